Context: an optimization exercise on an open-source flow, tuned for small area, a short achievable clock period and few clock cycles. The choices shown serve that exercise and are no tape-out recipe. Where RTL was checked, it was by simulation tests only, not by an equivalence proof against the original. The runs stand in the order in which they began. Some may have run side by side, so a run need not build on the results above it, and the first need not be the original design. Not every run is shown, and edits may drop behaviour that the tests do not exercise. No functional check of the RTL was part of runs 2 to 5, 11 to 13, 18, 23 and 26. Power and IR drop assume default switching activity.

===== design.v =====
module Register(clk, reset, wrtEn, dataIn, dataOut);
	parameter BIT_WIDTH = 32;
	parameter INST_BIT_WIDTH				 = 32;
	parameter RESET_VALUE = 0;
	input clk, reset, wrtEn;
	input[BIT_WIDTH - 1: 0] dataIn;
	output[BIT_WIDTH - 1: 0] dataOut;
	reg[BIT_WIDTH - 1: 0] dataOut;
	always @(posedge clk) begin
		if (reset == 1'b1)
			dataOut <= RESET_VALUE;
		else if (wrtEn == 1'b1)
			dataOut <= dataIn;
	end
endmodule
module Mux2(s, d0, d1, out);
	parameter BIT_WIDTH = 32;
	input s;
	input [BIT_WIDTH - 1 : 0] d0, d1;
	output [BIT_WIDTH - 1 : 0] out;
	assign out = (s == 0) ? d0 : d1;
endmodule
module Mux4(s, d0, d1, d2, d3, out);
	parameter BIT_WIDTH = 32;
	input [1 : 0] s;
	input [BIT_WIDTH - 1 : 0] d0, d1, d2, d3;
	output [BIT_WIDTH - 1 : 0] out;
	assign out = (s == 0) ? d0 : (s == 1) ? d1 : (s == 2) ? d2 : d3;
endmodule
module PCIncrementer(a, c);
	parameter BIT_WIDTH = 32;
	input[BIT_WIDTH - 1 : 0] a;
	output[BIT_WIDTH - 1 : 0] c;
	assign c = a + {{(BIT_WIDTH - 3){1'b0}}, 3'b100};
endmodule
module SignExtension (dIn, dOut);
  parameter IN_BIT_WIDTH = 16;
  parameter OUT_BIT_WIDTH = 32;
  input [(IN_BIT_WIDTH-1):0]  dIn;
  output[(OUT_BIT_WIDTH-1):0] dOut;
  assign dOut = {{(OUT_BIT_WIDTH - IN_BIT_WIDTH){dIn[IN_BIT_WIDTH-1]}}, dIn};
endmodule
module ALU(aluop, a, b, c, cmdflag);
	parameter BIT_WIDTH = 32;
	input[4 : 0] aluop;
	input[BIT_WIDTH - 1 : 0] a;
	input[BIT_WIDTH - 1 : 0] b;
	output reg[BIT_WIDTH - 1 : 0] c;
	output reg cmdflag;
	wire[BIT_WIDTH - 1 : 0] out_one = {{(BIT_WIDTH - 1){1'b0}}, 1'b1};
	wire[BIT_WIDTH - 1 : 0] out_zero = {BIT_WIDTH{1'b0}};
	wire lt, gt, eq;
	SignedComparator #(BIT_WIDTH) sc1(a, b, lt, gt, eq);
	wire ltz, gtz, eqz;
	SignedComparator #(BIT_WIDTH) sc2(a, out_zero, ltz, gtz, eqz);
	always @(aluop or a or b) begin
		case (aluop)
			5'b0: begin
				c <= {BIT_WIDTH{1'b0}};
				cmdflag <= 1'b0;
			end
			5'b1: begin
				c <= a + b;
				cmdflag <= 1'b0;
			end
			5'b10: begin
				c <= a - b;
				cmdflag <= 1'b0;
			end
			5'b11: begin
				c <= a & b;
				cmdflag <= 1'b0;
			end
			5'b100: begin
				c <= a | b;
				cmdflag <= 1'b0;
			end
			5'b101: begin
				c <= a ^ b;
				cmdflag <= 1'b0;
			end
			5'b110: begin
				c <= ~(a & b);
				cmdflag <= 1'b0;
			end
			5'b111: begin
				c <= ~(a | b);
				cmdflag <= 1'b0;
			end
			5'b1000: begin
				c <= a ^~ b;
				cmdflag <= 1'b0;
			end
			5'b1001: begin
				c <= ((b & ((1 << ((BIT_WIDTH >> 1) + 1))) - 1) << (BIT_WIDTH >> 1));
				cmdflag <= 1'b0;
			end
			5'b1010: begin
				c <= out_zero;
				cmdflag <= 1'b0;
			end
			5'b1011: begin
				if (eq) begin
					c <= out_one;
					cmdflag <= 1'b1;
				end else begin
					c <= out_zero;
					cmdflag <= 1'b0;
				end
			end
			5'b1100: begin
				if (lt) begin
					c <= out_one;
					cmdflag <= 1'b1;
				end else begin
					c <= out_zero;
					cmdflag <= 1'b0;
				end
			end
			5'b1101: begin
				if (lt || eq) begin
					c <= out_one;
					cmdflag <= 1'b1;
				end else begin
					c <= out_zero;
					cmdflag <= 1'b0;
				end
			end
			5'b1110: begin
				c <= out_one;
				cmdflag <= 1'b1;
			end
			5'b1111: begin
				if (a != b) begin
					c <= out_one;
					cmdflag <= 1'b1;
				end else begin
					c <= out_zero;
					cmdflag <= 1'b0;
				end
			end
			5'b10000: begin
				if (gt || eq) begin
					c <= out_one;
					cmdflag <= 1'b1;
				end else begin
					c <= out_zero;
					cmdflag <= 1'b0;
				end
			end
			5'b10001: begin
				if (gt) begin
					c <= out_one;
					cmdflag <= 1'b1;
				end else begin
					c <= out_zero;
					cmdflag <= 1'b0;
				end
			end
			5'b10010: begin
				if (eqz) begin
					c <= out_one;
					cmdflag <= 1'b1;
				end else begin
					c <= out_zero;
					cmdflag <= 1'b0;
				end
			end
			5'b10011: begin
				if (ltz) begin
					c <= out_one;
					cmdflag <= 1'b1;
				end else begin
					c <= out_zero;
					cmdflag <= 1'b0;
				end
			end
			5'b10100: begin
				if (ltz || eqz) begin
					c <= out_one;
					cmdflag <= 1'b1;
				end else begin
					c <= out_zero;
					cmdflag <= 1'b0;
				end
			end
			5'b10101: begin
				if (!eqz) begin
					c <= out_one;
					cmdflag <= 1'b1;
				end else begin
					c <= out_zero;
					cmdflag <= 1'b0;
				end
			end
			5'b10110: begin
				if (gtz || eqz) begin
					c <= out_one;
					cmdflag <= 1'b1;
				end else begin
					c <= out_zero;
					cmdflag <= 1'b0;
				end
			end
			5'b10111: begin
				if (gtz) begin
					c <= out_one;
					cmdflag <= 1'b1;
				end else begin
					c <= out_zero;
					cmdflag <= 1'b0;
				end
			end
			default: begin
				c <= {BIT_WIDTH{1'bx}};
				cmdflag <= 1'b0;
			end
		endcase
	end
endmodule
module SignedComparator(a, b, lt, gt, eq);
	parameter BIT_WIDTH = 32;
	input[BIT_WIDTH - 1 : 0] a;
	input[BIT_WIDTH  - 1: 0] b;
	output lt;
	output gt;
	output eq;
	wire[BIT_WIDTH - 1 : 0] delta = a - b;
	wire diff = delta[BIT_WIDTH - 1];
	assign eq = (a == b) ? 1'b1 : 1'b0;
	assign lt = (!eq && diff == 1'b1) ? 1'b1 : 1'b0;
	assign gt = (!eq && diff == 1'b0) ? 1'b1 : 1'b0;
endmodule
module Controller(in, src_index1, src_index2, dst_index, imm, alu_op, alu_mux, dstdata_mux, reg_wrt_en, mem_wrt_en, nextpc_mux, cmd_flag, fn_exe_in, fn_exe_out, jump_sel);
	parameter INST_BIT_WIDTH = 32;
	input [INST_BIT_WIDTH - 1 : 0] in;
	input cmd_flag;
	output[3:0] src_index1, src_index2, dst_index;
	output alu_mux, dstdata_mux;
	output[1:0] nextpc_mux;
	output reg_wrt_en, mem_wrt_en;
	output [4:0] alu_op;
	output[15:0] imm;
	input[3:0] fn_exe_in;
	output[3:0] fn_exe_out;
	output jump_sel;
	wire [3:0] op;
	wire [3:0] fn;
	wire [8:0] x;
	wire [8:0] out;
	assign fn = in[31:28];
	assign src_index1 = (fn == 4'b0010) ? in[23:20] : in[19:16];
	assign src_index2 = (fn == 4'b0010) ? in[19:16] : (fn == 4'b0011) ? in [23:20] : in[15:12];
	assign dst_index = in[23:20];
	assign imm = in[15:0];
	assign x = {in[INST_BIT_WIDTH - 1 : 24]};
	assign alu_op = out[8:4];
	assign alu_mux = out[3];
	assign dstdata_mux = out[2];
	assign reg_wrt_en = out[1];
	assign mem_wrt_en = out[0];
	assign fn_exe_out = fn;
	assign jump_sel = (fn_exe_in == 4'b0110) ? 1 : 0;
	assign nextpc_mux =	(fn_exe_in == 4'b0110) ? 2 :
						(cmd_flag == 1 & fn_exe_in == 4'b0010) ? 1 : 0;
	assign out =	(x == 8'b11000111) ? 9'b000010010 :
					(x == 8'b11000110) ? 9'b000100010 :
					(x == 8'b11000000) ? 9'b000110010 :
					(x == 8'b11000001) ? 9'b001000010 :
					(x == 8'b11000010) ? 9'b001010010 :
					(x == 8'b11001000) ? 9'b001100010 :
					(x == 8'b11001001) ? 9'b001110010 :
					(x == 8'b11001010) ? 9'b010000010 :
					(x == 8'b01000111) ? 9'b000011010 :
					(x == 8'b01000110) ? 9'b000101010 :
					(x == 8'b01000000) ? 9'b000111010 :
					(x == 8'b01000001) ? 9'b001001010 :
					(x == 8'b01000010) ? 9'b001011010 :
					(x == 8'b01001000) ? 9'b001101010 :
					(x == 8'b01001001) ? 9'b001111010 :
					(x == 8'b01001010) ? 9'b010001010 :
					(x == 8'b01001111) ? 9'b010011010 :
					(x == 8'b01110000) ? 9'b000011110 :
					(x == 8'b00110000) ? 9'b000011001 :
					(x == 8'b11010011) ? 9'b010100010 :
					(x == 8'b11010110) ? 9'b010110010 :
					(x == 8'b11011001) ? 9'b011000010 :
					(x == 8'b11011100) ? 9'b011010010 :
					(x == 8'b11010000) ? 9'b011100010 :
					(x == 8'b11010101) ? 9'b011110010 :
					(x == 8'b11011010) ? 9'b100000010 :
					(x == 8'b11011111) ? 9'b100010010 :
					(x == 8'b01010011) ? 9'b010101010 :
					(x == 8'b01010110) ? 9'b010111010 :
					(x == 8'b01011001) ? 9'b011001010 :
					(x == 8'b01011100) ? 9'b011011010 :
					(x == 8'b01010000) ? 9'b011101010 :
					(x == 8'b01010101) ? 9'b011111010 :
					(x == 8'b01011010) ? 9'b100001010 :
					(x == 8'b01011111) ? 9'b100011010 :
					(x == 8'b00100011) ? 9'b010100000 :
					(x == 8'b00100110) ? 9'b010110000 :
					(x == 8'b00101001) ? 9'b011000000 :
					(x == 8'b00101100) ? 9'b011010000 :
					(x == 8'b00100010) ? 9'b100100000 :
					(x == 8'b00101101) ? 9'b100110000 :
					(x == 8'b00101000) ? 9'b101000000 :
					(x == 8'b00100000) ? 9'b011100000 :
					(x == 8'b00100101) ? 9'b011110000 :
					(x == 8'b00101010) ? 9'b100000000 :
					(x == 8'b00101011) ? 9'b100010000 :
					(x == 8'b00100001) ? 9'b101010000 :
					(x == 8'b00101110) ? 9'b101100000 :
					(x == 8'b00101111) ? 9'b101110000 :
					(x == 8'b01100000) ? 9'b000011010 :
					(x == 8'b11000111) ? 9'b000010010 :
					(x == 8'b11000110) ? 9'b000100010 :
					(x == 8'b11000000) ? 9'b000110010 :
					(x == 8'b11000001) ? 9'b001000010 :
					(x == 8'b11000010) ? 9'b001010010 :
					(x == 8'b11001000) ? 9'b001100010 :
					(x == 8'b11001001) ? 9'b001110010 :
					(x == 8'b11001010) ? 9'b010000010 :
					(x == 8'b01000111) ? 9'b000011010 :
					(x == 8'b01000110) ? 9'b000101010 :
					(x == 8'b01000000) ? 9'b000111010 :
					(x == 8'b01000001) ? 9'b001001010 :
					(x == 8'b01000010) ? 9'b001011010 :
					(x == 8'b01001000) ? 9'b001101010 :
					(x == 8'b01001001) ? 9'b001111010 :
					(x == 8'b01001010) ? 9'b010001010 :
					(x == 8'b01001111) ? 9'b010011010 :
					(x == 8'b01110000) ? 9'b000011110 :
					(x == 8'b00110000) ? 9'b000011001 :
					(x == 8'b11010011) ? 9'b010100010 :
					(x == 8'b11010110) ? 9'b010110010 :
					(x == 8'b11011001) ? 9'b011000010 :
					(x == 8'b11011100) ? 9'b011010010 :
					(x == 8'b11010000) ? 9'b011100010 :
					(x == 8'b11010101) ? 9'b011110010 :
					(x == 8'b11011010) ? 9'b100000010 :
					(x == 8'b11011111) ? 9'b100010010 :
					(x == 8'b01010011) ? 9'b010101010 :
					(x == 8'b01010110) ? 9'b010111010 :
					(x == 8'b01011001) ? 9'b011001010 :
					(x == 8'b01011100) ? 9'b011011010 :
					(x == 8'b01010000) ? 9'b011101010 :
					(x == 8'b01010101) ? 9'b011111010 :
					(x == 8'b01011010) ? 9'b100001010 :
					(x == 8'b01011111) ? 9'b100011010 :
					(x == 8'b00100011) ? 9'b010100000 :
					(x == 8'b00100110) ? 9'b010110000 :
					(x == 8'b00101001) ? 9'b011000000 :
					(x == 8'b00101100) ? 9'b011010000 :
					(x == 8'b00100010) ? 9'b100100000 :
					(x == 8'b00101101) ? 9'b100110000 :
					(x == 8'b00101000) ? 9'b101000000 :
					(x == 8'b00100000) ? 9'b011100000 :
					(x == 8'b00100101) ? 9'b011110000 :
					(x == 8'b00101010) ? 9'b100000000 :
					(x == 8'b00101011) ? 9'b100010000 :
					(x == 8'b00100001) ? 9'b101010000 :
					(x == 8'b00101110) ? 9'b101100000 :
					(x == 8'b00101111) ? 9'b101110000 :
					(x == 8'b01100000) ? 9'b000011010 :
					{13{x}};
endmodule
module HazardControl(src1, src2, cmd_flag, dst_exe, wrt_en_exe, dst_data_mux_exe, dst_mem, wrt_en_mem, src1_sel, src2_sel,
    if_dec_reset, dec_exe_reset, if_dec_en, dec_exe_en, pc_wrt_en, dst_wb, wrt_en_wb, fn_exe_in);
    parameter BIT_WIDTH = 32;
    parameter REG_INDEX_BIT_WIDTH = 4;
    input [REG_INDEX_BIT_WIDTH - 1 : 0] src1, src2, dst_exe, dst_mem, dst_wb;
    input wrt_en_exe, wrt_en_mem, wrt_en_wb, cmd_flag;
    input dst_data_mux_exe;
    input [3:0] fn_exe_in;
    output reg[1 : 0] src1_sel, src2_sel;
    output reg if_dec_reset, if_dec_en, dec_exe_en, pc_wrt_en, dec_exe_reset;
    always @ (*) begin
        if (src1 == dst_exe & dst_data_mux_exe == 0 & wrt_en_exe == 1) begin
            src1_sel <= 1;
        end else if (src1 == dst_mem & wrt_en_mem == 1) begin
            src1_sel <= 2;
        end else if (src1 == dst_wb & wrt_en_wb == 1) begin
            src1_sel <= 3;
        end else begin
            src1_sel <= 0;
        end
        if (src2 == dst_exe & dst_data_mux_exe == 0 & wrt_en_exe == 1) begin
            src2_sel <= 1;
        end else if (src2 == dst_mem & wrt_en_mem == 1) begin
            src2_sel <= 2;
        end else if (src2 == dst_wb & wrt_en_wb == 1) begin
            src2_sel <= 3;
        end else begin
            src2_sel <= 0;
        end
        if ((src1 == dst_exe | src2 == dst_exe) & dst_data_mux_exe == 1 & wrt_en_exe == 1) begin
            if_dec_en <= 0;
            dec_exe_en <= 0;
            pc_wrt_en <= 0;
            if_dec_reset <= 0;
            dec_exe_reset <= 1;
        end else if ((cmd_flag == 1 & fn_exe_in == 4'b0010 ) | fn_exe_in == 4'b0110) begin
            dec_exe_en <= 1;
            if_dec_en <= 0;
            if_dec_reset <= 1;
            pc_wrt_en <= 1;
            dec_exe_reset <= 1;
        end else begin
            dec_exe_en <= 1;
            if_dec_en <= 1;
            if_dec_reset <= 0;
            pc_wrt_en <= 1;
            dec_exe_reset <= 0;
        end
    end
endmodule
module RegFile(clk, rst, src1, src2, dst, dst_data, src1_data, src2_data, wrt_en);
	parameter BIT_WIDTH = 32;
	input clk, rst;
	input [3:0] src1, src2, dst;
	input [BIT_WIDTH - 1 : 0] dst_data;
	input	wrt_en;
	output [BIT_WIDTH - 1 : 0] src1_data, src2_data;
	reg [BIT_WIDTH - 1 : 0]	file [0:15];
	assign src1_data = file[src1];
	assign src2_data = file[src2];
	integer i;
	always @ (posedge clk) begin
		if (rst) begin
			for (i = 0; i < 16; i = i + 1) begin
				file[i] <= 0;
			end
		end else if (wrt_en == 1'b1) begin
			file[dst] <= dst_data;
		end
	end
endmodule
module IF_DEC_Buffer(clk, reset, en, pc_in, pc_out, inst_in, inst_out);
	parameter BIT_WIDTH = 32;
	parameter INST_BIT_WIDTH				 = 32;
	input clk, reset, en;
	input[BIT_WIDTH-1 : 0] pc_in;
	input[INST_BIT_WIDTH-1 : 0] inst_in;
	output[BIT_WIDTH-1 : 0] pc_out;
	output[INST_BIT_WIDTH-1 : 0] inst_out;
	Register #(.BIT_WIDTH(BIT_WIDTH)) pc_reg(clk, reset, en, pc_in, pc_out);
	Register #(.BIT_WIDTH(INST_BIT_WIDTH)) inst_reg(clk, reset, en, inst_in, inst_out);
endmodule
module DEC_EXE_Buffer(clk, reset, en, pc_in, pc_out, src1_in, src1_out, src2_in,
	src2_out, imm_in, imm_out, alu_op_in, alu_op_out, alu_mux_in, alu_mux_out, dst_mux_in, 
	dst_mux_out, dst_ind_in, dst_ind_out, mem_wrt_en_in, mem_wrt_en_out, reg_file_wrt_en_in,
	reg_file_wrt_en_out, fn_exe_in, fn_exe_out);
	parameter BIT_WIDTH = 32;
	parameter REG_INDEX_BIT_WIDTH 		 = 4;
	input clk, reset, en, mem_wrt_en_in, reg_file_wrt_en_in;
	input[BIT_WIDTH-1 : 0] pc_in, imm_in;
	input[BIT_WIDTH-1 : 0] src1_in, src2_in;
	input[REG_INDEX_BIT_WIDTH-1: 0] dst_ind_in;
	input alu_mux_in;
	input[4:0] alu_op_in;
	input[3:0] fn_exe_in;
	input dst_mux_in;
	output mem_wrt_en_out, reg_file_wrt_en_out;
	output[BIT_WIDTH-1 : 0] pc_out, imm_out;
	output[BIT_WIDTH-1 : 0] src1_out, src2_out;
	output[REG_INDEX_BIT_WIDTH-1: 0] dst_ind_out;
	output alu_mux_out;
	output[4:0] alu_op_out;
	output[3:0] fn_exe_out;
	output dst_mux_out;
	Register #(.BIT_WIDTH(1)) mem_en_reg(clk, reset, en, mem_wrt_en_in, mem_wrt_en_out);
	Register #(.BIT_WIDTH(1)) reg_file_en_reg(clk, reset, en,
		reg_file_wrt_en_in, reg_file_wrt_en_out);
	Register #(.BIT_WIDTH(1)) alu_mux_reg(clk, reset, en, alu_mux_in, alu_mux_out);
	Register #(.BIT_WIDTH(BIT_WIDTH)) pc_reg(clk, reset, en, pc_in, pc_out);
	Register #(.BIT_WIDTH(5)) alu_op_reg(clk, reset, en, alu_op_in, alu_op_out);
	Register #(.BIT_WIDTH(BIT_WIDTH)) src1_reg(clk,
		reset, en, src1_in, src1_out);
	Register #(.BIT_WIDTH(BIT_WIDTH)) src2_reg(clk,
		reset, en, src2_in, src2_out);
	Register #(.BIT_WIDTH(BIT_WIDTH)) imm_reg(clk,
		reset, en, imm_in, imm_out);
	Register #(.BIT_WIDTH(REG_INDEX_BIT_WIDTH)) dst_reg(clk,
		reset, en, dst_ind_in, dst_ind_out);
	Register #(.BIT_WIDTH(1)) dst_mux_reg(clk, reset, en, dst_mux_in, dst_mux_out);
	Register #(.BIT_WIDTH(4)) fn_exe_reg(clk, reset, en, fn_exe_in, fn_exe_out);
endmodule
module EXE_MEM_Buffer(clk, reset, en, src1_in, src1_out, alu_res_in, alu_res_out, dst_ind_in,
	dst_ind_out, dst_mux_in, dst_mux_out, mem_wrt_en_in, mem_wrt_en_out, reg_file_wrt_en_in, reg_file_wrt_en_out, src2_in, src2_out);
	parameter BIT_WIDTH = 32;
	parameter REG_INDEX_BIT_WIDTH 		 = 4;
	input clk, reset, en, mem_wrt_en_in, reg_file_wrt_en_in;
	input[REG_INDEX_BIT_WIDTH-1 : 0] dst_ind_in;
	input[BIT_WIDTH-1 : 0] alu_res_in, src1_in, src2_in;
	input dst_mux_in;
	output mem_wrt_en_out, reg_file_wrt_en_out;
	output[REG_INDEX_BIT_WIDTH-1 : 0] dst_ind_out;
	output[BIT_WIDTH-1 : 0] alu_res_out, src1_out, src2_out;
	output dst_mux_out;
	Register #(.BIT_WIDTH(1)) mem_en_reg(clk, reset, en, mem_wrt_en_in, mem_wrt_en_out);
	Register #(.BIT_WIDTH(1)) reg_file_en_reg(clk, reset, en,
		reg_file_wrt_en_in, reg_file_wrt_en_out);
	Register #(.BIT_WIDTH(BIT_WIDTH)) alu_res_reg(clk, reset, en, alu_res_in,
		alu_res_out);
	Register #(.BIT_WIDTH(BIT_WIDTH)) src1_reg(clk,
		reset, en, src1_in, src1_out);
	Register #(.BIT_WIDTH(BIT_WIDTH)) src2_reg(clk,
		reset, en, src2_in, src2_out);
	Register #(.BIT_WIDTH(REG_INDEX_BIT_WIDTH)) dst_reg(clk,
		reset, en, dst_ind_in, dst_ind_out);
	Register #(.BIT_WIDTH(1)) dst_mux_reg(clk, reset, en, dst_mux_in, dst_mux_out);
endmodule
module MEM_WB_Buffer(clk, reset, en, reg_file_wrt_en_in, reg_file_wrt_en_out, dst_ind_in,
	dst_ind_out, end_res_in, end_res_out);
    parameter BIT_WIDTH = 32;
    parameter REG_INDEX_BIT_WIDTH        = 4;
    input clk, reset, en, reg_file_wrt_en_in;
    input[REG_INDEX_BIT_WIDTH-1 : 0] dst_ind_in;
    input[BIT_WIDTH-1 : 0] end_res_in;
    output reg_file_wrt_en_out;
    output[REG_INDEX_BIT_WIDTH-1 : 0] dst_ind_out;
    output[BIT_WIDTH-1 : 0] end_res_out;
    Register #(.BIT_WIDTH(1)) reg_file_en_reg(clk, reset, en,
        reg_file_wrt_en_in, reg_file_wrt_en_out);
    Register #(.BIT_WIDTH(REG_INDEX_BIT_WIDTH)) dst_reg(clk,
        reset, en, dst_ind_in, dst_ind_out);
    Register #(.BIT_WIDTH(BIT_WIDTH)) end_res(clk,
        reset, en, end_res_in, end_res_out);
endmodule
module PipelinedCPU(clk, reset, imem_addr, imem_data, dmem_addr, dmem_wdata, dmem_we, dmem_rdata);
	input  clk;
	input  reset;
	output [31:0] imem_addr;
	input  [31:0] imem_data;
	output [31:0] dmem_addr;
	output [31:0] dmem_wdata;
	output dmem_we;
	input  [31:0] dmem_rdata;
	parameter DBITS                        = 32;
	parameter INST_SIZE                    = 32'd4;
	parameter INST_BIT_WIDTH               = 32;
	parameter START_PC                     = 32'h40;
	parameter REG_INDEX_BIT_WIDTH          = 4;
	parameter ADDR_KEY                     = 32'hF0000010;
	parameter ADDR_SW                      = 32'hF0000014;
	parameter ADDR_HEX                     = 32'hF0000000;
	parameter ADDR_LEDR                    = 32'hF0000004;
	parameter IMEM_INIT_FILE               = "Sorter2.mif";
	parameter IMEM_ADDR_BIT_WIDTH          = 11;
	parameter IMEM_DATA_BIT_WIDTH          = INST_BIT_WIDTH;
	parameter IMEM_PC_BITS_HI              = IMEM_ADDR_BIT_WIDTH + 2;
	parameter IMEM_PC_BITS_LO              = 2;
	parameter DMEMADDRBITS                 = 13;
	parameter DMEMWORDBITS                 = 2;
	parameter DMEMTOTALBITS                = 32;
	parameter DMEMWORDS                    = 2048;
	parameter OP1_ALUR                     = 4'b0000;
	parameter OP1_ALUI                     = 4'b1000;
	parameter OP1_CMPR                     = 4'b0010;
	parameter OP1_CMPI                     = 4'b1010;
	parameter OP1_BCOND                    = 4'b0110;
	parameter OP1_SW                       = 4'b0101;
	parameter OP1_LW                       = 4'b1001;
	parameter OP1_JAL                      = 4'b1011;
	wire ifDecEn, decExeEn, exeMemEn, memWbEn;
	wire[DBITS - 1: 0] pcOutPlusOne;
	wire[DBITS - 1: 0] pcBranchIn;
	wire[DBITS - 1: 0] pcBufOut1;
	wire pcWrtEn;
	wire[DBITS - 1: 0] pcIn;
	wire[DBITS - 1: 0] pcOut;
	wire[IMEM_DATA_BIT_WIDTH - 1: 0] instOut;
	wire[IMEM_DATA_BIT_WIDTH - 1: 0] instBufOut;
	wire[15:0] imm;
	wire[DBITS-1: 0] imm_ext;
	wire alu_mux, dstdata_mux;
	wire[1:0] next_pc_mux;
	wire reg_wrt_en, mem_wrt_en;
	wire[REG_INDEX_BIT_WIDTH - 1: 0] src_index1, src_index2, dst_index;
	wire[4:0] alu_op;
	wire[DBITS - 1 : 0] src1_data, src2_data;
	wire[DBITS - 1 : 0] src1_forward, src2_forward;
	wire[DBITS - 1 : 0] pcBufOut2, src1_buf_out, src2_buf_out, imm_buf_out;
	wire reg_wrt_en_1;
	wire mem_wrt_en_1;
	wire[REG_INDEX_BIT_WIDTH - 1: 0] dst_index_1;
	wire[4:0] alu_op_buf_out;
	wire alu_mux_buf_out, dstdata_mux_1;
	wire[DBITS - 1 : 0] alu_b;
	wire[DBITS - 1 : 0] alu_out;
	wire[DBITS - 1 : 0] alu_res_in;
	wire cmd_flag;
	wire[DBITS - 1 : 0] alu_res_out, src1_buf_out_1, src2_buf_out_1;
	wire reg_wrt_en_2;
	wire mem_wrt_en_2;
	wire[REG_INDEX_BIT_WIDTH - 1: 0] dst_index_2;
	wire dstdata_mux_2;
	wire[DBITS - 1 : 0] mem_out;
	wire[DBITS - 1 : 0] end_res_in;
	wire[DBITS - 1 : 0] end_res_out; 
	wire reg_wrt_en_3;
	wire[REG_INDEX_BIT_WIDTH - 1: 0] dst_index_3;
	wire ifDecReset, decExeReset;
	wire isStalled = 1'b0;
	wire [1:0] src1_sel, src2_sel;
	wire[9:0] led_wire;
	wire[15:0] hex_wire;
	wire[3:0] fn_exe_out, fn_exe_in;
	wire jump_sel;
	assign exeMemEn = 1;
	assign memWbEn = 1;
	HazardControl #(.BIT_WIDTH(DBITS), .REG_INDEX_BIT_WIDTH(REG_INDEX_BIT_WIDTH)) hazardControl(src_index1, src_index2, cmd_flag,
		dst_index_1, reg_wrt_en_1, dstdata_mux_1, dst_index_2, reg_wrt_en_2, src1_sel, src2_sel,
		ifDecReset, decExeReset, ifDecEn, decExeEn, pcWrtEn, dst_index_3, reg_wrt_en_3, fn_exe_in);
	PCIncrementer #(.BIT_WIDTH(DBITS)) pcPlusOneAdder (pcOut, pcOutPlusOne);
	Mux4 #(.BIT_WIDTH(DBITS)) pcInMux (next_pc_mux, pcOutPlusOne, imm_buf_out * 4 + pcBufOut2, imm_buf_out * 4 + src1_buf_out, 0, pcIn);
	Register #(.BIT_WIDTH(DBITS), .RESET_VALUE(START_PC)) pc (clk, reset, pcWrtEn, pcIn, pcOut);
	assign imem_addr = pcOut;
	assign instOut = imem_data;
	IF_DEC_Buffer if_dec_buf(clk, ifDecReset | reset, ifDecEn, pcOutPlusOne, pcBufOut1, instOut, instBufOut);
	Controller #(.INST_BIT_WIDTH(DBITS)) control(instBufOut, src_index1, src_index2, dst_index, imm,
	  alu_op, alu_mux, dstdata_mux, reg_wrt_en, mem_wrt_en, next_pc_mux, cmd_flag, fn_exe_in, fn_exe_out, jump_sel);
	Mux4 #(.BIT_WIDTH(DBITS)) src1_mux(src1_sel, src1_data, alu_res_in, end_res_in, end_res_out, src1_forward);
	Mux4 #(.BIT_WIDTH(DBITS)) src2_mux(src2_sel, src2_data, alu_res_in, end_res_in, end_res_out, src2_forward);
	RegFile #(.BIT_WIDTH(DBITS)) regfile(clk, reset, src_index1, src_index2, dst_index_3, end_res_out, src1_data, src2_data, reg_wrt_en_3);
	DEC_EXE_Buffer dec_exe_buf(clk, decExeReset | reset, decExeEn, pcBufOut1, pcBufOut2, src1_forward, src1_buf_out, src2_forward, 
	  src2_buf_out, imm_ext, imm_buf_out, alu_op, alu_op_buf_out, alu_mux, alu_mux_buf_out, dstdata_mux, dstdata_mux_1,
	  dst_index, dst_index_1, mem_wrt_en, mem_wrt_en_1, reg_wrt_en, reg_wrt_en_1, fn_exe_out, fn_exe_in);
	Mux2 #(.BIT_WIDTH(DBITS)) aluSrc2Mux (alu_mux_buf_out, src2_buf_out, imm_buf_out, alu_b);
	SignExtension #(16, DBITS) sign_ext(imm, imm_ext);
	ALU #(.BIT_WIDTH(DBITS)) alu(alu_op_buf_out, src1_buf_out, alu_b, alu_out, cmd_flag);
	Mux2 #(.BIT_WIDTH(DBITS)) aluOut2Mux (jump_sel, alu_out, pcBufOut2, alu_res_in);
	EXE_MEM_Buffer exe_mem_buf(clk, reset, exeMemEn, src1_buf_out, src1_buf_out_1, alu_res_in, alu_res_out, dst_index_1, 
	  dst_index_2, dstdata_mux_1, dstdata_mux_2, mem_wrt_en_1, mem_wrt_en_2, reg_wrt_en_1, reg_wrt_en_2, src2_buf_out, src2_buf_out_1);
	assign dmem_addr = alu_res_out;
	assign dmem_wdata = src2_buf_out_1;
	assign dmem_we = mem_wrt_en_2;
	assign mem_out = dmem_rdata;
	Mux2 #(.BIT_WIDTH(DBITS)) registerDestMux (dstdata_mux_2, alu_res_out, mem_out, end_res_in);
	MEM_WB_Buffer mem_wb_buf(clk, reset, memWbEn, reg_wrt_en_2, reg_wrt_en_3, dst_index_2,
	  dst_index_3, end_res_in, end_res_out);
endmodule

===== run.sh =====
#!/bin/bash
# synth_recipe.tcl (not shown) runs the flow's synth.tcl, then flattens the netlist and writes it again
# the make line also repeats each setting of config.mk as NAME=value (left out here)
make -C /OpenROAD-flow-scripts/flow DESIGN_CONFIG=/design/flow/config.mk WORK_HOME=/design/flow/orfs CLKGATE_MAP_FILE= SYNTH_SCRIPT=/design/flow/synth_recipe.tcl finish

===== config.mk =====
export PLATFORM = sky130hd
export DESIGN_NAME = PipelinedCPU
export DESIGN_NICKNAME = PipelinedCPU
export VERILOG_FILES = /design/flow/design.v
export SDC_FILE = /design/flow/constraint.sdc
export NUM_CORES = 4
export LEC_CHECK = 0
export CAP_MARGIN = 20
export CORE_MARGIN = 2
export CORE_UTILIZATION = 40
export SLEW_MARGIN = 20

===== constraint.sdc =====
create_clock -name core_clock -period 8.0 [get_ports {clk}]
set_input_delay 1.6000 -clock core_clock [delete_from_list [all_inputs] [get_ports {clk}]]
set_output_delay 1.6000 -clock core_clock [all_outputs]
set_load 0.01 [all_outputs]

==> results.txt, run 1 <==
Root Driver -> clkbuf_16
clock transition at the registers of the reported paths -> 0.06 ns
Routed WL -> 194 mm
Final Hold Vio Count -> 0
Synth warnings -> 8
crit path kind -> reg -> reg
P&R area growth vs syn -> 13.0%
peak supply drop -> 170 uV
Hold Crit Start -> if_dec_buf.pc_reg.dataOut[7]$_SDFFE_PP0P_
most frequent cells in the layout -> and2_1, edfxtp_1, a21oi_1, nand2_1, dfxtp_1
post-synth cell types -> 92
final setup fails -> 0
Setup TNS -> 0 ns
H-tree Lvls -> 3
chip width -> 358 um
largest net degree at the start of global routing -> 100
cts bufs inserted -> 93
Mapped Cells -> 4,817
R2R Path End -> pc.dataOut[7]$_SDFFE_PP0N_
final count of pins violating max slew -> 0
dpl cell area -> 53,500 um2
via/cell ratio -> 6.21
# Max-Cap Violations -> 0
Final ANT Viol Nets -> 0
Final GP Congestion -> 1.11
# fillers -> 11,400
drt pass-1 iters -> 6
number of global-route vias before repair -> 38,800
drt wl/cell -> 29.8 um
post-CTS setup buffer count -> 0
CTS tree -> done
Reg area -> 22,000 um2
Worst EP required -> 8.61 ns
Placed Cells -> 6,334
Overall Power -> 12.4 mW
share of flip-flops with an asynchronous set or reset -> 0
Hold WC Path Type -> reg -> reg
status -> complete, no violations
FMAX -> 0.166 GHz
drc violations -> 0
Ports -> 163
clk sinks -> 845
Slew HR -> 0.163
post-route cell area -> 56,700 um2
hold path depth -> 2
R2R Setup Slk -> 1.98 ns
cell area after synthesis -> 50,100 um2
RR Startpoint -> dec_exe_buf.alu_mux_reg.dataOut$_SDFFE_PP0N_
initial antenna violation count -> 9
most common cell after layout, fill and taps aside -> and2_1
core area -> 124,000 um2
Total GRT Usage -> 0.297
final period utilization -> 0.753
PwrDens -> 219 nW/um2
Die Ht -> 358 um
Final min period -> 6.02 ns
most common flop cell mapped by yosys -> edfxtp_1
Die ar. -> 128,000 um2
critical path startpoint category -> flip-flop
Congestion Overflow GR -> 0
worst skew pair latency -> 0.73 ns
first-iteration detailed-routing DRC count -> 4,940
crit path max fanout -> 32
first-pass GRT wire length -> 277 mm
hold buffers post-CTS -> 0
#FFs+latches synth -> 845
share of cells above drive strength 1 -> 0.127
Avg Cell Area, Syn -> 10.4 um2
vias post-DR -> 40,400
r2r worst-path depth -> 14
post-detail-place hpwl -> 129 mm
Hold Path Sink -> if_dec_buf.pc_reg.dataOut[7]$_SDFFE_PP0P_
post-CTS sizing -> 0
Final Skew -> 0.0562 ns
crit path DAT -> 6.63 ns
Seq/Total Area, Yosys -> 0.440
Port Buf Inserts -> 162
final non-filler cell total -> 6,504
footprint of the multi-input gates -> 26,300 um2
RSZ-0062 raised after global routing -> no
Initial Util -> 0.404
fin util -> 0.457
Tightest Pin Transition -> 1.22 ns
final net count -> 5,017
# rows -> 129
P_leak -> 21.2 nW
maximum clock insertion buffer count -> 3
Worst setup EP type -> flip-flop
EDFF count, synth -> 512
area by class of cell:
type                    count  area share
repair buffers            274      0.0454
well taps                1637      0.0361
flip-flops and latches    845       0.389
clock inverters            36     0.00826
multi-input cells        3431       0.464
clock buffers             132      0.0471
inverters                 148     0.00980
diodes                      1   0.0000442
per-stage QoR:
step	setup slack, ns	hold WS (ns)
final	1.98	0.446
after global routing	1.67	0.462
after CTS	2.09	0.450
after detailed placement	2.13	0.439
after global placement	2.28	0.434
after floorplan	2.89	0.408
registers in the layout, summed over array words and instances (netlist names), 4 cells and up:
register,flops
if_dec_buf.inst_reg.dataOut,32
exe_mem_buf.src2_reg.dataOut,32
mem_wb_buf.end_res.dataOut,32
dec_exe_buf.src1_reg.dataOut,32
mem_wb_buf.dst_reg.dataOut,4
exe_mem_buf.dst_reg.dataOut,4
dec_exe_buf.fn_exe_reg.dataOut,4
if_dec_buf.pc_reg.dataOut,32
exe_mem_buf.alu_res_reg.dataOut,32
pc.dataOut,32
regfile.file,512
dec_exe_buf.imm_reg.dataOut,16
dec_exe_buf.dst_reg.dataOut,4
dec_exe_buf.alu_op_reg.dataOut,5
dec_exe_buf.pc_reg.dataOut,32
dec_exe_buf.src2_reg.dataOut,32
synthesized netlist by cell type (all sizes together) (11+ instances only):
master,count,area (um2)
a221oi,27,236
nand3,168,841
o22ai,21,131
mux2,25,282
xor2,41,359
o21a,29,218
a311oi,16,140
edfxtp,512,15400
o221ai,12,105
a21boi,11,82.6
ha,154,1930
a22oi,12,90.1
a2111oi,16,159
clkbuf,309,1170
nor2b,70,438
nor4,33,219
nor3,59,312
o21ai,165,830
nand2b,42,263
a211o,12,105
nor2,308,1160
nand2,345,1290
o211ai,31,233
dfxtp,333,6670
mux2i,110,1100
buf,84,420
xnor2,86,753
and3,29,186
a21o,29,218
a211oi,124,931
o32ai,14,123
o21bai,18,135
inv,147,552
o2111ai,13,114
or2,11,68.8
a21oi,346,1730
nand4,19,119
and2,584,3650
mux4,256,5770
or3,19,124
a31oi,53,332
report_power, final:
part	internal [mW]	switching (mW)	leakage (nW)
Sequential	4.84	0.328	8.02
Clock	2.54	1.92	1.53
Combinational	1.05	1.76	11.6
Total	8.42	4.01	21.2
per-layer routing:
| layer | routed length, um | GRT usage | share of wire |
|---|---|---|---|
| met5 | 115 | 0 | 0.00059 |
| met4 | 12800 | 0.171 | 0.066 |
| met3 | 19100 | 0.0641 | 0.099 |
| met2 | 87700 | 0.467 | 0.45 |
| met1 | 74000 | 0.380 | 0.38 |
cells by family after synthesis:
logic type      share of synthesized area
compound gates                      0.135
flops                               0.440
mux                                 0.143
simple gates                        0.178
fa+ha+maj                          0.0400
xor+xnor                           0.0222
buf+inv                            0.0427
worst max-delay path: stages (launching register included):
cell      delay [ns]
dfxtp_1         0.34
buf_4           0.36
mux2i_1         0.40
ha_1            0.47
nor3_1          0.54
nand3_1         0.19
a311o_1         0.43
a211o_1         0.31
a21oi_1         0.48
nor3_1          0.16
or3_1           0.68
nor2_4          0.74
buf_4           0.44
a221oi_1        0.14
o21ai_0         0.17
worst max-delay path by stage:
stage / from / endpoint / slack, ns / cells after the start
global route: dec_exe_buf.alu_mux_reg.dataOut$_SDFFE_PP0N_ / if_dec_buf.inst_reg.dataOut[16]$_SDFFE_PP0P_ / 1.67 / 14
floorplan: reset / regfile.file[12][0]$_SDFFCE_PN0P_ / 2.89 / 6
CTS: dec_exe_buf.alu_mux_reg.dataOut$_SDFFE_PP0N_ / pc.dataOut[7]$_SDFFE_PP0N_ / 2.09 / 14
finish: dec_exe_buf.alu_mux_reg.dataOut$_SDFFE_PP0N_ / pc.dataOut[7]$_SDFFE_PP0N_ / 1.98 / 14
detailed placement: dec_exe_buf.alu_mux_reg.dataOut$_SDFFE_PP0N_ / pc.dataOut[7]$_SDFFE_PP0N_ / 2.13 / 14
global placement: dec_exe_buf.alu_mux_reg.dataOut$_SDFFE_PP0N_ / pc.dataOut[7]$_SDFFE_PP0N_ / 2.28 / 14
Testbench counts, summed over its fixed seeds: cycles 43,327.
==> run 2: changes to the inputs <==
==> design.v (replaced) <==
module RegFile(clk, rst, src1, src2, src1_data, src2_data, wrt_en, dst, dst_data);
	input clk, rst;
	input [3:0] src1, src2, dst;
	input wrt_en;
	input [31:0] dst_data;
	output [31:0] src1_data, src2_data;
	wire [31:0] wdata = rst ? 32'b0 : dst_data;
	wire [31:0] q [0:15];
	genvar i;
	generate
		for (i = 0; i < 16; i = i + 1) begin : r
			reg [31:0] val;
			always @(posedge clk)
				if (rst | (wrt_en & (dst == i)))
					val <= wdata;
			assign q[i] = val;
		end
	endgenerate
	assign src1_data = q[src1];
	assign src2_data = q[src2];
endmodule
module PipelinedCPU(clk, reset, imem_addr, imem_data, dmem_addr, dmem_wdata, dmem_we, dmem_rdata);
	input  clk;
	input  reset;
	output [31:0] imem_addr;
	input  [31:0] imem_data;
	output [31:0] dmem_addr;
	output [31:0] dmem_wdata;
	output dmem_we;
	input  [31:0] dmem_rdata;
	parameter START_PC = 32'h40;
	wire [3:0]  f_cls = imem_data[31:28];
	wire [3:0]  f_op  = imem_data[27:24];
	wire [3:0]  f_a   = imem_data[23:20];
	wire [3:0]  f_b   = imem_data[19:16];
	wire [3:0]  f_c   = imem_data[15:12];
	wire [15:0] f_imm = imem_data[15:0];
	wire f_alur = (f_cls == 4'hC);
	wire f_alui = (f_cls == 4'h4);
	wire f_cmpr = (f_cls == 4'hD);
	wire f_cmpi = (f_cls == 4'h5);
	wire f_br   = (f_cls == 4'h2);
	wire f_jal  = (f_cls == 4'h6);
	wire f_lw   = (f_cls == 4'h7);
	wire f_sw   = (f_cls == 4'h3);
	wire f_mvhi = f_alui & (f_op == 4'hF);
	wire f_brz  = f_br & (f_op == 4'h2 | f_op == 4'hD | f_op == 4'h8 |
	                      f_op == 4'h1 | f_op == 4'hE | f_op == 4'hF);
	wire [3:0] idx1 = f_br ? f_a : f_b;
	wire [3:0] idx2 = f_br ? f_b : (f_sw ? f_a : f_c);
	wire [31:0] rf1, rf2;
	wire        x_we;
	wire [3:0]  x_dst;
	wire [31:0] x_res;
	RegFile regfile(clk, reset, idx1, idx2, rf1, rf2, x_we, x_dst, x_res);
	wire fwd1 = x_we & (x_dst == idx1);
	wire fwd2 = x_we & (x_dst == idx2);
	wire [31:0] f_simm = {{16{f_imm[15]}}, f_imm};
	wire [31:0] f_opa = fwd1 ? x_res : rf1;
	wire [31:0] f_opb = f_mvhi ? {f_imm, 16'b0} :
	                    (f_alui | f_cmpi) ? f_simm :
	                    f_brz ? 32'b0 :
	                    fwd2 ? x_res : rf2;
	reg [2:0] f_tt;
	always @(*) begin
		case (f_op)
			4'h0: f_tt = 3'b111;  
			4'h1: f_tt = 3'b011;  
			4'h2: f_tt = 3'b100;  
			4'h3: f_tt = 3'b000;  
			4'h5: f_tt = 3'b011;  
			4'h6: f_tt = 3'b100;  
			4'h8: f_tt = 3'b110;  
			4'h9: f_tt = 3'b010;  
			4'hA: f_tt = 3'b101;  
			4'hB: f_tt = 3'b001;  
			4'hC: f_tt = 3'b110;  
			4'hD: f_tt = 3'b010;  
			4'hE: f_tt = 3'b101;  
			default: f_tt = 3'b001;  
		endcase
	end
	wire f_isalu = f_alur | (f_alui & ~f_mvhi);
	wire f_radd  = f_isalu & (f_op == 4'h7);
	wire f_rsub  = f_isalu & (f_op == 4'h6);
	wire f_rlog  = f_isalu & ~(f_op == 4'h7) & ~(f_op == 4'h6);
	wire f_rcmp  = f_cmpr | f_cmpi;
	wire [17:0] f_immr = (f_lw | f_sw) ? {{2{f_imm[15]}}, f_imm} : {f_imm, 2'b00};
	reg  [31:0] opA, opB;
	reg  [31:0] pc4;       
	reg  [17:0] immr;
	reg  [3:0]  dst;
	reg         we, st, ld, br, jal;
	reg         radd, rsub, rlog, rcmp, rmvhi, rlink;
	reg  [2:0]  lop;       
	reg  [2:0]  tt;
	wire [31:0] next_pc;
	always @(posedge clk) begin
		opA  <= f_opa;
		opB  <= f_opb;
		immr <= f_immr;
		dst  <= f_a;
		lop  <= {f_op[3], f_op[1], f_op[0]};
		tt   <= f_tt;
		radd <= f_radd;
		rsub <= f_rsub;
		rlog <= f_rlog;
		rcmp <= f_rcmp;
		rmvhi <= f_mvhi;
		rlink <= f_jal;
		if (reset) begin
			pc4 <= START_PC;
			we  <= 1'b0;
			st  <= 1'b0;
			ld  <= 1'b0;
			br  <= 1'b0;
			jal <= 1'b0;
		end else begin
			pc4 <= next_pc + 32'd4;
			we  <= f_alur | f_alui | f_cmpr | f_cmpi | f_jal | f_lw;
			st  <= f_sw;
			ld  <= f_lw;
			br  <= f_br;
			jal <= f_jal;
		end
	end
	wire [31:0] simmr = {{14{immr[17]}}, immr};
	wire [31:0] addr  = opA + simmr;         
	wire [31:0] btgt  = pc4 + simmr;         
	wire [31:0] sum   = opA + opB;
	wire [31:0] diff  = opA - opB;
	wire        eq    = (opA == opB);
	wire        cond  = eq ? tt[2] : (diff[31] ? tt[1] : tt[0]);
	wire [31:0] lres0 = lop[1] ? (opA ^ opB) : lop[0] ? (opA | opB) : (opA & opB);
	wire [31:0] lres  = lres0 ^ {32{lop[2]}};
	assign x_res = ld    ? dmem_rdata :
	               rlink ? pc4 :
	               rmvhi ? opB :
	               radd  ? sum :
	               rsub  ? diff :
	               rlog  ? lres :
	               {31'b0, cond};
	assign x_we  = we;
	assign x_dst = dst;
	assign next_pc = (br & cond) ? btgt : jal ? addr : pc4;
	assign imem_addr  = next_pc;
	assign dmem_addr  = addr;
	assign dmem_wdata = opB;
	assign dmem_we    = st;
endmodule
==> results.txt, run 2 <==
cts bufs inserted -> 69 (was 93)
core area -> 92,900 um2 (was 124,000 um2)
maximum clock insertion buffer count -> 3 (unchanged)
clk sinks -> 646 (was 845)
critical path startpoint category -> flip-flop (unchanged)
crit path kind -> reg -> out (was reg -> reg)
final count of pins violating max slew -> 0 (unchanged)
drt pass-1 iters -> 8 (was 6)
hold buffers post-CTS -> 0 (unchanged)
RR Startpoint -> opA[19]$_DFF_P_ (was dec_exe_buf.alu_mux_reg.dataOut$_SDFFE_PP0N_)
clock transition at the registers of the reported paths -> 0.07 ns (was 0.06 ns)
Tightest Pin Transition -> 1.17 ns (was 1.22 ns)
Worst path slowest cell -> dfxtp_1 (was nor2_4)
CTS tree -> done (unchanged)
max reg flops -> 512 (unchanged)
Die ar. -> 95,800 um2 (was 128,000 um2)
via/cell ratio -> 6.82 (was 6.21)
EDFF count, synth -> 512 (unchanged)
cell area after synthesis -> 37,300 um2 (was 50,100 um2)
Routed WL -> 167 mm (was 194 mm)
Port Buf Inserts -> 162 (unchanged)
share of cells above drive strength 1 -> 0.0888 (was 0.127)
FMAX -> 0.135 GHz (was 0.166 GHz)
Root Driver -> clkbuf_16 (unchanged)
final period utilization -> 0.923 (was 0.753)
crit path DAT -> 5.79 ns (was 6.63 ns)
first-pass GRT wire length -> 232 mm (was 277 mm)
Crit path largest cell delay -> 0.62 ns (was 0.74 ns)
Die Ht -> 309 um (was 358 um)
worst skew pair latency -> 0.66 ns (was 0.73 ns)
Hold Crit Start -> regfile.r[0].val[19]$_DFFE_PP_ (was if_dec_buf.pc_reg.dataOut[7]$_SDFFE_PP0P_)
peak supply drop -> 134 uV (was 170 uV)
P_leak -> 15.5 nW (was 21.2 nW)
Final min period -> 7.39 ns (was 6.02 ns)
Synth top area share -> 0.412 (was 0.307)
Synth top cells by count -> edfxtp_1, a22oi_1, a21oi_1 (was and2_1, edfxtp_1, a21oi_1)
#FFs+latches synth -> 646 (was 845)
P&R area growth vs syn -> 15.6% (was 13.0%)
H-tree Lvls -> 3 (unchanged)
most frequent cell after synthesis -> edfxtp_1 (was and2_1)
pre-CTS setup slack -> 1.36 ns (was 2.13 ns)
hold path depth -> 2 (unchanged)
r2r worst-path depth -> 21 (was 14)
final net count -> 3,963 (was 5,017)
Final ANT Viol Nets -> 0 (unchanged)
largest net degree at the start of global routing -> 64 (was 100)
share of flip-flops with an asynchronous set or reset -> 0 (unchanged)
PwrDens -> 252 nW/um2 (was 219 nW/um2)
Worst EP required -> 6.40 ns (was 8.61 ns)
Worst setup EP type -> primary output (was flip-flop)
crit path max fanout -> 18 (was 32)
Mapped Cells -> 3,632 (was 4,817)
Setup TNS -> 0 ns (unchanged)
vias post-DR -> 34,300 (was 40,400)
Hold WC Path Type -> reg -> reg (unchanged)
WP buf/inv -> 4 (was 2)
top post-synthesis cells by area -> edfxtp_1, dfxtp_1, a22oi_1 (was edfxtp_1, dfxtp_1, mux4_2)
leading area contributor after synthesis -> edfxtp_1 (unchanged)
post-synth cell types -> 86 (was 92)
most frequent cells in the layout -> edfxtp_1, a22oi_1, a21oi_1, nor2_1, nand2_1 (was and2_1, edfxtp_1, a21oi_1, nand2_1, dfxtp_1)
CP top delay family -> simple AND/OR/NAND/NOR gates (unchanged)
final setup fails -> 0 (unchanged)
Hold Path Sink -> opA[19]$_DFF_P_ (was if_dec_buf.pc_reg.dataOut[7]$_SDFFE_PP0P_)
R2R Path End -> pc4[30]$_SDFF_PP0_ (was pc.dataOut[7]$_SDFFE_PP0N_)
final setup margin -> 0.613 ns (was 1.98 ns)
CP Cell Sequence -> inv_1 -> ha_1 -> nor4_1 -> o311a_1 -> o41a_1 -> nor4_2 -> or2_1 -> a2111oi_4 -> buf_4 -> or2_1 -> buf_4 -> nor2_1 -> a21oi_1 -> clkdlybuf4s50_1 (was buf_4 -> mux2i_1 -> ha_1 -> nor3_1 -> nand3_1 -> a311o_1 -> a211o_1 -> a21oi_1 -> nor3_1 -> or3_1 -> nor2_4 -> buf_4 -> a221oi_1 -> o21ai_0)
drt wl/cell -> 33.1 um (was 29.8 um)
status -> complete, no violations (unchanged)
Avg Cell Area, Syn -> 10.3 um2 (was 10.4 um2)
Initial Util -> 0.402 (was 0.404)
post-detail-place hpwl -> 112 mm (was 129 mm)
Placed Cells -> 4,911 (was 6,334)
post-CTS setup buffer count -> 0 (unchanged)
register with the most flip-flops -> regfile.r.val (was regfile.file)
chip width -> 309 um (was 358 um)
Final Hold Vio Count -> 0 (unchanged)
Final GP Congestion -> 1.06 (was 1.11)
first-iteration detailed-routing DRC count -> 5,307 (was 4,940)
Slew HR -> 0.212 (was 0.163)
RSZ-0062 raised after global routing -> no (unchanged)
Final Skew -> 0.0605 ns (was 0.0562 ns)
Total GRT Usage -> 0.338 (was 0.297)
most common cell after layout, fill and taps aside -> edfxtp_1 (was and2_1)
post-CTS sizing -> 0 (unchanged)
Overall Power -> 10.9 mW (was 12.4 mW)
number of global-route vias before repair -> 32,100 (was 38,800)
# rows -> 112 (was 129)
Synth warnings -> 2 (was 8)
# Max-Cap Violations -> 0 (unchanged)
drc violations -> 0 (unchanged)
most common flop cell mapped by yosys -> edfxtp_1 (unchanged)
final non-filler cell total -> 5,038 (was 6,504)
R2R Setup Slk -> 1.31 ns (was 1.98 ns)
initial antenna violation count -> 8 (was 9)
Seq/Total Area, Yosys -> 0.484 (was 0.440)
Congestion Overflow GR -> 0 (unchanged)
Ports -> 163 (unchanged)
## run 2: cell families (layout without fill, tap and decap cells)
logic type,count (synthesis),after routing,share of synthesized area
AOI/OAI and AO/OA,1319,1319,0.245
other,0,1,0
muxes,87,87,0.0243
adders and majority gates,168,168,0.0571
DFF,646,646,0.484
buffers and inverters,393,544,0.0401
xor gates and xnor gates,153,153,0.0359
and+or+nand+nor,866,866,0.114
## run 2: layer usage
layer | wire [um] | GRT usage
met5 | 94 | 0
met4 | 12800 | 0.223
met3 | 23200 | 0.115
met2 | 72000 | 0.511
met1 | 58700 | 0.409
## run 2: layout make-up
cell class	instances	area (um2)
clock buffers	87	1900
multi-input cells	2593	18200
fillers	8627	49800
flip-flops and latches	646	18100
diodes	1	2.50
inverters	146	548
clock inverters	38	375
repair buffers	273	2460
well taps	1254	1570
## run 2: how the worst max path moves through the flow
stage	startpoint	to	slack [ns]	depth (start not counted)
2_1_floorplan	opB[9]$_SDFF_PP0_	pc4[30]$_SDFF_PP0_	2.27	23
3_3_place_gp	opB[29]$_DFF_P_	pc4[30]$_SDFF_PP0_	1.33	22
3_5_place_dp	opB[29]$_DFF_P_	pc4[30]$_SDFF_PP0_	1.36	22
4_1_cts	opA[4]$_DFF_P_	imem_addr[18]	0.68	14
5_1_grt	opA[4]$_DFF_P_	imem_addr[18]	0.40	14
6_report	opA[4]$_DFF_P_	imem_addr[18]	0.61	14
## run 2: power by group
part	internal, mW	switching, mW
Clock	1.86	1.42
Combinational	1.15	2.01
Sequential	4.04	0.373
Total	7.05	3.81
## run 2: worst min-delay path, delay by kind of cell, from the launching register on
kind	cells	cell delay [ns]
AOI/OAI and AO/OA	2	0.27
DFF	1	0.36
## run 2: stage by stage
step | area, um2 | util | hold slack, ns
floorplan | 37300 | - | 0.532
global placement | 40800 | 0.439 | 0.609
detailed placement | 40800 | 0.439 | 0.623
CTS | 43100 | 0.464 | 0.647
global route | 43100 | 0.464 | 0.700
finish | 43100 | 0.464 | 0.666
==> run 3: changes to the inputs <==
--- a/config.mk
+++ b/config.mk
@@ -8,4 +8,5 @@
 export CAP_MARGIN = 20
 export CORE_MARGIN = 2
 export CORE_UTILIZATION = 40
+export SETUP_SLACK_MARGIN = 3.5
 export SLEW_MARGIN = 20
==> results.txt, run 3 <==
Total GRT Usage -> 0.375 (was 0.338)
pre-CTS setup slack -> 1.48 ns (was 1.36 ns)
crit path DAT -> 4.14 ns (was 5.79 ns)
maximum clock insertion buffer count -> 3 (unchanged)
Die Ht -> 309 um (unchanged)
most frequent cells in the layout -> edfxtp_1, a22oi_1, buf_4, a21oi_1, nor2_1 (was edfxtp_1, a22oi_1, a21oi_1, nor2_1, nand2_1)
vias post-DR -> 36,400 (was 34,300)
Synth top cells by count -> edfxtp_1, a22oi_1, a21oi_1 (unchanged)
CP Cell Sequence -> inv_4 -> ha_4 -> or4_4 -> or3_4 -> a21oi_4 -> nor4_4 -> or2_4 -> a2111oi_4 -> buf_6 -> or2_4 -> buf_6 -> nand2_4 -> o21ai_2 -> o22ai_2 -> nor2_1 -> buf_2 (was inv_1 -> ha_1 -> nor4_1 -> o311a_1 -> o41a_1 -> nor4_2 -> or2_1 -> a2111oi_4 -> buf_4 -> or2_1 -> buf_4 -> nor2_1 -> a21oi_1 -> clkdlybuf4s50_1)
chip width -> 309 um (unchanged)
Final Hold Vio Count -> 0 (unchanged)
R2R Setup Slk -> 2.79 ns (was 1.31 ns)
Seq/Total Area, Yosys -> 0.484 (unchanged)
largest net degree at the start of global routing -> 58 (was 64)
Final min period -> 5.74 ns (was 7.39 ns)
final non-filler cell total -> 5,334 (was 5,038)
# fillers -> 8,117 (was 8,627)
status -> complete, no violations (unchanged)
first-pass GRT wire length -> 254 mm (was 232 mm)
Congestion Overflow GR -> 0 (unchanged)
top post-synthesis cells by area -> edfxtp_1, dfxtp_1, a22oi_1 (unchanged)
Worst path slowest cell -> or4_4 (was dfxtp_1)
RSZ-0062 raised after global routing -> yes (was no)
register with the most flip-flops -> regfile.r.val (unchanged)
Port Buf Inserts -> 162 (unchanged)
Setup TNS -> 0 ns (unchanged)
share of cells above drive strength 1 -> 0.255 (was 0.0888)
drc violations -> 0 (unchanged)
post-synth cell types -> 86 (unchanged)
Min Hold Slack -> 0.698 ns (was 0.666 ns)
fin util -> 0.522 (was 0.464)
PwrDens -> 247 nW/um2 (was 252 nW/um2)
max reg flops -> 512 (unchanged)
final setup fails -> 0 (unchanged)
most common flop cell mapped by yosys -> edfxtp_1 (unchanged)
Final Skew -> 0.0433 ns (was 0.0605 ns)
clock transition at the registers of the reported paths -> 0.07 ns (about the same)
core area -> 92,900 um2 (unchanged)
Worst setup EP type -> primary output (unchanged)
Slew HR -> 0.214 (was 0.212)
cell area after synthesis -> 37,300 um2 (unchanged)
post-route cell area -> 48,500 um2 (was 43,100 um2)
clk sinks -> 646 (unchanged)
Avg Cell Area, Syn -> 10.3 um2 (unchanged)
Synth top area share -> 0.412 (unchanged)
Root Driver -> clkbuf_16 (unchanged)
Worst EP required -> 6.40 ns (about the same)
EDFF count, synth -> 512 (unchanged)
final setup margin -> 2.26 ns (was 0.613 ns)
number of global-route vias before repair -> 33,800 (was 32,100)
final net count -> 4,249 (was 3,963)
#FFs+latches synth -> 646 (unchanged)
Ports -> 163 (unchanged)
Tightest Pin Transition -> 1.18 ns (was 1.17 ns)
crit path kind -> reg -> out (unchanged)
dpl cell area -> 41,200 um2 (was 40,800 um2)
Mapped Cells -> 3,632 (unchanged)
peak supply drop -> 156 uV (was 134 uV)
# rows -> 112 (unchanged)
worst skew pair latency -> 0.66 ns (about the same)
CTS tree -> done (unchanged)
Final ANT Viol Nets -> 0 (unchanged)
share of flip-flops with an asynchronous set or reset -> 0 (unchanged)
Placed Cells -> 4,922 (was 4,911)
P&R area growth vs syn -> 30.0% (was 15.6%)
H-tree Lvls -> 3 (unchanged)
Synth warnings -> 2 (unchanged)
final period utilization -> 0.718 (was 0.923)
final count of pins violating max slew -> 0 (unchanged)
cts bufs inserted -> 72 (was 69)
most frequent cell after synthesis -> edfxtp_1 (unchanged)
Final GP Congestion -> 1.02 (was 1.06)
drt wl/cell -> 35.0 um (was 33.1 um)
most common cell after layout, fill and taps aside -> edfxtp_1 (unchanged)
Routed WL -> 187 mm (was 167 mm)
Initial Util -> 0.402 (unchanged)
initial antenna violation count -> 12 (was 8)
FMAX -> 0.174 GHz (was 0.135 GHz)
critical path startpoint category -> flip-flop (unchanged)
Crit path largest cell delay -> 0.55 ns (was 0.62 ns)
Hold WC Path Type -> reg -> reg (unchanged)
first-iteration detailed-routing DRC count -> 6,429 (was 5,307)
# Max-Cap Violations -> 0 (unchanged)
drt pass-1 iters -> 10 (was 8)
crit path max fanout -> 7 (was 18)
post-detail-place hpwl -> 118 mm (was 112 mm)
via/cell ratio -> 6.83 (was 6.82)
Die ar. -> 95,800 um2 (unchanged)
Overall Power -> 12.0 mW (was 10.9 mW)
hold buffers post-CTS -> 0 (unchanged)
P_leak -> 17.8 nW (was 15.5 nW)
leading area contributor after synthesis -> edfxtp_1 (unchanged)
==> run 3: cell count changes in the layout (fill, tap and decap cells not counted), sizes merged, moves of 2 or more <==
cell           previous run  this run
bufinv                    5         8
or2                      12        14
clkbuf                   87        95
nor2                    249       255
clkinvlp                  6         2
diode                     1        10
dlygate4sd2               0         6
buf                     112       438
dlymetal6s2s              0         3
clkdlybuf4s50           161        94
==> run 3: power by group <==
| part | leakage [nW] | internal (mW) | total (mW) | switching [mW] |
|---|---|---|---|---|
| Combinational | 10.2 | 1.63 | 4.12 | 2.49 |
| Sequential | 6.41 | 4.05 | 4.36 | 0.314 |
| Clock | 1.21 | 2.02 | 3.52 | 1.50 |
| Total | 17.8 | 7.70 | 12.0 | 4.30 |
==> run 3: layer usage <==
metal  routed length, um  track usage  vias to the layer above
met2               79700        0.556                     3070
li1                    -            -                    14900
met1               66700        0.460                    17600
met3               25500        0.128                      800
met4               14600        0.255                        6
met5                 115            0                        -
==> run 3: cell type report <==
class,count,area [um2],share of cell area
Antenna cell,10,25.0,0.000516
Clock buffer,90,1950,0.0403
Clock inverter,39,505,0.0104
Inverter,146,559,0.0115
Multi-Input combinational cell,2603,20700,0.427
Sequential cell,646,18200,0.375
Tap cell,1254,1570,0.0324
Timing Repair Buffer,546,4990,0.103
==> run 3: final timing paths <==
path | to | startpoint | cells after the start
worst min register to register | opA[15]$_DFF_P_ | regfile.r[0].val[15]$_DFFE_PP_ | 2
worst max-delay path | imem_addr[31] | opA[7]$_DFF_P_ | 16
worst max register to register | pc4[30]$_SDFF_PP0_ | opA[7]$_DFF_P_ | 23
worst min-delay path | opA[15]$_DFF_P_ | regfile.r[0].val[15]$_DFFE_PP_ | 2
==> run 3: critical path: cells and delay by family, from the launching register on <==
| kind | cells | cell delay (ns) |
|---|---|---|
| AOI/OAI and AO/OA | 4 | 0.68 |
| adders and majority gates | 1 | 0.23 |
| buffers and inverters | 4 | 0.54 |
| DFF | 1 | 0.37 |
| and+or+nand+nor | 7 | 1.66 |
==> run 3: what timing repair did <==
item	in CTS	in global routing
gates resized for setup	527	280
buffers inserted	153	109
setup endpoints to repair	469	450
pin swaps	94	108
cloned	10	1
==> run 3: kinds of logic after synthesis <==
logic type,count (synthesis),synth area share
AOI/OAI and AO/OA,1319,0.245
and+or+nand+nor,866,0.114
DFF,646,0.484
buffers and inverters,393,0.0401
adders and majority gates,168,0.0571
xor gates and xnor gates,153,0.0359
muxes,87,0.0243
==> run 4: changes to the inputs <==
--- a/config.mk
+++ b/config.mk
@@ -5,6 +5,7 @@
 export SDC_FILE = /design/flow/constraint.sdc
 export NUM_CORES = 4
 export LEC_CHECK = 0
+export ABC_AREA = 1
 export CAP_MARGIN = 20
 export CORE_MARGIN = 2
 export CORE_UTILIZATION = 40
==> results.txt, run 4 <==
Hold WC Path Type -> reg -> reg (unchanged)
Synth top area share -> 0.384 (was 0.412)
Tightest Pin Transition -> 1.37 ns (was 1.18 ns)
Die ar. -> 103,000 um2 (was 95,800 um2)
# rows -> 116 (was 112)
Avg Cell Area, Syn -> 8.07 um2 (was 10.3 um2)
peak supply drop -> 219 uV (was 156 uV)
Final Skew -> 0.0456 ns (was 0.0433 ns)
hold buffers post-CTS -> 0 (unchanged)
CTS tree -> done (unchanged)
core area -> 99,700 um2 (was 92,900 um2)
P&R area growth vs syn -> 30.8% (was 30.0%)
Congestion Overflow GR -> 0 (unchanged)
largest net degree at the start of global routing -> 52 (was 58)
Initial Util -> 0.401 (was 0.402)
drc violations -> 0 (unchanged)
max reg flops -> 512 (unchanged)
final count of pins violating max slew -> 0 (unchanged)
drt wl/cell -> 29.9 um (was 35.0 um)
# Max-Cap Violations -> 0 (unchanged)
crit path kind -> reg -> out (unchanged)
leading area contributor after synthesis -> edfxtp_1 (unchanged)
crit path max fanout -> 6 (was 7)
RSZ-0062 raised after global routing -> yes (unchanged)
Final Hold Vio Count -> 0 (unchanged)
most common cell after layout, fill and taps aside -> nand2_1 (was edfxtp_1)
most common flop cell mapped by yosys -> edfxtp_1 (unchanged)
P_leak -> 21.2 nW (was 17.8 nW)
Final min period -> 5.02 ns (was 5.74 ns)
top post-synthesis cells by area -> edfxtp_1, nand2_1, dfxtp_1 (was edfxtp_1, dfxtp_1, a22oi_1)
Synth warnings -> 2 (unchanged)
chip width -> 320 um (was 309 um)
Ports -> 163 (unchanged)
FMAX -> 0.199 GHz (was 0.174 GHz)
final period utilization -> 0.628 (was 0.718)
Worst setup EP type -> primary output (unchanged)
status -> complete, no violations (unchanged)
Mapped Cells -> 4,957 (was 3,632)
post-detail-place hpwl -> 134 mm (was 118 mm)
drt pass-1 iters -> 8 (was 10)
Routed WL -> 203 mm (was 187 mm)
Slew HR -> 0.0802 (was 0.214)
Die Ht -> 320 um (was 309 um)
share of flip-flops with an asynchronous set or reset -> 0 (unchanged)
via/cell ratio -> 6.19 (was 6.83)
maximum clock insertion buffer count -> 3 (unchanged)
EDFF count, synth -> 512 (unchanged)
#FFs+latches synth -> 646 (unchanged)
share of cells above drive strength 1 -> 0.237 (was 0.255)
Final GP Congestion -> 1.04 (was 1.02)
Seq/Total Area, Yosys -> 0.451 (was 0.484)
Setup TNS -> 0 ns (unchanged)
most frequent cells in the layout -> nand2_1, inv_1, edfxtp_1, buf_4, o21ai_0 (was edfxtp_1, a22oi_1, buf_4, a21oi_1, nor2_1)
post-route cell area -> 52,400 um2 (was 48,500 um2)
crit path DAT -> 3.42 ns (was 4.14 ns)
PwrDens -> 240 nW/um2 (was 247 nW/um2)
initial antenna violation count -> 8 (was 12)
register with the most flip-flops -> regfile.r.val (unchanged)
Synth top cells by count -> nand2_1, inv_1, edfxtp_1 (was edfxtp_1, a22oi_1, a21oi_1)
dpl cell area -> 43,400 um2 (was 41,200 um2)
Port Buf Inserts -> 162 (unchanged)
vias post-DR -> 42,100 (was 36,400)
clk sinks -> 646 (unchanged)
clock transition at the registers of the reported paths -> 0.06 ns (was 0.07 ns)
first-iteration detailed-routing DRC count -> 6,819 (was 6,429)
number of global-route vias before repair -> 38,600 (was 33,800)
final setup fails -> 0 (unchanged)
cts bufs inserted -> 75 (was 72)
most frequent cell after synthesis -> nand2_1 (was edfxtp_1)
Worst EP required -> 6.40 ns (about the same)
post-synth cell types -> 66 (was 86)
critical path startpoint category -> flip-flop (unchanged)
cell area after synthesis -> 40,000 um2 (was 37,300 um2)
Root Driver -> clkbuf_16 (unchanged)
Final ANT Viol Nets -> 0 (unchanged)
H-tree Lvls -> 3 (unchanged)
Total GRT Usage -> 0.380 (was 0.375)
first-pass GRT wire length -> 279 mm (was 254 mm)
worst skew pair latency -> 0.67 ns (was 0.66 ns)
final net count -> 5,680 (was 4,249)
-- run 4: worst paths after layout --
path	slack [ns]	cells past startpoint	from	endpoint
worst max-delay path	2.98	20	opA[21]$_DFF_P_	imem_addr[12]
worst min-delay path	0.51	2	regfile.r[0].val[13]$_DFFE_PP_	opA[13]$_DFF_P_
worst min register to register	0.51	2	regfile.r[0].val[13]$_DFFE_PP_	opA[13]$_DFF_P_
worst max register to register	3.42	31	opB[18]$_DFF_P_	regfile.r[2].val[23]$_DFFE_PP_
-- run 4: timing repair --
item | CTS | global route
resized for setup | 785 | 388
setup buffers | 223 | 111
setup endpoints to repair | 378 | 398
pin swaps | 106 | 137
gates cloned | 7 | 4
-- run 4: kinds of logic after synthesis --
logic type	Yosys count	share of synthesized area
muxes	1	0.000250
DFF	646	0.451
adders and majority gates	168	0.0533
and+or+nand+nor	1955	0.210
AOI/OAI and AO/OA	1227	0.182
xor gates and xnor gates	69	0.0151
buffers and inverters	891	0.0881
-- run 4: metrics by stage --
| step | utilization | std cells | power [mW] | hold WS (ns) | setup slack [ns] |
|---|---|---|---|---|---|
| 6_report | 0.525 | 6808 | 12.6 | 0.511 | 2.98 |
| 3_5_place_dp | 0.435 | 6322 | 7.47 | 0.515 | 1.76 |
| 5_1_grt | 0.525 | 6806 | 12.9 | 0.573 | 2.90 |
| 4_1_cts | 0.502 | 6691 | 12.0 | 0.501 | 2.89 |
| 2_1_floorplan | - | 4957 | 6.06 | 0.493 | 3.82 |
| 3_3_place_gp | 0.435 | 6322 | 7.47 | 0.509 | 1.73 |
-- run 4: power by group --
part / internal, mW / total [mW] / leakage [nW] / switching (mW)
combinational: 1.78 / 4.68 / 13.6 / 2.90
sequential: 3.95 / 4.20 / 6.43 / 0.255
clock: 2.17 / 3.71 / 1.26 / 1.54
total: 7.90 / 12.6 / 21.2 / 4.69
-- run 4: worst max-delay path, cell delays in order, from the launching register on --
cell     delay, ns
dfxtp_4       0.42
inv_1         0.09
ha_4          0.34
nor2_4        0.07
inv_1         0.11
nor2_4        0.05
nand2_1       0.08
nand2_2       0.07
a21oi_4       0.24
nand2_4       0.10
nand2_4       0.08
nand3_4       0.09
nand3_4       0.10
buf_12        0.17
nand3_4       0.11
buf_12        0.16
buf_6         0.11
buf_6         0.11
nand2_4       0.06
nand2_4       0.06
buf_6         0.13
-- run 4: routing by layer --
layer,track usage,share of wire,up-vias
met2,0.579,0.43,3336
met1,0.465,0.36,19800
met4,0.249,0.082,6
met5,0,0.00033,-
met3,0.116,0.13,872
li1,-,-,18100
-- run 4: final cells by class --
type | count | area (um2)
antenna | 2 | 5.00
clock buffer | 97 | 2050
clock inverter | 42 | 602
fill | 9166 | 47300
inverter | 695 | 2740
multi-input combinational | 3427 | 21500
sequential | 646 | 18300
tap | 1298 | 1620
timing repair buffer | 601 | 5580
==> run 5: changes to the inputs <==
--- a/config.mk
+++ b/config.mk
@@ -9,5 +9,6 @@
 export CAP_MARGIN = 20
 export CORE_MARGIN = 2
 export CORE_UTILIZATION = 40
-export SETUP_SLACK_MARGIN = 3.5
+export SETUP_SLACK_MARGIN = 4.0
 export SLEW_MARGIN = 20
+export TNS_END_PERCENT = 20
==> results.txt, run 5 <==
most frequent cell after synthesis -> nand2_1 (unchanged)
R2R Setup Slk -> 3.24 ns (was 3.42 ns)
first-pass GRT wire length -> 280 mm (was 279 mm)
PwrDens -> 237 nW/um2 (was 240 nW/um2)
EDFF count, synth -> 512 (unchanged)
Initial Util -> 0.401 (unchanged)
maximum clock insertion buffer count -> 3 (unchanged)
P&R area growth vs syn -> 30.3% (was 30.8%)
Die ar. -> 103,000 um2 (unchanged)
most common flop cell mapped by yosys -> edfxtp_1 (unchanged)
combinational power share -> 0.383 (was 0.372)
most frequent cells in the layout -> nand2_1, inv_1, edfxtp_1, buf_4, o21ai_0 (unchanged)
Hold WC Path Type -> reg -> reg (unchanged)
Crit path largest cell delay -> 0.41 ns (was 0.42 ns)
drc violations -> 0 (unchanged)
most common cell after layout, fill and taps aside -> nand2_1 (unchanged)
# rows -> 116 (unchanged)
Worst setup EP type -> primary output (unchanged)
crit path kind -> reg -> out (unchanged)
RSZ-0062 raised after global routing -> yes (unchanged)
mux share of post-synthesis cell area -> 0.000250 (unchanged)
Total GRT Usage -> 0.379 (was 0.380)
Mapped Cells -> 4,957 (unchanged)
drt wl/cell -> 29.6 um (was 29.9 um)
Avg Cell Area, Syn -> 8.07 um2 (unchanged)
CP dominant cell by count -> nand2_1 (was nand2_4)
largest net degree at the start of global routing -> 61 (was 52)
Final Hold Vio Count -> 0 (unchanged)
power share of the sequential group -> 0.342 (was 0.334)
final net count -> 5,688 (was 5,680)
Slew HR -> 0.251 (was 0.0802)
Synth top area share -> 0.384 (unchanged)
FMAX -> 0.198 GHz (was 0.199 GHz)
crit path DAT -> 3.44 ns (was 3.42 ns)
Tightest Pin Transition -> 1.12 ns (was 1.37 ns)
Ports -> 163 (unchanged)
drt pass-1 iters -> 7 (was 8)
Die Ht -> 320 um (unchanged)
P_sw -> 4.61 mW (was 4.69 mW)
top post-synthesis cells by area -> edfxtp_1, nand2_1, dfxtp_1 (unchanged)
Synth top cells by count -> nand2_1, inv_1, edfxtp_1 (unchanged)
RR Startpoint -> opB[26]$_DFF_P_ (was opB[18]$_DFF_P_)
crit path max fanout -> 8 (was 6)
Hold Path Sink -> opA[17]$_DFF_P_ (was opA[13]$_DFF_P_)
H-tree Lvls -> 3 (unchanged)
Final min period -> 5.04 ns (was 5.02 ns)
Synth warnings -> 2 (unchanged)
P_leak -> 21.2 nW (about the same)
max reg flops -> 512 (unchanged)
#FFs+latches synth -> 646 (unchanged)
initial antenna violation count -> 12 (was 8)
post-detail-place hpwl -> 133 mm (was 134 mm)
via/cell ratio -> 6.22 (was 6.19)
post-synth cell types -> 66 (unchanged)
critical path startpoint category -> flip-flop (unchanged)
Seq/Total Area, Yosys -> 0.451 (unchanged)
Switching Fraction -> 0.373 (about the same)
Power Internal -> 7.75 mW (was 7.90 mW)
clock transition at the registers of the reported paths -> 0.06 ns (about the same)
number of global-route vias before repair -> 39,400 (was 38,600)
clk sinks -> 646 (unchanged)
Congestion Overflow GR -> 0 (unchanged)
cell area after synthesis -> 40,000 um2 (unchanged)
hold path depth -> 2 (unchanged)
vias post-DR -> 42,400 (was 42,100)
CP Cell Sequence -> buf_4 -> buf_6 -> ha_4 -> nand2_1 -> nor2_2 -> nand2_1 -> o21a_1 -> nand2_1 -> inv_1 -> o21ai_4 -> xor2_2 -> buf_4 -> o21bai_1 -> nand2_1 -> buf_2 (was inv_1 -> ha_4 -> nor2_4 -> inv_1 -> nor2_4 -> nand2_1 -> nand2_2 -> a21oi_4 -> nand2_4 -> nand2_4 -> nand3_4 -> nand3_4 -> buf_12 -> nand3_4 -> buf_12 -> buf_6 -> buf_6 -> nand2_4 -> nand2_4 -> buf_6)
leading area contributor after synthesis -> edfxtp_1 (unchanged)
combinational family with the most area after synthesis -> simple AND/OR/NAND/NOR gates (unchanged)
Hold Crit Start -> regfile.r[0].val[17]$_DFFE_PP_ (was regfile.r[0].val[13]$_DFFE_PP_)
final period utilization -> 0.630 (was 0.628)
status -> complete, no violations (unchanged)
complex-gate fraction of the synthesized area -> 0.182 (unchanged)
worst skew pair latency -> 0.67 ns (about the same)
Clk pwr share -> 0.275 (was 0.294)
Min Hold Slack -> 0.543 ns (was 0.511 ns)
Port Buf Inserts -> 162 (unchanged)
final setup fails -> 0 (unchanged)
R2R Path End -> pc4[12]$_SDFF_PP0_ (was regfile.r[2].val[23]$_DFFE_PP_)
post-synthesis adder-cell area fraction -> 0.0533 (unchanged)
# Max-Cap Violations -> 0 (unchanged)
final count of pins violating max slew -> 0 (unchanged)
Setup TNS -> 0 ns (unchanged)
share of flip-flops with an asynchronous set or reset -> 0 (unchanged)
r2r worst-path depth -> 36 (was 31)
Final ANT Viol Nets -> 0 (unchanged)
Routed WL -> 202 mm (was 203 mm)
core area -> 99,700 um2 (unchanged)
first-iteration detailed-routing DRC count -> 7,330 (was 6,819)
Final Skew -> 0.0481 ns (was 0.0456 ns)
CTS tree -> done (unchanged)
peak supply drop -> 148 uV (was 219 uV)
share of cells above drive strength 1 -> 0.233 (was 0.237)
Root Driver -> clkbuf_16 (unchanged)
register with the most flip-flops -> regfile.r.val (unchanged)
# fillers -> 9,260 (was 9,166)
Simple-Gate Fraction of Synth Area -> 0.210 (unchanged)
chip width -> 320 um (unchanged)
Final GP Congestion -> 1.03 (was 1.04)
Synth Area in XOR/XNOR -> 0.0151 (unchanged)
cts bufs inserted -> 71 (was 75)
Worst EP required -> 6.40 ns (about the same)
Worst path slowest cell -> dfxtp_4 (unchanged)
[run 5: cell families after synthesis]
family / Yosys count
adders and majority gates: 168
xor gates and xnor gates: 69
DFF: 646
and+or+nand+nor: 1955
buffers and inverters: 891
AOI/OAI and AO/OA: 1227
muxes: 1
[run 5: how the worst max path moves through the flow]
stage | start | to | slack [ns] | cells after the start
CTS | opA[9]$_DFF_P_ | imem_addr[31] | 2.99 | 19
floorplan | opB[4]$_SDFF_PP0_ | imem_addr[31] | 4.00 | 21
finish | immr[17]$_DFF_P_ | imem_addr[31] | 2.96 | 15
global placement | imem_data[28] | opB[28]$_DFF_P_ | 1.65 | 20
detailed placement | imem_data[29] | opA[30]$_DFF_P_ | 1.60 | 15
global route | opA[18]$_DFF_P_ | imem_addr[21] | 2.92 | 19
[run 5: layout make-up]
cell class / count / area, um2 / share of cell area
antenna: 5 / 12.5 / 0.000240
clock buffer: 92 / 1940 / 0.0372
clock inverter: 35 / 422 / 0.00809
inverter: 695 / 2740 / 0.0526
multi-input combinational: 3429 / 21300 / 0.408
sequential: 646 / 18300 / 0.351
tap: 1298 / 1620 / 0.0311
timing repair buffer: 611 / 5830 / 0.112
[run 5: metal layers]
metal | share of wire | track usage | wire length [um] | up-vias
li1 | - | - | - | 18100
met1 | 0.36 | 0.468 | 72500 | 19900
met2 | 0.42 | 0.572 | 85500 | 3438
met3 | 0.13 | 0.107 | 26100 | 924
met4 | 0.088 | 0.266 | 17700 | 10
met5 | 0.00036 | 0 | 73 | -
[run 5: metrics by stage]
step | setup slack (ns) | instances | util | power (mW) | instance area (um2)
finish | 2.96 | 6811 | 0.523 | 12.4 | 52100
detailed placement | 1.60 | 6324 | 0.439 | 7.60 | 43800
global route | 2.92 | 6806 | 0.523 | 12.7 | 52100
CTS | 2.99 | 6734 | 0.509 | 11.9 | 50700
floorplan | 4.00 | 4957 | - | 6.20 | 40500
global placement | 1.65 | 6322 | 0.439 | 7.60 | 43700
[run 5: repair_timing]
action | 4_1_cts | 5_1_grt
hold buffers | 0 | 0
pin swaps | 126 | 105
buffers inserted | 271 | 71
gates resized for setup | 787 | 230
endpoints found under the setup margin | 556 | 552
hold endpoints to repair | 0 | 0
gates cloned | 12 | 1
[run 5: power by group through the flow]
stage                     Sequential (mW)  Combinational [mW]  Clock [mW]
after floorplan                      4.15                2.05           0
after global placement               4.29                3.31           0
after detailed placement             4.30                3.31           0
after CTS                            4.21                4.24        3.40
after global routing                 4.23                4.96        3.54
final                                4.23                4.74        3.39
[run 5: worst max-delay path, delay by kind of cell (launching register included)]
family,cells,cell delay [ns]
xor+xnor,1,0.10
simple gates,5,0.62
fa+ha+maj,1,0.31
flops,1,0.41
buf+inv,5,0.69
compound gates,3,0.65
==> run 6: changes to the inputs <==
==> design.v (replaced) <==
module RegFile(clk, rst, src1, src2, byp1, byp2, byp_data, src1_data, src2_data, wrt_en, dst, dst_data);
	input clk, rst;
	input [3:0] src1, src2, dst;
	input byp1, byp2;
	input [31:0] byp_data;
	input wrt_en;
	input [31:0] dst_data;
	output reg [31:0] src1_data, src2_data;
	wire [31:0] wdata = rst ? 32'b0 : dst_data;
	wire [31:0] q [0:15];
	genvar i;
	generate
		for (i = 0; i < 16; i = i + 1) begin : r
			reg [31:0] val;
			always @(posedge clk)
				if (rst | (wrt_en & (dst == i)))
					val <= wdata;
			assign q[i] = val;
		end
	endgenerate
	integer k;
	always @(*) begin
		src1_data = byp_data & {32{byp1}};
		src2_data = byp_data & {32{byp2}};
		for (k = 0; k < 16; k = k + 1) begin
			src1_data = src1_data | (q[k] & {32{~byp1 & (src1 == k)}});
			src2_data = src2_data | (q[k] & {32{~byp2 & (src2 == k)}});
		end
	end
endmodule
module PipelinedCPU(clk, reset, imem_addr, imem_data, dmem_addr, dmem_wdata, dmem_we, dmem_rdata);
	input  clk;
	input  reset;
	output [31:0] imem_addr;
	input  [31:0] imem_data;
	output [31:0] dmem_addr;
	output [31:0] dmem_wdata;
	output dmem_we;
	input  [31:0] dmem_rdata;
	parameter START_PC = 32'h40;
	wire [3:0]  f_cls = imem_data[31:28];
	wire [3:0]  f_op  = imem_data[27:24];
	wire [3:0]  f_a   = imem_data[23:20];
	wire [3:0]  f_b   = imem_data[19:16];
	wire [3:0]  f_c   = imem_data[15:12];
	wire [15:0] f_imm = imem_data[15:0];
	wire f_alur = (f_cls == 4'hC);
	wire f_alui = (f_cls == 4'h4);
	wire f_cmpr = (f_cls == 4'hD);
	wire f_cmpi = (f_cls == 4'h5);
	wire f_br   = (f_cls == 4'h2);
	wire f_jal  = (f_cls == 4'h6);
	wire f_lw   = (f_cls == 4'h7);
	wire f_sw   = (f_cls == 4'h3);
	wire f_mvhi = f_alui & (f_op == 4'hF);
	wire f_brz  = f_br & (f_op == 4'h2 | f_op == 4'hD | f_op == 4'h8 |
	                      f_op == 4'h1 | f_op == 4'hE | f_op == 4'hF);
	wire [3:0] idx1 = f_br ? f_a : f_b;
	wire [3:0] idx2 = f_br ? f_b : (f_sw ? f_a : f_c);
	wire       use2 = f_alur | f_cmpr | f_sw | (f_br & ~f_brz);
	wire [31:0] rf1, rf2;
	wire        x_we;
	wire [3:0]  x_dst;
	wire [31:0] x_res;
	wire byp1 = x_we & (x_dst == idx1);
	wire byp2 = x_we & (x_dst == idx2) & use2;
	RegFile regfile(clk, reset, idx1, idx2, byp1, byp2, x_res, rf1, rf2, x_we, x_dst, x_res);
	wire [31:0] f_simm = {{16{f_imm[15]}}, f_imm};
	wire [31:0] f_bval = f_mvhi ? {f_imm, 16'b0} :
	                     (f_alui | f_cmpi) ? f_simm :
	                     use2 ? rf2 : 32'b0;
	reg [2:0] f_tt;
	always @(*) begin
		case (f_op)
			4'h0: f_tt = 3'b111;  
			4'h1: f_tt = 3'b011;  
			4'h2: f_tt = 3'b100;  
			4'h3: f_tt = 3'b000;  
			4'h5: f_tt = 3'b011;  
			4'h6: f_tt = 3'b100;  
			4'h8: f_tt = 3'b110;  
			4'h9: f_tt = 3'b010;  
			4'hA: f_tt = 3'b101;  
			4'hB: f_tt = 3'b001;  
			4'hC: f_tt = 3'b110;  
			4'hD: f_tt = 3'b010;  
			4'hE: f_tt = 3'b101;  
			default: f_tt = 3'b001;  
		endcase
	end
	wire f_isalu = f_alur | (f_alui & ~f_mvhi);
	wire f_radd  = f_isalu & (f_op == 4'h7);
	wire f_rsub  = f_isalu & (f_op == 4'h6);
	wire f_rlog  = f_isalu & ~(f_op == 4'h7) & ~(f_op == 4'h6);
	wire f_cmp   = f_cmpr | f_cmpi;
	wire f_sub   = f_rsub | f_cmp | f_br;
	wire [18:0] f_imm4 = {f_imm[15], f_imm, 2'b00};
	wire [18:0] f_immr = (f_lw | f_sw) ? {{3{f_imm[15]}}, f_imm} :
	                     f_br ? f_imm4 + 19'd4 : f_imm4;
	reg  [31:0] opA, opB;
	reg  [31:2] pc;        
	reg  [18:0] immr;
	reg  [3:0]  dst;
	reg         we, st, ld, br, jal;
	reg         sub, rarith, rlog, rmvhi, rlink;
	reg  [2:0]  lop;       
	reg  [2:0]  tt;
	wire [31:2] next_pc;
	always @(posedge clk) begin
		opA  <= rf1;
		opB  <= f_bval ^ {32{f_sub}};
		immr <= f_immr;
		dst  <= f_a;
		lop  <= {f_op[3], f_op[1], f_op[0]};
		tt   <= f_tt;
		sub  <= f_sub;
		rarith <= f_radd | f_rsub;
		rlog <= f_rlog;
		rmvhi <= f_mvhi;
		rlink <= f_jal;
		if (reset) begin
			pc  <= (START_PC >> 2) - 30'd1;
			we  <= 1'b0;
			st  <= 1'b0;
			ld  <= 1'b0;
			br  <= 1'b0;
			jal <= 1'b0;
		end else begin
			pc  <= next_pc;
			we  <= f_alur | f_alui | f_cmpr | f_cmpi | f_jal | f_lw;
			st  <= f_sw;
			ld  <= f_lw;
			br  <= f_br;
			jal <= f_jal;
		end
	end
	wire [31:0] simmr = {{13{immr[18]}}, immr};
	wire [31:0] as    = opA + opB + {31'b0, sub};   
	wire [31:0] addr  = opA + simmr;                
	wire [31:2] pc4   = pc + 30'd1;
	wire [31:2] btgt  = pc + simmr[31:2];           
	wire        eq    = &(opA ^ opB);               
	wire        cond  = eq ? tt[2] : (as[31] ? tt[1] : tt[0]);
	wire [31:0] lres0 = lop[1] ? (opA ^ opB) : lop[0] ? (opA | opB) : (opA & opB);
	wire [31:0] lres  = lres0 ^ {32{lop[2]}};
	assign x_res = ld     ? dmem_rdata :
	               rlink  ? {pc4, 2'b00} :
	               rmvhi  ? opB :
	               rarith ? as :
	               rlog   ? lres :
	               {31'b0, cond};
	assign x_we  = we;
	assign x_dst = dst;
	assign next_pc = (br & cond) ? btgt : jal ? addr[31:2] : pc4;
	assign imem_addr  = {next_pc, 2'b00};
	assign dmem_addr  = addr;
	assign dmem_wdata = opB;
	assign dmem_we    = st;
endmodule
--- a/config.mk
+++ b/config.mk
@@ -5,10 +5,8 @@
 export SDC_FILE = /design/flow/constraint.sdc
 export NUM_CORES = 4
 export LEC_CHECK = 0
-export ABC_AREA = 1
 export CAP_MARGIN = 20
 export CORE_MARGIN = 2
 export CORE_UTILIZATION = 40
-export SETUP_SLACK_MARGIN = 4.0
+export SETUP_SLACK_MARGIN = 3.5
 export SLEW_MARGIN = 20
-export TNS_END_PERCENT = 20
==> results.txt, run 6 <==
status -> complete, no violations (unchanged)
chip width -> 300 um (was 320 um)
Worst EP required -> 6.40 ns (about the same)
PwrDens -> 229 nW/um2 (was 237 nW/um2)
cell area after synthesis -> 35,100 um2 (was 40,000 um2)
worst skew pair latency -> 0.65 ns (was 0.67 ns)
Tightest Pin Transition -> 1.09 ns (was 1.12 ns)
footprint of the multi-input gates -> 17,400 um2 (was 21,300 um2)
Worst setup EP type -> primary output (unchanged)
Final GP Congestion -> 0.979 (was 1.03)
Reg area -> 18,100 um2 (was 18,300 um2)
most frequent cell after synthesis -> edfxtp_1 (was nand2_1)
Die ar. -> 90,200 um2 (was 103,000 um2)
crit path max fanout -> 9 (was 8)
Hold WC Path Type -> reg -> reg (unchanged)
crit path kind -> reg -> out (unchanged)
max reg flops -> 512 (unchanged)
P&R area growth vs syn -> 25.2% (was 30.3%)
post-detail-place hpwl -> 102 mm (was 133 mm)
peak supply drop -> 155 uV (was 148 uV)
drt wl/cell -> 34.2 um (was 29.6 um)
# fillers -> 7,641 (was 9,260)
most common cell after layout, fill and taps aside -> edfxtp_1 (was nand2_1)
clock transition at the registers of the reported paths -> 0.06 ns (about the same)
initial antenna violation count -> 8 (was 12)
clk sinks -> 645 (was 646)
drc violations -> 0 (unchanged)
Largest regs -> regfile.r.val: 512 flops, opA: 32 flops, opB: 32 flops
via/cell ratio -> 6.80 (was 6.22)
largest net degree at the start of global routing -> 52 (was 61)
final setup margin -> 1.86 ns (was 2.96 ns)
final period utilization -> 0.768 (was 0.630)
Placed Cells -> 4,474 (was 6,324)
final count of pins violating max slew -> 0 (unchanged)
Final ANT Viol Nets -> 0 (unchanged)
Final Skew -> 0.0270 ns (was 0.0481 ns)
Synth warnings -> 2 (unchanged)
Overall Power -> 10.1 mW (was 12.4 mW)
Final Hold Vio Count -> 0 (unchanged)
EDFF count, synth -> 512 (unchanged)
CTS tree -> done (unchanged)
Routed WL -> 163 mm (was 202 mm)
post-synth cell types -> 88 (was 66)
Setup TNS -> 0 ns (unchanged)
pre-CTS setup slack -> 1.27 ns (was 1.60 ns)
share of flip-flops with an asynchronous set or reset -> 0 (unchanged)
core area -> 86,900 um2 (was 99,700 um2)
drt pass-1 iters -> 10 (was 7)
Slew HR -> 0.275 (was 0.251)
vias post-DR -> 32,400 (was 42,400)
dpl cell area -> 38,800 um2 (was 43,800 um2)
Avg Cell Area, Syn -> 10.8 um2 (was 8.07 um2)
most frequent cells in the layout -> edfxtp_1, a22oi_1, buf_4, a21oi_1, nor2_1 (was nand2_1, inv_1, edfxtp_1, buf_4, o21ai_0)
top post-synthesis cells by area -> edfxtp_1, a22oi_1, dfxtp_1 (was edfxtp_1, nand2_1, dfxtp_1)
cts bufs inserted -> 73 (was 71)
Synth top cells by count -> edfxtp_1, a22oi_1, nor2_1 (was nand2_1, inv_1, edfxtp_1)
final setup fails -> 0 (unchanged)
Die Ht -> 300 um (was 320 um)
critical path startpoint category -> flip-flop (unchanged)
post-route cell area -> 44,000 um2 (was 52,100 um2)
leading area contributor after synthesis -> edfxtp_1 (unchanged)
fin util -> 0.506 (was 0.523)
FMAX -> 0.163 GHz (was 0.198 GHz)
number of global-route vias before repair -> 30,900 (was 39,400)
# Max-Cap Violations -> 0 (unchanged)
Port Buf Inserts -> 160 (was 162)
final non-filler cell total -> 4,767 (was 6,811)
share of cells above drive strength 1 -> 0.210 (was 0.233)
Congestion Overflow GR -> 0 (unchanged)
H-tree Lvls -> 3 (unchanged)
# rows -> 108 (was 116)
Synth top area share -> 0.438 (was 0.384)
Final min period -> 6.14 ns (was 5.04 ns)
Total GRT Usage -> 0.349 (was 0.379)
P_leak -> 16.1 nW (was 21.2 nW)
Root Driver -> clkbuf_16 (unchanged)
final net count -> 3,748 (was 5,688)
maximum clock insertion buffer count -> 3 (unchanged)
first-pass GRT wire length -> 226 mm (was 280 mm)
Seq/Total Area, Yosys -> 0.514 (was 0.451)
register with the most flip-flops -> regfile.r.val (unchanged)
Mapped Cells -> 3,264 (was 4,957)
#FFs+latches synth -> 645 (was 646)
most common flop cell mapped by yosys -> edfxtp_1 (unchanged)
RSZ-0062 raised after global routing -> yes (unchanged)
crit path DAT -> 4.54 ns (was 3.44 ns)
first-iteration detailed-routing DRC count -> 5,823 (was 7,330)
Initial Util -> 0.404 (was 0.401)
Min Hold Slack -> 0.637 ns (was 0.543 ns)
Ports -> 163 (unchanged)
[run 6: what timing repair did]
| item | 4_1_cts | 5_1_grt |
|---|---|---|
| endpoints found under the setup margin | 242 | 264 |
| pin swaps | 71 | 76 |
| gates cloned | 7 | 3 |
| resized for setup | 492 | 152 |
| endpoints found under the hold margin | 0 | 0 |
| hold buffers | 0 | 0 |
| buffers inserted | 90 | 58 |
[run 6: path summary, 6_finish.rpt]
| path | startpoint | endpoint | slack [ns] | cells after the start |
|---|---|---|---|---|
| max | opB[6]$_DFF_P_ | imem_addr[14] | 1.86 | 16 |
| min | regfile.r[3].val[11]$_DFFE_PP_ | opA[11]$_DFF_P_ | 0.64 | 3 |
| min reg2reg | regfile.r[3].val[11]$_DFFE_PP_ | opA[11]$_DFF_P_ | 0.64 | 3 |
| max reg2reg | opB[0]$_DFF_P_ | opA[28]$_DFF_P_ | 3.58 | 15 |
[run 6: where the power goes]
group / switching, mW / internal [mW]
clock: 1.47 / 1.95
sequential: 0.272 / 3.91
combinational: 1.47 / 0.995
[run 6: cell type report]
type                       instances  area share
timing repair buffer             420      0.0939
inverter                         113     0.00979
clock inverter                    40      0.0106
antenna                            2    0.000114
multi-input combinational       2299       0.397
tap                             1155      0.0329
sequential                       645       0.412
clock buffer                      93      0.0437
[run 6: layer usage]
layer  GRT usage  vias to the layer above  wire length, um
met3       0.105                      798            21800
met1       0.424                    15500            57100
met4       0.231                        8            13200
met5           0                        -               50
met2       0.538                     2838            70900
li1            -                    13300                -
[run 6: worst max-delay path, cell delays in order, from the launching register on]
cell and delay, ns:
dfxtp_4 0.40, inv_4 0.05, ha_4 0.21, a21o_1 0.18
a221oi_2 0.31, o211ai_1 0.16, o211ai_2 0.27, a21oi_2 0.11
a221o_2 0.41, a31oi_4 0.35, a21oi_4 0.15, buf_6 0.15
or4b_4 0.51, buf_12 0.18, nor2_4 0.12, a21oi_4 0.03
dlygate4sd2_1 0.28
[run 6: kinds of logic after synthesis]
family          count (synthesis)  synth area share
xor+xnor                      184            0.0459
buf+inv                       327            0.0377
flops                         645             0.514
compound gates               1143             0.228
fa+ha+maj                     130            0.0472
simple gates                  785             0.112
other cells                     1          0.000107
mux                            49            0.0151
Testbench counts for the RTL of run 6, summed over its fixed seeds: cycles 34,244.
==> run 7: changes to the inputs <==
--- a/config.mk
+++ b/config.mk
@@ -5,6 +5,7 @@
 export SDC_FILE = /design/flow/constraint.sdc
 export NUM_CORES = 4
 export LEC_CHECK = 0
+export ABC_AREA = 1
 export CAP_MARGIN = 20
 export CORE_MARGIN = 2
 export CORE_UTILIZATION = 40
==> results.txt, run 7 <==
status -> complete, no violations (unchanged)
share of cells above drive strength 1 -> 0.180 (was 0.210)
first-pass GRT wire length -> 262 mm (was 226 mm)
crit path DAT -> 3.53 ns (was 4.54 ns)
CTS tree -> done (unchanged)
final count of pins violating max slew -> 0 (unchanged)
Initial Util -> 0.403 (was 0.404)
Tightest Pin Transition -> 1.14 ns (was 1.09 ns)
critical path startpoint category -> flip-flop (unchanged)
vias post-DR -> 39,500 (was 32,400)
Synth warnings -> 2 (unchanged)
Routed WL -> 191 mm (was 163 mm)
post-detail-place hpwl -> 123 mm (was 102 mm)
met2 routed wirelength -> 80.8 mm (was 70.9 mm)
post-synth cell types -> 56 (was 88)
most frequent cells in the layout -> nand2_1, edfxtp_1, inv_1, nor2_1, nand3_1 (was edfxtp_1, a22oi_1, buf_4, a21oi_1, nor2_1)
#FFs+latches synth -> 645 (unchanged)
Setup TNS -> 0 ns (unchanged)
fin util -> 0.509 (was 0.506)
most common flop cell mapped by yosys -> edfxtp_1 (unchanged)
drt wl/cell -> 29.5 um (was 34.2 um)
via/cell ratio -> 6.09 (was 6.80)
worst skew pair latency -> 0.68 ns (was 0.65 ns)
final net count -> 5,342 (was 3,748)
Final ANT Viol Nets -> 0 (unchanged)
P&R area growth vs syn -> 26.5% (was 25.2%)
Final min period -> 5.13 ns (was 6.14 ns)
Synth top cells by count -> nand2_1, inv_1, edfxtp_1 (was edfxtp_1, a22oi_1, nor2_1)
# rows -> 113 (was 108)
FMAX -> 0.195 GHz (was 0.163 GHz)
top post-synthesis cells by area -> edfxtp_1, nand2_1, dfxtp_1 (was edfxtp_1, a22oi_1, dfxtp_1)
most frequent cell after synthesis -> nand2_1 (was edfxtp_1)
drt pass-1 iters -> 7 (was 10)
cell area after synthesis -> 38,200 um2 (was 35,100 um2)
Largest regs -> regfile.r.val: 512 flops, opA: 32 flops, opB: 32 flops (unchanged)
uppermost routed layer -> met5 (unchanged)
Final GP Congestion -> 1.04 (was 0.979)
hold buffers post-CTS -> 0 (unchanged)
largest net degree at the start of global routing -> 50 (was 52)
final period utilization -> 0.641 (was 0.768)
share of flip-flops with an asynchronous set or reset -> 0 (unchanged)
initial antenna violation count -> 7 (was 8)
Port Buf Inserts -> 160 (unchanged)
Die Ht -> 313 um (was 300 um)
register with the most flip-flops -> regfile.r.val (unchanged)
clock transition at the registers of the reported paths -> 0.06 ns (about the same)
most common cell after layout, fill and taps aside -> nand2_1 (was edfxtp_1)
RSZ-0062 raised after global routing -> yes (unchanged)
Seq/Total Area, Yosys -> 0.472 (was 0.514)
drc violations -> 0 (unchanged)
peak supply drop -> 147 uV (was 155 uV)
Final Skew -> 0.0398 ns (was 0.0270 ns)
Root Driver -> clkbuf_16 (unchanged)
Worst setup EP type -> primary output (unchanged)
Die ar. -> 98,000 um2 (was 90,200 um2)
Ports -> 163 (unchanged)
Congestion Overflow GR -> 0 (unchanged)
WL met3 -> 26.7 mm (was 21.8 mm)
H-tree Lvls -> 3 (unchanged)
Worst EP required -> 6.40 ns (about the same)
Final Hold Vio Count -> 0 (unchanged)
# Max-Cap Violations -> 0 (unchanged)
wl on met1 -> 68.7 mm (was 57.1 mm)
core area -> 94,900 um2 (was 86,900 um2)
EDFF count, synth -> 512 (unchanged)
cts bufs inserted -> 73 (unchanged)
Mapped Cells -> 4,796 (was 3,264)
leading area contributor after synthesis -> edfxtp_1 (unchanged)
crit path max fanout -> 9 (unchanged)
Synth top area share -> 0.402 (was 0.438)
Hold WC Path Type -> reg -> reg (unchanged)
chip width -> 313 um (was 300 um)
crit path kind -> reg -> out (unchanged)
first-iteration detailed-routing DRC count -> 6,330 (was 5,823)
Overall Power -> 10.6 mW (was 10.1 mW)
P_leak -> 20.4 nW (was 16.1 nW)
number of global-route vias before repair -> 36,000 (was 30,900)
final setup fails -> 0 (unchanged)
PwrDens -> 220 nW/um2 (was 229 nW/um2)
clk sinks -> 645 (unchanged)
Total GRT Usage -> 0.375 (was 0.349)
Slew HR -> 0.238 (was 0.275)
Avg Cell Area, Syn -> 7.96 um2 (was 10.8 um2)
# fillers -> 8,901 (was 7,641)
maximum clock insertion buffer count -> 3 (unchanged)
max reg flops -> 512 (unchanged)
run 7: cell count changes after synthesis, moves of 89 or more:
cell,change
a22oi_1,-375
inv_1,+403
nand2_1,+1178
nand3_1,+328
nor2_1,+185
o21ai_0,+183
xnor2_1,-89
run 7: stage by stage:
| stage | instance area [um2] | hold WS, ns | worst slack [ns] | cells |
|---|---|---|---|---|
| floorplan | 38200 | 0.464 | 3.66 | 4797 |
| global placement | 41600 | 0.505 | 1.78 | 6151 |
| detailed placement | 41600 | 0.510 | 1.73 | 6151 |
| CTS | 47200 | 0.526 | 2.89 | 6410 |
| global route | 48300 | 0.544 | 2.80 | 6473 |
| finish | 48300 | 0.537 | 2.87 | 6477 |
run 7: path summary, 6_finish.rpt:
kind / slack, ns / depth (start not counted) / end / start
worst min register to register: 0.54 / 2 / opA[18]$_DFF_P_ / regfile.r[13].val[18]$_DFFE_PP_
worst max register to register: 2.88 / 34 / pc[26]$_SDFF_PP0_ / opA[4]$_DFF_P_
worst min-delay path: 0.54 / 2 / opA[18]$_DFF_P_ / regfile.r[13].val[18]$_DFFE_PP_
worst max-delay path: 2.87 / 17 / imem_addr[29] / opA[4]$_DFF_P_
run 7: report_power, final:
| part | internal [mW] | switching [mW] | leakage (nW) |
|---|---|---|---|
| Combinational | 1.15 | 1.90 | 12.8 |
| Clock | 1.94 | 1.50 | 1.15 |
| Sequential | 3.91 | 0.242 | 6.42 |
| Total | 7.00 | 3.64 | 20.4 |
run 7: timing repair:
action | CTS | global route
endpoints found under the setup margin | 123 | 165
cloned | 13 | 0
resized for setup | 689 | 201
buffers inserted | 110 | 62
hold endpoints to repair | 0 | 0
pin swaps | 99 | 91
run 7: final cells by class:
cell class / count / area, um2 / share of cell area
inverter: 540 / 2070 / 0.0429
timing repair buffer: 447 / 4330 / 0.0897
antenna: 5 / 12.5 / 0.000259
tap: 1265 / 1580 / 0.0328
multi-input combinational: 3439 / 19700 / 0.407
clock inverter: 33 / 399 / 0.00826
sequential: 645 / 18200 / 0.377
clock buffer: 103 / 2010 / 0.0416
run 7: critical path, cell delays in order, from the launching register on:
cell	delay, ns
dfxtp_4	0.45
inv_4	0.05
ha_4	0.30
nand2_4	0.06
nor2_4	0.11
nand4_1	0.20
nor3_4	0.22
nand4_1	0.16
buf_4	0.18
nand3_4	0.07
nand3_4	0.15
buf_6	0.17
buf_12	0.13
buf_16	0.15
a21oi_2	0.12
o21ai_1	0.10
nand2_1	0.10
buf_2	0.13
run 7: kinds of logic (layout without fill, tap and decap cells):
family	count (synthesis)	after routing	synth area share
other	1	7	0.0000982
flip-flops	645	645	0.472
XOR/XNOR	92	92	0.0211
AO/OA/AOI/OAI	874	874	0.134
AND/OR/NAND/NOR	2340	2341	0.256
buffers and inverters	714	1123	0.0732
adder cells (fa/ha/maj)	130	130	0.0434
run 7: layer usage:
metal | up-vias | global-route usage
met1 | 18500 | 0.476
met3 | 748 | 0.110
met2 | 3249 | 0.560
met4 | 4 | 0.238
li1 | 17000 | -
met5 | - | 0
==> run 8: changes to the inputs <==
==> flow/run.sh (new file) <==
#!/bin/bash
# Own flow: the standard layout (standard.sh, unchanged synthesis), with the port buffers
# made from plain buffers (sky130_fd_sc_hd__buf_4) instead of the delay cells buffer_ports
# picks by default. Each step's output goes to its own log file here.
set -euo pipefail
export BUFFER_PORTS_ARGS="-buffer_cell sky130_fd_sc_hd__buf_4"
bash standard.sh synth > synth.log 2>&1
bash standard.sh > layout.log 2>&1
==> standard.sh (new file) <==
#!/bin/bash
# synth_recipe.tcl (not shown) runs the flow's synth.tcl, then flattens the netlist and writes it again
# the make line also repeats each setting of config.mk as NAME=value (left out here)
make -C /OpenROAD-flow-scripts/flow DESIGN_CONFIG=/design/flow/config.mk WORK_HOME=/design/flow/orfs CLKGATE_MAP_FILE= SYNTH_SCRIPT=/design/flow/synth_recipe.tcl "${@:-finish}"
removed: run.sh
==> results.txt, run 8 <==
H-tree Lvls -> 3 (unchanged)
core area -> 94,900 um2 (unchanged)
Min Hold Slack -> 0.554 ns (was 0.537 ns)
Avg Cell Area, Syn -> 7.96 um2 (unchanged)
Reg area -> 18,300 um2 (was 18,200 um2)
most frequent cell after synthesis -> nand2_1 (unchanged)
Die ar. -> 98,000 um2 (unchanged)
clock transition at the registers of the reported paths -> 0.06 ns (about the same)
crit path DAT -> 3.59 ns (was 3.53 ns)
RSZ-0062 raised after global routing -> yes (unchanged)
most frequent cells in the layout -> nand2_1, edfxtp_1, inv_1, nor2_1, nand3_1 (unchanged)
crit path kind -> reg -> out (unchanged)
Port Buf Inserts -> 160 (unchanged)
final count of pins violating max slew -> 0 (unchanged)
first-pass GRT wire length -> 263 mm (was 262 mm)
Final Hold Vio Count -> 0 (unchanged)
chip width -> 313 um (unchanged)
post-detail-place hpwl -> 124 mm (was 123 mm)
clk sinks -> 645 (unchanged)
CTS tree -> done (unchanged)
final setup fails -> 0 (unchanged)
Worst path slowest cell -> dfxtp_4 (unchanged)
critical path startpoint category -> flip-flop (unchanged)
Mapped Cells -> 4,796 (unchanged)
max reg flops -> 512 (unchanged)
#FFs+latches synth -> 645 (unchanged)
footprint of the multi-input gates -> 19,900 um2 (was 19,700 um2)
maximum clock insertion buffer count -> 3 (unchanged)
Ports -> 163 (unchanged)
via/cell ratio -> 6.11 (was 6.09)
Hold WC Path Type -> reg -> reg (unchanged)
drc violations -> 0 (unchanged)
share of flip-flops with an asynchronous set or reset -> 0 (unchanged)
worst skew pair latency -> 0.66 ns (was 0.68 ns)
hold buffers post-CTS -> 0 (unchanged)
P_leak -> 20.4 nW (about the same)
Critical Path Start -> opB[29]$_DFF_P_ (was opA[4]$_DFF_P_)
Routed WL -> 191 mm (about the same)
Total GRT Usage -> 0.375 (about the same)
R2R Setup Slk -> 2.87 ns (was 2.88 ns)
Switching Fraction -> 0.346 (was 0.343)
first-iteration detailed-routing DRC count -> 6,758 (was 6,330)
# fillers -> 8,884 (was 8,901)
peak supply drop -> 132 uV (was 147 uV)
Root Driver -> clkbuf_16 (unchanged)
Crit path largest cell delay -> 0.40 ns (was 0.45 ns)
most common cell after layout, fill and taps aside -> nand2_1 (unchanged)
number of global-route vias before repair -> 36,100 (was 36,000)
P_sw -> 3.64 mW (about the same)
r2r worst-path depth -> 31 (was 34)
leading area contributor after synthesis -> edfxtp_1 (unchanged)
register with the most flip-flops -> regfile.r.val (unchanged)
cts bufs inserted -> 74 (was 73)
EDFF count, synth -> 512 (unchanged)
Initial Util -> 0.403 (unchanged)
drt pass-1 iters -> 9 (was 7)
status -> complete, no violations (unchanged)
P&R area growth vs syn -> 26.3% (was 26.5%)
Final ANT Viol Nets -> 0 (unchanged)
most common flop cell mapped by yosys -> edfxtp_1 (unchanged)
Seq/Total Area, Yosys -> 0.472 (unchanged)
Synth top cells by count -> nand2_1, inv_1, edfxtp_1 (unchanged)
Overall Power -> 10.5 mW (was 10.6 mW)
post-synth cell types -> 56 (unchanged)
Synth warnings -> 2 (unchanged)
PwrDens -> 218 nW/um2 (was 220 nW/um2)
Worst setup EP type -> primary output (unchanged)
final period utilization -> 0.648 (was 0.641)
drt wl/cell -> 29.6 um (was 29.5 um)
final net count -> 5,337 (was 5,342)
vias post-DR -> 39,500 (about the same)
Final min period -> 5.19 ns (was 5.13 ns)
Setup TNS -> 0 ns (unchanged)
top post-synthesis cells by area -> edfxtp_1, nand2_1, dfxtp_1 (unchanged)
CP Cell Sequence -> inv_1 -> ha_4 -> nand2_1 -> inv_1 -> a21oi_1 -> nand2_1 -> a21oi_4 -> nand2_2 -> nand2_2 -> nand3_2 -> nand3_2 -> nand3_4 -> buf_4 -> buf_6 -> buf_12 -> buf_16 -> o211ai_1 -> inv_1 -> a21oi_2 -> buf_4 (was inv_4 -> ha_4 -> nand2_4 -> nor2_4 -> nand4_1 -> nor3_4 -> nand4_1 -> buf_4 -> nand3_4 -> nand3_4 -> buf_6 -> buf_12 -> buf_16 -> a21oi_2 -> o21ai_1 -> nand2_1 -> buf_2)
Slew HR -> 0.243 (was 0.238)
Setup crit end -> imem_addr[12] (was imem_addr[29])
CP dominant cell by count -> inv_1
Clk pwr share -> 0.323 (about the same)
R2R Path End -> pc[15]$_SDFF_PP0_ (was pc[26]$_SDFF_PP0_)
Final GP Congestion -> 1.05 (was 1.04)
Final Skew -> 0.0579 ns (was 0.0398 ns)
Congestion Overflow GR -> 0 (unchanged)
# Max-Cap Violations -> 0 (unchanged)
combinational power share -> 0.284 (was 0.286)
RR Startpoint -> opB[31]$_DFF_P_ (was opA[4]$_DFF_P_)
largest net degree at the start of global routing -> 69 (was 50)
Synth top area share -> 0.402 (unchanged)
power share of the sequential group -> 0.393 (was 0.390)
Power Internal -> 6.89 mW (was 7.00 mW)
crit path max fanout -> 5 (was 9)
share of cells above drive strength 1 -> 0.206 (was 0.180)
Largest regs -> regfile.r.val: 512 flops, opA: 32 flops, opB: 32 flops (unchanged)
Tightest Pin Transition -> 1.14 ns (about the same)
Worst EP required -> 6.40 ns (about the same)
Die Ht -> 313 um (unchanged)
# rows -> 113 (unchanged)
FMAX -> 0.193 GHz (was 0.195 GHz)
cell area after synthesis -> 38,200 um2 (unchanged)
initial antenna violation count -> 12 (was 7)
==> run 8: cell count changes in the layout (fill, tap and decap cells not counted), moves of 8 or more <==
| cell | change |
|---|---|
| buf_2 | -28 |
| ha_4 | +9 |
| nand2_1 | -24 |
| nand2_4 | +14 |
| nand2_2 | +10 |
| clkbuf_1 | -11 |
| nor2_4 | +8 |
| clkdlybuf4s50_1 | -89 |
| clkbuf_2 | -8 |
| buf_6 | +18 |
| buf_4 | +118 |
==> run 8: how the worst min path moves through the flow <==
stage                                         start              end  slack (ns)  cells after the start
floorplan            regfile.r[13].val[9]$_DFFE_PP_   opA[9]$_DFF_P_        0.46                      2
global placement     regfile.r[0].val[25]$_DFFE_PP_  opA[25]$_DFF_P_        0.53                      2
detailed placement   regfile.r[4].val[25]$_DFFE_PP_  opA[25]$_DFF_P_        0.52                      2
CTS                  regfile.r[0].val[25]$_DFFE_PP_  opA[25]$_DFF_P_        0.54                      2
global route        regfile.r[13].val[25]$_DFFE_PP_  opA[25]$_DFF_P_        0.58                      2
finish              regfile.r[15].val[31]$_DFFE_PP_  opA[31]$_DFF_P_        0.55                      2
==> run 8: metrics by stage <==
stage / cells / cell area, um2 / utilization / worst slack (ns)
after CTS: 6416 / 46700 / 0.493 / 2.95
after detailed placement: 6142 / 41200 / 0.434 / 2.09
after floorplan: 4797 / 38200 / - / 3.66
after global routing: 6462 / 48200 / 0.508 / 2.75
final: 6469 / 48200 / 0.508 / 2.81
after global placement: 6142 / 41200 / 0.434 / 2.13
==> run 8: critical path, delay by kind of cell, from the launching register on <==
kind | cells | cell delay [ns]
compound gates | 4 | 0.62
fa+ha+maj | 1 | 0.27
buf+inv | 8 | 0.88
flops | 1 | 0.40
simple gates | 7 | 0.72
==> run 8: layout make-up <==
| class | instances | share of cell area |
|---|---|---|
| repair buffers | 437 | 0.0829 |
| multi-input cells | 3441 | 0.412 |
| clock inverters | 43 | 0.00900 |
| repair inverters | 2 | 0.000571 |
| clock buffers | 89 | 0.0402 |
| flip-flops and latches | 645 | 0.378 |
| diodes | 7 | 0.000363 |
| inverters | 540 | 0.0435 |
| well taps | 1265 | 0.0328 |
==> run 8: per-layer routing <==
metal | wire length (um) | up-vias | global-route usage
li1 | - | 17000 | -
met1 | 68600 | 18400 | 0.474
met2 | 80900 | 3250 | 0.563
met3 | 26400 | 803 | 0.113
met4 | 15500 | 8 | 0.231
met5 | 58 | - | 0
==> run 8: kinds of logic (layout without fill, tap and decap cells) <==
kind of cell	after synthesis	count (layout)	share of synthesized area
flip-flops	645	645	0.472
AO/OA/AOI/OAI	874	874	0.134
AND/OR/NAND/NOR	2340	2343	0.256
other	1	9	0.0000982
adder cells (fa/ha/maj)	130	130	0.0434
XOR/XNOR	92	92	0.0211
buffers and inverters	714	1111	0.0732
==> run 8: timing repair <==
item | CTS | global route
hold endpoints to repair | 0 | 0
cloned | 11 | 3
resized for setup | 464 | 255
setup buffers | 131 | 43
endpoints found under the setup margin | 117 | 114
pin swaps | 76 | 85
==> run 8: power groups by stage <==
| stage | Clock [mW] | Sequential [mW] | Combinational (mW) |
|---|---|---|---|
| global route | 3.55 | 4.15 | 3.13 |
| global placement | 0 | 4.18 | 2.22 |
| detailed placement | 0 | 4.18 | 2.22 |
| CTS | 3.42 | 4.13 | 2.67 |
| finish | 3.40 | 4.14 | 2.99 |
| floorplan | 0 | 4.08 | 1.26 |
==> run 9: changes to the inputs <==
--- a/design.v
+++ b/design.v
@@ -55,20 +55,20 @@
 	wire f_mvhi = f_alui & (f_op == 4'hF);
 	wire f_brz  = f_br & (f_op == 4'h2 | f_op == 4'hD | f_op == 4'h8 |
 	                      f_op == 4'h1 | f_op == 4'hE | f_op == 4'hF);
-	wire [3:0] idx1 = f_br ? f_a : f_b;
-	wire [3:0] idx2 = f_br ? f_b : (f_sw ? f_a : f_c);
-	wire       use2 = f_alur | f_cmpr | f_sw | (f_br & ~f_brz);
+	wire       f_bs  = (f_cls[3:1] == 3'b001);         
+	wire [3:0] idx1 = f_b;
+	wire [3:0] idx2 = f_bs ? f_a : f_c;
 	wire [31:0] rf1, rf2;
 	wire        x_we;
 	wire [3:0]  x_dst;
 	wire [31:0] x_res;
 	wire byp1 = x_we & (x_dst == idx1);
-	wire byp2 = x_we & (x_dst == idx2) & use2;
+	wire byp2 = x_we & (x_dst == idx2);
 	RegFile regfile(clk, reset, idx1, idx2, byp1, byp2, x_res, rf1, rf2, x_we, x_dst, x_res);
 	wire [31:0] f_simm = {{16{f_imm[15]}}, f_imm};
 	wire [31:0] f_bval = f_mvhi ? {f_imm, 16'b0} :
 	                     (f_alui | f_cmpi) ? f_simm :
-	                     use2 ? rf2 : 32'b0;
+	                     rf2;
 	reg [2:0] f_tt;
 	always @(*) begin
 		case (f_op)
@@ -94,21 +94,30 @@
 	wire f_rlog  = f_isalu & ~(f_op == 4'h7) & ~(f_op == 4'h6);
 	wire f_cmp   = f_cmpr | f_cmpi;
 	wire f_sub   = f_rsub | f_cmp | f_br;
-	wire [18:0] f_imm4 = {f_imm[15], f_imm, 2'b00};
-	wire [18:0] f_immr = (f_lw | f_sw) ? {{3{f_imm[15]}}, f_imm} :
-	                     f_br ? f_imm4 + 19'd4 : f_imm4;
+	wire f_invb  = f_rsub | f_cmp;
+	wire f_inva  = f_br;
+	wire [17:0] f_immr = f_jal ? {f_imm, 2'b00} : {{2{f_imm[15]}}, f_imm};
+	wire f_bwd  = f_imm[15];
+	wire f_nul  = (f_imm == 16'h0000);
+	wire f_pred = f_br & (f_bwd ? (f_op != 4'h3) : (f_op == 4'h0 | f_op == 4'h5 | f_op == 4'h1));
+	wire [31:2] fa     = imem_addr[31:2];
+	wire [31:2] f_npc  = fa + 30'd1;
+	wire [31:2] f_btgt = fa + {{14{f_imm[15]}}, f_imm} + 30'd1;
 	reg  [31:0] opA, opB;
-	reg  [31:2] pc;        
-	reg  [18:0] immr;
+	reg  [31:2] npc;       
+	reg  [31:2] btgt;      
+	reg  [17:0] immr;
 	reg  [3:0]  dst;
-	reg         we, st, ld, br, jal;
+	reg         we, st, ld, br, jal, pred, nul;
 	reg         sub, rarith, rlog, rmvhi, rlink;
 	reg  [2:0]  lop;       
 	reg  [2:0]  tt;
-	wire [31:2] next_pc;
+	wire        cond;
+	wire        mispredict = br & ~nul & (cond ^ pred);
 	always @(posedge clk) begin
-		opA  <= rf1;
-		opB  <= f_bval ^ {32{f_sub}};
+		opA  <= (rf1 ^ {32{f_inva}}) | {32{f_brz}};
+		opB  <= f_bval ^ {32{f_invb}};
+		btgt <= f_btgt;
 		immr <= f_immr;
 		dst  <= f_a;
 		lop  <= {f_op[3], f_op[1], f_op[0]};
@@ -118,15 +127,17 @@
 		rlog <= f_rlog;
 		rmvhi <= f_mvhi;
 		rlink <= f_jal;
-		if (reset) begin
-			pc  <= (START_PC >> 2) - 30'd1;
+		pred <= f_pred;
+		nul  <= f_nul;
+		if (reset | mispredict) begin
+			npc <= reset ? START_PC[31:2] : (cond ? btgt : npc);
 			we  <= 1'b0;
 			st  <= 1'b0;
 			ld  <= 1'b0;
 			br  <= 1'b0;
 			jal <= 1'b0;
 		end else begin
-			pc  <= next_pc;
+			npc <= f_npc;
 			we  <= f_alur | f_alui | f_cmpr | f_cmpi | f_jal | f_lw;
 			st  <= f_sw;
 			ld  <= f_lw;
@@ -134,25 +145,22 @@
 			jal <= f_jal;
 		end
 	end
-	wire [31:0] simmr = {{13{immr[18]}}, immr};
+	wire [31:0] simmr = {{14{immr[17]}}, immr};
 	wire [31:0] as    = opA + opB + {31'b0, sub};   
 	wire [31:0] addr  = opA + simmr;                
-	wire [31:2] pc4   = pc + 30'd1;
-	wire [31:2] btgt  = pc + simmr[31:2];           
 	wire        eq    = &(opA ^ opB);               
-	wire        cond  = eq ? tt[2] : (as[31] ? tt[1] : tt[0]);
+	assign      cond  = eq ? tt[2] : (as[31] ? tt[1] : tt[0]);
 	wire [31:0] lres0 = lop[1] ? (opA ^ opB) : lop[0] ? (opA | opB) : (opA & opB);
 	wire [31:0] lres  = lres0 ^ {32{lop[2]}};
 	assign x_res = ld     ? dmem_rdata :
-	               rlink  ? {pc4, 2'b00} :
+	               rlink  ? {npc, 2'b00} :
 	               rmvhi  ? opB :
 	               rarith ? as :
 	               rlog   ? lres :
 	               {31'b0, cond};
 	assign x_we  = we;
 	assign x_dst = dst;
-	assign next_pc = (br & cond) ? btgt : jal ? addr[31:2] : pc4;
-	assign imem_addr  = {next_pc, 2'b00};
+	assign imem_addr  = {jal ? addr[31:2] : (br & pred) ? btgt : npc, 2'b00};
 	assign dmem_addr  = addr;
 	assign dmem_wdata = opB;
 	assign dmem_we    = st;
==> run.sh (new file) <==
#!/bin/bash
# synth_recipe.tcl (not shown) runs the flow's synth.tcl, then flattens the netlist and writes it again
# the make line also repeats each setting of config.mk as NAME=value (left out here)
make -C /OpenROAD-flow-scripts/flow DESIGN_CONFIG=/design/flow/config.mk WORK_HOME=/design/flow/orfs CLKGATE_MAP_FILE= SYNTH_SCRIPT=/design/flow/synth_recipe.tcl finish
--- a/config.mk
+++ b/config.mk
@@ -5,9 +5,8 @@
 export SDC_FILE = /design/flow/constraint.sdc
 export NUM_CORES = 4
 export LEC_CHECK = 0
-export ABC_AREA = 1
 export CAP_MARGIN = 20
 export CORE_MARGIN = 2
 export CORE_UTILIZATION = 40
-export SETUP_SLACK_MARGIN = 3.5
+export SETUP_SLACK_MARGIN = 3.8
 export SLEW_MARGIN = 20
removed: flow/run.sh
removed: standard.sh
==> results.txt, run 9 <==
vias post-DR -> 35,700 (was 39,500)
share of flip-flops with an asynchronous set or reset -> 0 (unchanged)
fin util -> 0.529 (was 0.508)
Synth top area share -> 0.436 (was 0.402)
Final Hold Vio Count -> 0 (unchanged)
Mapped Cells -> 3,462 (was 4,796)
Total GRT Usage -> 0.353 (was 0.375)
RSZ-0062 raised after global routing -> yes (unchanged)
Hold WC Path Type -> reg -> reg (unchanged)
Avg Cell Area, Syn -> 10.8 um2 (was 7.96 um2)
PwrDens -> 233 nW/um2 (was 218 nW/um2)
final net count -> 4,045 (was 5,337)
final period utilization -> 0.662 (was 0.648)
# Max-Cap Violations -> 0 (unchanged)
post-detail-place hpwl -> 109 mm (was 124 mm)
share of cells above drive strength 1 -> 0.271 (was 0.206)
R2R Setup Slk -> 3.16 ns (was 2.87 ns)
drt wl/cell -> 34.6 um (was 29.6 um)
Worst EP required -> 6.40 ns (about the same)
Seq/Total Area, Yosys -> 0.508 (was 0.472)
final setup fails -> 0 (unchanged)
crit path DAT -> 3.70 ns (was 3.59 ns)
max reg flops -> 512 (unchanged)
FMAX -> 0.189 GHz (was 0.193 GHz)
Congestion Overflow GR -> 0 (unchanged)
Final GP Congestion -> 0.975 (was 1.05)
Crit path largest cell delay -> 0.44 ns (was 0.40 ns)
complex-gate fraction of the synthesized area -> 0.231 (was 0.134)
crit path kind -> reg -> out (unchanged)
via/cell ratio -> 6.93 (was 6.11)
WP buf/inv -> 2 (was 8)
hold buffers post-CTS -> 0 (unchanged)
Worst setup EP type -> primary output (unchanged)
Synth Area in XOR/XNOR -> 0.0381 (was 0.0211)
Die ar. -> 95,700 um2 (was 98,000 um2)
Die Ht -> 309 um (was 313 um)
Critical Path Start -> opA[12]$_DFF_P_ (was opB[29]$_DFF_P_)
most frequent cell after synthesis -> edfxtp_1 (was nand2_1)
number of global-route vias before repair -> 33,200 (was 36,100)
drc violations -> 0 (unchanged)
chip width -> 309 um (was 313 um)
Final Skew -> 0.0308 ns (was 0.0579 ns)
WP depth -> 12 (was 20)
P&R area growth vs syn -> 30.7% (was 26.3%)
Synth warnings -> 2 (unchanged)
R2R Path End -> btgt[31]$_DFF_P_ (was pc[15]$_SDFF_PP0_)
drt pass-1 iters -> 17 (was 9)
clk sinks -> 676 (was 645)
first-pass GRT wire length -> 241 mm (was 263 mm)
EDFF count, synth -> 542 (was 512)
core area -> 92,100 um2 (was 94,900 um2)
register with the most flip-flops -> regfile.r.val (unchanged)
maximum clock insertion buffer count -> 3 (unchanged)
status -> complete, no violations (unchanged)
most common cell after layout, fill and taps aside -> edfxtp_1 (was nand2_1)
Setup crit end -> imem_addr[31] (was imem_addr[12])
post-synth cell types -> 101 (was 56)
Worst path slowest cell -> a2111oi_4 (was dfxtp_4)
top post-synthesis cells by area -> edfxtp_1, dfxtp_1, a22oi_1 (was edfxtp_1, nand2_1, dfxtp_1)
met2 GRT Util -> 0.524 (was 0.563)
critical path startpoint category -> flip-flop (unchanged)
final count of pins violating max slew -> 0 (unchanged)
Setup TNS -> 0 ns (unchanged)
met1 Usage GRT -> 0.424 (was 0.474)
mux share of post-synthesis cell area -> 0.0261 (was 0)
cts bufs inserted -> 74 (unchanged)
Root Driver -> clkbuf_16 (unchanged)
Largest regs -> regfile.r.val: 512 flops, opA: 32 flops, opB: 32 flops (unchanged)
Tightest Pin Transition -> 1.37 ns (was 1.14 ns)
Slew HR -> 0.0835 (was 0.243)
clock transition at the registers of the reported paths -> 0.06 ns (about the same)
met3 track demand over resource -> 0.119 (was 0.113)
post-route cell area -> 48,700 um2 (was 48,200 um2)
P_leak -> 18.0 nW (was 20.4 nW)
CTS tree -> done (unchanged)
Min Hold Slack -> 0.601 ns (was 0.554 ns)
initial antenna violation count -> 7 (was 12)
Final ANT Viol Nets -> 0 (unchanged)
Initial Util -> 0.405 (was 0.403)
Final min period -> 5.30 ns (was 5.19 ns)
dpl cell area -> 41,200 um2 (about the same)
# rows -> 111 (was 113)
Simple-Gate Fraction of Synth Area -> 0.113 (was 0.256)
CP top delay family -> compound AO/OA/AOI/OAI gates (was buffers and inverters)
r2r worst-path depth -> 26 (was 31)
Port Buf Inserts -> 160 (unchanged)
cell area after synthesis -> 37,300 um2 (was 38,200 um2)
first-iteration detailed-routing DRC count -> 7,149 (was 6,758)
largest net degree at the start of global routing -> 65 (was 69)
Ports -> 163 (unchanged)
worst skew pair latency -> 0.66 ns (about the same)
final non-filler cell total -> 5,159 (was 6,469)
Placed Cells -> 4,729 (was 6,142)
combinational family with the most area after synthesis -> compound AO/OA/AOI/OAI gates (was simple AND/OR/NAND/NOR gates)
H-tree Lvls -> 3 (unchanged)
#FFs+latches synth -> 676 (was 645)
most frequent cells in the layout -> edfxtp_1, a22oi_1, buf_4, nor2_1, nand2_1 (was nand2_1, edfxtp_1, inv_1, nor2_1, nand3_1)
post-synthesis adder-cell area fraction -> 0.0441 (was 0.0434)
most common flop cell mapped by yosys -> edfxtp_1 (unchanged)
CP Cell Sequence -> ha_4 -> a211oi_4 -> o21bai_4 -> a2111oi_4 -> a21oi_4 -> a221o_1 -> a31o_4 -> and2_4 -> or4_4 -> nand3_4 -> inv_2 -> buf_6 (was inv_1 -> ha_4 -> nand2_1 -> inv_1 -> a21oi_1 -> nand2_1 -> a21oi_4 -> nand2_2 -> nand2_2 -> nand3_2 -> nand3_2 -> nand3_4 -> buf_4 -> buf_6 -> buf_12 -> buf_16 -> o211ai_1 -> inv_1 -> a21oi_2 -> buf_4)
Synth top cells by count -> edfxtp_1, a22oi_1, nor2_1 (was nand2_1, inv_1, edfxtp_1)
Routed WL -> 178 mm (was 191 mm)
busiest grt layer -> met2 (unchanged)
crit path max fanout -> 3 (was 5)
RR Startpoint -> opA[0]$_DFF_P_ (was opB[31]$_DFF_P_)
leading area contributor after synthesis -> edfxtp_1 (unchanged)
peak supply drop -> 177 uV (was 132 uV)
## run 9: changes by cell type in the layout (fill, tap and decap cells not counted), sizes merged, moves of 173 or more
cell / change
nand3: -301
o21ai: -173
inv: -417
nand2: -1150
nor2: -202
a22oi: +290
## run 9: layout make-up
cell class | instances | area, um2
Tap cell | 1243 | 1560
Inverter | 121 | 470
Clock buffer | 98 | 2010
Clock inverter | 38 | 438
Multi-Input combinational cell | 2421 | 19800
Sequential cell | 676 | 19100
Antenna cell | 6 | 15.0
Timing Repair Buffer | 556 | 5370
Fill cell | 7776 | 43400
## run 9: worst min-delay path, delay by kind of cell, from the launching register on
| family | cells | cell delay, ns |
|---|---|---|
| DFF | 1 | 0.34 |
| and+or+nand+nor | 1 | 0.08 |
| muxes | 1 | 0.07 |
## run 9: power breakdown
| group | switching [mW] | total [mW] | internal [mW] |
|---|---|---|---|
| combinational | 1.90 | 3.28 | 1.38 |
| clock | 1.49 | 3.53 | 2.04 |
| sequential | 0.399 | 4.56 | 4.16 |
| total | 3.79 | 11.4 | 7.58 |
## run 9: per-stage QoR
step           setup WS (ns)  power [mW]
3_5_place_dp            1.58        7.09
6_report                2.70        11.4
5_1_grt                 2.67        11.7
2_1_floorplan           3.61        5.96
4_1_cts                 2.70        10.9
3_3_place_gp            1.75        7.08
## run 9: how the worst min path moves through the flow
stage | slack, ns | start | cells after the start | end
after floorplan | 0.52 | btgt[31]$_DFF_P_ | 1 | npc[31]$_DFFE_PP_
after global placement | 0.58 | btgt[31]$_DFF_P_ | 1 | npc[31]$_DFFE_PP_
after detailed placement | 0.57 | btgt[31]$_DFF_P_ | 1 | npc[31]$_DFFE_PP_
after CTS | 0.58 | btgt[31]$_DFF_P_ | 1 | npc[31]$_DFFE_PP_
after global routing | 0.64 | btgt[31]$_DFF_P_ | 1 | npc[31]$_DFFE_PP_
final | 0.60 | btgt[5]$_DFF_P_ | 2 | npc[5]$_DFFE_PP_
## run 9: logic make-up after synthesis
logic type	count (synthesis)
AO/OA/AOI/OAI	1186
AND/OR/NAND/NOR	844
flip-flops	676
buffers and inverters	370
XOR/XNOR	162
adder cells (fa/ha/maj)	129
multiplexers	94
other	1
## run 9: repair_timing
action | CTS | global route
gates resized for setup | 519 | 352
setup buffers | 157 | 113
cloned | 7 | 11
pin swaps | 104 | 198
setup endpoints to repair | 515 | 580
## run 9: layer usage
metal / vias up / routed length, um
met2: 3263 / 74300
met4: 10 / 17300
met3: 993 / 25600
met5: - / 224
met1: 17000 / 60800
li1: 14500 / -
Testbench counts for the RTL of run 9, summed over its fixed seeds: cycles 35,396.
==> run 10: changes to the inputs <==
--- a/config.mk
+++ b/config.mk
@@ -5,6 +5,7 @@
 export SDC_FILE = /design/flow/constraint.sdc
 export NUM_CORES = 4
 export LEC_CHECK = 0
+export ABC_AREA = 1
 export CAP_MARGIN = 20
 export CORE_MARGIN = 2
 export CORE_UTILIZATION = 40
==> results.txt, run 10 <==
status -> complete, no violations (unchanged)
crit path kind -> reg -> out (unchanged)
post-synth cell types -> 61 (was 101)
worst skew pair latency -> 0.68 ns (was 0.66 ns)
first-iteration detailed-routing DRC count -> 6,274 (was 7,149)
Worst path slowest cell -> dfxtp_4 (was a2111oi_4)
largest net degree at the start of global routing -> 54 (was 65)
P&R area growth vs syn -> 26.0% (was 30.7%)
WP depth -> 13 (was 12)
register with the most flip-flops -> regfile.r.val (unchanged)
Largest regs -> regfile.r.val: 512 flops, opA: 32 flops, opB: 32 flops (unchanged)
number of global-route vias before repair -> 36,300 (was 33,200)
#FFs+latches synth -> 676 (unchanged)
CP Cell Sequence -> ha_4 -> a21o_1 -> nand2_1 -> nand2_2 -> a21oi_4 -> inv_1 -> nand2_2 -> nand3_1 -> nand2_1 -> nand3_1 -> nand2_2 -> inv_2 -> clkdlybuf4s15_2 (was ha_4 -> a211oi_4 -> o21bai_4 -> a2111oi_4 -> a21oi_4 -> a221o_1 -> a31o_4 -> and2_4 -> or4_4 -> nand3_4 -> inv_2 -> buf_6)
Mapped Cells -> 4,981 (was 3,462)
Synth top area share -> 0.409 (was 0.436)
CP top delay family -> simple AND/OR/NAND/NOR gates (was compound AO/OA/AOI/OAI gates)
cts bufs inserted -> 79 (was 74)
dpl cell area -> 42,900 um2 (was 41,200 um2)
most frequent cells in the layout -> nand2_1, inv_1, edfxtp_1, nor2_1, o21ai_0 (was edfxtp_1, a22oi_1, buf_4, nor2_1, nand2_1)
chip width -> 319 um (was 309 um)
final count of pins violating max slew -> 0 (unchanged)
first-pass GRT wire length -> 265 mm (was 241 mm)
core area -> 98,400 um2 (was 92,100 um2)
CP dominant cell by count -> nand2_2
initial antenna violation count -> 4 (was 7)
hold path depth -> 2 (unchanged)
Routed WL -> 194 mm (was 178 mm)
Seq/Total Area, Yosys -> 0.477 (was 0.508)
Root Driver -> clkbuf_16 (unchanged)
Synth warnings -> 2 (unchanged)
CTS tree -> done (unchanged)
drc violations -> 0 (unchanged)
FMAX -> 0.222 GHz (was 0.189 GHz)
Congestion Overflow GR -> 0 (unchanged)
clk sinks -> 676 (unchanged)
vias post-DR -> 40,000 (was 35,700)
WP buf/inv -> 3 (was 2)
Reg area -> 19,000 um2 (was 19,100 um2)
drt wl/cell -> 28.9 um (was 34.6 um)
Synth top cells by count -> nand2_1, inv_1, edfxtp_1 (was edfxtp_1, a22oi_1, nor2_1)
Final GP Congestion -> 1.02 (was 0.975)
P_leak -> 21.2 nW (was 18.0 nW)
most common flop cell mapped by yosys -> edfxtp_1 (unchanged)
share of cells above drive strength 1 -> 0.187 (was 0.271)
# Max-Cap Violations -> 0 (unchanged)
Setup TNS -> 0 ns (unchanged)
clock transition at the registers of the reported paths -> 0.06 ns (about the same)
Crit path largest cell delay -> 0.39 ns (was 0.44 ns)
Initial Util -> 0.404 (was 0.405)
most frequent cell after synthesis -> nand2_1 (was edfxtp_1)
RSZ-0062 raised after global routing -> yes (unchanged)
drt pass-1 iters -> 8 (was 17)
Final min period -> 4.50 ns (was 5.30 ns)
post-detail-place hpwl -> 127 mm (was 109 mm)
final net count -> 5,547 (was 4,045)
footprint of the multi-input gates -> 19,900 um2 (was 19,800 um2)
Tightest Pin Transition -> 1.17 ns (was 1.37 ns)
PwrDens -> 229 nW/um2 (was 233 nW/um2)
Ports -> 163 (unchanged)
max reg flops -> 512 (unchanged)
Avg Cell Area, Syn -> 7.99 um2 (was 10.8 um2)
final non-filler cell total -> 6,697 (was 5,159)
crit path DAT -> 2.90 ns (was 3.70 ns)
crit path max fanout -> 4 (was 3)
final setup fails -> 0 (unchanged)
Slew HR -> 0.221 (was 0.0835)
maximum clock insertion buffer count -> 3 (unchanged)
# rows -> 115 (was 111)
most common cell after layout, fill and taps aside -> nand2_1 (was edfxtp_1)
H-tree Lvls -> 3 (unchanged)
Worst EP required -> 6.40 ns (about the same)
Placed Cells -> 6,332 (was 4,729)
Hold WC Path Type -> reg -> reg (unchanged)
EDFF count, synth -> 542 (unchanged)
peak supply drop -> 133 uV (was 177 uV)
Final ANT Viol Nets -> 0 (unchanged)
share of flip-flops with an asynchronous set or reset -> 0 (unchanged)
critical path startpoint category -> flip-flop (unchanged)
top post-synthesis cells by area -> edfxtp_1, nand2_1, dfxtp_1 (was edfxtp_1, dfxtp_1, a22oi_1)
post-route cell area -> 50,100 um2 (was 48,700 um2)
Total GRT Usage -> 0.365 (was 0.353)
Final Skew -> 0.0277 ns (was 0.0308 ns)
Final Hold Vio Count -> 0 (unchanged)
# fillers -> 9,305 (was 7,776)
Port Buf Inserts -> 160 (unchanged)
Die Ht -> 319 um (was 309 um)
final period utilization -> 0.562 (was 0.662)
Worst setup EP type -> primary output (unchanged)
Die ar. -> 102,000 um2 (was 95,700 um2)
r2r worst-path depth -> 25 (was 26)
via/cell ratio -> 5.97 (was 6.93)
leading area contributor after synthesis -> edfxtp_1 (unchanged)
cell area after synthesis -> 39,800 um2 (was 37,300 um2)
## run 10: routing by layer
| metal | up-vias | global-route usage | wire length, um |
|---|---|---|---|
| li1 | 17500 | - | - |
| met1 | 18700 | 0.458 | 71200 |
| met2 | 3049 | 0.545 | 82100 |
| met3 | 700 | 0.116 | 26000 |
| met4 | 4 | 0.226 | 14300 |
| met5 | - | 0 | 183 |
## run 10: worst reg2reg max path: cells and delay by family (launching register included)
family          cells  cell delay, ns
buf+inv             5            0.53
xor+xnor            3            0.51
flops               1            0.39
compound gates      7            1.24
simple gates        8            0.76
fa+ha+maj           2            0.59
## run 10: area by class of cell
class | instances | share of cell area
Clock inverter | 31 | 0.00579
Timing Repair Buffer | 460 | 0.0867
Timing Repair inverter | 2 | 0.000300
Multi-Input combinational cell | 3440 | 0.397
Antenna cell | 1 | 0.0000499
Clock buffer | 107 | 0.0432
Sequential cell | 676 | 0.380
Inverter | 693 | 0.0546
Tap cell | 1287 | 0.0321
## run 10: kinds of logic after synthesis
kind of cell             Yosys count  synth area share
flip-flops                       676             0.477
AO/OA/AOI/OAI                    981             0.142
other                              1         0.0000943
adder cells (fa/ha/maj)          129            0.0413
AND/OR/NAND/NOR                 2247             0.235
multiplexers                       3          0.000786
buffers and inverters            868            0.0875
XOR/XNOR                          76            0.0169
## run 10: where the power goes
group / switching (mW) / internal (mW) / leakage, nW
sequential: 0.343 / 4.17 / 6.78
combinational: 2.14 / 1.28 / 13.2
clock: 1.53 / 2.00 / 1.20
## run 10: repair_timing
item	CTS	global route
resized for setup	725	263
buffers inserted	133	88
gates cloned	2	3
endpoints found under the setup margin	326	474
pin swaps	121	85
hold buffers	0	0
## run 10: worst paths after layout
| check | from | end | slack (ns) |
|---|---|---|---|
| worst max-delay path | opA[6]$_DFF_P_ | imem_addr[21] | 3.50 |
| worst min-delay path | btgt[20]$_DFF_P_ | npc[20]$_DFFE_PP_ | 0.56 |
| worst max register to register | opA[6]$_DFF_P_ | btgt[31]$_DFF_P_ | 3.87 |
| worst min register to register | btgt[20]$_DFF_P_ | npc[20]$_DFFE_PP_ | 0.56 |
## run 10: per-stage QoR
| stage | utilization | worst slack, ns | total power [mW] | hold slack [ns] |
|---|---|---|---|---|
| 2_1_floorplan | - | 3.99 | 5.90 | 0.496 |
| 3_3_place_gp | 0.436 | 2.27 | 7.14 | 0.550 |
| 3_5_place_dp | 0.436 | 2.25 | 7.15 | 0.557 |
| 4_1_cts | 0.492 | 3.49 | 11.1 | 0.563 |
| 5_1_grt | 0.509 | 3.41 | 11.8 | 0.590 |
| 6_report | 0.509 | 3.50 | 11.5 | 0.562 |
==> run 11: changes to the inputs <==
--- a/design.v
+++ b/design.v
@@ -113,7 +113,8 @@
 	reg  [2:0]  lop;       
 	reg  [2:0]  tt;
 	wire        cond;
-	wire        mispredict = br & ~nul & (cond ^ pred);
+	wire [31:0] addr;
+	wire        mispredict = (br & ~nul & (cond ^ pred)) | jal;
 	always @(posedge clk) begin
 		opA  <= (rf1 ^ {32{f_inva}}) | {32{f_brz}};
 		opB  <= f_bval ^ {32{f_invb}};
@@ -130,7 +131,7 @@
 		pred <= f_pred;
 		nul  <= f_nul;
 		if (reset | mispredict) begin
-			npc <= reset ? START_PC[31:2] : (cond ? btgt : npc);
+			npc <= reset ? START_PC[31:2] : jal ? addr[31:2] : (cond ? btgt : npc);
 			we  <= 1'b0;
 			st  <= 1'b0;
 			ld  <= 1'b0;
@@ -147,7 +148,7 @@
 	end
 	wire [31:0] simmr = {{14{immr[17]}}, immr};
 	wire [31:0] as    = opA + opB + {31'b0, sub};   
-	wire [31:0] addr  = opA + simmr;                
+	assign      addr  = opA + simmr;                
 	wire        eq    = &(opA ^ opB);               
 	assign      cond  = eq ? tt[2] : (as[31] ? tt[1] : tt[0]);
 	wire [31:0] lres0 = lop[1] ? (opA ^ opB) : lop[0] ? (opA | opB) : (opA & opB);
@@ -160,7 +161,7 @@
 	               {31'b0, cond};
 	assign x_we  = we;
 	assign x_dst = dst;
-	assign imem_addr  = {jal ? addr[31:2] : (br & pred) ? btgt : npc, 2'b00};
+	assign imem_addr  = {(br & pred) ? btgt : npc, 2'b00};
 	assign dmem_addr  = addr;
 	assign dmem_wdata = opB;
 	assign dmem_we    = st;
==> results.txt, run 11 <==
Final GP Congestion -> 1.05 (was 1.02)
worst skew pair latency -> 0.67 ns (was 0.68 ns)
Port Buf Inserts -> 160 (unchanged)
complex-gate fraction of the synthesized area -> 0.148 (was 0.142)
Synth warnings -> 2 (unchanged)
Simple-Gate Fraction of Synth Area -> 0.220 (was 0.235)
Power Internal -> 7.81 mW (was 7.45 mW)
Seq/Total Area, Yosys -> 0.484 (was 0.477)
Largest regs -> regfile.r.val: 512 flops, opA: 32 flops, opB: 32 flops (unchanged)
post-synth cell types -> 70 (was 61)
combinational power share -> 0.317 (was 0.299)
Avg Cell Area, Syn -> 8.27 um2 (was 7.99 um2)
Mapped Cells -> 4,742 (was 4,981)
register with the most flip-flops -> regfile.r.val (unchanged)
P_sw -> 4.35 mW (was 4.02 mW)
Slew HR -> 0.274 (was 0.221)
RR Startpoint -> opB[0]$_DFF_P_ (was opA[6]$_DFF_P_)
clock transition at the registers of the reported paths -> 0.06 ns (about the same)
P&R area growth vs syn -> 22.4% (was 26.0%)
top post-synthesis cells by area -> edfxtp_1, nand2_1, dfxtp_1 (unchanged)
Die ar. -> 101,000 um2 (was 102,000 um2)
R2R Setup Slk -> 3.97 ns (was 3.87 ns)
mux share of post-synthesis cell area -> 0.000287 (was 0.000786)
Die Ht -> 317 um (was 319 um)
first-pass GRT wire length -> 254 mm (was 265 mm)
Synth top cells by count -> nand2_1, inv_1, edfxtp_1 (unchanged)
post-detail-place hpwl -> 123 mm (was 127 mm)
Setup TNS -> 0 ns (unchanged)
Ports -> 163 (unchanged)
Final min period -> 4.62 ns (was 4.50 ns)
H-tree Lvls -> 3 (unchanged)
final setup fails -> 0 (unchanged)
post-synthesis adder-cell area fraction -> 0.0419 (was 0.0413)
final net count -> 5,190 (was 5,547)
cts bufs inserted -> 75 (was 79)
R2R Path End -> regfile.r[6].val[16]$_DFFE_PP_ (was btgt[31]$_DFF_P_)
Congestion Overflow GR -> 0 (unchanged)
Total GRT Usage -> 0.356 (was 0.365)
P_leak -> 19.7 nW (was 21.2 nW)
CTS tree -> done (unchanged)
Min Hold Slack -> 0.688 ns (was 0.562 ns)
combinational family with the most area after synthesis -> simple AND/OR/NAND/NOR gates (unchanged)
most common cell after layout, fill and taps aside -> nand2_1 (unchanged)
Hold WC Path Type -> reg -> reg (unchanged)
chip width -> 317 um (was 319 um)
maximum clock insertion buffer count -> 3 (unchanged)
final period utilization -> 0.578 (was 0.562)
Routed WL -> 185 mm (was 194 mm)
Clk pwr share -> 0.302 (was 0.308)
Tightest Pin Transition -> 1.08 ns (was 1.17 ns)
clk sinks -> 676 (unchanged)
vias post-DR -> 38,300 (was 40,000)
Synth Area in XOR/XNOR -> 0.0228 (was 0.0169)
crit path DAT -> 3.02 ns (was 2.90 ns)
Initial Util -> 0.405 (was 0.404)
initial antenna violation count -> 6 (was 4)
EDFF count, synth -> 542 (unchanged)
RSZ-0062 raised after global routing -> yes (unchanged)
drt pass-1 iters -> 10 (was 8)
Final ANT Viol Nets -> 0 (unchanged)
final count of pins violating max slew -> 0 (unchanged)
drc violations -> 0 (unchanged)
via/cell ratio -> 6.04 (was 5.97)
Root Driver -> clkbuf_16 (unchanged)
leading area contributor after synthesis -> edfxtp_1 (unchanged)
Worst EP required -> 6.40 ns (about the same)
# rows -> 114 (was 115)
share of flip-flops with an asynchronous set or reset -> 0 (unchanged)
power share of the sequential group -> 0.381 (was 0.393)
Critical Path Start -> opA[0]$_DFF_P_ (was opA[6]$_DFF_P_)
r2r worst-path depth -> 16 (was 25)
most common flop cell mapped by yosys -> edfxtp_1 (unchanged)
number of global-route vias before repair -> 35,000 (was 36,300)
most frequent cells in the layout -> nand2_1, inv_1, edfxtp_1, nor2_1, o21ai_0 (unchanged)
Switching Fraction -> 0.358 (was 0.351)
largest net degree at the start of global routing -> 55 (was 54)
Synth top area share -> 0.415 (was 0.409)
# Max-Cap Violations -> 0 (unchanged)
cell area after synthesis -> 39,200 um2 (was 39,800 um2)
Final Hold Vio Count -> 0 (unchanged)
status -> complete, no violations (unchanged)
PwrDens -> 253 nW/um2 (was 229 nW/um2)
share of cells above drive strength 1 -> 0.150 (was 0.187)
critical path startpoint category -> flip-flop (unchanged)
peak supply drop -> 177 uV (was 133 uV)
FMAX -> 0.216 GHz (was 0.222 GHz)
Worst setup EP type -> primary output (unchanged)
crit path kind -> reg -> out (unchanged)
max reg flops -> 512 (unchanged)
#FFs+latches synth -> 676 (unchanged)
core area -> 96,900 um2 (was 98,400 um2)
crit path max fanout -> 4 (unchanged)
Overall Power -> 12.2 mW (was 11.5 mW)
Final Skew -> 0.0236 ns (was 0.0277 ns)
first-iteration detailed-routing DRC count -> 6,409 (was 6,274)
Setup crit end -> dmem_addr[26] (was imem_addr[21])
most frequent cell after synthesis -> nand2_1 (unchanged)
drt wl/cell -> 29.2 um (was 28.9 um)
# fillers -> 9,155 (was 9,305)
[run 11: cell types whose count changed after synthesis, sizes merged, moves of 11 or more]
cell	change
nand2	-72
inv	-66
nor2	-66
nand3	-51
xor2	+15
xnor2	+11
[run 11: routing by layer]
metal,wire length [um],vias to the layer above,global-route usage
met3,25500,770,0.107
met4,14300,14,0.224
met2,78600,3135,0.532
met1,66200,17900,0.451
li1,-,16500,-
met5,166,-,0
[run 11: what timing repair did]
action / 4_1_cts / 5_1_grt
pin swaps: 59 / 69
cloned: 1 / 2
gates resized for setup: 423 / 198
setup endpoints to repair: 226 / 429
hold buffers: 0 / 0
setup buffers: 66 / 39
[run 11: stage by stage]
step / utilization / worst slack (ns) / cell area [um2] / cells
after detailed placement: 0.437 / 2.10 / 42300 / 6085
after global routing: 0.495 / 3.30 / 48000 / 6331
final: 0.496 / 3.38 / 48000 / 6332
after global placement: 0.437 / 2.18 / 42300 / 6083
after floorplan: - / 3.99 / 39200 / 4743
after CTS: 0.484 / 3.41 / 46800 / 6289
[run 11: how the worst min path moves through the flow]
stage / slack (ns) / end / startpoint / cells past startpoint
6_report: 0.69 / opA[24]$_DFF_P_ / regfile.r[13].val[24]$_DFFE_PP_ / 4
4_1_cts: 0.67 / opA[24]$_DFF_P_ / regfile.r[12].val[24]$_DFFE_PP_ / 4
2_1_floorplan: 0.59 / npc[27]$_DFFE_PP_ / btgt[27]$_DFF_P_ / 2
3_3_place_gp: 0.65 / opA[24]$_DFF_P_ / regfile.r[13].val[24]$_DFFE_PP_ / 4
5_1_grt: 0.73 / npc[6]$_DFFE_PP_ / btgt[6]$_DFF_P_ / 2
3_5_place_dp: 0.65 / opA[24]$_DFF_P_ / regfile.r[13].val[24]$_DFFE_PP_ / 4
[run 11: logic make-up after synthesis]
logic type / count (synthesis)
flip-flops: 676
AND/OR/NAND/NOR: 2046
XOR/XNOR: 102
buffers and inverters: 803
other: 1
multiplexers: 1
adder cells (fa/ha/maj): 129
AO/OA/AOI/OAI: 984
[run 11: final cells by class]
| class | count | area [um2] | area share |
|---|---|---|---|
| sequential | 676 | 19000 | 0.397 |
| multi-input combinational | 3266 | 19000 | 0.396 |
| antenna | 1 | 2.50 | 0.0000521 |
| inverter | 629 | 2470 | 0.0515 |
| timing repair buffer | 347 | 3280 | 0.0684 |
| clock buffer | 93 | 2070 | 0.0431 |
| tap | 1276 | 1600 | 0.0333 |
| clock inverter | 44 | 513 | 0.0107 |
[run 11: power groups by stage]
stage          Clock [mW]  Combinational (mW)  Sequential, mW
5_1_grt              3.81                4.13            4.64
4_1_cts              3.68                3.55            4.61
3_3_place_gp            0                3.21            4.66
6_report             3.67                3.86            4.63
3_5_place_dp            0                3.23            4.66
2_1_floorplan           0                1.95            4.50
[run 11: critical path, cell delays in order (launching register included)]
cell,delay (ns)
dfxtp_4,0.40
ha_4,0.15
inv_2,0.04
fa_2,0.41
o21ai_4,0.20
nand3_2,0.11
nand3_4,0.15
a21oi_4,0.08
o21bai_4,0.16
a21oi_4,0.09
o21ai_2,0.14
xor2_1,0.16
buf_4,0.17
buf_6,0.10
==> run 12: changes to the inputs <==
==> flow/run.sh (new file) <==
#!/bin/bash
# Own flow: the standard layout (standard.sh, unchanged synthesis), with the port buffers
# made from plain buffers (sky130_fd_sc_hd__buf_4) instead of the delay cells buffer_ports
# picks by default. Each step's output goes to its own log file here.
set -euo pipefail
export BUFFER_PORTS_ARGS="-buffer_cell sky130_fd_sc_hd__buf_4"
bash standard.sh synth > synth.log 2>&1
bash standard.sh > layout.log 2>&1
==> standard.sh (new file) <==
#!/bin/bash
# synth_recipe.tcl (not shown) runs the flow's synth.tcl, then flattens the netlist and writes it again
# the make line also repeats each setting of config.mk as NAME=value (left out here)
make -C /OpenROAD-flow-scripts/flow DESIGN_CONFIG=/design/flow/config.mk WORK_HOME=/design/flow/orfs CLKGATE_MAP_FILE= SYNTH_SCRIPT=/design/flow/synth_recipe.tcl "${@:-finish}"
removed: run.sh
==> results.txt, run 12 <==
status -> complete, no violations (unchanged)
Ports -> 163 (unchanged)
Mapped Cells -> 4,742 (unchanged)
dpl cell area -> 41,900 um2 (was 42,300 um2)
final count of pins violating max slew -> 0 (unchanged)
Routed WL -> 185 mm (about the same)
Worst EP required -> 6.40 ns (about the same)
crit path max fanout -> 6 (was 4)
max reg flops -> 512 (unchanged)
Final ANT Viol Nets -> 0 (unchanged)
core area -> 96,900 um2 (unchanged)
CTS tree -> done (unchanged)
chip width -> 317 um (unchanged)
Power Internal -> 7.59 mW (was 7.81 mW)
CP top delay family -> compound AO/OA/AOI/OAI gates (unchanged)
Final Hold Vio Count -> 0 (unchanged)
Worst path slowest cell -> ha_1 (was fa_2)
most common flop cell mapped by yosys -> edfxtp_1 (unchanged)
Port Buf Inserts -> 160 (unchanged)
Setup TNS -> 0 ns (unchanged)
Final GP Congestion -> 1.02 (was 1.05)
RSZ-0062 raised after global routing -> yes (unchanged)
share of cells above drive strength 1 -> 0.158 (was 0.150)
post-route cell area -> 46,700 um2 (was 48,000 um2)
# fillers -> 9,203 (was 9,155)
largest net degree at the start of global routing -> 60 (was 55)
Initial Util -> 0.405 (unchanged)
PwrDens -> 255 nW/um2 (was 253 nW/um2)
# rows -> 114 (unchanged)
Synth top area share -> 0.415 (unchanged)
drc violations -> 0 (unchanged)
clock transition at the registers of the reported paths -> 0.06 ns (about the same)
first-pass GRT wire length -> 253 mm (was 254 mm)
vias post-DR -> 38,300 (about the same)
most frequent cells in the layout -> nand2_1, inv_1, edfxtp_1, nor2_1, o21ai_0 (unchanged)
Total GRT Usage -> 0.357 (was 0.356)
post-synth cell types -> 70 (unchanged)
worst skew pair latency -> 0.68 ns (was 0.67 ns)
Largest regs -> regfile.r.val: 512 flops, opA: 32 flops, opB: 32 flops (unchanged)
combinational power share -> 0.309 (was 0.317)
crit path kind -> reg -> out (unchanged)
P_leak -> 19.5 nW (was 19.7 nW)
peak supply drop -> 158 uV (was 177 uV)
first-iteration detailed-routing DRC count -> 6,641 (was 6,409)
Final min period -> 4.64 ns (was 4.62 ns)
Synth top cells by count -> nand2_1, inv_1, edfxtp_1 (unchanged)
# Max-Cap Violations -> 0 (unchanged)
P&R area growth vs syn -> 19.1% (was 22.4%)
Die Ht -> 317 um (unchanged)
Seq/Total Area, Yosys -> 0.484 (unchanged)
Placed Cells -> 6,078 (was 6,085)
most frequent cell after synthesis -> nand2_1 (unchanged)
top post-synthesis cells by area -> edfxtp_1, nand2_1, dfxtp_1 (unchanged)
Congestion Overflow GR -> 0 (unchanged)
EDFF count, synth -> 542 (unchanged)
cell area after synthesis -> 39,200 um2 (unchanged)
via/cell ratio -> 6.07 (was 6.04)
fin util -> 0.482 (was 0.496)
Slew HR -> 0.234 (was 0.274)
CP Cell Sequence -> ha_1 -> a21oi_1 -> o21ai_1 -> a21oi_1 -> nor2_1 -> a211oi_1 -> nand2_1 -> xor2_4 -> buf_4 (was ha_4 -> inv_2 -> fa_2 -> o21ai_4 -> nand3_2 -> nand3_4 -> a21oi_4 -> o21bai_4 -> a21oi_4 -> o21ai_2 -> xor2_1 -> buf_4 -> buf_6)
CP dominant cell by count -> a21oi_1 (was a21oi_4)
hold buffers post-CTS -> 0 (unchanged)
leading area contributor after synthesis -> edfxtp_1 (unchanged)
initial antenna violation count -> 4 (was 6)
register with the most flip-flops -> regfile.r.val (unchanged)
cts bufs inserted -> 76 (was 75)
Hold WC Path Type -> reg -> reg (unchanged)
maximum clock insertion buffer count -> 3 (unchanged)
number of global-route vias before repair -> 34,600 (was 35,000)
crit path DAT -> 3.04 ns (was 3.02 ns)
final setup fails -> 0 (unchanged)
most common cell after layout, fill and taps aside -> nand2_1 (unchanged)
post-detail-place hpwl -> 120 mm (was 123 mm)
clk sinks -> 676 (unchanged)
drt pass-1 iters -> 6 (was 10)
critical path startpoint category -> flip-flop (unchanged)
Tightest Pin Transition -> 1.14 ns (was 1.08 ns)
Clk pwr share -> 0.301 (was 0.302)
#FFs+latches synth -> 676 (unchanged)
FMAX -> 0.215 GHz (was 0.216 GHz)
final period utilization -> 0.580 (was 0.578)
Final Skew -> 0.0317 ns (was 0.0236 ns)
H-tree Lvls -> 3 (unchanged)
WP buf/inv -> 1 (was 3)
power share of the sequential group -> 0.390 (was 0.381)
final net count -> 5,162 (was 5,190)
final non-filler cell total -> 6,309 (was 6,332)
share of flip-flops with an asynchronous set or reset -> 0 (unchanged)
Root Driver -> clkbuf_16 (unchanged)
Die ar. -> 101,000 um2 (unchanged)
Crit path largest cell delay -> 0.44 ns (was 0.41 ns)
Avg Cell Area, Syn -> 8.27 um2 (unchanged)
P_sw -> 4.31 mW (was 4.35 mW)
drt wl/cell -> 29.3 um (was 29.2 um)
Worst setup EP type -> primary output (unchanged)
Synth warnings -> 2 (unchanged)
Switching Fraction -> 0.362 (was 0.358)
==> run 12: cell counts after synthesis <==
No cell type changed its count.
==> run 12: final timing paths <==
check | cells past startpoint | start | slack [ns] | endpoint
worst max-delay path | 9 | opA[13]$_DFF_P_ | 3.36 | dmem_addr[28]
worst min-delay path | 4 | regfile.r[6].val[2]$_DFFE_PP_ | 0.68 | opA[2]$_DFF_P_
worst max register to register | 9 | lop[1]$_DFF_P_ | 3.83 | regfile.r[6].val[4]$_DFFE_PP_
worst min register to register | 4 | regfile.r[6].val[2]$_DFFE_PP_ | 0.68 | opA[2]$_DFF_P_
==> run 12: logic make-up after synthesis <==
logic type,share of synthesized area
XOR/XNOR,0.0228
buffers and inverters,0.0832
AND/OR/NAND/NOR,0.220
AO/OA/AOI/OAI,0.148
multiplexers,0.000287
flip-flops,0.484
other,0.0000957
adder cells (fa/ha/maj),0.0419
==> run 12: metal layers <==
layer	global-route usage	up-vias	wire length (um)
met5	0	-	26
met4	0.222	4	14200
met3	0.103	760	26100
met2	0.529	3124	77600
met1	0.458	18000	67000
li1	-	16500	-
==> run 12: timing repair <==
| action | 4_1_cts | 5_1_grt |
|---|---|---|
| pin swaps | 43 | 52 |
| gates resized for setup | 223 | 151 |
| setup endpoints to repair | 154 | 307 |
| hold endpoints to repair | 0 | 0 |
| setup buffers | 47 | 37 |
==> run 12: layout make-up <==
class                   count  area, um2  share of cell area
diodes                      5       12.5            0.000268
clock buffers              99       2080              0.0446
clock inverters            40        424             0.00908
inverters                 629       2410              0.0516
multi-input cells        3264      18500               0.397
flip-flops and latches    676      19100               0.408
well taps                1276       1600              0.0342
repair buffers            320       2570              0.0551
==> run 12: metrics by stage <==
| stage | setup WS, ns | total power [mW] | hold WS [ns] |
|---|---|---|---|
| 2_1_floorplan | 3.99 | 6.45 | 0.588 |
| 3_5_place_dp | 2.61 | 7.79 | 0.660 |
| 3_3_place_gp | 2.62 | 7.78 | 0.660 |
| 4_1_cts | 3.42 | 11.6 | 0.665 |
| 6_report | 3.36 | 11.9 | 0.680 |
| 5_1_grt | 3.27 | 12.3 | 0.712 |
==> run 12: power groups by stage <==
stage	Clock (mW)	Sequential [mW]	Combinational (mW)
final	3.58	4.64	3.68
after global routing	3.72	4.65	3.96
after CTS	3.59	4.61	3.37
after detailed placement	0	4.67	3.12
after global placement	0	4.67	3.10
after floorplan	0	4.50	1.95
==> run 12: tightest hold or removal path, delay by kind of cell, from the launching register on <==
family,cells,cell delay (ns)
buffers and inverters,1,0.05
and+or+nand+nor,1,0.10
DFF,1,0.34
AOI/OAI and AO/OA,2,0.16
==> run 13: changes to the inputs <==
==> run.sh (new file) <==
#!/bin/bash
# synth_recipe.tcl (not shown) runs the flow's synth.tcl, then flattens the netlist and writes it again
# the make line also repeats each setting of config.mk as NAME=value (left out here)
make -C /OpenROAD-flow-scripts/flow DESIGN_CONFIG=/design/flow/config.mk WORK_HOME=/design/flow/orfs CLKGATE_MAP_FILE= SYNTH_SCRIPT=/design/flow/synth_recipe.tcl finish
--- a/config.mk
+++ b/config.mk
@@ -9,5 +9,6 @@
 export CAP_MARGIN = 20
 export CORE_MARGIN = 2
 export CORE_UTILIZATION = 40
+export CTS_BUF_LIST = sky130_fd_sc_hd__clkbuf_8
 export SETUP_SLACK_MARGIN = 3.8
 export SLEW_MARGIN = 20
removed: flow/run.sh
removed: standard.sh
==> results.txt, run 13 <==
H-tree Lvls -> 3 (unchanged)
final period utilization -> 0.589 (was 0.580)
# fillers -> 9,177 (was 9,203)
leading area contributor after synthesis -> edfxtp_1 (unchanged)
crit path DAT -> 3.11 ns (was 3.04 ns)
final net count -> 5,236 (was 5,162)
register with the most flip-flops -> regfile.r.val (unchanged)
Final GP Congestion -> 1.05 (was 1.02)
drt pass-1 iters -> 7 (was 6)
Root Driver -> clkbuf_8 (was clkbuf_16)
crit path max fanout -> 4 (was 6)
via/cell ratio -> 6.00 (was 6.07)
most frequent cells in the layout -> nand2_1, inv_1, edfxtp_1, nor2_1, o21ai_0 (unchanged)
cell area after synthesis -> 39,200 um2 (unchanged)
Worst setup EP type -> primary output (unchanged)
critical path startpoint category -> flip-flop (unchanged)
post-synth cell types -> 70 (unchanged)
Power Internal -> 7.46 mW (was 7.59 mW)
Synth warnings -> 2 (unchanged)
first-pass GRT wire length -> 254 mm (was 253 mm)
Final Hold Vio Count -> 0 (unchanged)
R2R Setup Slk -> 3.80 ns (was 3.83 ns)
Slew HR -> 0.287 (was 0.234)
post-detail-place hpwl -> 123 mm (was 120 mm)
#FFs+latches synth -> 676 (unchanged)
Switching Fraction -> 0.370 (was 0.362)
Setup TNS -> 0 ns (unchanged)
max reg flops -> 512 (unchanged)
Placed Cells -> 6,085 (was 6,078)
P_sw -> 4.37 mW (was 4.31 mW)
Largest regs -> regfile.r.val: 512 flops, opA: 32 flops, opB: 32 flops (unchanged)
status -> complete, no violations (unchanged)
clk sinks -> 676 (unchanged)
P_leak -> 19.9 nW (was 19.5 nW)
top post-synthesis cells by area -> edfxtp_1, nand2_1, dfxtp_1 (unchanged)
footprint of the multi-input gates -> 19,100 um2 (was 18,500 um2)
maximum clock insertion buffer count -> 3 (unchanged)
Synth top area share -> 0.415 (unchanged)
number of global-route vias before repair -> 35,300 (was 34,600)
final count of pins violating max slew -> 0 (unchanged)
core area -> 96,900 um2 (unchanged)
Ports -> 163 (unchanged)
Final Skew -> 0.0723 ns (was 0.0317 ns)
Avg Cell Area, Syn -> 8.27 um2 (unchanged)
Routed WL -> 186 mm (was 185 mm)
Clk pwr share -> 0.278 (was 0.301)
Total GRT Usage -> 0.356 (was 0.357)
Port Buf Inserts -> 160 (unchanged)
combinational power share -> 0.331 (was 0.309)
EDFF count, synth -> 542 (unchanged)
Hold WC Path Type -> reg -> reg (unchanged)
PwrDens -> 246 nW/um2 (was 255 nW/um2)
Final min period -> 4.71 ns (was 4.64 ns)
Mapped Cells -> 4,742 (unchanged)
chip width -> 317 um (unchanged)
FMAX -> 0.212 GHz (was 0.215 GHz)
cts bufs inserted -> 114 (was 76)
initial antenna violation count -> 3 (was 4)
clock transition at the registers of the reported paths -> 0.06 ns (about the same)
Initial Util -> 0.405 (unchanged)
Overall Power -> 11.8 mW (was 11.9 mW)
worst skew pair latency -> 0.81 ns (was 0.68 ns)
Congestion Overflow GR -> 0 (unchanged)
Final ANT Viol Nets -> 0 (unchanged)
vias post-DR -> 38,500 (was 38,300)
Die Ht -> 317 um (unchanged)
crit path kind -> reg -> out (unchanged)
Seq/Total Area, Yosys -> 0.484 (unchanged)
drc violations -> 0 (unchanged)
Reg area -> 19,000 um2 (was 19,100 um2)
share of flip-flops with an asynchronous set or reset -> 0 (unchanged)
CTS tree -> done (unchanged)
power share of the sequential group -> 0.391 (was 0.390)
final setup fails -> 0 (unchanged)
# Max-Cap Violations -> 0 (unchanged)
most common flop cell mapped by yosys -> edfxtp_1 (unchanged)
Worst EP required -> 6.40 ns (about the same)
RSZ-0062 raised after global routing -> yes (unchanged)
Die ar. -> 101,000 um2 (unchanged)
share of cells above drive strength 1 -> 0.156 (was 0.158)
final non-filler cell total -> 6,421 (was 6,309)
P&R area growth vs syn -> 22.5% (was 19.1%)
drt wl/cell -> 29.0 um (was 29.3 um)
largest net degree at the start of global routing -> 55 (was 60)
most frequent cell after synthesis -> nand2_1 (unchanged)
most common cell after layout, fill and taps aside -> nand2_1 (unchanged)
Tightest Pin Transition -> 1.07 ns (was 1.14 ns)
first-iteration detailed-routing DRC count -> 6,454 (was 6,641)
# rows -> 114 (unchanged)
peak supply drop -> 137 uV (was 158 uV)
Synth top cells by count -> nand2_1, inv_1, edfxtp_1 (unchanged)
==> run 13: cell count changes in the layout (fill, tap and decap cells not counted), sizes merged <==
cell | previous run | this run
clkbuf | 99 | 135
clkinvlp | 7 | 11
nand2 | 1290 | 1292
clkdlybuf4s50 | 0 | 115
dlymetal6s2s | 0 | 8
dlygate4sd2 | 0 | 10
bufinv | 4 | 7
buf | 320 | 217
clkinv | 31 | 39
bufbuf | 0 | 1
diode | 5 | 7
inv | 627 | 653
==> run 13: repair_timing <==
action / 4_1_cts / 5_1_grt
buffers inserted: 66 / 43
gates resized for setup: 432 / 219
gates cloned: 1 / 5
pin swaps: 65 / 59
hold buffers: 0 / 0
setup endpoints to repair: 211 / 432
==> run 13: logic make-up (layout without fill, tap and decap cells) <==
family	after synthesis	after routing	synth area share
multiplexers	1	1	0.000287
XOR/XNOR	102	102	0.0228
AO/OA/AOI/OAI	984	984	0.148
buffers and inverters	803	1196	0.0832
AND/OR/NAND/NOR	2046	2048	0.220
flip-flops	676	676	0.484
other	1	9	0.0000957
adder cells (fa/ha/maj)	129	129	0.0419
==> run 13: metal layers <==
metal,vias up,wire length [um],global-route usage
li1,16600,-,-
met1,18100,68100,0.455
met2,3101,79400,0.534
met3,716,24500,0.0983
met4,2,14000,0.224
met5,-,11,0.00142
==> run 13: final cells by class <==
cell class | count | share of cell area
multi-input cells | 3266 | 0.397
flip-flops and latches | 676 | 0.397
repair buffers | 354 | 0.0713
inverters | 629 | 0.0516
clock buffers | 132 | 0.0378
well taps | 1276 | 0.0333
clock inverters | 81 | 0.0118
diodes | 7 | 0.000365
==> run 13: worst max-delay path, cell delays in order (launching register included) <==
cell and delay, ns:
dfxtp_4 0.39, ha_4 0.15, inv_2 0.03, fa_2 0.37, o21ai_4 0.21, nand3_2 0.13
nand3_4 0.16, a21oi_4 0.09, o21bai_4 0.15, a21oi_2 0.08, o21ai_1 0.15, xor2_1 0.16
buf_4 0.16, buf_6 0.10
==> run 13: worst paths after layout <==
kind                                        start               to  cells after the start
hold reg to reg   regfile.r[13].val[24]$_DFFE_PP_  opA[24]$_DFF_P_                      4
setup / recovery                   opA[0]$_DFF_P_    dmem_addr[26]                     13
hold / removal    regfile.r[13].val[24]$_DFFE_PP_  opA[24]$_DFF_P_                      4
setup reg to reg                   lop[0]$_DFF_P_   opB[3]$_DFF_P_                     16
==> run 13: stage by stage <==
step	setup WS (ns)	area (um2)	utilization	hold slack (ns)
floorplan	3.99	39200	-	0.588
global placement	2.18	42300	0.437	0.651
detailed placement	2.10	42300	0.437	0.655
CTS	3.29	46600	0.482	0.664
global route	3.23	48000	0.495	0.734
finish	3.29	48000	0.496	0.695
==> run 13: power groups by stage <==
stage	Sequential [mW]	Clock, mW	Combinational, mW
after floorplan	4.50	0	1.95
after detailed placement	4.66	0	3.23
after CTS	4.61	3.30	3.58
after global routing	4.64	3.45	4.18
final	4.63	3.29	3.91
after global placement	4.66	0	3.21
==> run 14: changes to the inputs <==
--- a/design.v
+++ b/design.v
@@ -113,8 +113,7 @@
 	reg  [2:0]  lop;       
 	reg  [2:0]  tt;
 	wire        cond;
-	wire [31:0] addr;
-	wire        mispredict = (br & ~nul & (cond ^ pred)) | jal;
+	wire        mispredict = br & ~nul & (cond ^ pred);
 	always @(posedge clk) begin
 		opA  <= (rf1 ^ {32{f_inva}}) | {32{f_brz}};
 		opB  <= f_bval ^ {32{f_invb}};
@@ -131,7 +130,7 @@
 		pred <= f_pred;
 		nul  <= f_nul;
 		if (reset | mispredict) begin
-			npc <= reset ? START_PC[31:2] : jal ? addr[31:2] : (cond ? btgt : npc);
+			npc <= reset ? START_PC[31:2] : (cond ? btgt : npc);
 			we  <= 1'b0;
 			st  <= 1'b0;
 			ld  <= 1'b0;
@@ -148,7 +147,7 @@
 	end
 	wire [31:0] simmr = {{14{immr[17]}}, immr};
 	wire [31:0] as    = opA + opB + {31'b0, sub};   
-	assign      addr  = opA + simmr;                
+	wire [31:0] addr  = opA + simmr;                
 	wire        eq    = &(opA ^ opB);               
 	assign      cond  = eq ? tt[2] : (as[31] ? tt[1] : tt[0]);
 	wire [31:0] lres0 = lop[1] ? (opA ^ opB) : lop[0] ? (opA | opB) : (opA & opB);
@@ -161,7 +160,7 @@
 	               {31'b0, cond};
 	assign x_we  = we;
 	assign x_dst = dst;
-	assign imem_addr  = {(br & pred) ? btgt : npc, 2'b00};
+	assign imem_addr  = {jal ? addr[31:2] : (br & pred) ? btgt : npc, 2'b00};
 	assign dmem_addr  = addr;
 	assign dmem_wdata = opB;
 	assign dmem_we    = st;
==> flow/run.sh (new file) <==
#!/bin/bash
# Own flow: the standard layout (standard.sh, unchanged synthesis), with the port buffers
# made from plain buffers (sky130_fd_sc_hd__buf_4) instead of the delay cells buffer_ports
# picks by default. Each step's output goes to its own log file here.
set -euo pipefail
export BUFFER_PORTS_ARGS="-buffer_cell sky130_fd_sc_hd__buf_4"
bash standard.sh synth > synth.log 2>&1
bash standard.sh > layout.log 2>&1
==> standard.sh (new file) <==
#!/bin/bash
# synth_recipe.tcl (not shown) runs the flow's synth.tcl, then flattens the netlist and writes it again
# the make line also repeats each setting of config.mk as NAME=value (left out here)
make -C /OpenROAD-flow-scripts/flow DESIGN_CONFIG=/design/flow/config.mk WORK_HOME=/design/flow/orfs CLKGATE_MAP_FILE= SYNTH_SCRIPT=/design/flow/synth_recipe.tcl "${@:-finish}"
--- a/config.mk
+++ b/config.mk
@@ -9,6 +9,5 @@
 export CAP_MARGIN = 20
 export CORE_MARGIN = 2
 export CORE_UTILIZATION = 40
-export CTS_BUF_LIST = sky130_fd_sc_hd__clkbuf_8
 export SETUP_SLACK_MARGIN = 3.8
 export SLEW_MARGIN = 20
removed: run.sh
==> results.txt, run 14 <==
P_leak -> 20.9 nW (was 19.9 nW)
EDFF count, synth -> 542 (unchanged)
share of cells above drive strength 1 -> 0.194 (was 0.156)
# rows -> 115 (was 114)
Critical Path Start -> opA[13]$_DFF_P_ (was opA[0]$_DFF_P_)
crit path max fanout -> 4 (unchanged)
leading area contributor after synthesis -> edfxtp_1 (unchanged)
Synth warnings -> 2 (unchanged)
cts bufs inserted -> 76 (was 114)
final period utilization -> 0.560 (was 0.589)
Largest regs -> regfile.r.val: 512 flops, opA: 32 flops, opB: 32 flops (unchanged)
final net count -> 5,504 (was 5,236)
Port Buf Inserts -> 160 (unchanged)
final non-filler cell total -> 6,658 (was 6,421)
Ports -> 163 (unchanged)
Root Driver -> clkbuf_16 (was clkbuf_8)
R2R Setup Slk -> 3.80 ns (about the same)
drt pass-1 iters -> 7 (unchanged)
hold path depth -> 2 (was 4)
post-synth cell types -> 61 (was 70)
Hold Crit Start -> btgt[8]$_DFF_P_ (was regfile.r[13].val[24]$_DFFE_PP_)
Setup TNS -> 0 ns (unchanged)
first-iteration detailed-routing DRC count -> 6,027 (was 6,454)
RSZ-0062 raised after global routing -> yes (unchanged)
PwrDens -> 232 nW/um2 (was 246 nW/um2)
top post-synthesis cells by area -> edfxtp_1, nand2_1, dfxtp_1 (unchanged)
H-tree Lvls -> 3 (unchanged)
post-detail-place hpwl -> 128 mm (was 123 mm)
# fillers -> 9,359 (was 9,177)
peak supply drop -> 155 uV (was 137 uV)
Routed WL -> 193 mm (was 186 mm)
Worst EP required -> 6.40 ns (about the same)
chip width -> 319 um (was 317 um)
most frequent cells in the layout -> nand2_1, inv_1, edfxtp_1, nor2_1, buf_4 (was nand2_1, inv_1, edfxtp_1, nor2_1, o21ai_0)
register with the most flip-flops -> regfile.r.val (unchanged)
P&R area growth vs syn -> 23.3% (was 22.5%)
Total GRT Usage -> 0.365 (was 0.356)
Slew HR -> 0.203 (was 0.287)
hold buffers post-CTS -> 0 (unchanged)
cell area after synthesis -> 39,800 um2 (was 39,200 um2)
Worst setup EP type -> primary output (unchanged)
initial antenna violation count -> 2 (was 3)
Final GP Congestion -> 1.01 (was 1.05)
final setup fails -> 0 (unchanged)
FMAX -> 0.223 GHz (was 0.212 GHz)
Synth top area share -> 0.409 (was 0.415)
r2r worst-path depth -> 25 (was 16)
max reg flops -> 512 (unchanged)
# Max-Cap Violations -> 0 (unchanged)
core area -> 98,400 um2 (was 96,900 um2)
CTS tree -> done (unchanged)
drt wl/cell -> 29.0 um (about the same)
Final Skew -> 0.0371 ns (was 0.0723 ns)
worst skew pair latency -> 0.67 ns (was 0.81 ns)
most common cell after layout, fill and taps aside -> nand2_1 (unchanged)
via/cell ratio -> 5.94 (was 6.00)
Hold WC Path Type -> reg -> reg (unchanged)
Die ar. -> 102,000 um2 (was 101,000 um2)
most frequent cell after synthesis -> nand2_1 (unchanged)
Initial Util -> 0.404 (was 0.405)
status -> complete, no violations (unchanged)
number of global-route vias before repair -> 36,100 (was 35,300)
crit path DAT -> 2.88 ns (was 3.11 ns)
Die Ht -> 319 um (was 317 um)
first-pass GRT wire length -> 265 mm (was 254 mm)
Congestion Overflow GR -> 0 (unchanged)
Final min period -> 4.48 ns (was 4.71 ns)
drc violations -> 0 (unchanged)
vias post-DR -> 39,600 (was 38,500)
RR Startpoint -> opA[7]$_DFF_P_ (was lop[0]$_DFF_P_)
Avg Cell Area, Syn -> 7.99 um2 (was 8.27 um2)
Placed Cells -> 6,329 (was 6,085)
maximum clock insertion buffer count -> 3 (unchanged)
#FFs+latches synth -> 676 (unchanged)
Hold Path Sink -> npc[8]$_DFFE_PP_ (was opA[24]$_DFF_P_)
Tightest Pin Transition -> 1.20 ns (was 1.07 ns)
Seq/Total Area, Yosys -> 0.477 (was 0.484)
Final ANT Viol Nets -> 0 (unchanged)
R2R Path End -> btgt[31]$_DFF_P_ (was opB[3]$_DFF_P_)
most common flop cell mapped by yosys -> edfxtp_1 (unchanged)
Synth top cells by count -> nand2_1, inv_1, edfxtp_1 (unchanged)
critical path startpoint category -> flip-flop (unchanged)
share of flip-flops with an asynchronous set or reset -> 0 (unchanged)
Mapped Cells -> 4,981 (was 4,742)
clock transition at the registers of the reported paths -> 0.06 ns (about the same)
final count of pins violating max slew -> 0 (unchanged)
largest net degree at the start of global routing -> 54 (was 55)
clk sinks -> 676 (unchanged)
Final Hold Vio Count -> 0 (unchanged)
crit path kind -> reg -> out (unchanged)
-- run 14: cell types whose count changed in the layout (fill, tap and decap cells not counted), moves of 30 or more --
cell	previous run	this run
clkbuf_16	3	78
nand2_2	28	66
inv_2	18	48
nand2_4	16	46
nor2_1	320	385
buf_4	139	335
clkbuf_8	132	3
clkdlybuf4s50_1	115	0
-- run 14: cell type report --
class	count	area, um2	share of cell area
sequential	676	19000	0.388
multi-input combinational	3440	19700	0.402
clock buffer	103	2080	0.0423
inverter	693	2670	0.0544
tap	1287	1610	0.0328
antenna	1	2.50	0.0000510
clock inverter	36	374	0.00763
timing repair buffer	421	3520	0.0718
timing repair inverter	1	7.51	0.000153
-- run 14: logic make-up after synthesis --
logic type	Yosys count	share of synthesized area
and+or+nand+nor	2247	0.235
AOI/OAI and AO/OA	981	0.142
buffers and inverters	868	0.0875
DFF	676	0.477
adders and majority gates	129	0.0413
xor gates and xnor gates	76	0.0169
muxes	3	0.000786
other	1	0.0000943
-- run 14: worst max path at each step --
stage | to | slack, ns | depth (start not counted)
floorplan | btgt[28]$_DFF_P_ | 3.99 | 16
global placement | opB[18]$_DFF_P_ | 2.31 | 19
detailed placement | opB[18]$_DFF_P_ | 2.28 | 21
CTS | imem_addr[24] | 3.46 | 16
global route | imem_addr[31] | 3.42 | 14
finish | imem_addr[31] | 3.52 | 13
-- run 14: metal layers --
metal | wire [um] | part of all wire | vias up | global-route usage
met1 | 72000 | 0.37 | 18600 | 0.470
met3 | 25700 | 0.13 | 619 | 0.109
li1 | - | - | 17400 | -
met4 | 13000 | 0.067 | 2 | 0.198
met5 | 31 | 0.00016 | - | 0
met2 | 82300 | 0.43 | 2947 | 0.550
-- run 14: what timing repair did --
item,in CTS,in global routing
buffers inserted,117,68
cloned,2,1
pin swaps,102,114
setup endpoints to repair,302,475
gates resized for setup,468,221
-- run 14: power by group --
| group | switching, mW | total (mW) | internal (mW) | leakage, nW |
|---|---|---|---|---|
| logic | 2.12 | 3.36 | 1.24 | 12.9 |
| clock network | 1.50 | 3.50 | 2.00 | 1.18 |
| registers | 0.353 | 4.52 | 4.17 | 6.78 |
-- run 14: critical path: stages (launching register included) --
cell and delay [ns]:
dfxtp_4 0.41, ha_4 0.32, nand2_4 0.07, o21ai_0 0.35
nand2_1 0.13, nand2_1 0.12, a21oi_2 0.08, nand2_2 0.09
inv_2 0.04, o211ai_1 0.24, nand3_2 0.11, nand2_2 0.11
inv_2 0.05, buf_6 0.11
-- run 14: stage by stage --
stage	total power [mW]	instance area, um2	util	hold slack (ns)	worst slack, ns
finish	11.4	49100	0.498	0.572	3.52
detailed placement	7.10	42500	0.432	0.541	2.28
CTS	11.1	47700	0.484	0.557	3.46
global route	11.8	49000	0.498	0.589	3.42
global placement	7.09	42500	0.432	0.532	2.31
floorplan	5.90	39800	-	0.496	3.99
Testbench counts for the RTL of run 14, summed over its fixed seeds: cycles 35,396.
==> run 15: changes to the inputs <==
==> flow/run.sh (replaced) <==
#!/bin/bash
# Own flow: the standard layout (standard.sh, unchanged synthesis) with two changes:
#  - the port buffers are plain buffers (sky130_fd_sc_hd__buf_4) instead of the delay cells
#    buffer_ports picks by default;
#  - clock tree synthesis uses larger sink clusters and no dummy loads, for a shallower tree.
# Each step's output goes to its own log file here.
set -euo pipefail
export BUFFER_PORTS_ARGS="-buffer_cell sky130_fd_sc_hd__buf_4"
export CTS_ARGS="-sink_clustering_enable -repair_clock_nets -sink_clustering_size 30 -sink_clustering_max_diameter 100 -dont_use_dummy_load"
bash standard.sh synth > synth.log 2>&1
bash standard.sh > layout.log 2>&1
==> results.txt, run 15 <==
drt wl/cell -> 29.3 um (was 29.0 um)
H-tree Lvls -> 1 (was 3)
Final ANT Viol Nets -> 0 (unchanged)
most frequent cell after synthesis -> nand2_1 (unchanged)
Slew HR -> 0.207 (was 0.203)
Routed WL -> 192 mm (was 193 mm)
Die Ht -> 319 um (unchanged)
post-synth cell types -> 61 (unchanged)
FMAX -> 0.221 GHz (was 0.223 GHz)
register with the most flip-flops -> regfile.r.val (unchanged)
Worst EP required -> 6.40 ns (about the same)
Hold Path Sink -> npc[8]$_DFFE_PP_ (unchanged)
Root Driver -> clkbuf_16 (unchanged)
Crit path largest cell delay -> 0.42 ns (was 0.41 ns)
crit path kind -> reg -> out (unchanged)
first-iteration detailed-routing DRC count -> 6,205 (was 6,027)
initial antenna violation count -> 4 (was 2)
clk sinks -> 676 (unchanged)
Mapped Cells -> 4,981 (unchanged)
Final Hold Vio Count -> 0 (unchanged)
cell area after synthesis -> 39,800 um2 (unchanged)
crit path max fanout -> 4 (unchanged)
CP Cell Sequence -> ha_4 -> nand2_2 -> nor2_4 -> buf_4 -> nand2_1 -> nand2_1 -> a21oi_4 -> nand2_4 -> inv_1 -> o211ai_1 -> nand3_2 -> nand2_2 -> inv_2 -> buf_4 (was ha_4 -> nand2_4 -> o21ai_0 -> nand2_1 -> nand2_1 -> a21oi_2 -> nand2_2 -> inv_2 -> o211ai_1 -> nand3_2 -> nand2_2 -> inv_2 -> buf_6)
crit path DAT -> 2.93 ns (was 2.88 ns)
first-pass GRT wire length -> 262 mm (was 265 mm)
final count of pins violating max slew -> 0 (unchanged)
hold path depth -> 2 (unchanged)
share of cells above drive strength 1 -> 0.181 (was 0.194)
PwrDens -> 204 nW/um2 (was 232 nW/um2)
chip width -> 319 um (unchanged)
final setup fails -> 0 (unchanged)
most common flop cell mapped by yosys -> edfxtp_1 (unchanged)
maximum clock insertion buffer count -> 3 (unchanged)
Ports -> 163 (unchanged)
drt pass-1 iters -> 7 (unchanged)
R2R Setup Slk -> 3.74 ns (was 3.80 ns)
Final Skew -> 0.127 ns (was 0.0371 ns)
R2R Path End -> btgt[31]$_DFF_P_ (unchanged)
status -> complete, no violations (unchanged)
vias post-DR -> 39,100 (was 39,600)
post-route cell area -> 47,200 um2 (was 49,100 um2)
Largest regs -> regfile.r.val: 512 flops, opA: 32 flops, opB: 32 flops (unchanged)
Initial Util -> 0.404 (unchanged)
#FFs+latches synth -> 676 (unchanged)
Hold Crit Start -> btgt[8]$_DFF_P_ (unchanged)
Setup TNS -> 0 ns (unchanged)
Total GRT Usage -> 0.360 (was 0.365)
Final GP Congestion -> 1.01 (unchanged)
dpl cell area -> 42,500 um2 (unchanged)
share of flip-flops with an asynchronous set or reset -> 0 (unchanged)
largest net degree at the start of global routing -> 54 (unchanged)
leading area contributor after synthesis -> edfxtp_1 (unchanged)
final period utilization -> 0.567 (was 0.560)
Die ar. -> 102,000 um2 (unchanged)
top post-synthesis cells by area -> edfxtp_1, nand2_1, dfxtp_1 (unchanged)
critical path startpoint category -> flip-flop (unchanged)
Worst path slowest cell -> dfxtp_4 (unchanged)
hold buffers post-CTS -> 0 (unchanged)
core area -> 98,400 um2 (unchanged)
Synth top cells by count -> nand2_1, inv_1, edfxtp_1 (unchanged)
clock transition at the registers of the reported paths -> 0.11 ns (was 0.06 ns)
Tightest Pin Transition -> 1.19 ns (was 1.20 ns)
Min Hold Slack -> 0.574 ns (was 0.572 ns)
# rows -> 115 (unchanged)
CTS tree -> done (unchanged)
P_leak -> 20.0 nW (was 20.9 nW)
final net count -> 5,439 (was 5,504)
RSZ-0062 raised after global routing -> yes (unchanged)
Port Buf Inserts -> 160 (unchanged)
Hold WC Path Type -> reg -> reg (unchanged)
# Max-Cap Violations -> 0 (unchanged)
via/cell ratio -> 5.99 (was 5.94)
post-detail-place hpwl -> 128 mm (unchanged)
cts bufs inserted -> 30 (was 76)
Seq/Total Area, Yosys -> 0.477 (unchanged)
Worst setup EP type -> primary output (unchanged)
P&R area growth vs syn -> 18.7% (was 23.3%)
most frequent cells in the layout -> nand2_1, inv_1, edfxtp_1, nor2_1, buf_4 (unchanged)
Synth warnings -> 2 (unchanged)
Synth top area share -> 0.409 (unchanged)
Final min period -> 4.53 ns (was 4.48 ns)
Congestion Overflow GR -> 0 (unchanged)
EDFF count, synth -> 542 (unchanged)
worst skew pair latency -> 0.70 ns (was 0.67 ns)
max reg flops -> 512 (unchanged)
Avg Cell Area, Syn -> 7.99 um2 (unchanged)
number of global-route vias before repair -> 35,400 (was 36,100)
RR Startpoint -> opA[2]$_DFF_P_ (was opA[7]$_DFF_P_)
r2r worst-path depth -> 26 (was 25)
drc violations -> 0 (unchanged)
peak supply drop -> 144 uV (was 155 uV)
most common cell after layout, fill and taps aside -> nand2_1 (unchanged)
==> run 15: power breakdown <==
| group | switching (mW) | internal (mW) | total (mW) |
|---|---|---|---|
| clock | 1.10 | 0.668 | 1.77 |
| sequential | 0.351 | 4.16 | 4.51 |
| combinational | 2.12 | 1.24 | 3.36 |
==> run 15: worst max-delay path by stage <==
stage,from,to,slack [ns],depth (start not counted)
2_1_floorplan,imem_data[0],btgt[28]$_DFF_P_,3.99,16
3_3_place_gp,imem_data[30],opB[18]$_DFF_P_,2.31,19
3_5_place_dp,imem_data[30],opB[18]$_DFF_P_,2.28,21
4_1_cts,opA[16]$_DFF_P_,imem_addr[31],3.39,13
5_1_grt,opA[13]$_DFF_P_,imem_addr[31],3.38,13
6_report,opA[16]$_DFF_P_,imem_addr[31],3.47,14
==> run 15: layout make-up <==
type	instances	area (um2)
inverter	693	2660
fill	9551	51200
clock buffer	30	751
sequential	676	19000
timing repair buffer	402	3380
timing repair inverter	1	7.51
antenna	5	12.5
tap	1287	1610
multi-input combinational	3440	19800
==> run 15: critical path: cells and delay by family, from the launching register on <==
kind | cells | cell delay (ns)
AND/OR/NAND/NOR | 7 | 0.78
flip-flops | 1 | 0.42
buffers and inverters | 4 | 0.38
AO/OA/AOI/OAI | 2 | 0.34
adder cells (fa/ha/maj) | 1 | 0.32
==> run 15: what timing repair did <==
action,4_1_cts,5_1_grt
gates resized for setup,423,244
endpoints found under the setup margin,299,473
pin swaps,74,87
cloned,2,1
setup buffers,96,70
==> run 15: cell families (layout without fill, tap and decap cells) <==
kind of cell             after synthesis  count (layout)  synth area share
AO/OA/AOI/OAI                        981             981             0.142
XOR/XNOR                              76              76            0.0169
adder cells (fa/ha/maj)              129             129            0.0413
buffers and inverters                868            1126            0.0875
flip-flops                           676             676             0.477
multiplexers                           3               3          0.000786
other                                  1               7         0.0000943
AND/OR/NAND/NOR                     2247            2249             0.235
==> run 15: metal layers <==
layer  GRT usage  vias up  wire length (um)
met5           0        -                 0
met4       0.191        0             13400
met3       0.106      628             26100
met2       0.543     2942             81200
met1       0.466    18400             71000
li1            -    17200                 -
==> run 15: through the flow <==
step / utilization / cells / setup WS, ns / power, mW
6_report: 0.480 / 6534 / 3.47 / 9.64
5_1_grt: 0.480 / 6530 / 3.38 / 9.98
4_1_cts: 0.465 / 6457 / 3.39 / 9.27
3_5_place_dp: 0.432 / 6329 / 2.28 / 7.10
3_3_place_gp: 0.432 / 6329 / 2.31 / 7.09
2_1_floorplan: - / 4982 / 3.99 / 5.90
==> run 16: changes to the inputs <==
--- a/flow/run.sh
+++ b/flow/run.sh
@@ -6,6 +6,6 @@
 # Each step's output goes to its own log file here.
 set -euo pipefail
 export BUFFER_PORTS_ARGS="-buffer_cell sky130_fd_sc_hd__buf_4"
-export CTS_ARGS="-sink_clustering_enable -repair_clock_nets -sink_clustering_size 30 -sink_clustering_max_diameter 100 -dont_use_dummy_load"
+export CTS_ARGS="-sink_clustering_enable -repair_clock_nets -sink_clustering_size 20 -sink_clustering_max_diameter 80 -dont_use_dummy_load"
 bash standard.sh synth > synth.log 2>&1
 bash standard.sh > layout.log 2>&1
==> results.txt, run 16 <==
dpl cell area -> 42,500 um2 (unchanged)
most frequent cells in the layout -> nand2_1, inv_1, edfxtp_1, nor2_1, buf_4 (unchanged)
Synth top area share -> 0.409 (unchanged)
first-pass GRT wire length -> 261 mm (was 262 mm)
Root Driver -> clkbuf_16 (unchanged)
EDFF count, synth -> 542 (unchanged)
register with the most flip-flops -> regfile.r.val (unchanged)
most common cell after layout, fill and taps aside -> nand2_1 (unchanged)
Synth warnings -> 2 (unchanged)
worst skew pair latency -> 0.66 ns (was 0.70 ns)
Worst setup EP type -> primary output (unchanged)
clock transition at the registers of the reported paths -> 0.09 ns (was 0.11 ns)
#FFs+latches synth -> 676 (unchanged)
initial antenna violation count -> 5 (was 4)
FMAX -> 0.225 GHz (was 0.221 GHz)
Port Buf Inserts -> 160 (unchanged)
share of cells above drive strength 1 -> 0.176 (was 0.181)
CP top delay family -> simple AND/OR/NAND/NOR gates (unchanged)
drc violations -> 0 (unchanged)
WL met3 -> 26.8 mm (was 26.1 mm)
complex-gate fraction of the synthesized area -> 0.142 (unchanged)
Mapped Cells -> 4,981 (unchanged)
Critical Path Start -> opA[2]$_DFF_P_ (was opA[16]$_DFF_P_)
Tightest Pin Transition -> 1.18 ns (was 1.19 ns)
Worst path slowest cell -> dfxtp_4 (unchanged)
clk sinks -> 676 (unchanged)
via/cell ratio -> 5.99 (about the same)
post-detail-place hpwl -> 128 mm (unchanged)
# fillers -> 9,576 (was 9,551)
post-synthesis adder-cell area fraction -> 0.0413 (unchanged)
cts bufs inserted -> 44 (was 30)
# rows -> 115 (unchanged)
number of global-route vias before repair -> 35,300 (was 35,400)
CP Cell Sequence -> ha_4 -> buf_6 -> nand3_4 -> nand2_4 -> nand2_4 -> nand2_8 -> buf_6 -> nand2_4 -> nand3_4 -> a21oi_4 -> inv_2 -> nand2_4 -> nand3_4 -> nand2_4 -> inv_2 -> buf_6 (was ha_4 -> nand2_2 -> nor2_4 -> buf_4 -> nand2_1 -> nand2_1 -> a21oi_4 -> nand2_4 -> inv_1 -> o211ai_1 -> nand3_2 -> nand2_2 -> inv_2 -> buf_4)
RR Startpoint -> opA[0]$_DFF_P_ (was opA[2]$_DFF_P_)
mux share of post-synthesis cell area -> 0.000786 (unchanged)
top post-synthesis cells by area -> edfxtp_1, nand2_1, dfxtp_1 (unchanged)
Hold WC Path Type -> reg -> reg (unchanged)
first-iteration detailed-routing DRC count -> 6,031 (was 6,205)
Simple-Gate Fraction of Synth Area -> 0.235 (unchanged)
Seq/Total Area, Yosys -> 0.477 (unchanged)
Largest regs -> regfile.r.val: 512 flops, opA: 32 flops, opB: 32 flops (unchanged)
vias post-DR -> 39,000 (was 39,100)
combinational family with the most area after synthesis -> simple AND/OR/NAND/NOR gates (unchanged)
Routed WL -> 191 mm (was 192 mm)
Crit path largest cell delay -> 0.43 ns (was 0.42 ns)
final setup fails -> 0 (unchanged)
PwrDens -> 211 nW/um2 (was 204 nW/um2)
RSZ-0062 raised after global routing -> yes (unchanged)
most frequent cell after synthesis -> nand2_1 (unchanged)
post-route cell area -> 47,100 um2 (was 47,200 um2)
Final Hold Vio Count -> 0 (unchanged)
post-synth cell types -> 61 (unchanged)
Avg Cell Area, Syn -> 7.99 um2 (unchanged)
maximum clock insertion buffer count -> 3 (unchanged)
hold buffers post-CTS -> 0 (unchanged)
share of flip-flops with an asynchronous set or reset -> 0 (unchanged)
final period utilization -> 0.555 (was 0.567)
peak supply drop -> 176 uV (was 144 uV)
drt wl/cell -> 29.3 um (about the same)
Final GP Congestion -> 1.01 (unchanged)
status -> complete, no violations (unchanged)
Initial Util -> 0.404 (unchanged)
core area -> 98,400 um2 (unchanged)
Setup TNS -> 0 ns (unchanged)
met2 routed wirelength -> 81.0 mm (was 81.2 mm)
P&R area growth vs syn -> 18.5% (was 18.7%)
Die ar. -> 102,000 um2 (unchanged)
Congestion Overflow GR -> 0 (unchanged)
# Max-Cap Violations -> 0 (unchanged)
crit path DAT -> 2.84 ns (was 2.93 ns)
Worst EP required -> 6.40 ns (about the same)
final count of pins violating max slew -> 0 (unchanged)
Synth Area in XOR/XNOR -> 0.0169 (unchanged)
Total GRT Usage -> 0.360 (about the same)
largest net degree at the start of global routing -> 54 (unchanged)
max reg flops -> 512 (unchanged)
chip width -> 319 um (unchanged)
leading area contributor after synthesis -> edfxtp_1 (unchanged)
wl on met1 -> 70.4 mm (was 71.0 mm)
P_leak -> 19.9 nW (was 20.0 nW)
WP buf/inv -> 5 (was 4)
Die Ht -> 319 um (unchanged)
Hold Crit Start -> btgt[16]$_DFF_P_ (was btgt[8]$_DFF_P_)
H-tree Lvls -> 2 (was 1)
Slew HR -> 0.211 (was 0.207)
Ports -> 163 (unchanged)
final net count -> 5,426 (was 5,439)
crit path kind -> reg -> out (unchanged)
Final min period -> 4.44 ns (was 4.53 ns)
uppermost routed layer -> met5 (was met4)
CP dominant cell by count -> nand2_4
crit path max fanout -> 5 (was 4)
cell area after synthesis -> 39,800 um2 (unchanged)
CTS tree -> done (unchanged)
Final ANT Viol Nets -> 0 (unchanged)
drt pass-1 iters -> 7 (unchanged)
Synth top cells by count -> nand2_1, inv_1, edfxtp_1 (unchanged)
most common flop cell mapped by yosys -> edfxtp_1 (unchanged)
Final Skew -> 0.119 ns (was 0.127 ns)
critical path startpoint category -> flip-flop (unchanged)
run 16: cell type report:
cell class                 count  area (um2)  area share
timing repair buffer         375        3050      0.0647
timing repair inverter         1        7.51    0.000159
antenna                        3        7.51    0.000159
multi-input combinational   3440       19600       0.416
clock buffer                  44        1100      0.0234
tap                         1287        1610      0.0342
inverter                     693        2670      0.0567
sequential                   676       19100       0.404
run 16: through the flow:
step | utilization | hold WS (ns) | std cells | worst slack, ns | total power [mW]
global placement | 0.432 | 0.532 | 6329 | 2.31 | 7.09
detailed placement | 0.432 | 0.541 | 6329 | 2.28 | 7.10
floorplan | - | 0.496 | 4982 | 3.99 | 5.90
CTS | 0.465 | 0.558 | 6464 | 3.50 | 9.58
global route | 0.479 | 0.589 | 6516 | 3.44 | 10.3
finish | 0.479 | 0.565 | 6519 | 3.56 | 9.92
run 16: report_power, final:
group | internal [mW] | switching, mW | total, mW
registers | 4.17 | 0.352 | 4.52
clock network | 0.975 | 1.19 | 2.17
logic | 1.16 | 2.08 | 3.24
run 16: worst reg2reg max path, stage by stage (launching register included):
cell	delay, ns
dfxtp_4	0.38
ha_4	0.14
inv_2	0.03
fa_2	0.36
inv_2	0.10
nand3_4	0.07
nand2_4	0.08
nand2_4	0.07
nand2_8	0.09
buf_6	0.10
buf_6	0.09
nand3_4	0.06
nand4_1	0.19
nand3_2	0.13
nand2_2	0.13
inv_2	0.06
buf_4	0.14
ha_1	0.35
a21oi_1	0.22
o21ai_0	0.15
a21oi_1	0.24
nand3_2	0.17
nand2_1	0.09
o211ai_1	0.16
a21oi_1	0.24
xor2_1	0.19
xor2_1	0.16
inv_1	0.05
run 16: cells by family (layout without fill, tap and decap cells):
group | count (synthesis) | after routing
simple gates | 2247 | 2249
compound gates | 981 | 981
buf+inv | 868 | 1113
flops | 676 | 676
fa+ha+maj | 129 | 129
xor+xnor | 76 | 76
mux | 3 | 3
other cells | 1 | 5
run 16: final timing paths:
check / end / slack, ns / cells past startpoint
max: imem_addr[18] / 3.56 / 16
min: npc[16]$_DFFE_PP_ / 0.57 / 2
max reg2reg: btgt[31]$_DFF_P_ / 3.68 / 27
min reg2reg: npc[16]$_DFFE_PP_ / 0.57 / 2
run 16: timing repair:
item	CTS	global route
buffers inserted	90	50
gates cloned	1	2
endpoints found under the setup margin	292	472
pin swaps	82	74
gates resized for setup	388	248
run 16: routing by layer:
layer | up-vias | global-route usage
met5 | - | 0
met4 | 6 | 0.193
met3 | 630 | 0.112
met2 | 2910 | 0.540
met1 | 18300 | 0.462
li1 | 17100 | -
==> run 17: changes to the inputs <==
--- a/config.mk
+++ b/config.mk
@@ -9,5 +9,5 @@
 export CAP_MARGIN = 20
 export CORE_MARGIN = 2
 export CORE_UTILIZATION = 40
-export SETUP_SLACK_MARGIN = 3.8
+export SETUP_SLACK_MARGIN = 3.2
 export SLEW_MARGIN = 20
==> results.txt, run 17 <==
Final GP Congestion -> 1.01 (unchanged)
cts bufs inserted -> 44 (unchanged)
Synth top area share -> 0.409 (unchanged)
RSZ-0062 raised after global routing -> yes (unchanged)
Reg area -> 19,000 um2 (was 19,100 um2)
FMAX -> 0.209 GHz (was 0.225 GHz)
R2R Path End -> regfile.r[11].val[23]$_DFFE_PP_ (was btgt[31]$_DFF_P_)
most common cell after layout, fill and taps aside -> nand2_1 (unchanged)
Setup TNS -> 0 ns (unchanged)
Hold WC Path Type -> reg -> reg (unchanged)
Total GRT Usage -> 0.355 (was 0.360)
Final Skew -> 0.126 ns (was 0.119 ns)
final non-filler cell total -> 6,400 (was 6,519)
Final ANT Viol Nets -> 0 (unchanged)
Initial Util -> 0.404 (unchanged)
Avg Cell Area, Syn -> 7.99 um2 (unchanged)
hold buffers post-CTS -> 0 (unchanged)
crit path max fanout -> 20 (was 5)
maximum clock insertion buffer count -> 3 (unchanged)
Die Ht -> 319 um (unchanged)
post-detail-place hpwl -> 128 mm (unchanged)
most common flop cell mapped by yosys -> edfxtp_1 (unchanged)
final period utilization -> 0.599 (was 0.555)
# fillers -> 9,855 (was 9,576)
PwrDens -> 211 nW/um2 (about the same)
most frequent cells in the layout -> nand2_1, inv_1, edfxtp_1, nor2_1, o21ai_0 (was nand2_1, inv_1, edfxtp_1, nor2_1, buf_4)
Slew HR -> 0.220 (was 0.211)
drt wl/cell -> 29.4 um (was 29.3 um)
# rows -> 115 (unchanged)
pre-CTS setup slack -> 2.28 ns (unchanged)
Largest regs -> regfile.r.val: 512 flops, opA: 32 flops, opB: 32 flops (unchanged)
drc violations -> 0 (unchanged)
number of global-route vias before repair -> 34,500 (was 35,300)
H-tree Lvls -> 2 (unchanged)
Setup crit end -> opB[27]$_DFF_P_ (was imem_addr[18])
peak supply drop -> 178 uV (was 176 uV)
core area -> 98,400 um2 (unchanged)
EDFF count, synth -> 542 (unchanged)
#FFs+latches synth -> 676 (unchanged)
register with the most flip-flops -> regfile.r.val (unchanged)
CTS tree -> done (unchanged)
Overall Power -> 9.37 mW (was 9.92 mW)
largest net degree at the start of global routing -> 54 (unchanged)
Worst setup EP type -> flip-flop (was primary output)
Tightest Pin Transition -> 1.17 ns (was 1.18 ns)
R2R Setup Slk -> 3.41 ns (was 3.68 ns)
max reg flops -> 512 (unchanged)
first-iteration detailed-routing DRC count -> 6,201 (was 6,031)
first-pass GRT wire length -> 257 mm (was 261 mm)
leading area contributor after synthesis -> edfxtp_1 (unchanged)
via/cell ratio -> 5.95 (was 5.99)
Ports -> 163 (unchanged)
RR Startpoint -> opB[13]$_DFF_P_ (was opA[0]$_DFF_P_)
crit path DAT -> 5.21 ns (was 2.84 ns)
final net count -> 5,307 (was 5,426)
initial antenna violation count -> 4 (was 5)
top post-synthesis cells by area -> edfxtp_1, nand2_1, dfxtp_1 (unchanged)
clock transition at the registers of the reported paths -> 0.07 ns (was 0.09 ns)
vias post-DR -> 38,100 (was 39,000)
footprint of the multi-input gates -> 18,000 um2 (was 19,600 um2)
post-synth cell types -> 61 (unchanged)
# Max-Cap Violations -> 0 (unchanged)
Worst EP required -> 8.42 ns (was 6.40 ns)
most frequent cell after synthesis -> nand2_1 (unchanged)
P&R area growth vs syn -> 11.4% (was 18.5%)
clk sinks -> 676 (unchanged)
cell area after synthesis -> 39,800 um2 (unchanged)
crit path kind -> in -> reg (was reg -> out)
drt pass-1 iters -> 7 (unchanged)
r2r worst-path depth -> 17 (was 27)
Placed Cells -> 6,329 (unchanged)
Synth warnings -> 2 (unchanged)
share of flip-flops with an asynchronous set or reset -> 0 (unchanged)
status -> complete, no violations (unchanged)
Seq/Total Area, Yosys -> 0.477 (unchanged)
final setup fails -> 0 (unchanged)
Final Hold Vio Count -> 0 (unchanged)
Port Buf Inserts -> 160 (unchanged)
chip width -> 319 um (unchanged)
Mapped Cells -> 4,981 (unchanged)
Synth top cells by count -> nand2_1, inv_1, edfxtp_1 (unchanged)
Routed WL -> 188 mm (was 191 mm)
Die ar. -> 102,000 um2 (unchanged)
final count of pins violating max slew -> 0 (unchanged)
worst skew pair latency -> 0.65 ns (was 0.66 ns)
share of cells above drive strength 1 -> 0.107 (was 0.176)
P_leak -> 19.0 nW (was 19.9 nW)
Final min period -> 4.79 ns (was 4.44 ns)
Root Driver -> clkbuf_16 (unchanged)
final setup margin -> 3.21 ns (was 3.56 ns)
Critical Path Start -> imem_data[30] (was opA[2]$_DFF_P_)
critical path startpoint category -> primary input (was flip-flop)
Congestion Overflow GR -> 0 (unchanged)
Min Hold Slack -> 0.555 ns (was 0.565 ns)
==> run 17: cell counts after synthesis <==
Identical to the previous run, type by type.
==> run 17: cell families (layout without fill, tap and decap cells) <==
group	count (synthesis)	after routing	synth area share
other	1	5	0.0000943
xor gates and xnor gates	76	76	0.0169
AOI/OAI and AO/OA	981	981	0.142
muxes	3	3	0.000786
and+or+nand+nor	2247	2248	0.235
DFF	676	676	0.477
adders and majority gates	129	129	0.0413
buffers and inverters	868	995	0.0875
==> run 17: how the worst min path moves through the flow <==
| stage | slack (ns) | from | to | cells past startpoint |
|---|---|---|---|---|
| 2_1_floorplan | 0.50 | btgt[30]$_DFF_P_ | npc[30]$_DFFE_PP_ | 2 |
| 3_3_place_gp | 0.53 | btgt[8]$_DFF_P_ | npc[8]$_DFFE_PP_ | 2 |
| 3_5_place_dp | 0.54 | btgt[8]$_DFF_P_ | npc[8]$_DFFE_PP_ | 2 |
| 4_1_cts | 0.56 | btgt[16]$_DFF_P_ | npc[16]$_DFFE_PP_ | 2 |
| 5_1_grt | 0.60 | btgt[16]$_DFF_P_ | npc[16]$_DFFE_PP_ | 2 |
| 6_report | 0.56 | btgt[16]$_DFF_P_ | npc[16]$_DFFE_PP_ | 2 |
==> run 17: worst max-delay path, stage by stage <==
cell and delay (ns):
buf_4 0.14, nor2_4 0.13, nand2_4 0.13, nand2_1 0.11, o21ai_2 0.09, nand2_1 0.07
o21ai_1 0.08, nor2_2 0.37, nand3_4 0.46, nand2_4 0.43, inv_2 0.40, nand2_1 0.15
nand2_1 0.07, nor2_1 0.08, nand3_1 0.09, nor2_1 0.40, nand2_1 0.09, nand2_1 0.09
nand2_1 0.05, nand2_1 0.05, nand2_1 0.06
==> run 17: area by class of cell <==
class / count / area share
sequential: 676 / 0.429
antenna: 3 / 0.000169
multi-input combinational: 3439 / 0.407
inverter: 693 / 0.0587
tap: 1287 / 0.0363
clock buffer: 44 / 0.0248
timing repair buffer: 258 / 0.0440
==> run 17: what timing repair did <==
action                     4_1_cts  5_1_grt
setup buffers                    3       19
pin swaps                        4        8
cloned                           0        1
gates resized for setup         47       87
setup endpoints to repair       56      154
hold endpoints to repair         0        0
==> run 17: per-layer routing <==
layer | up-vias | global-route usage | wire, um
met2 | 2805 | 0.538 | 80000
met4 | 6 | 0.175 | 11800
met1 | 17800 | 0.462 | 71000
met5 | - | 0 | 45
li1 | 16900 | - | -
met3 | 596 | 0.103 | 25100
==> run 17: power by group <==
| part | internal (mW) | switching [mW] |
|---|---|---|
| Clock | 0.975 | 1.18 |
| Combinational | 0.858 | 1.85 |
| Sequential | 4.16 | 0.350 |
==> run 17: stage by stage <==
step / instance area [um2] / utilization
after global routing: 44300 / 0.450
after detailed placement: 42500 / 0.432
after floorplan: 39800 / -
after CTS: 43800 / 0.445
after global placement: 42500 / 0.432
final: 44300 / 0.450
==> run 18: changes to the inputs <==
--- a/design.v
+++ b/design.v
@@ -1,3 +1,27 @@
+module KSAdd(a, b, cin, s);
+	parameter W = 32;
+	input  [W-1:0] a, b;
+	input  cin;
+	output [W-1:0] s;
+	reg [W-1:0] g, p, gn, pn;
+	integer i, d;
+	always @(*) begin
+		g = a & b;
+		p = a ^ b;
+		g[0] = g[0] | (p[0] & cin);
+		for (d = 1; d < W; d = d * 2) begin
+			gn = g;
+			pn = p;
+			for (i = d; i < W; i = i + 1) begin
+				gn[i] = g[i] | (p[i] & g[i-d]);
+				pn[i] = p[i] & p[i-d];
+			end
+			g = gn;
+			p = pn;
+		end
+	end
+	assign s = (a ^ b) ^ {g[W-2:0], cin};
+endmodule
 module RegFile(clk, rst, src1, src2, byp1, byp2, byp_data, src1_data, src2_data, wrt_en, dst, dst_data);
 	input clk, rst;
 	input [3:0] src1, src2, dst;
@@ -102,7 +126,8 @@
 	wire f_pred = f_br & (f_bwd ? (f_op != 4'h3) : (f_op == 4'h0 | f_op == 4'h5 | f_op == 4'h1));
 	wire [31:2] fa     = imem_addr[31:2];
 	wire [31:2] f_npc  = fa + 30'd1;
-	wire [31:2] f_btgt = fa + {{14{f_imm[15]}}, f_imm} + 30'd1;
+	wire [31:2] f_btgt;
+	KSAdd #(30) add_btgt(fa, {{14{f_imm[15]}}, f_imm}, 1'b1, f_btgt);
 	reg  [31:0] opA, opB;
 	reg  [31:2] npc;       
 	reg  [31:2] btgt;      
@@ -146,8 +171,10 @@
 		end
 	end
 	wire [31:0] simmr = {{14{immr[17]}}, immr};
-	wire [31:0] as    = opA + opB + {31'b0, sub};   
-	wire [31:0] addr  = opA + simmr;                
+	wire [31:0] as;                                 
+	KSAdd add_as(opA, opB, sub, as);
+	wire [31:0] addr;                               
+	KSAdd add_addr(opA, simmr, 1'b0, addr);
 	wire        eq    = &(opA ^ opB);               
 	assign      cond  = eq ? tt[2] : (as[31] ? tt[1] : tt[0]);
 	wire [31:0] lres0 = lop[1] ? (opA ^ opB) : lop[0] ? (opA | opB) : (opA & opB);
--- a/config.mk
+++ b/config.mk
@@ -9,5 +9,5 @@
 export CAP_MARGIN = 20
 export CORE_MARGIN = 2
 export CORE_UTILIZATION = 40
-export SETUP_SLACK_MARGIN = 3.2
+export SETUP_SLACK_MARGIN = 3.5
 export SLEW_MARGIN = 20
==> results.txt, run 18 <==
Hold WC Path Type -> reg -> reg (unchanged)
Worst path slowest cell -> dfxtp_1 (was nand3_4)
leading area contributor after synthesis -> edfxtp_1 (unchanged)
drt pass-1 iters -> 9 (was 7)
clock transition at the registers of the reported paths -> 0.07 ns (about the same)
P&R area growth vs syn -> 13.9% (was 11.4%)
most common flop cell mapped by yosys -> edfxtp_1 (unchanged)
via/cell ratio -> 5.98 (was 5.95)
drt wl/cell -> 29.1 um (was 29.4 um)
max reg flops -> 512 (unchanged)
most common cell after layout, fill and taps aside -> nand2_1 (unchanged)
crit path max fanout -> 4 (was 20)
CP dominant cell by count -> nand2_1 (unchanged)
Crit path largest cell delay -> 0.45 ns (was 0.46 ns)
R2R Setup Slk -> 3.61 ns (was 3.41 ns)
cts bufs inserted -> 46 (was 44)
PwrDens -> 212 nW/um2 (was 211 nW/um2)
Final GP Congestion -> 1.01 (about the same)
Final ANT Viol Nets -> 0 (unchanged)
Hold Crit Start -> btgt[4]$_DFF_P_ (was btgt[16]$_DFF_P_)
critical path startpoint category -> flip-flop (was primary input)
Worst EP required -> 6.40 ns (was 8.42 ns)
top post-synthesis cells by area -> edfxtp_1, nand2_1, dfxtp_1 (unchanged)
Overall Power -> 9.58 mW (was 9.37 mW)
RSZ-0062 raised after global routing -> yes (unchanged)
final count of pins violating max slew -> 0 (unchanged)
Tightest Pin Transition -> 1.21 ns (was 1.17 ns)
FMAX -> 0.222 GHz (was 0.209 GHz)
Slew HR -> 0.188 (was 0.220)
core area -> 98,400 um2 (unchanged)
Simple-Gate Fraction of Synth Area -> 0.261 (was 0.235)
Root Driver -> clkbuf_16 (unchanged)
largest net degree at the start of global routing -> 51 (was 54)
r2r worst-path depth -> 15 (was 17)
post-synthesis adder-cell area fraction -> 0.0414 (was 0.0413)
most frequent cells in the layout -> nand2_1, inv_1, edfxtp_1, nor2_1, nand3_1 (was nand2_1, inv_1, edfxtp_1, nor2_1, o21ai_0)
Die Ht -> 319 um (about the same)
Initial Util -> 0.404 (about the same)
post-detail-place hpwl -> 129 mm (was 128 mm)
Routed WL -> 189 mm (was 188 mm)
Seq/Total Area, Yosys -> 0.477 (about the same)
cell area after synthesis -> 39,700 um2 (was 39,800 um2)
mux share of post-synthesis cell area -> 0.00220 (was 0.000786)
Synth top cells by count -> nand2_1, inv_1, edfxtp_1 (unchanged)
Congestion Overflow GR -> 0 (unchanged)
Worst setup EP type -> primary output (was flip-flop)
initial antenna violation count -> 6 (was 4)
drc violations -> 0 (unchanged)
maximum clock insertion buffer count -> 3 (unchanged)
first-pass GRT wire length -> 262 mm (was 257 mm)
Total GRT Usage -> 0.360 (was 0.355)
H-tree Lvls -> 2 (unchanged)
number of global-route vias before repair -> 35,600 (was 34,500)
status -> complete, no violations (unchanged)
# rows -> 115 (unchanged)
crit path DAT -> 2.91 ns (was 5.21 ns)
# Max-Cap Violations -> 0 (unchanged)
P_leak -> 19.7 nW (was 19.0 nW)
Final min period -> 4.51 ns (was 4.79 ns)
Mapped Cells -> 5,048 (was 4,981)
Synth top area share -> 0.410 (was 0.409)
Synth warnings -> 4 (was 2)
first-iteration detailed-routing DRC count -> 6,478 (was 6,201)
vias post-DR -> 38,800 (was 38,100)
RR Startpoint -> dst[1]$_DFF_P_ (was opB[13]$_DFF_P_)
EDFF count, synth -> 542 (unchanged)
share of cells above drive strength 1 -> 0.128 (was 0.107)
Setup TNS -> 0 ns (unchanged)
combinational family with the most area after synthesis -> simple AND/OR/NAND/NOR gates (unchanged)
hold buffers post-CTS -> 0 (unchanged)
share of flip-flops with an asynchronous set or reset -> 0 (unchanged)
final net count -> 5,407 (was 5,307)
Port Buf Inserts -> 160 (unchanged)
Final Skew -> 0.128 ns (was 0.126 ns)
Min Hold Slack -> 0.552 ns (was 0.555 ns)
worst skew pair latency -> 0.68 ns (was 0.65 ns)
#FFs+latches synth -> 676 (unchanged)
complex-gate fraction of the synthesized area -> 0.125 (was 0.142)
final setup fails -> 0 (unchanged)
CP Cell Sequence -> ha_2 -> a21oi_2 -> o21ai_1 -> inv_1 -> nand2_1 -> a21oi_1 -> nand2_1 -> nand2_1 -> nand3_1 -> nand2_1 -> inv_1 -> buf_4 (was buf_4 -> nor2_4 -> nand2_4 -> nand2_1 -> o21ai_2 -> nand2_1 -> o21ai_1 -> nor2_2 -> nand3_4 -> nand2_4 -> inv_2 -> nand2_1 -> nand2_1 -> nor2_1 -> nand3_1 -> nor2_1 -> nand2_1 -> nand2_1 -> nand2_1 -> nand2_1 -> nand2_1)
most frequent cell after synthesis -> nand2_1 (unchanged)
Synth Area in XOR/XNOR -> 0.0163 (was 0.0169)
post-synth cell types -> 57 (was 61)
crit path kind -> reg -> out (was in -> reg)
register with the most flip-flops -> regfile.r.val (unchanged)
Largest regs -> regfile.r.val: 512 flops, opA: 32 flops, opB: 32 flops (unchanged)
Avg Cell Area, Syn -> 7.87 um2 (was 7.99 um2)
CTS tree -> done (unchanged)
Die ar. -> 102,000 um2 (about the same)
Ports -> 163 (unchanged)
Final Hold Vio Count -> 0 (unchanged)
chip width -> 319 um (about the same)
R2R Path End -> opA[27]$_DFF_P_ (was regfile.r[11].val[23]$_DFFE_PP_)
hold path depth -> 2 (unchanged)
Hold Path Sink -> npc[4]$_DFFE_PP_ (was npc[16]$_DFFE_PP_)
final period utilization -> 0.564 (was 0.599)
clk sinks -> 676 (unchanged)
peak supply drop -> 163 uV (was 178 uV)
-- run 18: how the worst max path moves through the flow --
stage                                 from                        endpoint  slack, ns  cells past startpoint
after CTS                   opA[5]$_DFF_P_                   imem_addr[12]       3.36                      9
after global routing      immr[17]$_DFF_P_                   imem_addr[31]       3.33                     13
after floorplan                      reset  regfile.r[10].val[0]$_DFFE_PP_       4.16                      4
after global placement       imem_data[15]                 opB[25]$_DFF_P_       2.31                     19
final                      opA[16]$_DFF_P_                   imem_addr[27]       3.49                     12
after detailed placement     imem_data[15]                 opB[25]$_DFF_P_       2.25                     19
-- run 18: layer usage --
| layer | vias to the layer above | wire length, um | global-route usage |
|---|---|---|---|
| met2 | 2889 | 79700 | 0.542 |
| met4 | 2 | 12200 | 0.188 |
| met1 | 18200 | 72200 | 0.470 |
| met3 | 563 | 25200 | 0.101 |
| met5 | - | 14 | 0 |
| li1 | 17100 | - | - |
-- run 18: stage by stage --
step / worst slack [ns] / area (um2) / std cells / util
floorplan: 4.16 / 39700 / 5049 / -
global placement: 2.31 / 42600 / 6395 / 0.433
detailed placement: 2.25 / 42600 / 6395 / 0.433
CTS: 3.36 / 44600 / 6471 / 0.454
global route: 3.33 / 45200 / 6497 / 0.460
finish: 3.49 / 45300 / 6498 / 0.460
-- run 18: kinds of logic after synthesis --
logic type / Yosys count
XOR/XNOR: 74
AND/OR/NAND/NOR: 2537
other: 1
adder cells (fa/ha/maj): 129
flip-flops: 676
multiplexers: 8
AO/OA/AOI/OAI: 838
buffers and inverters: 785
-- run 18: layout make-up --
type / count / area [um2]
antenna: 1 / 2.50
tap: 1287 / 1610
sequential: 676 / 19000
clock buffer: 46 / 1150
multi-input combinational: 3589 / 18900
fill: 9822 / 53200
inverter: 605 / 2330
timing repair inverter: 1 / 7.51
timing repair buffer: 293 / 2230
-- run 18: repair_timing --
action                                  CTS  global route
buffers inserted                         29            24
cloned                                    1             1
gates resized for setup                 192           119
pin swaps                                15            22
endpoints found under the setup margin  263           240
-- run 18: critical path: cells and delay by family (launching register included) --
family          cells  cell delay, ns
simple gates        5            0.53
fa+ha+maj           1            0.38
buf+inv             3            0.41
compound gates      3            0.57
flops               1            0.45
-- run 18: power breakdown --
part | leakage [nW] | total [mW] | internal, mW | switching [mW]
Sequential | 6.78 | 4.52 | 4.16 | 0.366
Clock | 0.567 | 2.24 | 1.02 | 1.22
Combinational | 12.4 | 2.81 | 0.912 | 1.90
Total | 19.7 | 9.58 | 6.09 | 3.49
==> run 19: changes to the inputs <==
--- a/design.v
+++ b/design.v
@@ -1,27 +1,3 @@
-module KSAdd(a, b, cin, s);
-	parameter W = 32;
-	input  [W-1:0] a, b;
-	input  cin;
-	output [W-1:0] s;
-	reg [W-1:0] g, p, gn, pn;
-	integer i, d;
-	always @(*) begin
-		g = a & b;
-		p = a ^ b;
-		g[0] = g[0] | (p[0] & cin);
-		for (d = 1; d < W; d = d * 2) begin
-			gn = g;
-			pn = p;
-			for (i = d; i < W; i = i + 1) begin
-				gn[i] = g[i] | (p[i] & g[i-d]);
-				pn[i] = p[i] & p[i-d];
-			end
-			g = gn;
-			p = pn;
-		end
-	end
-	assign s = (a ^ b) ^ {g[W-2:0], cin};
-endmodule
 module RegFile(clk, rst, src1, src2, byp1, byp2, byp_data, src1_data, src2_data, wrt_en, dst, dst_data);
 	input clk, rst;
 	input [3:0] src1, src2, dst;
@@ -126,8 +102,7 @@
 	wire f_pred = f_br & (f_bwd ? (f_op != 4'h3) : (f_op == 4'h0 | f_op == 4'h5 | f_op == 4'h1));
 	wire [31:2] fa     = imem_addr[31:2];
 	wire [31:2] f_npc  = fa + 30'd1;
-	wire [31:2] f_btgt;
-	KSAdd #(30) add_btgt(fa, {{14{f_imm[15]}}, f_imm}, 1'b1, f_btgt);
+	wire [31:2] f_btgt = fa + {{14{f_imm[15]}}, f_imm} + 30'd1;
 	reg  [31:0] opA, opB;
 	reg  [31:2] npc;       
 	reg  [31:2] btgt;      
@@ -171,10 +146,8 @@
 		end
 	end
 	wire [31:0] simmr = {{14{immr[17]}}, immr};
-	wire [31:0] as;                                 
-	KSAdd add_as(opA, opB, sub, as);
-	wire [31:0] addr;                               
-	KSAdd add_addr(opA, simmr, 1'b0, addr);
+	wire [31:0] as    = opA + opB + {31'b0, sub};   
+	wire [31:0] addr  = opA + simmr;                
 	wire        eq    = &(opA ^ opB);               
 	assign      cond  = eq ? tt[2] : (as[31] ? tt[1] : tt[0]);
 	wire [31:0] lres0 = lop[1] ? (opA ^ opB) : lop[0] ? (opA | opB) : (opA & opB);
--- a/config.mk
+++ b/config.mk
@@ -9,5 +9,6 @@
 export CAP_MARGIN = 20
 export CORE_MARGIN = 2
 export CORE_UTILIZATION = 40
+export PLACE_DENSITY = 0.75
 export SETUP_SLACK_MARGIN = 3.5
 export SLEW_MARGIN = 20
==> results.txt, run 19 <==
status -> complete, no violations (unchanged)
largest net degree at the start of global routing -> 45 (was 51)
Final Skew -> 0.103 ns (was 0.128 ns)
# rows -> 115 (unchanged)
Root Driver -> clkbuf_16 (unchanged)
chip width -> 319 um (about the same)
FMAX -> 0.215 GHz (was 0.222 GHz)
maximum clock insertion buffer count -> 3 (unchanged)
Initial Util -> 0.404 (about the same)
WP depth -> 14 (was 12)
Reg area -> 19,000 um2 (about the same)
Critical Path Start -> immr[17]$_DFF_P_ (was opA[16]$_DFF_P_)
drt pass-1 iters -> 13 (was 9)
Ports -> 163 (unchanged)
CP top delay family -> simple AND/OR/NAND/NOR gates (was compound AO/OA/AOI/OAI gates)
clock transition at the registers of the reported paths -> 0.08 ns (was 0.07 ns)
post-detail-place hpwl -> 128 mm (was 129 mm)
critical path startpoint category -> flip-flop (unchanged)
# fillers -> 9,672 (was 9,822)
Crit path largest cell delay -> 0.39 ns (was 0.45 ns)
R2R Setup Slk -> 3.56 ns (was 3.61 ns)
Synth warnings -> 2 (was 4)
Total GRT Usage -> 0.351 (was 0.360)
final setup fails -> 0 (unchanged)
via/cell ratio -> 6.17 (was 5.98)
H-tree Lvls -> 2 (unchanged)
#FFs+latches synth -> 676 (unchanged)
Largest regs -> regfile.r.val: 512 flops, opA: 32 flops, opB: 32 flops (unchanged)
number of global-route vias before repair -> 36,300 (was 35,600)
post-synth cell types -> 61 (was 57)
Port Buf Inserts -> 160 (unchanged)
Die Ht -> 319 um (about the same)
P_leak -> 19.3 nW (was 19.7 nW)
peak supply drop -> 162 uV (was 163 uV)
worst skew pair latency -> 0.65 ns (was 0.68 ns)
top post-synthesis cells by area -> edfxtp_1, nand2_1, dfxtp_1 (unchanged)
drc violations -> 0 (unchanged)
CP Cell Sequence -> buf_6 -> ha_4 -> nand2_1 -> nor2_1 -> inv_1 -> nor4_2 -> nand2_1 -> nand2_1 -> inv_1 -> o211ai_1 -> nand3_1 -> nand2_2 -> inv_1 -> buf_4 (was ha_2 -> a21oi_2 -> o21ai_1 -> inv_1 -> nand2_1 -> a21oi_1 -> nand2_1 -> nand2_1 -> nand3_1 -> nand2_1 -> inv_1 -> buf_4)
Final GP Congestion -> 1.05 (was 1.01)
Routed WL -> 186 mm (was 189 mm)
first-iteration detailed-routing DRC count -> 7,403 (was 6,478)
crit path DAT -> 3.04 ns (was 2.91 ns)
leading area contributor after synthesis -> edfxtp_1 (unchanged)
share of flip-flops with an asynchronous set or reset -> 0 (unchanged)
Overall Power -> 9.63 mW (was 9.58 mW)
Worst EP required -> 6.40 ns (about the same)
Setup TNS -> 0 ns (unchanged)
r2r worst-path depth -> 21 (was 15)
Tightest Pin Transition -> 1.16 ns (was 1.21 ns)
initial antenna violation count -> 6 (unchanged)
Synth top cells by count -> nand2_1, inv_1, edfxtp_1 (unchanged)
core area -> 98,400 um2 (unchanged)
PwrDens -> 213 nW/um2 (was 212 nW/um2)
Avg Cell Area, Syn -> 7.99 um2 (was 7.87 um2)
R2R Path End -> opA[22]$_DFF_P_ (was opA[27]$_DFF_P_)
footprint of the multi-input gates -> 18,600 um2 (was 18,900 um2)
most frequent cells in the layout -> nand2_1, inv_1, edfxtp_1, nor2_1, o21ai_0 (was nand2_1, inv_1, edfxtp_1, nor2_1, nand3_1)
Final min period -> 4.64 ns (was 4.51 ns)
Final Hold Vio Count -> 0 (unchanged)
final period utilization -> 0.580 (was 0.564)
max reg flops -> 512 (unchanged)
EDFF count, synth -> 542 (unchanged)
final count of pins violating max slew -> 0 (unchanged)
Final ANT Viol Nets -> 0 (unchanged)
share of cells above drive strength 1 -> 0.131 (was 0.128)
drt wl/cell -> 28.9 um (was 29.1 um)
most common cell after layout, fill and taps aside -> nand2_1 (unchanged)
first-pass GRT wire length -> 257 mm (was 262 mm)
Seq/Total Area, Yosys -> 0.477 (about the same)
Die ar. -> 102,000 um2 (about the same)
pre-CTS setup slack -> 2.52 ns (was 2.25 ns)
Synth top area share -> 0.409 (was 0.410)
# Max-Cap Violations -> 0 (unchanged)
Worst setup EP type -> primary output (unchanged)
Hold WC Path Type -> reg -> reg (unchanged)
Setup crit end -> imem_addr[31] (was imem_addr[27])
clk sinks -> 676 (unchanged)
most frequent cell after synthesis -> nand2_1 (unchanged)
cell area after synthesis -> 39,800 um2 (was 39,700 um2)
crit path kind -> reg -> out (unchanged)
most common flop cell mapped by yosys -> edfxtp_1 (unchanged)
CTS tree -> done (unchanged)
cts bufs inserted -> 45 (was 46)
final net count -> 5,345 (was 5,407)
Worst path slowest cell -> dfxtp_4 (was dfxtp_1)
RR Startpoint -> opB[0]$_DFF_P_ (was dst[1]$_DFF_P_)
crit path max fanout -> 8 (was 4)
Slew HR -> 0.215 (was 0.188)
P&R area growth vs syn -> 13.8% (was 13.9%)
register with the most flip-flops -> regfile.r.val (unchanged)
Mapped Cells -> 4,981 (was 5,048)
RSZ-0062 raised after global routing -> yes (unchanged)
vias post-DR -> 39,800 (was 38,800)
WP buf/inv -> 5 (was 3)
Congestion Overflow GR -> 0 (unchanged)
final setup margin -> 3.36 ns (was 3.49 ns)
## run 19: cell count changes in the layout (fill, tap and decap cells not counted), sizes merged, moves of 9 or more
cell	before	now
a21oi	270	289
nand3	320	261
o22ai	65	106
nand2	1618	1363
a221oi	53	27
o211ai	51	42
inv	593	690
o21ai	284	390
o221ai	14	23
a211oi	7	19
a22o	16	6
## run 19: worst register-to-register path, cell delays in order, from the launching register on
cell	delay [ns]
dfxtp_1	0.48
inv_1	0.16
fa_1	0.43
inv_1	0.11
fa_1	0.25
inv_1	0.06
o21ai_1	0.34
a21boi_0	0.33
o21ai_2	0.37
nand3_1	0.19
nand2_1	0.10
nand2_1	0.05
nand3_1	0.17
nand2_1	0.09
nand2_1	0.07
nand2_1	0.08
nand2_1	0.19
nand2_1	0.30
o21ai_2	0.38
nand2_1	0.09
o21ai_1	0.11
inv_1	0.05
## run 19: power by group
part           leakage [nW]  internal (mW)  switching (mW)  total [mW]
Combinational          11.9          0.949            1.95        2.90
Clock                 0.555          0.995            1.20        2.19
Sequential             6.77           4.16           0.370        4.53
## run 19: final cells by class
| cell class | count | share of cell area |
|---|---|---|
| well taps | 1287 | 0.0356 |
| multi-input cells | 3440 | 0.411 |
| repair buffers | 294 | 0.0494 |
| flip-flops and latches | 676 | 0.420 |
| inverters | 693 | 0.0580 |
| clock buffers | 45 | 0.0249 |
| diodes | 8 | 0.000442 |
## run 19: worst min-delay path by stage
| stage | start | endpoint | slack, ns | cells after the start |
|---|---|---|---|---|
| after floorplan | btgt[30]$_DFF_P_ | npc[30]$_DFFE_PP_ | 0.50 | 2 |
| after global placement | btgt[5]$_DFF_P_ | npc[5]$_DFFE_PP_ | 0.54 | 2 |
| after detailed placement | btgt[5]$_DFF_P_ | npc[5]$_DFFE_PP_ | 0.55 | 2 |
| after CTS | btgt[10]$_DFF_P_ | npc[10]$_DFFE_PP_ | 0.59 | 2 |
| after global routing | btgt[4]$_DFF_P_ | npc[4]$_DFFE_PP_ | 0.61 | 2 |
| final | btgt[10]$_DFF_P_ | npc[10]$_DFFE_PP_ | 0.59 | 2 |
## run 19: per-stage QoR
stage | std cells | area (um2) | hold slack, ns | utilization
2_1_floorplan | 4982 | 39800 | 0.496 | -
3_3_place_gp | 6339 | 42600 | 0.544 | 0.433
3_5_place_dp | 6341 | 42600 | 0.550 | 0.433
4_1_cts | 6411 | 44600 | 0.587 | 0.453
5_1_grt | 6435 | 45200 | 0.612 | 0.460
6_report | 6443 | 45300 | 0.588 | 0.460
## run 19: kinds of logic after synthesis
family          Yosys count  share of synthesized area
buf+inv                 868                     0.0875
xor+xnor                 76                     0.0169
compound gates          981                      0.142
simple gates           2247                      0.235
flops                   676                      0.477
other cells               1                  0.0000943
mux                       3                   0.000786
fa+ha+maj               129                     0.0413
## run 19: repair_timing
| item | in CTS | in global routing |
|---|---|---|
| gates cloned | 1 | 1 |
| hold buffers | 0 | 0 |
| resized for setup | 170 | 135 |
| endpoints found under the setup margin | 136 | 232 |
| pin swaps | 18 | 33 |
| setup buffers | 24 | 23 |
## run 19: metal layers
metal  GRT usage  share of wire  up-vias
met5           0        0.00033        -
met4       0.204          0.076        6
met3       0.124           0.15      836
met2       0.511           0.41     3515
met1       0.448           0.36    18500
li1            -              -    17000
Testbench counts for the RTL of run 19, summed over its fixed seeds: cycles 35,396.
==> run 20: changes to the inputs <==
--- a/config.mk
+++ b/config.mk
@@ -8,7 +8,6 @@
 export ABC_AREA = 1
 export CAP_MARGIN = 20
 export CORE_MARGIN = 2
-export CORE_UTILIZATION = 40
-export PLACE_DENSITY = 0.75
+export CORE_UTILIZATION = 55
 export SETUP_SLACK_MARGIN = 3.5
 export SLEW_MARGIN = 20
==> results.txt, run 20 <==
post-detail-place hpwl -> 119 mm (was 128 mm)
max reg flops -> 512 (unchanged)
final count of pins violating max slew -> 0 (unchanged)
register with the most flip-flops -> regfile.r.val (unchanged)
Final min period -> 4.58 ns (was 4.64 ns)
final setup fails -> 0 (unchanged)
Min Hold Slack -> 0.565 ns (was 0.588 ns)
footprint of the multi-input gates -> 18,500 um2 (was 18,600 um2)
drt pass-1 iters -> 8 (was 13)
Switching Fraction -> 0.357 (was 0.366)
worst skew pair latency -> 0.67 ns (was 0.65 ns)
core area -> 71,600 um2 (was 98,400 um2)
Seq/Total Area, Yosys -> 0.477 (unchanged)
share of cells above drive strength 1 -> 0.124 (was 0.131)
P_sw -> 3.38 mW (was 3.52 mW)
Worst setup EP type -> primary output (unchanged)
chip width -> 273 um (was 319 um)
drt wl/cell -> 28.9 um (about the same)
P&R area growth vs syn -> 12.1% (was 13.8%)
Total GRT Usage -> 0.459 (was 0.351)
EDFF count, synth -> 542 (unchanged)
combinational power share -> 0.293 (was 0.301)
leading area contributor after synthesis -> edfxtp_1 (unchanged)
Congestion Overflow GR -> 0 (unchanged)
clk sinks -> 676 (unchanged)
clock transition at the registers of the reported paths -> 0.09 ns (was 0.08 ns)
Clk pwr share -> 0.230 (was 0.228)
Final ANT Viol Nets -> 0 (unchanged)
P_leak -> 19.1 nW (was 19.3 nW)
vias post-DR -> 38,600 (was 39,800)
drc violations -> 0 (unchanged)
Avg Cell Area, Syn -> 7.99 um2 (unchanged)
CTS tree -> done (unchanged)
most common flop cell mapped by yosys -> edfxtp_1 (unchanged)
Final Hold Vio Count -> 0 (unchanged)
initial antenna violation count -> 5 (was 6)
crit path DAT -> 2.98 ns (was 3.04 ns)
final period utilization -> 0.573 (was 0.580)
Routed WL -> 175 mm (was 186 mm)
Hold WC Path Type -> reg -> reg (unchanged)
crit path kind -> reg -> out (unchanged)
# fillers -> 6,486 (was 9,672)
RSZ-0062 raised after global routing -> yes (unchanged)
Synth top cells by count -> nand2_1, inv_1, edfxtp_1 (unchanged)
Slew HR -> 0.218 (was 0.215)
Ports -> 163 (unchanged)
critical path startpoint category -> flip-flop (unchanged)
Final GP Congestion -> 1.02 (was 1.05)
first-pass GRT wire length -> 244 mm (was 257 mm)
largest net degree at the start of global routing -> 54 (was 45)
most frequent cell after synthesis -> nand2_1 (unchanged)
power share of the sequential group -> 0.476 (was 0.471)
most common cell after layout, fill and taps aside -> nand2_1 (unchanged)
via/cell ratio -> 6.36 (was 6.17)
Die ar. -> 74,500 um2 (was 102,000 um2)
status -> complete, no violations (unchanged)
Synth warnings -> 2 (unchanged)
Tightest Pin Transition -> 1.17 ns (was 1.16 ns)
first-iteration detailed-routing DRC count -> 6,655 (was 7,403)
dpl cell area -> 42,000 um2 (was 42,600 um2)
Mapped Cells -> 4,981 (unchanged)
Largest regs -> regfile.r.val: 512 flops, opA: 32 flops, opB: 32 flops (unchanged)
post-synth cell types -> 61 (unchanged)
Initial Util -> 0.556 (was 0.404)
Worst EP required -> 6.40 ns (about the same)
Final Skew -> 0.106 ns (was 0.103 ns)
FMAX -> 0.218 GHz (was 0.215 GHz)
number of global-route vias before repair -> 35,000 (was 36,300)
Overall Power -> 9.46 mW (was 9.63 mW)
PwrDens -> 212 nW/um2 (was 213 nW/um2)
cts bufs inserted -> 45 (unchanged)
peak supply drop -> 227 uV (was 162 uV)
cell area after synthesis -> 39,800 um2 (unchanged)
Synth top area share -> 0.409 (unchanged)
Worst path slowest cell -> dfxtp_4 (unchanged)
# rows -> 98 (was 115)
Reg area -> 19,000 um2 (about the same)
final non-filler cell total -> 6,072 (was 6,443)
top post-synthesis cells by area -> edfxtp_1, nand2_1, dfxtp_1 (unchanged)
#FFs+latches synth -> 676 (unchanged)
CP Cell Sequence -> ha_4 -> inv_1 -> fa_2 -> inv_2 -> buf_4 -> nand3_1 -> nand3_1 -> nand4_1 -> nand3_1 -> nand3_1 -> nand2_2 -> inv_1 -> buf_4 (was buf_6 -> ha_4 -> nand2_1 -> nor2_1 -> inv_1 -> nor4_2 -> nand2_1 -> nand2_1 -> inv_1 -> o211ai_1 -> nand3_1 -> nand2_2 -> inv_1 -> buf_4)
Root Driver -> clkbuf_16 (unchanged)
Placed Cells -> 5,982 (was 6,341)
Setup TNS -> 0 ns (unchanged)
# Max-Cap Violations -> 0 (unchanged)
hold buffers post-CTS -> 0 (unchanged)
H-tree Lvls -> 2 (unchanged)
post-route cell area -> 44,600 um2 (was 45,300 um2)
Power Internal -> 6.08 mW (was 6.11 mW)
Port Buf Inserts -> 160 (unchanged)
crit path max fanout -> 4 (was 8)
CP dominant cell by count -> nand3_1
maximum clock insertion buffer count -> 3 (unchanged)
final net count -> 5,318 (was 5,345)
most frequent cells in the layout -> nand2_1, inv_1, edfxtp_1, nor2_1, o21ai_0 (unchanged)
share of flip-flops with an asynchronous set or reset -> 0 (unchanged)
Die Ht -> 273 um (was 319 um)
Crit path largest cell delay -> 0.38 ns (was 0.39 ns)
## run 20: changes by cell type in the layout (fill, tap and decap cells not counted), sizes merged
cell	delta
buf	-26
inv	-1
clkinvlp	+1
nand2	-1
diode	-7
## run 20: path summary, 6_finish.rpt
check	startpoint	to	slack [ns]	cells after the start
setup / recovery	opA[0]$_DFF_P_	imem_addr[26]	3.42	13
hold reg to reg	btgt[5]$_DFF_P_	npc[5]$_DFFE_PP_	0.56	2
setup reg to reg	opB[0]$_DFF_P_	opA[22]$_DFF_P_	3.54	21
hold / removal	btgt[5]$_DFF_P_	npc[5]$_DFFE_PP_	0.56	2
## run 20: final cells by class
cell class                      count  share of cell area
Sequential cell                   676               0.427
Clock buffer                       45              0.0253
Timing Repair Buffer              268              0.0462
Tap cell                          950              0.0267
Multi-Input combinational cell   3439               0.416
Antenna cell                        1           0.0000561
Inverter                          693              0.0588
## run 20: critical path, delay by kind of cell, from the launching register on
kind | cells | cell delay (ns)
and+or+nand+nor | 6 | 0.98
adders and majority gates | 2 | 0.52
DFF | 1 | 0.38
buffers and inverters | 5 | 0.50
## run 20: power by group through the flow
stage / clock network (mW) / registers (mW) / logic, mW
after floorplan: 0 / 4.38 / 1.52
after global placement: 0 / 4.54 / 2.45
after detailed placement: 0 / 4.54 / 2.46
after CTS: 2.16 / 4.48 / 2.60
after global routing: 2.26 / 4.52 / 2.98
final: 2.18 / 4.51 / 2.78
## run 20: repair_timing
| item | CTS | global route |
|---|---|---|
| gates cloned | 1 | 0 |
| pin swaps | 13 | 26 |
| buffers inserted | 27 | 13 |
| resized for setup | 166 | 115 |
| setup endpoints to repair | 185 | 168 |
## run 20: cell families (layout without fill, tap and decap cells)
group                    Yosys count  after routing  synth area share
AND/OR/NAND/NOR                 2247           2248             0.235
AO/OA/AOI/OAI                    981            981             0.142
XOR/XNOR                          76             76            0.0169
flip-flops                       676            676             0.477
buffers and inverters            868           1006            0.0875
multiplexers                       3              3          0.000786
other                              1              3         0.0000943
adder cells (fa/ha/maj)          129            129            0.0413
## run 20: metrics by stage
step	setup slack, ns	util
2_1_floorplan	3.99	-
3_3_place_gp	2.50	0.586
3_5_place_dp	2.43	0.587
4_1_cts	3.42	0.614
5_1_grt	3.39	0.623
6_report	3.42	0.623
## run 20: routing by layer
layer | GRT usage | routed length, um | vias up | share of wire
met5 | 0 | 43 | - | 0.00025
li1 | - | - | 16900 | -
met2 | 0.682 | 73600 | 3200 | 0.42
met1 | 0.570 | 60700 | 17700 | 0.35
met4 | 0.331 | 15700 | 6 | 0.089
met3 | 0.135 | 25200 | 802 | 0.14
==> run 21: changes to the inputs <==
--- a/config.mk
+++ b/config.mk
@@ -8,6 +8,6 @@
 export ABC_AREA = 1
 export CAP_MARGIN = 20
 export CORE_MARGIN = 2
-export CORE_UTILIZATION = 55
+export CORE_UTILIZATION = 40
 export SETUP_SLACK_MARGIN = 3.5
 export SLEW_MARGIN = 20
==> results.txt, run 21 <==
status -> complete, no violations (unchanged)
final setup margin -> 3.47 ns (was 3.42 ns)
critical path startpoint category -> flip-flop (unchanged)
Synth top area share -> 0.409 (unchanged)
# rows -> 115 (was 98)
drt wl/cell -> 29.3 um (was 28.9 um)
#FFs+latches synth -> 676 (unchanged)
most frequent cells in the layout -> nand2_1, inv_1, edfxtp_1, nor2_1, o21ai_0 (unchanged)
cell area after synthesis -> 39,800 um2 (unchanged)
H-tree Lvls -> 2 (unchanged)
post-synth cell types -> 61 (unchanged)
power share of the sequential group -> 0.472 (was 0.476)
# fillers -> 9,777 (was 6,486)
maximum clock insertion buffer count -> 3 (unchanged)
clock transition at the registers of the reported paths -> 0.08 ns (was 0.09 ns)
cts bufs inserted -> 44 (was 45)
most common flop cell mapped by yosys -> edfxtp_1 (unchanged)
Congestion Overflow GR -> 0 (unchanged)
P_sw -> 3.46 mW (was 3.38 mW)
core area -> 98,400 um2 (was 71,600 um2)
register with the most flip-flops -> regfile.r.val (unchanged)
footprint of the multi-input gates -> 18,700 um2 (was 18,500 um2)
Worst EP required -> 6.40 ns (about the same)
largest net degree at the start of global routing -> 54 (unchanged)
dpl cell area -> 42,500 um2 (was 42,000 um2)
share of flip-flops with an asynchronous set or reset -> 0 (unchanged)
Power Internal -> 6.10 mW (was 6.08 mW)
share of cells above drive strength 1 -> 0.133 (was 0.124)
Crit path largest cell delay -> 0.38 ns (about the same)
R2R Setup Slk -> 3.63 ns (was 3.54 ns)
Setup TNS -> 0 ns (unchanged)
Port Buf Inserts -> 160 (unchanged)
Synth top cells by count -> nand2_1, inv_1, edfxtp_1 (unchanged)
Seq/Total Area, Yosys -> 0.477 (unchanged)
Largest regs -> regfile.r.val: 512 flops, opA: 32 flops, opB: 32 flops (unchanged)
CP dominant cell by count -> nand2_1 (was nand3_1)
Final GP Congestion -> 1.01 (was 1.02)
Avg Cell Area, Syn -> 7.99 um2 (unchanged)
R2R Path End -> opA[22]$_DFF_P_ (unchanged)
Mapped Cells -> 4,981 (unchanged)
final non-filler cell total -> 6,438 (was 6,072)
Synth warnings -> 2 (unchanged)
RSZ-0062 raised after global routing -> yes (unchanged)
post-route cell area -> 45,300 um2 (was 44,600 um2)
# Max-Cap Violations -> 0 (unchanged)
final net count -> 5,345 (was 5,318)
vias post-DR -> 38,400 (was 38,600)
EDFF count, synth -> 542 (unchanged)
Total GRT Usage -> 0.356 (was 0.459)
most common cell after layout, fill and taps aside -> nand2_1 (unchanged)
Worst path slowest cell -> dfxtp_4 (unchanged)
first-iteration detailed-routing DRC count -> 6,310 (was 6,655)
Setup crit end -> imem_addr[28] (was imem_addr[26])
crit path kind -> reg -> out (unchanged)
Switching Fraction -> 0.362 (was 0.357)
crit path DAT -> 2.93 ns (was 2.98 ns)
number of global-route vias before repair -> 34,800 (was 35,000)
RR Startpoint -> opB[0]$_DFF_P_ (unchanged)
via/cell ratio -> 5.96 (was 6.36)
P_leak -> 19.3 nW (was 19.1 nW)
P&R area growth vs syn -> 13.9% (was 12.1%)
PwrDens -> 211 nW/um2 (was 212 nW/um2)
Root Driver -> clkbuf_16 (unchanged)
Hold WC Path Type -> reg -> reg (unchanged)
pre-CTS setup slack -> 2.28 ns (was 2.43 ns)
max reg flops -> 512 (unchanged)
CP Cell Sequence -> ha_4 -> inv_1 -> fa_2 -> inv_2 -> nand3_2 -> nand2_4 -> buf_4 -> nand2_1 -> nand3_2 -> nand4_1 -> nand2_1 -> nand2_1 -> nand3_1 -> nand2_2 -> inv_2 -> buf_4 (was ha_4 -> inv_1 -> fa_2 -> inv_2 -> buf_4 -> nand3_1 -> nand3_1 -> nand4_1 -> nand3_1 -> nand3_1 -> nand2_2 -> inv_1 -> buf_4)
drc violations -> 0 (unchanged)
final period utilization -> 0.567 (was 0.573)
Final Hold Vio Count -> 0 (unchanged)
Die Ht -> 319 um (was 273 um)
top post-synthesis cells by area -> edfxtp_1, nand2_1, dfxtp_1 (unchanged)
final count of pins violating max slew -> 0 (unchanged)
first-pass GRT wire length -> 259 mm (was 244 mm)
Tightest Pin Transition -> 1.19 ns (was 1.17 ns)
Ports -> 163 (unchanged)
Final ANT Viol Nets -> 0 (unchanged)
most frequent cell after synthesis -> nand2_1 (unchanged)
chip width -> 319 um (was 273 um)
Placed Cells -> 6,329 (was 5,982)
Final min period -> 4.53 ns (was 4.58 ns)
Clk pwr share -> 0.226 (was 0.230)
Reg area -> 19,000 um2 (about the same)
FMAX -> 0.221 GHz (was 0.218 GHz)
worst skew pair latency -> 0.66 ns (was 0.67 ns)
drt pass-1 iters -> 8 (unchanged)
crit path max fanout -> 4 (unchanged)
Initial Util -> 0.404 (was 0.556)
CTS tree -> done (unchanged)
peak supply drop -> 178 uV (was 227 uV)
hold buffers post-CTS -> 0 (unchanged)
post-detail-place hpwl -> 128 mm (was 119 mm)
combinational power share -> 0.302 (was 0.293)
Die ar. -> 102,000 um2 (was 74,500 um2)
clk sinks -> 676 (unchanged)
Worst setup EP type -> primary output (unchanged)
Hold Crit Start -> btgt[16]$_DFF_P_ (was btgt[5]$_DFF_P_)
Critical Path Start -> opA[0]$_DFF_P_ (unchanged)
initial antenna violation count -> 4 (was 5)
leading area contributor after synthesis -> edfxtp_1 (unchanged)
final setup fails -> 0 (unchanged)
Final Skew -> 0.127 ns (was 0.106 ns)
r2r worst-path depth -> 21 (unchanged)
Routed WL -> 189 mm (was 175 mm)
Slew HR -> 0.207 (was 0.218)
## run 21: area by class of cell
cell class,instances,share of cell area
well taps,1287,0.0355
repair buffers,296,0.0500
flip-flops and latches,676,0.420
multi-input cells,3439,0.412
inverters,693,0.0580
diodes,3,0.000166
clock buffers,44,0.0243
## run 21: kinds of logic after synthesis
group	count (synthesis)	synth area share
and+or+nand+nor	2247	0.235
AOI/OAI and AO/OA	981	0.142
buffers and inverters	868	0.0875
DFF	676	0.477
adders and majority gates	129	0.0413
xor gates and xnor gates	76	0.0169
muxes	3	0.000786
other	1	0.0000943
## run 21: layer usage
metal,GRT usage,part of all wire,vias up
met4,0.184,0.062,4
met1,0.463,0.38,18100
met3,0.105,0.13,581
met2,0.538,0.43,2750
met5,0,0.00016,-
li1,-,-,17000
## run 21: power groups by stage
stage / Sequential, mW / Combinational [mW] / Clock [mW]
3_3_place_gp: 4.56 / 2.53 / 0
5_1_grt: 4.52 / 3.10 / 2.27
6_report: 4.52 / 2.88 / 2.16
4_1_cts: 4.49 / 2.67 / 2.16
3_5_place_dp: 4.56 / 2.54 / 0
2_1_floorplan: 4.38 / 1.52 / 0
## run 21: per-stage QoR
step,power [mW],util,hold slack [ns]
6_report,9.56,0.460,0.558
5_1_grt,9.90,0.460,0.599
4_1_cts,9.32,0.452,0.558
3_5_place_dp,7.10,0.432,0.541
3_3_place_gp,7.09,0.432,0.532
2_1_floorplan,5.90,-,0.496
## run 21: what timing repair did
item                                    CTS  global route
endpoints found under the setup margin  178           208
resized for setup                       162           156
pin swaps                                15            48
buffers inserted                         23            37
gates cloned                              1             0
## run 21: how the worst min path moves through the flow
stage                        endpoint  slack [ns]  cells after the start
global route        npc[16]$_DFFE_PP_        0.60                      2
detailed placement   npc[8]$_DFFE_PP_        0.54                      2
floorplan           npc[30]$_DFFE_PP_        0.50                      2
CTS                 npc[16]$_DFFE_PP_        0.56                      2
finish              npc[16]$_DFFE_PP_        0.56                      2
global placement     npc[8]$_DFFE_PP_        0.53                      2
## run 21: worst max-delay path, delay by kind of cell (launching register included)
kind / cells / cell delay, ns
adders and majority gates: 2 / 0.51
buffers and inverters: 5 / 0.47
DFF: 1 / 0.38
and+or+nand+nor: 9 / 0.99
==> run 22: changes to the inputs <==
==> flow/run.sh (replaced) <==
#!/bin/bash
# Own flow: the standard layout (standard.sh) with these changes:
#  - synthesis is the standard flow's script (synth_recipe.tcl) with flow/abc_split.tcl added, which maps
#    the register file with ABC's speed script and the rest with the chosen one (the design
#    is synthesized per module, SYNTH_HIERARCHICAL 1, and flattened as the standard flow's script does);
#  - the port buffers are plain buffers (sky130_fd_sc_hd__buf_4) instead of the delay cells
#    buffer_ports picks by default;
#  - clock tree synthesis uses larger sink clusters and no dummy loads, for a shallower tree.
# Each step's output goes to its own log file here.
set -euo pipefail
export BUFFER_PORTS_ARGS="-buffer_cell sky130_fd_sc_hd__buf_4"
export CTS_ARGS="-sink_clustering_enable -repair_clock_nets -sink_clustering_size 20 -sink_clustering_max_diameter 80 -dont_use_dummy_load"
{ head -n 1 synth_recipe.tcl; cat flow/abc_split.tcl; tail -n +2 synth_recipe.tcl; } > my_synth.tcl
sed 's#synth_recipe\.tcl#my_synth.tcl#g' standard.sh > my_standard.sh
grep -q my_synth.tcl my_standard.sh
bash my_standard.sh synth > synth.log 2>&1
bash my_standard.sh > layout.log 2>&1
==> flow/abc_split.tcl (new file) <==
# Technology mapping with two ABC scripts: the register file (its read multiplexers) with the
# speed script, which maps them onto mux4 cells in far less area, and the rest of the design
# with the script the flow settings choose. Registers are mapped before ABC runs, so they are
# the same as in the standard synthesis.
proc abc {args} {
  set i [lsearch -exact $args -script]
  set rest [lreplace $args $i [expr {$i + 1}]]
  set chosen [lindex $args [expr {$i + 1}]]
  yosys abc -script $::env(SCRIPTS_DIR)/abc_speed.script {*}$rest RegFile
  yosys abc -script $chosen {*}$rest PipelinedCPU
}
--- a/config.mk
+++ b/config.mk
@@ -11,3 +11,4 @@
 export CORE_UTILIZATION = 40
 export SETUP_SLACK_MARGIN = 3.5
 export SLEW_MARGIN = 20
+export SYNTH_HIERARCHICAL = 1
==> results.txt, run 22 <==
P_leak -> 17.8 nW (was 19.3 nW)
RSZ-0062 raised after global routing -> yes (unchanged)
final net count -> 4,534 (was 5,345)
core area -> 96,900 um2 (was 98,400 um2)
critical path startpoint category -> primary input (was flip-flop)
Critical Path Start -> imem_data[16] (was opA[0]$_DFF_P_)
CTS tree -> done (unchanged)
crit path kind -> in -> reg (was reg -> out)
peak supply drop -> 182 uV (was 178 uV)
first-iteration detailed-routing DRC count -> 7,111 (was 6,310)
Placed Cells -> 5,465 (was 6,329)
most common flop cell mapped by yosys -> edfxtp_1 (unchanged)
chip width -> 317 um (was 319 um)
number of global-route vias before repair -> 33,500 (was 34,800)
P&R area growth vs syn -> 14.3% (was 13.9%)
maximum clock insertion buffer count -> 3 (unchanged)
status -> complete, no violations (unchanged)
post-detail-place hpwl -> 122 mm (was 128 mm)
#FFs+latches synth -> 676 (unchanged)
clock transition at the registers of the reported paths -> 0.07 ns (was 0.08 ns)
PwrDens -> 209 nW/um2 (was 211 nW/um2)
Reg area -> 19,000 um2 (about the same)
Congestion Overflow GR -> 0 (unchanged)
Ports -> 163 (unchanged)
share of flip-flops with an asynchronous set or reset -> 0 (unchanged)
Final Hold Vio Count -> 0 (unchanged)
Seq/Total Area, Yosys -> 0.484 (was 0.477)
crit path DAT -> 5.17 ns (was 2.93 ns)
Synth warnings -> 8 (was 2)
leading area contributor after synthesis -> edfxtp_1 (unchanged)
Hold Crit Start -> btgt[21]$_DFF_P_ (was btgt[16]$_DFF_P_)
Synth top area share -> 0.416 (was 0.409)
via/cell ratio -> 6.52 (was 5.96)
drc violations -> 0 (unchanged)
final setup fails -> 0 (unchanged)
largest net degree at the start of global routing -> 49 (was 54)
# Max-Cap Violations -> 0 (unchanged)
footprint of the multi-input gates -> 18,700 um2 (about the same)
Synth top cells by count -> nand2_1, edfxtp_1, inv_1 (was nand2_1, inv_1, edfxtp_1)
hold buffers post-CTS -> 0 (unchanged)
Die ar. -> 100,000 um2 (was 102,000 um2)
Setup TNS -> 0 ns (unchanged)
most common cell after layout, fill and taps aside -> nand2_1 (unchanged)
drt pass-1 iters -> 10 (was 8)
Total GRT Usage -> 0.348 (was 0.356)
Final ANT Viol Nets -> 0 (unchanged)
Largest regs -> regfile.r.val: 512 flops, opA: 32 flops, opB: 32 flops (unchanged)
Mapped Cells -> 4,150 (was 4,981)
most frequent cell after synthesis -> nand2_1 (unchanged)
H-tree Lvls -> 2 (unchanged)
most frequent cells in the layout -> nand2_1, edfxtp_1, inv_1, buf_4, a22oi_1 (was nand2_1, inv_1, edfxtp_1, nor2_1, o21ai_0)
Tightest Pin Transition -> 1.16 ns (was 1.19 ns)
drt wl/cell -> 32.3 um (was 29.3 um)
Worst EP required -> 8.48 ns (was 6.40 ns)
Avg Cell Area, Syn -> 9.43 um2 (was 7.99 um2)
register with the most flip-flops -> regfile.r.val (unchanged)
initial antenna violation count -> 5 (was 4)
Final Skew -> 0.122 ns (was 0.127 ns)
Initial Util -> 0.404 (about the same)
Worst setup EP type -> flip-flop (was primary output)
first-pass GRT wire length -> 248 mm (was 259 mm)
worst skew pair latency -> 0.68 ns (was 0.66 ns)
Slew HR -> 0.219 (was 0.207)
max reg flops -> 512 (unchanged)
clk sinks -> 676 (unchanged)
Port Buf Inserts -> 160 (unchanged)
RR Startpoint -> opB[16]$_DFF_P_ (was opB[0]$_DFF_P_)
Die Ht -> 317 um (was 319 um)
Root Driver -> clkbuf_16 (unchanged)
Final min period -> 4.70 ns (was 4.53 ns)
R2R Setup Slk -> 3.47 ns (was 3.63 ns)
Hold WC Path Type -> reg -> reg (unchanged)
cell area after synthesis -> 39,100 um2 (was 39,800 um2)
share of cells above drive strength 1 -> 0.182 (was 0.133)
final non-filler cell total -> 5,621 (was 6,438)
vias post-DR -> 36,600 (was 38,400)
# rows -> 114 (was 115)
EDFF count, synth -> 542 (unchanged)
FMAX -> 0.213 GHz (was 0.221 GHz)
# fillers -> 9,154 (was 9,777)
crit path max fanout -> 29 (was 4)
final count of pins violating max slew -> 0 (unchanged)
post-synth cell types -> 79 (was 61)
cts bufs inserted -> 45 (was 44)
top post-synthesis cells by area -> edfxtp_1, nand2_1, dfxtp_1 (unchanged)
Routed WL -> 182 mm (was 189 mm)
Final GP Congestion -> 0.997 (was 1.01)
final period utilization -> 0.587 (was 0.567)
## run 22: cell types whose count changed after synthesis, sizes merged, moves of 48 or more
cell / delta
nor2: -188
a222oi: +51
o21ai: -178
nand3: -48
nand2: -578
a22oi: +273
o22ai: -94
mux2i: +58
inv: -298
a21oi: -79
mux2: +63
## run 22: final timing paths
check        cells past startpoint                 to
max                             13    opA[23]$_DFF_P_
min                              2  npc[21]$_DFFE_PP_
max reg2reg                     18    opA[24]$_DFF_P_
min reg2reg                      2  npc[21]$_DFFE_PP_
## run 22: what timing repair did
| action | 4_1_cts | 5_1_grt |
|---|---|---|
| cloned | 3 | 4 |
| pin swaps | 31 | 28 |
| setup buffers | 56 | 40 |
| gates resized for setup | 112 | 115 |
| setup endpoints to repair | 252 | 392 |
## run 22: cell families (layout without fill, tap and decap cells)
family	Yosys count	after routing	share of synthesized area
xor+xnor	97	97	0.0217
flops	676	676	0.484
mux	125	125	0.0343
other cells	1	10	0.0000958
simple gates	1549	1553	0.187
fa+ha+maj	129	129	0.0420
buf+inv	599	781	0.0624
compound gates	974	974	0.168
## run 22: worst max-delay path: stages
cell       delay, ns
buf_6           0.38
a21boi_0        0.18
o221ai_1        0.14
a2111oi_4       0.09
buf_4           0.20
or3b_2          0.69
nor3_4          0.28
buf_4           0.41
a22oi_1         0.18
and4_1          0.26
nand3_1         0.32
nor2_1          0.09
a21oi_1         0.28
## run 22: final cells by class
cell class	instances	area share
Tap cell	1276	0.0357
Inverter	396	0.0332
Timing Repair Buffer	340	0.0635
Antenna cell	8	0.000447
Sequential cell	676	0.425
Multi-Input combinational cell	2880	0.417
Clock buffer	45	0.0252
## run 22: report_power, final
group          internal, mW  switching, mW  leakage [nW]
clock network         0.994           1.21         0.555
logic                 0.884           1.74          10.5
registers              4.13          0.391          6.78
## run 22: per-module statistics from Yosys, one instance, submodules excluded
module	cells inside	flops+latches
RegFile	1544	512
PipelinedCPU	2606	164
## run 22: routing by layer
layer | vias to the layer above | GRT usage | wire length [um]
met5 | - | 0 | 170
met4 | 4 | 0.201 | 12800
met3 | 751 | 0.129 | 27200
met2 | 3058 | 0.515 | 75800
met1 | 17400 | 0.435 | 65600
li1 | 15400 | - | -
## run 22: metrics by stage
stage	util	worst slack, ns	hold WS [ns]	total power, mW	cell area, um2
2_1_floorplan	-	3.53	0.497	5.82	39200
3_3_place_gp	0.433	1.65	0.525	6.94	41900
3_5_place_dp	0.433	1.51	0.529	6.95	41900
4_1_cts	0.454	3.44	0.555	9.16	44000
5_1_grt	0.462	3.39	0.565	9.63	44700
6_report	0.462	3.30	0.552	9.35	44800
==> run 23: changes to the inputs <==
--- a/design.v
+++ b/design.v
@@ -102,10 +102,8 @@
 	wire f_pred = f_br & (f_bwd ? (f_op != 4'h3) : (f_op == 4'h0 | f_op == 4'h5 | f_op == 4'h1));
 	wire [31:2] fa     = imem_addr[31:2];
 	wire [31:2] f_npc  = fa + 30'd1;
-	wire [31:2] f_btgt = fa + {{14{f_imm[15]}}, f_imm} + 30'd1;
 	reg  [31:0] opA, opB;
 	reg  [31:2] npc;       
-	reg  [31:2] btgt;      
 	reg  [17:0] immr;
 	reg  [3:0]  dst;
 	reg         we, st, ld, br, jal, pred, nul;
@@ -113,11 +111,11 @@
 	reg  [2:0]  lop;       
 	reg  [2:0]  tt;
 	wire        cond;
+	wire [31:2] btgt = npc + {{12{immr[17]}}, immr};   
 	wire        mispredict = br & ~nul & (cond ^ pred);
 	always @(posedge clk) begin
 		opA  <= (rf1 ^ {32{f_inva}}) | {32{f_brz}};
 		opB  <= f_bval ^ {32{f_invb}};
-		btgt <= f_btgt;
 		immr <= f_immr;
 		dst  <= f_a;
 		lop  <= {f_op[3], f_op[1], f_op[0]};
==> flow/run.sh (replaced) <==
#!/bin/bash
# Own flow: the standard layout (standard.sh, unchanged synthesis) with two changes:
#  - the port buffers are plain buffers (sky130_fd_sc_hd__buf_4) instead of the delay cells
#    buffer_ports picks by default;
#  - clock tree synthesis uses larger sink clusters and no dummy loads, for a shallower tree.
# Each step's output goes to its own log file here.
set -euo pipefail
export BUFFER_PORTS_ARGS="-buffer_cell sky130_fd_sc_hd__buf_4"
export CTS_ARGS="-sink_clustering_enable -repair_clock_nets -sink_clustering_size 20 -sink_clustering_max_diameter 80 -dont_use_dummy_load"
bash standard.sh synth > synth.log 2>&1
bash standard.sh > layout.log 2>&1
--- a/config.mk
+++ b/config.mk
@@ -11,4 +11,3 @@
 export CORE_UTILIZATION = 40
 export SETUP_SLACK_MARGIN = 3.5
 export SLEW_MARGIN = 20
-export SYNTH_HIERARCHICAL = 1
removed: flow/abc_split.tcl
==> results.txt, run 23 <==
status -> complete, no violations (unchanged)
cts bufs inserted -> 42 (was 45)
Hold Crit Start -> regfile.r[7].val[16]$_DFFE_PP_ (was btgt[21]$_DFF_P_)
Initial Util -> 0.404 (about the same)
Port Buf Inserts -> 160 (unchanged)
r2r worst-path depth -> 12 (was 18)
final non-filler cell total -> 6,749 (was 5,621)
Worst EP required -> 6.40 ns (was 8.48 ns)
most common flop cell mapped by yosys -> edfxtp_1 (unchanged)
CP Cell Sequence -> ha_4 -> nand2_1 -> a21oi_1 -> o21ai_2 -> nand3_2 -> nand2_2 -> nand3_2 -> nand2_2 -> nand3_2 -> or2_4 -> nand3_4 -> a21oi_4 -> inv_2 -> buf_6 (was buf_6 -> a21boi_0 -> o221ai_1 -> a2111oi_4 -> buf_4 -> or3b_2 -> nor3_4 -> buf_4 -> a22oi_1 -> and4_1 -> nand3_1 -> nor2_1 -> a21oi_1)
vias post-DR -> 40,800 (was 36,600)
#FFs+latches synth -> 646 (was 676)
P_leak -> 20.1 nW (was 17.8 nW)
PwrDens -> 195 nW/um2 (was 209 nW/um2)
Final ANT Viol Nets -> 0 (unchanged)
Final min period -> 4.63 ns (was 4.70 ns)
Slew HR -> 0.187 (was 0.219)
final count of pins violating max slew -> 0 (unchanged)
Die ar. -> 102,000 um2 (was 100,000 um2)
Tightest Pin Transition -> 1.22 ns (was 1.16 ns)
via/cell ratio -> 6.05 (was 6.52)
Critical Path Start -> npc[4]$_DFFE_PP_ (was imem_data[16])
Synth top cells by count -> nand2_1, inv_1, edfxtp_1 (was nand2_1, edfxtp_1, inv_1)
Mapped Cells -> 5,211 (was 4,150)
top post-synthesis cells by area -> edfxtp_1, nand2_1, inv_1 (was edfxtp_1, nand2_1, dfxtp_1)
RR Startpoint -> opB[0]$_DFF_P_ (was opB[16]$_DFF_P_)
FMAX -> 0.216 GHz (was 0.213 GHz)
Routed WL -> 201 mm (was 182 mm)
first-pass GRT wire length -> 274 mm (was 248 mm)
Worst path slowest cell -> edfxtp_1 (was or3b_2)
Seq/Total Area, Yosys -> 0.461 (was 0.484)
crit path max fanout -> 6 (was 29)
Worst setup EP type -> primary output (was flip-flop)
drt wl/cell -> 29.7 um (was 32.3 um)
peak supply drop -> 166 uV (was 182 uV)
leading area contributor after synthesis -> edfxtp_1 (unchanged)
R2R Setup Slk -> 3.51 ns (was 3.47 ns)
Hold WC Path Type -> reg -> reg (unchanged)
# fillers -> 9,757 (was 9,154)
share of cells above drive strength 1 -> 0.168 (was 0.182)
register with the most flip-flops -> regfile.r.val (unchanged)
CTS tree -> done (unchanged)
crit path DAT -> 3.03 ns (was 5.17 ns)
Largest regs -> regfile.r.val: 512 flops, opA: 32 flops, opB: 32 flops (unchanged)
first-iteration detailed-routing DRC count -> 6,421 (was 7,111)
post-synth cell types -> 53 (was 79)
RSZ-0062 raised after global routing -> yes (unchanged)
most frequent cell after synthesis -> nand2_1 (unchanged)
Final GP Congestion -> 1.05 (was 0.997)
drt pass-1 iters -> 6 (was 10)
final net count -> 5,654 (was 4,534)
Setup TNS -> 0 ns (unchanged)
clk sinks -> 646 (was 676)
max reg flops -> 512 (unchanged)
final setup fails -> 0 (unchanged)
Synth warnings -> 2 (was 8)
Placed Cells -> 6,570 (was 5,465)
chip width -> 320 um (was 317 um)
P&R area growth vs syn -> 18.2% (was 14.3%)
largest net degree at the start of global routing -> 57 (was 49)
CP dominant cell by count -> nand3_2 (was buf_4)
most frequent cells in the layout -> nand2_1, inv_1, edfxtp_1, nor2_1, buf_4 (was nand2_1, edfxtp_1, inv_1, buf_4, a22oi_1)
crit path kind -> reg -> out (was in -> reg)
Total GRT Usage -> 0.378 (was 0.348)
worst skew pair latency -> 0.68 ns (about the same)
drc violations -> 0 (unchanged)
initial antenna violation count -> 3 (was 5)
footprint of the multi-input gates -> 20,000 um2 (was 18,700 um2)
# rows -> 115 (was 114)
clock transition at the registers of the reported paths -> 0.09 ns (was 0.07 ns)
WP buf/inv -> 2 (was 3)
Crit path largest cell delay -> 0.44 ns (was 0.69 ns)
final period utilization -> 0.579 (was 0.587)
Final Skew -> 0.105 ns (was 0.122 ns)
critical path startpoint category -> flip-flop (was primary input)
R2R Path End -> regfile.r[15].val[4]$_DFFE_PP_ (was opA[24]$_DFF_P_)
hold path depth -> 5 (was 2)
Ports -> 163 (unchanged)
Final Hold Vio Count -> 0 (unchanged)
core area -> 98,600 um2 (was 96,900 um2)
Synth top area share -> 0.409 (was 0.416)
most common cell after layout, fill and taps aside -> nand2_1 (unchanged)
share of flip-flops with an asynchronous set or reset -> 0 (unchanged)
H-tree Lvls -> 2 (unchanged)
fin util -> 0.478 (was 0.462)
Reg area -> 18,400 um2 (was 19,000 um2)
Hold Path Sink -> opB[16]$_DFF_P_ (was npc[21]$_DFFE_PP_)
Avg Cell Area, Syn -> 7.64 um2 (was 9.43 um2)
Root Driver -> clkbuf_16 (unchanged)
CP top delay family -> simple AND/OR/NAND/NOR gates (unchanged)
# Max-Cap Violations -> 0 (unchanged)
maximum clock insertion buffer count -> 3 (unchanged)
EDFF count, synth -> 542 (unchanged)
post-detail-place hpwl -> 134 mm (was 122 mm)
Die Ht -> 320 um (was 317 um)
cell area after synthesis -> 39,800 um2 (was 39,100 um2)
Congestion Overflow GR -> 0 (unchanged)
number of global-route vias before repair -> 37,100 (was 33,500)
-- run 23: cell count changes in the layout (fill, tap and decap cells not counted), sizes merged, moves of 41 or more --
cell	previous run	this run
nand2	784	1497
o22ai	12	159
nor2b	41	0
nand3	212	309
mux2i	60	0
a22oi	277	7
inv	393	758
nor2	260	478
o21ai	212	367
mux2	64	0
a222oi	51	0
a21oi	210	261
-- run 23: area by class of cell --
cell class | count | area share
Antenna cell | 5 | 0.000266
Clock buffer | 42 | 0.0223
Inverter | 764 | 0.0618
Multi-Input combinational cell | 3628 | 0.425
Sequential cell | 646 | 0.392
Tap cell | 1287 | 0.0342
Timing Repair Buffer | 377 | 0.0644
-- run 23: worst min-delay path, cell delays in order, from the launching register on --
cell and delay, ns:
edfxtp_1 0.36, a21oi_1 0.07, nand3_1 0.07, o21ai_1 0.07, nand3_1 0.06, nand2_1 0.05
-- run 23: cells by family (layout without fill, tap and decap cells) --
| logic type | Yosys count | after routing | share of synthesized area |
|---|---|---|---|
| AND/OR/NAND/NOR | 2505 | 2507 | 0.261 |
| AO/OA/AOI/OAI | 943 | 943 | 0.135 |
| buffers and inverters | 940 | 1183 | 0.0913 |
| flip-flops | 646 | 646 | 0.461 |
| adder cells (fa/ha/maj) | 129 | 129 | 0.0413 |
| XOR/XNOR | 47 | 47 | 0.0103 |
| other | 1 | 7 | 0.0000942 |
-- run 23: timing repair --
item                       in CTS  in global routing
pin swaps                      41                107
hold buffers                    0                  0
setup endpoints to repair     117                224
setup buffers                  61                 64
hold endpoints to repair        0                  0
cloned                          4                  1
resized for setup             258                314
-- run 23: worst max-delay path by stage --
stage,to,cells past startpoint
2_1_floorplan,imem_addr[31],11
3_3_place_gp,opB[21]$_DFF_P_,22
3_5_place_dp,opB[21]$_DFF_P_,22
4_1_cts,imem_addr[31],13
5_1_grt,imem_addr[31],16
6_report,imem_addr[31],14
-- run 23: where the power goes --
| part | switching (mW) | total (mW) | internal, mW |
|---|---|---|---|
| Combinational | 1.94 | 2.87 | 0.931 |
| Sequential | 0.279 | 4.21 | 3.93 |
| Clock | 1.17 | 2.11 | 0.932 |
-- run 23: layer usage --
metal  track usage  share of wire
met1         0.496           0.37
met2         0.544           0.41
met3         0.126           0.15
met4         0.213          0.069
met5             0       0.000070
-- run 23: stage by stage --
| stage | total power, mW | instance area, um2 | setup WS (ns) | hold slack, ns |
|---|---|---|---|---|
| after detailed placement | 6.67 | 42800 | 2.19 | 0.691 |
| after floorplan | 5.54 | 39800 | 3.96 | 0.591 |
| final | 9.18 | 47100 | 3.37 | 0.710 |
| after global routing | 9.47 | 47100 | 3.25 | 0.754 |
| after CTS | 8.85 | 45300 | 3.31 | 0.700 |
| after global placement | 6.67 | 42800 | 2.28 | 0.691 |
==> run 24: changes to the inputs <==
--- a/design.v
+++ b/design.v
@@ -5,7 +5,7 @@
 	input [31:0] byp_data;
 	input wrt_en;
 	input [31:0] dst_data;
-	output reg [31:0] src1_data, src2_data;
+	output [31:0] src1_data, src2_data;
 	wire [31:0] wdata = rst ? 32'b0 : dst_data;
 	wire [31:0] q [0:15];
 	genvar i;
@@ -18,15 +18,30 @@
 			assign q[i] = val;
 		end
 	endgenerate
-	integer k;
-	always @(*) begin
-		src1_data = byp_data & {32{byp1}};
-		src2_data = byp_data & {32{byp2}};
-		for (k = 0; k < 16; k = k + 1) begin
-			src1_data = src1_data | (q[k] & {32{~byp1 & (src1 == k)}});
-			src2_data = src2_data | (q[k] & {32{~byp2 & (src2 == k)}});
+	function [31:0] rd;
+		input [3:0] idx;
+		input byp;
+		input [511:0] all;
+		input [31:0] bval;
+		reg [3:0] lo, hi;
+		reg [31:0] g;
+		integer j, k;
+		begin
+			lo = 4'b0001 << idx[1:0];
+			hi = (4'b0001 << idx[3:2]) & {4{~byp}};
+			rd = bval & {32{byp}};
+			for (j = 0; j < 4; j = j + 1) begin
+				g = 32'b0;
+				for (k = 0; k < 4; k = k + 1)
+					g = g | (all[(j * 4 + k) * 32 +: 32] & {32{lo[k]}});
+				rd = rd | (g & {32{hi[j]}});
+			end
 		end
-	end
+	endfunction
+	wire [511:0] all = {q[15], q[14], q[13], q[12], q[11], q[10], q[9], q[8],
+	                    q[7], q[6], q[5], q[4], q[3], q[2], q[1], q[0]};
+	assign src1_data = rd(src1, byp1, all, byp_data);
+	assign src2_data = rd(src2, byp2, all, byp_data);
 endmodule
 module PipelinedCPU(clk, reset, imem_addr, imem_data, dmem_addr, dmem_wdata, dmem_we, dmem_rdata);
 	input  clk;
@@ -102,8 +117,10 @@
 	wire f_pred = f_br & (f_bwd ? (f_op != 4'h3) : (f_op == 4'h0 | f_op == 4'h5 | f_op == 4'h1));
 	wire [31:2] fa     = imem_addr[31:2];
 	wire [31:2] f_npc  = fa + 30'd1;
+	wire [31:2] f_btgt = fa + {{14{f_imm[15]}}, f_imm} + 30'd1;
 	reg  [31:0] opA, opB;
 	reg  [31:2] npc;       
+	reg  [31:2] btgt;      
 	reg  [17:0] immr;
 	reg  [3:0]  dst;
 	reg         we, st, ld, br, jal, pred, nul;
@@ -111,11 +128,11 @@
 	reg  [2:0]  lop;       
 	reg  [2:0]  tt;
 	wire        cond;
-	wire [31:2] btgt = npc + {{12{immr[17]}}, immr};   
 	wire        mispredict = br & ~nul & (cond ^ pred);
 	always @(posedge clk) begin
 		opA  <= (rf1 ^ {32{f_inva}}) | {32{f_brz}};
 		opB  <= f_bval ^ {32{f_invb}};
+		btgt <= f_btgt;
 		immr <= f_immr;
 		dst  <= f_a;
 		lop  <= {f_op[3], f_op[1], f_op[0]};
--- a/config.mk
+++ b/config.mk
@@ -8,6 +8,6 @@
 export ABC_AREA = 1
 export CAP_MARGIN = 20
 export CORE_MARGIN = 2
-export CORE_UTILIZATION = 40
+export CORE_UTILIZATION = 55
 export SETUP_SLACK_MARGIN = 3.5
 export SLEW_MARGIN = 20
==> results.txt, run 24 <==
status -> complete, no violations (unchanged)
crit path kind -> reg -> out (unchanged)
share of cells above drive strength 1 -> 0.129 (was 0.168)
wl on met1 -> 59.1 mm (was 74.8 mm)
Mapped Cells -> 4,811 (was 5,211)
Synth top cells by count -> nand2_1, inv_1, edfxtp_1 (unchanged)
FMAX -> 0.222 GHz (was 0.216 GHz)
Die Ht -> 272 um (was 320 um)
H-tree Lvls -> 2 (unchanged)
Synth top area share -> 0.413 (was 0.409)
Ports -> 163 (unchanged)
Congestion Overflow GR -> 0 (unchanged)
Final min period -> 4.50 ns (was 4.63 ns)
clk sinks -> 676 (was 646)
most frequent cell after synthesis -> nand2_1 (unchanged)
final count of pins violating max slew -> 0 (unchanged)
leading area contributor after synthesis -> edfxtp_1 (unchanged)
EDFF count, synth -> 542 (unchanged)
Worst EP required -> 6.40 ns (about the same)
chip width -> 272 um (was 320 um)
met2 routed wirelength -> 70.6 mm (was 82.3 mm)
PwrDens -> 214 nW/um2 (was 195 nW/um2)
Final Hold Vio Count -> 0 (unchanged)
register with the most flip-flops -> regfile.r.val (unchanged)
hold path depth -> 2 (was 5)
maximum clock insertion buffer count -> 3 (unchanged)
Final ANT Viol Nets -> 0 (unchanged)
Hold Path Sink -> npc[31]$_DFFE_PP_ (was opB[16]$_DFF_P_)
Clk pwr share -> 0.230 (was 0.229)
pre-CTS setup slack -> 2.74 ns (was 2.19 ns)
max reg flops -> 512 (unchanged)
post-route cell area -> 44,200 um2 (was 47,100 um2)
P_sw -> 3.38 mW (was 3.39 mW)
Avg Cell Area, Syn -> 8.20 um2 (was 7.64 um2)
core area -> 71,200 um2 (was 98,600 um2)
Port Buf Inserts -> 160 (unchanged)
CTS tree -> done (unchanged)
post-detail-place hpwl -> 110 mm (was 134 mm)
Switching Fraction -> 0.357 (was 0.369)
Largest regs -> regfile.r.val: 512 flops, opA: 32 flops, opB: 32 flops (unchanged)
Worst setup EP type -> primary output (unchanged)
Power Internal -> 6.09 mW (was 5.79 mW)
final net count -> 5,109 (was 5,654)
#FFs+latches synth -> 676 (was 646)
R2R Setup Slk -> 3.61 ns (was 3.51 ns)
Final Skew -> 0.110 ns (was 0.105 ns)
cell area after synthesis -> 39,400 um2 (was 39,800 um2)
drt pass-1 iters -> 7 (was 6)
Seq/Total Area, Yosys -> 0.481 (was 0.461)
Setup TNS -> 0 ns (unchanged)
Overall Power -> 9.47 mW (was 9.18 mW)
WL met3 -> 23.1 mm (was 29.8 mm)
top post-synthesis cells by area -> edfxtp_1, nand2_1, dfxtp_1 (was edfxtp_1, nand2_1, inv_1)
Synth warnings -> 2 (unchanged)
peak supply drop -> 227 uV (was 166 uV)
P_leak -> 18.3 nW (was 20.1 nW)
number of global-route vias before repair -> 34,000 (was 37,100)
# rows -> 98 (was 115)
Final GP Congestion -> 1.02 (was 1.05)
Min Hold Slack -> 0.542 ns (was 0.710 ns)
clock transition at the registers of the reported paths -> 0.08 ns (was 0.09 ns)
final period utilization -> 0.563 (was 0.579)
final setup fails -> 0 (unchanged)
Root Driver -> clkbuf_16 (unchanged)
dpl cell area -> 41,700 um2 (was 42,800 um2)
crit path DAT -> 2.90 ns (was 3.03 ns)
r2r worst-path depth -> 14 (was 12)
initial antenna violation count -> 8 (was 3)
# Max-Cap Violations -> 0 (unchanged)
via/cell ratio -> 6.39 (was 6.05)
combinational power share -> 0.295 (was 0.312)
most frequent cells in the layout -> nand2_1, inv_1, edfxtp_1, a21oi_1, o21ai_0 (was nand2_1, inv_1, edfxtp_1, nor2_1, buf_4)
final setup margin -> 3.50 ns (was 3.37 ns)
Tightest Pin Transition -> 1.27 ns (was 1.22 ns)
crit path max fanout -> 5 (was 6)
critical path startpoint category -> flip-flop (unchanged)
drc violations -> 0 (unchanged)
first-iteration detailed-routing DRC count -> 5,609 (was 6,421)
power share of the sequential group -> 0.475 (was 0.458)
RSZ-0062 raised after global routing -> yes (unchanged)
post-synth cell types -> 59 (was 53)
most common cell after layout, fill and taps aside -> nand2_1 (unchanged)
# fillers -> 6,358 (was 9,757)
largest net degree at the start of global routing -> 100 (was 57)
cts bufs inserted -> 45 (was 42)
Slew HR -> 0.150 (was 0.187)
RR Startpoint -> opB[12]$_DFF_P_ (was opB[0]$_DFF_P_)
vias post-DR -> 37,500 (was 40,800)
Die ar. -> 73,900 um2 (was 102,000 um2)
share of flip-flops with an asynchronous set or reset -> 0 (unchanged)
Hold Crit Start -> btgt[31]$_DFF_P_ (was regfile.r[7].val[16]$_DFFE_PP_)
Routed WL -> 164 mm (was 201 mm)
most common flop cell mapped by yosys -> edfxtp_1 (unchanged)
R2R Path End -> npc[16]$_DFFE_PP_ (was regfile.r[15].val[4]$_DFFE_PP_)
Hold WC Path Type -> reg -> reg (unchanged)
first-pass GRT wire length -> 231 mm (was 274 mm)
P&R area growth vs syn -> 12.2% (was 18.2%)
drt wl/cell -> 27.9 um (was 29.7 um)
uppermost routed layer -> met5 (unchanged)
Initial Util -> 0.554 (was 0.404)
worst skew pair latency -> 0.64 ns (was 0.68 ns)
Total GRT Usage -> 0.428 (was 0.378)
## run 24: cell types whose count changed after synthesis, moves of 16 or more
cell,delta
nand2_1,-376
nor2_1,-196
a21oi_1,+173
inv_1,-115
o21ai_0,+90
nand3_1,-89
nand4_1,-46
a221oi_1,+44
dfxtp_1,+30
o22ai_1,+30
buf_2,+29
a22o_1,+28
xor2_1,+23
nor3_1,-16
## run 24: cell families (layout without fill, tap and decap cells)
logic type | after synthesis | count (layout) | share of synthesized area
AO/OA/AOI/OAI | 1279 | 1279 | 0.186
XOR/XNOR | 80 | 80 | 0.0178
adder cells (fa/ha/maj) | 129 | 129 | 0.0417
buffers and inverters | 866 | 965 | 0.0853
flip-flops | 676 | 676 | 0.481
multiplexers | 4 | 4 | 0.00111
other | 1 | 6 | 0.0000951
AND/OR/NAND/NOR | 1776 | 1777 | 0.188
## run 24: area by class of cell
type                    count  area [um2]  area share
diodes                      4        10.0    0.000226
flip-flops and latches    676       19000       0.431
multi-input cells        3271       18300       0.413
clock buffers              45        1130      0.0255
well taps                 950        1190      0.0269
inverters                 643        2450      0.0555
repair inverters            1        7.51    0.000170
repair buffers            276        2150      0.0485
## run 24: repair_timing
| item | in CTS | in global routing |
|---|---|---|
| hold buffers | 0 | 0 |
| pin swaps | 5 | 31 |
| resized for setup | 115 | 171 |
| cloned | 1 | 1 |
| setup endpoints to repair | 90 | 210 |
| buffers inserted | 7 | 38 |
## run 24: worst max-delay path by stage
stage	start	end	slack, ns	depth (start not counted)
2_1_floorplan	reset	regfile.r[4].val[0]$_DFFE_PP_	4.08	4
3_3_place_gp	imem_data[30]	opB[30]$_DFF_P_	2.76	17
3_5_place_dp	imem_data[30]	opB[21]$_DFF_P_	2.74	16
4_1_cts	opA[4]$_DFF_P_	imem_addr[31]	3.34	14
5_1_grt	imem_data[30]	opB[27]$_DFF_P_	3.37	17
6_report	opA[8]$_DFF_P_	imem_addr[31]	3.50	14
## run 24: power by group through the flow
stage / clock (mW) / sequential (mW) / combinational [mW]
2_1_floorplan: 0 / 4.37 / 1.58
3_3_place_gp: 0 / 4.54 / 2.49
3_5_place_dp: 0 / 4.54 / 2.51
4_1_cts: 2.17 / 4.47 / 2.57
5_1_grt: 2.28 / 4.51 / 3.01
6_report: 2.18 / 4.50 / 2.79
## run 24: through the flow
step	utilization	std cells
after floorplan	-	4812
after global placement	0.585	5769
after detailed placement	0.585	5769
after CTS	0.607	5822
after global routing	0.621	5863
final	0.621	5866
## run 24: routing by layer
layer	up-vias	global-route usage
li1	16700	-
met1	17500	0.549
met2	2755	0.651
met3	559	0.128
met4	2	0.229
met5	-	0
## run 24: worst max-delay path, cell delays in order, from the launching register on
cell and delay [ns]:
dfxtp_4 0.41, ha_4 0.23, a21oi_1 0.14, inv_1 0.10, a21oi_2 0.21, o21bai_1 0.12, nand2_1 0.13, nand3_2 0.10
nand2_1 0.08, nand3_2 0.08, xor2_2 0.21, nand2_1 0.10, nand2_2 0.13, inv_1 0.06, buf_4 0.14
Testbench counts for the RTL of run 24, summed over its fixed seeds: cycles 35,396.
==> run 25: changes to the inputs <==
--- a/config.mk
+++ b/config.mk
@@ -8,6 +8,6 @@
 export ABC_AREA = 1
 export CAP_MARGIN = 20
 export CORE_MARGIN = 2
-export CORE_UTILIZATION = 55
+export CORE_UTILIZATION = 40
 export SETUP_SLACK_MARGIN = 3.5
 export SLEW_MARGIN = 20
==> results.txt, run 25 <==
initial antenna violation count -> 4 (was 8)
Switching Fraction -> 0.360 (was 0.357)
drc violations -> 0 (unchanged)
critical path startpoint category -> flip-flop (unchanged)
Final GP Congestion -> 0.982 (was 1.02)
final count of pins violating max slew -> 0 (unchanged)
Seq/Total Area, Yosys -> 0.481 (unchanged)
P&R area growth vs syn -> 13.6% (was 12.2%)
final setup margin -> 3.47 ns (was 3.50 ns)
first-iteration detailed-routing DRC count -> 5,571 (was 5,609)
number of global-route vias before repair -> 33,600 (was 34,000)
Congestion Overflow GR -> 0 (unchanged)
peak supply drop -> 155 uV (was 227 uV)
Total GRT Usage -> 0.320 (was 0.428)
Port Buf Inserts -> 160 (unchanged)
max reg flops -> 512 (unchanged)
Placed Cells -> 6,103 (was 5,769)
drt pass-1 iters -> 6 (was 7)
most frequent cell after synthesis -> nand2_1 (unchanged)
Worst setup EP type -> primary output (unchanged)
clock transition at the registers of the reported paths -> 0.06 ns (was 0.08 ns)
Clk pwr share -> 0.228 (was 0.230)
share of cells above drive strength 1 -> 0.135 (was 0.129)
Final min period -> 4.53 ns (was 4.50 ns)
pre-CTS setup slack -> 2.80 ns (was 2.74 ns)
Mapped Cells -> 4,811 (unchanged)
Slew HR -> 0.155 (was 0.150)
via/cell ratio -> 5.99 (was 6.39)
Simple-Gate Fraction of Synth Area -> 0.188 (unchanged)
cell area after synthesis -> 39,400 um2 (unchanged)
EDFF count, synth -> 542 (unchanged)
complex-gate fraction of the synthesized area -> 0.186 (unchanged)
core area -> 98,000 um2 (was 71,200 um2)
PwrDens -> 212 nW/um2 (was 214 nW/um2)
combinational family with the most area after synthesis -> simple AND/OR/NAND/NOR gates (unchanged)
Ports -> 163 (unchanged)
final setup fails -> 0 (unchanged)
Synth warnings -> 2 (unchanged)
crit path max fanout -> 8 (was 5)
worst skew pair latency -> 0.64 ns (about the same)
cts bufs inserted -> 44 (was 45)
Root Driver -> clkbuf_16 (unchanged)
FMAX -> 0.221 GHz (was 0.222 GHz)
top post-synthesis cells by area -> edfxtp_1, nand2_1, dfxtp_1 (unchanged)
crit path kind -> reg -> out (unchanged)
most common cell after layout, fill and taps aside -> nand2_1 (unchanged)
Power Internal -> 6.09 mW (about the same)
Avg Cell Area, Syn -> 8.20 um2 (unchanged)
uppermost routed layer -> met4 (was met5)
most frequent cells in the layout -> nand2_1, inv_1, edfxtp_1, a21oi_1, o21ai_0 (unchanged)
power share of the sequential group -> 0.472 (was 0.475)
met2 routed wirelength -> 74.2 mm (was 70.6 mm)
#FFs+latches synth -> 676 (unchanged)
leading area contributor after synthesis -> edfxtp_1 (unchanged)
vias post-DR -> 37,100 (was 37,500)
Largest regs -> regfile.r.val: 512 flops, opA: 32 flops, opB: 32 flops (unchanged)
# Max-Cap Violations -> 0 (unchanged)
post-detail-place hpwl -> 111 mm (was 110 mm)
share of flip-flops with an asynchronous set or reset -> 0 (unchanged)
register with the most flip-flops -> regfile.r.val (unchanged)
Synth top area share -> 0.413 (unchanged)
final period utilization -> 0.566 (was 0.563)
post-synth cell types -> 59 (unchanged)
Overall Power -> 9.51 mW (was 9.47 mW)
wl on met1 -> 65.1 mm (was 59.1 mm)
Die Ht -> 318 um (was 272 um)
CTS tree -> done (unchanged)
H-tree Lvls -> 2 (unchanged)
RSZ-0062 raised after global routing -> yes (unchanged)
Setup TNS -> 0 ns (unchanged)
maximum clock insertion buffer count -> 3 (unchanged)
final net count -> 5,112 (was 5,109)
most common flop cell mapped by yosys -> edfxtp_1 (unchanged)
Synth Area in XOR/XNOR -> 0.0178 (unchanged)
chip width -> 318 um (was 272 um)
fin util -> 0.457 (was 0.621)
# rows -> 115 (was 98)
status -> complete, no violations (unchanged)
combinational power share -> 0.300 (was 0.295)
crit path DAT -> 2.93 ns (was 2.90 ns)
post-synthesis adder-cell area fraction -> 0.0417 (unchanged)
Initial Util -> 0.402 (was 0.554)
mux share of post-synthesis cell area -> 0.00111 (unchanged)
R2R Setup Slk -> 3.57 ns (was 3.61 ns)
Hold WC Path Type -> reg -> reg (unchanged)
P_sw -> 3.42 mW (was 3.38 mW)
largest net degree at the start of global routing -> 118 (was 100)
final non-filler cell total -> 6,203 (was 5,866)
Tightest Pin Transition -> 1.25 ns (was 1.27 ns)
drt wl/cell -> 27.3 um (was 27.9 um)
Final Hold Vio Count -> 0 (unchanged)
Routed WL -> 169 mm (was 164 mm)
first-pass GRT wire length -> 237 mm (was 231 mm)
Worst EP required -> 6.40 ns (about the same)
Final ANT Viol Nets -> 0 (unchanged)
Final Skew -> 0.0893 ns (was 0.110 ns)
Synth top cells by count -> nand2_1, inv_1, edfxtp_1 (unchanged)
WL met3 -> 20.1 mm (was 23.1 mm)
P_leak -> 18.4 nW (was 18.3 nW)
clk sinks -> 676 (unchanged)
Die ar. -> 101,000 um2 (was 73,900 um2)
run 25: cell counts after synthesis:
No cell type changed its count.
run 25: metal layers:
layer,GRT usage,vias up
li1,-,16600
met1,0.424,17600
met2,0.495,2424
met3,0.0705,422
met4,0.157,0
met5,0,-
run 25: power by group through the flow:
| stage | Sequential, mW | Combinational, mW | Clock [mW] |
|---|---|---|---|
| after CTS | 4.47 | 2.67 | 2.18 |
| after global routing | 4.50 | 3.06 | 2.29 |
| after detailed placement | 4.54 | 2.54 | 0 |
| after floorplan | 4.37 | 1.58 | 0 |
| final | 4.49 | 2.85 | 2.17 |
| after global placement | 4.54 | 2.54 | 0 |
run 25: final cells by class:
| cell class | instances | area (um2) |
|---|---|---|
| Fill cell | 9542 | 53200 |
| Sequential cell | 676 | 19000 |
| Multi-Input combinational cell | 3270 | 18400 |
| Inverter | 643 | 2450 |
| Timing Repair Buffer | 281 | 2190 |
| Tap cell | 1287 | 1610 |
| Clock buffer | 44 | 1100 |
| Timing Repair inverter | 1 | 7.51 |
| Antenna cell | 1 | 2.50 |
run 25: path summary, 6_finish.rpt:
check                   startpoint                             end  depth (start not counted)
setup / recovery  immr[17]$_DFF_P_                   imem_addr[31]                         15
hold / removal    btgt[31]$_DFF_P_               npc[31]$_DFFE_PP_                          2
setup reg to reg   opB[15]$_DFF_P_  regfile.r[8].val[28]$_DFFE_PP_                         14
hold reg to reg   btgt[31]$_DFF_P_               npc[31]$_DFFE_PP_                          2
run 25: cell families (layout without fill, tap and decap cells):
| family | Yosys count | count (layout) |
|---|---|---|
| buf+inv | 866 | 969 |
| other cells | 1 | 3 |
| simple gates | 1776 | 1776 |
| mux | 4 | 4 |
| fa+ha+maj | 129 | 129 |
| compound gates | 1279 | 1279 |
| flops | 676 | 676 |
| xor+xnor | 80 | 80 |
run 25: through the flow:
stage | instance area [um2] | hold WS, ns
after CTS | 43900 | 0.533
after detailed placement | 42100 | 0.519
after global placement | 42100 | 0.513
final | 44800 | 0.531
after floorplan | 39400 | 0.496
after global routing | 44800 | 0.580
run 25: worst max-delay path, stage by stage, from the launching register on:
cell and delay, ns:
dfxtp_4 0.38, buf_4 0.16, ha_4 0.29, nand2_2 0.08, nor2_4 0.14, inv_2 0.07, nor2_4 0.12, nand3b_1 0.18
nand3_2 0.14, nand2_1 0.08, nand3_2 0.11, xor2_4 0.19, nand2_1 0.08, nand2_2 0.11, inv_1 0.06, buf_4 0.15
run 25: timing repair:
item                       CTS  global route
setup endpoints to repair  126           231
gates resized for setup    159           154
setup buffers               25            29
pin swaps                   19            48
cloned                       1             0
hold buffers                 0             0
==> run 26: changes to the inputs <==
--- a/design.v
+++ b/design.v
@@ -1,6 +1,6 @@
-module RegFile(clk, rst, src1, src2, byp1, byp2, byp_data, src1_data, src2_data, wrt_en, dst, dst_data);
+module RegFile(clk, rst, lo1, hi1, lo2, hi2, byp1, byp2, byp_data, src1_data, src2_data, wrt_en, dst, dst_data);
 	input clk, rst;
-	input [3:0] src1, src2, dst;
+	input [3:0] lo1, hi1, lo2, hi2, dst;
 	input byp1, byp2;
 	input [31:0] byp_data;
 	input wrt_en;
@@ -19,16 +19,15 @@
 		end
 	endgenerate
 	function [31:0] rd;
-		input [3:0] idx;
+		input [3:0] lo, hi_in;
 		input byp;
 		input [511:0] all;
 		input [31:0] bval;
-		reg [3:0] lo, hi;
+		reg [3:0] hi;
 		reg [31:0] g;
 		integer j, k;
 		begin
-			lo = 4'b0001 << idx[1:0];
-			hi = (4'b0001 << idx[3:2]) & {4{~byp}};
+			hi = hi_in & {4{~byp}};
 			rd = bval & {32{byp}};
 			for (j = 0; j < 4; j = j + 1) begin
 				g = 32'b0;
@@ -40,8 +39,8 @@
 	endfunction
 	wire [511:0] all = {q[15], q[14], q[13], q[12], q[11], q[10], q[9], q[8],
 	                    q[7], q[6], q[5], q[4], q[3], q[2], q[1], q[0]};
-	assign src1_data = rd(src1, byp1, all, byp_data);
-	assign src2_data = rd(src2, byp2, all, byp_data);
+	assign src1_data = rd(lo1, hi1, byp1, all, byp_data);
+	assign src2_data = rd(lo2, hi2, byp2, all, byp_data);
 endmodule
 module PipelinedCPU(clk, reset, imem_addr, imem_data, dmem_addr, dmem_wdata, dmem_we, dmem_rdata);
 	input  clk;
@@ -71,15 +70,17 @@
 	wire f_brz  = f_br & (f_op == 4'h2 | f_op == 4'hD | f_op == 4'h8 |
 	                      f_op == 4'h1 | f_op == 4'hE | f_op == 4'hF);
 	wire       f_bs  = (f_cls[3:1] == 3'b001);         
-	wire [3:0] idx1 = f_b;
-	wire [3:0] idx2 = f_bs ? f_a : f_c;
+	wire [3:0] a_lo = 4'b0001 << f_a[1:0], a_hi = 4'b0001 << f_a[3:2];
+	wire [3:0] b_lo = 4'b0001 << f_b[1:0], b_hi = 4'b0001 << f_b[3:2];
+	wire [3:0] c_lo = 4'b0001 << f_c[1:0], c_hi = 4'b0001 << f_c[3:2];
 	wire [31:0] rf1, rf2;
 	wire        x_we;
 	wire [3:0]  x_dst;
 	wire [31:0] x_res;
-	wire byp1 = x_we & (x_dst == idx1);
-	wire byp2 = x_we & (x_dst == idx2);
-	RegFile regfile(clk, reset, idx1, idx2, byp1, byp2, x_res, rf1, rf2, x_we, x_dst, x_res);
+	wire byp1 = x_we & (x_dst == f_b);
+	wire byp2 = x_we & (f_bs ? (x_dst == f_a) : (x_dst == f_c));
+	RegFile regfile(clk, reset, b_lo, b_hi, f_bs ? a_lo : c_lo, f_bs ? a_hi : c_hi,
+	                byp1, byp2, x_res, rf1, rf2, x_we, x_dst, x_res);
 	wire [31:0] f_simm = {{16{f_imm[15]}}, f_imm};
 	wire [31:0] f_bval = f_mvhi ? {f_imm, 16'b0} :
 	                     (f_alui | f_cmpi) ? f_simm :
@@ -145,7 +146,7 @@
 		pred <= f_pred;
 		nul  <= f_nul;
 		if (reset | mispredict) begin
-			npc <= reset ? START_PC[31:2] : (cond ? btgt : npc);
+			npc <= reset ? START_PC[31:2] : (pred ? npc : btgt);
 			we  <= 1'b0;
 			st  <= 1'b0;
 			ld  <= 1'b0;
--- a/config.mk
+++ b/config.mk
@@ -8,6 +8,6 @@
 export ABC_AREA = 1
 export CAP_MARGIN = 20
 export CORE_MARGIN = 2
-export CORE_UTILIZATION = 40
+export CORE_UTILIZATION = 55
 export SETUP_SLACK_MARGIN = 3.5
 export SLEW_MARGIN = 20
==> results.txt, run 26 <==
Total GRT Usage -> 0.418 (was 0.320)
CP Cell Sequence -> buf_4 -> inv_1 -> o21ai_1 -> nor2_1 -> nand2_1 -> or3_1 -> buf_4 -> nand2_4 -> inv_1 -> o21ai_0 -> nand2_1 -> nor3_1 -> nand2_1 -> o21ai_0 -> inv_1 (was buf_4 -> ha_4 -> nand2_2 -> nor2_4 -> inv_2 -> nor2_4 -> nand3b_1 -> nand3_2 -> nand2_1 -> nand3_2 -> xor2_4 -> nand2_1 -> nand2_2 -> inv_1 -> buf_4)
CTS tree -> done (unchanged)
Slew HR -> 0.267 (was 0.155)
post-synth cell types -> 66 (was 59)
PwrDens -> 205 nW/um2 (was 212 nW/um2)
Seq/Total Area, Yosys -> 0.477 (was 0.481)
number of global-route vias before repair -> 34,300 (was 33,600)
chip width -> 273 um (was 318 um)
initial antenna violation count -> 3 (was 4)
first-iteration detailed-routing DRC count -> 5,303 (was 5,571)
clk sinks -> 676 (unchanged)
Initial Util -> 0.556 (was 0.402)
most common cell after layout, fill and taps aside -> nand2_1 (unchanged)
critical path startpoint category -> primary input (was flip-flop)
vias post-DR -> 37,000 (was 37,100)
Setup TNS -> 0 ns (unchanged)
Congestion Overflow GR -> 0 (unchanged)
Final min period -> 4.54 ns (was 4.53 ns)
worst skew pair latency -> 0.66 ns (was 0.64 ns)
post-detail-place hpwl -> 108 mm (was 111 mm)
share of cells above drive strength 1 -> 0.138 (was 0.135)
Hold Path Sink -> npc[8]$_DFFE_PP_ (was npc[31]$_DFFE_PP_)
final setup fails -> 0 (unchanged)
Final Skew -> 0.109 ns (was 0.0893 ns)
P&R area growth vs syn -> 12.2% (was 13.6%)
R2R Path End -> regfile.r[5].val[21]$_DFFE_PP_ (was regfile.r[8].val[28]$_DFFE_PP_)
cts bufs inserted -> 46 (was 44)
FMAX -> 0.220 GHz (was 0.221 GHz)
RSZ-0062 raised after global routing -> yes (unchanged)
hold path depth -> 2 (unchanged)
# rows -> 98 (was 115)
r2r worst-path depth -> 18 (was 14)
most common flop cell mapped by yosys -> edfxtp_1 (unchanged)
Routed WL -> 160 mm (was 169 mm)
cell area after synthesis -> 39,800 um2 (was 39,400 um2)
clock transition at the registers of the reported paths -> 0.08 ns (was 0.06 ns)
# Max-Cap Violations -> 0 (unchanged)
Ports -> 163 (unchanged)
top post-synthesis cells by area -> edfxtp_1, nand2_1, dfxtp_1 (unchanged)
max reg flops -> 512 (unchanged)
Synth top area share -> 0.409 (was 0.413)
crit path max fanout -> 27 (was 8)
crit path kind -> in -> reg (was reg -> out)
WP buf/inv -> 5 (was 4)
final period utilization -> 0.567 (was 0.566)
H-tree Lvls -> 2 (unchanged)
Final ANT Viol Nets -> 0 (unchanged)
Worst setup EP type -> flip-flop (was primary output)
first-pass GRT wire length -> 228 mm (was 237 mm)
EDFF count, synth -> 542 (unchanged)
Worst EP required -> 8.50 ns (was 6.40 ns)
hold buffers post-CTS -> 0 (unchanged)
final count of pins violating max slew -> 0 (unchanged)
WP depth -> 15 (unchanged)
maximum clock insertion buffer count -> 3 (unchanged)
final net count -> 5,155 (was 5,112)
Synth top cells by count -> nand2_1, inv_1, edfxtp_1 (unchanged)
status -> complete, no violations (unchanged)
most frequent cells in the layout -> nand2_1, inv_1, edfxtp_1, a21oi_1, o21ai_0 (unchanged)
register with the most flip-flops -> regfile.r.val (unchanged)
Tightest Pin Transition -> 1.09 ns (was 1.25 ns)
Hold Crit Start -> btgt[8]$_DFF_P_ (was btgt[31]$_DFF_P_)
Avg Cell Area, Syn -> 8.22 um2 (was 8.20 um2)
R2R Setup Slk -> 3.68 ns (was 3.57 ns)
Final GP Congestion -> 1.08 (was 0.982)
leading area contributor after synthesis -> edfxtp_1 (unchanged)
P_leak -> 18.5 nW (was 18.4 nW)
#FFs+latches synth -> 676 (unchanged)
drt wl/cell -> 27.1 um (was 27.3 um)
drt pass-1 iters -> 7 (was 6)
Power Internal -> 5.98 mW (was 6.09 mW)
power share of the sequential group -> 0.478 (was 0.472)
Ant. Diodes -> 0 (was 1)
fin util -> 0.624 (was 0.457)
largest net degree at the start of global routing -> 117 (was 118)
Die Ht -> 273 um (was 318 um)
core area -> 71,500 um2 (was 98,000 um2)
Clk pwr share -> 0.242 (was 0.228)
P_sw -> 3.19 mW (was 3.42 mW)
Crit path largest cell delay -> 0.59 ns (was 0.38 ns)
peak supply drop -> 244 uV (was 155 uV)
most frequent cell after synthesis -> nand2_1 (unchanged)
Synth warnings -> 2 (unchanged)
Die ar. -> 74,500 um2 (was 101,000 um2)
drc violations -> 0 (unchanged)
CP top delay family -> simple AND/OR/NAND/NOR gates (unchanged)
Worst path slowest cell -> or3_1 (was dfxtp_4)
crit path DAT -> 5.04 ns (was 2.93 ns)
Largest regs -> regfile.r.val: 512 flops, opA: 32 flops, opB: 32 flops (unchanged)
Switching Fraction -> 0.348 (was 0.360)
Root Driver -> clkbuf_16 (unchanged)
combinational power share -> 0.280 (was 0.300)
Port Buf Inserts -> 160 (unchanged)
RR Startpoint -> opB[12]$_DFF_P_ (was opB[15]$_DFF_P_)
Mapped Cells -> 4,838 (was 4,811)
via/cell ratio -> 6.27 (was 5.99)
Final Hold Vio Count -> 0 (unchanged)
Hold WC Path Type -> reg -> reg (unchanged)
share of flip-flops with an asynchronous set or reset -> 0 (unchanged)
run 26: through the flow:
| stage | power, mW | worst slack (ns) | cell area (um2) | hold WS [ns] | cells |
|---|---|---|---|---|---|
| after global routing | 9.47 | 3.39 | 44600 | 0.564 | 5908 |
| final | 9.16 | 3.46 | 44600 | 0.549 | 5908 |
| after global placement | 6.71 | 2.82 | 41900 | 0.522 | 5791 |
| after CTS | 8.97 | 3.42 | 43800 | 0.549 | 5863 |
| after floorplan | 5.75 | 4.04 | 39800 | 0.496 | 4839 |
| after detailed placement | 6.73 | 2.79 | 41900 | 0.523 | 5791 |
run 26: cell families (layout without fill, tap and decap cells):
family | Yosys count | after routing | synth area share
flip-flops | 676 | 676 | 0.477
AO/OA/AOI/OAI | 1278 | 1278 | 0.184
multiplexers | 2 | 2 | 0.000535
AND/OR/NAND/NOR | 1789 | 1792 | 0.191
adder cells (fa/ha/maj) | 129 | 129 | 0.0413
XOR/XNOR | 84 | 84 | 0.0191
other | 1 | 2 | 0.0000943
buffers and inverters | 879 | 995 | 0.0876
run 26: worst max-delay path by stage:
stage | slack (ns) | end | startpoint
4_1_cts | 3.42 | imem_addr[29] | immr[17]$_DFF_P_
3_3_place_gp | 2.82 | opB[28]$_DFF_P_ | imem_data[30]
3_5_place_dp | 2.79 | opB[28]$_DFF_P_ | imem_data[30]
2_1_floorplan | 4.04 | regfile.r[4].val[0]$_DFFE_PP_ | reset
5_1_grt | 3.39 | imem_addr[31] | immr[17]$_DFF_P_
6_report | 3.46 | opA[13]$_DFF_P_ | imem_data[16]
run 26: power by group through the flow:
stage | combinational [mW] | sequential, mW | clock, mW
6_report | 2.57 | 4.38 | 2.22
5_1_grt | 2.76 | 4.39 | 2.31
4_1_cts | 2.39 | 4.37 | 2.21
3_5_place_dp | 2.30 | 4.43 | 0
3_3_place_gp | 2.28 | 4.43 | 0
2_1_floorplan | 1.45 | 4.30 | 0
run 26: what timing repair did:
item | 4_1_cts | 5_1_grt
gates resized for setup | 133 | 135
buffers inserted | 25 | 41
endpoints found under the hold margin | 0 | 0
pin swaps | 17 | 54
setup endpoints to repair | 57 | 114
cloned | 1 | 3
run 26: layout make-up:
cell class,count,area (um2)
flip-flops and latches,676,19000
repair buffers,292,2280
well taps,950,1190
multi-input cells,3287,18500
clock buffers,46,1150
fillers,6275,26900
repair inverters,1,7.51
inverters,656,2480
run 26: layer usage:
layer,vias up,global-route usage,part of all wire
met1,17300,0.547,0.37
met5,-,0,0.000050
met2,2428,0.635,0.43
met4,2,0.260,0.072
li1,16800,-,-
met3,525,0.0892,0.12
run 26: worst min-delay path, stage by stage, from the launching register on:
cell and delay, ns:
dfxtp_1 0.33, nand2_1 0.05, o21ai_0 0.06
==> run 27: changes to the inputs <==
==> design.v: back to that of run 24 <==
--- a/config.mk
+++ b/config.mk
@@ -9,5 +9,5 @@
 export CAP_MARGIN = 20
 export CORE_MARGIN = 2
 export CORE_UTILIZATION = 55
-export SETUP_SLACK_MARGIN = 3.5
+export SETUP_SLACK_MARGIN = 4.0
 export SLEW_MARGIN = 20
==> results.txt, run 27 <==
status -> complete, no violations (unchanged)
Placed Cells -> 5,769 (was 5,791)
most common cell after layout, fill and taps aside -> nand2_1 (unchanged)
via/cell ratio -> 6.40 (was 6.27)
share of flip-flops with an asynchronous set or reset -> 0 (unchanged)
final period utilization -> 0.554 (was 0.567)
Final min period -> 4.43 ns (was 4.54 ns)
hold buffers post-CTS -> 0 (unchanged)
Ports -> 163 (unchanged)
Mapped Cells -> 4,811 (was 4,838)
R2R Path End -> btgt[29]$_DFF_P_ (was regfile.r[5].val[21]$_DFFE_PP_)
maximum clock insertion buffer count -> 3 (unchanged)
post-route cell area -> 46,100 um2 (was 44,600 um2)
final setup margin -> 3.57 ns (was 3.46 ns)
Hold WC Path Type -> reg -> reg (unchanged)
# fillers -> 6,184 (was 6,275)
Congestion Overflow GR -> 0 (unchanged)
r2r worst-path depth -> 27 (was 18)
RSZ-0062 raised after global routing -> yes (unchanged)
Die ar. -> 73,900 um2 (was 74,500 um2)
Setup TNS -> 0 ns (unchanged)
Worst path slowest cell -> dfxtp_4 (was or3_1)
clock transition at the registers of the reported paths -> 0.06 ns (was 0.08 ns)
vias post-DR -> 38,100 (was 37,000)
FMAX -> 0.226 GHz (was 0.220 GHz)
CP Cell Sequence -> buf_12 -> ha_4 -> nand2_4 -> nor2_4 -> inv_2 -> nor2_4 -> nand3b_1 -> nand3_2 -> nand2_1 -> nand3_2 -> xor2_2 -> nand2_1 -> nand2_2 -> inv_2 -> buf_6 (was buf_4 -> inv_1 -> o21ai_1 -> nor2_1 -> nand2_1 -> or3_1 -> buf_4 -> nand2_4 -> inv_1 -> o21ai_0 -> nand2_1 -> nor3_1 -> nand2_1 -> o21ai_0 -> inv_1)
Root Driver -> clkbuf_16 (unchanged)
Avg Cell Area, Syn -> 8.20 um2 (was 8.22 um2)
Worst EP required -> 6.40 ns (was 8.50 ns)
# Max-Cap Violations -> 0 (unchanged)
EDFF count, synth -> 542 (unchanged)
crit path kind -> reg -> out (was in -> reg)
top post-synthesis cells by area -> edfxtp_1, nand2_1, dfxtp_1 (unchanged)
RR Startpoint -> opA[0]$_DFF_P_ (was opB[12]$_DFF_P_)
most frequent cell after synthesis -> nand2_1 (unchanged)
drt pass-1 iters -> 6 (was 7)
Port Buf Inserts -> 160 (unchanged)
CTS tree -> done (unchanged)
Min Hold Slack -> 0.542 ns (was 0.549 ns)
Largest regs -> regfile.r.val: 512 flops, opA: 32 flops, opB: 32 flops (unchanged)
first-pass GRT wire length -> 236 mm (was 228 mm)
largest net degree at the start of global routing -> 100 (was 117)
hold path depth -> 2 (unchanged)
cts bufs inserted -> 45 (was 46)
Hold Path Sink -> npc[31]$_DFFE_PP_ (was npc[8]$_DFFE_PP_)
Final Skew -> 0.106 ns (was 0.109 ns)
cell area after synthesis -> 39,400 um2 (was 39,800 um2)
Slew HR -> 0.222 (was 0.267)
Overall Power -> 9.78 mW (was 9.16 mW)
final setup fails -> 0 (unchanged)
Die Ht -> 272 um (was 273 um)
# rows -> 98 (unchanged)
share of cells above drive strength 1 -> 0.180 (was 0.138)
Hold Crit Start -> btgt[31]$_DFF_P_ (was btgt[8]$_DFF_P_)
Synth top cells by count -> nand2_1, inv_1, edfxtp_1 (unchanged)
Tightest Pin Transition -> 1.15 ns (was 1.09 ns)
PwrDens -> 212 nW/um2 (was 205 nW/um2)
clk sinks -> 676 (unchanged)
initial antenna violation count -> 5 (was 3)
post-detail-place hpwl -> 110 mm (was 108 mm)
Final Hold Vio Count -> 0 (unchanged)
register with the most flip-flops -> regfile.r.val (unchanged)
P&R area growth vs syn -> 17.0% (was 12.2%)
R2R Setup Slk -> 3.89 ns (was 3.68 ns)
chip width -> 272 um (was 273 um)
Synth warnings -> 2 (unchanged)
final count of pins violating max slew -> 0 (unchanged)
final net count -> 5,205 (was 5,155)
Initial Util -> 0.554 (was 0.556)
Final GP Congestion -> 1.02 (was 1.08)
most common flop cell mapped by yosys -> edfxtp_1 (unchanged)
P_leak -> 19.0 nW (was 18.5 nW)
pre-CTS setup slack -> 2.74 ns (was 2.79 ns)
Seq/Total Area, Yosys -> 0.481 (was 0.477)
most frequent cells in the layout -> nand2_1, inv_1, edfxtp_1, a21oi_1, o21ai_0 (unchanged)
first-iteration detailed-routing DRC count -> 5,450 (was 5,303)
core area -> 71,200 um2 (was 71,500 um2)
H-tree Lvls -> 2 (unchanged)
crit path DAT -> 2.83 ns (was 5.04 ns)
drc violations -> 0 (unchanged)
Worst setup EP type -> primary output (was flip-flop)
dpl cell area -> 41,700 um2 (was 41,900 um2)
Crit path largest cell delay -> 0.39 ns (was 0.59 ns)
Total GRT Usage -> 0.438 (was 0.418)
footprint of the multi-input gates -> 19,200 um2 (was 18,500 um2)
max reg flops -> 512 (unchanged)
#FFs+latches synth -> 676 (unchanged)
Routed WL -> 169 mm (was 160 mm)
number of global-route vias before repair -> 35,000 (was 34,300)
fin util -> 0.648 (was 0.624)
drt wl/cell -> 28.3 um (was 27.1 um)
crit path max fanout -> 7 (was 27)
final non-filler cell total -> 5,959 (was 5,908)
peak supply drop -> 230 uV (was 244 uV)
leading area contributor after synthesis -> edfxtp_1 (unchanged)
Synth top area share -> 0.413 (was 0.409)
post-synth cell types -> 59 (was 66)
Reg area -> 19,100 um2 (was 19,000 um2)
Final ANT Viol Nets -> 0 (unchanged)
critical path startpoint category -> flip-flop (was primary input)
worst skew pair latency -> 0.65 ns (was 0.66 ns)
## run 27: cell count changes in the layout (fill, tap and decap cells not counted), moves of 22 or more
cell / before / now
a21oi_1: 428 / 391
buf_4: 280 / 317
nand2_1: 1069 / 1034
buf_6: 8 / 34
o22ai_1: 213 / 189
nor2_1: 247 / 225
## run 27: cell type report
class                      count  area share
multi-input combinational   3276       0.416
clock buffer                  45      0.0244
sequential                   676       0.413
timing repair buffer         365      0.0656
tap                          950      0.0258
timing repair inverter         3    0.000515
inverter                     643      0.0542
antenna                        1   0.0000542
## run 27: worst max path at each step
stage | from | endpoint | cells past startpoint
floorplan | reset | regfile.r[4].val[0]$_DFFE_PP_ | 4
global placement | imem_data[30] | opB[30]$_DFF_P_ | 17
detailed placement | imem_data[30] | opB[21]$_DFF_P_ | 16
CTS | immr[17]$_DFF_P_ | imem_addr[31] | 15
global route | opA[11]$_DFF_P_ | imem_addr[28] | 12
finish | immr[17]$_DFF_P_ | imem_addr[31] | 15
## run 27: cell families (layout without fill, tap and decap cells)
group | after synthesis | after routing | share of synthesized area
flops | 676 | 676 | 0.481
simple gates | 1776 | 1782 | 0.188
other cells | 1 | 3 | 0.0000951
fa+ha+maj | 129 | 129 | 0.0417
buf+inv | 866 | 1056 | 0.0853
compound gates | 1279 | 1279 | 0.186
mux | 4 | 4 | 0.00111
xor+xnor | 80 | 80 | 0.0178
## run 27: worst max-delay path, delay by kind of cell, from the launching register on
kind                     cells  cell delay, ns
AND/OR/NAND/NOR              9            0.94
flip-flops                   1            0.39
buffers and inverters        4            0.39
adder cells (fa/ha/maj)      1            0.31
XOR/XNOR                     1            0.21
## run 27: layer usage
layer	track usage	up-vias	wire (um)
met2	0.664	2918	72400
met5	0.000642	-	13
met3	0.123	615	23500
li1	-	16900	-
met4	0.259	2	12400
met1	0.561	17800	60300
## run 27: timing repair
item,in CTS,in global routing
pin swaps,89,61
setup endpoints to repair,406,564
setup buffers,95,38
gates resized for setup,420,165
cloned,5,6
## run 27: where the power goes
part           switching [mW]  internal, mW  total, mW
Combinational            1.99          1.11       3.09
Clock                    1.19         0.994       2.18
Sequential              0.345          4.16       4.51
Testbench counts for the RTL of run 27, summed over its fixed seeds: cycles 35,396.
==> run 28: changes to the inputs <==
--- a/config.mk
+++ b/config.mk
@@ -8,6 +8,6 @@
 export ABC_AREA = 1
 export CAP_MARGIN = 20
 export CORE_MARGIN = 2
-export CORE_UTILIZATION = 55
-export SETUP_SLACK_MARGIN = 4.0
+export CORE_UTILIZATION = 65
+export SETUP_SLACK_MARGIN = 3.7
 export SLEW_MARGIN = 20
==> results.txt, run 28 <==
Die ar. -> 62,700 um2 (was 73,900 um2)
initial antenna violation count -> 3 (was 5)
chip width -> 250 um (was 272 um)
Mapped Cells -> 4,811 (unchanged)
post-synth cell types -> 59 (unchanged)
Final ANT Viol Nets -> 0 (unchanged)
most common flop cell mapped by yosys -> edfxtp_1 (unchanged)
P_leak -> 18.8 nW (was 19.0 nW)
crit path max fanout -> 3 (was 7)
FMAX -> 0.221 GHz (was 0.226 GHz)
hold buffers post-CTS -> 0 (unchanged)
maximum clock insertion buffer count -> 3 (unchanged)
Tightest Pin Transition -> 1.40 ns (was 1.15 ns)
CP top delay family -> simple AND/OR/NAND/NOR gates (unchanged)
dpl cell area -> 41,500 um2 (was 41,700 um2)
EDFF count, synth -> 542 (unchanged)
first-pass GRT wire length -> 227 mm (was 236 mm)
leading area contributor after synthesis -> edfxtp_1 (unchanged)
Worst path slowest cell -> dfxtp_4 (unchanged)
Port Buf Inserts -> 160 (unchanged)
max reg flops -> 512 (unchanged)
# Max-Cap Violations -> 0 (unchanged)
post-detail-place hpwl -> 104 mm (was 110 mm)
clk sinks -> 676 (unchanged)
peak supply drop -> 202 uV (was 230 uV)
final setup fails -> 0 (unchanged)
most frequent cell after synthesis -> nand2_1 (unchanged)
Root Driver -> clkbuf_16 (unchanged)
post-route cell area -> 45,200 um2 (was 46,100 um2)
Die Ht -> 250 um (was 272 um)
Final Skew -> 0.102 ns (was 0.106 ns)
final net count -> 5,191 (was 5,205)
drt wl/cell -> 27.7 um (was 28.3 um)
drc violations -> 0 (unchanged)
register with the most flip-flops -> regfile.r.val (unchanged)
vias post-DR -> 39,000 (was 38,100)
Crit path largest cell delay -> 0.43 ns (was 0.39 ns)
Final GP Congestion -> 1.02 (about the same)
Seq/Total Area, Yosys -> 0.481 (unchanged)
H-tree Lvls -> 2 (unchanged)
# rows -> 90 (was 98)
Final min period -> 4.53 ns (was 4.43 ns)
Avg Cell Area, Syn -> 8.20 um2 (unchanged)
CP Cell Sequence -> ha_4 -> a21o_4 -> a21oi_4 -> buf_4 -> o21bai_4 -> nand2_2 -> nand3_2 -> nand2_2 -> nand3_4 -> xor2_4 -> nand2_1 -> nand2_2 -> inv_2 -> buf_6 (was buf_12 -> ha_4 -> nand2_4 -> nor2_4 -> inv_2 -> nor2_4 -> nand3b_1 -> nand3_2 -> nand2_1 -> nand3_2 -> xor2_2 -> nand2_1 -> nand2_2 -> inv_2 -> buf_6)
WP buf/inv -> 3 (was 4)
Congestion Overflow GR -> 0 (unchanged)
cell area after synthesis -> 39,400 um2 (unchanged)
cts bufs inserted -> 43 (was 45)
status -> complete, no violations (unchanged)
first-iteration detailed-routing DRC count -> 6,736 (was 5,450)
Hold WC Path Type -> reg -> reg (unchanged)
drt pass-1 iters -> 7 (was 6)
largest net degree at the start of global routing -> 116 (was 100)
number of global-route vias before repair -> 35,500 (was 35,000)
Worst setup EP type -> primary output (unchanged)
PwrDens -> 214 nW/um2 (was 212 nW/um2)
Synth top area share -> 0.413 (unchanged)
crit path DAT -> 2.93 ns (was 2.83 ns)
Overall Power -> 9.65 mW (was 9.78 mW)
Synth top cells by count -> nand2_1, inv_1, edfxtp_1 (unchanged)
P&R area growth vs syn -> 14.7% (was 17.0%)
Largest regs -> regfile.r.val: 512 flops, opA: 32 flops, opB: 32 flops (unchanged)
Setup TNS -> 0 ns (unchanged)
Initial Util -> 0.656 (was 0.554)
final count of pins violating max slew -> 0 (unchanged)
# fillers -> 4,463 (was 6,184)
share of cells above drive strength 1 -> 0.163 (was 0.180)
Synth warnings -> 2 (unchanged)
RSZ-0062 raised after global routing -> yes (unchanged)
CP dominant cell by count -> nand2_2
Total GRT Usage -> 0.493 (was 0.438)
worst skew pair latency -> 0.66 ns (was 0.65 ns)
most frequent cells in the layout -> nand2_1, inv_1, edfxtp_1, a21oi_1, o21ai_0 (unchanged)
Routed WL -> 160 mm (was 169 mm)
via/cell ratio -> 6.75 (was 6.40)
Worst EP required -> 6.40 ns (about the same)
clock transition at the registers of the reported paths -> 0.08 ns (was 0.06 ns)
#FFs+latches synth -> 676 (unchanged)
Final Hold Vio Count -> 0 (unchanged)
Ports -> 163 (unchanged)
final period utilization -> 0.566 (was 0.554)
core area -> 60,100 um2 (was 71,200 um2)
share of flip-flops with an asynchronous set or reset -> 0 (unchanged)
top post-synthesis cells by area -> edfxtp_1, nand2_1, dfxtp_1 (unchanged)
critical path startpoint category -> flip-flop (unchanged)
CTS tree -> done (unchanged)
most common cell after layout, fill and taps aside -> nand2_1 (unchanged)
Slew HR -> 0.0576 (was 0.222)
crit path kind -> reg -> out (unchanged)
-- run 28: metal layers --
| metal | global-route usage | vias up | wire length, um |
|---|---|---|---|
| met1 | 0.611 | 17800 | 52600 |
| met4 | 0.362 | 2 | 15300 |
| li1 | - | 16800 | - |
| met3 | 0.171 | 935 | 26300 |
| met5 | 0 | - | 138 |
| met2 | 0.716 | 3498 | 66100 |
-- run 28: final cells by class --
class                   instances  area, um2  share of cell area
flip-flops and latches        676      19100               0.422
multi-input cells            3271      18800               0.415
repair buffers                359       2840              0.0627
inverters                     643       2470              0.0547
clock buffers                  43       1080              0.0238
well taps                     782        978              0.0216
repair inverters                2       15.0            0.000332
diodes                          5       12.5            0.000277
-- run 28: logic make-up after synthesis --
| family | count (synthesis) | share of synthesized area |
|---|---|---|
| other | 1 | 0.0000951 |
| adder cells (fa/ha/maj) | 129 | 0.0417 |
| buffers and inverters | 866 | 0.0853 |
| flip-flops | 676 | 0.481 |
| AND/OR/NAND/NOR | 1776 | 0.188 |
| AO/OA/AOI/OAI | 1279 | 0.186 |
| multiplexers | 4 | 0.00111 |
| XOR/XNOR | 80 | 0.0178 |
-- run 28: worst register-to-register path, cell delays in order, from the launching register on --
cell	delay [ns]
dfxtp_4	0.40
clkinvlp_4	0.17
fa_2	0.40
buf_4	0.15
xnor2_2	0.16
or2_2	0.29
o21ai_1	0.24
ha_1	0.21
inv_1	0.06
fa_1	0.39
nand3_1	0.09
nand2_1	0.09
nand2_1	0.07
nand2_1	0.05
a21oi_1	0.19
o21ai_1	0.17
a21oi_2	0.25
inv_1	0.08
a21oi_2	0.21
o21bai_1	0.13
a31oi_1	0.17
xor2_1	0.15
-- run 28: worst paths after layout --
kind              cells past startpoint                 to              from  slack, ns
hold reg to reg                       2  npc[31]$_DFFE_PP_  btgt[31]$_DFF_P_       0.56
setup reg to reg                     21   btgt[28]$_DFF_P_    opA[1]$_DFF_P_       3.79
hold / removal                        2  npc[31]$_DFFE_PP_  btgt[31]$_DFF_P_       0.56
setup / recovery                     14      imem_addr[31]   opA[10]$_DFF_P_       3.47
-- run 28: stage by stage --
step	hold slack [ns]	cells	setup slack [ns]	util
final	0.561	5781	3.47	0.752
after global routing	0.586	5777	3.38	0.752
after CTS	0.555	5714	3.54	0.731
after detailed placement	0.527	5601	2.74	0.689
after global placement	0.518	5600	2.80	0.689
after floorplan	0.496	4812	4.08	-
-- run 28: power breakdown --
group	internal, mW	switching, mW	total [mW]
logic	1.08	1.95	3.02
clock network	0.953	1.17	2.12
registers	4.16	0.352	4.51
-- run 28: what timing repair did --
item,in CTS,in global routing
setup endpoints to repair,151,345
resized for setup,268,201
cloned,2,1
buffers inserted,68,61
pin swaps,50,68
==> run 29: changes to the inputs <==
--- a/config.mk
+++ b/config.mk
@@ -8,6 +8,6 @@
 export ABC_AREA = 1
 export CAP_MARGIN = 20
 export CORE_MARGIN = 2
-export CORE_UTILIZATION = 65
+export CORE_UTILIZATION = 55
 export SETUP_SLACK_MARGIN = 3.7
 export SLEW_MARGIN = 20
==> results.txt, run 29 <==
Die ar. -> 73,900 um2 (was 62,700 um2)
Synth top cells by count -> nand2_1, inv_1, edfxtp_1 (unchanged)
drt pass-1 iters -> 7 (unchanged)
crit path kind -> reg -> out (unchanged)
Slew HR -> 0.202 (was 0.0576)
final non-filler cell total -> 5,929 (was 5,781)
FMAX -> 0.228 GHz (was 0.221 GHz)
Total GRT Usage -> 0.431 (was 0.493)
maximum clock insertion buffer count -> 3 (unchanged)
cell area after synthesis -> 39,400 um2 (unchanged)
Worst path slowest cell -> dfxtp_4 (unchanged)
mux share of post-synthesis cell area -> 0.00111 (unchanged)
clock transition at the registers of the reported paths -> 0.09 ns (was 0.08 ns)
hold buffers post-CTS -> 0 (unchanged)
Routed WL -> 166 mm (was 160 mm)
Synth warnings -> 2 (unchanged)
post-detail-place hpwl -> 110 mm (was 104 mm)
Die Ht -> 272 um (was 250 um)
final period utilization -> 0.549 (was 0.566)
Tightest Pin Transition -> 1.19 ns (was 1.40 ns)
Congestion Overflow GR -> 0 (unchanged)
Mapped Cells -> 4,811 (unchanged)
chip width -> 272 um (was 250 um)
first-iteration detailed-routing DRC count -> 5,432 (was 6,736)
post-synthesis adder-cell area fraction -> 0.0417 (unchanged)
Initial Util -> 0.554 (was 0.656)
P_leak -> 18.8 nW (about the same)
first-pass GRT wire length -> 233 mm (was 227 mm)
PwrDens -> 213 nW/um2 (was 214 nW/um2)
Ports -> 163 (unchanged)
Worst EP required -> 6.40 ns (about the same)
CP dominant cell by count -> inv_2 (was nand2_2)
Setup TNS -> 0 ns (unchanged)
top post-synthesis cells by area -> edfxtp_1, nand2_1, dfxtp_1 (unchanged)
# fillers -> 6,228 (was 4,463)
complex-gate fraction of the synthesized area -> 0.186 (unchanged)
post-synth cell types -> 59 (unchanged)
crit path DAT -> 2.79 ns (was 2.93 ns)
Overall Power -> 9.70 mW (was 9.65 mW)
number of global-route vias before repair -> 34,500 (was 35,500)
Synth Area in XOR/XNOR -> 0.0178 (unchanged)
Synth top area share -> 0.413 (unchanged)
# rows -> 98 (was 90)
CTS tree -> done (unchanged)
Final Skew -> 0.111 ns (was 0.102 ns)
met2 GRT Util -> 0.651 (was 0.716)
Simple-Gate Fraction of Synth Area -> 0.188 (unchanged)
Largest regs -> regfile.r.val: 512 flops, opA: 32 flops, opB: 32 flops (unchanged)
cts bufs inserted -> 45 (was 43)
final setup margin -> 3.61 ns (was 3.47 ns)
most frequent cells in the layout -> nand2_1, inv_1, edfxtp_1, a21oi_1, o21ai_0 (unchanged)
share of cells above drive strength 1 -> 0.165 (was 0.163)
share of flip-flops with an asynchronous set or reset -> 0 (unchanged)
final count of pins violating max slew -> 0 (unchanged)
worst skew pair latency -> 0.65 ns (was 0.66 ns)
P&R area growth vs syn -> 15.5% (was 14.7%)
clk sinks -> 676 (unchanged)
H-tree Lvls -> 2 (unchanged)
most common flop cell mapped by yosys -> edfxtp_1 (unchanged)
initial antenna violation count -> 6 (was 3)
Seq/Total Area, Yosys -> 0.481 (unchanged)
max reg flops -> 512 (unchanged)
core area -> 71,200 um2 (was 60,100 um2)
most frequent cell after synthesis -> nand2_1 (unchanged)
drt wl/cell -> 28.0 um (was 27.7 um)
EDFF count, synth -> 542 (unchanged)
RSZ-0062 raised after global routing -> yes (unchanged)
Final ANT Viol Nets -> 0 (unchanged)
Placed Cells -> 5,769 (was 5,601)
status -> complete, no violations (unchanged)
CP Cell Sequence -> ha_4 -> inv_2 -> fa_2 -> inv_2 -> nand4_1 -> o211ai_4 -> nand2_2 -> nand2_4 -> nand2_1 -> nand3_1 -> nand3_1 -> o21ai_2 -> inv_2 -> buf_4 (was ha_4 -> a21o_4 -> a21oi_4 -> buf_4 -> o21bai_4 -> nand2_2 -> nand3_2 -> nand2_2 -> nand3_4 -> xor2_4 -> nand2_1 -> nand2_2 -> inv_2 -> buf_6)
Root Driver -> clkbuf_16 (unchanged)
critical path startpoint category -> flip-flop (unchanged)
combinational family with the most area after synthesis -> simple AND/OR/NAND/NOR gates (unchanged)
Hold WC Path Type -> reg -> reg (unchanged)
Crit path largest cell delay -> 0.38 ns (was 0.43 ns)
drc violations -> 0 (unchanged)
largest net degree at the start of global routing -> 100 (was 116)
Final GP Congestion -> 1.02 (about the same)
#FFs+latches synth -> 676 (unchanged)
pre-CTS setup slack -> 2.74 ns (about the same)
vias post-DR -> 38,100 (was 39,000)
met3 track demand over resource -> 0.122 (was 0.171)
Port Buf Inserts -> 160 (unchanged)
register with the most flip-flops -> regfile.r.val (unchanged)
final setup fails -> 0 (unchanged)
met1 Usage GRT -> 0.557 (was 0.611)
final net count -> 5,173 (was 5,191)
Final min period -> 4.39 ns (was 4.53 ns)
peak supply drop -> 229 uV (was 202 uV)
Worst setup EP type -> primary output (unchanged)
crit path max fanout -> 4 (was 3)
Final Hold Vio Count -> 0 (unchanged)
most common cell after layout, fill and taps aside -> nand2_1 (unchanged)
leading area contributor after synthesis -> edfxtp_1 (unchanged)
Avg Cell Area, Syn -> 8.20 um2 (unchanged)
busiest grt layer -> met2 (unchanged)
# Max-Cap Violations -> 0 (unchanged)
via/cell ratio -> 6.42 (was 6.75)
run 29: critical path: cells and delay by family, from the launching register on:
| kind | cells | cell delay (ns) |
|---|---|---|
| buf+inv | 4 | 0.35 |
| simple gates | 6 | 0.66 |
| compound gates | 2 | 0.28 |
| flops | 1 | 0.38 |
| fa+ha+maj | 2 | 0.51 |
run 29: routing by layer:
metal	vias up	share of wire
met5	-	0
met4	0	0.073
met3	611	0.14
met2	2812	0.43
met1	17900	0.36
li1	16800	-
run 29: path summary, 6_finish.rpt:
path                         start                end  slack [ns]  cells after the start
setup reg to reg    opA[0]$_DFF_P_    opA[16]$_DFF_P_        3.81                     20
hold / removal    btgt[31]$_DFF_P_  npc[31]$_DFFE_PP_        0.54                      2
hold reg to reg   btgt[31]$_DFF_P_  npc[31]$_DFFE_PP_        0.54                      2
setup / recovery    opA[0]$_DFF_P_      imem_addr[18]        3.61                     14
run 29: cells by family (layout without fill, tap and decap cells):
logic type	count (synthesis)	in the layout
compound gates	1279	1279
xor+xnor	80	80
fa+ha+maj	129	129
buf+inv	866	1027
flops	676	676
mux	4	4
other cells	1	5
simple gates	1776	1779
run 29: through the flow:
step	area [um2]	hold WS, ns	utilization
2_1_floorplan	39400	0.496	-
3_3_place_gp	41700	0.528	0.585
3_5_place_dp	41700	0.531	0.585
4_1_cts	44300	0.541	0.622
5_1_grt	45600	0.572	0.639
6_report	45600	0.540	0.640
run 29: power breakdown:
part,leakage [nW],switching [mW],internal (mW)
logic,11.4,1.96,1.05
clock network,0.555,1.19,0.994
registers,6.78,0.345,4.16
run 29: layout make-up:
cell class	instances	area [um2]	share of cell area
antenna	3	7.51	0.000165
clock buffer	45	1130	0.0247
inverter	643	2460	0.0541
multi-input combinational	3273	19000	0.417
sequential	676	19100	0.418
tap	950	1190	0.0261
timing repair buffer	338	2690	0.0590
timing repair inverter	1	7.51	0.000165
run 29: timing repair:
item,in CTS,in global routing
gates resized for setup,285,210
setup endpoints to repair,144,400
pin swaps,52,95
buffers inserted,49,58
gates cloned,2,2
==> run 30: changes to the inputs <==
--- a/flow/run.sh
+++ b/flow/run.sh
@@ -6,6 +6,6 @@
 # Each step's output goes to its own log file here.
 set -euo pipefail
 export BUFFER_PORTS_ARGS="-buffer_cell sky130_fd_sc_hd__buf_4"
-export CTS_ARGS="-sink_clustering_enable -repair_clock_nets -sink_clustering_size 20 -sink_clustering_max_diameter 80 -dont_use_dummy_load"
+export CTS_ARGS="-sink_clustering_enable -repair_clock_nets -sink_clustering_size 30 -sink_clustering_max_diameter 100 -dont_use_dummy_load"
 bash standard.sh synth > synth.log 2>&1
 bash standard.sh > layout.log 2>&1
==> results.txt, run 30 <==
drt wl/cell -> 27.8 um (was 28.0 um)
leading area contributor after synthesis -> edfxtp_1 (unchanged)
Synth top cells by count -> nand2_1, inv_1, edfxtp_1 (unchanged)
vias post-DR -> 37,600 (was 38,100)
max reg flops -> 512 (unchanged)
initial antenna violation count -> 6 (unchanged)
# fillers -> 6,340 (was 6,228)
core area -> 71,200 um2 (unchanged)
share of flip-flops with an asynchronous set or reset -> 0 (unchanged)
final net count -> 5,134 (was 5,173)
Overall Power -> 9.21 mW (was 9.70 mW)
most frequent cell after synthesis -> nand2_1 (unchanged)
Initial Util -> 0.554 (unchanged)
cell area after synthesis -> 39,400 um2 (unchanged)
Synth top area share -> 0.413 (unchanged)
Final min period -> 4.46 ns (was 4.39 ns)
peak supply drop -> 243 uV (was 229 uV)
register with the most flip-flops -> regfile.r.val (unchanged)
crit path kind -> reg -> out (unchanged)
Total GRT Usage -> 0.429 (was 0.431)
Root Driver -> clkbuf_16 (unchanged)
Synth warnings -> 2 (unchanged)
final setup fails -> 0 (unchanged)
first-pass GRT wire length -> 232 mm (was 233 mm)
hold path depth -> 2 (unchanged)
post-detail-place hpwl -> 110 mm (unchanged)
via/cell ratio -> 6.38 (was 6.42)
top post-synthesis cells by area -> edfxtp_1, nand2_1, dfxtp_1 (unchanged)
Congestion Overflow GR -> 0 (unchanged)
crit path DAT -> 2.86 ns (was 2.79 ns)
most common cell after layout, fill and taps aside -> nand2_1 (unchanged)
worst skew pair latency -> 0.70 ns (was 0.65 ns)
drc violations -> 0 (unchanged)
Ports -> 163 (unchanged)
# rows -> 98 (unchanged)
Worst setup EP type -> primary output (unchanged)
hold buffers post-CTS -> 0 (unchanged)
clk sinks -> 676 (unchanged)
Avg Cell Area, Syn -> 8.20 um2 (unchanged)
# Max-Cap Violations -> 0 (unchanged)
first-iteration detailed-routing DRC count -> 5,356 (was 5,432)
most common flop cell mapped by yosys -> edfxtp_1 (unchanged)
EDFF count, synth -> 542 (unchanged)
final count of pins violating max slew -> 0 (unchanged)
Setup TNS -> 0 ns (unchanged)
cts bufs inserted -> 31 (was 45)
FMAX -> 0.224 GHz (was 0.228 GHz)
critical path startpoint category -> flip-flop (unchanged)
post-synth cell types -> 59 (unchanged)
clock transition at the registers of the reported paths -> 0.08 ns (was 0.09 ns)
Mapped Cells -> 4,811 (unchanged)
Slew HR -> 0.208 (was 0.202)
drt pass-1 iters -> 9 (was 7)
number of global-route vias before repair -> 34,200 (was 34,500)
Die ar. -> 73,900 um2 (unchanged)
RSZ-0062 raised after global routing -> yes (unchanged)
crit path max fanout -> 8 (was 4)
Port Buf Inserts -> 160 (unchanged)
Final GP Congestion -> 1.02 (unchanged)
most frequent cells in the layout -> nand2_1, inv_1, edfxtp_1, a21oi_1, o21ai_0 (unchanged)
largest net degree at the start of global routing -> 100 (unchanged)
#FFs+latches synth -> 676 (unchanged)
PwrDens -> 206 nW/um2 (was 213 nW/um2)
r2r worst-path depth -> 21 (was 20)
Final ANT Viol Nets -> 0 (unchanged)
Final Skew -> 0.125 ns (was 0.111 ns)
H-tree Lvls -> 1 (was 2)
Tightest Pin Transition -> 1.18 ns (was 1.19 ns)
Largest regs -> regfile.r.val: 512 flops, opA: 32 flops, opB: 32 flops (unchanged)
maximum clock insertion buffer count -> 3 (unchanged)
Worst EP required -> 6.40 ns (about the same)
Final Hold Vio Count -> 0 (unchanged)
Routed WL -> 164 mm (was 166 mm)
P_leak -> 18.4 nW (was 18.8 nW)
CTS tree -> done (unchanged)
status -> complete, no violations (unchanged)
Hold WC Path Type -> reg -> reg (unchanged)
chip width -> 272 um (unchanged)
Seq/Total Area, Yosys -> 0.481 (unchanged)
P&R area growth vs syn -> 13.2% (was 15.5%)
share of cells above drive strength 1 -> 0.150 (was 0.165)
Die Ht -> 272 um (unchanged)
final period utilization -> 0.558 (was 0.549)
run 30: cell counts after synthesis:
Identical to the previous run, type by type.
run 30: cells by family (layout without fill, tap and decap cells):
| group | after synthesis | after routing | synth area share |
|---|---|---|---|
| buffers and inverters | 866 | 990 | 0.0853 |
| DFF | 676 | 676 | 0.481 |
| muxes | 4 | 4 | 0.00111 |
| AOI/OAI and AO/OA | 1279 | 1279 | 0.186 |
| other | 1 | 5 | 0.0000951 |
| and+or+nand+nor | 1776 | 1777 | 0.188 |
| xor gates and xnor gates | 80 | 80 | 0.0178 |
| adders and majority gates | 129 | 129 | 0.0417 |
run 30: final cells by class:
| type | instances | area, um2 | share of cell area |
|---|---|---|---|
| Sequential cell | 676 | 19100 | 0.427 |
| Tap cell | 950 | 1190 | 0.0266 |
| Clock buffer | 31 | 776 | 0.0174 |
| Timing Repair inverter | 1 | 7.51 | 0.000168 |
| Inverter | 643 | 2460 | 0.0552 |
| Timing Repair Buffer | 315 | 2480 | 0.0556 |
| Antenna cell | 3 | 7.51 | 0.000168 |
| Multi-Input combinational cell | 3271 | 18700 | 0.418 |
run 30: metal layers:
layer / routed length (um) / vias up / track usage
met4: 11300 / 2 / 0.238
met5: 12 / - / 0
met1: 60100 / 17700 / 0.557
met3: 21400 / 535 / 0.110
li1: - / 16700 / -
met2: 70700 / 2702 / 0.656
run 30: final timing paths:
path                  endpoint  slack (ns)             start
max              imem_addr[28]        3.54  immr[17]$_DFF_P_
min          npc[31]$_DFFE_PP_        0.54  btgt[31]$_DFF_P_
max reg2reg   btgt[28]$_DFF_P_        3.74    opA[0]$_DFF_P_
min reg2reg  npc[31]$_DFFE_PP_        0.54  btgt[31]$_DFF_P_
run 30: per-stage QoR:
step           area, um2  worst slack (ns)  std cells  hold WS (ns)   util
3_3_place_gp       41700              2.76       5769         0.528  0.585
5_1_grt            44600              3.43       5888         0.582  0.627
4_1_cts            43800              3.55       5851         0.542  0.615
3_5_place_dp       41700              2.74       5769         0.531  0.585
6_report           44600              3.54       5890         0.540  0.627
2_1_floorplan      39400              4.08       4812         0.496      -
run 30: report_power, final:
group	internal, mW	switching, mW
registers	4.16	0.344
logic	1.01	1.91
clock network	0.689	1.10
run 30: worst max-delay path, stage by stage, from the launching register on:
cell and delay, ns:
dfxtp_4 0.39, buf_12 0.16, buf_4 0.14, ha_4 0.29, nand2_2 0.10, nor4_4 0.36, nand4_1 0.20, nand3_1 0.14
nand3_1 0.12, nand2_2 0.14, inv_2 0.06, buf_4 0.14
run 30: what timing repair did:
action | CTS | global route
gates resized for setup | 269 | 153
endpoints found under the setup margin | 149 | 384
pin swaps | 49 | 57
buffers inserted | 49 | 35
cloned | 2 | 0
==> run 31: changes to the inputs <==
--- a/flow/run.sh
+++ b/flow/run.sh
@@ -6,6 +6,6 @@
 # Each step's output goes to its own log file here.
 set -euo pipefail
 export BUFFER_PORTS_ARGS="-buffer_cell sky130_fd_sc_hd__buf_4"
-export CTS_ARGS="-sink_clustering_enable -repair_clock_nets -sink_clustering_size 30 -sink_clustering_max_diameter 100 -dont_use_dummy_load"
+export CTS_ARGS="-sink_clustering_enable -repair_clock_nets -sink_clustering_size 20 -sink_clustering_max_diameter 80 -dont_use_dummy_load"
 bash standard.sh synth > synth.log 2>&1
 bash standard.sh > layout.log 2>&1
--- a/config.mk
+++ b/config.mk
@@ -8,6 +8,6 @@
 export ABC_AREA = 1
 export CAP_MARGIN = 20
 export CORE_MARGIN = 2
-export CORE_UTILIZATION = 55
+export CORE_UTILIZATION = 50
 export SETUP_SLACK_MARGIN = 3.7
 export SLEW_MARGIN = 20
==> results.txt, run 31 <==
core area -> 77,700 um2 (was 71,200 um2)
Ports -> 163 (unchanged)
Tightest Pin Transition -> 1.16 ns (was 1.18 ns)
maximum clock insertion buffer count -> 3 (unchanged)
Hold WC Path Type -> reg -> reg (unchanged)
# rows -> 102 (was 98)
Synth top area share -> 0.413 (unchanged)
leading area contributor after synthesis -> edfxtp_1 (unchanged)
max reg flops -> 512 (unchanged)
WP buf/inv -> 6 (was 4)
Mapped Cells -> 4,811 (unchanged)
Overall Power -> 9.68 mW (was 9.21 mW)
Slew HR -> 0.225 (was 0.208)
EDFF count, synth -> 542 (unchanged)
Congestion Overflow GR -> 0 (unchanged)
PwrDens -> 212 nW/um2 (was 206 nW/um2)
first-iteration detailed-routing DRC count -> 5,220 (was 5,356)
worst skew pair latency -> 0.64 ns (was 0.70 ns)
drt wl/cell -> 28.0 um (was 27.8 um)
most common flop cell mapped by yosys -> edfxtp_1 (unchanged)
number of global-route vias before repair -> 34,700 (was 34,200)
clk sinks -> 676 (unchanged)
Final Skew -> 0.0631 ns (was 0.125 ns)
CP Cell Sequence -> buf_4 -> buf_4 -> ha_4 -> inv_1 -> nor3_2 -> inv_1 -> nor2_1 -> nor2_1 -> nand3_2 -> xor2_2 -> nand2_1 -> nand2_2 -> inv_2 -> buf_6 (was buf_12 -> buf_4 -> ha_4 -> nand2_2 -> nor4_4 -> nand4_1 -> nand3_1 -> nand3_1 -> nand2_2 -> inv_2 -> buf_4)
Synth warnings -> 2 (unchanged)
Final min period -> 4.47 ns (was 4.46 ns)
largest net degree at the start of global routing -> 118 (was 100)
Routed WL -> 169 mm (was 164 mm)
Worst setup EP type -> primary output (unchanged)
FMAX -> 0.224 GHz (about the same)
Avg Cell Area, Syn -> 8.20 um2 (unchanged)
crit path DAT -> 2.87 ns (was 2.86 ns)
register with the most flip-flops -> regfile.r.val (unchanged)
post-route cell area -> 45,600 um2 (was 44,600 um2)
Final Hold Vio Count -> 0 (unchanged)
cts bufs inserted -> 43 (was 31)
chip width -> 285 um (was 272 um)
final count of pins violating max slew -> 0 (unchanged)
first-pass GRT wire length -> 239 mm (was 232 mm)
Min Hold Slack -> 0.540 ns (about the same)
Worst EP required -> 6.40 ns (about the same)
Root Driver -> clkbuf_16 (unchanged)
drt pass-1 iters -> 9 (unchanged)
critical path startpoint category -> flip-flop (unchanged)
post-detail-place hpwl -> 111 mm (was 110 mm)
dpl cell area -> 41,800 um2 (was 41,700 um2)
crit path max fanout -> 6 (was 8)
r2r worst-path depth -> 15 (was 21)
Setup TNS -> 0 ns (unchanged)
P_leak -> 18.8 nW (was 18.4 nW)
R2R Setup Slk -> 3.80 ns (was 3.74 ns)
most frequent cell after synthesis -> nand2_1 (unchanged)
RSZ-0062 raised after global routing -> yes (unchanged)
via/cell ratio -> 6.24 (was 6.38)
post-synth cell types -> 59 (unchanged)
H-tree Lvls -> 2 (was 1)
drc violations -> 0 (unchanged)
Total GRT Usage -> 0.400 (was 0.429)
# Max-Cap Violations -> 0 (unchanged)
peak supply drop -> 203 uV (was 243 uV)
Crit path largest cell delay -> 0.38 ns (was 0.39 ns)
status -> complete, no violations (unchanged)
CP top delay family -> simple AND/OR/NAND/NOR gates (unchanged)
Worst path slowest cell -> dfxtp_4 (unchanged)
share of flip-flops with an asynchronous set or reset -> 0 (unchanged)
Synth top cells by count -> nand2_1, inv_1, edfxtp_1 (unchanged)
Final ANT Viol Nets -> 0 (unchanged)
most common cell after layout, fill and taps aside -> nand2_1 (unchanged)
top post-synthesis cells by area -> edfxtp_1, nand2_1, dfxtp_1 (unchanged)
final setup fails -> 0 (unchanged)
#FFs+latches synth -> 676 (unchanged)
crit path kind -> reg -> out (unchanged)
cell area after synthesis -> 39,400 um2 (unchanged)
hold buffers post-CTS -> 0 (unchanged)
Die Ht -> 285 um (was 272 um)
Port Buf Inserts -> 160 (unchanged)
initial antenna violation count -> 4 (was 6)
Die ar. -> 81,100 um2 (was 73,900 um2)
# fillers -> 7,016 (was 6,340)
P&R area growth vs syn -> 15.7% (was 13.2%)
hold path depth -> 2 (unchanged)
Initial Util -> 0.507 (was 0.554)
Seq/Total Area, Yosys -> 0.481 (unchanged)
vias post-DR -> 37,600 (about the same)
Final GP Congestion -> 1.03 (was 1.02)
WP depth -> 14 (was 11)
Largest regs -> regfile.r.val: 512 flops, opA: 32 flops, opB: 32 flops (unchanged)
clock transition at the registers of the reported paths -> 0.07 ns (was 0.08 ns)
final net count -> 5,183 (was 5,134)
most frequent cells in the layout -> nand2_1, inv_1, edfxtp_1, a21oi_1, o21ai_0 (unchanged)
CTS tree -> done (unchanged)
final period utilization -> 0.559 (was 0.558)
share of cells above drive strength 1 -> 0.165 (was 0.150)
-- run 31: what timing repair did --
| action | CTS | global route |
|---|---|---|
| pin swaps | 68 | 70 |
| buffers inserted | 78 | 41 |
| gates cloned | 2 | 3 |
| resized for setup | 307 | 167 |
| setup endpoints to repair | 198 | 419 |
-- run 31: through the flow --
stage | utilization | instances | setup slack (ns)
floorplan | - | 4812 | 4.08
global placement | 0.538 | 5858 | 2.90
detailed placement | 0.538 | 5858 | 2.85
CTS | 0.575 | 5981 | 3.56
global route | 0.587 | 6026 | 3.47
finish | 0.587 | 6029 | 3.53
-- run 31: worst register-to-register path, delay by kind of cell, from the launching register on --
family | cells | cell delay [ns]
AOI/OAI and AO/OA | 1 | 0.10
DFF | 1 | 0.66
buffers and inverters | 3 | 0.58
and+or+nand+nor | 10 | 2.15
adders and majority gates | 1 | 0.43
-- run 31: final timing paths --
path / startpoint / endpoint
worst max register to register: opB[16]$_DFF_P_ / npc[15]$_DFFE_PP_
worst min-delay path: btgt[31]$_DFF_P_ / npc[31]$_DFFE_PP_
worst min register to register: btgt[31]$_DFF_P_ / npc[31]$_DFFE_PP_
worst max-delay path: immr[17]$_DFF_P_ / imem_addr[31]
-- run 31: final cells by class --
cell class | count | area (um2) | share of cell area
Timing Repair Buffer | 350 | 2850 | 0.0626
Antenna cell | 3 | 7.51 | 0.000165
Multi-Input combinational cell | 3272 | 18800 | 0.413
Clock buffer | 43 | 1080 | 0.0236
Tap cell | 1040 | 1300 | 0.0285
Sequential cell | 676 | 19100 | 0.418
Inverter | 643 | 2470 | 0.0541
Timing Repair inverter | 2 | 15.0 | 0.000329
-- run 31: report_power, final --
group	total (mW)	switching [mW]	internal [mW]
combinational	3.04	1.96	1.08
sequential	4.51	0.351	4.16
clock	2.14	1.18	0.954
total	9.68	3.49	6.19
-- run 31: layer usage --
layer | GRT usage | vias to the layer above | wire (um)
met1 | 0.525 | 17700 | 63500
met3 | 0.0945 | 502 | 20400
met2 | 0.614 | 2607 | 73700
li1 | - | 16800 | -
met4 | 0.219 | 2 | 11300
met5 | 0 | - | 14
-- run 31: kinds of logic (layout without fill, tap and decap cells) --
logic type	Yosys count	after routing	share of synthesized area
flip-flops	676	676	0.481
other	1	5	0.0000951
XOR/XNOR	80	80	0.0178
AO/OA/AOI/OAI	1279	1279	0.186
AND/OR/NAND/NOR	1776	1778	0.188
adder cells (fa/ha/maj)	129	129	0.0417
buffers and inverters	866	1038	0.0853
multiplexers	4	4	0.00111
==> run 32: changes to the inputs <==
--- a/config.mk
+++ b/config.mk
@@ -8,6 +8,7 @@
 export ABC_AREA = 1
 export CAP_MARGIN = 20
 export CORE_MARGIN = 2
-export CORE_UTILIZATION = 50
-export SETUP_SLACK_MARGIN = 3.7
+export CORE_UTILIZATION = 55
+export GPL_ROUTABILITY_DRIVEN = 0
+export SETUP_SLACK_MARGIN = 3.6
 export SLEW_MARGIN = 20
==> results.txt, run 32 <==
core area -> 71,200 um2 (was 77,700 um2)
P_leak -> 18.4 nW (was 18.8 nW)
Total GRT Usage -> 0.423 (was 0.400)
Routed WL -> 161 mm (was 169 mm)
post-route cell area -> 44,500 um2 (was 45,600 um2)
Hold Crit Start -> btgt[8]$_DFF_P_ (was btgt[31]$_DFF_P_)
via/cell ratio -> 6.38 (was 6.24)
cell area after synthesis -> 39,400 um2 (unchanged)
top post-synthesis cells by area -> edfxtp_1, nand2_1, dfxtp_1 (unchanged)
Seq/Total Area, Yosys -> 0.481 (unchanged)
drt wl/cell -> 27.4 um (was 28.0 um)
share of flip-flops with an asynchronous set or reset -> 0 (unchanged)
cts bufs inserted -> 45 (was 43)
most frequent cell after synthesis -> nand2_1 (unchanged)
drc violations -> 0 (unchanged)
Final Skew -> 0.0917 ns (was 0.0631 ns)
Crit path largest cell delay -> 0.46 ns (was 0.38 ns)
Die ar. -> 73,900 um2 (was 81,100 um2)
crit path kind -> reg -> out (unchanged)
Worst setup EP type -> primary output (unchanged)
RSZ-0062 raised after global routing -> yes (unchanged)
Die Ht -> 272 um (was 285 um)
P&R area growth vs syn -> 12.8% (was 15.7%)
final period utilization -> 0.564 (was 0.559)
hold buffers post-CTS -> 0 (unchanged)
Final ANT Viol Nets -> 0 (unchanged)
H-tree Lvls -> 2 (unchanged)
initial antenna violation count -> 4 (unchanged)
# fillers -> 6,223 (was 7,016)
Hold Path Sink -> npc[8]$_DFFE_PP_ (was npc[31]$_DFFE_PP_)
Ports -> 163 (unchanged)
most frequent cells in the layout -> nand2_1, inv_1, edfxtp_1, a21oi_1, o21ai_0 (unchanged)
Synth top area share -> 0.413 (unchanged)
first-iteration detailed-routing DRC count -> 5,377 (was 5,220)
first-pass GRT wire length -> 228 mm (was 239 mm)
max reg flops -> 512 (unchanged)
Ant. Diodes -> 0 (was 3)
worst skew pair latency -> 0.64 ns (about the same)
Worst path slowest cell -> xor2_1 (was dfxtp_4)
final count of pins violating max slew -> 0 (unchanged)
critical path startpoint category -> flip-flop (unchanged)
number of global-route vias before repair -> 33,800 (was 34,700)
Final min period -> 4.51 ns (was 4.47 ns)
post-synth cell types -> 59 (unchanged)
Root Driver -> clkbuf_16 (unchanged)
Congestion Overflow GR -> 0 (unchanged)
chip width -> 272 um (was 285 um)
drt pass-1 iters -> 9 (unchanged)
EDFF count, synth -> 542 (unchanged)
crit path DAT -> 2.91 ns (was 2.87 ns)
crit path max fanout -> 5 (was 6)
CP Cell Sequence -> ha_4 -> a21oi_2 -> inv_1 -> a21oi_4 -> buf_4 -> nand3_1 -> xor2_1 -> nand2_1 -> o21ai_2 -> buf_4 (was buf_4 -> buf_4 -> ha_4 -> inv_1 -> nor3_2 -> inv_1 -> nor2_1 -> nor2_1 -> nand3_2 -> xor2_2 -> nand2_1 -> nand2_2 -> inv_2 -> buf_6)
pre-CTS setup slack -> 2.88 ns (was 2.85 ns)
most common cell after layout, fill and taps aside -> nand2_1 (unchanged)
maximum clock insertion buffer count -> 3 (unchanged)
Final Hold Vio Count -> 0 (unchanged)
#FFs+latches synth -> 676 (unchanged)
Initial Util -> 0.554 (was 0.507)
post-detail-place hpwl -> 107 mm (was 111 mm)
register with the most flip-flops -> regfile.r.val (unchanged)
Hold WC Path Type -> reg -> reg (unchanged)
most common flop cell mapped by yosys -> edfxtp_1 (unchanged)
RR Startpoint -> opB[12]$_DFF_P_ (was opB[16]$_DFF_P_)
R2R Path End -> regfile.r[12].val[21]$_DFFE_PP_ (was npc[15]$_DFFE_PP_)
final setup margin -> 3.49 ns (was 3.53 ns)
# rows -> 98 (was 102)
Overall Power -> 9.49 mW (was 9.68 mW)
Setup TNS -> 0 ns (unchanged)
Worst EP required -> 6.40 ns (about the same)
FMAX -> 0.222 GHz (was 0.224 GHz)
PwrDens -> 213 nW/um2 (was 212 nW/um2)
Slew HR -> 0.233 (was 0.225)
vias post-DR -> 37,500 (was 37,600)
Tightest Pin Transition -> 1.14 ns (was 1.16 ns)
fin util -> 0.624 (was 0.587)
leading area contributor after synthesis -> edfxtp_1 (unchanged)
R2R Setup Slk -> 3.49 ns (was 3.80 ns)
CP dominant cell by count -> buf_4
share of cells above drive strength 1 -> 0.139 (was 0.165)
hold path depth -> 2 (unchanged)
clock transition at the registers of the reported paths -> 0.09 ns (was 0.07 ns)
CTS tree -> done (unchanged)
Synth warnings -> 2 (unchanged)
dpl cell area -> 41,700 um2 (was 41,800 um2)
status -> complete, no violations (unchanged)
Avg Cell Area, Syn -> 8.20 um2 (unchanged)
Largest regs -> regfile.r.val: 512 flops, opA: 32 flops, opB: 32 flops (unchanged)
largest net degree at the start of global routing -> 116 (was 118)
Port Buf Inserts -> 160 (unchanged)
peak supply drop -> 242 uV (was 203 uV)
r2r worst-path depth -> 14 (was 15)
final net count -> 5,122 (was 5,183)
Synth top cells by count -> nand2_1, inv_1, edfxtp_1 (unchanged)
final setup fails -> 0 (unchanged)
Mapped Cells -> 4,811 (unchanged)
clk sinks -> 676 (unchanged)
# Max-Cap Violations -> 0 (unchanged)
## run 32: cells by family (layout without fill, tap and decap cells)
group | Yosys count | after routing | synth area share
AND/OR/NAND/NOR | 1776 | 1776 | 0.188
AO/OA/AOI/OAI | 1279 | 1279 | 0.186
buffers and inverters | 866 | 979 | 0.0853
flip-flops | 676 | 676 | 0.481
adder cells (fa/ha/maj) | 129 | 129 | 0.0417
XOR/XNOR | 80 | 80 | 0.0178
multiplexers | 4 | 4 | 0.00111
other | 1 | 2 | 0.0000951
## run 32: critical path: cells and delay by family, from the launching register on
family	cells	cell delay (ns)
buffers and inverters	3	0.42
XOR/XNOR	1	0.46
AO/OA/AOI/OAI	3	0.45
adder cells (fa/ha/maj)	1	0.28
flip-flops	1	0.39
AND/OR/NAND/NOR	2	0.25
## run 32: worst max path at each step
stage | from | endpoint | slack [ns] | depth (start not counted)
after floorplan | reset | regfile.r[4].val[0]$_DFFE_PP_ | 4.08 | 4
after global placement | imem_data[30] | opB[20]$_DFF_P_ | 2.93 | 20
after detailed placement | imem_data[30] | opB[21]$_DFF_P_ | 2.88 | 20
after CTS | immr[17]$_DFF_P_ | imem_addr[31] | 3.47 | 15
after global routing | opA[9]$_DFF_P_ | imem_addr[22] | 3.39 | 13
final | opA[8]$_DFF_P_ | imem_addr[11] | 3.49 | 10
## run 32: cell type report
type                            count  area (um2)  area share
Clock buffer                       45        1130      0.0253
Timing Repair Buffer              290        2250      0.0506
Sequential cell                   676       19000       0.428
Tap cell                          950        1190      0.0267
Timing Repair inverter              1        7.51    0.000169
Multi-Input combinational cell   3270       18400       0.414
Inverter                          643        2430      0.0546
## run 32: timing repair
action	4_1_cts	5_1_grt
resized for setup	154	183
pin swaps	19	51
setup buffers	19	34
gates cloned	1	0
setup endpoints to repair	126	219
## run 32: report_power, final
group | internal [mW] | switching, mW | total (mW)
Combinational | 0.963 | 1.86 | 2.83
Clock | 0.995 | 1.18 | 2.17
Sequential | 4.16 | 0.335 | 4.49
## run 32: layer usage
metal	track usage	wire [um]
met1	0.551	58800
met2	0.629	68300
met3	0.110	21500
met4	0.263	12200
met5	0	28
## run 32: through the flow
stage          instances  hold slack (ns)
6_report            5875            0.539
5_1_grt             5875            0.555
3_3_place_gp        5775            0.520
3_5_place_dp        5775            0.527
2_1_floorplan       4812            0.496
4_1_cts             5840            0.545

==> re-timing with driven ports <==
Ports are ideal in the flow. The routed layouts listed here were re-timed in OpenROAD. Step 1 sets driving cells, clkbuf_16 on the clock port and buf_2 on the other inputs (assumed; they add their load-dependent delay and slew). Step 2 moves the port delays by t, midway between the first and last clock arrival at a register: inputs arrive t later, outputs are due t later. That takes back most of the time a late clock gives input paths. a / b / c = ideal ports / drivers / drivers and shift; a / b = the first two.
run	t, ns	setup WS [ns]	slew at the worst register clock pin (ns)	worst data-port slew with drivers (ns)	pins driven straight from the clock port
run 1	0.790	1.979 / 1.979 / 1.979	0.07 / 0.07	0.09	1
run 2	0.691	0.613 / 0.549 / 1.239	0.08 / 0.08	0.16	1
run 3	0.708	2.256 / 2.193 / 2.616	0.07 / 0.07	0.33	1
run 4	0.714	2.979 / 2.910 / 2.856	0.07 / 0.07	0.09	1
run 5	0.712	2.962 / 2.893 / 3.123	0.07 / 0.07	0.08	1
run 6	0.701	1.858 / 1.789 / 2.490	0.07 / 0.07	0.15	1
run 7	0.722	2.869 / 2.803 / 2.882	0.07 / 0.07	0.12	1
run 8	0.702	2.814 / 2.747 / 2.871	0.07 / 0.07	0.12	1
run 9	0.708	2.702 / 2.634 / 2.765	0.07 / 0.07	0.16	1
run 10	0.737	3.502 / 3.428 / 3.128	0.07 / 0.07	0.08	1
run 11	0.728	3.378 / 3.307 / 3.085	0.07 / 0.07	0.04	1
run 12	0.735	3.359 / 3.288 / 3.142	0.07 / 0.07	0.06	1
run 13	0.835	3.291 / 3.228 / 2.965	0.07 / 0.07	0.04	1
run 14	0.720	3.519 / 3.449 / 3.212	0.06 / 0.06	0.09	1
run 15	0.709	3.466 / 3.396 / 3.137	0.12 / 0.12	0.09	1
run 16	0.665	3.564 / 3.494 / 3.117	0.09 / 0.09	0.09	1
run 17	0.660	3.210 / 3.190 / 2.589	0.09 / 0.09	0.09	1
run 18	0.684	3.488 / 3.420 / 2.885	0.09 / 0.09	0.07	1
run 19	0.666	3.359 / 3.293 / 2.776	0.09 / 0.09	0.08	1
run 20	0.696	3.419 / 3.344 / 2.929	0.09 / 0.09	0.05	1
run 21	0.662	3.468 / 3.398 / 2.944	0.09 / 0.09	0.09	1
run 22	0.686	3.303 / 3.330 / 2.644	0.10 / 0.10	0.12	1
run 23	0.693	3.367 / 3.298 / 2.750	0.09 / 0.09	0.07	1
run 24	0.662	3.495 / 3.423 / 2.903	0.09 / 0.09	0.06	1
run 25	0.668	3.470 / 3.399 / 2.988	0.09 / 0.09	0.06	1
run 26	0.677	3.462 / 3.413 / 2.806	0.09 / 0.09	0.12	1
run 27	0.671	3.570 / 3.496 / 3.119	0.09 / 0.09	0.06	1
run 28	0.673	3.468 / 3.400 / 3.002	0.09 / 0.09	0.09	1
run 29	0.665	3.606 / 3.532 / 3.198	0.09 / 0.09	0.06	1
run 30	0.714	3.539 / 3.466 / 3.049	0.12 / 0.12	0.06	1
run 31	0.677	3.531 / 3.463 / 3.069	0.10 / 0.10	0.08	1
run 32	0.670	3.488 / 3.416 / 2.991	0.09 / 0.09	0.08	1
After both steps setup and hold are still met in every run listed. For run 22, which loses most, drivers alone change the setup slack by +0.027 ns; drivers and shift together by -0.659 ns.
